This design comes from an exercise in tuning for small area, a short achievable clock period and few clock cycles on the open sky130 flow, not from production work. RTL that was checked went through simulation tests only; none was proved equivalent to the original. Order is by start time. A run may have started before the one above it ended, and the first run may already hold edits. Some runs may be left out. An edit can pass the tests and still lose a function that they never use. No functional check of the RTL was part of runs 1 to 4, 6, 7, 9, 15 and 16. No activity file was given, so power comes from the tool's default toggle rates.

==> design/flow/design.v <==
package cpu_pkg;
endpackage
module MulPP(input logic [63:0] a, input logic [63:0] b, output logic [358:0] pp);
    wire n0 = b[0] ^ 1'b0;
    wire n1 = (b[1] & ~b[0] & ~1'b0) | (~b[1] & b[0] & 1'b0);
    wire n2 = b[1] & ~(b[0] & 1'b0);
    wire n3 = (a[0] & n0) ^ n2;
    wire n4 = ((a[1] & n0) | (a[0] & n1)) ^ n2;
    wire n5 = ((a[2] & n0) | (a[1] & n1)) ^ n2;
    wire n6 = ((a[3] & n0) | (a[2] & n1)) ^ n2;
    wire n7 = ((a[4] & n0) | (a[3] & n1)) ^ n2;
    wire n8 = ((a[5] & n0) | (a[4] & n1)) ^ n2;
    wire n9 = ((a[6] & n0) | (a[5] & n1)) ^ n2;
    wire n10 = ((a[7] & n0) | (a[6] & n1)) ^ n2;
    wire n11 = ((a[8] & n0) | (a[7] & n1)) ^ n2;
    wire n12 = ((a[9] & n0) | (a[8] & n1)) ^ n2;
    wire n13 = ((a[10] & n0) | (a[9] & n1)) ^ n2;
    wire n14 = ((a[11] & n0) | (a[10] & n1)) ^ n2;
    wire n15 = ((a[12] & n0) | (a[11] & n1)) ^ n2;
    wire n16 = ((a[13] & n0) | (a[12] & n1)) ^ n2;
    wire n17 = ((a[14] & n0) | (a[13] & n1)) ^ n2;
    wire n18 = ((a[15] & n0) | (a[14] & n1)) ^ n2;
    wire n19 = ((a[16] & n0) | (a[15] & n1)) ^ n2;
    wire n20 = ((a[17] & n0) | (a[16] & n1)) ^ n2;
    wire n21 = ((a[18] & n0) | (a[17] & n1)) ^ n2;
    wire n22 = ((a[19] & n0) | (a[18] & n1)) ^ n2;
    wire n23 = ((a[20] & n0) | (a[19] & n1)) ^ n2;
    wire n24 = ((a[21] & n0) | (a[20] & n1)) ^ n2;
    wire n25 = ((a[22] & n0) | (a[21] & n1)) ^ n2;
    wire n26 = ((a[23] & n0) | (a[22] & n1)) ^ n2;
    wire n27 = ((a[24] & n0) | (a[23] & n1)) ^ n2;
    wire n28 = ((a[25] & n0) | (a[24] & n1)) ^ n2;
    wire n29 = ((a[26] & n0) | (a[25] & n1)) ^ n2;
    wire n30 = ((a[27] & n0) | (a[26] & n1)) ^ n2;
    wire n31 = ((a[28] & n0) | (a[27] & n1)) ^ n2;
    wire n32 = ((a[29] & n0) | (a[28] & n1)) ^ n2;
    wire n33 = ((a[30] & n0) | (a[29] & n1)) ^ n2;
    wire n34 = ((a[31] & n0) | (a[30] & n1)) ^ n2;
    wire n35 = ((a[32] & n0) | (a[31] & n1)) ^ n2;
    wire n36 = ((a[33] & n0) | (a[32] & n1)) ^ n2;
    wire n37 = ((a[34] & n0) | (a[33] & n1)) ^ n2;
    wire n38 = ((a[35] & n0) | (a[34] & n1)) ^ n2;
    wire n39 = ((a[36] & n0) | (a[35] & n1)) ^ n2;
    wire n40 = ((a[37] & n0) | (a[36] & n1)) ^ n2;
    wire n41 = ((a[38] & n0) | (a[37] & n1)) ^ n2;
    wire n42 = ((a[39] & n0) | (a[38] & n1)) ^ n2;
    wire n43 = ((a[40] & n0) | (a[39] & n1)) ^ n2;
    wire n44 = ((a[41] & n0) | (a[40] & n1)) ^ n2;
    wire n45 = ((a[42] & n0) | (a[41] & n1)) ^ n2;
    wire n46 = ((a[43] & n0) | (a[42] & n1)) ^ n2;
    wire n47 = ((a[44] & n0) | (a[43] & n1)) ^ n2;
    wire n48 = ((a[45] & n0) | (a[44] & n1)) ^ n2;
    wire n49 = ((a[46] & n0) | (a[45] & n1)) ^ n2;
    wire n50 = ((a[47] & n0) | (a[46] & n1)) ^ n2;
    wire n51 = ((a[48] & n0) | (a[47] & n1)) ^ n2;
    wire n52 = ((a[49] & n0) | (a[48] & n1)) ^ n2;
    wire n53 = ((a[50] & n0) | (a[49] & n1)) ^ n2;
    wire n54 = ((a[51] & n0) | (a[50] & n1)) ^ n2;
    wire n55 = ((a[52] & n0) | (a[51] & n1)) ^ n2;
    wire n56 = ((a[53] & n0) | (a[52] & n1)) ^ n2;
    wire n57 = ((a[54] & n0) | (a[53] & n1)) ^ n2;
    wire n58 = ((a[55] & n0) | (a[54] & n1)) ^ n2;
    wire n59 = ((a[56] & n0) | (a[55] & n1)) ^ n2;
    wire n60 = ((a[57] & n0) | (a[56] & n1)) ^ n2;
    wire n61 = ((a[58] & n0) | (a[57] & n1)) ^ n2;
    wire n62 = ((a[59] & n0) | (a[58] & n1)) ^ n2;
    wire n63 = ((a[60] & n0) | (a[59] & n1)) ^ n2;
    wire n64 = ((a[61] & n0) | (a[60] & n1)) ^ n2;
    wire n65 = ((a[62] & n0) | (a[61] & n1)) ^ n2;
    wire n66 = ((a[63] & n0) | (a[62] & n1)) ^ n2;
    wire n67 = b[2] ^ b[1];
    wire n68 = (b[3] & ~b[2] & ~b[1]) | (~b[3] & b[2] & b[1]);
    wire n69 = b[3] & ~(b[2] & b[1]);
    wire n70 = (a[0] & n67) ^ n69;
    wire n71 = ((a[1] & n67) | (a[0] & n68)) ^ n69;
    wire n72 = ((a[2] & n67) | (a[1] & n68)) ^ n69;
    wire n73 = ((a[3] & n67) | (a[2] & n68)) ^ n69;
    wire n74 = ((a[4] & n67) | (a[3] & n68)) ^ n69;
    wire n75 = ((a[5] & n67) | (a[4] & n68)) ^ n69;
    wire n76 = ((a[6] & n67) | (a[5] & n68)) ^ n69;
    wire n77 = ((a[7] & n67) | (a[6] & n68)) ^ n69;
    wire n78 = ((a[8] & n67) | (a[7] & n68)) ^ n69;
    wire n79 = ((a[9] & n67) | (a[8] & n68)) ^ n69;
    wire n80 = ((a[10] & n67) | (a[9] & n68)) ^ n69;
    wire n81 = ((a[11] & n67) | (a[10] & n68)) ^ n69;
    wire n82 = ((a[12] & n67) | (a[11] & n68)) ^ n69;
    wire n83 = ((a[13] & n67) | (a[12] & n68)) ^ n69;
    wire n84 = ((a[14] & n67) | (a[13] & n68)) ^ n69;
    wire n85 = ((a[15] & n67) | (a[14] & n68)) ^ n69;
    wire n86 = ((a[16] & n67) | (a[15] & n68)) ^ n69;
    wire n87 = ((a[17] & n67) | (a[16] & n68)) ^ n69;
    wire n88 = ((a[18] & n67) | (a[17] & n68)) ^ n69;
    wire n89 = ((a[19] & n67) | (a[18] & n68)) ^ n69;
    wire n90 = ((a[20] & n67) | (a[19] & n68)) ^ n69;
    wire n91 = ((a[21] & n67) | (a[20] & n68)) ^ n69;
    wire n92 = ((a[22] & n67) | (a[21] & n68)) ^ n69;
    wire n93 = ((a[23] & n67) | (a[22] & n68)) ^ n69;
    wire n94 = ((a[24] & n67) | (a[23] & n68)) ^ n69;
    wire n95 = ((a[25] & n67) | (a[24] & n68)) ^ n69;
    wire n96 = ((a[26] & n67) | (a[25] & n68)) ^ n69;
    wire n97 = ((a[27] & n67) | (a[26] & n68)) ^ n69;
    wire n98 = ((a[28] & n67) | (a[27] & n68)) ^ n69;
    wire n99 = ((a[29] & n67) | (a[28] & n68)) ^ n69;
    wire n100 = ((a[30] & n67) | (a[29] & n68)) ^ n69;
    wire n101 = ((a[31] & n67) | (a[30] & n68)) ^ n69;
    wire n102 = ((a[32] & n67) | (a[31] & n68)) ^ n69;
    wire n103 = ((a[33] & n67) | (a[32] & n68)) ^ n69;
    wire n104 = ((a[34] & n67) | (a[33] & n68)) ^ n69;
    wire n105 = ((a[35] & n67) | (a[34] & n68)) ^ n69;
    wire n106 = ((a[36] & n67) | (a[35] & n68)) ^ n69;
    wire n107 = ((a[37] & n67) | (a[36] & n68)) ^ n69;
    wire n108 = ((a[38] & n67) | (a[37] & n68)) ^ n69;
    wire n109 = ((a[39] & n67) | (a[38] & n68)) ^ n69;
    wire n110 = ((a[40] & n67) | (a[39] & n68)) ^ n69;
    wire n111 = ((a[41] & n67) | (a[40] & n68)) ^ n69;
    wire n112 = ((a[42] & n67) | (a[41] & n68)) ^ n69;
    wire n113 = ((a[43] & n67) | (a[42] & n68)) ^ n69;
    wire n114 = ((a[44] & n67) | (a[43] & n68)) ^ n69;
    wire n115 = ((a[45] & n67) | (a[44] & n68)) ^ n69;
    wire n116 = ((a[46] & n67) | (a[45] & n68)) ^ n69;
    wire n117 = ((a[47] & n67) | (a[46] & n68)) ^ n69;
    wire n118 = ((a[48] & n67) | (a[47] & n68)) ^ n69;
    wire n119 = ((a[49] & n67) | (a[48] & n68)) ^ n69;
    wire n120 = ((a[50] & n67) | (a[49] & n68)) ^ n69;
    wire n121 = ((a[51] & n67) | (a[50] & n68)) ^ n69;
    wire n122 = ((a[52] & n67) | (a[51] & n68)) ^ n69;
    wire n123 = ((a[53] & n67) | (a[52] & n68)) ^ n69;
    wire n124 = ((a[54] & n67) | (a[53] & n68)) ^ n69;
    wire n125 = ((a[55] & n67) | (a[54] & n68)) ^ n69;
    wire n126 = ((a[56] & n67) | (a[55] & n68)) ^ n69;
    wire n127 = ((a[57] & n67) | (a[56] & n68)) ^ n69;
    wire n128 = ((a[58] & n67) | (a[57] & n68)) ^ n69;
    wire n129 = ((a[59] & n67) | (a[58] & n68)) ^ n69;
    wire n130 = ((a[60] & n67) | (a[59] & n68)) ^ n69;
    wire n131 = ((a[61] & n67) | (a[60] & n68)) ^ n69;
    wire n132 = b[4] ^ b[3];
    wire n133 = (b[5] & ~b[4] & ~b[3]) | (~b[5] & b[4] & b[3]);
    wire n134 = b[5] & ~(b[4] & b[3]);
    wire n135 = (a[0] & n132) ^ n134;
    wire n136 = ((a[1] & n132) | (a[0] & n133)) ^ n134;
    wire n137 = ((a[2] & n132) | (a[1] & n133)) ^ n134;
    wire n138 = ((a[3] & n132) | (a[2] & n133)) ^ n134;
    wire n139 = ((a[4] & n132) | (a[3] & n133)) ^ n134;
    wire n140 = ((a[5] & n132) | (a[4] & n133)) ^ n134;
    wire n141 = ((a[6] & n132) | (a[5] & n133)) ^ n134;
    wire n142 = ((a[7] & n132) | (a[6] & n133)) ^ n134;
    wire n143 = ((a[8] & n132) | (a[7] & n133)) ^ n134;
    wire n144 = ((a[9] & n132) | (a[8] & n133)) ^ n134;
    wire n145 = ((a[10] & n132) | (a[9] & n133)) ^ n134;
    wire n146 = ((a[11] & n132) | (a[10] & n133)) ^ n134;
    wire n147 = ((a[12] & n132) | (a[11] & n133)) ^ n134;
    wire n148 = ((a[13] & n132) | (a[12] & n133)) ^ n134;
    wire n149 = ((a[14] & n132) | (a[13] & n133)) ^ n134;
    wire n150 = ((a[15] & n132) | (a[14] & n133)) ^ n134;
    wire n151 = ((a[16] & n132) | (a[15] & n133)) ^ n134;
    wire n152 = ((a[17] & n132) | (a[16] & n133)) ^ n134;
    wire n153 = ((a[18] & n132) | (a[17] & n133)) ^ n134;
    wire n154 = ((a[19] & n132) | (a[18] & n133)) ^ n134;
    wire n155 = ((a[20] & n132) | (a[19] & n133)) ^ n134;
    wire n156 = ((a[21] & n132) | (a[20] & n133)) ^ n134;
    wire n157 = ((a[22] & n132) | (a[21] & n133)) ^ n134;
    wire n158 = ((a[23] & n132) | (a[22] & n133)) ^ n134;
    wire n159 = ((a[24] & n132) | (a[23] & n133)) ^ n134;
    wire n160 = ((a[25] & n132) | (a[24] & n133)) ^ n134;
    wire n161 = ((a[26] & n132) | (a[25] & n133)) ^ n134;
    wire n162 = ((a[27] & n132) | (a[26] & n133)) ^ n134;
    wire n163 = ((a[28] & n132) | (a[27] & n133)) ^ n134;
    wire n164 = ((a[29] & n132) | (a[28] & n133)) ^ n134;
    wire n165 = ((a[30] & n132) | (a[29] & n133)) ^ n134;
    wire n166 = ((a[31] & n132) | (a[30] & n133)) ^ n134;
    wire n167 = ((a[32] & n132) | (a[31] & n133)) ^ n134;
    wire n168 = ((a[33] & n132) | (a[32] & n133)) ^ n134;
    wire n169 = ((a[34] & n132) | (a[33] & n133)) ^ n134;
    wire n170 = ((a[35] & n132) | (a[34] & n133)) ^ n134;
    wire n171 = ((a[36] & n132) | (a[35] & n133)) ^ n134;
    wire n172 = ((a[37] & n132) | (a[36] & n133)) ^ n134;
    wire n173 = ((a[38] & n132) | (a[37] & n133)) ^ n134;
    wire n174 = ((a[39] & n132) | (a[38] & n133)) ^ n134;
    wire n175 = ((a[40] & n132) | (a[39] & n133)) ^ n134;
    wire n176 = ((a[41] & n132) | (a[40] & n133)) ^ n134;
    wire n177 = ((a[42] & n132) | (a[41] & n133)) ^ n134;
    wire n178 = ((a[43] & n132) | (a[42] & n133)) ^ n134;
    wire n179 = ((a[44] & n132) | (a[43] & n133)) ^ n134;
    wire n180 = ((a[45] & n132) | (a[44] & n133)) ^ n134;
    wire n181 = ((a[46] & n132) | (a[45] & n133)) ^ n134;
    wire n182 = ((a[47] & n132) | (a[46] & n133)) ^ n134;
    wire n183 = ((a[48] & n132) | (a[47] & n133)) ^ n134;
    wire n184 = ((a[49] & n132) | (a[48] & n133)) ^ n134;
    wire n185 = ((a[50] & n132) | (a[49] & n133)) ^ n134;
    wire n186 = ((a[51] & n132) | (a[50] & n133)) ^ n134;
    wire n187 = ((a[52] & n132) | (a[51] & n133)) ^ n134;
    wire n188 = ((a[53] & n132) | (a[52] & n133)) ^ n134;
    wire n189 = ((a[54] & n132) | (a[53] & n133)) ^ n134;
    wire n190 = ((a[55] & n132) | (a[54] & n133)) ^ n134;
    wire n191 = ((a[56] & n132) | (a[55] & n133)) ^ n134;
    wire n192 = ((a[57] & n132) | (a[56] & n133)) ^ n134;
    wire n193 = ((a[58] & n132) | (a[57] & n133)) ^ n134;
    wire n194 = ((a[59] & n132) | (a[58] & n133)) ^ n134;
    wire n195 = b[6] ^ b[5];
    wire n196 = (b[7] & ~b[6] & ~b[5]) | (~b[7] & b[6] & b[5]);
    wire n197 = b[7] & ~(b[6] & b[5]);
    wire n198 = (a[0] & n195) ^ n197;
    wire n199 = ((a[1] & n195) | (a[0] & n196)) ^ n197;
    wire n200 = ((a[2] & n195) | (a[1] & n196)) ^ n197;
    wire n201 = ((a[3] & n195) | (a[2] & n196)) ^ n197;
    wire n202 = ((a[4] & n195) | (a[3] & n196)) ^ n197;
    wire n203 = ((a[5] & n195) | (a[4] & n196)) ^ n197;
    wire n204 = ((a[6] & n195) | (a[5] & n196)) ^ n197;
    wire n205 = ((a[7] & n195) | (a[6] & n196)) ^ n197;
    wire n206 = ((a[8] & n195) | (a[7] & n196)) ^ n197;
    wire n207 = ((a[9] & n195) | (a[8] & n196)) ^ n197;
    wire n208 = ((a[10] & n195) | (a[9] & n196)) ^ n197;
    wire n209 = ((a[11] & n195) | (a[10] & n196)) ^ n197;
    wire n210 = ((a[12] & n195) | (a[11] & n196)) ^ n197;
    wire n211 = ((a[13] & n195) | (a[12] & n196)) ^ n197;
    wire n212 = ((a[14] & n195) | (a[13] & n196)) ^ n197;
    wire n213 = ((a[15] & n195) | (a[14] & n196)) ^ n197;
    wire n214 = ((a[16] & n195) | (a[15] & n196)) ^ n197;
    wire n215 = ((a[17] & n195) | (a[16] & n196)) ^ n197;
    wire n216 = ((a[18] & n195) | (a[17] & n196)) ^ n197;
    wire n217 = ((a[19] & n195) | (a[18] & n196)) ^ n197;
    wire n218 = ((a[20] & n195) | (a[19] & n196)) ^ n197;
    wire n219 = ((a[21] & n195) | (a[20] & n196)) ^ n197;
    wire n220 = ((a[22] & n195) | (a[21] & n196)) ^ n197;
    wire n221 = ((a[23] & n195) | (a[22] & n196)) ^ n197;
    wire n222 = ((a[24] & n195) | (a[23] & n196)) ^ n197;
    wire n223 = ((a[25] & n195) | (a[24] & n196)) ^ n197;
    wire n224 = ((a[26] & n195) | (a[25] & n196)) ^ n197;
    wire n225 = ((a[27] & n195) | (a[26] & n196)) ^ n197;
    wire n226 = ((a[28] & n195) | (a[27] & n196)) ^ n197;
    wire n227 = ((a[29] & n195) | (a[28] & n196)) ^ n197;
    wire n228 = ((a[30] & n195) | (a[29] & n196)) ^ n197;
    wire n229 = ((a[31] & n195) | (a[30] & n196)) ^ n197;
    wire n230 = ((a[32] & n195) | (a[31] & n196)) ^ n197;
    wire n231 = ((a[33] & n195) | (a[32] & n196)) ^ n197;
    wire n232 = ((a[34] & n195) | (a[33] & n196)) ^ n197;
    wire n233 = ((a[35] & n195) | (a[34] & n196)) ^ n197;
    wire n234 = ((a[36] & n195) | (a[35] & n196)) ^ n197;
    wire n235 = ((a[37] & n195) | (a[36] & n196)) ^ n197;
    wire n236 = ((a[38] & n195) | (a[37] & n196)) ^ n197;
    wire n237 = ((a[39] & n195) | (a[38] & n196)) ^ n197;
    wire n238 = ((a[40] & n195) | (a[39] & n196)) ^ n197;
    wire n239 = ((a[41] & n195) | (a[40] & n196)) ^ n197;
    wire n240 = ((a[42] & n195) | (a[41] & n196)) ^ n197;
    wire n241 = ((a[43] & n195) | (a[42] & n196)) ^ n197;
    wire n242 = ((a[44] & n195) | (a[43] & n196)) ^ n197;
    wire n243 = ((a[45] & n195) | (a[44] & n196)) ^ n197;
    wire n244 = ((a[46] & n195) | (a[45] & n196)) ^ n197;
    wire n245 = ((a[47] & n195) | (a[46] & n196)) ^ n197;
    wire n246 = ((a[48] & n195) | (a[47] & n196)) ^ n197;
    wire n247 = ((a[49] & n195) | (a[48] & n196)) ^ n197;
    wire n248 = ((a[50] & n195) | (a[49] & n196)) ^ n197;
    wire n249 = ((a[51] & n195) | (a[50] & n196)) ^ n197;
    wire n250 = ((a[52] & n195) | (a[51] & n196)) ^ n197;
    wire n251 = ((a[53] & n195) | (a[52] & n196)) ^ n197;
    wire n252 = ((a[54] & n195) | (a[53] & n196)) ^ n197;
    wire n253 = ((a[55] & n195) | (a[54] & n196)) ^ n197;
    wire n254 = ((a[56] & n195) | (a[55] & n196)) ^ n197;
    wire n255 = ((a[57] & n195) | (a[56] & n196)) ^ n197;
    wire n256 = b[8] ^ b[7];
    wire n257 = (b[9] & ~b[8] & ~b[7]) | (~b[9] & b[8] & b[7]);
    wire n258 = b[9] & ~(b[8] & b[7]);
    wire n259 = (a[0] & n256) ^ n258;
    wire n260 = ((a[1] & n256) | (a[0] & n257)) ^ n258;
    wire n261 = ((a[2] & n256) | (a[1] & n257)) ^ n258;
    wire n262 = ((a[3] & n256) | (a[2] & n257)) ^ n258;
    wire n263 = ((a[4] & n256) | (a[3] & n257)) ^ n258;
    wire n264 = ((a[5] & n256) | (a[4] & n257)) ^ n258;
    wire n265 = ((a[6] & n256) | (a[5] & n257)) ^ n258;
    wire n266 = ((a[7] & n256) | (a[6] & n257)) ^ n258;
    wire n267 = ((a[8] & n256) | (a[7] & n257)) ^ n258;
    wire n268 = ((a[9] & n256) | (a[8] & n257)) ^ n258;
    wire n269 = ((a[10] & n256) | (a[9] & n257)) ^ n258;
    wire n270 = ((a[11] & n256) | (a[10] & n257)) ^ n258;
    wire n271 = ((a[12] & n256) | (a[11] & n257)) ^ n258;
    wire n272 = ((a[13] & n256) | (a[12] & n257)) ^ n258;
    wire n273 = ((a[14] & n256) | (a[13] & n257)) ^ n258;
    wire n274 = ((a[15] & n256) | (a[14] & n257)) ^ n258;
    wire n275 = ((a[16] & n256) | (a[15] & n257)) ^ n258;
    wire n276 = ((a[17] & n256) | (a[16] & n257)) ^ n258;
    wire n277 = ((a[18] & n256) | (a[17] & n257)) ^ n258;
    wire n278 = ((a[19] & n256) | (a[18] & n257)) ^ n258;
    wire n279 = ((a[20] & n256) | (a[19] & n257)) ^ n258;
    wire n280 = ((a[21] & n256) | (a[20] & n257)) ^ n258;
    wire n281 = ((a[22] & n256) | (a[21] & n257)) ^ n258;
    wire n282 = ((a[23] & n256) | (a[22] & n257)) ^ n258;
    wire n283 = ((a[24] & n256) | (a[23] & n257)) ^ n258;
    wire n284 = ((a[25] & n256) | (a[24] & n257)) ^ n258;
    wire n285 = ((a[26] & n256) | (a[25] & n257)) ^ n258;
    wire n286 = ((a[27] & n256) | (a[26] & n257)) ^ n258;
    wire n287 = ((a[28] & n256) | (a[27] & n257)) ^ n258;
    wire n288 = ((a[29] & n256) | (a[28] & n257)) ^ n258;
    wire n289 = ((a[30] & n256) | (a[29] & n257)) ^ n258;
    wire n290 = ((a[31] & n256) | (a[30] & n257)) ^ n258;
    wire n291 = ((a[32] & n256) | (a[31] & n257)) ^ n258;
    wire n292 = ((a[33] & n256) | (a[32] & n257)) ^ n258;
    wire n293 = ((a[34] & n256) | (a[33] & n257)) ^ n258;
    wire n294 = ((a[35] & n256) | (a[34] & n257)) ^ n258;
    wire n295 = ((a[36] & n256) | (a[35] & n257)) ^ n258;
    wire n296 = ((a[37] & n256) | (a[36] & n257)) ^ n258;
    wire n297 = ((a[38] & n256) | (a[37] & n257)) ^ n258;
    wire n298 = ((a[39] & n256) | (a[38] & n257)) ^ n258;
    wire n299 = ((a[40] & n256) | (a[39] & n257)) ^ n258;
    wire n300 = ((a[41] & n256) | (a[40] & n257)) ^ n258;
    wire n301 = ((a[42] & n256) | (a[41] & n257)) ^ n258;
    wire n302 = ((a[43] & n256) | (a[42] & n257)) ^ n258;
    wire n303 = ((a[44] & n256) | (a[43] & n257)) ^ n258;
    wire n304 = ((a[45] & n256) | (a[44] & n257)) ^ n258;
    wire n305 = ((a[46] & n256) | (a[45] & n257)) ^ n258;
    wire n306 = ((a[47] & n256) | (a[46] & n257)) ^ n258;
    wire n307 = ((a[48] & n256) | (a[47] & n257)) ^ n258;
    wire n308 = ((a[49] & n256) | (a[48] & n257)) ^ n258;
    wire n309 = ((a[50] & n256) | (a[49] & n257)) ^ n258;
    wire n310 = ((a[51] & n256) | (a[50] & n257)) ^ n258;
    wire n311 = ((a[52] & n256) | (a[51] & n257)) ^ n258;
    wire n312 = ((a[53] & n256) | (a[52] & n257)) ^ n258;
    wire n313 = ((a[54] & n256) | (a[53] & n257)) ^ n258;
    wire n314 = ((a[55] & n256) | (a[54] & n257)) ^ n258;
    wire n315 = b[10] ^ b[9];
    wire n316 = (b[11] & ~b[10] & ~b[9]) | (~b[11] & b[10] & b[9]);
    wire n317 = b[11] & ~(b[10] & b[9]);
    wire n318 = (a[0] & n315) ^ n317;
    wire n319 = ((a[1] & n315) | (a[0] & n316)) ^ n317;
    wire n320 = ((a[2] & n315) | (a[1] & n316)) ^ n317;
    wire n321 = ((a[3] & n315) | (a[2] & n316)) ^ n317;
    wire n322 = ((a[4] & n315) | (a[3] & n316)) ^ n317;
    wire n323 = ((a[5] & n315) | (a[4] & n316)) ^ n317;
    wire n324 = ((a[6] & n315) | (a[5] & n316)) ^ n317;
    wire n325 = ((a[7] & n315) | (a[6] & n316)) ^ n317;
    wire n326 = ((a[8] & n315) | (a[7] & n316)) ^ n317;
    wire n327 = ((a[9] & n315) | (a[8] & n316)) ^ n317;
    wire n328 = ((a[10] & n315) | (a[9] & n316)) ^ n317;
    wire n329 = ((a[11] & n315) | (a[10] & n316)) ^ n317;
    wire n330 = ((a[12] & n315) | (a[11] & n316)) ^ n317;
    wire n331 = ((a[13] & n315) | (a[12] & n316)) ^ n317;
    wire n332 = ((a[14] & n315) | (a[13] & n316)) ^ n317;
    wire n333 = ((a[15] & n315) | (a[14] & n316)) ^ n317;
    wire n334 = ((a[16] & n315) | (a[15] & n316)) ^ n317;
    wire n335 = ((a[17] & n315) | (a[16] & n316)) ^ n317;
    wire n336 = ((a[18] & n315) | (a[17] & n316)) ^ n317;
    wire n337 = ((a[19] & n315) | (a[18] & n316)) ^ n317;
    wire n338 = ((a[20] & n315) | (a[19] & n316)) ^ n317;
    wire n339 = ((a[21] & n315) | (a[20] & n316)) ^ n317;
    wire n340 = ((a[22] & n315) | (a[21] & n316)) ^ n317;
    wire n341 = ((a[23] & n315) | (a[22] & n316)) ^ n317;
    wire n342 = ((a[24] & n315) | (a[23] & n316)) ^ n317;
    wire n343 = ((a[25] & n315) | (a[24] & n316)) ^ n317;
    wire n344 = ((a[26] & n315) | (a[25] & n316)) ^ n317;
    wire n345 = ((a[27] & n315) | (a[26] & n316)) ^ n317;
    wire n346 = ((a[28] & n315) | (a[27] & n316)) ^ n317;
    wire n347 = ((a[29] & n315) | (a[28] & n316)) ^ n317;
    wire n348 = ((a[30] & n315) | (a[29] & n316)) ^ n317;
    wire n349 = ((a[31] & n315) | (a[30] & n316)) ^ n317;
    wire n350 = ((a[32] & n315) | (a[31] & n316)) ^ n317;
    wire n351 = ((a[33] & n315) | (a[32] & n316)) ^ n317;
    wire n352 = ((a[34] & n315) | (a[33] & n316)) ^ n317;
    wire n353 = ((a[35] & n315) | (a[34] & n316)) ^ n317;
    wire n354 = ((a[36] & n315) | (a[35] & n316)) ^ n317;
    wire n355 = ((a[37] & n315) | (a[36] & n316)) ^ n317;
    wire n356 = ((a[38] & n315) | (a[37] & n316)) ^ n317;
    wire n357 = ((a[39] & n315) | (a[38] & n316)) ^ n317;
    wire n358 = ((a[40] & n315) | (a[39] & n316)) ^ n317;
    wire n359 = ((a[41] & n315) | (a[40] & n316)) ^ n317;
    wire n360 = ((a[42] & n315) | (a[41] & n316)) ^ n317;
    wire n361 = ((a[43] & n315) | (a[42] & n316)) ^ n317;
    wire n362 = ((a[44] & n315) | (a[43] & n316)) ^ n317;
    wire n363 = ((a[45] & n315) | (a[44] & n316)) ^ n317;
    wire n364 = ((a[46] & n315) | (a[45] & n316)) ^ n317;
    wire n365 = ((a[47] & n315) | (a[46] & n316)) ^ n317;
    wire n366 = ((a[48] & n315) | (a[47] & n316)) ^ n317;
    wire n367 = ((a[49] & n315) | (a[48] & n316)) ^ n317;
    wire n368 = ((a[50] & n315) | (a[49] & n316)) ^ n317;
    wire n369 = ((a[51] & n315) | (a[50] & n316)) ^ n317;
    wire n370 = ((a[52] & n315) | (a[51] & n316)) ^ n317;
    wire n371 = ((a[53] & n315) | (a[52] & n316)) ^ n317;
    wire n372 = b[12] ^ b[11];
    wire n373 = (b[13] & ~b[12] & ~b[11]) | (~b[13] & b[12] & b[11]);
    wire n374 = b[13] & ~(b[12] & b[11]);
    wire n375 = (a[0] & n372) ^ n374;
    wire n376 = ((a[1] & n372) | (a[0] & n373)) ^ n374;
    wire n377 = ((a[2] & n372) | (a[1] & n373)) ^ n374;
    wire n378 = ((a[3] & n372) | (a[2] & n373)) ^ n374;
    wire n379 = ((a[4] & n372) | (a[3] & n373)) ^ n374;
    wire n380 = ((a[5] & n372) | (a[4] & n373)) ^ n374;
    wire n381 = ((a[6] & n372) | (a[5] & n373)) ^ n374;
    wire n382 = ((a[7] & n372) | (a[6] & n373)) ^ n374;
    wire n383 = ((a[8] & n372) | (a[7] & n373)) ^ n374;
    wire n384 = ((a[9] & n372) | (a[8] & n373)) ^ n374;
    wire n385 = ((a[10] & n372) | (a[9] & n373)) ^ n374;
    wire n386 = ((a[11] & n372) | (a[10] & n373)) ^ n374;
    wire n387 = ((a[12] & n372) | (a[11] & n373)) ^ n374;
    wire n388 = ((a[13] & n372) | (a[12] & n373)) ^ n374;
    wire n389 = ((a[14] & n372) | (a[13] & n373)) ^ n374;
    wire n390 = ((a[15] & n372) | (a[14] & n373)) ^ n374;
    wire n391 = ((a[16] & n372) | (a[15] & n373)) ^ n374;
    wire n392 = ((a[17] & n372) | (a[16] & n373)) ^ n374;
    wire n393 = ((a[18] & n372) | (a[17] & n373)) ^ n374;
    wire n394 = ((a[19] & n372) | (a[18] & n373)) ^ n374;
    wire n395 = ((a[20] & n372) | (a[19] & n373)) ^ n374;
    wire n396 = ((a[21] & n372) | (a[20] & n373)) ^ n374;
    wire n397 = ((a[22] & n372) | (a[21] & n373)) ^ n374;
    wire n398 = ((a[23] & n372) | (a[22] & n373)) ^ n374;
    wire n399 = ((a[24] & n372) | (a[23] & n373)) ^ n374;
    wire n400 = ((a[25] & n372) | (a[24] & n373)) ^ n374;
    wire n401 = ((a[26] & n372) | (a[25] & n373)) ^ n374;
    wire n402 = ((a[27] & n372) | (a[26] & n373)) ^ n374;
    wire n403 = ((a[28] & n372) | (a[27] & n373)) ^ n374;
    wire n404 = ((a[29] & n372) | (a[28] & n373)) ^ n374;
    wire n405 = ((a[30] & n372) | (a[29] & n373)) ^ n374;
    wire n406 = ((a[31] & n372) | (a[30] & n373)) ^ n374;
    wire n407 = ((a[32] & n372) | (a[31] & n373)) ^ n374;
    wire n408 = ((a[33] & n372) | (a[32] & n373)) ^ n374;
    wire n409 = ((a[34] & n372) | (a[33] & n373)) ^ n374;
    wire n410 = ((a[35] & n372) | (a[34] & n373)) ^ n374;
    wire n411 = ((a[36] & n372) | (a[35] & n373)) ^ n374;
    wire n412 = ((a[37] & n372) | (a[36] & n373)) ^ n374;
    wire n413 = ((a[38] & n372) | (a[37] & n373)) ^ n374;
    wire n414 = ((a[39] & n372) | (a[38] & n373)) ^ n374;
    wire n415 = ((a[40] & n372) | (a[39] & n373)) ^ n374;
    wire n416 = ((a[41] & n372) | (a[40] & n373)) ^ n374;
    wire n417 = ((a[42] & n372) | (a[41] & n373)) ^ n374;
    wire n418 = ((a[43] & n372) | (a[42] & n373)) ^ n374;
    wire n419 = ((a[44] & n372) | (a[43] & n373)) ^ n374;
    wire n420 = ((a[45] & n372) | (a[44] & n373)) ^ n374;
    wire n421 = ((a[46] & n372) | (a[45] & n373)) ^ n374;
    wire n422 = ((a[47] & n372) | (a[46] & n373)) ^ n374;
    wire n423 = ((a[48] & n372) | (a[47] & n373)) ^ n374;
    wire n424 = ((a[49] & n372) | (a[48] & n373)) ^ n374;
    wire n425 = ((a[50] & n372) | (a[49] & n373)) ^ n374;
    wire n426 = ((a[51] & n372) | (a[50] & n373)) ^ n374;
    wire n427 = b[14] ^ b[13];
    wire n428 = (b[15] & ~b[14] & ~b[13]) | (~b[15] & b[14] & b[13]);
    wire n429 = b[15] & ~(b[14] & b[13]);
    wire n430 = (a[0] & n427) ^ n429;
    wire n431 = ((a[1] & n427) | (a[0] & n428)) ^ n429;
    wire n432 = ((a[2] & n427) | (a[1] & n428)) ^ n429;
    wire n433 = ((a[3] & n427) | (a[2] & n428)) ^ n429;
    wire n434 = ((a[4] & n427) | (a[3] & n428)) ^ n429;
    wire n435 = ((a[5] & n427) | (a[4] & n428)) ^ n429;
    wire n436 = ((a[6] & n427) | (a[5] & n428)) ^ n429;
    wire n437 = ((a[7] & n427) | (a[6] & n428)) ^ n429;
    wire n438 = ((a[8] & n427) | (a[7] & n428)) ^ n429;
    wire n439 = ((a[9] & n427) | (a[8] & n428)) ^ n429;
    wire n440 = ((a[10] & n427) | (a[9] & n428)) ^ n429;
    wire n441 = ((a[11] & n427) | (a[10] & n428)) ^ n429;
    wire n442 = ((a[12] & n427) | (a[11] & n428)) ^ n429;
    wire n443 = ((a[13] & n427) | (a[12] & n428)) ^ n429;
    wire n444 = ((a[14] & n427) | (a[13] & n428)) ^ n429;
    wire n445 = ((a[15] & n427) | (a[14] & n428)) ^ n429;
    wire n446 = ((a[16] & n427) | (a[15] & n428)) ^ n429;
    wire n447 = ((a[17] & n427) | (a[16] & n428)) ^ n429;
    wire n448 = ((a[18] & n427) | (a[17] & n428)) ^ n429;
    wire n449 = ((a[19] & n427) | (a[18] & n428)) ^ n429;
    wire n450 = ((a[20] & n427) | (a[19] & n428)) ^ n429;
    wire n451 = ((a[21] & n427) | (a[20] & n428)) ^ n429;
    wire n452 = ((a[22] & n427) | (a[21] & n428)) ^ n429;
    wire n453 = ((a[23] & n427) | (a[22] & n428)) ^ n429;
    wire n454 = ((a[24] & n427) | (a[23] & n428)) ^ n429;
    wire n455 = ((a[25] & n427) | (a[24] & n428)) ^ n429;
    wire n456 = ((a[26] & n427) | (a[25] & n428)) ^ n429;
    wire n457 = ((a[27] & n427) | (a[26] & n428)) ^ n429;
    wire n458 = ((a[28] & n427) | (a[27] & n428)) ^ n429;
    wire n459 = ((a[29] & n427) | (a[28] & n428)) ^ n429;
    wire n460 = ((a[30] & n427) | (a[29] & n428)) ^ n429;
    wire n461 = ((a[31] & n427) | (a[30] & n428)) ^ n429;
    wire n462 = ((a[32] & n427) | (a[31] & n428)) ^ n429;
    wire n463 = ((a[33] & n427) | (a[32] & n428)) ^ n429;
    wire n464 = ((a[34] & n427) | (a[33] & n428)) ^ n429;
    wire n465 = ((a[35] & n427) | (a[34] & n428)) ^ n429;
    wire n466 = ((a[36] & n427) | (a[35] & n428)) ^ n429;
    wire n467 = ((a[37] & n427) | (a[36] & n428)) ^ n429;
    wire n468 = ((a[38] & n427) | (a[37] & n428)) ^ n429;
    wire n469 = ((a[39] & n427) | (a[38] & n428)) ^ n429;
    wire n470 = ((a[40] & n427) | (a[39] & n428)) ^ n429;
    wire n471 = ((a[41] & n427) | (a[40] & n428)) ^ n429;
    wire n472 = ((a[42] & n427) | (a[41] & n428)) ^ n429;
    wire n473 = ((a[43] & n427) | (a[42] & n428)) ^ n429;
    wire n474 = ((a[44] & n427) | (a[43] & n428)) ^ n429;
    wire n475 = ((a[45] & n427) | (a[44] & n428)) ^ n429;
    wire n476 = ((a[46] & n427) | (a[45] & n428)) ^ n429;
    wire n477 = ((a[47] & n427) | (a[46] & n428)) ^ n429;
    wire n478 = ((a[48] & n427) | (a[47] & n428)) ^ n429;
    wire n479 = ((a[49] & n427) | (a[48] & n428)) ^ n429;
    wire n480 = b[16] ^ b[15];
    wire n481 = (b[17] & ~b[16] & ~b[15]) | (~b[17] & b[16] & b[15]);
    wire n482 = b[17] & ~(b[16] & b[15]);
    wire n483 = (a[0] & n480) ^ n482;
    wire n484 = ((a[1] & n480) | (a[0] & n481)) ^ n482;
    wire n485 = ((a[2] & n480) | (a[1] & n481)) ^ n482;
    wire n486 = ((a[3] & n480) | (a[2] & n481)) ^ n482;
    wire n487 = ((a[4] & n480) | (a[3] & n481)) ^ n482;
    wire n488 = ((a[5] & n480) | (a[4] & n481)) ^ n482;
    wire n489 = ((a[6] & n480) | (a[5] & n481)) ^ n482;
    wire n490 = ((a[7] & n480) | (a[6] & n481)) ^ n482;
    wire n491 = ((a[8] & n480) | (a[7] & n481)) ^ n482;
    wire n492 = ((a[9] & n480) | (a[8] & n481)) ^ n482;
    wire n493 = ((a[10] & n480) | (a[9] & n481)) ^ n482;
    wire n494 = ((a[11] & n480) | (a[10] & n481)) ^ n482;
    wire n495 = ((a[12] & n480) | (a[11] & n481)) ^ n482;
    wire n496 = ((a[13] & n480) | (a[12] & n481)) ^ n482;
    wire n497 = ((a[14] & n480) | (a[13] & n481)) ^ n482;
    wire n498 = ((a[15] & n480) | (a[14] & n481)) ^ n482;
    wire n499 = ((a[16] & n480) | (a[15] & n481)) ^ n482;
    wire n500 = ((a[17] & n480) | (a[16] & n481)) ^ n482;
    wire n501 = ((a[18] & n480) | (a[17] & n481)) ^ n482;
    wire n502 = ((a[19] & n480) | (a[18] & n481)) ^ n482;
    wire n503 = ((a[20] & n480) | (a[19] & n481)) ^ n482;
    wire n504 = ((a[21] & n480) | (a[20] & n481)) ^ n482;
    wire n505 = ((a[22] & n480) | (a[21] & n481)) ^ n482;
    wire n506 = ((a[23] & n480) | (a[22] & n481)) ^ n482;
    wire n507 = ((a[24] & n480) | (a[23] & n481)) ^ n482;
    wire n508 = ((a[25] & n480) | (a[24] & n481)) ^ n482;
    wire n509 = ((a[26] & n480) | (a[25] & n481)) ^ n482;
    wire n510 = ((a[27] & n480) | (a[26] & n481)) ^ n482;
    wire n511 = ((a[28] & n480) | (a[27] & n481)) ^ n482;
    wire n512 = ((a[29] & n480) | (a[28] & n481)) ^ n482;
    wire n513 = ((a[30] & n480) | (a[29] & n481)) ^ n482;
    wire n514 = ((a[31] & n480) | (a[30] & n481)) ^ n482;
    wire n515 = ((a[32] & n480) | (a[31] & n481)) ^ n482;
    wire n516 = ((a[33] & n480) | (a[32] & n481)) ^ n482;
    wire n517 = ((a[34] & n480) | (a[33] & n481)) ^ n482;
    wire n518 = ((a[35] & n480) | (a[34] & n481)) ^ n482;
    wire n519 = ((a[36] & n480) | (a[35] & n481)) ^ n482;
    wire n520 = ((a[37] & n480) | (a[36] & n481)) ^ n482;
    wire n521 = ((a[38] & n480) | (a[37] & n481)) ^ n482;
    wire n522 = ((a[39] & n480) | (a[38] & n481)) ^ n482;
    wire n523 = ((a[40] & n480) | (a[39] & n481)) ^ n482;
    wire n524 = ((a[41] & n480) | (a[40] & n481)) ^ n482;
    wire n525 = ((a[42] & n480) | (a[41] & n481)) ^ n482;
    wire n526 = ((a[43] & n480) | (a[42] & n481)) ^ n482;
    wire n527 = ((a[44] & n480) | (a[43] & n481)) ^ n482;
    wire n528 = ((a[45] & n480) | (a[44] & n481)) ^ n482;
    wire n529 = ((a[46] & n480) | (a[45] & n481)) ^ n482;
    wire n530 = ((a[47] & n480) | (a[46] & n481)) ^ n482;
    wire n531 = b[18] ^ b[17];
    wire n532 = (b[19] & ~b[18] & ~b[17]) | (~b[19] & b[18] & b[17]);
    wire n533 = b[19] & ~(b[18] & b[17]);
    wire n534 = (a[0] & n531) ^ n533;
    wire n535 = ((a[1] & n531) | (a[0] & n532)) ^ n533;
    wire n536 = ((a[2] & n531) | (a[1] & n532)) ^ n533;
    wire n537 = ((a[3] & n531) | (a[2] & n532)) ^ n533;
    wire n538 = ((a[4] & n531) | (a[3] & n532)) ^ n533;
    wire n539 = ((a[5] & n531) | (a[4] & n532)) ^ n533;
    wire n540 = ((a[6] & n531) | (a[5] & n532)) ^ n533;
    wire n541 = ((a[7] & n531) | (a[6] & n532)) ^ n533;
    wire n542 = ((a[8] & n531) | (a[7] & n532)) ^ n533;
    wire n543 = ((a[9] & n531) | (a[8] & n532)) ^ n533;
    wire n544 = ((a[10] & n531) | (a[9] & n532)) ^ n533;
    wire n545 = ((a[11] & n531) | (a[10] & n532)) ^ n533;
    wire n546 = ((a[12] & n531) | (a[11] & n532)) ^ n533;
    wire n547 = ((a[13] & n531) | (a[12] & n532)) ^ n533;
    wire n548 = ((a[14] & n531) | (a[13] & n532)) ^ n533;
    wire n549 = ((a[15] & n531) | (a[14] & n532)) ^ n533;
    wire n550 = ((a[16] & n531) | (a[15] & n532)) ^ n533;
    wire n551 = ((a[17] & n531) | (a[16] & n532)) ^ n533;
    wire n552 = ((a[18] & n531) | (a[17] & n532)) ^ n533;
    wire n553 = ((a[19] & n531) | (a[18] & n532)) ^ n533;
    wire n554 = ((a[20] & n531) | (a[19] & n532)) ^ n533;
    wire n555 = ((a[21] & n531) | (a[20] & n532)) ^ n533;
    wire n556 = ((a[22] & n531) | (a[21] & n532)) ^ n533;
    wire n557 = ((a[23] & n531) | (a[22] & n532)) ^ n533;
    wire n558 = ((a[24] & n531) | (a[23] & n532)) ^ n533;
    wire n559 = ((a[25] & n531) | (a[24] & n532)) ^ n533;
    wire n560 = ((a[26] & n531) | (a[25] & n532)) ^ n533;
    wire n561 = ((a[27] & n531) | (a[26] & n532)) ^ n533;
    wire n562 = ((a[28] & n531) | (a[27] & n532)) ^ n533;
    wire n563 = ((a[29] & n531) | (a[28] & n532)) ^ n533;
    wire n564 = ((a[30] & n531) | (a[29] & n532)) ^ n533;
    wire n565 = ((a[31] & n531) | (a[30] & n532)) ^ n533;
    wire n566 = ((a[32] & n531) | (a[31] & n532)) ^ n533;
    wire n567 = ((a[33] & n531) | (a[32] & n532)) ^ n533;
    wire n568 = ((a[34] & n531) | (a[33] & n532)) ^ n533;
    wire n569 = ((a[35] & n531) | (a[34] & n532)) ^ n533;
    wire n570 = ((a[36] & n531) | (a[35] & n532)) ^ n533;
    wire n571 = ((a[37] & n531) | (a[36] & n532)) ^ n533;
    wire n572 = ((a[38] & n531) | (a[37] & n532)) ^ n533;
    wire n573 = ((a[39] & n531) | (a[38] & n532)) ^ n533;
    wire n574 = ((a[40] & n531) | (a[39] & n532)) ^ n533;
    wire n575 = ((a[41] & n531) | (a[40] & n532)) ^ n533;
    wire n576 = ((a[42] & n531) | (a[41] & n532)) ^ n533;
    wire n577 = ((a[43] & n531) | (a[42] & n532)) ^ n533;
    wire n578 = ((a[44] & n531) | (a[43] & n532)) ^ n533;
    wire n579 = ((a[45] & n531) | (a[44] & n532)) ^ n533;
    wire n580 = b[20] ^ b[19];
    wire n581 = (b[21] & ~b[20] & ~b[19]) | (~b[21] & b[20] & b[19]);
    wire n582 = b[21] & ~(b[20] & b[19]);
    wire n583 = (a[0] & n580) ^ n582;
    wire n584 = ((a[1] & n580) | (a[0] & n581)) ^ n582;
    wire n585 = ((a[2] & n580) | (a[1] & n581)) ^ n582;
    wire n586 = ((a[3] & n580) | (a[2] & n581)) ^ n582;
    wire n587 = ((a[4] & n580) | (a[3] & n581)) ^ n582;
    wire n588 = ((a[5] & n580) | (a[4] & n581)) ^ n582;
    wire n589 = ((a[6] & n580) | (a[5] & n581)) ^ n582;
    wire n590 = ((a[7] & n580) | (a[6] & n581)) ^ n582;
    wire n591 = ((a[8] & n580) | (a[7] & n581)) ^ n582;
    wire n592 = ((a[9] & n580) | (a[8] & n581)) ^ n582;
    wire n593 = ((a[10] & n580) | (a[9] & n581)) ^ n582;
    wire n594 = ((a[11] & n580) | (a[10] & n581)) ^ n582;
    wire n595 = ((a[12] & n580) | (a[11] & n581)) ^ n582;
    wire n596 = ((a[13] & n580) | (a[12] & n581)) ^ n582;
    wire n597 = ((a[14] & n580) | (a[13] & n581)) ^ n582;
    wire n598 = ((a[15] & n580) | (a[14] & n581)) ^ n582;
    wire n599 = ((a[16] & n580) | (a[15] & n581)) ^ n582;
    wire n600 = ((a[17] & n580) | (a[16] & n581)) ^ n582;
    wire n601 = ((a[18] & n580) | (a[17] & n581)) ^ n582;
    wire n602 = ((a[19] & n580) | (a[18] & n581)) ^ n582;
    wire n603 = ((a[20] & n580) | (a[19] & n581)) ^ n582;
    wire n604 = ((a[21] & n580) | (a[20] & n581)) ^ n582;
    wire n605 = ((a[22] & n580) | (a[21] & n581)) ^ n582;
    wire n606 = ((a[23] & n580) | (a[22] & n581)) ^ n582;
    wire n607 = ((a[24] & n580) | (a[23] & n581)) ^ n582;
    wire n608 = ((a[25] & n580) | (a[24] & n581)) ^ n582;
    wire n609 = ((a[26] & n580) | (a[25] & n581)) ^ n582;
    wire n610 = ((a[27] & n580) | (a[26] & n581)) ^ n582;
    wire n611 = ((a[28] & n580) | (a[27] & n581)) ^ n582;
    wire n612 = ((a[29] & n580) | (a[28] & n581)) ^ n582;
    wire n613 = ((a[30] & n580) | (a[29] & n581)) ^ n582;
    wire n614 = ((a[31] & n580) | (a[30] & n581)) ^ n582;
    wire n615 = ((a[32] & n580) | (a[31] & n581)) ^ n582;
    wire n616 = ((a[33] & n580) | (a[32] & n581)) ^ n582;
    wire n617 = ((a[34] & n580) | (a[33] & n581)) ^ n582;
    wire n618 = ((a[35] & n580) | (a[34] & n581)) ^ n582;
    wire n619 = ((a[36] & n580) | (a[35] & n581)) ^ n582;
    wire n620 = ((a[37] & n580) | (a[36] & n581)) ^ n582;
    wire n621 = ((a[38] & n580) | (a[37] & n581)) ^ n582;
    wire n622 = ((a[39] & n580) | (a[38] & n581)) ^ n582;
    wire n623 = ((a[40] & n580) | (a[39] & n581)) ^ n582;
    wire n624 = ((a[41] & n580) | (a[40] & n581)) ^ n582;
    wire n625 = ((a[42] & n580) | (a[41] & n581)) ^ n582;
    wire n626 = ((a[43] & n580) | (a[42] & n581)) ^ n582;
    wire n627 = b[22] ^ b[21];
    wire n628 = (b[23] & ~b[22] & ~b[21]) | (~b[23] & b[22] & b[21]);
    wire n629 = b[23] & ~(b[22] & b[21]);
    wire n630 = (a[0] & n627) ^ n629;
    wire n631 = ((a[1] & n627) | (a[0] & n628)) ^ n629;
    wire n632 = ((a[2] & n627) | (a[1] & n628)) ^ n629;
    wire n633 = ((a[3] & n627) | (a[2] & n628)) ^ n629;
    wire n634 = ((a[4] & n627) | (a[3] & n628)) ^ n629;
    wire n635 = ((a[5] & n627) | (a[4] & n628)) ^ n629;
    wire n636 = ((a[6] & n627) | (a[5] & n628)) ^ n629;
    wire n637 = ((a[7] & n627) | (a[6] & n628)) ^ n629;
    wire n638 = ((a[8] & n627) | (a[7] & n628)) ^ n629;
    wire n639 = ((a[9] & n627) | (a[8] & n628)) ^ n629;
    wire n640 = ((a[10] & n627) | (a[9] & n628)) ^ n629;
    wire n641 = ((a[11] & n627) | (a[10] & n628)) ^ n629;
    wire n642 = ((a[12] & n627) | (a[11] & n628)) ^ n629;
    wire n643 = ((a[13] & n627) | (a[12] & n628)) ^ n629;
    wire n644 = ((a[14] & n627) | (a[13] & n628)) ^ n629;
    wire n645 = ((a[15] & n627) | (a[14] & n628)) ^ n629;
    wire n646 = ((a[16] & n627) | (a[15] & n628)) ^ n629;
    wire n647 = ((a[17] & n627) | (a[16] & n628)) ^ n629;
    wire n648 = ((a[18] & n627) | (a[17] & n628)) ^ n629;
    wire n649 = ((a[19] & n627) | (a[18] & n628)) ^ n629;
    wire n650 = ((a[20] & n627) | (a[19] & n628)) ^ n629;
    wire n651 = ((a[21] & n627) | (a[20] & n628)) ^ n629;
    wire n652 = ((a[22] & n627) | (a[21] & n628)) ^ n629;
    wire n653 = ((a[23] & n627) | (a[22] & n628)) ^ n629;
    wire n654 = ((a[24] & n627) | (a[23] & n628)) ^ n629;
    wire n655 = ((a[25] & n627) | (a[24] & n628)) ^ n629;
    wire n656 = ((a[26] & n627) | (a[25] & n628)) ^ n629;
    wire n657 = ((a[27] & n627) | (a[26] & n628)) ^ n629;
    wire n658 = ((a[28] & n627) | (a[27] & n628)) ^ n629;
    wire n659 = ((a[29] & n627) | (a[28] & n628)) ^ n629;
    wire n660 = ((a[30] & n627) | (a[29] & n628)) ^ n629;
    wire n661 = ((a[31] & n627) | (a[30] & n628)) ^ n629;
    wire n662 = ((a[32] & n627) | (a[31] & n628)) ^ n629;
    wire n663 = ((a[33] & n627) | (a[32] & n628)) ^ n629;
    wire n664 = ((a[34] & n627) | (a[33] & n628)) ^ n629;
    wire n665 = ((a[35] & n627) | (a[34] & n628)) ^ n629;
    wire n666 = ((a[36] & n627) | (a[35] & n628)) ^ n629;
    wire n667 = ((a[37] & n627) | (a[36] & n628)) ^ n629;
    wire n668 = ((a[38] & n627) | (a[37] & n628)) ^ n629;
    wire n669 = ((a[39] & n627) | (a[38] & n628)) ^ n629;
    wire n670 = ((a[40] & n627) | (a[39] & n628)) ^ n629;
    wire n671 = ((a[41] & n627) | (a[40] & n628)) ^ n629;
    wire n672 = b[24] ^ b[23];
    wire n673 = (b[25] & ~b[24] & ~b[23]) | (~b[25] & b[24] & b[23]);
    wire n674 = b[25] & ~(b[24] & b[23]);
    wire n675 = (a[0] & n672) ^ n674;
    wire n676 = ((a[1] & n672) | (a[0] & n673)) ^ n674;
    wire n677 = ((a[2] & n672) | (a[1] & n673)) ^ n674;
    wire n678 = ((a[3] & n672) | (a[2] & n673)) ^ n674;
    wire n679 = ((a[4] & n672) | (a[3] & n673)) ^ n674;
    wire n680 = ((a[5] & n672) | (a[4] & n673)) ^ n674;
    wire n681 = ((a[6] & n672) | (a[5] & n673)) ^ n674;
    wire n682 = ((a[7] & n672) | (a[6] & n673)) ^ n674;
    wire n683 = ((a[8] & n672) | (a[7] & n673)) ^ n674;
    wire n684 = ((a[9] & n672) | (a[8] & n673)) ^ n674;
    wire n685 = ((a[10] & n672) | (a[9] & n673)) ^ n674;
    wire n686 = ((a[11] & n672) | (a[10] & n673)) ^ n674;
    wire n687 = ((a[12] & n672) | (a[11] & n673)) ^ n674;
    wire n688 = ((a[13] & n672) | (a[12] & n673)) ^ n674;
    wire n689 = ((a[14] & n672) | (a[13] & n673)) ^ n674;
    wire n690 = ((a[15] & n672) | (a[14] & n673)) ^ n674;
    wire n691 = ((a[16] & n672) | (a[15] & n673)) ^ n674;
    wire n692 = ((a[17] & n672) | (a[16] & n673)) ^ n674;
    wire n693 = ((a[18] & n672) | (a[17] & n673)) ^ n674;
    wire n694 = ((a[19] & n672) | (a[18] & n673)) ^ n674;
    wire n695 = ((a[20] & n672) | (a[19] & n673)) ^ n674;
    wire n696 = ((a[21] & n672) | (a[20] & n673)) ^ n674;
    wire n697 = ((a[22] & n672) | (a[21] & n673)) ^ n674;
    wire n698 = ((a[23] & n672) | (a[22] & n673)) ^ n674;
    wire n699 = ((a[24] & n672) | (a[23] & n673)) ^ n674;
    wire n700 = ((a[25] & n672) | (a[24] & n673)) ^ n674;
    wire n701 = ((a[26] & n672) | (a[25] & n673)) ^ n674;
    wire n702 = ((a[27] & n672) | (a[26] & n673)) ^ n674;
    wire n703 = ((a[28] & n672) | (a[27] & n673)) ^ n674;
    wire n704 = ((a[29] & n672) | (a[28] & n673)) ^ n674;
    wire n705 = ((a[30] & n672) | (a[29] & n673)) ^ n674;
    wire n706 = ((a[31] & n672) | (a[30] & n673)) ^ n674;
    wire n707 = ((a[32] & n672) | (a[31] & n673)) ^ n674;
    wire n708 = ((a[33] & n672) | (a[32] & n673)) ^ n674;
    wire n709 = ((a[34] & n672) | (a[33] & n673)) ^ n674;
    wire n710 = ((a[35] & n672) | (a[34] & n673)) ^ n674;
    wire n711 = ((a[36] & n672) | (a[35] & n673)) ^ n674;
    wire n712 = ((a[37] & n672) | (a[36] & n673)) ^ n674;
    wire n713 = ((a[38] & n672) | (a[37] & n673)) ^ n674;
    wire n714 = ((a[39] & n672) | (a[38] & n673)) ^ n674;
    wire n715 = b[26] ^ b[25];
    wire n716 = (b[27] & ~b[26] & ~b[25]) | (~b[27] & b[26] & b[25]);
    wire n717 = b[27] & ~(b[26] & b[25]);
    wire n718 = (a[0] & n715) ^ n717;
    wire n719 = ((a[1] & n715) | (a[0] & n716)) ^ n717;
    wire n720 = ((a[2] & n715) | (a[1] & n716)) ^ n717;
    wire n721 = ((a[3] & n715) | (a[2] & n716)) ^ n717;
    wire n722 = ((a[4] & n715) | (a[3] & n716)) ^ n717;
    wire n723 = ((a[5] & n715) | (a[4] & n716)) ^ n717;
    wire n724 = ((a[6] & n715) | (a[5] & n716)) ^ n717;
    wire n725 = ((a[7] & n715) | (a[6] & n716)) ^ n717;
    wire n726 = ((a[8] & n715) | (a[7] & n716)) ^ n717;
    wire n727 = ((a[9] & n715) | (a[8] & n716)) ^ n717;
    wire n728 = ((a[10] & n715) | (a[9] & n716)) ^ n717;
    wire n729 = ((a[11] & n715) | (a[10] & n716)) ^ n717;
    wire n730 = ((a[12] & n715) | (a[11] & n716)) ^ n717;
    wire n731 = ((a[13] & n715) | (a[12] & n716)) ^ n717;
    wire n732 = ((a[14] & n715) | (a[13] & n716)) ^ n717;
    wire n733 = ((a[15] & n715) | (a[14] & n716)) ^ n717;
    wire n734 = ((a[16] & n715) | (a[15] & n716)) ^ n717;
    wire n735 = ((a[17] & n715) | (a[16] & n716)) ^ n717;
    wire n736 = ((a[18] & n715) | (a[17] & n716)) ^ n717;
    wire n737 = ((a[19] & n715) | (a[18] & n716)) ^ n717;
    wire n738 = ((a[20] & n715) | (a[19] & n716)) ^ n717;
    wire n739 = ((a[21] & n715) | (a[20] & n716)) ^ n717;
    wire n740 = ((a[22] & n715) | (a[21] & n716)) ^ n717;
    wire n741 = ((a[23] & n715) | (a[22] & n716)) ^ n717;
    wire n742 = ((a[24] & n715) | (a[23] & n716)) ^ n717;
    wire n743 = ((a[25] & n715) | (a[24] & n716)) ^ n717;
    wire n744 = ((a[26] & n715) | (a[25] & n716)) ^ n717;
    wire n745 = ((a[27] & n715) | (a[26] & n716)) ^ n717;
    wire n746 = ((a[28] & n715) | (a[27] & n716)) ^ n717;
    wire n747 = ((a[29] & n715) | (a[28] & n716)) ^ n717;
    wire n748 = ((a[30] & n715) | (a[29] & n716)) ^ n717;
    wire n749 = ((a[31] & n715) | (a[30] & n716)) ^ n717;
    wire n750 = ((a[32] & n715) | (a[31] & n716)) ^ n717;
    wire n751 = ((a[33] & n715) | (a[32] & n716)) ^ n717;
    wire n752 = ((a[34] & n715) | (a[33] & n716)) ^ n717;
    wire n753 = ((a[35] & n715) | (a[34] & n716)) ^ n717;
    wire n754 = ((a[36] & n715) | (a[35] & n716)) ^ n717;
    wire n755 = ((a[37] & n715) | (a[36] & n716)) ^ n717;
    wire n756 = b[28] ^ b[27];
    wire n757 = (b[29] & ~b[28] & ~b[27]) | (~b[29] & b[28] & b[27]);
    wire n758 = b[29] & ~(b[28] & b[27]);
    wire n759 = (a[0] & n756) ^ n758;
    wire n760 = ((a[1] & n756) | (a[0] & n757)) ^ n758;
    wire n761 = ((a[2] & n756) | (a[1] & n757)) ^ n758;
    wire n762 = ((a[3] & n756) | (a[2] & n757)) ^ n758;
    wire n763 = ((a[4] & n756) | (a[3] & n757)) ^ n758;
    wire n764 = ((a[5] & n756) | (a[4] & n757)) ^ n758;
    wire n765 = ((a[6] & n756) | (a[5] & n757)) ^ n758;
    wire n766 = ((a[7] & n756) | (a[6] & n757)) ^ n758;
    wire n767 = ((a[8] & n756) | (a[7] & n757)) ^ n758;
    wire n768 = ((a[9] & n756) | (a[8] & n757)) ^ n758;
    wire n769 = ((a[10] & n756) | (a[9] & n757)) ^ n758;
    wire n770 = ((a[11] & n756) | (a[10] & n757)) ^ n758;
    wire n771 = ((a[12] & n756) | (a[11] & n757)) ^ n758;
    wire n772 = ((a[13] & n756) | (a[12] & n757)) ^ n758;
    wire n773 = ((a[14] & n756) | (a[13] & n757)) ^ n758;
    wire n774 = ((a[15] & n756) | (a[14] & n757)) ^ n758;
    wire n775 = ((a[16] & n756) | (a[15] & n757)) ^ n758;
    wire n776 = ((a[17] & n756) | (a[16] & n757)) ^ n758;
    wire n777 = ((a[18] & n756) | (a[17] & n757)) ^ n758;
    wire n778 = ((a[19] & n756) | (a[18] & n757)) ^ n758;
    wire n779 = ((a[20] & n756) | (a[19] & n757)) ^ n758;
    wire n780 = ((a[21] & n756) | (a[20] & n757)) ^ n758;
    wire n781 = ((a[22] & n756) | (a[21] & n757)) ^ n758;
    wire n782 = ((a[23] & n756) | (a[22] & n757)) ^ n758;
    wire n783 = ((a[24] & n756) | (a[23] & n757)) ^ n758;
    wire n784 = ((a[25] & n756) | (a[24] & n757)) ^ n758;
    wire n785 = ((a[26] & n756) | (a[25] & n757)) ^ n758;
    wire n786 = ((a[27] & n756) | (a[26] & n757)) ^ n758;
    wire n787 = ((a[28] & n756) | (a[27] & n757)) ^ n758;
    wire n788 = ((a[29] & n756) | (a[28] & n757)) ^ n758;
    wire n789 = ((a[30] & n756) | (a[29] & n757)) ^ n758;
    wire n790 = ((a[31] & n756) | (a[30] & n757)) ^ n758;
    wire n791 = ((a[32] & n756) | (a[31] & n757)) ^ n758;
    wire n792 = ((a[33] & n756) | (a[32] & n757)) ^ n758;
    wire n793 = ((a[34] & n756) | (a[33] & n757)) ^ n758;
    wire n794 = ((a[35] & n756) | (a[34] & n757)) ^ n758;
    wire n795 = b[30] ^ b[29];
    wire n796 = (b[31] & ~b[30] & ~b[29]) | (~b[31] & b[30] & b[29]);
    wire n797 = b[31] & ~(b[30] & b[29]);
    wire n798 = (a[0] & n795) ^ n797;
    wire n799 = ((a[1] & n795) | (a[0] & n796)) ^ n797;
    wire n800 = ((a[2] & n795) | (a[1] & n796)) ^ n797;
    wire n801 = ((a[3] & n795) | (a[2] & n796)) ^ n797;
    wire n802 = ((a[4] & n795) | (a[3] & n796)) ^ n797;
    wire n803 = ((a[5] & n795) | (a[4] & n796)) ^ n797;
    wire n804 = ((a[6] & n795) | (a[5] & n796)) ^ n797;
    wire n805 = ((a[7] & n795) | (a[6] & n796)) ^ n797;
    wire n806 = ((a[8] & n795) | (a[7] & n796)) ^ n797;
    wire n807 = ((a[9] & n795) | (a[8] & n796)) ^ n797;
    wire n808 = ((a[10] & n795) | (a[9] & n796)) ^ n797;
    wire n809 = ((a[11] & n795) | (a[10] & n796)) ^ n797;
    wire n810 = ((a[12] & n795) | (a[11] & n796)) ^ n797;
    wire n811 = ((a[13] & n795) | (a[12] & n796)) ^ n797;
    wire n812 = ((a[14] & n795) | (a[13] & n796)) ^ n797;
    wire n813 = ((a[15] & n795) | (a[14] & n796)) ^ n797;
    wire n814 = ((a[16] & n795) | (a[15] & n796)) ^ n797;
    wire n815 = ((a[17] & n795) | (a[16] & n796)) ^ n797;
    wire n816 = ((a[18] & n795) | (a[17] & n796)) ^ n797;
    wire n817 = ((a[19] & n795) | (a[18] & n796)) ^ n797;
    wire n818 = ((a[20] & n795) | (a[19] & n796)) ^ n797;
    wire n819 = ((a[21] & n795) | (a[20] & n796)) ^ n797;
    wire n820 = ((a[22] & n795) | (a[21] & n796)) ^ n797;
    wire n821 = ((a[23] & n795) | (a[22] & n796)) ^ n797;
    wire n822 = ((a[24] & n795) | (a[23] & n796)) ^ n797;
    wire n823 = ((a[25] & n795) | (a[24] & n796)) ^ n797;
    wire n824 = ((a[26] & n795) | (a[25] & n796)) ^ n797;
    wire n825 = ((a[27] & n795) | (a[26] & n796)) ^ n797;
    wire n826 = ((a[28] & n795) | (a[27] & n796)) ^ n797;
    wire n827 = ((a[29] & n795) | (a[28] & n796)) ^ n797;
    wire n828 = ((a[30] & n795) | (a[29] & n796)) ^ n797;
    wire n829 = ((a[31] & n795) | (a[30] & n796)) ^ n797;
    wire n830 = ((a[32] & n795) | (a[31] & n796)) ^ n797;
    wire n831 = ((a[33] & n795) | (a[32] & n796)) ^ n797;
    wire n832 = b[32] ^ b[31];
    wire n833 = (b[33] & ~b[32] & ~b[31]) | (~b[33] & b[32] & b[31]);
    wire n834 = b[33] & ~(b[32] & b[31]);
    wire n835 = (a[0] & n832) ^ n834;
    wire n836 = ((a[1] & n832) | (a[0] & n833)) ^ n834;
    wire n837 = ((a[2] & n832) | (a[1] & n833)) ^ n834;
    wire n838 = ((a[3] & n832) | (a[2] & n833)) ^ n834;
    wire n839 = ((a[4] & n832) | (a[3] & n833)) ^ n834;
    wire n840 = ((a[5] & n832) | (a[4] & n833)) ^ n834;
    wire n841 = ((a[6] & n832) | (a[5] & n833)) ^ n834;
    wire n842 = ((a[7] & n832) | (a[6] & n833)) ^ n834;
    wire n843 = ((a[8] & n832) | (a[7] & n833)) ^ n834;
    wire n844 = ((a[9] & n832) | (a[8] & n833)) ^ n834;
    wire n845 = ((a[10] & n832) | (a[9] & n833)) ^ n834;
    wire n846 = ((a[11] & n832) | (a[10] & n833)) ^ n834;
    wire n847 = ((a[12] & n832) | (a[11] & n833)) ^ n834;
    wire n848 = ((a[13] & n832) | (a[12] & n833)) ^ n834;
    wire n849 = ((a[14] & n832) | (a[13] & n833)) ^ n834;
    wire n850 = ((a[15] & n832) | (a[14] & n833)) ^ n834;
    wire n851 = ((a[16] & n832) | (a[15] & n833)) ^ n834;
    wire n852 = ((a[17] & n832) | (a[16] & n833)) ^ n834;
    wire n853 = ((a[18] & n832) | (a[17] & n833)) ^ n834;
    wire n854 = ((a[19] & n832) | (a[18] & n833)) ^ n834;
    wire n855 = ((a[20] & n832) | (a[19] & n833)) ^ n834;
    wire n856 = ((a[21] & n832) | (a[20] & n833)) ^ n834;
    wire n857 = ((a[22] & n832) | (a[21] & n833)) ^ n834;
    wire n858 = ((a[23] & n832) | (a[22] & n833)) ^ n834;
    wire n859 = ((a[24] & n832) | (a[23] & n833)) ^ n834;
    wire n860 = ((a[25] & n832) | (a[24] & n833)) ^ n834;
    wire n861 = ((a[26] & n832) | (a[25] & n833)) ^ n834;
    wire n862 = ((a[27] & n832) | (a[26] & n833)) ^ n834;
    wire n863 = ((a[28] & n832) | (a[27] & n833)) ^ n834;
    wire n864 = ((a[29] & n832) | (a[28] & n833)) ^ n834;
    wire n865 = ((a[30] & n832) | (a[29] & n833)) ^ n834;
    wire n866 = ((a[31] & n832) | (a[30] & n833)) ^ n834;
    wire n867 = b[34] ^ b[33];
    wire n868 = (b[35] & ~b[34] & ~b[33]) | (~b[35] & b[34] & b[33]);
    wire n869 = b[35] & ~(b[34] & b[33]);
    wire n870 = (a[0] & n867) ^ n869;
    wire n871 = ((a[1] & n867) | (a[0] & n868)) ^ n869;
    wire n872 = ((a[2] & n867) | (a[1] & n868)) ^ n869;
    wire n873 = ((a[3] & n867) | (a[2] & n868)) ^ n869;
    wire n874 = ((a[4] & n867) | (a[3] & n868)) ^ n869;
    wire n875 = ((a[5] & n867) | (a[4] & n868)) ^ n869;
    wire n876 = ((a[6] & n867) | (a[5] & n868)) ^ n869;
    wire n877 = ((a[7] & n867) | (a[6] & n868)) ^ n869;
    wire n878 = ((a[8] & n867) | (a[7] & n868)) ^ n869;
    wire n879 = ((a[9] & n867) | (a[8] & n868)) ^ n869;
    wire n880 = ((a[10] & n867) | (a[9] & n868)) ^ n869;
    wire n881 = ((a[11] & n867) | (a[10] & n868)) ^ n869;
    wire n882 = ((a[12] & n867) | (a[11] & n868)) ^ n869;
    wire n883 = ((a[13] & n867) | (a[12] & n868)) ^ n869;
    wire n884 = ((a[14] & n867) | (a[13] & n868)) ^ n869;
    wire n885 = ((a[15] & n867) | (a[14] & n868)) ^ n869;
    wire n886 = ((a[16] & n867) | (a[15] & n868)) ^ n869;
    wire n887 = ((a[17] & n867) | (a[16] & n868)) ^ n869;
    wire n888 = ((a[18] & n867) | (a[17] & n868)) ^ n869;
    wire n889 = ((a[19] & n867) | (a[18] & n868)) ^ n869;
    wire n890 = ((a[20] & n867) | (a[19] & n868)) ^ n869;
    wire n891 = ((a[21] & n867) | (a[20] & n868)) ^ n869;
    wire n892 = ((a[22] & n867) | (a[21] & n868)) ^ n869;
    wire n893 = ((a[23] & n867) | (a[22] & n868)) ^ n869;
    wire n894 = ((a[24] & n867) | (a[23] & n868)) ^ n869;
    wire n895 = ((a[25] & n867) | (a[24] & n868)) ^ n869;
    wire n896 = ((a[26] & n867) | (a[25] & n868)) ^ n869;
    wire n897 = ((a[27] & n867) | (a[26] & n868)) ^ n869;
    wire n898 = ((a[28] & n867) | (a[27] & n868)) ^ n869;
    wire n899 = ((a[29] & n867) | (a[28] & n868)) ^ n869;
    wire n900 = b[36] ^ b[35];
    wire n901 = (b[37] & ~b[36] & ~b[35]) | (~b[37] & b[36] & b[35]);
    wire n902 = b[37] & ~(b[36] & b[35]);
    wire n903 = (a[0] & n900) ^ n902;
    wire n904 = ((a[1] & n900) | (a[0] & n901)) ^ n902;
    wire n905 = ((a[2] & n900) | (a[1] & n901)) ^ n902;
    wire n906 = ((a[3] & n900) | (a[2] & n901)) ^ n902;
    wire n907 = ((a[4] & n900) | (a[3] & n901)) ^ n902;
    wire n908 = ((a[5] & n900) | (a[4] & n901)) ^ n902;
    wire n909 = ((a[6] & n900) | (a[5] & n901)) ^ n902;
    wire n910 = ((a[7] & n900) | (a[6] & n901)) ^ n902;
    wire n911 = ((a[8] & n900) | (a[7] & n901)) ^ n902;
    wire n912 = ((a[9] & n900) | (a[8] & n901)) ^ n902;
    wire n913 = ((a[10] & n900) | (a[9] & n901)) ^ n902;
    wire n914 = ((a[11] & n900) | (a[10] & n901)) ^ n902;
    wire n915 = ((a[12] & n900) | (a[11] & n901)) ^ n902;
    wire n916 = ((a[13] & n900) | (a[12] & n901)) ^ n902;
    wire n917 = ((a[14] & n900) | (a[13] & n901)) ^ n902;
    wire n918 = ((a[15] & n900) | (a[14] & n901)) ^ n902;
    wire n919 = ((a[16] & n900) | (a[15] & n901)) ^ n902;
    wire n920 = ((a[17] & n900) | (a[16] & n901)) ^ n902;
    wire n921 = ((a[18] & n900) | (a[17] & n901)) ^ n902;
    wire n922 = ((a[19] & n900) | (a[18] & n901)) ^ n902;
    wire n923 = ((a[20] & n900) | (a[19] & n901)) ^ n902;
    wire n924 = ((a[21] & n900) | (a[20] & n901)) ^ n902;
    wire n925 = ((a[22] & n900) | (a[21] & n901)) ^ n902;
    wire n926 = ((a[23] & n900) | (a[22] & n901)) ^ n902;
    wire n927 = ((a[24] & n900) | (a[23] & n901)) ^ n902;
    wire n928 = ((a[25] & n900) | (a[24] & n901)) ^ n902;
    wire n929 = ((a[26] & n900) | (a[25] & n901)) ^ n902;
    wire n930 = ((a[27] & n900) | (a[26] & n901)) ^ n902;
    wire n931 = b[38] ^ b[37];
    wire n932 = (b[39] & ~b[38] & ~b[37]) | (~b[39] & b[38] & b[37]);
    wire n933 = b[39] & ~(b[38] & b[37]);
    wire n934 = (a[0] & n931) ^ n933;
    wire n935 = ((a[1] & n931) | (a[0] & n932)) ^ n933;
    wire n936 = ((a[2] & n931) | (a[1] & n932)) ^ n933;
    wire n937 = ((a[3] & n931) | (a[2] & n932)) ^ n933;
    wire n938 = ((a[4] & n931) | (a[3] & n932)) ^ n933;
    wire n939 = ((a[5] & n931) | (a[4] & n932)) ^ n933;
    wire n940 = ((a[6] & n931) | (a[5] & n932)) ^ n933;
    wire n941 = ((a[7] & n931) | (a[6] & n932)) ^ n933;
    wire n942 = ((a[8] & n931) | (a[7] & n932)) ^ n933;
    wire n943 = ((a[9] & n931) | (a[8] & n932)) ^ n933;
    wire n944 = ((a[10] & n931) | (a[9] & n932)) ^ n933;
    wire n945 = ((a[11] & n931) | (a[10] & n932)) ^ n933;
    wire n946 = ((a[12] & n931) | (a[11] & n932)) ^ n933;
    wire n947 = ((a[13] & n931) | (a[12] & n932)) ^ n933;
    wire n948 = ((a[14] & n931) | (a[13] & n932)) ^ n933;
    wire n949 = ((a[15] & n931) | (a[14] & n932)) ^ n933;
    wire n950 = ((a[16] & n931) | (a[15] & n932)) ^ n933;
    wire n951 = ((a[17] & n931) | (a[16] & n932)) ^ n933;
    wire n952 = ((a[18] & n931) | (a[17] & n932)) ^ n933;
    wire n953 = ((a[19] & n931) | (a[18] & n932)) ^ n933;
    wire n954 = ((a[20] & n931) | (a[19] & n932)) ^ n933;
    wire n955 = ((a[21] & n931) | (a[20] & n932)) ^ n933;
    wire n956 = ((a[22] & n931) | (a[21] & n932)) ^ n933;
    wire n957 = ((a[23] & n931) | (a[22] & n932)) ^ n933;
    wire n958 = ((a[24] & n931) | (a[23] & n932)) ^ n933;
    wire n959 = ((a[25] & n931) | (a[24] & n932)) ^ n933;
    wire n960 = b[40] ^ b[39];
    wire n961 = (b[41] & ~b[40] & ~b[39]) | (~b[41] & b[40] & b[39]);
    wire n962 = b[41] & ~(b[40] & b[39]);
    wire n963 = (a[0] & n960) ^ n962;
    wire n964 = ((a[1] & n960) | (a[0] & n961)) ^ n962;
    wire n965 = ((a[2] & n960) | (a[1] & n961)) ^ n962;
    wire n966 = ((a[3] & n960) | (a[2] & n961)) ^ n962;
    wire n967 = ((a[4] & n960) | (a[3] & n961)) ^ n962;
    wire n968 = ((a[5] & n960) | (a[4] & n961)) ^ n962;
    wire n969 = ((a[6] & n960) | (a[5] & n961)) ^ n962;
    wire n970 = ((a[7] & n960) | (a[6] & n961)) ^ n962;
    wire n971 = ((a[8] & n960) | (a[7] & n961)) ^ n962;
    wire n972 = ((a[9] & n960) | (a[8] & n961)) ^ n962;
    wire n973 = ((a[10] & n960) | (a[9] & n961)) ^ n962;
    wire n974 = ((a[11] & n960) | (a[10] & n961)) ^ n962;
    wire n975 = ((a[12] & n960) | (a[11] & n961)) ^ n962;
    wire n976 = ((a[13] & n960) | (a[12] & n961)) ^ n962;
    wire n977 = ((a[14] & n960) | (a[13] & n961)) ^ n962;
    wire n978 = ((a[15] & n960) | (a[14] & n961)) ^ n962;
    wire n979 = ((a[16] & n960) | (a[15] & n961)) ^ n962;
    wire n980 = ((a[17] & n960) | (a[16] & n961)) ^ n962;
    wire n981 = ((a[18] & n960) | (a[17] & n961)) ^ n962;
    wire n982 = ((a[19] & n960) | (a[18] & n961)) ^ n962;
    wire n983 = ((a[20] & n960) | (a[19] & n961)) ^ n962;
    wire n984 = ((a[21] & n960) | (a[20] & n961)) ^ n962;
    wire n985 = ((a[22] & n960) | (a[21] & n961)) ^ n962;
    wire n986 = ((a[23] & n960) | (a[22] & n961)) ^ n962;
    wire n987 = b[42] ^ b[41];
    wire n988 = (b[43] & ~b[42] & ~b[41]) | (~b[43] & b[42] & b[41]);
    wire n989 = b[43] & ~(b[42] & b[41]);
    wire n990 = (a[0] & n987) ^ n989;
    wire n991 = ((a[1] & n987) | (a[0] & n988)) ^ n989;
    wire n992 = ((a[2] & n987) | (a[1] & n988)) ^ n989;
    wire n993 = ((a[3] & n987) | (a[2] & n988)) ^ n989;
    wire n994 = ((a[4] & n987) | (a[3] & n988)) ^ n989;
    wire n995 = ((a[5] & n987) | (a[4] & n988)) ^ n989;
    wire n996 = ((a[6] & n987) | (a[5] & n988)) ^ n989;
    wire n997 = ((a[7] & n987) | (a[6] & n988)) ^ n989;
    wire n998 = ((a[8] & n987) | (a[7] & n988)) ^ n989;
    wire n999 = ((a[9] & n987) | (a[8] & n988)) ^ n989;
    wire n1000 = ((a[10] & n987) | (a[9] & n988)) ^ n989;
    wire n1001 = ((a[11] & n987) | (a[10] & n988)) ^ n989;
    wire n1002 = ((a[12] & n987) | (a[11] & n988)) ^ n989;
    wire n1003 = ((a[13] & n987) | (a[12] & n988)) ^ n989;
    wire n1004 = ((a[14] & n987) | (a[13] & n988)) ^ n989;
    wire n1005 = ((a[15] & n987) | (a[14] & n988)) ^ n989;
    wire n1006 = ((a[16] & n987) | (a[15] & n988)) ^ n989;
    wire n1007 = ((a[17] & n987) | (a[16] & n988)) ^ n989;
    wire n1008 = ((a[18] & n987) | (a[17] & n988)) ^ n989;
    wire n1009 = ((a[19] & n987) | (a[18] & n988)) ^ n989;
    wire n1010 = ((a[20] & n987) | (a[19] & n988)) ^ n989;
    wire n1011 = ((a[21] & n987) | (a[20] & n988)) ^ n989;
    wire n1012 = b[44] ^ b[43];
    wire n1013 = (b[45] & ~b[44] & ~b[43]) | (~b[45] & b[44] & b[43]);
    wire n1014 = b[45] & ~(b[44] & b[43]);
    wire n1015 = (a[0] & n1012) ^ n1014;
    wire n1016 = ((a[1] & n1012) | (a[0] & n1013)) ^ n1014;
    wire n1017 = ((a[2] & n1012) | (a[1] & n1013)) ^ n1014;
    wire n1018 = ((a[3] & n1012) | (a[2] & n1013)) ^ n1014;
    wire n1019 = ((a[4] & n1012) | (a[3] & n1013)) ^ n1014;
    wire n1020 = ((a[5] & n1012) | (a[4] & n1013)) ^ n1014;
    wire n1021 = ((a[6] & n1012) | (a[5] & n1013)) ^ n1014;
    wire n1022 = ((a[7] & n1012) | (a[6] & n1013)) ^ n1014;
    wire n1023 = ((a[8] & n1012) | (a[7] & n1013)) ^ n1014;
    wire n1024 = ((a[9] & n1012) | (a[8] & n1013)) ^ n1014;
    wire n1025 = ((a[10] & n1012) | (a[9] & n1013)) ^ n1014;
    wire n1026 = ((a[11] & n1012) | (a[10] & n1013)) ^ n1014;
    wire n1027 = ((a[12] & n1012) | (a[11] & n1013)) ^ n1014;
    wire n1028 = ((a[13] & n1012) | (a[12] & n1013)) ^ n1014;
    wire n1029 = ((a[14] & n1012) | (a[13] & n1013)) ^ n1014;
    wire n1030 = ((a[15] & n1012) | (a[14] & n1013)) ^ n1014;
    wire n1031 = ((a[16] & n1012) | (a[15] & n1013)) ^ n1014;
    wire n1032 = ((a[17] & n1012) | (a[16] & n1013)) ^ n1014;
    wire n1033 = ((a[18] & n1012) | (a[17] & n1013)) ^ n1014;
    wire n1034 = ((a[19] & n1012) | (a[18] & n1013)) ^ n1014;
    wire n1035 = b[46] ^ b[45];
    wire n1036 = (b[47] & ~b[46] & ~b[45]) | (~b[47] & b[46] & b[45]);
    wire n1037 = b[47] & ~(b[46] & b[45]);
    wire n1038 = (a[0] & n1035) ^ n1037;
    wire n1039 = ((a[1] & n1035) | (a[0] & n1036)) ^ n1037;
    wire n1040 = ((a[2] & n1035) | (a[1] & n1036)) ^ n1037;
    wire n1041 = ((a[3] & n1035) | (a[2] & n1036)) ^ n1037;
    wire n1042 = ((a[4] & n1035) | (a[3] & n1036)) ^ n1037;
    wire n1043 = ((a[5] & n1035) | (a[4] & n1036)) ^ n1037;
    wire n1044 = ((a[6] & n1035) | (a[5] & n1036)) ^ n1037;
    wire n1045 = ((a[7] & n1035) | (a[6] & n1036)) ^ n1037;
    wire n1046 = ((a[8] & n1035) | (a[7] & n1036)) ^ n1037;
    wire n1047 = ((a[9] & n1035) | (a[8] & n1036)) ^ n1037;
    wire n1048 = ((a[10] & n1035) | (a[9] & n1036)) ^ n1037;
    wire n1049 = ((a[11] & n1035) | (a[10] & n1036)) ^ n1037;
    wire n1050 = ((a[12] & n1035) | (a[11] & n1036)) ^ n1037;
    wire n1051 = ((a[13] & n1035) | (a[12] & n1036)) ^ n1037;
    wire n1052 = ((a[14] & n1035) | (a[13] & n1036)) ^ n1037;
    wire n1053 = ((a[15] & n1035) | (a[14] & n1036)) ^ n1037;
    wire n1054 = ((a[16] & n1035) | (a[15] & n1036)) ^ n1037;
    wire n1055 = ((a[17] & n1035) | (a[16] & n1036)) ^ n1037;
    wire n1056 = b[48] ^ b[47];
    wire n1057 = (b[49] & ~b[48] & ~b[47]) | (~b[49] & b[48] & b[47]);
    wire n1058 = b[49] & ~(b[48] & b[47]);
    wire n1059 = (a[0] & n1056) ^ n1058;
    wire n1060 = ((a[1] & n1056) | (a[0] & n1057)) ^ n1058;
    wire n1061 = ((a[2] & n1056) | (a[1] & n1057)) ^ n1058;
    wire n1062 = ((a[3] & n1056) | (a[2] & n1057)) ^ n1058;
    wire n1063 = ((a[4] & n1056) | (a[3] & n1057)) ^ n1058;
    wire n1064 = ((a[5] & n1056) | (a[4] & n1057)) ^ n1058;
    wire n1065 = ((a[6] & n1056) | (a[5] & n1057)) ^ n1058;
    wire n1066 = ((a[7] & n1056) | (a[6] & n1057)) ^ n1058;
    wire n1067 = ((a[8] & n1056) | (a[7] & n1057)) ^ n1058;
    wire n1068 = ((a[9] & n1056) | (a[8] & n1057)) ^ n1058;
    wire n1069 = ((a[10] & n1056) | (a[9] & n1057)) ^ n1058;
    wire n1070 = ((a[11] & n1056) | (a[10] & n1057)) ^ n1058;
    wire n1071 = ((a[12] & n1056) | (a[11] & n1057)) ^ n1058;
    wire n1072 = ((a[13] & n1056) | (a[12] & n1057)) ^ n1058;
    wire n1073 = ((a[14] & n1056) | (a[13] & n1057)) ^ n1058;
    wire n1074 = ((a[15] & n1056) | (a[14] & n1057)) ^ n1058;
    wire n1075 = b[50] ^ b[49];
    wire n1076 = (b[51] & ~b[50] & ~b[49]) | (~b[51] & b[50] & b[49]);
    wire n1077 = b[51] & ~(b[50] & b[49]);
    wire n1078 = (a[0] & n1075) ^ n1077;
    wire n1079 = ((a[1] & n1075) | (a[0] & n1076)) ^ n1077;
    wire n1080 = ((a[2] & n1075) | (a[1] & n1076)) ^ n1077;
    wire n1081 = ((a[3] & n1075) | (a[2] & n1076)) ^ n1077;
    wire n1082 = ((a[4] & n1075) | (a[3] & n1076)) ^ n1077;
    wire n1083 = ((a[5] & n1075) | (a[4] & n1076)) ^ n1077;
    wire n1084 = ((a[6] & n1075) | (a[5] & n1076)) ^ n1077;
    wire n1085 = ((a[7] & n1075) | (a[6] & n1076)) ^ n1077;
    wire n1086 = ((a[8] & n1075) | (a[7] & n1076)) ^ n1077;
    wire n1087 = ((a[9] & n1075) | (a[8] & n1076)) ^ n1077;
    wire n1088 = ((a[10] & n1075) | (a[9] & n1076)) ^ n1077;
    wire n1089 = ((a[11] & n1075) | (a[10] & n1076)) ^ n1077;
    wire n1090 = ((a[12] & n1075) | (a[11] & n1076)) ^ n1077;
    wire n1091 = ((a[13] & n1075) | (a[12] & n1076)) ^ n1077;
    wire n1092 = b[52] ^ b[51];
    wire n1093 = (b[53] & ~b[52] & ~b[51]) | (~b[53] & b[52] & b[51]);
    wire n1094 = b[53] & ~(b[52] & b[51]);
    wire n1095 = (a[0] & n1092) ^ n1094;
    wire n1096 = ((a[1] & n1092) | (a[0] & n1093)) ^ n1094;
    wire n1097 = ((a[2] & n1092) | (a[1] & n1093)) ^ n1094;
    wire n1098 = ((a[3] & n1092) | (a[2] & n1093)) ^ n1094;
    wire n1099 = ((a[4] & n1092) | (a[3] & n1093)) ^ n1094;
    wire n1100 = ((a[5] & n1092) | (a[4] & n1093)) ^ n1094;
    wire n1101 = ((a[6] & n1092) | (a[5] & n1093)) ^ n1094;
    wire n1102 = ((a[7] & n1092) | (a[6] & n1093)) ^ n1094;
    wire n1103 = ((a[8] & n1092) | (a[7] & n1093)) ^ n1094;
    wire n1104 = ((a[9] & n1092) | (a[8] & n1093)) ^ n1094;
    wire n1105 = ((a[10] & n1092) | (a[9] & n1093)) ^ n1094;
    wire n1106 = ((a[11] & n1092) | (a[10] & n1093)) ^ n1094;
    wire n1107 = b[54] ^ b[53];
    wire n1108 = (b[55] & ~b[54] & ~b[53]) | (~b[55] & b[54] & b[53]);
    wire n1109 = b[55] & ~(b[54] & b[53]);
    wire n1110 = (a[0] & n1107) ^ n1109;
    wire n1111 = ((a[1] & n1107) | (a[0] & n1108)) ^ n1109;
    wire n1112 = ((a[2] & n1107) | (a[1] & n1108)) ^ n1109;
    wire n1113 = ((a[3] & n1107) | (a[2] & n1108)) ^ n1109;
    wire n1114 = ((a[4] & n1107) | (a[3] & n1108)) ^ n1109;
    wire n1115 = ((a[5] & n1107) | (a[4] & n1108)) ^ n1109;
    wire n1116 = ((a[6] & n1107) | (a[5] & n1108)) ^ n1109;
    wire n1117 = ((a[7] & n1107) | (a[6] & n1108)) ^ n1109;
    wire n1118 = ((a[8] & n1107) | (a[7] & n1108)) ^ n1109;
    wire n1119 = ((a[9] & n1107) | (a[8] & n1108)) ^ n1109;
    wire n1120 = b[56] ^ b[55];
    wire n1121 = (b[57] & ~b[56] & ~b[55]) | (~b[57] & b[56] & b[55]);
    wire n1122 = b[57] & ~(b[56] & b[55]);
    wire n1123 = (a[0] & n1120) ^ n1122;
    wire n1124 = ((a[1] & n1120) | (a[0] & n1121)) ^ n1122;
    wire n1125 = ((a[2] & n1120) | (a[1] & n1121)) ^ n1122;
    wire n1126 = ((a[3] & n1120) | (a[2] & n1121)) ^ n1122;
    wire n1127 = ((a[4] & n1120) | (a[3] & n1121)) ^ n1122;
    wire n1128 = ((a[5] & n1120) | (a[4] & n1121)) ^ n1122;
    wire n1129 = ((a[6] & n1120) | (a[5] & n1121)) ^ n1122;
    wire n1130 = ((a[7] & n1120) | (a[6] & n1121)) ^ n1122;
    wire n1131 = b[58] ^ b[57];
    wire n1132 = (b[59] & ~b[58] & ~b[57]) | (~b[59] & b[58] & b[57]);
    wire n1133 = b[59] & ~(b[58] & b[57]);
    wire n1134 = (a[0] & n1131) ^ n1133;
    wire n1135 = ((a[1] & n1131) | (a[0] & n1132)) ^ n1133;
    wire n1136 = ((a[2] & n1131) | (a[1] & n1132)) ^ n1133;
    wire n1137 = ((a[3] & n1131) | (a[2] & n1132)) ^ n1133;
    wire n1138 = ((a[4] & n1131) | (a[3] & n1132)) ^ n1133;
    wire n1139 = ((a[5] & n1131) | (a[4] & n1132)) ^ n1133;
    wire n1140 = b[60] ^ b[59];
    wire n1141 = (b[61] & ~b[60] & ~b[59]) | (~b[61] & b[60] & b[59]);
    wire n1142 = b[61] & ~(b[60] & b[59]);
    wire n1143 = (a[0] & n1140) ^ n1142;
    wire n1144 = ((a[1] & n1140) | (a[0] & n1141)) ^ n1142;
    wire n1145 = ((a[2] & n1140) | (a[1] & n1141)) ^ n1142;
    wire n1146 = ((a[3] & n1140) | (a[2] & n1141)) ^ n1142;
    wire n1147 = b[62] ^ b[61];
    wire n1148 = (b[63] & ~b[62] & ~b[61]) | (~b[63] & b[62] & b[61]);
    wire n1149 = b[63] & ~(b[62] & b[61]);
    wire n1150 = (a[0] & n1147) ^ n1149;
    wire n1151 = ((a[1] & n1147) | (a[0] & n1148)) ^ n1149;
    wire n1152 = n57 ^ n122;
    wire n1153 = n57 & n122;
    wire n1154 = n58 ^ n123;
    wire n1155 = n58 & n123;
    wire n1156 = n59 ^ n124 ^ n187;
    wire n1157 = (n59 & n124) | (n59 & n187) | (n124 & n187);
    wire n1158 = n248 ^ n307;
    wire n1159 = n248 & n307;
    wire n1160 = n60 ^ n125 ^ n188;
    wire n1161 = (n60 & n125) | (n60 & n188) | (n125 & n188);
    wire n1162 = n249 ^ n308;
    wire n1163 = n249 & n308;
    wire n1164 = n61 ^ n126 ^ n189;
    wire n1165 = (n61 & n126) | (n61 & n189) | (n126 & n189);
    wire n1166 = n250 ^ n309 ^ n366;
    wire n1167 = (n250 & n309) | (n250 & n366) | (n309 & n366);
    wire n1168 = n421 ^ n474;
    wire n1169 = n421 & n474;
    wire n1170 = n62 ^ n127 ^ n190;
    wire n1171 = (n62 & n127) | (n62 & n190) | (n127 & n190);
    wire n1172 = n251 ^ n310 ^ n367;
    wire n1173 = (n251 & n310) | (n251 & n367) | (n310 & n367);
    wire n1174 = n422 ^ n475;
    wire n1175 = n422 & n475;
    wire n1176 = n63 ^ n128 ^ n191;
    wire n1177 = (n63 & n128) | (n63 & n191) | (n128 & n191);
    wire n1178 = n252 ^ n311 ^ n368;
    wire n1179 = (n252 & n311) | (n252 & n368) | (n311 & n368);
    wire n1180 = n423 ^ n476 ^ n527;
    wire n1181 = (n423 & n476) | (n423 & n527) | (n476 & n527);
    wire n1182 = n576 ^ n623;
    wire n1183 = n576 & n623;
    wire n1184 = n64 ^ n129 ^ n192;
    wire n1185 = (n64 & n129) | (n64 & n192) | (n129 & n192);
    wire n1186 = n253 ^ n312 ^ n369;
    wire n1187 = (n253 & n312) | (n253 & n369) | (n312 & n369);
    wire n1188 = n424 ^ n477 ^ n528;
    wire n1189 = (n424 & n477) | (n424 & n528) | (n477 & n528);
    wire n1190 = n577 ^ n624;
    wire n1191 = n577 & n624;
    wire n1192 = n65 ^ n130 ^ n193;
    wire n1193 = (n65 & n130) | (n65 & n193) | (n130 & n193);
    wire n1194 = n254 ^ n313 ^ n370;
    wire n1195 = (n254 & n313) | (n254 & n370) | (n313 & n370);
    wire n1196 = n425 ^ n478 ^ n529;
    wire n1197 = (n425 & n478) | (n425 & n529) | (n478 & n529);
    wire n1198 = n578 ^ n625 ^ n670;
    wire n1199 = (n578 & n625) | (n578 & n670) | (n625 & n670);
    wire n1200 = n713 ^ n754;
    wire n1201 = n713 & n754;
    wire n1202 = n66 ^ n131 ^ n194;
    wire n1203 = (n66 & n131) | (n66 & n194) | (n131 & n194);
    wire n1204 = n255 ^ n314 ^ n371;
    wire n1205 = (n255 & n314) | (n255 & n371) | (n314 & n371);
    wire n1206 = n426 ^ n479 ^ n530;
    wire n1207 = (n426 & n479) | (n426 & n530) | (n479 & n530);
    wire n1208 = n579 ^ n626 ^ n671;
    wire n1209 = (n579 & n626) | (n579 & n671) | (n626 & n671);
    wire n1210 = n714 ^ n755;
    wire n1211 = n714 & n755;
    wire n1212 = n39 ^ n104;
    wire n1213 = n39 & n104;
    wire n1214 = n40 ^ n105;
    wire n1215 = n40 & n105;
    wire n1216 = n41 ^ n106 ^ n169;
    wire n1217 = (n41 & n106) | (n41 & n169) | (n106 & n169);
    wire n1218 = n230 ^ n289;
    wire n1219 = n230 & n289;
    wire n1220 = n42 ^ n107 ^ n170;
    wire n1221 = (n42 & n107) | (n42 & n170) | (n107 & n170);
    wire n1222 = n231 ^ n290;
    wire n1223 = n231 & n290;
    wire n1224 = n43 ^ n108 ^ n171;
    wire n1225 = (n43 & n108) | (n43 & n171) | (n108 & n171);
    wire n1226 = n232 ^ n291 ^ n348;
    wire n1227 = (n232 & n291) | (n232 & n348) | (n291 & n348);
    wire n1228 = n403 ^ n456;
    wire n1229 = n403 & n456;
    wire n1230 = n44 ^ n109 ^ n172;
    wire n1231 = (n44 & n109) | (n44 & n172) | (n109 & n172);
    wire n1232 = n233 ^ n292 ^ n349;
    wire n1233 = (n233 & n292) | (n233 & n349) | (n292 & n349);
    wire n1234 = n404 ^ n457;
    wire n1235 = n404 & n457;
    wire n1236 = n45 ^ n110 ^ n173;
    wire n1237 = (n45 & n110) | (n45 & n173) | (n110 & n173);
    wire n1238 = n234 ^ n293 ^ n350;
    wire n1239 = (n234 & n293) | (n234 & n350) | (n293 & n350);
    wire n1240 = n405 ^ n458 ^ n509;
    wire n1241 = (n405 & n458) | (n405 & n509) | (n458 & n509);
    wire n1242 = n558 ^ n605;
    wire n1243 = n558 & n605;
    wire n1244 = n46 ^ n111 ^ n174;
    wire n1245 = (n46 & n111) | (n46 & n174) | (n111 & n174);
    wire n1246 = n235 ^ n294 ^ n351;
    wire n1247 = (n235 & n294) | (n235 & n351) | (n294 & n351);
    wire n1248 = n406 ^ n459 ^ n510;
    wire n1249 = (n406 & n459) | (n406 & n510) | (n459 & n510);
    wire n1250 = n559 ^ n606;
    wire n1251 = n559 & n606;
    wire n1252 = n47 ^ n112 ^ n175;
    wire n1253 = (n47 & n112) | (n47 & n175) | (n112 & n175);
    wire n1254 = n236 ^ n295 ^ n352;
    wire n1255 = (n236 & n295) | (n236 & n352) | (n295 & n352);
    wire n1256 = n407 ^ n460 ^ n511;
    wire n1257 = (n407 & n460) | (n407 & n511) | (n460 & n511);
    wire n1258 = n560 ^ n607 ^ n652;
    wire n1259 = (n560 & n607) | (n560 & n652) | (n607 & n652);
    wire n1260 = n695 ^ n736;
    wire n1261 = n695 & n736;
    wire n1262 = n48 ^ n113 ^ n176;
    wire n1263 = (n48 & n113) | (n48 & n176) | (n113 & n176);
    wire n1264 = n237 ^ n296 ^ n353;
    wire n1265 = (n237 & n296) | (n237 & n353) | (n296 & n353);
    wire n1266 = n408 ^ n461 ^ n512;
    wire n1267 = (n408 & n461) | (n408 & n512) | (n461 & n512);
    wire n1268 = n561 ^ n608 ^ n653;
    wire n1269 = (n561 & n608) | (n561 & n653) | (n608 & n653);
    wire n1270 = n696 ^ n737;
    wire n1271 = n696 & n737;
    wire n1272 = n49 ^ n114 ^ n177;
    wire n1273 = (n49 & n114) | (n49 & n177) | (n114 & n177);
    wire n1274 = n238 ^ n297 ^ n354;
    wire n1275 = (n238 & n297) | (n238 & n354) | (n297 & n354);
    wire n1276 = n409 ^ n462 ^ n513;
    wire n1277 = (n409 & n462) | (n409 & n513) | (n462 & n513);
    wire n1278 = n562 ^ n609 ^ n654;
    wire n1279 = (n562 & n609) | (n562 & n654) | (n609 & n654);
    wire n1280 = n697 ^ n738 ^ n777;
    wire n1281 = (n697 & n738) | (n697 & n777) | (n738 & n777);
    wire n1282 = n814 ^ n849;
    wire n1283 = n814 & n849;
    wire n1284 = n50 ^ n115 ^ n178;
    wire n1285 = (n50 & n115) | (n50 & n178) | (n115 & n178);
    wire n1286 = n239 ^ n298 ^ n355;
    wire n1287 = (n239 & n298) | (n239 & n355) | (n298 & n355);
    wire n1288 = n410 ^ n463 ^ n514;
    wire n1289 = (n410 & n463) | (n410 & n514) | (n463 & n514);
    wire n1290 = n563 ^ n610 ^ n655;
    wire n1291 = (n563 & n610) | (n563 & n655) | (n610 & n655);
    wire n1292 = n698 ^ n739 ^ n778;
    wire n1293 = (n698 & n739) | (n698 & n778) | (n739 & n778);
    wire n1294 = n815 ^ n850;
    wire n1295 = n815 & n850;
    wire n1296 = n51 ^ n116 ^ n179;
    wire n1297 = (n51 & n116) | (n51 & n179) | (n116 & n179);
    wire n1298 = n240 ^ n299 ^ n356;
    wire n1299 = (n240 & n299) | (n240 & n356) | (n299 & n356);
    wire n1300 = n411 ^ n464 ^ n515;
    wire n1301 = (n411 & n464) | (n411 & n515) | (n464 & n515);
    wire n1302 = n564 ^ n611 ^ n656;
    wire n1303 = (n564 & n611) | (n564 & n656) | (n611 & n656);
    wire n1304 = n699 ^ n740 ^ n779;
    wire n1305 = (n699 & n740) | (n699 & n779) | (n740 & n779);
    wire n1306 = n816 ^ n851 ^ n884;
    wire n1307 = (n816 & n851) | (n816 & n884) | (n851 & n884);
    wire n1308 = n915 ^ n944;
    wire n1309 = n915 & n944;
    wire n1310 = n52 ^ n117 ^ n180;
    wire n1311 = (n52 & n117) | (n52 & n180) | (n117 & n180);
    wire n1312 = n241 ^ n300 ^ n357;
    wire n1313 = (n241 & n300) | (n241 & n357) | (n300 & n357);
    wire n1314 = n412 ^ n465 ^ n516;
    wire n1315 = (n412 & n465) | (n412 & n516) | (n465 & n516);
    wire n1316 = n565 ^ n612 ^ n657;
    wire n1317 = (n565 & n612) | (n565 & n657) | (n612 & n657);
    wire n1318 = n700 ^ n741 ^ n780;
    wire n1319 = (n700 & n741) | (n700 & n780) | (n741 & n780);
    wire n1320 = n817 ^ n852 ^ n885;
    wire n1321 = (n817 & n852) | (n817 & n885) | (n852 & n885);
    wire n1322 = n916 ^ n945;
    wire n1323 = n916 & n945;
    wire n1324 = n53 ^ n118 ^ n181;
    wire n1325 = (n53 & n118) | (n53 & n181) | (n118 & n181);
    wire n1326 = n242 ^ n301 ^ n358;
    wire n1327 = (n242 & n301) | (n242 & n358) | (n301 & n358);
    wire n1328 = n413 ^ n466 ^ n517;
    wire n1329 = (n413 & n466) | (n413 & n517) | (n466 & n517);
    wire n1330 = n566 ^ n613 ^ n658;
    wire n1331 = (n566 & n613) | (n566 & n658) | (n613 & n658);
    wire n1332 = n701 ^ n742 ^ n781;
    wire n1333 = (n701 & n742) | (n701 & n781) | (n742 & n781);
    wire n1334 = n818 ^ n853 ^ n886;
    wire n1335 = (n818 & n853) | (n818 & n886) | (n853 & n886);
    wire n1336 = n917 ^ n946 ^ n973;
    wire n1337 = (n917 & n946) | (n917 & n973) | (n946 & n973);
    wire n1338 = n998 ^ n1021;
    wire n1339 = n998 & n1021;
    wire n1340 = n54 ^ n119 ^ n182;
    wire n1341 = (n54 & n119) | (n54 & n182) | (n119 & n182);
    wire n1342 = n243 ^ n302 ^ n359;
    wire n1343 = (n243 & n302) | (n243 & n359) | (n302 & n359);
    wire n1344 = n414 ^ n467 ^ n518;
    wire n1345 = (n414 & n467) | (n414 & n518) | (n467 & n518);
    wire n1346 = n567 ^ n614 ^ n659;
    wire n1347 = (n567 & n614) | (n567 & n659) | (n614 & n659);
    wire n1348 = n702 ^ n743 ^ n782;
    wire n1349 = (n702 & n743) | (n702 & n782) | (n743 & n782);
    wire n1350 = n819 ^ n854 ^ n887;
    wire n1351 = (n819 & n854) | (n819 & n887) | (n854 & n887);
    wire n1352 = n918 ^ n947 ^ n974;
    wire n1353 = (n918 & n947) | (n918 & n974) | (n947 & n974);
    wire n1354 = n999 ^ n1022;
    wire n1355 = n999 & n1022;
    wire n1356 = n55 ^ n120 ^ n183;
    wire n1357 = (n55 & n120) | (n55 & n183) | (n120 & n183);
    wire n1358 = n244 ^ n303 ^ n360;
    wire n1359 = (n244 & n303) | (n244 & n360) | (n303 & n360);
    wire n1360 = n415 ^ n468 ^ n519;
    wire n1361 = (n415 & n468) | (n415 & n519) | (n468 & n519);
    wire n1362 = n568 ^ n615 ^ n660;
    wire n1363 = (n568 & n615) | (n568 & n660) | (n615 & n660);
    wire n1364 = n703 ^ n744 ^ n783;
    wire n1365 = (n703 & n744) | (n703 & n783) | (n744 & n783);
    wire n1366 = n820 ^ n855 ^ n888;
    wire n1367 = (n820 & n855) | (n820 & n888) | (n855 & n888);
    wire n1368 = n919 ^ n948 ^ n975;
    wire n1369 = (n919 & n948) | (n919 & n975) | (n948 & n975);
    wire n1370 = n1000 ^ n1023 ^ n1044;
    wire n1371 = (n1000 & n1023) | (n1000 & n1044) | (n1023 & n1044);
    wire n1372 = n1063 ^ n1080;
    wire n1373 = n1063 & n1080;
    wire n1374 = n56 ^ n121 ^ n184;
    wire n1375 = (n56 & n121) | (n56 & n184) | (n121 & n184);
    wire n1376 = n245 ^ n304 ^ n361;
    wire n1377 = (n245 & n304) | (n245 & n361) | (n304 & n361);
    wire n1378 = n416 ^ n469 ^ n520;
    wire n1379 = (n416 & n469) | (n416 & n520) | (n469 & n520);
    wire n1380 = n569 ^ n616 ^ n661;
    wire n1381 = (n569 & n616) | (n569 & n661) | (n616 & n661);
    wire n1382 = n704 ^ n745 ^ n784;
    wire n1383 = (n704 & n745) | (n704 & n784) | (n745 & n784);
    wire n1384 = n821 ^ n856 ^ n889;
    wire n1385 = (n821 & n856) | (n821 & n889) | (n856 & n889);
    wire n1386 = n920 ^ n949 ^ n976;
    wire n1387 = (n920 & n949) | (n920 & n976) | (n949 & n976);
    wire n1388 = n1001 ^ n1024 ^ n1045;
    wire n1389 = (n1001 & n1024) | (n1001 & n1045) | (n1024 & n1045);
    wire n1390 = n1064 ^ n1081;
    wire n1391 = n1064 & n1081;
    wire n1392 = n1152 ^ n185 ^ n246;
    wire n1393 = (n1152 & n185) | (n1152 & n246) | (n185 & n246);
    wire n1394 = n305 ^ n362 ^ n417;
    wire n1395 = (n305 & n362) | (n305 & n417) | (n362 & n417);
    wire n1396 = n470 ^ n521 ^ n570;
    wire n1397 = (n470 & n521) | (n470 & n570) | (n521 & n570);
    wire n1398 = n617 ^ n662 ^ n705;
    wire n1399 = (n617 & n662) | (n617 & n705) | (n662 & n705);
    wire n1400 = n746 ^ n785 ^ n822;
    wire n1401 = (n746 & n785) | (n746 & n822) | (n785 & n822);
    wire n1402 = n857 ^ n890 ^ n921;
    wire n1403 = (n857 & n890) | (n857 & n921) | (n890 & n921);
    wire n1404 = n950 ^ n977 ^ n1002;
    wire n1405 = (n950 & n977) | (n950 & n1002) | (n977 & n1002);
    wire n1406 = n1025 ^ n1046 ^ n1065;
    wire n1407 = (n1025 & n1046) | (n1025 & n1065) | (n1046 & n1065);
    wire n1408 = n1082 ^ n1097 ^ n1110;
    wire n1409 = (n1082 & n1097) | (n1082 & n1110) | (n1097 & n1110);
    wire n1410 = n1153 ^ n1154 ^ n186;
    wire n1411 = (n1153 & n1154) | (n1153 & n186) | (n1154 & n186);
    wire n1412 = n247 ^ n306 ^ n363;
    wire n1413 = (n247 & n306) | (n247 & n363) | (n306 & n363);
    wire n1414 = n418 ^ n471 ^ n522;
    wire n1415 = (n418 & n471) | (n418 & n522) | (n471 & n522);
    wire n1416 = n571 ^ n618 ^ n663;
    wire n1417 = (n571 & n618) | (n571 & n663) | (n618 & n663);
    wire n1418 = n706 ^ n747 ^ n786;
    wire n1419 = (n706 & n747) | (n706 & n786) | (n747 & n786);
    wire n1420 = n823 ^ n858 ^ n891;
    wire n1421 = (n823 & n858) | (n823 & n891) | (n858 & n891);
    wire n1422 = n922 ^ n951 ^ n978;
    wire n1423 = (n922 & n951) | (n922 & n978) | (n951 & n978);
    wire n1424 = n1003 ^ n1026 ^ n1047;
    wire n1425 = (n1003 & n1026) | (n1003 & n1047) | (n1026 & n1047);
    wire n1426 = n1066 ^ n1083 ^ n1098;
    wire n1427 = (n1066 & n1083) | (n1066 & n1098) | (n1083 & n1098);
    wire n1428 = n1155 ^ n1156 ^ n1158;
    wire n1429 = (n1155 & n1156) | (n1155 & n1158) | (n1156 & n1158);
    wire n1430 = n364 ^ n419 ^ n472;
    wire n1431 = (n364 & n419) | (n364 & n472) | (n419 & n472);
    wire n1432 = n523 ^ n572 ^ n619;
    wire n1433 = (n523 & n572) | (n523 & n619) | (n572 & n619);
    wire n1434 = n664 ^ n707 ^ n748;
    wire n1435 = (n664 & n707) | (n664 & n748) | (n707 & n748);
    wire n1436 = n787 ^ n824 ^ n859;
    wire n1437 = (n787 & n824) | (n787 & n859) | (n824 & n859);
    wire n1438 = n892 ^ n923 ^ n952;
    wire n1439 = (n892 & n923) | (n892 & n952) | (n923 & n952);
    wire n1440 = n979 ^ n1004 ^ n1027;
    wire n1441 = (n979 & n1004) | (n979 & n1027) | (n1004 & n1027);
    wire n1442 = n1048 ^ n1067 ^ n1084;
    wire n1443 = (n1048 & n1067) | (n1048 & n1084) | (n1067 & n1084);
    wire n1444 = n1099 ^ n1112 ^ n1123;
    wire n1445 = (n1099 & n1112) | (n1099 & n1123) | (n1112 & n1123);
    wire n1446 = n1157 ^ n1159 ^ n1160;
    wire n1447 = (n1157 & n1159) | (n1157 & n1160) | (n1159 & n1160);
    wire n1448 = n1162 ^ n365 ^ n420;
    wire n1449 = (n1162 & n365) | (n1162 & n420) | (n365 & n420);
    wire n1450 = n473 ^ n524 ^ n573;
    wire n1451 = (n473 & n524) | (n473 & n573) | (n524 & n573);
    wire n1452 = n620 ^ n665 ^ n708;
    wire n1453 = (n620 & n665) | (n620 & n708) | (n665 & n708);
    wire n1454 = n749 ^ n788 ^ n825;
    wire n1455 = (n749 & n788) | (n749 & n825) | (n788 & n825);
    wire n1456 = n860 ^ n893 ^ n924;
    wire n1457 = (n860 & n893) | (n860 & n924) | (n893 & n924);
    wire n1458 = n953 ^ n980 ^ n1005;
    wire n1459 = (n953 & n980) | (n953 & n1005) | (n980 & n1005);
    wire n1460 = n1028 ^ n1049 ^ n1068;
    wire n1461 = (n1028 & n1049) | (n1028 & n1068) | (n1049 & n1068);
    wire n1462 = n1085 ^ n1100 ^ n1113;
    wire n1463 = (n1085 & n1100) | (n1085 & n1113) | (n1100 & n1113);
    wire n1464 = n1161 ^ n1163 ^ n1164;
    wire n1465 = (n1161 & n1163) | (n1161 & n1164) | (n1163 & n1164);
    wire n1466 = n1166 ^ n1168 ^ n525;
    wire n1467 = (n1166 & n1168) | (n1166 & n525) | (n1168 & n525);
    wire n1468 = n574 ^ n621 ^ n666;
    wire n1469 = (n574 & n621) | (n574 & n666) | (n621 & n666);
    wire n1470 = n709 ^ n750 ^ n789;
    wire n1471 = (n709 & n750) | (n709 & n789) | (n750 & n789);
    wire n1472 = n826 ^ n861 ^ n894;
    wire n1473 = (n826 & n861) | (n826 & n894) | (n861 & n894);
    wire n1474 = n925 ^ n954 ^ n981;
    wire n1475 = (n925 & n954) | (n925 & n981) | (n954 & n981);
    wire n1476 = n1006 ^ n1029 ^ n1050;
    wire n1477 = (n1006 & n1029) | (n1006 & n1050) | (n1029 & n1050);
    wire n1478 = n1069 ^ n1086 ^ n1101;
    wire n1479 = (n1069 & n1086) | (n1069 & n1101) | (n1086 & n1101);
    wire n1480 = n1114 ^ n1125 ^ n1134;
    wire n1481 = (n1114 & n1125) | (n1114 & n1134) | (n1125 & n1134);
    wire n1482 = n1165 ^ n1167 ^ n1169;
    wire n1483 = (n1165 & n1167) | (n1165 & n1169) | (n1167 & n1169);
    wire n1484 = n1170 ^ n1172 ^ n1174;
    wire n1485 = (n1170 & n1172) | (n1170 & n1174) | (n1172 & n1174);
    wire n1486 = n526 ^ n575 ^ n622;
    wire n1487 = (n526 & n575) | (n526 & n622) | (n575 & n622);
    wire n1488 = n667 ^ n710 ^ n751;
    wire n1489 = (n667 & n710) | (n667 & n751) | (n710 & n751);
    wire n1490 = n790 ^ n827 ^ n862;
    wire n1491 = (n790 & n827) | (n790 & n862) | (n827 & n862);
    wire n1492 = n895 ^ n926 ^ n955;
    wire n1493 = (n895 & n926) | (n895 & n955) | (n926 & n955);
    wire n1494 = n982 ^ n1007 ^ n1030;
    wire n1495 = (n982 & n1007) | (n982 & n1030) | (n1007 & n1030);
    wire n1496 = n1051 ^ n1070 ^ n1087;
    wire n1497 = (n1051 & n1070) | (n1051 & n1087) | (n1070 & n1087);
    wire n1498 = n1102 ^ n1115 ^ n1126;
    wire n1499 = (n1102 & n1115) | (n1102 & n1126) | (n1115 & n1126);
    wire n1500 = n1171 ^ n1173 ^ n1175;
    wire n1501 = (n1171 & n1173) | (n1171 & n1175) | (n1173 & n1175);
    wire n1502 = n1176 ^ n1178 ^ n1180;
    wire n1503 = (n1176 & n1178) | (n1176 & n1180) | (n1178 & n1180);
    wire n1504 = n1182 ^ n668 ^ n711;
    wire n1505 = (n1182 & n668) | (n1182 & n711) | (n668 & n711);
    wire n1506 = n752 ^ n791 ^ n828;
    wire n1507 = (n752 & n791) | (n752 & n828) | (n791 & n828);
    wire n1508 = n863 ^ n896 ^ n927;
    wire n1509 = (n863 & n896) | (n863 & n927) | (n896 & n927);
    wire n1510 = n956 ^ n983 ^ n1008;
    wire n1511 = (n956 & n983) | (n956 & n1008) | (n983 & n1008);
    wire n1512 = n1031 ^ n1052 ^ n1071;
    wire n1513 = (n1031 & n1052) | (n1031 & n1071) | (n1052 & n1071);
    wire n1514 = n1088 ^ n1103 ^ n1116;
    wire n1515 = (n1088 & n1103) | (n1088 & n1116) | (n1103 & n1116);
    wire n1516 = n1127 ^ n1136 ^ n1143;
    wire n1517 = (n1127 & n1136) | (n1127 & n1143) | (n1136 & n1143);
    wire n1518 = n1177 ^ n1179 ^ n1181;
    wire n1519 = (n1177 & n1179) | (n1177 & n1181) | (n1179 & n1181);
    wire n1520 = n1183 ^ n1184 ^ n1186;
    wire n1521 = (n1183 & n1184) | (n1183 & n1186) | (n1184 & n1186);
    wire n1522 = n1188 ^ n1190 ^ n669;
    wire n1523 = (n1188 & n1190) | (n1188 & n669) | (n1190 & n669);
    wire n1524 = n712 ^ n753 ^ n792;
    wire n1525 = (n712 & n753) | (n712 & n792) | (n753 & n792);
    wire n1526 = n829 ^ n864 ^ n897;
    wire n1527 = (n829 & n864) | (n829 & n897) | (n864 & n897);
    wire n1528 = n928 ^ n957 ^ n984;
    wire n1529 = (n928 & n957) | (n928 & n984) | (n957 & n984);
    wire n1530 = n1009 ^ n1032 ^ n1053;
    wire n1531 = (n1009 & n1032) | (n1009 & n1053) | (n1032 & n1053);
    wire n1532 = n1072 ^ n1089 ^ n1104;
    wire n1533 = (n1072 & n1089) | (n1072 & n1104) | (n1089 & n1104);
    wire n1534 = n1117 ^ n1128 ^ n1137;
    wire n1535 = (n1117 & n1128) | (n1117 & n1137) | (n1128 & n1137);
    wire n1536 = n1185 ^ n1187 ^ n1189;
    wire n1537 = (n1185 & n1187) | (n1185 & n1189) | (n1187 & n1189);
    wire n1538 = n1191 ^ n1192 ^ n1194;
    wire n1539 = (n1191 & n1192) | (n1191 & n1194) | (n1192 & n1194);
    wire n1540 = n1196 ^ n1198 ^ n1200;
    wire n1541 = (n1196 & n1198) | (n1196 & n1200) | (n1198 & n1200);
    wire n1542 = n793 ^ n830 ^ n865;
    wire n1543 = (n793 & n830) | (n793 & n865) | (n830 & n865);
    wire n1544 = n898 ^ n929 ^ n958;
    wire n1545 = (n898 & n929) | (n898 & n958) | (n929 & n958);
    wire n1546 = n985 ^ n1010 ^ n1033;
    wire n1547 = (n985 & n1010) | (n985 & n1033) | (n1010 & n1033);
    wire n1548 = n1054 ^ n1073 ^ n1090;
    wire n1549 = (n1054 & n1073) | (n1054 & n1090) | (n1073 & n1090);
    wire n1550 = n1105 ^ n1118 ^ n1129;
    wire n1551 = (n1105 & n1118) | (n1105 & n1129) | (n1118 & n1129);
    wire n1552 = n1138 ^ n1145 ^ n1150;
    wire n1553 = (n1138 & n1145) | (n1138 & n1150) | (n1145 & n1150);
    wire n1554 = n1193 ^ n1195 ^ n1197;
    wire n1555 = (n1193 & n1195) | (n1193 & n1197) | (n1195 & n1197);
    wire n1556 = n1199 ^ n1201 ^ n1202;
    wire n1557 = (n1199 & n1201) | (n1199 & n1202) | (n1201 & n1202);
    wire n1558 = n1204 ^ n1206 ^ n1208;
    wire n1559 = (n1204 & n1206) | (n1204 & n1208) | (n1206 & n1208);
    wire n1560 = n1210 ^ n794 ^ n831;
    wire n1561 = (n1210 & n794) | (n1210 & n831) | (n794 & n831);
    wire n1562 = n866 ^ n899 ^ n930;
    wire n1563 = (n866 & n899) | (n866 & n930) | (n899 & n930);
    wire n1564 = n959 ^ n986 ^ n1011;
    wire n1565 = (n959 & n986) | (n959 & n1011) | (n986 & n1011);
    wire n1566 = n1034 ^ n1055 ^ n1074;
    wire n1567 = (n1034 & n1055) | (n1034 & n1074) | (n1055 & n1074);
    wire n1568 = n1091 ^ n1106 ^ n1119;
    wire n1569 = (n1091 & n1106) | (n1091 & n1119) | (n1106 & n1119);
    wire n1570 = n1130 ^ n1139 ^ n1146;
    wire n1571 = (n1130 & n1139) | (n1130 & n1146) | (n1139 & n1146);
    wire n1572 = n27 ^ n92;
    wire n1573 = n27 & n92;
    wire n1574 = n28 ^ n93;
    wire n1575 = n28 & n93;
    wire n1576 = n29 ^ n94 ^ n157;
    wire n1577 = (n29 & n94) | (n29 & n157) | (n94 & n157);
    wire n1578 = n218 ^ n277;
    wire n1579 = n218 & n277;
    wire n1580 = n30 ^ n95 ^ n158;
    wire n1581 = (n30 & n95) | (n30 & n158) | (n95 & n158);
    wire n1582 = n219 ^ n278;
    wire n1583 = n219 & n278;
    wire n1584 = n31 ^ n96 ^ n159;
    wire n1585 = (n31 & n96) | (n31 & n159) | (n96 & n159);
    wire n1586 = n220 ^ n279 ^ n336;
    wire n1587 = (n220 & n279) | (n220 & n336) | (n279 & n336);
    wire n1588 = n391 ^ n444;
    wire n1589 = n391 & n444;
    wire n1590 = n32 ^ n97 ^ n160;
    wire n1591 = (n32 & n97) | (n32 & n160) | (n97 & n160);
    wire n1592 = n221 ^ n280 ^ n337;
    wire n1593 = (n221 & n280) | (n221 & n337) | (n280 & n337);
    wire n1594 = n392 ^ n445;
    wire n1595 = n392 & n445;
    wire n1596 = n33 ^ n98 ^ n161;
    wire n1597 = (n33 & n98) | (n33 & n161) | (n98 & n161);
    wire n1598 = n222 ^ n281 ^ n338;
    wire n1599 = (n222 & n281) | (n222 & n338) | (n281 & n338);
    wire n1600 = n393 ^ n446 ^ n497;
    wire n1601 = (n393 & n446) | (n393 & n497) | (n446 & n497);
    wire n1602 = n546 ^ n593;
    wire n1603 = n546 & n593;
    wire n1604 = n34 ^ n99 ^ n162;
    wire n1605 = (n34 & n99) | (n34 & n162) | (n99 & n162);
    wire n1606 = n223 ^ n282 ^ n339;
    wire n1607 = (n223 & n282) | (n223 & n339) | (n282 & n339);
    wire n1608 = n394 ^ n447 ^ n498;
    wire n1609 = (n394 & n447) | (n394 & n498) | (n447 & n498);
    wire n1610 = n547 ^ n594;
    wire n1611 = n547 & n594;
    wire n1612 = n35 ^ n100 ^ n163;
    wire n1613 = (n35 & n100) | (n35 & n163) | (n100 & n163);
    wire n1614 = n224 ^ n283 ^ n340;
    wire n1615 = (n224 & n283) | (n224 & n340) | (n283 & n340);
    wire n1616 = n395 ^ n448 ^ n499;
    wire n1617 = (n395 & n448) | (n395 & n499) | (n448 & n499);
    wire n1618 = n548 ^ n595 ^ n640;
    wire n1619 = (n548 & n595) | (n548 & n640) | (n595 & n640);
    wire n1620 = n683 ^ n724;
    wire n1621 = n683 & n724;
    wire n1622 = n36 ^ n101 ^ n164;
    wire n1623 = (n36 & n101) | (n36 & n164) | (n101 & n164);
    wire n1624 = n225 ^ n284 ^ n341;
    wire n1625 = (n225 & n284) | (n225 & n341) | (n284 & n341);
    wire n1626 = n396 ^ n449 ^ n500;
    wire n1627 = (n396 & n449) | (n396 & n500) | (n449 & n500);
    wire n1628 = n549 ^ n596 ^ n641;
    wire n1629 = (n549 & n596) | (n549 & n641) | (n596 & n641);
    wire n1630 = n684 ^ n725;
    wire n1631 = n684 & n725;
    wire n1632 = n37 ^ n102 ^ n165;
    wire n1633 = (n37 & n102) | (n37 & n165) | (n102 & n165);
    wire n1634 = n226 ^ n285 ^ n342;
    wire n1635 = (n226 & n285) | (n226 & n342) | (n285 & n342);
    wire n1636 = n397 ^ n450 ^ n501;
    wire n1637 = (n397 & n450) | (n397 & n501) | (n450 & n501);
    wire n1638 = n550 ^ n597 ^ n642;
    wire n1639 = (n550 & n597) | (n550 & n642) | (n597 & n642);
    wire n1640 = n685 ^ n726 ^ n765;
    wire n1641 = (n685 & n726) | (n685 & n765) | (n726 & n765);
    wire n1642 = n802 ^ n837;
    wire n1643 = n802 & n837;
    wire n1644 = n38 ^ n103 ^ n166;
    wire n1645 = (n38 & n103) | (n38 & n166) | (n103 & n166);
    wire n1646 = n227 ^ n286 ^ n343;
    wire n1647 = (n227 & n286) | (n227 & n343) | (n286 & n343);
    wire n1648 = n398 ^ n451 ^ n502;
    wire n1649 = (n398 & n451) | (n398 & n502) | (n451 & n502);
    wire n1650 = n551 ^ n598 ^ n643;
    wire n1651 = (n551 & n598) | (n551 & n643) | (n598 & n643);
    wire n1652 = n686 ^ n727 ^ n766;
    wire n1653 = (n686 & n727) | (n686 & n766) | (n727 & n766);
    wire n1654 = n803 ^ n838;
    wire n1655 = n803 & n838;
    wire n1656 = n1212 ^ n167 ^ n228;
    wire n1657 = (n1212 & n167) | (n1212 & n228) | (n167 & n228);
    wire n1658 = n287 ^ n344 ^ n399;
    wire n1659 = (n287 & n344) | (n287 & n399) | (n344 & n399);
    wire n1660 = n452 ^ n503 ^ n552;
    wire n1661 = (n452 & n503) | (n452 & n552) | (n503 & n552);
    wire n1662 = n599 ^ n644 ^ n687;
    wire n1663 = (n599 & n644) | (n599 & n687) | (n644 & n687);
    wire n1664 = n728 ^ n767 ^ n804;
    wire n1665 = (n728 & n767) | (n728 & n804) | (n767 & n804);
    wire n1666 = n839 ^ n872 ^ n903;
    wire n1667 = (n839 & n872) | (n839 & n903) | (n872 & n903);
    wire n1668 = n1213 ^ n1214 ^ n168;
    wire n1669 = (n1213 & n1214) | (n1213 & n168) | (n1214 & n168);
    wire n1670 = n229 ^ n288 ^ n345;
    wire n1671 = (n229 & n288) | (n229 & n345) | (n288 & n345);
    wire n1672 = n400 ^ n453 ^ n504;
    wire n1673 = (n400 & n453) | (n400 & n504) | (n453 & n504);
    wire n1674 = n553 ^ n600 ^ n645;
    wire n1675 = (n553 & n600) | (n553 & n645) | (n600 & n645);
    wire n1676 = n688 ^ n729 ^ n768;
    wire n1677 = (n688 & n729) | (n688 & n768) | (n729 & n768);
    wire n1678 = n805 ^ n840 ^ n873;
    wire n1679 = (n805 & n840) | (n805 & n873) | (n840 & n873);
    wire n1680 = n1215 ^ n1216 ^ n1218;
    wire n1681 = (n1215 & n1216) | (n1215 & n1218) | (n1216 & n1218);
    wire n1682 = n346 ^ n401 ^ n454;
    wire n1683 = (n346 & n401) | (n346 & n454) | (n401 & n454);
    wire n1684 = n505 ^ n554 ^ n601;
    wire n1685 = (n505 & n554) | (n505 & n601) | (n554 & n601);
    wire n1686 = n646 ^ n689 ^ n730;
    wire n1687 = (n646 & n689) | (n646 & n730) | (n689 & n730);
    wire n1688 = n769 ^ n806 ^ n841;
    wire n1689 = (n769 & n806) | (n769 & n841) | (n806 & n841);
    wire n1690 = n874 ^ n905 ^ n934;
    wire n1691 = (n874 & n905) | (n874 & n934) | (n905 & n934);
    wire n1692 = n1217 ^ n1219 ^ n1220;
    wire n1693 = (n1217 & n1219) | (n1217 & n1220) | (n1219 & n1220);
    wire n1694 = n1222 ^ n347 ^ n402;
    wire n1695 = (n1222 & n347) | (n1222 & n402) | (n347 & n402);
    wire n1696 = n455 ^ n506 ^ n555;
    wire n1697 = (n455 & n506) | (n455 & n555) | (n506 & n555);
    wire n1698 = n602 ^ n647 ^ n690;
    wire n1699 = (n602 & n647) | (n602 & n690) | (n647 & n690);
    wire n1700 = n731 ^ n770 ^ n807;
    wire n1701 = (n731 & n770) | (n731 & n807) | (n770 & n807);
    wire n1702 = n842 ^ n875 ^ n906;
    wire n1703 = (n842 & n875) | (n842 & n906) | (n875 & n906);
    wire n1704 = n1221 ^ n1223 ^ n1224;
    wire n1705 = (n1221 & n1223) | (n1221 & n1224) | (n1223 & n1224);
    wire n1706 = n1226 ^ n1228 ^ n507;
    wire n1707 = (n1226 & n1228) | (n1226 & n507) | (n1228 & n507);
    wire n1708 = n556 ^ n603 ^ n648;
    wire n1709 = (n556 & n603) | (n556 & n648) | (n603 & n648);
    wire n1710 = n691 ^ n732 ^ n771;
    wire n1711 = (n691 & n732) | (n691 & n771) | (n732 & n771);
    wire n1712 = n808 ^ n843 ^ n876;
    wire n1713 = (n808 & n843) | (n808 & n876) | (n843 & n876);
    wire n1714 = n907 ^ n936 ^ n963;
    wire n1715 = (n907 & n936) | (n907 & n963) | (n936 & n963);
    wire n1716 = n1225 ^ n1227 ^ n1229;
    wire n1717 = (n1225 & n1227) | (n1225 & n1229) | (n1227 & n1229);
    wire n1718 = n1230 ^ n1232 ^ n1234;
    wire n1719 = (n1230 & n1232) | (n1230 & n1234) | (n1232 & n1234);
    wire n1720 = n508 ^ n557 ^ n604;
    wire n1721 = (n508 & n557) | (n508 & n604) | (n557 & n604);
    wire n1722 = n649 ^ n692 ^ n733;
    wire n1723 = (n649 & n692) | (n649 & n733) | (n692 & n733);
    wire n1724 = n772 ^ n809 ^ n844;
    wire n1725 = (n772 & n809) | (n772 & n844) | (n809 & n844);
    wire n1726 = n877 ^ n908 ^ n937;
    wire n1727 = (n877 & n908) | (n877 & n937) | (n908 & n937);
    wire n1728 = n1231 ^ n1233 ^ n1235;
    wire n1729 = (n1231 & n1233) | (n1231 & n1235) | (n1233 & n1235);
    wire n1730 = n1236 ^ n1238 ^ n1240;
    wire n1731 = (n1236 & n1238) | (n1236 & n1240) | (n1238 & n1240);
    wire n1732 = n1242 ^ n650 ^ n693;
    wire n1733 = (n1242 & n650) | (n1242 & n693) | (n650 & n693);
    wire n1734 = n734 ^ n773 ^ n810;
    wire n1735 = (n734 & n773) | (n734 & n810) | (n773 & n810);
    wire n1736 = n845 ^ n878 ^ n909;
    wire n1737 = (n845 & n878) | (n845 & n909) | (n878 & n909);
    wire n1738 = n938 ^ n965 ^ n990;
    wire n1739 = (n938 & n965) | (n938 & n990) | (n965 & n990);
    wire n1740 = n1237 ^ n1239 ^ n1241;
    wire n1741 = (n1237 & n1239) | (n1237 & n1241) | (n1239 & n1241);
    wire n1742 = n1243 ^ n1244 ^ n1246;
    wire n1743 = (n1243 & n1244) | (n1243 & n1246) | (n1244 & n1246);
    wire n1744 = n1248 ^ n1250 ^ n651;
    wire n1745 = (n1248 & n1250) | (n1248 & n651) | (n1250 & n651);
    wire n1746 = n694 ^ n735 ^ n774;
    wire n1747 = (n694 & n735) | (n694 & n774) | (n735 & n774);
    wire n1748 = n811 ^ n846 ^ n879;
    wire n1749 = (n811 & n846) | (n811 & n879) | (n846 & n879);
    wire n1750 = n910 ^ n939 ^ n966;
    wire n1751 = (n910 & n939) | (n910 & n966) | (n939 & n966);
    wire n1752 = n1245 ^ n1247 ^ n1249;
    wire n1753 = (n1245 & n1247) | (n1245 & n1249) | (n1247 & n1249);
    wire n1754 = n1251 ^ n1252 ^ n1254;
    wire n1755 = (n1251 & n1252) | (n1251 & n1254) | (n1252 & n1254);
    wire n1756 = n1256 ^ n1258 ^ n1260;
    wire n1757 = (n1256 & n1258) | (n1256 & n1260) | (n1258 & n1260);
    wire n1758 = n775 ^ n812 ^ n847;
    wire n1759 = (n775 & n812) | (n775 & n847) | (n812 & n847);
    wire n1760 = n880 ^ n911 ^ n940;
    wire n1761 = (n880 & n911) | (n880 & n940) | (n911 & n940);
    wire n1762 = n967 ^ n992 ^ n1015;
    wire n1763 = (n967 & n992) | (n967 & n1015) | (n992 & n1015);
    wire n1764 = n1253 ^ n1255 ^ n1257;
    wire n1765 = (n1253 & n1255) | (n1253 & n1257) | (n1255 & n1257);
    wire n1766 = n1259 ^ n1261 ^ n1262;
    wire n1767 = (n1259 & n1261) | (n1259 & n1262) | (n1261 & n1262);
    wire n1768 = n1264 ^ n1266 ^ n1268;
    wire n1769 = (n1264 & n1266) | (n1264 & n1268) | (n1266 & n1268);
    wire n1770 = n1270 ^ n776 ^ n813;
    wire n1771 = (n1270 & n776) | (n1270 & n813) | (n776 & n813);
    wire n1772 = n848 ^ n881 ^ n912;
    wire n1773 = (n848 & n881) | (n848 & n912) | (n881 & n912);
    wire n1774 = n941 ^ n968 ^ n993;
    wire n1775 = (n941 & n968) | (n941 & n993) | (n968 & n993);
    wire n1776 = n1263 ^ n1265 ^ n1267;
    wire n1777 = (n1263 & n1265) | (n1263 & n1267) | (n1265 & n1267);
    wire n1778 = n1269 ^ n1271 ^ n1272;
    wire n1779 = (n1269 & n1271) | (n1269 & n1272) | (n1271 & n1272);
    wire n1780 = n1274 ^ n1276 ^ n1278;
    wire n1781 = (n1274 & n1276) | (n1274 & n1278) | (n1276 & n1278);
    wire n1782 = n1280 ^ n1282 ^ n882;
    wire n1783 = (n1280 & n1282) | (n1280 & n882) | (n1282 & n882);
    wire n1784 = n913 ^ n942 ^ n969;
    wire n1785 = (n913 & n942) | (n913 & n969) | (n942 & n969);
    wire n1786 = n994 ^ n1017 ^ n1038;
    wire n1787 = (n994 & n1017) | (n994 & n1038) | (n1017 & n1038);
    wire n1788 = n1273 ^ n1275 ^ n1277;
    wire n1789 = (n1273 & n1275) | (n1273 & n1277) | (n1275 & n1277);
    wire n1790 = n1279 ^ n1281 ^ n1283;
    wire n1791 = (n1279 & n1281) | (n1279 & n1283) | (n1281 & n1283);
    wire n1792 = n1284 ^ n1286 ^ n1288;
    wire n1793 = (n1284 & n1286) | (n1284 & n1288) | (n1286 & n1288);
    wire n1794 = n1290 ^ n1292 ^ n1294;
    wire n1795 = (n1290 & n1292) | (n1290 & n1294) | (n1292 & n1294);
    wire n1796 = n883 ^ n914 ^ n943;
    wire n1797 = (n883 & n914) | (n883 & n943) | (n914 & n943);
    wire n1798 = n970 ^ n995 ^ n1018;
    wire n1799 = (n970 & n995) | (n970 & n1018) | (n995 & n1018);
    wire n1800 = n1285 ^ n1287 ^ n1289;
    wire n1801 = (n1285 & n1287) | (n1285 & n1289) | (n1287 & n1289);
    wire n1802 = n1291 ^ n1293 ^ n1295;
    wire n1803 = (n1291 & n1293) | (n1291 & n1295) | (n1293 & n1295);
    wire n1804 = n1296 ^ n1298 ^ n1300;
    wire n1805 = (n1296 & n1298) | (n1296 & n1300) | (n1298 & n1300);
    wire n1806 = n1302 ^ n1304 ^ n1306;
    wire n1807 = (n1302 & n1304) | (n1302 & n1306) | (n1304 & n1306);
    wire n1808 = n1308 ^ n971 ^ n996;
    wire n1809 = (n1308 & n971) | (n1308 & n996) | (n971 & n996);
    wire n1810 = n1019 ^ n1040 ^ n1059;
    wire n1811 = (n1019 & n1040) | (n1019 & n1059) | (n1040 & n1059);
    wire n1812 = n1297 ^ n1299 ^ n1301;
    wire n1813 = (n1297 & n1299) | (n1297 & n1301) | (n1299 & n1301);
    wire n1814 = n1303 ^ n1305 ^ n1307;
    wire n1815 = (n1303 & n1305) | (n1303 & n1307) | (n1305 & n1307);
    wire n1816 = n1309 ^ n1310 ^ n1312;
    wire n1817 = (n1309 & n1310) | (n1309 & n1312) | (n1310 & n1312);
    wire n1818 = n1314 ^ n1316 ^ n1318;
    wire n1819 = (n1314 & n1316) | (n1314 & n1318) | (n1316 & n1318);
    wire n1820 = n1320 ^ n1322 ^ n972;
    wire n1821 = (n1320 & n1322) | (n1320 & n972) | (n1322 & n972);
    wire n1822 = n997 ^ n1020 ^ n1041;
    wire n1823 = (n997 & n1020) | (n997 & n1041) | (n1020 & n1041);
    wire n1824 = n1311 ^ n1313 ^ n1315;
    wire n1825 = (n1311 & n1313) | (n1311 & n1315) | (n1313 & n1315);
    wire n1826 = n1317 ^ n1319 ^ n1321;
    wire n1827 = (n1317 & n1319) | (n1317 & n1321) | (n1319 & n1321);
    wire n1828 = n1323 ^ n1324 ^ n1326;
    wire n1829 = (n1323 & n1324) | (n1323 & n1326) | (n1324 & n1326);
    wire n1830 = n1328 ^ n1330 ^ n1332;
    wire n1831 = (n1328 & n1330) | (n1328 & n1332) | (n1330 & n1332);
    wire n1832 = n1334 ^ n1336 ^ n1338;
    wire n1833 = (n1334 & n1336) | (n1334 & n1338) | (n1336 & n1338);
    wire n1834 = n1042 ^ n1061 ^ n1078;
    wire n1835 = (n1042 & n1061) | (n1042 & n1078) | (n1061 & n1078);
    wire n1836 = n1325 ^ n1327 ^ n1329;
    wire n1837 = (n1325 & n1327) | (n1325 & n1329) | (n1327 & n1329);
    wire n1838 = n1331 ^ n1333 ^ n1335;
    wire n1839 = (n1331 & n1333) | (n1331 & n1335) | (n1333 & n1335);
    wire n1840 = n1337 ^ n1339 ^ n1340;
    wire n1841 = (n1337 & n1339) | (n1337 & n1340) | (n1339 & n1340);
    wire n1842 = n1342 ^ n1344 ^ n1346;
    wire n1843 = (n1342 & n1344) | (n1342 & n1346) | (n1344 & n1346);
    wire n1844 = n1348 ^ n1350 ^ n1352;
    wire n1845 = (n1348 & n1350) | (n1348 & n1352) | (n1350 & n1352);
    wire n1846 = n1354 ^ n1043 ^ n1062;
    wire n1847 = (n1354 & n1043) | (n1354 & n1062) | (n1043 & n1062);
    wire n1848 = n1341 ^ n1343 ^ n1345;
    wire n1849 = (n1341 & n1343) | (n1341 & n1345) | (n1343 & n1345);
    wire n1850 = n1347 ^ n1349 ^ n1351;
    wire n1851 = (n1347 & n1349) | (n1347 & n1351) | (n1349 & n1351);
    wire n1852 = n1353 ^ n1355 ^ n1356;
    wire n1853 = (n1353 & n1355) | (n1353 & n1356) | (n1355 & n1356);
    wire n1854 = n1358 ^ n1360 ^ n1362;
    wire n1855 = (n1358 & n1360) | (n1358 & n1362) | (n1360 & n1362);
    wire n1856 = n1364 ^ n1366 ^ n1368;
    wire n1857 = (n1364 & n1366) | (n1364 & n1368) | (n1366 & n1368);
    wire n1858 = n1370 ^ n1372 ^ n1095;
    wire n1859 = (n1370 & n1372) | (n1370 & n1095) | (n1372 & n1095);
    wire n1860 = n1357 ^ n1359 ^ n1361;
    wire n1861 = (n1357 & n1359) | (n1357 & n1361) | (n1359 & n1361);
    wire n1862 = n1363 ^ n1365 ^ n1367;
    wire n1863 = (n1363 & n1365) | (n1363 & n1367) | (n1365 & n1367);
    wire n1864 = n1369 ^ n1371 ^ n1373;
    wire n1865 = (n1369 & n1371) | (n1369 & n1373) | (n1371 & n1373);
    wire n1866 = n1374 ^ n1376 ^ n1378;
    wire n1867 = (n1374 & n1376) | (n1374 & n1378) | (n1376 & n1378);
    wire n1868 = n1380 ^ n1382 ^ n1384;
    wire n1869 = (n1380 & n1382) | (n1380 & n1384) | (n1382 & n1384);
    wire n1870 = n1386 ^ n1388 ^ n1390;
    wire n1871 = (n1386 & n1388) | (n1386 & n1390) | (n1388 & n1390);
    wire n1872 = n1375 ^ n1377 ^ n1379;
    wire n1873 = (n1375 & n1377) | (n1375 & n1379) | (n1377 & n1379);
    wire n1874 = n1381 ^ n1383 ^ n1385;
    wire n1875 = (n1381 & n1383) | (n1381 & n1385) | (n1383 & n1385);
    wire n1876 = n1387 ^ n1389 ^ n1391;
    wire n1877 = (n1387 & n1389) | (n1387 & n1391) | (n1389 & n1391);
    wire n1878 = n1392 ^ n1394 ^ n1396;
    wire n1879 = (n1392 & n1394) | (n1392 & n1396) | (n1394 & n1396);
    wire n1880 = n1398 ^ n1400 ^ n1402;
    wire n1881 = (n1398 & n1400) | (n1398 & n1402) | (n1400 & n1402);
    wire n1882 = n1404 ^ n1406 ^ n1408;
    wire n1883 = (n1404 & n1406) | (n1404 & n1408) | (n1406 & n1408);
    wire n1884 = n1393 ^ n1395 ^ n1397;
    wire n1885 = (n1393 & n1395) | (n1393 & n1397) | (n1395 & n1397);
    wire n1886 = n1399 ^ n1401 ^ n1403;
    wire n1887 = (n1399 & n1401) | (n1399 & n1403) | (n1401 & n1403);
    wire n1888 = n1405 ^ n1407 ^ n1409;
    wire n1889 = (n1405 & n1407) | (n1405 & n1409) | (n1407 & n1409);
    wire n1890 = n1410 ^ n1412 ^ n1414;
    wire n1891 = (n1410 & n1412) | (n1410 & n1414) | (n1412 & n1414);
    wire n1892 = n1416 ^ n1418 ^ n1420;
    wire n1893 = (n1416 & n1418) | (n1416 & n1420) | (n1418 & n1420);
    wire n1894 = n1422 ^ n1424 ^ n1426;
    wire n1895 = (n1422 & n1424) | (n1422 & n1426) | (n1424 & n1426);
    wire n1896 = n1411 ^ n1413 ^ n1415;
    wire n1897 = (n1411 & n1413) | (n1411 & n1415) | (n1413 & n1415);
    wire n1898 = n1417 ^ n1419 ^ n1421;
    wire n1899 = (n1417 & n1419) | (n1417 & n1421) | (n1419 & n1421);
    wire n1900 = n1423 ^ n1425 ^ n1427;
    wire n1901 = (n1423 & n1425) | (n1423 & n1427) | (n1425 & n1427);
    wire n1902 = n1428 ^ n1430 ^ n1432;
    wire n1903 = (n1428 & n1430) | (n1428 & n1432) | (n1430 & n1432);
    wire n1904 = n1434 ^ n1436 ^ n1438;
    wire n1905 = (n1434 & n1436) | (n1434 & n1438) | (n1436 & n1438);
    wire n1906 = n1440 ^ n1442 ^ n1444;
    wire n1907 = (n1440 & n1442) | (n1440 & n1444) | (n1442 & n1444);
    wire n1908 = n1429 ^ n1431 ^ n1433;
    wire n1909 = (n1429 & n1431) | (n1429 & n1433) | (n1431 & n1433);
    wire n1910 = n1435 ^ n1437 ^ n1439;
    wire n1911 = (n1435 & n1437) | (n1435 & n1439) | (n1437 & n1439);
    wire n1912 = n1441 ^ n1443 ^ n1445;
    wire n1913 = (n1441 & n1443) | (n1441 & n1445) | (n1443 & n1445);
    wire n1914 = n1446 ^ n1448 ^ n1450;
    wire n1915 = (n1446 & n1448) | (n1446 & n1450) | (n1448 & n1450);
    wire n1916 = n1452 ^ n1454 ^ n1456;
    wire n1917 = (n1452 & n1454) | (n1452 & n1456) | (n1454 & n1456);
    wire n1918 = n1458 ^ n1460 ^ n1462;
    wire n1919 = (n1458 & n1460) | (n1458 & n1462) | (n1460 & n1462);
    wire n1920 = n1447 ^ n1449 ^ n1451;
    wire n1921 = (n1447 & n1449) | (n1447 & n1451) | (n1449 & n1451);
    wire n1922 = n1453 ^ n1455 ^ n1457;
    wire n1923 = (n1453 & n1455) | (n1453 & n1457) | (n1455 & n1457);
    wire n1924 = n1459 ^ n1461 ^ n1463;
    wire n1925 = (n1459 & n1461) | (n1459 & n1463) | (n1461 & n1463);
    wire n1926 = n1464 ^ n1466 ^ n1468;
    wire n1927 = (n1464 & n1466) | (n1464 & n1468) | (n1466 & n1468);
    wire n1928 = n1470 ^ n1472 ^ n1474;
    wire n1929 = (n1470 & n1472) | (n1470 & n1474) | (n1472 & n1474);
    wire n1930 = n1476 ^ n1478 ^ n1480;
    wire n1931 = (n1476 & n1478) | (n1476 & n1480) | (n1478 & n1480);
    wire n1932 = n1465 ^ n1467 ^ n1469;
    wire n1933 = (n1465 & n1467) | (n1465 & n1469) | (n1467 & n1469);
    wire n1934 = n1471 ^ n1473 ^ n1475;
    wire n1935 = (n1471 & n1473) | (n1471 & n1475) | (n1473 & n1475);
    wire n1936 = n1477 ^ n1479 ^ n1481;
    wire n1937 = (n1477 & n1479) | (n1477 & n1481) | (n1479 & n1481);
    wire n1938 = n1482 ^ n1484 ^ n1486;
    wire n1939 = (n1482 & n1484) | (n1482 & n1486) | (n1484 & n1486);
    wire n1940 = n1488 ^ n1490 ^ n1492;
    wire n1941 = (n1488 & n1490) | (n1488 & n1492) | (n1490 & n1492);
    wire n1942 = n1494 ^ n1496 ^ n1498;
    wire n1943 = (n1494 & n1496) | (n1494 & n1498) | (n1496 & n1498);
    wire n1944 = n1483 ^ n1485 ^ n1487;
    wire n1945 = (n1483 & n1485) | (n1483 & n1487) | (n1485 & n1487);
    wire n1946 = n1489 ^ n1491 ^ n1493;
    wire n1947 = (n1489 & n1491) | (n1489 & n1493) | (n1491 & n1493);
    wire n1948 = n1495 ^ n1497 ^ n1499;
    wire n1949 = (n1495 & n1497) | (n1495 & n1499) | (n1497 & n1499);
    wire n1950 = n1500 ^ n1502 ^ n1504;
    wire n1951 = (n1500 & n1502) | (n1500 & n1504) | (n1502 & n1504);
    wire n1952 = n1506 ^ n1508 ^ n1510;
    wire n1953 = (n1506 & n1508) | (n1506 & n1510) | (n1508 & n1510);
    wire n1954 = n1512 ^ n1514 ^ n1516;
    wire n1955 = (n1512 & n1514) | (n1512 & n1516) | (n1514 & n1516);
    wire n1956 = n1501 ^ n1503 ^ n1505;
    wire n1957 = (n1501 & n1503) | (n1501 & n1505) | (n1503 & n1505);
    wire n1958 = n1507 ^ n1509 ^ n1511;
    wire n1959 = (n1507 & n1509) | (n1507 & n1511) | (n1509 & n1511);
    wire n1960 = n1513 ^ n1515 ^ n1517;
    wire n1961 = (n1513 & n1515) | (n1513 & n1517) | (n1515 & n1517);
    wire n1962 = n1518 ^ n1520 ^ n1522;
    wire n1963 = (n1518 & n1520) | (n1518 & n1522) | (n1520 & n1522);
    wire n1964 = n1524 ^ n1526 ^ n1528;
    wire n1965 = (n1524 & n1526) | (n1524 & n1528) | (n1526 & n1528);
    wire n1966 = n1530 ^ n1532 ^ n1534;
    wire n1967 = (n1530 & n1532) | (n1530 & n1534) | (n1532 & n1534);
    wire n1968 = n1519 ^ n1521 ^ n1523;
    wire n1969 = (n1519 & n1521) | (n1519 & n1523) | (n1521 & n1523);
    wire n1970 = n1525 ^ n1527 ^ n1529;
    wire n1971 = (n1525 & n1527) | (n1525 & n1529) | (n1527 & n1529);
    wire n1972 = n1531 ^ n1533 ^ n1535;
    wire n1973 = (n1531 & n1533) | (n1531 & n1535) | (n1533 & n1535);
    wire n1974 = n1536 ^ n1538 ^ n1540;
    wire n1975 = (n1536 & n1538) | (n1536 & n1540) | (n1538 & n1540);
    wire n1976 = n1542 ^ n1544 ^ n1546;
    wire n1977 = (n1542 & n1544) | (n1542 & n1546) | (n1544 & n1546);
    wire n1978 = n1548 ^ n1550 ^ n1552;
    wire n1979 = (n1548 & n1550) | (n1548 & n1552) | (n1550 & n1552);
    wire n1980 = n1537 ^ n1539 ^ n1541;
    wire n1981 = (n1537 & n1539) | (n1537 & n1541) | (n1539 & n1541);
    wire n1982 = n1543 ^ n1545 ^ n1547;
    wire n1983 = (n1543 & n1545) | (n1543 & n1547) | (n1545 & n1547);
    wire n1984 = n1549 ^ n1551 ^ n1553;
    wire n1985 = (n1549 & n1551) | (n1549 & n1553) | (n1551 & n1553);
    wire n1986 = n1554 ^ n1556 ^ n1558;
    wire n1987 = (n1554 & n1556) | (n1554 & n1558) | (n1556 & n1558);
    wire n1988 = n1560 ^ n1562 ^ n1564;
    wire n1989 = (n1560 & n1562) | (n1560 & n1564) | (n1562 & n1564);
    wire n1990 = n1566 ^ n1568 ^ n1570;
    wire n1991 = (n1566 & n1568) | (n1566 & n1570) | (n1568 & n1570);
    wire n1992 = n19 ^ n84;
    wire n1993 = n19 & n84;
    wire n1994 = n20 ^ n85;
    wire n1995 = n20 & n85;
    wire n1996 = n21 ^ n86 ^ n149;
    wire n1997 = (n21 & n86) | (n21 & n149) | (n86 & n149);
    wire n1998 = n210 ^ n269;
    wire n1999 = n210 & n269;
    wire n2000 = n22 ^ n87 ^ n150;
    wire n2001 = (n22 & n87) | (n22 & n150) | (n87 & n150);
    wire n2002 = n211 ^ n270;
    wire n2003 = n211 & n270;
    wire n2004 = n23 ^ n88 ^ n151;
    wire n2005 = (n23 & n88) | (n23 & n151) | (n88 & n151);
    wire n2006 = n212 ^ n271 ^ n328;
    wire n2007 = (n212 & n271) | (n212 & n328) | (n271 & n328);
    wire n2008 = n383 ^ n436;
    wire n2009 = n383 & n436;
    wire n2010 = n24 ^ n89 ^ n152;
    wire n2011 = (n24 & n89) | (n24 & n152) | (n89 & n152);
    wire n2012 = n213 ^ n272 ^ n329;
    wire n2013 = (n213 & n272) | (n213 & n329) | (n272 & n329);
    wire n2014 = n384 ^ n437;
    wire n2015 = n384 & n437;
    wire n2016 = n25 ^ n90 ^ n153;
    wire n2017 = (n25 & n90) | (n25 & n153) | (n90 & n153);
    wire n2018 = n214 ^ n273 ^ n330;
    wire n2019 = (n214 & n273) | (n214 & n330) | (n273 & n330);
    wire n2020 = n385 ^ n438 ^ n489;
    wire n2021 = (n385 & n438) | (n385 & n489) | (n438 & n489);
    wire n2022 = n538 ^ n585;
    wire n2023 = n538 & n585;
    wire n2024 = n26 ^ n91 ^ n154;
    wire n2025 = (n26 & n91) | (n26 & n154) | (n91 & n154);
    wire n2026 = n215 ^ n274 ^ n331;
    wire n2027 = (n215 & n274) | (n215 & n331) | (n274 & n331);
    wire n2028 = n386 ^ n439 ^ n490;
    wire n2029 = (n386 & n439) | (n386 & n490) | (n439 & n490);
    wire n2030 = n539 ^ n586;
    wire n2031 = n539 & n586;
    wire n2032 = n1572 ^ n155 ^ n216;
    wire n2033 = (n1572 & n155) | (n1572 & n216) | (n155 & n216);
    wire n2034 = n275 ^ n332 ^ n387;
    wire n2035 = (n275 & n332) | (n275 & n387) | (n332 & n387);
    wire n2036 = n440 ^ n491 ^ n540;
    wire n2037 = (n440 & n491) | (n440 & n540) | (n491 & n540);
    wire n2038 = n587 ^ n632 ^ n675;
    wire n2039 = (n587 & n632) | (n587 & n675) | (n632 & n675);
    wire n2040 = n1573 ^ n1574 ^ n156;
    wire n2041 = (n1573 & n1574) | (n1573 & n156) | (n1574 & n156);
    wire n2042 = n217 ^ n276 ^ n333;
    wire n2043 = (n217 & n276) | (n217 & n333) | (n276 & n333);
    wire n2044 = n388 ^ n441 ^ n492;
    wire n2045 = (n388 & n441) | (n388 & n492) | (n441 & n492);
    wire n2046 = n541 ^ n588 ^ n633;
    wire n2047 = (n541 & n588) | (n541 & n633) | (n588 & n633);
    wire n2048 = n1575 ^ n1576 ^ n1578;
    wire n2049 = (n1575 & n1576) | (n1575 & n1578) | (n1576 & n1578);
    wire n2050 = n334 ^ n389 ^ n442;
    wire n2051 = (n334 & n389) | (n334 & n442) | (n389 & n442);
    wire n2052 = n493 ^ n542 ^ n589;
    wire n2053 = (n493 & n542) | (n493 & n589) | (n542 & n589);
    wire n2054 = n634 ^ n677 ^ n718;
    wire n2055 = (n634 & n677) | (n634 & n718) | (n677 & n718);
    wire n2056 = n1577 ^ n1579 ^ n1580;
    wire n2057 = (n1577 & n1579) | (n1577 & n1580) | (n1579 & n1580);
    wire n2058 = n1582 ^ n335 ^ n390;
    wire n2059 = (n1582 & n335) | (n1582 & n390) | (n335 & n390);
    wire n2060 = n443 ^ n494 ^ n543;
    wire n2061 = (n443 & n494) | (n443 & n543) | (n494 & n543);
    wire n2062 = n590 ^ n635 ^ n678;
    wire n2063 = (n590 & n635) | (n590 & n678) | (n635 & n678);
    wire n2064 = n1581 ^ n1583 ^ n1584;
    wire n2065 = (n1581 & n1583) | (n1581 & n1584) | (n1583 & n1584);
    wire n2066 = n1586 ^ n1588 ^ n495;
    wire n2067 = (n1586 & n1588) | (n1586 & n495) | (n1588 & n495);
    wire n2068 = n544 ^ n591 ^ n636;
    wire n2069 = (n544 & n591) | (n544 & n636) | (n591 & n636);
    wire n2070 = n679 ^ n720 ^ n759;
    wire n2071 = (n679 & n720) | (n679 & n759) | (n720 & n759);
    wire n2072 = n1585 ^ n1587 ^ n1589;
    wire n2073 = (n1585 & n1587) | (n1585 & n1589) | (n1587 & n1589);
    wire n2074 = n1590 ^ n1592 ^ n1594;
    wire n2075 = (n1590 & n1592) | (n1590 & n1594) | (n1592 & n1594);
    wire n2076 = n496 ^ n545 ^ n592;
    wire n2077 = (n496 & n545) | (n496 & n592) | (n545 & n592);
    wire n2078 = n637 ^ n680 ^ n721;
    wire n2079 = (n637 & n680) | (n637 & n721) | (n680 & n721);
    wire n2080 = n1591 ^ n1593 ^ n1595;
    wire n2081 = (n1591 & n1593) | (n1591 & n1595) | (n1593 & n1595);
    wire n2082 = n1596 ^ n1598 ^ n1600;
    wire n2083 = (n1596 & n1598) | (n1596 & n1600) | (n1598 & n1600);
    wire n2084 = n1602 ^ n638 ^ n681;
    wire n2085 = (n1602 & n638) | (n1602 & n681) | (n638 & n681);
    wire n2086 = n722 ^ n761 ^ n798;
    wire n2087 = (n722 & n761) | (n722 & n798) | (n761 & n798);
    wire n2088 = n1597 ^ n1599 ^ n1601;
    wire n2089 = (n1597 & n1599) | (n1597 & n1601) | (n1599 & n1601);
    wire n2090 = n1603 ^ n1604 ^ n1606;
    wire n2091 = (n1603 & n1604) | (n1603 & n1606) | (n1604 & n1606);
    wire n2092 = n1608 ^ n1610 ^ n639;
    wire n2093 = (n1608 & n1610) | (n1608 & n639) | (n1610 & n639);
    wire n2094 = n682 ^ n723 ^ n762;
    wire n2095 = (n682 & n723) | (n682 & n762) | (n723 & n762);
    wire n2096 = n1605 ^ n1607 ^ n1609;
    wire n2097 = (n1605 & n1607) | (n1605 & n1609) | (n1607 & n1609);
    wire n2098 = n1611 ^ n1612 ^ n1614;
    wire n2099 = (n1611 & n1612) | (n1611 & n1614) | (n1612 & n1614);
    wire n2100 = n1616 ^ n1618 ^ n1620;
    wire n2101 = (n1616 & n1618) | (n1616 & n1620) | (n1618 & n1620);
    wire n2102 = n763 ^ n800 ^ n835;
    wire n2103 = (n763 & n800) | (n763 & n835) | (n800 & n835);
    wire n2104 = n1613 ^ n1615 ^ n1617;
    wire n2105 = (n1613 & n1615) | (n1613 & n1617) | (n1615 & n1617);
    wire n2106 = n1619 ^ n1621 ^ n1622;
    wire n2107 = (n1619 & n1621) | (n1619 & n1622) | (n1621 & n1622);
    wire n2108 = n1624 ^ n1626 ^ n1628;
    wire n2109 = (n1624 & n1626) | (n1624 & n1628) | (n1626 & n1628);
    wire n2110 = n1630 ^ n764 ^ n801;
    wire n2111 = (n1630 & n764) | (n1630 & n801) | (n764 & n801);
    wire n2112 = n1623 ^ n1625 ^ n1627;
    wire n2113 = (n1623 & n1625) | (n1623 & n1627) | (n1625 & n1627);
    wire n2114 = n1629 ^ n1631 ^ n1632;
    wire n2115 = (n1629 & n1631) | (n1629 & n1632) | (n1631 & n1632);
    wire n2116 = n1634 ^ n1636 ^ n1638;
    wire n2117 = (n1634 & n1636) | (n1634 & n1638) | (n1636 & n1638);
    wire n2118 = n1640 ^ n1642 ^ n870;
    wire n2119 = (n1640 & n1642) | (n1640 & n870) | (n1642 & n870);
    wire n2120 = n1633 ^ n1635 ^ n1637;
    wire n2121 = (n1633 & n1635) | (n1633 & n1637) | (n1635 & n1637);
    wire n2122 = n1639 ^ n1641 ^ n1643;
    wire n2123 = (n1639 & n1641) | (n1639 & n1643) | (n1641 & n1643);
    wire n2124 = n1644 ^ n1646 ^ n1648;
    wire n2125 = (n1644 & n1646) | (n1644 & n1648) | (n1646 & n1648);
    wire n2126 = n1650 ^ n1652 ^ n1654;
    wire n2127 = (n1650 & n1652) | (n1650 & n1654) | (n1652 & n1654);
    wire n2128 = n1645 ^ n1647 ^ n1649;
    wire n2129 = (n1645 & n1647) | (n1645 & n1649) | (n1647 & n1649);
    wire n2130 = n1651 ^ n1653 ^ n1655;
    wire n2131 = (n1651 & n1653) | (n1651 & n1655) | (n1653 & n1655);
    wire n2132 = n1656 ^ n1658 ^ n1660;
    wire n2133 = (n1656 & n1658) | (n1656 & n1660) | (n1658 & n1660);
    wire n2134 = n1662 ^ n1664 ^ n1666;
    wire n2135 = (n1662 & n1664) | (n1662 & n1666) | (n1664 & n1666);
    wire n2136 = n1657 ^ n1659 ^ n1661;
    wire n2137 = (n1657 & n1659) | (n1657 & n1661) | (n1659 & n1661);
    wire n2138 = n1663 ^ n1665 ^ n1667;
    wire n2139 = (n1663 & n1665) | (n1663 & n1667) | (n1665 & n1667);
    wire n2140 = n1668 ^ n1670 ^ n1672;
    wire n2141 = (n1668 & n1670) | (n1668 & n1672) | (n1670 & n1672);
    wire n2142 = n1674 ^ n1676 ^ n1678;
    wire n2143 = (n1674 & n1676) | (n1674 & n1678) | (n1676 & n1678);
    wire n2144 = n1669 ^ n1671 ^ n1673;
    wire n2145 = (n1669 & n1671) | (n1669 & n1673) | (n1671 & n1673);
    wire n2146 = n1675 ^ n1677 ^ n1679;
    wire n2147 = (n1675 & n1677) | (n1675 & n1679) | (n1677 & n1679);
    wire n2148 = n1680 ^ n1682 ^ n1684;
    wire n2149 = (n1680 & n1682) | (n1680 & n1684) | (n1682 & n1684);
    wire n2150 = n1686 ^ n1688 ^ n1690;
    wire n2151 = (n1686 & n1688) | (n1686 & n1690) | (n1688 & n1690);
    wire n2152 = n1681 ^ n1683 ^ n1685;
    wire n2153 = (n1681 & n1683) | (n1681 & n1685) | (n1683 & n1685);
    wire n2154 = n1687 ^ n1689 ^ n1691;
    wire n2155 = (n1687 & n1689) | (n1687 & n1691) | (n1689 & n1691);
    wire n2156 = n1692 ^ n1694 ^ n1696;
    wire n2157 = (n1692 & n1694) | (n1692 & n1696) | (n1694 & n1696);
    wire n2158 = n1698 ^ n1700 ^ n1702;
    wire n2159 = (n1698 & n1700) | (n1698 & n1702) | (n1700 & n1702);
    wire n2160 = n1693 ^ n1695 ^ n1697;
    wire n2161 = (n1693 & n1695) | (n1693 & n1697) | (n1695 & n1697);
    wire n2162 = n1699 ^ n1701 ^ n1703;
    wire n2163 = (n1699 & n1701) | (n1699 & n1703) | (n1701 & n1703);
    wire n2164 = n1704 ^ n1706 ^ n1708;
    wire n2165 = (n1704 & n1706) | (n1704 & n1708) | (n1706 & n1708);
    wire n2166 = n1710 ^ n1712 ^ n1714;
    wire n2167 = (n1710 & n1712) | (n1710 & n1714) | (n1712 & n1714);
    wire n2168 = n1705 ^ n1707 ^ n1709;
    wire n2169 = (n1705 & n1707) | (n1705 & n1709) | (n1707 & n1709);
    wire n2170 = n1711 ^ n1713 ^ n1715;
    wire n2171 = (n1711 & n1713) | (n1711 & n1715) | (n1713 & n1715);
    wire n2172 = n1716 ^ n1718 ^ n1720;
    wire n2173 = (n1716 & n1718) | (n1716 & n1720) | (n1718 & n1720);
    wire n2174 = n1722 ^ n1724 ^ n1726;
    wire n2175 = (n1722 & n1724) | (n1722 & n1726) | (n1724 & n1726);
    wire n2176 = n1717 ^ n1719 ^ n1721;
    wire n2177 = (n1717 & n1719) | (n1717 & n1721) | (n1719 & n1721);
    wire n2178 = n1723 ^ n1725 ^ n1727;
    wire n2179 = (n1723 & n1725) | (n1723 & n1727) | (n1725 & n1727);
    wire n2180 = n1728 ^ n1730 ^ n1732;
    wire n2181 = (n1728 & n1730) | (n1728 & n1732) | (n1730 & n1732);
    wire n2182 = n1734 ^ n1736 ^ n1738;
    wire n2183 = (n1734 & n1736) | (n1734 & n1738) | (n1736 & n1738);
    wire n2184 = n1729 ^ n1731 ^ n1733;
    wire n2185 = (n1729 & n1731) | (n1729 & n1733) | (n1731 & n1733);
    wire n2186 = n1735 ^ n1737 ^ n1739;
    wire n2187 = (n1735 & n1737) | (n1735 & n1739) | (n1737 & n1739);
    wire n2188 = n1740 ^ n1742 ^ n1744;
    wire n2189 = (n1740 & n1742) | (n1740 & n1744) | (n1742 & n1744);
    wire n2190 = n1746 ^ n1748 ^ n1750;
    wire n2191 = (n1746 & n1748) | (n1746 & n1750) | (n1748 & n1750);
    wire n2192 = n1741 ^ n1743 ^ n1745;
    wire n2193 = (n1741 & n1743) | (n1741 & n1745) | (n1743 & n1745);
    wire n2194 = n1747 ^ n1749 ^ n1751;
    wire n2195 = (n1747 & n1749) | (n1747 & n1751) | (n1749 & n1751);
    wire n2196 = n1752 ^ n1754 ^ n1756;
    wire n2197 = (n1752 & n1754) | (n1752 & n1756) | (n1754 & n1756);
    wire n2198 = n1758 ^ n1760 ^ n1762;
    wire n2199 = (n1758 & n1760) | (n1758 & n1762) | (n1760 & n1762);
    wire n2200 = n1753 ^ n1755 ^ n1757;
    wire n2201 = (n1753 & n1755) | (n1753 & n1757) | (n1755 & n1757);
    wire n2202 = n1759 ^ n1761 ^ n1763;
    wire n2203 = (n1759 & n1761) | (n1759 & n1763) | (n1761 & n1763);
    wire n2204 = n1764 ^ n1766 ^ n1768;
    wire n2205 = (n1764 & n1766) | (n1764 & n1768) | (n1766 & n1768);
    wire n2206 = n1770 ^ n1772 ^ n1774;
    wire n2207 = (n1770 & n1772) | (n1770 & n1774) | (n1772 & n1774);
    wire n2208 = n1765 ^ n1767 ^ n1769;
    wire n2209 = (n1765 & n1767) | (n1765 & n1769) | (n1767 & n1769);
    wire n2210 = n1771 ^ n1773 ^ n1775;
    wire n2211 = (n1771 & n1773) | (n1771 & n1775) | (n1773 & n1775);
    wire n2212 = n1776 ^ n1778 ^ n1780;
    wire n2213 = (n1776 & n1778) | (n1776 & n1780) | (n1778 & n1780);
    wire n2214 = n1782 ^ n1784 ^ n1786;
    wire n2215 = (n1782 & n1784) | (n1782 & n1786) | (n1784 & n1786);
    wire n2216 = n1777 ^ n1779 ^ n1781;
    wire n2217 = (n1777 & n1779) | (n1777 & n1781) | (n1779 & n1781);
    wire n2218 = n1783 ^ n1785 ^ n1787;
    wire n2219 = (n1783 & n1785) | (n1783 & n1787) | (n1785 & n1787);
    wire n2220 = n1788 ^ n1790 ^ n1792;
    wire n2221 = (n1788 & n1790) | (n1788 & n1792) | (n1790 & n1792);
    wire n2222 = n1794 ^ n1796 ^ n1798;
    wire n2223 = (n1794 & n1796) | (n1794 & n1798) | (n1796 & n1798);
    wire n2224 = n1789 ^ n1791 ^ n1793;
    wire n2225 = (n1789 & n1791) | (n1789 & n1793) | (n1791 & n1793);
    wire n2226 = n1795 ^ n1797 ^ n1799;
    wire n2227 = (n1795 & n1797) | (n1795 & n1799) | (n1797 & n1799);
    wire n2228 = n1800 ^ n1802 ^ n1804;
    wire n2229 = (n1800 & n1802) | (n1800 & n1804) | (n1802 & n1804);
    wire n2230 = n1806 ^ n1808 ^ n1810;
    wire n2231 = (n1806 & n1808) | (n1806 & n1810) | (n1808 & n1810);
    wire n2232 = n1801 ^ n1803 ^ n1805;
    wire n2233 = (n1801 & n1803) | (n1801 & n1805) | (n1803 & n1805);
    wire n2234 = n1807 ^ n1809 ^ n1811;
    wire n2235 = (n1807 & n1809) | (n1807 & n1811) | (n1809 & n1811);
    wire n2236 = n1812 ^ n1814 ^ n1816;
    wire n2237 = (n1812 & n1814) | (n1812 & n1816) | (n1814 & n1816);
    wire n2238 = n1818 ^ n1820 ^ n1822;
    wire n2239 = (n1818 & n1820) | (n1818 & n1822) | (n1820 & n1822);
    wire n2240 = n1813 ^ n1815 ^ n1817;
    wire n2241 = (n1813 & n1815) | (n1813 & n1817) | (n1815 & n1817);
    wire n2242 = n1819 ^ n1821 ^ n1823;
    wire n2243 = (n1819 & n1821) | (n1819 & n1823) | (n1821 & n1823);
    wire n2244 = n1824 ^ n1826 ^ n1828;
    wire n2245 = (n1824 & n1826) | (n1824 & n1828) | (n1826 & n1828);
    wire n2246 = n1830 ^ n1832 ^ n1834;
    wire n2247 = (n1830 & n1832) | (n1830 & n1834) | (n1832 & n1834);
    wire n2248 = n1825 ^ n1827 ^ n1829;
    wire n2249 = (n1825 & n1827) | (n1825 & n1829) | (n1827 & n1829);
    wire n2250 = n1831 ^ n1833 ^ n1835;
    wire n2251 = (n1831 & n1833) | (n1831 & n1835) | (n1833 & n1835);
    wire n2252 = n1836 ^ n1838 ^ n1840;
    wire n2253 = (n1836 & n1838) | (n1836 & n1840) | (n1838 & n1840);
    wire n2254 = n1842 ^ n1844 ^ n1846;
    wire n2255 = (n1842 & n1844) | (n1842 & n1846) | (n1844 & n1846);
    wire n2256 = n1837 ^ n1839 ^ n1841;
    wire n2257 = (n1837 & n1839) | (n1837 & n1841) | (n1839 & n1841);
    wire n2258 = n1843 ^ n1845 ^ n1847;
    wire n2259 = (n1843 & n1845) | (n1843 & n1847) | (n1845 & n1847);
    wire n2260 = n1848 ^ n1850 ^ n1852;
    wire n2261 = (n1848 & n1850) | (n1848 & n1852) | (n1850 & n1852);
    wire n2262 = n1854 ^ n1856 ^ n1858;
    wire n2263 = (n1854 & n1856) | (n1854 & n1858) | (n1856 & n1858);
    wire n2264 = n1849 ^ n1851 ^ n1853;
    wire n2265 = (n1849 & n1851) | (n1849 & n1853) | (n1851 & n1853);
    wire n2266 = n1855 ^ n1857 ^ n1859;
    wire n2267 = (n1855 & n1857) | (n1855 & n1859) | (n1857 & n1859);
    wire n2268 = n1860 ^ n1862 ^ n1864;
    wire n2269 = (n1860 & n1862) | (n1860 & n1864) | (n1862 & n1864);
    wire n2270 = n1866 ^ n1868 ^ n1870;
    wire n2271 = (n1866 & n1868) | (n1866 & n1870) | (n1868 & n1870);
    wire n2272 = n1861 ^ n1863 ^ n1865;
    wire n2273 = (n1861 & n1863) | (n1861 & n1865) | (n1863 & n1865);
    wire n2274 = n1867 ^ n1869 ^ n1871;
    wire n2275 = (n1867 & n1869) | (n1867 & n1871) | (n1869 & n1871);
    wire n2276 = n1872 ^ n1874 ^ n1876;
    wire n2277 = (n1872 & n1874) | (n1872 & n1876) | (n1874 & n1876);
    wire n2278 = n1878 ^ n1880 ^ n1882;
    wire n2279 = (n1878 & n1880) | (n1878 & n1882) | (n1880 & n1882);
    wire n2280 = n1873 ^ n1875 ^ n1877;
    wire n2281 = (n1873 & n1875) | (n1873 & n1877) | (n1875 & n1877);
    wire n2282 = n1879 ^ n1881 ^ n1883;
    wire n2283 = (n1879 & n1881) | (n1879 & n1883) | (n1881 & n1883);
    wire n2284 = n1884 ^ n1886 ^ n1888;
    wire n2285 = (n1884 & n1886) | (n1884 & n1888) | (n1886 & n1888);
    wire n2286 = n1890 ^ n1892 ^ n1894;
    wire n2287 = (n1890 & n1892) | (n1890 & n1894) | (n1892 & n1894);
    wire n2288 = n1885 ^ n1887 ^ n1889;
    wire n2289 = (n1885 & n1887) | (n1885 & n1889) | (n1887 & n1889);
    wire n2290 = n1891 ^ n1893 ^ n1895;
    wire n2291 = (n1891 & n1893) | (n1891 & n1895) | (n1893 & n1895);
    wire n2292 = n1896 ^ n1898 ^ n1900;
    wire n2293 = (n1896 & n1898) | (n1896 & n1900) | (n1898 & n1900);
    wire n2294 = n1902 ^ n1904 ^ n1906;
    wire n2295 = (n1902 & n1904) | (n1902 & n1906) | (n1904 & n1906);
    wire n2296 = n1897 ^ n1899 ^ n1901;
    wire n2297 = (n1897 & n1899) | (n1897 & n1901) | (n1899 & n1901);
    wire n2298 = n1903 ^ n1905 ^ n1907;
    wire n2299 = (n1903 & n1905) | (n1903 & n1907) | (n1905 & n1907);
    wire n2300 = n1908 ^ n1910 ^ n1912;
    wire n2301 = (n1908 & n1910) | (n1908 & n1912) | (n1910 & n1912);
    wire n2302 = n1914 ^ n1916 ^ n1918;
    wire n2303 = (n1914 & n1916) | (n1914 & n1918) | (n1916 & n1918);
    wire n2304 = n1909 ^ n1911 ^ n1913;
    wire n2305 = (n1909 & n1911) | (n1909 & n1913) | (n1911 & n1913);
    wire n2306 = n1915 ^ n1917 ^ n1919;
    wire n2307 = (n1915 & n1917) | (n1915 & n1919) | (n1917 & n1919);
    wire n2308 = n1920 ^ n1922 ^ n1924;
    wire n2309 = (n1920 & n1922) | (n1920 & n1924) | (n1922 & n1924);
    wire n2310 = n1926 ^ n1928 ^ n1930;
    wire n2311 = (n1926 & n1928) | (n1926 & n1930) | (n1928 & n1930);
    wire n2312 = n1921 ^ n1923 ^ n1925;
    wire n2313 = (n1921 & n1923) | (n1921 & n1925) | (n1923 & n1925);
    wire n2314 = n1927 ^ n1929 ^ n1931;
    wire n2315 = (n1927 & n1929) | (n1927 & n1931) | (n1929 & n1931);
    wire n2316 = n1932 ^ n1934 ^ n1936;
    wire n2317 = (n1932 & n1934) | (n1932 & n1936) | (n1934 & n1936);
    wire n2318 = n1938 ^ n1940 ^ n1942;
    wire n2319 = (n1938 & n1940) | (n1938 & n1942) | (n1940 & n1942);
    wire n2320 = n1933 ^ n1935 ^ n1937;
    wire n2321 = (n1933 & n1935) | (n1933 & n1937) | (n1935 & n1937);
    wire n2322 = n1939 ^ n1941 ^ n1943;
    wire n2323 = (n1939 & n1941) | (n1939 & n1943) | (n1941 & n1943);
    wire n2324 = n1944 ^ n1946 ^ n1948;
    wire n2325 = (n1944 & n1946) | (n1944 & n1948) | (n1946 & n1948);
    wire n2326 = n1950 ^ n1952 ^ n1954;
    wire n2327 = (n1950 & n1952) | (n1950 & n1954) | (n1952 & n1954);
    wire n2328 = n1945 ^ n1947 ^ n1949;
    wire n2329 = (n1945 & n1947) | (n1945 & n1949) | (n1947 & n1949);
    wire n2330 = n1951 ^ n1953 ^ n1955;
    wire n2331 = (n1951 & n1953) | (n1951 & n1955) | (n1953 & n1955);
    wire n2332 = n1956 ^ n1958 ^ n1960;
    wire n2333 = (n1956 & n1958) | (n1956 & n1960) | (n1958 & n1960);
    wire n2334 = n1962 ^ n1964 ^ n1966;
    wire n2335 = (n1962 & n1964) | (n1962 & n1966) | (n1964 & n1966);
    wire n2336 = n1957 ^ n1959 ^ n1961;
    wire n2337 = (n1957 & n1959) | (n1957 & n1961) | (n1959 & n1961);
    wire n2338 = n1963 ^ n1965 ^ n1967;
    wire n2339 = (n1963 & n1965) | (n1963 & n1967) | (n1965 & n1967);
    wire n2340 = n1968 ^ n1970 ^ n1972;
    wire n2341 = (n1968 & n1970) | (n1968 & n1972) | (n1970 & n1972);
    wire n2342 = n1974 ^ n1976 ^ n1978;
    wire n2343 = (n1974 & n1976) | (n1974 & n1978) | (n1976 & n1978);
    wire n2344 = n1969 ^ n1971 ^ n1973;
    wire n2345 = (n1969 & n1971) | (n1969 & n1973) | (n1971 & n1973);
    wire n2346 = n1975 ^ n1977 ^ n1979;
    wire n2347 = (n1975 & n1977) | (n1975 & n1979) | (n1977 & n1979);
    wire n2348 = n1980 ^ n1982 ^ n1984;
    wire n2349 = (n1980 & n1982) | (n1980 & n1984) | (n1982 & n1984);
    wire n2350 = n1986 ^ n1988 ^ n1990;
    wire n2351 = (n1986 & n1988) | (n1986 & n1990) | (n1988 & n1990);
    wire n2352 = n13 ^ n78;
    wire n2353 = n13 & n78;
    wire n2354 = n14 ^ n79;
    wire n2355 = n14 & n79;
    wire n2356 = n15 ^ n80 ^ n143;
    wire n2357 = (n15 & n80) | (n15 & n143) | (n80 & n143);
    wire n2358 = n204 ^ n263;
    wire n2359 = n204 & n263;
    wire n2360 = n16 ^ n81 ^ n144;
    wire n2361 = (n16 & n81) | (n16 & n144) | (n81 & n144);
    wire n2362 = n205 ^ n264;
    wire n2363 = n205 & n264;
    wire n2364 = n17 ^ n82 ^ n145;
    wire n2365 = (n17 & n82) | (n17 & n145) | (n82 & n145);
    wire n2366 = n206 ^ n265 ^ n322;
    wire n2367 = (n206 & n265) | (n206 & n322) | (n265 & n322);
    wire n2368 = n377 ^ n430;
    wire n2369 = n377 & n430;
    wire n2370 = n18 ^ n83 ^ n146;
    wire n2371 = (n18 & n83) | (n18 & n146) | (n83 & n146);
    wire n2372 = n207 ^ n266 ^ n323;
    wire n2373 = (n207 & n266) | (n207 & n323) | (n266 & n323);
    wire n2374 = n378 ^ n431;
    wire n2375 = n378 & n431;
    wire n2376 = n1992 ^ n147 ^ n208;
    wire n2377 = (n1992 & n147) | (n1992 & n208) | (n147 & n208);
    wire n2378 = n267 ^ n324 ^ n379;
    wire n2379 = (n267 & n324) | (n267 & n379) | (n324 & n379);
    wire n2380 = n432 ^ n483 ^ n482;
    wire n2381 = (n432 & n483) | (n432 & n482) | (n483 & n482);
    wire n2382 = n1993 ^ n1994 ^ n148;
    wire n2383 = (n1993 & n1994) | (n1993 & n148) | (n1994 & n148);
    wire n2384 = n209 ^ n268 ^ n325;
    wire n2385 = (n209 & n268) | (n209 & n325) | (n268 & n325);
    wire n2386 = n380 ^ n433 ^ n484;
    wire n2387 = (n380 & n433) | (n380 & n484) | (n433 & n484);
    wire n2388 = n1995 ^ n1996 ^ n1998;
    wire n2389 = (n1995 & n1996) | (n1995 & n1998) | (n1996 & n1998);
    wire n2390 = n326 ^ n381 ^ n434;
    wire n2391 = (n326 & n381) | (n326 & n434) | (n381 & n434);
    wire n2392 = n485 ^ n534 ^ n533;
    wire n2393 = (n485 & n534) | (n485 & n533) | (n534 & n533);
    wire n2394 = n1997 ^ n1999 ^ n2000;
    wire n2395 = (n1997 & n1999) | (n1997 & n2000) | (n1999 & n2000);
    wire n2396 = n2002 ^ n327 ^ n382;
    wire n2397 = (n2002 & n327) | (n2002 & n382) | (n327 & n382);
    wire n2398 = n435 ^ n486 ^ n535;
    wire n2399 = (n435 & n486) | (n435 & n535) | (n486 & n535);
    wire n2400 = n2001 ^ n2003 ^ n2004;
    wire n2401 = (n2001 & n2003) | (n2001 & n2004) | (n2003 & n2004);
    wire n2402 = n2006 ^ n2008 ^ n487;
    wire n2403 = (n2006 & n2008) | (n2006 & n487) | (n2008 & n487);
    wire n2404 = n536 ^ n583 ^ n582;
    wire n2405 = (n536 & n583) | (n536 & n582) | (n583 & n582);
    wire n2406 = n2005 ^ n2007 ^ n2009;
    wire n2407 = (n2005 & n2007) | (n2005 & n2009) | (n2007 & n2009);
    wire n2408 = n2010 ^ n2012 ^ n2014;
    wire n2409 = (n2010 & n2012) | (n2010 & n2014) | (n2012 & n2014);
    wire n2410 = n488 ^ n537 ^ n584;
    wire n2411 = (n488 & n537) | (n488 & n584) | (n537 & n584);
    wire n2412 = n2011 ^ n2013 ^ n2015;
    wire n2413 = (n2011 & n2013) | (n2011 & n2015) | (n2013 & n2015);
    wire n2414 = n2016 ^ n2018 ^ n2020;
    wire n2415 = (n2016 & n2018) | (n2016 & n2020) | (n2018 & n2020);
    wire n2416 = n2022 ^ n630 ^ n629;
    wire n2417 = (n2022 & n630) | (n2022 & n629) | (n630 & n629);
    wire n2418 = n2017 ^ n2019 ^ n2021;
    wire n2419 = (n2017 & n2019) | (n2017 & n2021) | (n2019 & n2021);
    wire n2420 = n2023 ^ n2024 ^ n2026;
    wire n2421 = (n2023 & n2024) | (n2023 & n2026) | (n2024 & n2026);
    wire n2422 = n2028 ^ n2030 ^ n631;
    wire n2423 = (n2028 & n2030) | (n2028 & n631) | (n2030 & n631);
    wire n2424 = n2025 ^ n2027 ^ n2029;
    wire n2425 = (n2025 & n2027) | (n2025 & n2029) | (n2027 & n2029);
    wire n2426 = n2031 ^ n2032 ^ n2034;
    wire n2427 = (n2031 & n2032) | (n2031 & n2034) | (n2032 & n2034);
    wire n2428 = n2036 ^ n2038 ^ n674;
    wire n2429 = (n2036 & n2038) | (n2036 & n674) | (n2038 & n674);
    wire n2430 = n2033 ^ n2035 ^ n2037;
    wire n2431 = (n2033 & n2035) | (n2033 & n2037) | (n2035 & n2037);
    wire n2432 = n2039 ^ n2040 ^ n2042;
    wire n2433 = (n2039 & n2040) | (n2039 & n2042) | (n2040 & n2042);
    wire n2434 = n2044 ^ n2046 ^ n676;
    wire n2435 = (n2044 & n2046) | (n2044 & n676) | (n2046 & n676);
    wire n2436 = n2041 ^ n2043 ^ n2045;
    wire n2437 = (n2041 & n2043) | (n2041 & n2045) | (n2043 & n2045);
    wire n2438 = n2047 ^ n2048 ^ n2050;
    wire n2439 = (n2047 & n2048) | (n2047 & n2050) | (n2048 & n2050);
    wire n2440 = n2052 ^ n2054 ^ n717;
    wire n2441 = (n2052 & n2054) | (n2052 & n717) | (n2054 & n717);
    wire n2442 = n2049 ^ n2051 ^ n2053;
    wire n2443 = (n2049 & n2051) | (n2049 & n2053) | (n2051 & n2053);
    wire n2444 = n2055 ^ n2056 ^ n2058;
    wire n2445 = (n2055 & n2056) | (n2055 & n2058) | (n2056 & n2058);
    wire n2446 = n2060 ^ n2062 ^ n719;
    wire n2447 = (n2060 & n2062) | (n2060 & n719) | (n2062 & n719);
    wire n2448 = n2057 ^ n2059 ^ n2061;
    wire n2449 = (n2057 & n2059) | (n2057 & n2061) | (n2059 & n2061);
    wire n2450 = n2063 ^ n2064 ^ n2066;
    wire n2451 = (n2063 & n2064) | (n2063 & n2066) | (n2064 & n2066);
    wire n2452 = n2068 ^ n2070 ^ n758;
    wire n2453 = (n2068 & n2070) | (n2068 & n758) | (n2070 & n758);
    wire n2454 = n2065 ^ n2067 ^ n2069;
    wire n2455 = (n2065 & n2067) | (n2065 & n2069) | (n2067 & n2069);
    wire n2456 = n2071 ^ n2072 ^ n2074;
    wire n2457 = (n2071 & n2072) | (n2071 & n2074) | (n2072 & n2074);
    wire n2458 = n2076 ^ n2078 ^ n760;
    wire n2459 = (n2076 & n2078) | (n2076 & n760) | (n2078 & n760);
    wire n2460 = n2073 ^ n2075 ^ n2077;
    wire n2461 = (n2073 & n2075) | (n2073 & n2077) | (n2075 & n2077);
    wire n2462 = n2079 ^ n2080 ^ n2082;
    wire n2463 = (n2079 & n2080) | (n2079 & n2082) | (n2080 & n2082);
    wire n2464 = n2084 ^ n2086 ^ n797;
    wire n2465 = (n2084 & n2086) | (n2084 & n797) | (n2086 & n797);
    wire n2466 = n2081 ^ n2083 ^ n2085;
    wire n2467 = (n2081 & n2083) | (n2081 & n2085) | (n2083 & n2085);
    wire n2468 = n2087 ^ n2088 ^ n2090;
    wire n2469 = (n2087 & n2088) | (n2087 & n2090) | (n2088 & n2090);
    wire n2470 = n2092 ^ n2094 ^ n799;
    wire n2471 = (n2092 & n2094) | (n2092 & n799) | (n2094 & n799);
    wire n2472 = n2089 ^ n2091 ^ n2093;
    wire n2473 = (n2089 & n2091) | (n2089 & n2093) | (n2091 & n2093);
    wire n2474 = n2095 ^ n2096 ^ n2098;
    wire n2475 = (n2095 & n2096) | (n2095 & n2098) | (n2096 & n2098);
    wire n2476 = n2100 ^ n2102 ^ n834;
    wire n2477 = (n2100 & n2102) | (n2100 & n834) | (n2102 & n834);
    wire n2478 = n2097 ^ n2099 ^ n2101;
    wire n2479 = (n2097 & n2099) | (n2097 & n2101) | (n2099 & n2101);
    wire n2480 = n2103 ^ n2104 ^ n2106;
    wire n2481 = (n2103 & n2104) | (n2103 & n2106) | (n2104 & n2106);
    wire n2482 = n2108 ^ n2110 ^ n836;
    wire n2483 = (n2108 & n2110) | (n2108 & n836) | (n2110 & n836);
    wire n2484 = n2105 ^ n2107 ^ n2109;
    wire n2485 = (n2105 & n2107) | (n2105 & n2109) | (n2107 & n2109);
    wire n2486 = n2111 ^ n2112 ^ n2114;
    wire n2487 = (n2111 & n2112) | (n2111 & n2114) | (n2112 & n2114);
    wire n2488 = n2116 ^ n2118 ^ n869;
    wire n2489 = (n2116 & n2118) | (n2116 & n869) | (n2118 & n869);
    wire n2490 = n2113 ^ n2115 ^ n2117;
    wire n2491 = (n2113 & n2115) | (n2113 & n2117) | (n2115 & n2117);
    wire n2492 = n2119 ^ n2120 ^ n2122;
    wire n2493 = (n2119 & n2120) | (n2119 & n2122) | (n2120 & n2122);
    wire n2494 = n2124 ^ n2126 ^ n871;
    wire n2495 = (n2124 & n2126) | (n2124 & n871) | (n2126 & n871);
    wire n2496 = n2121 ^ n2123 ^ n2125;
    wire n2497 = (n2121 & n2123) | (n2121 & n2125) | (n2123 & n2125);
    wire n2498 = n2127 ^ n2128 ^ n2130;
    wire n2499 = (n2127 & n2128) | (n2127 & n2130) | (n2128 & n2130);
    wire n2500 = n2132 ^ n2134 ^ n902;
    wire n2501 = (n2132 & n2134) | (n2132 & n902) | (n2134 & n902);
    wire n2502 = n2129 ^ n2131 ^ n2133;
    wire n2503 = (n2129 & n2131) | (n2129 & n2133) | (n2131 & n2133);
    wire n2504 = n2135 ^ n2136 ^ n2138;
    wire n2505 = (n2135 & n2136) | (n2135 & n2138) | (n2136 & n2138);
    wire n2506 = n2140 ^ n2142 ^ n904;
    wire n2507 = (n2140 & n2142) | (n2140 & n904) | (n2142 & n904);
    wire n2508 = n2137 ^ n2139 ^ n2141;
    wire n2509 = (n2137 & n2139) | (n2137 & n2141) | (n2139 & n2141);
    wire n2510 = n2143 ^ n2144 ^ n2146;
    wire n2511 = (n2143 & n2144) | (n2143 & n2146) | (n2144 & n2146);
    wire n2512 = n2148 ^ n2150 ^ n933;
    wire n2513 = (n2148 & n2150) | (n2148 & n933) | (n2150 & n933);
    wire n2514 = n2145 ^ n2147 ^ n2149;
    wire n2515 = (n2145 & n2147) | (n2145 & n2149) | (n2147 & n2149);
    wire n2516 = n2151 ^ n2152 ^ n2154;
    wire n2517 = (n2151 & n2152) | (n2151 & n2154) | (n2152 & n2154);
    wire n2518 = n2156 ^ n2158 ^ n935;
    wire n2519 = (n2156 & n2158) | (n2156 & n935) | (n2158 & n935);
    wire n2520 = n2153 ^ n2155 ^ n2157;
    wire n2521 = (n2153 & n2155) | (n2153 & n2157) | (n2155 & n2157);
    wire n2522 = n2159 ^ n2160 ^ n2162;
    wire n2523 = (n2159 & n2160) | (n2159 & n2162) | (n2160 & n2162);
    wire n2524 = n2164 ^ n2166 ^ n962;
    wire n2525 = (n2164 & n2166) | (n2164 & n962) | (n2166 & n962);
    wire n2526 = n2161 ^ n2163 ^ n2165;
    wire n2527 = (n2161 & n2163) | (n2161 & n2165) | (n2163 & n2165);
    wire n2528 = n2167 ^ n2168 ^ n2170;
    wire n2529 = (n2167 & n2168) | (n2167 & n2170) | (n2168 & n2170);
    wire n2530 = n2172 ^ n2174 ^ n964;
    wire n2531 = (n2172 & n2174) | (n2172 & n964) | (n2174 & n964);
    wire n2532 = n2169 ^ n2171 ^ n2173;
    wire n2533 = (n2169 & n2171) | (n2169 & n2173) | (n2171 & n2173);
    wire n2534 = n2175 ^ n2176 ^ n2178;
    wire n2535 = (n2175 & n2176) | (n2175 & n2178) | (n2176 & n2178);
    wire n2536 = n2180 ^ n2182 ^ n989;
    wire n2537 = (n2180 & n2182) | (n2180 & n989) | (n2182 & n989);
    wire n2538 = n2177 ^ n2179 ^ n2181;
    wire n2539 = (n2177 & n2179) | (n2177 & n2181) | (n2179 & n2181);
    wire n2540 = n2183 ^ n2184 ^ n2186;
    wire n2541 = (n2183 & n2184) | (n2183 & n2186) | (n2184 & n2186);
    wire n2542 = n2188 ^ n2190 ^ n991;
    wire n2543 = (n2188 & n2190) | (n2188 & n991) | (n2190 & n991);
    wire n2544 = n2185 ^ n2187 ^ n2189;
    wire n2545 = (n2185 & n2187) | (n2185 & n2189) | (n2187 & n2189);
    wire n2546 = n2191 ^ n2192 ^ n2194;
    wire n2547 = (n2191 & n2192) | (n2191 & n2194) | (n2192 & n2194);
    wire n2548 = n2196 ^ n2198 ^ n1014;
    wire n2549 = (n2196 & n2198) | (n2196 & n1014) | (n2198 & n1014);
    wire n2550 = n2193 ^ n2195 ^ n2197;
    wire n2551 = (n2193 & n2195) | (n2193 & n2197) | (n2195 & n2197);
    wire n2552 = n2199 ^ n2200 ^ n2202;
    wire n2553 = (n2199 & n2200) | (n2199 & n2202) | (n2200 & n2202);
    wire n2554 = n2204 ^ n2206 ^ n1016;
    wire n2555 = (n2204 & n2206) | (n2204 & n1016) | (n2206 & n1016);
    wire n2556 = n2201 ^ n2203 ^ n2205;
    wire n2557 = (n2201 & n2203) | (n2201 & n2205) | (n2203 & n2205);
    wire n2558 = n2207 ^ n2208 ^ n2210;
    wire n2559 = (n2207 & n2208) | (n2207 & n2210) | (n2208 & n2210);
    wire n2560 = n2212 ^ n2214 ^ n1037;
    wire n2561 = (n2212 & n2214) | (n2212 & n1037) | (n2214 & n1037);
    wire n2562 = n2209 ^ n2211 ^ n2213;
    wire n2563 = (n2209 & n2211) | (n2209 & n2213) | (n2211 & n2213);
    wire n2564 = n2215 ^ n2216 ^ n2218;
    wire n2565 = (n2215 & n2216) | (n2215 & n2218) | (n2216 & n2218);
    wire n2566 = n2220 ^ n2222 ^ n1039;
    wire n2567 = (n2220 & n2222) | (n2220 & n1039) | (n2222 & n1039);
    wire n2568 = n2217 ^ n2219 ^ n2221;
    wire n2569 = (n2217 & n2219) | (n2217 & n2221) | (n2219 & n2221);
    wire n2570 = n2223 ^ n2224 ^ n2226;
    wire n2571 = (n2223 & n2224) | (n2223 & n2226) | (n2224 & n2226);
    wire n2572 = n2228 ^ n2230 ^ n1058;
    wire n2573 = (n2228 & n2230) | (n2228 & n1058) | (n2230 & n1058);
    wire n2574 = n2225 ^ n2227 ^ n2229;
    wire n2575 = (n2225 & n2227) | (n2225 & n2229) | (n2227 & n2229);
    wire n2576 = n2231 ^ n2232 ^ n2234;
    wire n2577 = (n2231 & n2232) | (n2231 & n2234) | (n2232 & n2234);
    wire n2578 = n2236 ^ n2238 ^ n1060;
    wire n2579 = (n2236 & n2238) | (n2236 & n1060) | (n2238 & n1060);
    wire n2580 = n2233 ^ n2235 ^ n2237;
    wire n2581 = (n2233 & n2235) | (n2233 & n2237) | (n2235 & n2237);
    wire n2582 = n2239 ^ n2240 ^ n2242;
    wire n2583 = (n2239 & n2240) | (n2239 & n2242) | (n2240 & n2242);
    wire n2584 = n2244 ^ n2246 ^ n1077;
    wire n2585 = (n2244 & n2246) | (n2244 & n1077) | (n2246 & n1077);
    wire n2586 = n2241 ^ n2243 ^ n2245;
    wire n2587 = (n2241 & n2243) | (n2241 & n2245) | (n2243 & n2245);
    wire n2588 = n2247 ^ n2248 ^ n2250;
    wire n2589 = (n2247 & n2248) | (n2247 & n2250) | (n2248 & n2250);
    wire n2590 = n2252 ^ n2254 ^ n1079;
    wire n2591 = (n2252 & n2254) | (n2252 & n1079) | (n2254 & n1079);
    wire n2592 = n2249 ^ n2251 ^ n2253;
    wire n2593 = (n2249 & n2251) | (n2249 & n2253) | (n2251 & n2253);
    wire n2594 = n2255 ^ n2256 ^ n2258;
    wire n2595 = (n2255 & n2256) | (n2255 & n2258) | (n2256 & n2258);
    wire n2596 = n2260 ^ n2262 ^ n1094;
    wire n2597 = (n2260 & n2262) | (n2260 & n1094) | (n2262 & n1094);
    wire n2598 = n2257 ^ n2259 ^ n2261;
    wire n2599 = (n2257 & n2259) | (n2257 & n2261) | (n2259 & n2261);
    wire n2600 = n2263 ^ n2264 ^ n2266;
    wire n2601 = (n2263 & n2264) | (n2263 & n2266) | (n2264 & n2266);
    wire n2602 = n2268 ^ n2270 ^ n1096;
    wire n2603 = (n2268 & n2270) | (n2268 & n1096) | (n2270 & n1096);
    wire n2604 = n2265 ^ n2267 ^ n2269;
    wire n2605 = (n2265 & n2267) | (n2265 & n2269) | (n2267 & n2269);
    wire n2606 = n2271 ^ n2272 ^ n2274;
    wire n2607 = (n2271 & n2272) | (n2271 & n2274) | (n2272 & n2274);
    wire n2608 = n2276 ^ n2278 ^ n1109;
    wire n2609 = (n2276 & n2278) | (n2276 & n1109) | (n2278 & n1109);
    wire n2610 = n2273 ^ n2275 ^ n2277;
    wire n2611 = (n2273 & n2275) | (n2273 & n2277) | (n2275 & n2277);
    wire n2612 = n2279 ^ n2280 ^ n2282;
    wire n2613 = (n2279 & n2280) | (n2279 & n2282) | (n2280 & n2282);
    wire n2614 = n2284 ^ n2286 ^ n1111;
    wire n2615 = (n2284 & n2286) | (n2284 & n1111) | (n2286 & n1111);
    wire n2616 = n2281 ^ n2283 ^ n2285;
    wire n2617 = (n2281 & n2283) | (n2281 & n2285) | (n2283 & n2285);
    wire n2618 = n2287 ^ n2288 ^ n2290;
    wire n2619 = (n2287 & n2288) | (n2287 & n2290) | (n2288 & n2290);
    wire n2620 = n2292 ^ n2294 ^ n1122;
    wire n2621 = (n2292 & n2294) | (n2292 & n1122) | (n2294 & n1122);
    wire n2622 = n2289 ^ n2291 ^ n2293;
    wire n2623 = (n2289 & n2291) | (n2289 & n2293) | (n2291 & n2293);
    wire n2624 = n2295 ^ n2296 ^ n2298;
    wire n2625 = (n2295 & n2296) | (n2295 & n2298) | (n2296 & n2298);
    wire n2626 = n2300 ^ n2302 ^ n1124;
    wire n2627 = (n2300 & n2302) | (n2300 & n1124) | (n2302 & n1124);
    wire n2628 = n2297 ^ n2299 ^ n2301;
    wire n2629 = (n2297 & n2299) | (n2297 & n2301) | (n2299 & n2301);
    wire n2630 = n2303 ^ n2304 ^ n2306;
    wire n2631 = (n2303 & n2304) | (n2303 & n2306) | (n2304 & n2306);
    wire n2632 = n2308 ^ n2310 ^ n1133;
    wire n2633 = (n2308 & n2310) | (n2308 & n1133) | (n2310 & n1133);
    wire n2634 = n2305 ^ n2307 ^ n2309;
    wire n2635 = (n2305 & n2307) | (n2305 & n2309) | (n2307 & n2309);
    wire n2636 = n2311 ^ n2312 ^ n2314;
    wire n2637 = (n2311 & n2312) | (n2311 & n2314) | (n2312 & n2314);
    wire n2638 = n2316 ^ n2318 ^ n1135;
    wire n2639 = (n2316 & n2318) | (n2316 & n1135) | (n2318 & n1135);
    wire n2640 = n2313 ^ n2315 ^ n2317;
    wire n2641 = (n2313 & n2315) | (n2313 & n2317) | (n2315 & n2317);
    wire n2642 = n2319 ^ n2320 ^ n2322;
    wire n2643 = (n2319 & n2320) | (n2319 & n2322) | (n2320 & n2322);
    wire n2644 = n2324 ^ n2326 ^ n1142;
    wire n2645 = (n2324 & n2326) | (n2324 & n1142) | (n2326 & n1142);
    wire n2646 = n2321 ^ n2323 ^ n2325;
    wire n2647 = (n2321 & n2323) | (n2321 & n2325) | (n2323 & n2325);
    wire n2648 = n2327 ^ n2328 ^ n2330;
    wire n2649 = (n2327 & n2328) | (n2327 & n2330) | (n2328 & n2330);
    wire n2650 = n2332 ^ n2334 ^ n1144;
    wire n2651 = (n2332 & n2334) | (n2332 & n1144) | (n2334 & n1144);
    wire n2652 = n2329 ^ n2331 ^ n2333;
    wire n2653 = (n2329 & n2331) | (n2329 & n2333) | (n2331 & n2333);
    wire n2654 = n2335 ^ n2336 ^ n2338;
    wire n2655 = (n2335 & n2336) | (n2335 & n2338) | (n2336 & n2338);
    wire n2656 = n2340 ^ n2342 ^ n1149;
    wire n2657 = (n2340 & n2342) | (n2340 & n1149) | (n2342 & n1149);
    wire n2658 = n2337 ^ n2339 ^ n2341;
    wire n2659 = (n2337 & n2339) | (n2337 & n2341) | (n2339 & n2341);
    wire n2660 = n2343 ^ n2344 ^ n2346;
    wire n2661 = (n2343 & n2344) | (n2343 & n2346) | (n2344 & n2346);
    wire n2662 = n2348 ^ n2350 ^ n1151;
    wire n2663 = (n2348 & n2350) | (n2348 & n1151) | (n2350 & n1151);
    assign pp[0] = n3;
    assign pp[1] = n2;
    assign pp[2] = n4;
    assign pp[3] = n5;
    assign pp[4] = n70;
    assign pp[5] = n69;
    assign pp[6] = n6;
    assign pp[7] = n71;
    assign pp[8] = n7;
    assign pp[9] = n72;
    assign pp[10] = n135;
    assign pp[11] = n134;
    assign pp[12] = n8;
    assign pp[13] = n73;
    assign pp[14] = n136;
    assign pp[15] = n9;
    assign pp[16] = n74;
    assign pp[17] = n137;
    assign pp[18] = n198;
    assign pp[19] = n197;
    assign pp[20] = n10;
    assign pp[21] = n75;
    assign pp[22] = n138;
    assign pp[23] = n199;
    assign pp[24] = n11;
    assign pp[25] = n76;
    assign pp[26] = n139;
    assign pp[27] = n200;
    assign pp[28] = n259;
    assign pp[29] = n258;
    assign pp[30] = n12;
    assign pp[31] = n77;
    assign pp[32] = n140;
    assign pp[33] = n201;
    assign pp[34] = n260;
    assign pp[35] = n2352;
    assign pp[36] = n141;
    assign pp[37] = n202;
    assign pp[38] = n261;
    assign pp[39] = n318;
    assign pp[40] = n317;
    assign pp[41] = n2353;
    assign pp[42] = n2354;
    assign pp[43] = n142;
    assign pp[44] = n203;
    assign pp[45] = n262;
    assign pp[46] = n319;
    assign pp[47] = n2355;
    assign pp[48] = n2356;
    assign pp[49] = n2358;
    assign pp[50] = n320;
    assign pp[51] = n375;
    assign pp[52] = n374;
    assign pp[53] = n2357;
    assign pp[54] = n2359;
    assign pp[55] = n2360;
    assign pp[56] = n2362;
    assign pp[57] = n321;
    assign pp[58] = n376;
    assign pp[59] = n2361;
    assign pp[60] = n2363;
    assign pp[61] = n2364;
    assign pp[62] = n2366;
    assign pp[63] = n2368;
    assign pp[64] = n429;
    assign pp[65] = n2365;
    assign pp[66] = n2367;
    assign pp[67] = n2369;
    assign pp[68] = n2370;
    assign pp[69] = n2372;
    assign pp[70] = n2374;
    assign pp[71] = n2371;
    assign pp[72] = n2373;
    assign pp[73] = n2375;
    assign pp[74] = n2376;
    assign pp[75] = n2378;
    assign pp[76] = n2380;
    assign pp[77] = n2377;
    assign pp[78] = n2379;
    assign pp[79] = n2381;
    assign pp[80] = n2382;
    assign pp[81] = n2384;
    assign pp[82] = n2386;
    assign pp[83] = n2383;
    assign pp[84] = n2385;
    assign pp[85] = n2387;
    assign pp[86] = n2388;
    assign pp[87] = n2390;
    assign pp[88] = n2392;
    assign pp[89] = n2389;
    assign pp[90] = n2391;
    assign pp[91] = n2393;
    assign pp[92] = n2394;
    assign pp[93] = n2396;
    assign pp[94] = n2398;
    assign pp[95] = n2395;
    assign pp[96] = n2397;
    assign pp[97] = n2399;
    assign pp[98] = n2400;
    assign pp[99] = n2402;
    assign pp[100] = n2404;
    assign pp[101] = n2401;
    assign pp[102] = n2403;
    assign pp[103] = n2405;
    assign pp[104] = n2406;
    assign pp[105] = n2408;
    assign pp[106] = n2410;
    assign pp[107] = n2407;
    assign pp[108] = n2409;
    assign pp[109] = n2411;
    assign pp[110] = n2412;
    assign pp[111] = n2414;
    assign pp[112] = n2416;
    assign pp[113] = n2413;
    assign pp[114] = n2415;
    assign pp[115] = n2417;
    assign pp[116] = n2418;
    assign pp[117] = n2420;
    assign pp[118] = n2422;
    assign pp[119] = n2419;
    assign pp[120] = n2421;
    assign pp[121] = n2423;
    assign pp[122] = n2424;
    assign pp[123] = n2426;
    assign pp[124] = n2428;
    assign pp[125] = n2425;
    assign pp[126] = n2427;
    assign pp[127] = n2429;
    assign pp[128] = n2430;
    assign pp[129] = n2432;
    assign pp[130] = n2434;
    assign pp[131] = n2431;
    assign pp[132] = n2433;
    assign pp[133] = n2435;
    assign pp[134] = n2436;
    assign pp[135] = n2438;
    assign pp[136] = n2440;
    assign pp[137] = n2437;
    assign pp[138] = n2439;
    assign pp[139] = n2441;
    assign pp[140] = n2442;
    assign pp[141] = n2444;
    assign pp[142] = n2446;
    assign pp[143] = n2443;
    assign pp[144] = n2445;
    assign pp[145] = n2447;
    assign pp[146] = n2448;
    assign pp[147] = n2450;
    assign pp[148] = n2452;
    assign pp[149] = n2449;
    assign pp[150] = n2451;
    assign pp[151] = n2453;
    assign pp[152] = n2454;
    assign pp[153] = n2456;
    assign pp[154] = n2458;
    assign pp[155] = n2455;
    assign pp[156] = n2457;
    assign pp[157] = n2459;
    assign pp[158] = n2460;
    assign pp[159] = n2462;
    assign pp[160] = n2464;
    assign pp[161] = n2461;
    assign pp[162] = n2463;
    assign pp[163] = n2465;
    assign pp[164] = n2466;
    assign pp[165] = n2468;
    assign pp[166] = n2470;
    assign pp[167] = n2467;
    assign pp[168] = n2469;
    assign pp[169] = n2471;
    assign pp[170] = n2472;
    assign pp[171] = n2474;
    assign pp[172] = n2476;
    assign pp[173] = n2473;
    assign pp[174] = n2475;
    assign pp[175] = n2477;
    assign pp[176] = n2478;
    assign pp[177] = n2480;
    assign pp[178] = n2482;
    assign pp[179] = n2479;
    assign pp[180] = n2481;
    assign pp[181] = n2483;
    assign pp[182] = n2484;
    assign pp[183] = n2486;
    assign pp[184] = n2488;
    assign pp[185] = n2485;
    assign pp[186] = n2487;
    assign pp[187] = n2489;
    assign pp[188] = n2490;
    assign pp[189] = n2492;
    assign pp[190] = n2494;
    assign pp[191] = n2491;
    assign pp[192] = n2493;
    assign pp[193] = n2495;
    assign pp[194] = n2496;
    assign pp[195] = n2498;
    assign pp[196] = n2500;
    assign pp[197] = n2497;
    assign pp[198] = n2499;
    assign pp[199] = n2501;
    assign pp[200] = n2502;
    assign pp[201] = n2504;
    assign pp[202] = n2506;
    assign pp[203] = n2503;
    assign pp[204] = n2505;
    assign pp[205] = n2507;
    assign pp[206] = n2508;
    assign pp[207] = n2510;
    assign pp[208] = n2512;
    assign pp[209] = n2509;
    assign pp[210] = n2511;
    assign pp[211] = n2513;
    assign pp[212] = n2514;
    assign pp[213] = n2516;
    assign pp[214] = n2518;
    assign pp[215] = n2515;
    assign pp[216] = n2517;
    assign pp[217] = n2519;
    assign pp[218] = n2520;
    assign pp[219] = n2522;
    assign pp[220] = n2524;
    assign pp[221] = n2521;
    assign pp[222] = n2523;
    assign pp[223] = n2525;
    assign pp[224] = n2526;
    assign pp[225] = n2528;
    assign pp[226] = n2530;
    assign pp[227] = n2527;
    assign pp[228] = n2529;
    assign pp[229] = n2531;
    assign pp[230] = n2532;
    assign pp[231] = n2534;
    assign pp[232] = n2536;
    assign pp[233] = n2533;
    assign pp[234] = n2535;
    assign pp[235] = n2537;
    assign pp[236] = n2538;
    assign pp[237] = n2540;
    assign pp[238] = n2542;
    assign pp[239] = n2539;
    assign pp[240] = n2541;
    assign pp[241] = n2543;
    assign pp[242] = n2544;
    assign pp[243] = n2546;
    assign pp[244] = n2548;
    assign pp[245] = n2545;
    assign pp[246] = n2547;
    assign pp[247] = n2549;
    assign pp[248] = n2550;
    assign pp[249] = n2552;
    assign pp[250] = n2554;
    assign pp[251] = n2551;
    assign pp[252] = n2553;
    assign pp[253] = n2555;
    assign pp[254] = n2556;
    assign pp[255] = n2558;
    assign pp[256] = n2560;
    assign pp[257] = n2557;
    assign pp[258] = n2559;
    assign pp[259] = n2561;
    assign pp[260] = n2562;
    assign pp[261] = n2564;
    assign pp[262] = n2566;
    assign pp[263] = n2563;
    assign pp[264] = n2565;
    assign pp[265] = n2567;
    assign pp[266] = n2568;
    assign pp[267] = n2570;
    assign pp[268] = n2572;
    assign pp[269] = n2569;
    assign pp[270] = n2571;
    assign pp[271] = n2573;
    assign pp[272] = n2574;
    assign pp[273] = n2576;
    assign pp[274] = n2578;
    assign pp[275] = n2575;
    assign pp[276] = n2577;
    assign pp[277] = n2579;
    assign pp[278] = n2580;
    assign pp[279] = n2582;
    assign pp[280] = n2584;
    assign pp[281] = n2581;
    assign pp[282] = n2583;
    assign pp[283] = n2585;
    assign pp[284] = n2586;
    assign pp[285] = n2588;
    assign pp[286] = n2590;
    assign pp[287] = n2587;
    assign pp[288] = n2589;
    assign pp[289] = n2591;
    assign pp[290] = n2592;
    assign pp[291] = n2594;
    assign pp[292] = n2596;
    assign pp[293] = n2593;
    assign pp[294] = n2595;
    assign pp[295] = n2597;
    assign pp[296] = n2598;
    assign pp[297] = n2600;
    assign pp[298] = n2602;
    assign pp[299] = n2599;
    assign pp[300] = n2601;
    assign pp[301] = n2603;
    assign pp[302] = n2604;
    assign pp[303] = n2606;
    assign pp[304] = n2608;
    assign pp[305] = n2605;
    assign pp[306] = n2607;
    assign pp[307] = n2609;
    assign pp[308] = n2610;
    assign pp[309] = n2612;
    assign pp[310] = n2614;
    assign pp[311] = n2611;
    assign pp[312] = n2613;
    assign pp[313] = n2615;
    assign pp[314] = n2616;
    assign pp[315] = n2618;
    assign pp[316] = n2620;
    assign pp[317] = n2617;
    assign pp[318] = n2619;
    assign pp[319] = n2621;
    assign pp[320] = n2622;
    assign pp[321] = n2624;
    assign pp[322] = n2626;
    assign pp[323] = n2623;
    assign pp[324] = n2625;
    assign pp[325] = n2627;
    assign pp[326] = n2628;
    assign pp[327] = n2630;
    assign pp[328] = n2632;
    assign pp[329] = n2629;
    assign pp[330] = n2631;
    assign pp[331] = n2633;
    assign pp[332] = n2634;
    assign pp[333] = n2636;
    assign pp[334] = n2638;
    assign pp[335] = n2635;
    assign pp[336] = n2637;
    assign pp[337] = n2639;
    assign pp[338] = n2640;
    assign pp[339] = n2642;
    assign pp[340] = n2644;
    assign pp[341] = n2641;
    assign pp[342] = n2643;
    assign pp[343] = n2645;
    assign pp[344] = n2646;
    assign pp[345] = n2648;
    assign pp[346] = n2650;
    assign pp[347] = n2647;
    assign pp[348] = n2649;
    assign pp[349] = n2651;
    assign pp[350] = n2652;
    assign pp[351] = n2654;
    assign pp[352] = n2656;
    assign pp[353] = n2653;
    assign pp[354] = n2655;
    assign pp[355] = n2657;
    assign pp[356] = n2658;
    assign pp[357] = n2660;
    assign pp[358] = n2662;
endmodule
module MulFin(input logic [358:0] pp, output logic [63:0] p);
    wire m0 = pp[15] ^ pp[16];
    wire m1 = pp[15] & pp[16];
    wire m2 = pp[20] ^ pp[21];
    wire m3 = pp[20] & pp[21];
    wire m4 = pp[24] ^ pp[25] ^ pp[26];
    wire m5 = (pp[24] & pp[25]) | (pp[24] & pp[26]) | (pp[25] & pp[26]);
    wire m6 = pp[27] ^ pp[28];
    wire m7 = pp[27] & pp[28];
    wire m8 = pp[30] ^ pp[31] ^ pp[32];
    wire m9 = (pp[30] & pp[31]) | (pp[30] & pp[32]) | (pp[31] & pp[32]);
    wire m10 = pp[33] ^ pp[34];
    wire m11 = pp[33] & pp[34];
    wire m12 = pp[35] ^ pp[36] ^ pp[37];
    wire m13 = (pp[35] & pp[36]) | (pp[35] & pp[37]) | (pp[36] & pp[37]);
    wire m14 = pp[38] ^ pp[39] ^ pp[40];
    wire m15 = (pp[38] & pp[39]) | (pp[38] & pp[40]) | (pp[39] & pp[40]);
    wire m16 = pp[41] ^ pp[42] ^ pp[43];
    wire m17 = (pp[41] & pp[42]) | (pp[41] & pp[43]) | (pp[42] & pp[43]);
    wire m18 = pp[44] ^ pp[45] ^ pp[46];
    wire m19 = (pp[44] & pp[45]) | (pp[44] & pp[46]) | (pp[45] & pp[46]);
    wire m20 = pp[47] ^ pp[48] ^ pp[49];
    wire m21 = (pp[47] & pp[48]) | (pp[47] & pp[49]) | (pp[48] & pp[49]);
    wire m22 = pp[50] ^ pp[51] ^ pp[52];
    wire m23 = (pp[50] & pp[51]) | (pp[50] & pp[52]) | (pp[51] & pp[52]);
    wire m24 = pp[53] ^ pp[54] ^ pp[55];
    wire m25 = (pp[53] & pp[54]) | (pp[53] & pp[55]) | (pp[54] & pp[55]);
    wire m26 = pp[56] ^ pp[57] ^ pp[58];
    wire m27 = (pp[56] & pp[57]) | (pp[56] & pp[58]) | (pp[57] & pp[58]);
    wire m28 = pp[59] ^ pp[60] ^ pp[61];
    wire m29 = (pp[59] & pp[60]) | (pp[59] & pp[61]) | (pp[60] & pp[61]);
    wire m30 = pp[62] ^ pp[63] ^ pp[64];
    wire m31 = (pp[62] & pp[63]) | (pp[62] & pp[64]) | (pp[63] & pp[64]);
    wire m32 = pp[65] ^ pp[66] ^ pp[67];
    wire m33 = (pp[65] & pp[66]) | (pp[65] & pp[67]) | (pp[66] & pp[67]);
    wire m34 = pp[68] ^ pp[69] ^ pp[70];
    wire m35 = (pp[68] & pp[69]) | (pp[68] & pp[70]) | (pp[69] & pp[70]);
    wire m36 = pp[71] ^ pp[72] ^ pp[73];
    wire m37 = (pp[71] & pp[72]) | (pp[71] & pp[73]) | (pp[72] & pp[73]);
    wire m38 = pp[74] ^ pp[75] ^ pp[76];
    wire m39 = (pp[74] & pp[75]) | (pp[74] & pp[76]) | (pp[75] & pp[76]);
    wire m40 = pp[77] ^ pp[78] ^ pp[79];
    wire m41 = (pp[77] & pp[78]) | (pp[77] & pp[79]) | (pp[78] & pp[79]);
    wire m42 = pp[80] ^ pp[81] ^ pp[82];
    wire m43 = (pp[80] & pp[81]) | (pp[80] & pp[82]) | (pp[81] & pp[82]);
    wire m44 = pp[83] ^ pp[84] ^ pp[85];
    wire m45 = (pp[83] & pp[84]) | (pp[83] & pp[85]) | (pp[84] & pp[85]);
    wire m46 = pp[86] ^ pp[87] ^ pp[88];
    wire m47 = (pp[86] & pp[87]) | (pp[86] & pp[88]) | (pp[87] & pp[88]);
    wire m48 = pp[89] ^ pp[90] ^ pp[91];
    wire m49 = (pp[89] & pp[90]) | (pp[89] & pp[91]) | (pp[90] & pp[91]);
    wire m50 = pp[92] ^ pp[93] ^ pp[94];
    wire m51 = (pp[92] & pp[93]) | (pp[92] & pp[94]) | (pp[93] & pp[94]);
    wire m52 = pp[95] ^ pp[96] ^ pp[97];
    wire m53 = (pp[95] & pp[96]) | (pp[95] & pp[97]) | (pp[96] & pp[97]);
    wire m54 = pp[98] ^ pp[99] ^ pp[100];
    wire m55 = (pp[98] & pp[99]) | (pp[98] & pp[100]) | (pp[99] & pp[100]);
    wire m56 = pp[101] ^ pp[102] ^ pp[103];
    wire m57 = (pp[101] & pp[102]) | (pp[101] & pp[103]) | (pp[102] & pp[103]);
    wire m58 = pp[104] ^ pp[105] ^ pp[106];
    wire m59 = (pp[104] & pp[105]) | (pp[104] & pp[106]) | (pp[105] & pp[106]);
    wire m60 = pp[107] ^ pp[108] ^ pp[109];
    wire m61 = (pp[107] & pp[108]) | (pp[107] & pp[109]) | (pp[108] & pp[109]);
    wire m62 = pp[110] ^ pp[111] ^ pp[112];
    wire m63 = (pp[110] & pp[111]) | (pp[110] & pp[112]) | (pp[111] & pp[112]);
    wire m64 = pp[113] ^ pp[114] ^ pp[115];
    wire m65 = (pp[113] & pp[114]) | (pp[113] & pp[115]) | (pp[114] & pp[115]);
    wire m66 = pp[116] ^ pp[117] ^ pp[118];
    wire m67 = (pp[116] & pp[117]) | (pp[116] & pp[118]) | (pp[117] & pp[118]);
    wire m68 = pp[119] ^ pp[120] ^ pp[121];
    wire m69 = (pp[119] & pp[120]) | (pp[119] & pp[121]) | (pp[120] & pp[121]);
    wire m70 = pp[122] ^ pp[123] ^ pp[124];
    wire m71 = (pp[122] & pp[123]) | (pp[122] & pp[124]) | (pp[123] & pp[124]);
    wire m72 = pp[125] ^ pp[126] ^ pp[127];
    wire m73 = (pp[125] & pp[126]) | (pp[125] & pp[127]) | (pp[126] & pp[127]);
    wire m74 = pp[128] ^ pp[129] ^ pp[130];
    wire m75 = (pp[128] & pp[129]) | (pp[128] & pp[130]) | (pp[129] & pp[130]);
    wire m76 = pp[131] ^ pp[132] ^ pp[133];
    wire m77 = (pp[131] & pp[132]) | (pp[131] & pp[133]) | (pp[132] & pp[133]);
    wire m78 = pp[134] ^ pp[135] ^ pp[136];
    wire m79 = (pp[134] & pp[135]) | (pp[134] & pp[136]) | (pp[135] & pp[136]);
    wire m80 = pp[137] ^ pp[138] ^ pp[139];
    wire m81 = (pp[137] & pp[138]) | (pp[137] & pp[139]) | (pp[138] & pp[139]);
    wire m82 = pp[140] ^ pp[141] ^ pp[142];
    wire m83 = (pp[140] & pp[141]) | (pp[140] & pp[142]) | (pp[141] & pp[142]);
    wire m84 = pp[143] ^ pp[144] ^ pp[145];
    wire m85 = (pp[143] & pp[144]) | (pp[143] & pp[145]) | (pp[144] & pp[145]);
    wire m86 = pp[146] ^ pp[147] ^ pp[148];
    wire m87 = (pp[146] & pp[147]) | (pp[146] & pp[148]) | (pp[147] & pp[148]);
    wire m88 = pp[149] ^ pp[150] ^ pp[151];
    wire m89 = (pp[149] & pp[150]) | (pp[149] & pp[151]) | (pp[150] & pp[151]);
    wire m90 = pp[152] ^ pp[153] ^ pp[154];
    wire m91 = (pp[152] & pp[153]) | (pp[152] & pp[154]) | (pp[153] & pp[154]);
    wire m92 = pp[155] ^ pp[156] ^ pp[157];
    wire m93 = (pp[155] & pp[156]) | (pp[155] & pp[157]) | (pp[156] & pp[157]);
    wire m94 = pp[158] ^ pp[159] ^ pp[160];
    wire m95 = (pp[158] & pp[159]) | (pp[158] & pp[160]) | (pp[159] & pp[160]);
    wire m96 = pp[161] ^ pp[162] ^ pp[163];
    wire m97 = (pp[161] & pp[162]) | (pp[161] & pp[163]) | (pp[162] & pp[163]);
    wire m98 = pp[164] ^ pp[165] ^ pp[166];
    wire m99 = (pp[164] & pp[165]) | (pp[164] & pp[166]) | (pp[165] & pp[166]);
    wire m100 = pp[167] ^ pp[168] ^ pp[169];
    wire m101 = (pp[167] & pp[168]) | (pp[167] & pp[169]) | (pp[168] & pp[169]);
    wire m102 = pp[170] ^ pp[171] ^ pp[172];
    wire m103 = (pp[170] & pp[171]) | (pp[170] & pp[172]) | (pp[171] & pp[172]);
    wire m104 = pp[173] ^ pp[174] ^ pp[175];
    wire m105 = (pp[173] & pp[174]) | (pp[173] & pp[175]) | (pp[174] & pp[175]);
    wire m106 = pp[176] ^ pp[177] ^ pp[178];
    wire m107 = (pp[176] & pp[177]) | (pp[176] & pp[178]) | (pp[177] & pp[178]);
    wire m108 = pp[179] ^ pp[180] ^ pp[181];
    wire m109 = (pp[179] & pp[180]) | (pp[179] & pp[181]) | (pp[180] & pp[181]);
    wire m110 = pp[182] ^ pp[183] ^ pp[184];
    wire m111 = (pp[182] & pp[183]) | (pp[182] & pp[184]) | (pp[183] & pp[184]);
    wire m112 = pp[185] ^ pp[186] ^ pp[187];
    wire m113 = (pp[185] & pp[186]) | (pp[185] & pp[187]) | (pp[186] & pp[187]);
    wire m114 = pp[188] ^ pp[189] ^ pp[190];
    wire m115 = (pp[188] & pp[189]) | (pp[188] & pp[190]) | (pp[189] & pp[190]);
    wire m116 = pp[191] ^ pp[192] ^ pp[193];
    wire m117 = (pp[191] & pp[192]) | (pp[191] & pp[193]) | (pp[192] & pp[193]);
    wire m118 = pp[194] ^ pp[195] ^ pp[196];
    wire m119 = (pp[194] & pp[195]) | (pp[194] & pp[196]) | (pp[195] & pp[196]);
    wire m120 = pp[197] ^ pp[198] ^ pp[199];
    wire m121 = (pp[197] & pp[198]) | (pp[197] & pp[199]) | (pp[198] & pp[199]);
    wire m122 = pp[200] ^ pp[201] ^ pp[202];
    wire m123 = (pp[200] & pp[201]) | (pp[200] & pp[202]) | (pp[201] & pp[202]);
    wire m124 = pp[203] ^ pp[204] ^ pp[205];
    wire m125 = (pp[203] & pp[204]) | (pp[203] & pp[205]) | (pp[204] & pp[205]);
    wire m126 = pp[206] ^ pp[207] ^ pp[208];
    wire m127 = (pp[206] & pp[207]) | (pp[206] & pp[208]) | (pp[207] & pp[208]);
    wire m128 = pp[209] ^ pp[210] ^ pp[211];
    wire m129 = (pp[209] & pp[210]) | (pp[209] & pp[211]) | (pp[210] & pp[211]);
    wire m130 = pp[212] ^ pp[213] ^ pp[214];
    wire m131 = (pp[212] & pp[213]) | (pp[212] & pp[214]) | (pp[213] & pp[214]);
    wire m132 = pp[215] ^ pp[216] ^ pp[217];
    wire m133 = (pp[215] & pp[216]) | (pp[215] & pp[217]) | (pp[216] & pp[217]);
    wire m134 = pp[218] ^ pp[219] ^ pp[220];
    wire m135 = (pp[218] & pp[219]) | (pp[218] & pp[220]) | (pp[219] & pp[220]);
    wire m136 = pp[221] ^ pp[222] ^ pp[223];
    wire m137 = (pp[221] & pp[222]) | (pp[221] & pp[223]) | (pp[222] & pp[223]);
    wire m138 = pp[224] ^ pp[225] ^ pp[226];
    wire m139 = (pp[224] & pp[225]) | (pp[224] & pp[226]) | (pp[225] & pp[226]);
    wire m140 = pp[227] ^ pp[228] ^ pp[229];
    wire m141 = (pp[227] & pp[228]) | (pp[227] & pp[229]) | (pp[228] & pp[229]);
    wire m142 = pp[230] ^ pp[231] ^ pp[232];
    wire m143 = (pp[230] & pp[231]) | (pp[230] & pp[232]) | (pp[231] & pp[232]);
    wire m144 = pp[233] ^ pp[234] ^ pp[235];
    wire m145 = (pp[233] & pp[234]) | (pp[233] & pp[235]) | (pp[234] & pp[235]);
    wire m146 = pp[236] ^ pp[237] ^ pp[238];
    wire m147 = (pp[236] & pp[237]) | (pp[236] & pp[238]) | (pp[237] & pp[238]);
    wire m148 = pp[239] ^ pp[240] ^ pp[241];
    wire m149 = (pp[239] & pp[240]) | (pp[239] & pp[241]) | (pp[240] & pp[241]);
    wire m150 = pp[242] ^ pp[243] ^ pp[244];
    wire m151 = (pp[242] & pp[243]) | (pp[242] & pp[244]) | (pp[243] & pp[244]);
    wire m152 = pp[245] ^ pp[246] ^ pp[247];
    wire m153 = (pp[245] & pp[246]) | (pp[245] & pp[247]) | (pp[246] & pp[247]);
    wire m154 = pp[248] ^ pp[249] ^ pp[250];
    wire m155 = (pp[248] & pp[249]) | (pp[248] & pp[250]) | (pp[249] & pp[250]);
    wire m156 = pp[251] ^ pp[252] ^ pp[253];
    wire m157 = (pp[251] & pp[252]) | (pp[251] & pp[253]) | (pp[252] & pp[253]);
    wire m158 = pp[254] ^ pp[255] ^ pp[256];
    wire m159 = (pp[254] & pp[255]) | (pp[254] & pp[256]) | (pp[255] & pp[256]);
    wire m160 = pp[257] ^ pp[258] ^ pp[259];
    wire m161 = (pp[257] & pp[258]) | (pp[257] & pp[259]) | (pp[258] & pp[259]);
    wire m162 = pp[260] ^ pp[261] ^ pp[262];
    wire m163 = (pp[260] & pp[261]) | (pp[260] & pp[262]) | (pp[261] & pp[262]);
    wire m164 = pp[263] ^ pp[264] ^ pp[265];
    wire m165 = (pp[263] & pp[264]) | (pp[263] & pp[265]) | (pp[264] & pp[265]);
    wire m166 = pp[266] ^ pp[267] ^ pp[268];
    wire m167 = (pp[266] & pp[267]) | (pp[266] & pp[268]) | (pp[267] & pp[268]);
    wire m168 = pp[269] ^ pp[270] ^ pp[271];
    wire m169 = (pp[269] & pp[270]) | (pp[269] & pp[271]) | (pp[270] & pp[271]);
    wire m170 = pp[272] ^ pp[273] ^ pp[274];
    wire m171 = (pp[272] & pp[273]) | (pp[272] & pp[274]) | (pp[273] & pp[274]);
    wire m172 = pp[275] ^ pp[276] ^ pp[277];
    wire m173 = (pp[275] & pp[276]) | (pp[275] & pp[277]) | (pp[276] & pp[277]);
    wire m174 = pp[278] ^ pp[279] ^ pp[280];
    wire m175 = (pp[278] & pp[279]) | (pp[278] & pp[280]) | (pp[279] & pp[280]);
    wire m176 = pp[281] ^ pp[282] ^ pp[283];
    wire m177 = (pp[281] & pp[282]) | (pp[281] & pp[283]) | (pp[282] & pp[283]);
    wire m178 = pp[284] ^ pp[285] ^ pp[286];
    wire m179 = (pp[284] & pp[285]) | (pp[284] & pp[286]) | (pp[285] & pp[286]);
    wire m180 = pp[287] ^ pp[288] ^ pp[289];
    wire m181 = (pp[287] & pp[288]) | (pp[287] & pp[289]) | (pp[288] & pp[289]);
    wire m182 = pp[290] ^ pp[291] ^ pp[292];
    wire m183 = (pp[290] & pp[291]) | (pp[290] & pp[292]) | (pp[291] & pp[292]);
    wire m184 = pp[293] ^ pp[294] ^ pp[295];
    wire m185 = (pp[293] & pp[294]) | (pp[293] & pp[295]) | (pp[294] & pp[295]);
    wire m186 = pp[296] ^ pp[297] ^ pp[298];
    wire m187 = (pp[296] & pp[297]) | (pp[296] & pp[298]) | (pp[297] & pp[298]);
    wire m188 = pp[299] ^ pp[300] ^ pp[301];
    wire m189 = (pp[299] & pp[300]) | (pp[299] & pp[301]) | (pp[300] & pp[301]);
    wire m190 = pp[302] ^ pp[303] ^ pp[304];
    wire m191 = (pp[302] & pp[303]) | (pp[302] & pp[304]) | (pp[303] & pp[304]);
    wire m192 = pp[305] ^ pp[306] ^ pp[307];
    wire m193 = (pp[305] & pp[306]) | (pp[305] & pp[307]) | (pp[306] & pp[307]);
    wire m194 = pp[308] ^ pp[309] ^ pp[310];
    wire m195 = (pp[308] & pp[309]) | (pp[308] & pp[310]) | (pp[309] & pp[310]);
    wire m196 = pp[311] ^ pp[312] ^ pp[313];
    wire m197 = (pp[311] & pp[312]) | (pp[311] & pp[313]) | (pp[312] & pp[313]);
    wire m198 = pp[314] ^ pp[315] ^ pp[316];
    wire m199 = (pp[314] & pp[315]) | (pp[314] & pp[316]) | (pp[315] & pp[316]);
    wire m200 = pp[317] ^ pp[318] ^ pp[319];
    wire m201 = (pp[317] & pp[318]) | (pp[317] & pp[319]) | (pp[318] & pp[319]);
    wire m202 = pp[320] ^ pp[321] ^ pp[322];
    wire m203 = (pp[320] & pp[321]) | (pp[320] & pp[322]) | (pp[321] & pp[322]);
    wire m204 = pp[323] ^ pp[324] ^ pp[325];
    wire m205 = (pp[323] & pp[324]) | (pp[323] & pp[325]) | (pp[324] & pp[325]);
    wire m206 = pp[326] ^ pp[327] ^ pp[328];
    wire m207 = (pp[326] & pp[327]) | (pp[326] & pp[328]) | (pp[327] & pp[328]);
    wire m208 = pp[329] ^ pp[330] ^ pp[331];
    wire m209 = (pp[329] & pp[330]) | (pp[329] & pp[331]) | (pp[330] & pp[331]);
    wire m210 = pp[332] ^ pp[333] ^ pp[334];
    wire m211 = (pp[332] & pp[333]) | (pp[332] & pp[334]) | (pp[333] & pp[334]);
    wire m212 = pp[335] ^ pp[336] ^ pp[337];
    wire m213 = (pp[335] & pp[336]) | (pp[335] & pp[337]) | (pp[336] & pp[337]);
    wire m214 = pp[338] ^ pp[339] ^ pp[340];
    wire m215 = (pp[338] & pp[339]) | (pp[338] & pp[340]) | (pp[339] & pp[340]);
    wire m216 = pp[341] ^ pp[342] ^ pp[343];
    wire m217 = (pp[341] & pp[342]) | (pp[341] & pp[343]) | (pp[342] & pp[343]);
    wire m218 = pp[344] ^ pp[345] ^ pp[346];
    wire m219 = (pp[344] & pp[345]) | (pp[344] & pp[346]) | (pp[345] & pp[346]);
    wire m220 = pp[347] ^ pp[348] ^ pp[349];
    wire m221 = (pp[347] & pp[348]) | (pp[347] & pp[349]) | (pp[348] & pp[349]);
    wire m222 = pp[350] ^ pp[351] ^ pp[352];
    wire m223 = (pp[350] & pp[351]) | (pp[350] & pp[352]) | (pp[351] & pp[352]);
    wire m224 = pp[353] ^ pp[354] ^ pp[355];
    wire m225 = (pp[353] & pp[354]) | (pp[353] & pp[355]) | (pp[354] & pp[355]);
    wire m226 = pp[356] ^ pp[357] ^ pp[358];
    wire m227 = (pp[356] & pp[357]) | (pp[356] & pp[358]) | (pp[357] & pp[358]);
    wire m228 = pp[8] ^ pp[9];
    wire m229 = pp[8] & pp[9];
    wire m230 = pp[12] ^ pp[13];
    wire m231 = pp[12] & pp[13];
    wire m232 = m0 ^ pp[17] ^ pp[18];
    wire m233 = (m0 & pp[17]) | (m0 & pp[18]) | (pp[17] & pp[18]);
    wire m234 = m1 ^ m2 ^ pp[22];
    wire m235 = (m1 & m2) | (m1 & pp[22]) | (m2 & pp[22]);
    wire m236 = m3 ^ m4 ^ m6;
    wire m237 = (m3 & m4) | (m3 & m6) | (m4 & m6);
    wire m238 = m5 ^ m7 ^ m8;
    wire m239 = (m5 & m7) | (m5 & m8) | (m7 & m8);
    wire m240 = m9 ^ m11 ^ m12;
    wire m241 = (m9 & m11) | (m9 & m12) | (m11 & m12);
    wire m242 = m13 ^ m15 ^ m16;
    wire m243 = (m13 & m15) | (m13 & m16) | (m15 & m16);
    wire m244 = m17 ^ m19 ^ m20;
    wire m245 = (m17 & m19) | (m17 & m20) | (m19 & m20);
    wire m246 = m21 ^ m23 ^ m24;
    wire m247 = (m21 & m23) | (m21 & m24) | (m23 & m24);
    wire m248 = m25 ^ m27 ^ m28;
    wire m249 = (m25 & m27) | (m25 & m28) | (m27 & m28);
    wire m250 = m29 ^ m31 ^ m32;
    wire m251 = (m29 & m31) | (m29 & m32) | (m31 & m32);
    wire m252 = m33 ^ m35 ^ m36;
    wire m253 = (m33 & m35) | (m33 & m36) | (m35 & m36);
    wire m254 = m37 ^ m39 ^ m40;
    wire m255 = (m37 & m39) | (m37 & m40) | (m39 & m40);
    wire m256 = m41 ^ m43 ^ m44;
    wire m257 = (m41 & m43) | (m41 & m44) | (m43 & m44);
    wire m258 = m45 ^ m47 ^ m48;
    wire m259 = (m45 & m47) | (m45 & m48) | (m47 & m48);
    wire m260 = m49 ^ m51 ^ m52;
    wire m261 = (m49 & m51) | (m49 & m52) | (m51 & m52);
    wire m262 = m53 ^ m55 ^ m56;
    wire m263 = (m53 & m55) | (m53 & m56) | (m55 & m56);
    wire m264 = m57 ^ m59 ^ m60;
    wire m265 = (m57 & m59) | (m57 & m60) | (m59 & m60);
    wire m266 = m61 ^ m63 ^ m64;
    wire m267 = (m61 & m63) | (m61 & m64) | (m63 & m64);
    wire m268 = m65 ^ m67 ^ m68;
    wire m269 = (m65 & m67) | (m65 & m68) | (m67 & m68);
    wire m270 = m69 ^ m71 ^ m72;
    wire m271 = (m69 & m71) | (m69 & m72) | (m71 & m72);
    wire m272 = m73 ^ m75 ^ m76;
    wire m273 = (m73 & m75) | (m73 & m76) | (m75 & m76);
    wire m274 = m77 ^ m79 ^ m80;
    wire m275 = (m77 & m79) | (m77 & m80) | (m79 & m80);
    wire m276 = m81 ^ m83 ^ m84;
    wire m277 = (m81 & m83) | (m81 & m84) | (m83 & m84);
    wire m278 = m85 ^ m87 ^ m88;
    wire m279 = (m85 & m87) | (m85 & m88) | (m87 & m88);
    wire m280 = m89 ^ m91 ^ m92;
    wire m281 = (m89 & m91) | (m89 & m92) | (m91 & m92);
    wire m282 = m93 ^ m95 ^ m96;
    wire m283 = (m93 & m95) | (m93 & m96) | (m95 & m96);
    wire m284 = m97 ^ m99 ^ m100;
    wire m285 = (m97 & m99) | (m97 & m100) | (m99 & m100);
    wire m286 = m101 ^ m103 ^ m104;
    wire m287 = (m101 & m103) | (m101 & m104) | (m103 & m104);
    wire m288 = m105 ^ m107 ^ m108;
    wire m289 = (m105 & m107) | (m105 & m108) | (m107 & m108);
    wire m290 = m109 ^ m111 ^ m112;
    wire m291 = (m109 & m111) | (m109 & m112) | (m111 & m112);
    wire m292 = m113 ^ m115 ^ m116;
    wire m293 = (m113 & m115) | (m113 & m116) | (m115 & m116);
    wire m294 = m117 ^ m119 ^ m120;
    wire m295 = (m117 & m119) | (m117 & m120) | (m119 & m120);
    wire m296 = m121 ^ m123 ^ m124;
    wire m297 = (m121 & m123) | (m121 & m124) | (m123 & m124);
    wire m298 = m125 ^ m127 ^ m128;
    wire m299 = (m125 & m127) | (m125 & m128) | (m127 & m128);
    wire m300 = m129 ^ m131 ^ m132;
    wire m301 = (m129 & m131) | (m129 & m132) | (m131 & m132);
    wire m302 = m133 ^ m135 ^ m136;
    wire m303 = (m133 & m135) | (m133 & m136) | (m135 & m136);
    wire m304 = m137 ^ m139 ^ m140;
    wire m305 = (m137 & m139) | (m137 & m140) | (m139 & m140);
    wire m306 = m141 ^ m143 ^ m144;
    wire m307 = (m141 & m143) | (m141 & m144) | (m143 & m144);
    wire m308 = m145 ^ m147 ^ m148;
    wire m309 = (m145 & m147) | (m145 & m148) | (m147 & m148);
    wire m310 = m149 ^ m151 ^ m152;
    wire m311 = (m149 & m151) | (m149 & m152) | (m151 & m152);
    wire m312 = m153 ^ m155 ^ m156;
    wire m313 = (m153 & m155) | (m153 & m156) | (m155 & m156);
    wire m314 = m157 ^ m159 ^ m160;
    wire m315 = (m157 & m159) | (m157 & m160) | (m159 & m160);
    wire m316 = m161 ^ m163 ^ m164;
    wire m317 = (m161 & m163) | (m161 & m164) | (m163 & m164);
    wire m318 = m165 ^ m167 ^ m168;
    wire m319 = (m165 & m167) | (m165 & m168) | (m167 & m168);
    wire m320 = m169 ^ m171 ^ m172;
    wire m321 = (m169 & m171) | (m169 & m172) | (m171 & m172);
    wire m322 = m173 ^ m175 ^ m176;
    wire m323 = (m173 & m175) | (m173 & m176) | (m175 & m176);
    wire m324 = m177 ^ m179 ^ m180;
    wire m325 = (m177 & m179) | (m177 & m180) | (m179 & m180);
    wire m326 = m181 ^ m183 ^ m184;
    wire m327 = (m181 & m183) | (m181 & m184) | (m183 & m184);
    wire m328 = m185 ^ m187 ^ m188;
    wire m329 = (m185 & m187) | (m185 & m188) | (m187 & m188);
    wire m330 = m189 ^ m191 ^ m192;
    wire m331 = (m189 & m191) | (m189 & m192) | (m191 & m192);
    wire m332 = m193 ^ m195 ^ m196;
    wire m333 = (m193 & m195) | (m193 & m196) | (m195 & m196);
    wire m334 = m197 ^ m199 ^ m200;
    wire m335 = (m197 & m199) | (m197 & m200) | (m199 & m200);
    wire m336 = m201 ^ m203 ^ m204;
    wire m337 = (m201 & m203) | (m201 & m204) | (m203 & m204);
    wire m338 = m205 ^ m207 ^ m208;
    wire m339 = (m205 & m207) | (m205 & m208) | (m207 & m208);
    wire m340 = m209 ^ m211 ^ m212;
    wire m341 = (m209 & m211) | (m209 & m212) | (m211 & m212);
    wire m342 = m213 ^ m215 ^ m216;
    wire m343 = (m213 & m215) | (m213 & m216) | (m215 & m216);
    wire m344 = m217 ^ m219 ^ m220;
    wire m345 = (m217 & m219) | (m217 & m220) | (m219 & m220);
    wire m346 = m221 ^ m223 ^ m224;
    wire m347 = (m221 & m223) | (m221 & m224) | (m223 & m224);
    wire m348 = pp[3] ^ pp[4];
    wire m349 = pp[3] & pp[4];
    wire m350 = pp[6] ^ pp[7];
    wire m351 = pp[6] & pp[7];
    wire m352 = m228 ^ pp[10] ^ pp[11];
    wire m353 = (m228 & pp[10]) | (m228 & pp[11]) | (pp[10] & pp[11]);
    wire m354 = m229 ^ m230 ^ pp[14];
    wire m355 = (m229 & m230) | (m229 & pp[14]) | (m230 & pp[14]);
    wire m356 = m231 ^ m232 ^ pp[19];
    wire m357 = (m231 & m232) | (m231 & pp[19]) | (m232 & pp[19]);
    wire m358 = m233 ^ m234 ^ pp[23];
    wire m359 = (m233 & m234) | (m233 & pp[23]) | (m234 & pp[23]);
    wire m360 = m235 ^ m236 ^ pp[29];
    wire m361 = (m235 & m236) | (m235 & pp[29]) | (m236 & pp[29]);
    wire m362 = m237 ^ m238 ^ m10;
    wire m363 = (m237 & m238) | (m237 & m10) | (m238 & m10);
    wire m364 = m239 ^ m240 ^ m14;
    wire m365 = (m239 & m240) | (m239 & m14) | (m240 & m14);
    wire m366 = m241 ^ m242 ^ m18;
    wire m367 = (m241 & m242) | (m241 & m18) | (m242 & m18);
    wire m368 = m243 ^ m244 ^ m22;
    wire m369 = (m243 & m244) | (m243 & m22) | (m244 & m22);
    wire m370 = m245 ^ m246 ^ m26;
    wire m371 = (m245 & m246) | (m245 & m26) | (m246 & m26);
    wire m372 = m247 ^ m248 ^ m30;
    wire m373 = (m247 & m248) | (m247 & m30) | (m248 & m30);
    wire m374 = m249 ^ m250 ^ m34;
    wire m375 = (m249 & m250) | (m249 & m34) | (m250 & m34);
    wire m376 = m251 ^ m252 ^ m38;
    wire m377 = (m251 & m252) | (m251 & m38) | (m252 & m38);
    wire m378 = m253 ^ m254 ^ m42;
    wire m379 = (m253 & m254) | (m253 & m42) | (m254 & m42);
    wire m380 = m255 ^ m256 ^ m46;
    wire m381 = (m255 & m256) | (m255 & m46) | (m256 & m46);
    wire m382 = m257 ^ m258 ^ m50;
    wire m383 = (m257 & m258) | (m257 & m50) | (m258 & m50);
    wire m384 = m259 ^ m260 ^ m54;
    wire m385 = (m259 & m260) | (m259 & m54) | (m260 & m54);
    wire m386 = m261 ^ m262 ^ m58;
    wire m387 = (m261 & m262) | (m261 & m58) | (m262 & m58);
    wire m388 = m263 ^ m264 ^ m62;
    wire m389 = (m263 & m264) | (m263 & m62) | (m264 & m62);
    wire m390 = m265 ^ m266 ^ m66;
    wire m391 = (m265 & m266) | (m265 & m66) | (m266 & m66);
    wire m392 = m267 ^ m268 ^ m70;
    wire m393 = (m267 & m268) | (m267 & m70) | (m268 & m70);
    wire m394 = m269 ^ m270 ^ m74;
    wire m395 = (m269 & m270) | (m269 & m74) | (m270 & m74);
    wire m396 = m271 ^ m272 ^ m78;
    wire m397 = (m271 & m272) | (m271 & m78) | (m272 & m78);
    wire m398 = m273 ^ m274 ^ m82;
    wire m399 = (m273 & m274) | (m273 & m82) | (m274 & m82);
    wire m400 = m275 ^ m276 ^ m86;
    wire m401 = (m275 & m276) | (m275 & m86) | (m276 & m86);
    wire m402 = m277 ^ m278 ^ m90;
    wire m403 = (m277 & m278) | (m277 & m90) | (m278 & m90);
    wire m404 = m279 ^ m280 ^ m94;
    wire m405 = (m279 & m280) | (m279 & m94) | (m280 & m94);
    wire m406 = m281 ^ m282 ^ m98;
    wire m407 = (m281 & m282) | (m281 & m98) | (m282 & m98);
    wire m408 = m283 ^ m284 ^ m102;
    wire m409 = (m283 & m284) | (m283 & m102) | (m284 & m102);
    wire m410 = m285 ^ m286 ^ m106;
    wire m411 = (m285 & m286) | (m285 & m106) | (m286 & m106);
    wire m412 = m287 ^ m288 ^ m110;
    wire m413 = (m287 & m288) | (m287 & m110) | (m288 & m110);
    wire m414 = m289 ^ m290 ^ m114;
    wire m415 = (m289 & m290) | (m289 & m114) | (m290 & m114);
    wire m416 = m291 ^ m292 ^ m118;
    wire m417 = (m291 & m292) | (m291 & m118) | (m292 & m118);
    wire m418 = m293 ^ m294 ^ m122;
    wire m419 = (m293 & m294) | (m293 & m122) | (m294 & m122);
    wire m420 = m295 ^ m296 ^ m126;
    wire m421 = (m295 & m296) | (m295 & m126) | (m296 & m126);
    wire m422 = m297 ^ m298 ^ m130;
    wire m423 = (m297 & m298) | (m297 & m130) | (m298 & m130);
    wire m424 = m299 ^ m300 ^ m134;
    wire m425 = (m299 & m300) | (m299 & m134) | (m300 & m134);
    wire m426 = m301 ^ m302 ^ m138;
    wire m427 = (m301 & m302) | (m301 & m138) | (m302 & m138);
    wire m428 = m303 ^ m304 ^ m142;
    wire m429 = (m303 & m304) | (m303 & m142) | (m304 & m142);
    wire m430 = m305 ^ m306 ^ m146;
    wire m431 = (m305 & m306) | (m305 & m146) | (m306 & m146);
    wire m432 = m307 ^ m308 ^ m150;
    wire m433 = (m307 & m308) | (m307 & m150) | (m308 & m150);
    wire m434 = m309 ^ m310 ^ m154;
    wire m435 = (m309 & m310) | (m309 & m154) | (m310 & m154);
    wire m436 = m311 ^ m312 ^ m158;
    wire m437 = (m311 & m312) | (m311 & m158) | (m312 & m158);
    wire m438 = m313 ^ m314 ^ m162;
    wire m439 = (m313 & m314) | (m313 & m162) | (m314 & m162);
    wire m440 = m315 ^ m316 ^ m166;
    wire m441 = (m315 & m316) | (m315 & m166) | (m316 & m166);
    wire m442 = m317 ^ m318 ^ m170;
    wire m443 = (m317 & m318) | (m317 & m170) | (m318 & m170);
    wire m444 = m319 ^ m320 ^ m174;
    wire m445 = (m319 & m320) | (m319 & m174) | (m320 & m174);
    wire m446 = m321 ^ m322 ^ m178;
    wire m447 = (m321 & m322) | (m321 & m178) | (m322 & m178);
    wire m448 = m323 ^ m324 ^ m182;
    wire m449 = (m323 & m324) | (m323 & m182) | (m324 & m182);
    wire m450 = m325 ^ m326 ^ m186;
    wire m451 = (m325 & m326) | (m325 & m186) | (m326 & m186);
    wire m452 = m327 ^ m328 ^ m190;
    wire m453 = (m327 & m328) | (m327 & m190) | (m328 & m190);
    wire m454 = m329 ^ m330 ^ m194;
    wire m455 = (m329 & m330) | (m329 & m194) | (m330 & m194);
    wire m456 = m331 ^ m332 ^ m198;
    wire m457 = (m331 & m332) | (m331 & m198) | (m332 & m198);
    wire m458 = m333 ^ m334 ^ m202;
    wire m459 = (m333 & m334) | (m333 & m202) | (m334 & m202);
    wire m460 = m335 ^ m336 ^ m206;
    wire m461 = (m335 & m336) | (m335 & m206) | (m336 & m206);
    wire m462 = m337 ^ m338 ^ m210;
    wire m463 = (m337 & m338) | (m337 & m210) | (m338 & m210);
    wire m464 = m339 ^ m340 ^ m214;
    wire m465 = (m339 & m340) | (m339 & m214) | (m340 & m214);
    wire m466 = m341 ^ m342 ^ m218;
    wire m467 = (m341 & m342) | (m341 & m218) | (m342 & m218);
    wire m468 = m343 ^ m344 ^ m222;
    wire m469 = (m343 & m344) | (m343 & m222) | (m344 & m222);
    wire m470 = m345 ^ m346 ^ m226;
    wire m471 = (m345 & m346) | (m345 & m226) | (m346 & m226);
    wire [63:0] ra = {m469, m467, m465, m463, m461, m459, m457, m455, m453, m451, m449, m447, m445, m443, m441, m439, m437, m435, m433, m431, m429, m427, m425, m423, m421, m419, m417, m415, m413, m411, m409, m407, m405, m403, m401, m399, m397, m395, m393, m391, m389, m387, m385, m383, m381, m379, m377, m375, m373, m371, m369, m367, m365, m363, m361, m359, m357, m355, m353, m351, m349, m348, pp[2], pp[0]};
    wire [63:0] rb = {m470, m468, m466, m464, m462, m460, m458, m456, m454, m452, m450, m448, m446, m444, m442, m440, m438, m436, m434, m432, m430, m428, m426, m424, m422, m420, m418, m416, m414, m412, m410, m408, m406, m404, m402, m400, m398, m396, m394, m392, m390, m388, m386, m384, m382, m380, m378, m376, m374, m372, m370, m368, m366, m364, m362, m360, m358, m356, m354, m352, m350, pp[5], 1'b0, pp[1]};
    assign p = ra + rb;
endmodule
module RegisterFile(input  logic        clk_i, we_i,
                    input  logic [4:0]  wa_i, ra1_i, ra2_i,
                    input  logic [63:0] wd_i,
                    output logic [63:0] rd1_o, rd2_o);
    logic [63:0] regs [1:31];
    always_ff @(posedge clk_i) begin
        if (we_i && wa_i != 5'd0)
            regs[wa_i] <= wd_i;
    end
    assign rd1_o = (ra1_i == 5'd0) ? 64'd0 : regs[ra1_i];
    assign rd2_o = (ra2_i == 5'd0) ? 64'd0 : regs[ra2_i];
endmodule
module CPU(input  logic        clk_i, rst_i,
           output logic [63:0] imem_addr_o,
           input  logic [31:0] imem_data_i,
           output logic        dmem_we_o, dmem_re_o,
           output logic [2:0]  dmem_funct3_o,
           output logic [63:0] dmem_addr_o, dmem_wdata_o,
           input  logic [63:0] dmem_rdata_i,
           output logic        wb_we_o,
           output logic [4:0]  wb_rd_o,
           output logic [63:0] wb_data_o);
    logic [63:2] pc_q;
    logic        d_v;
    logic [31:0] d_ins;
    logic        d_pred;
    logic [63:2] d_alt;
    logic        e_v;
    logic [63:0] e_a, e_b, e_sd;
    logic        e_fa_m, e_fa_w, e_fb_m, e_fb_w, e_fs_m, e_fs_w;
    logic        e_add, e_sub, e_and, e_or, e_mul;
    logic        e_ld, e_st, e_br, e_wr;
    logic [4:0]  e_rd;
    logic [2:0]  e_f3;
    logic        e_beq, e_bne, e_blt, e_bge;
    logic        e_pred;
    logic [63:2] e_alt;
    logic        m_wr, m_ld, m_mul, m_we, m_re;
    logic [4:0]  m_rd;
    logic [2:0]  m_f3;
    logic [63:0] m_res, m_sd;
    logic        w_wr;
    logic [4:0]  w_rd;
    logic [63:0] w_data;
    logic [31:0] ins;
    assign ins = imem_data_i;
    assign imem_addr_o = {pc_q, 2'b00};
    logic        f_immok, f_isbr, f_same, f_pred;
    logic [13:2] f_off;           
    logic [63:2] f_seq, f_tgt;
    logic [14:2] f_lo;
    logic [63:14] f_hi, f_hi_p1, f_hi_m1;
    assign f_immok = ins[1:0] == 2'b11;
    assign f_isbr  = ins[6:2] == 5'b11000;
    assign f_off   = f_immok ? {ins[31], ins[7], ins[30:25], ins[11:8]} : 12'b0;
    assign f_same  = ins[19:15] == ins[24:20];
    always_comb begin
        if (f_same)
            f_pred = (ins[14:12] == 3'b000) || (ins[14:12] == 3'b101) || (ins[14:12] == 3'b111);
        else
            f_pred = (f_off[13] || ins[14:12] == 3'b001 || ins[14:12] == 3'b101 || ins[14:12] == 3'b111)
                     && ins[14:13] != 2'b01;
        f_pred = f_pred && f_isbr && !(f_off == 12'd1);
    end
    assign f_seq   = pc_q + 62'd1;
    assign f_hi    = pc_q[63:14];
    assign f_hi_p1 = pc_q[63:14] + 50'd1;
    assign f_hi_m1 = pc_q[63:14] - 50'd1;
    assign f_lo    = {1'b0, pc_q[13:2]} + {1'b0, f_off};
    assign f_tgt[13:2]  = f_lo[13:2];
    assign f_tgt[63:14] = f_off[13] ? (f_lo[14] ? f_hi : f_hi_m1) : (f_lo[14] ? f_hi_p1 : f_hi);
    logic [4:0]  d_op, d_rs1, d_rs2, d_rd;
    logic [2:0]  d_f3;
    logic [6:0]  d_f7;
    logic        d_immok, d_r, d_i, d_ld, d_st, d_br, d_alu, d_wr, d_use1, d_use2;
    logic [11:0] d_imm;
    logic [63:0] d_rf1, d_rf2, d_v1, d_v2;
    logic        stall;
    assign d_op    = d_ins[6:2];
    assign d_rs1   = d_ins[19:15];
    assign d_rs2   = d_ins[24:20];
    assign d_rd    = d_ins[11:7];
    assign d_f3    = d_ins[14:12];
    assign d_f7    = d_ins[31:25];
    assign d_immok = d_ins[1:0] == 2'b11;
    assign d_r     = d_op == 5'b01100;
    assign d_i     = d_op == 5'b00100;
    assign d_ld    = d_op == 5'b00000;
    assign d_st    = d_op == 5'b01000;
    assign d_br    = d_op == 5'b11000 && !(d_immok && {d_ins[31], d_ins[7], d_ins[30:25], d_ins[11:8]} == 12'd1);
    assign d_alu   = d_r | d_i;
    assign d_wr    = (d_alu | d_ld) && d_rd != 5'd0;
    assign d_use1  = d_alu | d_ld | d_st | d_br;
    assign d_use2  = d_r | d_st | d_br;
    assign d_imm   = !d_immok ? 12'd0 : d_st ? {d_ins[31:25], d_ins[11:7]} : d_ins[31:20];
    RegisterFile rf(.clk_i, .we_i(w_wr), .wa_i(w_rd), .wd_i(w_data),
                    .ra1_i(d_rs1), .ra2_i(d_rs2), .rd1_o(d_rf1), .rd2_o(d_rf2));
    assign d_v1 = (w_wr && w_rd == d_rs1) ? w_data : d_rf1;
    assign d_v2 = (w_wr && w_rd == d_rs2) ? w_data : d_rf2;
    assign stall = d_v && e_v && e_wr && (e_ld || e_mul) &&
                   ((d_use1 && d_rs1 == e_rd) || (d_use2 && d_rs2 == e_rd));
    logic [63:0] x_a, x_b, x_s, x_sum, x_res;
    logic        x_eq, x_ltu, x_taken, x_redir;
    logic [63:0] x_op2;
    assign x_a = e_fa_m ? m_res : e_fa_w ? w_data : e_a;
    assign x_b = e_fb_m ? m_res : e_fb_w ? w_data : e_b;
    assign x_s = e_fs_m ? m_res : e_fs_w ? w_data : e_sd;
    assign x_op2 = e_sub ? ~x_b : x_b;
    assign x_sum = x_a + x_op2 + {63'd0, e_sub};
    always_comb begin
        x_res = x_sum;
        if (e_and) x_res = x_a & x_b;
        if (e_or)  x_res = x_a | x_b;
    end
    assign x_eq  = x_a == x_s;
    assign x_ltu = x_a < x_s;
    assign x_taken = (e_beq & x_eq) | (e_bne & ~x_eq) | (e_blt & x_ltu) | (e_bge & ~x_ltu);
    assign x_redir = e_v && e_br && (x_taken != e_pred);
    logic [358:0] x_pp, m_pp;
    MulPP mul_pp(.a(x_a), .b(x_b), .pp(x_pp));
    logic [63:0] m_prod;
    MulFin mul_fin(.pp(m_pp), .p(m_prod));
    assign dmem_we_o     = m_we;
    assign dmem_re_o     = m_re;
    assign dmem_funct3_o = m_f3;
    assign dmem_addr_o   = m_res;
    assign dmem_wdata_o  = m_sd;
    assign wb_we_o   = w_wr;
    assign wb_rd_o   = w_rd;
    assign wb_data_o = w_data;
    always_ff @(posedge clk_i) begin
        if (rst_i)
            pc_q <= 62'd0;
        else if (x_redir)
            pc_q <= e_alt;
        else if (!stall)
            pc_q <= f_pred ? f_tgt : f_seq;
        if (rst_i || x_redir)
            d_v <= 1'b0;
        else if (!stall)
            d_v <= 1'b1;
        if (!stall) begin
            d_ins  <= ins;
            d_pred <= f_pred;
            d_alt  <= f_pred ? f_seq : f_tgt;
        end
        e_v   <= !rst_i && !x_redir && d_v && !stall;
        e_a   <= d_v1;
        e_b   <= (d_i | d_ld | d_st) ? {{52{d_imm[11]}}, d_imm} : d_v2;
        e_sd  <= d_v2;
        e_fa_m <= e_v && e_wr && e_rd == d_rs1;
        e_fa_w <= m_wr && m_rd == d_rs1;
        e_fb_m <= !(d_i | d_ld | d_st) && e_v && e_wr && e_rd == d_rs2;
        e_fb_w <= !(d_i | d_ld | d_st) && m_wr && m_rd == d_rs2;
        e_fs_m <= e_v && e_wr && e_rd == d_rs2;
        e_fs_w <= m_wr && m_rd == d_rs2;
        e_sub <= d_alu && d_f7 == 7'b0100000 && d_f3 == 3'b000;
        e_and <= d_alu && d_f7 == 7'b0000000 && d_f3 == 3'b111;
        e_or  <= d_alu && d_f7 == 7'b0000000 && d_f3 == 3'b110;
        e_mul <= d_alu && d_f7 == 7'b0000001 && d_f3 == 3'b000;
        e_ld  <= d_ld;
        e_st  <= d_st;
        e_br  <= d_br;
        e_wr  <= d_wr;
        e_rd  <= d_rd;
        e_f3  <= d_f3;
        e_beq <= d_f3 == 3'b000;
        e_bne <= d_f3 == 3'b001;
        e_blt <= d_f3 == 3'b100 || d_f3 == 3'b110;
        e_bge <= d_f3 == 3'b101 || d_f3 == 3'b111;
        e_pred <= d_pred;
        e_alt  <= d_alt;
        m_wr  <= e_v && e_wr;
        m_we  <= e_v && e_st;
        m_re  <= e_v && e_ld;
        m_ld  <= e_ld;
        m_mul <= e_mul;
        m_rd  <= e_rd;
        m_f3  <= e_f3;
        m_res <= x_res;
        m_sd  <= x_s;
        m_pp  <= x_pp;
        w_wr   <= !rst_i && m_wr;
        w_rd   <= m_rd;
        w_data <= m_ld ? dmem_rdata_i : m_mul ? m_prod : m_res;
    end
endmodule
==> design/flow/run.sh <==
#!/bin/bash
# synth_recipe.tcl (not shown) runs the flow's synth.tcl, then flattens the netlist and writes it again
# the make line also repeats each setting of config.mk as NAME=value (left out here)
make -C /OpenROAD-flow-scripts/flow DESIGN_CONFIG=/design/flow/config.mk WORK_HOME=/design/flow/orfs CLKGATE_MAP_FILE= SYNTH_SCRIPT=/design/flow/synth_recipe.tcl finish
==> design/flow/config.mk <==
export PLATFORM = sky130hd
export DESIGN_NAME = CPU
export DESIGN_NICKNAME = CPU
export VERILOG_FILES = /design/flow/design.v
export SDC_FILE = /design/flow/constraint.sdc
export NUM_CORES = 8
export LEC_CHECK = 0
export CAP_MARGIN = 20
export CORE_MARGIN = 2
export CORE_UTILIZATION = 40
export SLEW_MARGIN = 20
==> design/flow/constraint.sdc <==
create_clock -name core_clock -period 16.0 [get_ports {clk_i}]
set_input_delay 3.2000 -clock core_clock [delete_from_list [all_inputs] [get_ports {clk_i}]]
set_output_delay 3.2000 -clock core_clock [all_outputs]
set_load 0.01 [all_outputs]
==> results of run 1 <==
sequential cells by signal, indices dropped and copies added (netlist names), 3 cells and up, named ones only:
signal   cells
e_f3         3
w_rd         5
d_alt       62
rf.regs   1984
m_pp       359
m_res       64
e_alt       62
e_b         64
m_f3         3
e_sd        64
m_rd         5
pc_q        62
m_sd        64
e_a         64
w_data      64
d_ins       32
e_rd         5
cells in the final DEF (no fill, tap or decap), types with 49 or more instances in the layout:
| cell | synthesis | final |
|---|---|---|
| edfxtp_1 | 2079 | 2079 |
| mux4_2 | 1152 | 1152 |
| inv_1 | 1094 | 1087 |
| xnor2_1 | 959 | 958 |
| nand2_1 | 915 | 911 |
| a22oi_1 | 908 | 908 |
| dfxtp_1 | 925 | 899 |
| fa_1 | 898 | 898 |
| mux2i_1 | 505 | 503 |
| o21ai_0 | 523 | 502 |
| xor2_1 | 435 | 435 |
| buf_4 | 9 | 424 |
| nor2_1 | 452 | 416 |
| a21oi_1 | 395 | 395 |
| clkdlybuf4s50_1 | 0 | 361 |
| clkbuf_16 | 0 | 344 |
| ha_1 | 296 | 283 |
| nand3_1 | 198 | 198 |
| a21o_1 | 118 | 118 |
| o21a_1 | 117 | 116 |
| diode_2 | 0 | 85 |
| nor3_1 | 95 | 85 |
| o211ai_1 | 84 | 84 |
| clkbuf_1 | 833 | 74 |
| a211oi_1 | 67 | 66 |
| clkinv_2 | 0 | 63 |
| nand4_1 | 62 | 62 |
| clkinv_1 | 4 | 49 |
worst paths after layout:
| path | start | endpoint | depth (start not counted) |
|---|---|---|---|
| max reg2reg | w_data[1] | m_pp[358] | 23 |
| min reg2reg | d_alt[45] | e_alt[45] | 0 |
| max | w_data[1] | m_pp[358] | 23 |
| min | d_alt[45] | e_alt[45] | 0 |
through the flow:
| stage | hold slack [ns] | area [sq um] | setup WS (ns) | utilization (%) | instances |
|---|---|---|---|---|---|
| after floorplan | 0.3096 | 179900 | 9.206 | - | 14020 |
| after global placement | 0.3122 | 191200 | 7.294 | 42.63 | 19640 |
| after detailed placement | 0.3121 | 191200 | 7.383 | 42.63 | 19640 |
| after CTS | 0.2957 | 202500 | 8.402 | 45.15 | 20270 |
| after global routing | 0.3066 | 202700 | 7.846 | 45.20 | 20340 |
| final | 0.2991 | 202800 | 8.202 | 45.21 | 20360 |
layer usage:
metal / vias up / GRT usage [%] / share of wire (%)
met5: - / 0.3295 / 0.045
met4: 22 / 21.85 / 8.4
met3: 2520 / 9.376 / 12
met2: 9447 / 47.06 / 44
met1: 65780 / 39.66 / 36
li1: 51400 / - / -
worst max-delay path, delay by kind of cell (launching register included):
kind	cells	cell delay (ns)
compound gates	2	1.06
xor+xnor	12	2.09
fa+ha+maj	2	0.96
buf+inv	4	1.68
flops	1	0.29
mux	1	0.30
simple gates	2	1.22
cells by family (layout without fill, tap and decap cells):
logic type / Yosys count / in the layout / synth area share [%]
and+or+nand+nor: 1994 / 1994 / 4.889
DFF: 3004 / 3004 / 45.01
xor gates and xnor gates: 1394 / 1394 / 6.789
other: 1 / 87 / 0.002085
muxes: 1660 / 1660 / 17.26
buffers and inverters: 2250 / 2546 / 4.739
AOI/OAI and AO/OA: 2524 / 2524 / 9.262
adders and majority gates: 1194 / 1194 / 12.06
layout make-up:
cell class,count,area share [%]
flip-flops and latches,3004,39.97
well taps,5952,3.673
multi-input cells,8768,45.08
repair buffers,805,3.530
clock buffers,433,4.485
inverters,1112,2.062
diodes,85,0.1049
clock inverters,196,1.097
==> flow_summary_export.csv, run 1 <==
group,metric,value,unit
run_status,status,"complete, no violations",
setup_path,required,16.89,ns
yosys,syn_area,179800,sq um
detailed_routing,ant_nets,0,
sta,rsz0062_at_grt,"false",
sta,setup_violations,0,
global_routing,grt_usage,31.63,%
cts,h-tree-depth,5,
setup_path,path_max_fanout,37,
cts,cts-root-buf,"clkbuf_16",
yosys,ys_seq_area_share,45.01,%
global_routing,grt_overflow_total,0,
cells_and_area,multi_input_area,91410,sq um
sta,slew_viol_final,0,
yosys,synth.area.top_cells,"edfxtp_1 (35%), mux4_2 (14%), dfxtp_1 (10%)",
run,drv_cap,0,
setup_path,crit_arrival,8.69,ns
placed_design,io_buffers,362,
floorplan,coreArea,448500,sq um
sta,finClkSkew,0.1172,ns
cts,clk_latency,1.03,ns
yosys,async_flop_share,0,%
sta,tightest_slew,1.361,ns
cts,cts_sinks,3004,
setup_path,critPathKind,"flop to flop",
placed_design,dp_hpwl,463200,microns
yosys,synth-edff-count,2079,
floorplan,die_y,674.5,microns
cts,cts.clk_slew.worst_paths,0.07,ns
sta,timing.final.crit_share,48.74,%
cts,cts_tree,"done",
sta,fmax,128.2,MHz
floorplan,dieArea,455000,sq um
placed_design,place.gp.congestion,1.009,
yosys,ys_warn_count,2,
floorplan,start_util,40.10,%
setup_path,slowest_delay,0.87,ns
setup_path,critPathCaptureType,"flop",
setup_path,rrSetupSlack,8.20,ns
cells_and_area,nets,15330,
yosys,avgSynthCellArea,12.83,sq um
sta,slew_headroom,8.288,%
yosys,ys_top_cells_by_count,"edfxtp_1 (2,079), mux4_2 (1,152), inv_1 (1,094)",
detailed_routing,wirelength,732700,microns
yosys,ys_ff_latch,3004,
cells_and_area,regArea,81030,sq um
sta,final-hold-violation-count,0,
cells_and_area,area_growth,12.73,%
detailed_routing,num_vias,129200,
cts,cts_resized,0,
yosys,yosys.cell_count.top_type,"edfxtp_1",
yosys,synth_top_area_share,34.71,%
detailed_routing,first_iter_violations,19330,
setup_path,crit_top_cell,"xnor2_1",
yosys,synth_flop_cell,"edfxtp_1",
yosys,synthDistinctLibCells,93,
floorplan,io_pins,365,
yosys,syn_inst,14020,
global_routing,grt_first_pass_wirelength,1010000,microns
sta,finalSetupTns,0,ns
yosys,synth_largest_area_cell,"edfxtp_1",
detailed_routing,post_drt_wl_per_cell,36.00,microns
global_routing,antenna_found_initial,77,
cells_and_area,n_fill_cell,40100,
cts,postCtsSetupBuffers,0,
cts,ctsHoldBuffers,0,
detailed_routing,drtPass1Iterations,10,
detailed_routing,drc,0,
cts,numCtsBuffers,343,
floorplan,core.rowCount,246,
detailed_routing,viasPerCell,6.346,
sta,fin_crit,7.798,ns
global_routing,grt_max_degree,142,
setup_path,slowest_stage,"o21a_1",
floorplan,fp.dieW,674.5,microns
worst_hold_path,hold_class,"flop to flop",
cells_and_area,drive_gt1_share,16.38,%
cts,cts_buffer_depth,4,
global_routing,grt_pass1_vias,126800,
setup_path,crit_chain,"buf_4 -> mux2i_1 -> o21a_1 -> clkinv_2 -> or3_1 -> nand2_2 -> buf_4 -> a22oi_1 -> xor2_1 -> fa_1 -> inv_1 -> fa_1 -> xnor2_1 -> xnor2_1 -> xnor2_1 -> xnor2_1 -> xnor2_1 -> xnor2_1 -> xnor2_1 -> xnor2_1 -> xnor2_1 -> xnor2_1 -> xnor2_1",
setup_path,critPathLaunchType,"flop",
Power of run 1 is not shown: default switching activity piles up to over one toggle a cycle in this logic, so the estimate is an artifact.
==> inputs of run 2 (changes only) <==
--- a/design/flow/config.mk
+++ b/design/flow/config.mk
@@ -7,5 +7,5 @@
 export LEC_CHECK = 0
-export CAP_MARGIN = 20
+export CAP_MARGIN = 60
 export CORE_MARGIN = 2
 export CORE_UTILIZATION = 40
-export SLEW_MARGIN = 20
+export SLEW_MARGIN = 60
==> flow_summary_export.csv, run 2 <==
group,metric,value,unit
cells_and_area,layout_commonest_cell,"edfxtp_1",
worst_hold_path,holdPathStages,0,
sta,final-hold-violation-count,0,
cts,h-tree-depth,5,
cells_and_area,layout_common_cells,"edfxtp_1 (2,079), mux4_2 (1,152), inv_1 (1,086), xnor2_1 (926), nand2_1 (911)",
sta,timing.final.crit_share,47.63,%
yosys,avgSynthCellArea,12.83,sq um
sta,slew_headroom,53.45,%
cells_and_area,post-route-util,46.24,%
yosys,synth-compound-area-share,9.262,%
sta,setup_violations,0,
sta,tightest_slew,0.6847,ns
setup_path,rrSetupSlack,8.85,ns
placed_design,place.gp.congestion,1.009,
yosys,syn_inst,14020,
setup_path,crit_top_cell,"o21ai_0",
yosys,synth.area.top_cells,"edfxtp_1 (35%), mux4_2 (14%), dfxtp_1 (10%)",
detailed_routing,wirelength,733700,microns
cts,cts_tree,"done",
setup_path,critPathKind,"input port to flop",
yosys,ys_top_cells_by_count,"edfxtp_1 (2,079), mux4_2 (1,152), inv_1 (1,094)",
yosys,synth_xor_area_share,6.789,%
cells_and_area,largest_reg_flops,1984,
detailed_routing,viasPerCell,6.344,
run_status,status,"complete, no violations",
global_routing,antenna_found_initial,76,
worst_hold_path,worstHoldStart,"d_alt[45]",
sta,finClkSkew,0.09241,ns
cts,clk_latency,1.02,ns
floorplan,core.rowCount,246,
setup_path,r2r_end,"m_pp[358]",
cts,cts.clk_slew.worst_paths,0.06,ns
yosys,synthDistinctLibCells,93,
cts,cts-root-buf,"clkbuf_16",
sta,rsz0062_at_grt,"false",
cts,numCtsBuffers,343,
detailed_routing,drc,0,
yosys,synth_largest_area_cell,"edfxtp_1",
detailed_routing,num_vias,129900,
setup_path,path_max_fanout,13,
setup_path,slowest_delay,0.79,ns
setup_path,required,16.93,ns
sta,finalSetupTns,0,ns
yosys,ys_warn_count,2,
cells_and_area,reg.largest.list,"rf.regs (1984), m_pp (359)",
floorplan,coreArea,448500,sq um
floorplan,io_pins,365,
floorplan,dieArea,455000,sq um
cells_and_area,n_fill_cell,39560,
setup_path,slowest_stage,"clkdlybuf4s50_1",
worst_hold_path,min_to,"e_alt[45]",
global_routing,grt_overflow_total,0,
sta,timing.final.ws_setup,8.380,ns
yosys,yosys.cell_count.top_type,"edfxtp_1",
yosys,ys_seq_area_share,45.01,%
sta,fmax,131.2,MHz
placed_design,io_buffers,362,
global_routing,grt_usage,31.65,%
yosys,synth.area.mux_share,17.26,%
placed_design,dp.cells,19730,
yosys,synth_top_area_share,34.71,%
yosys,synth-edff-count,2079,
cells_and_area,area_growth,15.31,%
floorplan,fp.dieW,674.5,microns
setup_path,crit_arrival,8.55,ns
detailed_routing,drtPass1Iterations,9,
cts,cts_resized,0,
detailed_routing,first_iter_violations,19480,
yosys,async_flop_share,0,%
setup_path,r2r-start,"e_fb_w",
sta,fin_crit,7.620,ns
global_routing,grt_first_pass_wirelength,1011000,microns
cts,postCtsSetupBuffers,0,
global_routing,grt_max_degree,86,
cts,ctsHoldBuffers,0,
placed_design,pre_cts_ws,7.608,ns
setup_path,critPathLaunchType,"input port",
cts,cts_buffer_depth,4,
setup_path,rr_worst_depth,24,
yosys,synth_flop_cell,"edfxtp_1",
sta,slew_viol_final,0,
yosys,synth_top_family_by_area,"multiplexers",
setup_path,crit_chain,"clkdlybuf4s50_1 -> nand3_1 -> inv_1 -> ha_1 -> inv_1 -> fa_1 -> nor2b_1 -> o21ai_0 -> a21oi_1 -> o21ai_0 -> a21oi_1 -> o21ai_0 -> o211ai_1 -> buf_2 -> buf_2 -> clkdlybuf4s15_2 -> buf_1 -> nand4_1 -> o21ai_0 -> a31oi_1 -> nor2_1 -> xnor2_1 -> a211oi_1",
yosys,synthSimpleGateAreaFrac,4.889,%
floorplan,die_y,674.5,microns
cells_and_area,nets,15430,
detailed_routing,post_drt_wl_per_cell,35.85,microns
run,drv_cap,0,
yosys,synth_fa_ha_area_share,12.06,%
worst_hold_path,hold_class,"flop to flop",
placed_design,dp_hpwl,476000,microns
cells_and_area,largest-register,"rf.regs",
floorplan,start_util,40.10,%
cts,cts_sinks,3004,
cells_and_area,drive_gt1_share,18.38,%
cells_and_area,instances_no_fill,20470,
yosys,ys_ff_latch,3004,
yosys,syn_area,179800,sq um
detailed_routing,ant_nets,0,
global_routing,grt_pass1_vias,127700,
setup_path,critPathCaptureType,"flop",
run 2: per-stage QoR:
| stage | hold slack (ns) | instance area, sq um |
|---|---|---|
| finish | 0.3128 | 207400 |
| global route | 0.3201 | 207300 |
| CTS | 0.3120 | 206600 |
| detailed placement | 0.3121 | 194900 |
| global placement | 0.3122 | 191200 |
| floorplan | 0.3096 | 179900 |
run 2: worst max path at each step:
stage                   start        to  cells after the start
2_1_floorplan  imem_data_i[0]  pc_q[40]                     20
3_3_place_gp   imem_data_i[0]  pc_q[40]                     19
3_5_place_dp   imem_data_i[1]  pc_q[59]                     23
4_1_cts        imem_data_i[1]  pc_q[58]                     23
5_1_grt        imem_data_i[1]  pc_q[59]                     23
6_report       imem_data_i[0]  pc_q[59]                     23
run 2: cells by family (layout without fill, tap and decap cells):
family | Yosys count | count (layout)
mux | 1660 | 1660
fa+ha+maj | 1194 | 1194
xor+xnor | 1394 | 1394
buf+inv | 2250 | 2646
flops | 3004 | 3004
other cells | 1 | 100
compound gates | 2524 | 2524
simple gates | 1994 | 1994
run 2: final cells by class:
type                    instances  area (sq um)  area share (%)
multi-input cells            8768         92590           44.65
diodes                         98         245.2          0.1183
repair buffers                908         10170           4.906
flip-flops and latches       3004         81050           39.09
inverters                    1112          4213           2.031
clock inverters               189          2479           1.195
well taps                    5952          7447           3.591
clock buffers                 437          9169           4.421
run 2: worst max-delay path, delay by kind of cell:
| family | cells | cell delay, ns |
|---|---|---|
| AOI/OAI and AO/OA | 9 | 2.03 |
| adders and majority gates | 2 | 0.58 |
| buffers and inverters | 7 | 1.79 |
| and+or+nand+nor | 4 | 0.86 |
| xor gates and xnor gates | 1 | 0.08 |
run 2: layer usage:
metal | global-route usage, % | wire length [microns]
met3 | 9.761 | 89140
met1 | 39.50 | 262200
met5 | 0.4145 | 455
met4 | 21.92 | 62370
met2 | 46.98 | 319600
Power of run 2 is left out for the same reason.
==> inputs of run 3 (changes only) <==
==> design/flow/flow/run.sh (new file) <==
#!/bin/bash
# Standard synthesis and layout (standard.sh), with one change: the delay cells
# (clkdlybuf4s*, dlygate*, dlymetal*) are kept out of the layout steps, so the port
# buffers and the resizer's buffers are plain buffers.
set -euo pipefail
PLATFORM_DONT_USE="sky130_fd_sc_hd__probe_p_8 sky130_fd_sc_hd__probec_p_8 sky130_fd_sc_hd__lpflow_bleeder_1 sky130_fd_sc_hd__lpflow_clkbufkapwr_1 sky130_fd_sc_hd__lpflow_clkbufkapwr_16 sky130_fd_sc_hd__lpflow_clkbufkapwr_2 sky130_fd_sc_hd__lpflow_clkbufkapwr_4 sky130_fd_sc_hd__lpflow_clkbufkapwr_8 sky130_fd_sc_hd__lpflow_clkinvkapwr_1 sky130_fd_sc_hd__lpflow_clkinvkapwr_16 sky130_fd_sc_hd__lpflow_clkinvkapwr_2 sky130_fd_sc_hd__lpflow_clkinvkapwr_4 sky130_fd_sc_hd__lpflow_clkinvkapwr_8 sky130_fd_sc_hd__lpflow_decapkapwr_12 sky130_fd_sc_hd__lpflow_decapkapwr_3 sky130_fd_sc_hd__lpflow_decapkapwr_4 sky130_fd_sc_hd__lpflow_decapkapwr_6 sky130_fd_sc_hd__lpflow_decapkapwr_8 sky130_fd_sc_hd__lpflow_inputiso0n_1 sky130_fd_sc_hd__lpflow_inputiso0p_1 sky130_fd_sc_hd__lpflow_inputiso1n_1 sky130_fd_sc_hd__lpflow_inputiso1p_1 sky130_fd_sc_hd__lpflow_inputisolatch_1 sky130_fd_sc_hd__lpflow_isobufsrc_1 sky130_fd_sc_hd__lpflow_isobufsrc_16 sky130_fd_sc_hd__lpflow_isobufsrc_2 sky130_fd_sc_hd__lpflow_isobufsrc_4 sky130_fd_sc_hd__lpflow_isobufsrc_8 sky130_fd_sc_hd__lpflow_isobufsrckapwr_16 sky130_fd_sc_hd__lpflow_lsbuf_lh_hl_isowell_tap_1 sky130_fd_sc_hd__lpflow_lsbuf_lh_hl_isowell_tap_2 sky130_fd_sc_hd__lpflow_lsbuf_lh_hl_isowell_tap_4 sky130_fd_sc_hd__lpflow_lsbuf_lh_isowell_4 sky130_fd_sc_hd__lpflow_lsbuf_lh_isowell_tap_1 sky130_fd_sc_hd__lpflow_lsbuf_lh_isowell_tap_2 sky130_fd_sc_hd__lpflow_lsbuf_lh_isowell_tap_4"
EXTRA_DONT_USE="sky130_fd_sc_hd__clkdlybuf4s* sky130_fd_sc_hd__dlygate* sky130_fd_sc_hd__dlymetal*"
bash standard.sh synth > synth.log 2>&1
bash standard.sh "DONT_USE_CELLS=$PLATFORM_DONT_USE $EXTRA_DONT_USE" finish > layout.log 2>&1
==> design/flow/standard.sh (new file) <==
#!/bin/bash
# synth_recipe.tcl (not shown) runs the flow's synth.tcl, then flattens the netlist and writes it again
# the make line also repeats each setting of config.mk as NAME=value (left out here)
make -C /OpenROAD-flow-scripts/flow DESIGN_CONFIG=/design/flow/config.mk WORK_HOME=/design/flow/orfs CLKGATE_MAP_FILE= SYNTH_SCRIPT=/design/flow/synth_recipe.tcl "${@:-finish}"
--- a/design/flow/config.mk
+++ b/design/flow/config.mk
@@ -7,5 +7,5 @@
 export LEC_CHECK = 0
-export CAP_MARGIN = 60
+export CAP_MARGIN = 20
 export CORE_MARGIN = 2
 export CORE_UTILIZATION = 40
-export SLEW_MARGIN = 60
+export SLEW_MARGIN = 20
removed: design/flow/run.sh
==> flow_summary_export.csv, run 3 <==
group,metric,value,unit
detailed_routing,drtPass1Iterations,6,
sta,setup_violations,0,
yosys,synthDistinctLibCells,93,
cells_and_area,n_fill_cell,40400,
sta,finalSetupTns,0,ns
yosys,ys_top_cells_by_count,"edfxtp_1 (2,079), mux4_2 (1,152), inv_1 (1,094)",
cts,cts_resized,0,
yosys,synth_top_area_share,34.71,%
detailed_routing,viasPerCell,6.247,
yosys,ys_warn_count,2,
cells_and_area,layout_common_cells,"edfxtp_1 (2,079), mux4_2 (1,152), inv_1 (1,088), xnor2_1 (948), nand2_1 (911)",
global_routing,grt_overflow_total,0,
run,drv_cap,0,
placed_design,dp_hpwl,485900,microns
cts,cts.clk_slew.worst_paths,0.06,ns
worst_hold_path,hold_class,"flop to flop",
sta,slew_headroom,9.716,%
yosys,ys_ff_latch,3004,
run_status,status,"complete, no violations",
cells_and_area,largest_reg_flops,1984,
global_routing,grt_pass1_vias,123900,
cells_and_area,nets,15320,
setup_path,critPathCaptureType,"flop",
placed_design,io_buffers,362,
yosys,synth_flop_cell,"edfxtp_1",
cells_and_area,reg.largest.list,"rf.regs (1984), m_pp (359)",
detailed_routing,post_drt_wl_per_cell,35.03,microns
yosys,synth-edff-count,2079,
cts,cts-root-buf,"clkbuf_16",
yosys,synth.area.top_cells,"edfxtp_1 (35%), mux4_2 (14%), dfxtp_1 (10%)",
yosys,yosys.cell_count.top_type,"edfxtp_1",
sta,final-hold-violation-count,0,
floorplan,coreArea,448500,sq um
cells_and_area,drive_gt1_share,15.77,%
floorplan,io_pins,365,
yosys,synth_largest_area_cell,"edfxtp_1",
setup_path,crit_arrival,9.07,ns
placed_design,place.gp.congestion,1.047,
detailed_routing,drc,0,
cts,cts_sinks,3004,
placed_design,place_area,187900,sq um
setup_path,required,16.77,ns
cells_and_area,area_growth,10.83,%
detailed_routing,num_vias,127200,
cells_and_area,layout_commonest_cell,"edfxtp_1",
sta,tightest_slew,1.345,ns
sta,finClkSkew,0.09640,ns
setup_path,critPathKind,"flop to flop",
cts,ctsHoldBuffers,0,
floorplan,core.rowCount,246,
detailed_routing,ant_nets,0,
cts,cts_buffer_depth,4,
setup_path,critPathLaunchType,"flop",
global_routing,grt_usage,30.74,%
detailed_routing,first_iter_violations,18120,
sta,slew_viol_final,0,
floorplan,fp.dieW,674.5,microns
setup_path,path_max_fanout,46,
sta,fin_crit,8.295,ns
yosys,ys_seq_area_share,45.01,%
cts,numCtsBuffers,328,
cts,h-tree-depth,5,
yosys,syn_area,179800,sq um
yosys,syn_inst,14020,
cts,postCtsSetupBuffers,0,
yosys,avgSynthCellArea,12.83,sq um
cts,clk_latency,0.99,ns
global_routing,antenna_found_initial,88,
cells_and_area,largest-register,"rf.regs",
floorplan,dieArea,455000,sq um
yosys,async_flop_share,0,%
sta,rsz0062_at_grt,"false",
floorplan,start_util,40.10,%
cells_and_area,design_area,199300,sq um
global_routing,grt_max_degree,117,
floorplan,die_y,674.5,microns
global_routing,grt_first_pass_wirelength,985000,microns
cts,cts_tree,"done",
sta,fmax,120.5,MHz
detailed_routing,wirelength,713300,microns
sta,timing.final.crit_share,51.85,%
## run 3: critical path, cell delays in order, from the launching register on
cell      delay, ns
dfxtp_4        0.71
buf_2          0.62
buf_2          0.77
mux2i_1        0.27
o21ai_4        0.56
ha_1           0.36
a21oi_1        0.16
nor2b_1        0.06
o21ai_0        0.15
nand2b_1       0.08
a21oi_1        0.17
o21ai_0        0.32
o21bai_1       0.25
nor4b_2        0.83
mux2i_1        0.34
nand2_1        0.16
mux2_2         0.94
buf_2          0.91
mux2i_1        0.27
nor2_1         0.05
## run 3: cell type report
class	instances	area (sq um)	share of cell area, %
multi-input combinational	8768	91420	45.86
sequential	3004	81030	40.65
clock buffer	434	9179	4.605
tap	5952	7447	3.736
inverter	1112	4179	2.097
timing repair buffer	809	3970	1.992
clock inverter	164	1812	0.9089
antenna	117	292.8	0.1469
## run 3: metal layers
layer | track usage [%] | vias to the layer above | part of all wire (%)
met5 | 0 | - | 0.017
met3 | 8.729 | 1754 | 12
met4 | 19.98 | 18 | 7.8
met2 | 46.26 | 8462 | 44
li1 | - | 51420 | -
met1 | 38.88 | 65530 | 36
## run 3: per-stage QoR
| step | utilization (%) | setup WS (ns) | instances | hold WS [ns] |
|---|---|---|---|---|
| 6_report | 44.45 | 7.705 | 20360 | 0.2610 |
| 4_1_cts | 44.36 | 8.038 | 20240 | 0.2817 |
| 3_5_place_dp | 41.91 | 7.758 | 19650 | 0.3182 |
| 5_1_grt | 44.44 | 7.434 | 20340 | 0.2985 |
| 2_1_floorplan | - | 9.206 | 14020 | 0.3096 |
| 3_3_place_gp | 41.89 | 7.688 | 19640 | 0.3136 |
## run 3: logic make-up (layout without fill, tap and decap cells)
group / count (synthesis) / count (layout) / synth area share (%)
adder cells (fa/ha/maj): 1194 / 1194 / 12.06
XOR/XNOR: 1394 / 1394 / 6.789
flip-flops: 3004 / 3004 / 45.01
other: 1 / 119 / 0.002085
AND/OR/NAND/NOR: 1994 / 1994 / 4.889
buffers and inverters: 2250 / 2519 / 4.739
multiplexers: 1660 / 1660 / 17.26
AO/OA/AOI/OAI: 2524 / 2524 / 9.262
## run 3: final timing paths
path / from / to / slack [ns] / cells past startpoint
worst max-delay path: e_fa_w / pc_q[15] / 7.70 / 19
worst max register to register: e_fa_w / pc_q[15] / 7.70 / 19
worst min register to register: d_alt[24] / e_alt[24] / 0.26 / 0
worst min-delay path: d_alt[24] / e_alt[24] / 0.26 / 0
Power of run 3 is left out for the same reason.
## Run 4: large edit since run 3, in outline
design/flow/design.v: 3691 -> 3543 lines; modules unchanged: 0
  MulPP: edited, 3025 -> 3045 lines, shown in part
  MulFin: edited, 477 -> 249 lines, not shown
  RegisterFile: edited, 12 -> 20 lines
  CPU: edited, 175 -> 227 lines
==> module MulPP as of run 4, first 28 of 3045 lines <==
module MulPP(input logic [63:0] a, input logic [31:0] one, two, neg, output logic [246:0] pp);
    wire n0 = (a[0] & one[0]) ^ neg[0];
    wire n1 = ((a[1] & one[0]) | (a[0] & two[0])) ^ neg[0];
    wire n2 = ((a[2] & one[0]) | (a[1] & two[0])) ^ neg[0];
    wire n3 = ((a[3] & one[0]) | (a[2] & two[0])) ^ neg[0];
    wire n4 = ((a[4] & one[0]) | (a[3] & two[0])) ^ neg[0];
    wire n5 = ((a[5] & one[0]) | (a[4] & two[0])) ^ neg[0];
    wire n6 = ((a[6] & one[0]) | (a[5] & two[0])) ^ neg[0];
    wire n7 = ((a[7] & one[0]) | (a[6] & two[0])) ^ neg[0];
    wire n8 = ((a[8] & one[0]) | (a[7] & two[0])) ^ neg[0];
    wire n9 = ((a[9] & one[0]) | (a[8] & two[0])) ^ neg[0];
    wire n10 = ((a[10] & one[0]) | (a[9] & two[0])) ^ neg[0];
    wire n11 = ((a[11] & one[0]) | (a[10] & two[0])) ^ neg[0];
    wire n12 = ((a[12] & one[0]) | (a[11] & two[0])) ^ neg[0];
    wire n13 = ((a[13] & one[0]) | (a[12] & two[0])) ^ neg[0];
    wire n14 = ((a[14] & one[0]) | (a[13] & two[0])) ^ neg[0];
    wire n15 = ((a[15] & one[0]) | (a[14] & two[0])) ^ neg[0];
    wire n16 = ((a[16] & one[0]) | (a[15] & two[0])) ^ neg[0];
    wire n17 = ((a[17] & one[0]) | (a[16] & two[0])) ^ neg[0];
    wire n18 = ((a[18] & one[0]) | (a[17] & two[0])) ^ neg[0];
    wire n19 = ((a[19] & one[0]) | (a[18] & two[0])) ^ neg[0];
    wire n20 = ((a[20] & one[0]) | (a[19] & two[0])) ^ neg[0];
    wire n21 = ((a[21] & one[0]) | (a[20] & two[0])) ^ neg[0];
    wire n22 = ((a[22] & one[0]) | (a[21] & two[0])) ^ neg[0];
    wire n23 = ((a[23] & one[0]) | (a[22] & two[0])) ^ neg[0];
    wire n24 = ((a[24] & one[0]) | (a[23] & two[0])) ^ neg[0];
    wire n25 = ((a[25] & one[0]) | (a[24] & two[0])) ^ neg[0];
    wire n26 = ((a[26] & one[0]) | (a[25] & two[0])) ^ neg[0];
==> module RegisterFile as of run 4 <==
module RegisterFile(input  logic        clk_i,
                    input  logic [31:1] we_i,
                    input  logic [63:0] wd_i,
                    input  logic [31:1] rs1_i, rs2_i,
                    output logic [63:0] rd1_o, rd2_o);
    logic [63:0] regs [1:31];
    always_ff @(posedge clk_i) begin
        for (int i = 1; i < 32; i++)
            if (we_i[i])
                regs[i] <= wd_i;
    end
    always_comb begin
        rd1_o = 64'd0;
        rd2_o = 64'd0;
        for (int i = 1; i < 32; i++) begin
            rd1_o = rd1_o | (regs[i] & {64{rs1_i[i]}});
            rd2_o = rd2_o | (regs[i] & {64{rs2_i[i]}});
        end
    end
endmodule
==> module CPU as of run 4 <==
module CPU(input  logic        clk_i, rst_i,
           output logic [63:0] imem_addr_o,
           input  logic [31:0] imem_data_i,
           output logic        dmem_we_o, dmem_re_o,
           output logic [2:0]  dmem_funct3_o,
           output logic [63:0] dmem_addr_o, dmem_wdata_o,
           input  logic [63:0] dmem_rdata_i,
           output logic        wb_we_o,
           output logic [4:0]  wb_rd_o,
           output logic [63:0] wb_data_o);
    logic [13:2]  pc_lo;
    logic [63:14] pc_hi;
    logic [1:0]   pc_adj;         
    logic         d_v;
    logic [31:0]  d_ins;
    logic [31:1]  d_rs1oh, d_rs2oh;
    logic         d_pred;
    logic [13:2]  d_alt_lo;
    logic [1:0]   d_alt_adj;
    logic [63:14] d_pchi;
    logic         e_v;
    logic [63:0]  e_a, e_b, e_sd;
    logic         e_fa_m, e_fa_w, e_fb_m, e_fb_w, e_fs_m, e_fs_w;
    logic         e_sub, e_and, e_or, e_mul;
    logic         e_ld, e_st, e_br, e_wr;
    logic [4:0]   e_rd;
    logic [2:0]   e_f3;
    logic         e_beq, e_bne, e_blt, e_bge;
    logic         e_pred;
    logic [63:2]  e_alt;
    logic [63:0]  e_ma;
    logic [31:0]  e_one, e_two, e_neg;
    logic         m_wr, m_ld, m_mul, m_we, m_re;
    logic [4:0]   m_rd;
    logic [2:0]   m_f3;
    logic [63:0]  m_res, m_sd;
    logic         w_wr;
    logic [4:0]   w_rd;
    logic [31:1]  w_oh;
    logic [63:0]  w_data;
    logic [31:0] ins;
    assign ins = imem_data_i;
    assign imem_addr_o = {pc_hi, pc_lo, 2'b00};
    logic        f_immok, f_isbr, f_same, f_pred, f_busy;
    logic [13:2] f_off;           
    logic [14:2] f_seq, f_tgt;    
    logic [1:0]  f_seq_adj, f_tgt_adj;
    logic [31:1] f_rs1oh, f_rs2oh;
    assign f_busy  = pc_adj != 2'b00;
    assign f_immok = ins[1:0] == 2'b11;
    assign f_isbr  = ins[6:2] == 5'b11000;
    assign f_off   = f_immok ? {ins[31], ins[7], ins[30:25], ins[11:8]} : 12'b0;
    assign f_same  = ins[19:15] == ins[24:20];
    always_comb begin
        if (f_same)
            f_pred = (ins[14:12] == 3'b000) || (ins[14:12] == 3'b101) || (ins[14:12] == 3'b111);
        else
            f_pred = (f_off[13] || ins[14:12] == 3'b001 || ins[14:12] == 3'b101 || ins[14:12] == 3'b111)
                     && ins[14:13] != 2'b01;
        f_pred = f_pred && f_isbr && !(f_off == 12'd1);
    end
    assign f_seq     = {1'b0, pc_lo} + 13'd1;
    assign f_seq_adj = {1'b0, f_seq[14]};
    assign f_tgt     = {1'b0, pc_lo} + {1'b0, f_off};
    assign f_tgt_adj = f_off[13] ? {~f_tgt[14], 1'b0} : {1'b0, f_tgt[14]};
    always_comb begin
        for (int i = 1; i < 32; i++) begin
            f_rs1oh[i] = ins[19:15] == i[4:0];
            f_rs2oh[i] = ins[24:20] == i[4:0];
        end
    end
    logic [4:0]  d_op, d_rs1, d_rs2, d_rd;
    logic [2:0]  d_f3;
    logic [6:0]  d_f7;
    logic        d_immok, d_r, d_i, d_ld, d_st, d_br, d_alu, d_mul, d_wr, d_use1, d_use2, d_useimm;
    logic [11:0] d_imm;
    logic [63:0] d_rf1, d_rf2, d_v1, d_v2, d_op2;
    logic [31:0] d_one, d_two, d_neg;
    logic        d_byp1, d_byp2;
    logic        stall;
    assign d_op    = d_ins[6:2];
    assign d_rs1   = d_ins[19:15];
    assign d_rs2   = d_ins[24:20];
    assign d_rd    = d_ins[11:7];
    assign d_f3    = d_ins[14:12];
    assign d_f7    = d_ins[31:25];
    assign d_immok = d_ins[1:0] == 2'b11;
    assign d_r     = d_op == 5'b01100;
    assign d_i     = d_op == 5'b00100;
    assign d_ld    = d_op == 5'b00000;
    assign d_st    = d_op == 5'b01000;
    assign d_br    = d_op == 5'b11000 && !(d_immok && {d_ins[31], d_ins[7], d_ins[30:25], d_ins[11:8]} == 12'd1);
    assign d_alu   = d_r | d_i;
    assign d_mul   = d_alu && d_f7 == 7'b0000001 && d_f3 == 3'b000;
    assign d_wr    = (d_alu | d_ld) && d_rd != 5'd0;
    assign d_use1  = d_alu | d_ld | d_st | d_br;
    assign d_use2  = d_r | d_st | d_br;
    assign d_useimm = d_i | d_ld | d_st;
    assign d_imm   = !d_immok ? 12'd0 : d_st ? {d_ins[31:25], d_ins[11:7]} : d_ins[31:20];
    RegisterFile rf(.clk_i, .we_i(w_oh), .wd_i(w_data),
                    .rs1_i(d_rs1oh), .rs2_i(d_rs2oh), .rd1_o(d_rf1), .rd2_o(d_rf2));
    assign d_byp1 = |(w_oh & d_rs1oh);
    assign d_byp2 = |(w_oh & d_rs2oh);
    assign d_v1 = d_byp1 ? w_data : d_rf1;
    assign d_v2 = d_byp2 ? w_data : d_rf2;
    assign d_op2 = d_useimm ? {{52{d_imm[11]}}, d_imm} : d_v2;
    always_comb begin
        for (int k = 0; k < 32; k++) begin
            logic b2, b1, b0;
            b2 = d_op2[2*k+1];
            b1 = d_op2[2*k];
            b0 = (k == 0) ? 1'b0 : d_op2[2*k-1];
            d_one[k] = b1 ^ b0;
            d_two[k] = (b2 & ~b1 & ~b0) | (~b2 & b1 & b0);
            d_neg[k] = b2 & ~(b1 & b0);
        end
    end
    assign stall = d_v && (
                   (e_v && e_wr && (e_ld || e_mul) &&
                    ((d_use1 && d_rs1 == e_rd) || (d_use2 && d_rs2 == e_rd))) ||
                   (d_mul && e_v && e_wr &&
                    ((d_use1 && d_rs1 == e_rd) || (d_use2 && d_rs2 == e_rd))) ||
                   (d_mul && m_wr &&
                    ((d_use1 && d_rs1 == m_rd) || (d_use2 && d_rs2 == m_rd))));
    logic [63:0] x_a, x_b, x_s, x_sum, x_res, x_op2;
    logic        x_eq, x_ltu, x_taken, x_redir;
    assign x_a = e_fa_m ? m_res : e_fa_w ? w_data : e_a;
    assign x_b = e_fb_m ? m_res : e_fb_w ? w_data : e_b;
    assign x_s = e_fs_m ? m_res : e_fs_w ? w_data : e_sd;
    assign x_op2 = e_sub ? ~x_b : x_b;
    assign x_sum = x_a + x_op2 + {63'd0, e_sub};
    always_comb begin
        x_res = x_sum;
        if (e_and) x_res = x_a & x_b;
        if (e_or)  x_res = x_a | x_b;
    end
    assign x_eq  = x_a == x_s;
    assign x_ltu = x_a < x_s;
    assign x_taken = (e_beq & x_eq) | (e_bne & ~x_eq) | (e_blt & x_ltu) | (e_bge & ~x_ltu);
    assign x_redir = e_v && e_br && (x_taken != e_pred);
    logic [246:0] x_pp, m_pp;
    MulPP mul_pp(.a(e_ma), .one(e_one), .two(e_two), .neg(e_neg), .pp(x_pp));
    logic [63:0] m_prod;
    MulFin mul_fin(.pp(m_pp), .p(m_prod));
    assign dmem_we_o     = m_we;
    assign dmem_re_o     = m_re;
    assign dmem_funct3_o = m_f3;
    assign dmem_addr_o   = m_res;
    assign dmem_wdata_o  = m_sd;
    assign wb_we_o   = w_wr;
    assign wb_rd_o   = w_rd;
    assign wb_data_o = w_data;
    always_ff @(posedge clk_i) begin
        if (rst_i) begin
            pc_lo  <= 12'd0;
            pc_hi  <= 50'd0;
            pc_adj <= 2'b00;
        end else if (x_redir) begin
            {pc_hi, pc_lo} <= e_alt;
            pc_adj <= 2'b00;
        end else if (f_busy) begin
            pc_hi  <= pc_adj[0] ? pc_hi + 50'd1 : pc_hi - 50'd1;
            pc_adj <= 2'b00;
        end else if (!stall) begin
            pc_lo  <= f_pred ? f_tgt[13:2] : f_seq[13:2];
            pc_adj <= f_pred ? f_tgt_adj : f_seq_adj;
        end
        if (rst_i || x_redir)
            d_v <= 1'b0;
        else if (!stall)
            d_v <= !f_busy;
        if (!stall) begin
            d_ins     <= ins;
            d_rs1oh   <= f_rs1oh;
            d_rs2oh   <= f_rs2oh;
            d_pred    <= f_pred;
            d_alt_lo  <= f_pred ? f_seq[13:2] : f_tgt[13:2];
            d_alt_adj <= f_pred ? f_seq_adj : f_tgt_adj;
            d_pchi    <= pc_hi;
        end
        e_v    <= !rst_i && !x_redir && d_v && !stall;
        e_a    <= d_v1;
        e_b    <= d_op2;
        e_sd   <= d_v2;
        e_fa_m <= e_v && e_wr && e_rd == d_rs1;
        e_fa_w <= m_wr && m_rd == d_rs1;
        e_fb_m <= !d_useimm && e_v && e_wr && e_rd == d_rs2;
        e_fb_w <= !d_useimm && m_wr && m_rd == d_rs2;
        e_fs_m <= e_v && e_wr && e_rd == d_rs2;
        e_fs_w <= m_wr && m_rd == d_rs2;
        e_sub  <= d_alu && d_f7 == 7'b0100000 && d_f3 == 3'b000;
        e_and  <= d_alu && d_f7 == 7'b0000000 && d_f3 == 3'b111;
        e_or   <= d_alu && d_f7 == 7'b0000000 && d_f3 == 3'b110;
        e_mul  <= d_mul;
        e_ma   <= d_mul ? d_v1  : 64'd0;
        e_one  <= d_mul ? d_one : 32'd0;
        e_two  <= d_mul ? d_two : 32'd0;
        e_neg  <= d_mul ? d_neg : 32'd0;
        e_ld   <= d_ld;
        e_st   <= d_st;
        e_br   <= d_br;
        e_wr   <= d_wr;
        e_rd   <= d_rd;
        e_f3   <= d_f3;
        e_beq  <= d_f3 == 3'b000;
        e_bne  <= d_f3 == 3'b001;
        e_blt  <= d_f3 == 3'b100 || d_f3 == 3'b110;
        e_bge  <= d_f3 == 3'b101 || d_f3 == 3'b111;
        e_pred <= d_pred;
        e_alt  <= {d_alt_adj[0] ? d_pchi + 50'd1 : d_alt_adj[1] ? d_pchi - 50'd1 : d_pchi, d_alt_lo};
        m_wr  <= e_v && e_wr;
        m_we  <= e_v && e_st;
        m_re  <= e_v && e_ld;
        m_ld  <= e_ld;
        m_mul <= e_mul;
        m_rd  <= e_rd;
        m_f3  <= e_f3;
        m_res <= x_res;
        m_sd  <= x_s;
        m_pp  <= x_pp;
        w_wr   <= !rst_i && m_wr;
        w_rd   <= m_rd;
        for (int i = 1; i < 32; i++)
            w_oh[i] <= !rst_i && m_wr && m_rd == i[4:0];
        w_data <= m_ld ? dmem_rdata_i : m_mul ? m_prod : m_res;
    end
endmodule
--- a/design/flow/flow/run.sh
+++ b/design/flow/flow/run.sh
@@ -1,5 +1,7 @@
 #!/bin/bash
-# Standard synthesis and layout (standard.sh), with one change: the delay cells
-# (clkdlybuf4s*, dlygate*, dlymetal*) are kept out of the layout steps, so the port
-# buffers and the resizer's buffers are plain buffers.
+# The standard synthesis, then the standard layout (standard.sh) with these changes:
+#  - the delay cells (clkdlybuf4s*, dlygate*, dlymetal*) are kept out of the layout steps,
+#    so the port buffers and the resizer's buffers are plain buffers;
+#  - the resizer's timing repair (after CTS and after global routing) works to a setup
+#    margin, so that paths end well inside the clock period (the SDC is the standard flow's, unchanged).
 set -euo pipefail
@@ -7,3 +9,4 @@
 EXTRA_DONT_USE="sky130_fd_sc_hd__clkdlybuf4s* sky130_fd_sc_hd__dlygate* sky130_fd_sc_hd__dlymetal*"
+MARGIN=$(cat flow/margin.txt)
 bash standard.sh synth > synth.log 2>&1
-bash standard.sh "DONT_USE_CELLS=$PLATFORM_DONT_USE $EXTRA_DONT_USE" finish > layout.log 2>&1
+bash standard.sh "DONT_USE_CELLS=$PLATFORM_DONT_USE $EXTRA_DONT_USE" "SETUP_SLACK_MARGIN=$MARGIN" finish > layout.log 2>&1
==> design/flow/flow/margin.txt (new file) <==
11
==> flow_summary_export.csv, run 4 <==
group,metric,value,unit
run_status,status,"complete, no violations",
cts,cts-root-buf,"clkbuf_16",
floorplan,fp.dieW,662.6,microns
cells_and_area,nets,16510,
yosys,syn_area,173500,sq um
sta,slew_headroom,7.095,%
cts,h-tree-depth,5,
yosys,ys_top_cells_by_count,"edfxtp_1 (2,143), a22oi_1 (1,873), dfxtp_1 (996)",
setup_path,critPathLaunchType,"flop",
sta,fmax,179.4,MHz
sta,final-hold-violation-count,0,
cells_and_area,post-route-util,45.93,%
cells_and_area,drive_gt1_share,12.12,%
yosys,synth-edff-count,2143,
placed_design,place_area,181200,sq um
placed_design,pre_cts_ws,8.284,ns
setup_path,required,16.95,ns
yosys,synth_flop_cell,"edfxtp_1",
cells_and_area,layout_commonest_cell,"edfxtp_1",
cts,cts_buffer_depth,4,
power,power.leakage,71.06,nW
power,ir_worst_vdd,0.1137,mV
cts,ctsHoldBuffers,0,
detailed_routing,drtPass1Iterations,13,
detailed_routing,viasPerCell,7.093,
placed_design,dp_hpwl,574100,microns
cells_and_area,largest_reg_flops,1984,
floorplan,coreArea,431500,sq um
yosys,synth.area.top_cells,"edfxtp_1 (37%), dfxtp_1 (11%), fa_1 (10%)",
sta,finClkSkew,0.1193,ns
yosys,ys_ff_latch,3139,
cells_and_area,instances_no_fill,21360,
setup_path,critPathKind,"flop to flop",
yosys,syn_inst,14900,
detailed_routing,ant_nets,0,
setup_path,path_max_fanout,24,
global_routing,grt_max_degree,83,
yosys,synth_top_area_share,37.09,%
yosys,synthDistinctLibCells,87,
floorplan,io_pins,365,
cells_and_area,area_growth,14.24,%
sta,whs,0.3007,ns
sta,fin_crit,5.575,ns
global_routing,antenna_found_initial,150,
setup_path,slowest_stage,"edfxtp_1",
floorplan,core.rowCount,241,
worst_hold_path,hold_class,"flop to flop",
yosys,synth_largest_area_cell,"edfxtp_1",
global_routing,grt_usage,40.30,%
floorplan,start_util,40.21,%
cts,cts.clk_slew.worst_paths,0.07,ns
cells_and_area,n_fill_cell,39460,
power,p_per_area,116.8,nW/um^2
cts,cts_sinks,3139,
power,power,23.16,mW
sta,finalSetupTns,0,ns
cts,clk_latency,1.09,ns
detailed_routing,drc,0,
cells_and_area,regArea,84900,sq um
sta,setup_violations,0,
yosys,avgSynthCellArea,11.64,sq um
yosys,yosys.cell_count.top_type,"edfxtp_1",
setup_path,crit_top_cell,"buf_2",
cells_and_area,layout_common_cells,"edfxtp_1 (2,143), a22oi_1 (1,873), fa_1 (895), inv_1 (864), xor2_1 (791)",
detailed_routing,wirelength,919900,microns
setup_path,critPathCaptureType,"flop",
cts,cts_tree,"done",
placed_design,place.gp.congestion,1.018,
sta,timing.final.crit_share,34.85,%
setup_path,slowest_delay,0.89,ns
detailed_routing,first_iter_violations,32340,
setup_path,crit_chain,"buf_4 -> buf_2 -> buf_2 -> a22oi_1 -> nand4_1 -> nor3_1 -> o21ai_1 -> buf_1 -> and2_1",
yosys,async_flop_share,0,%
cells_and_area,design_area,198200,sq um
sta,timing.final.ws_setup,10.42,ns
cells_and_area,reg.largest.list,"rf.regs (1984), m_pp (247)",
sta,slew_viol_final,0,
run,drv_cap,0,
yosys,ys_seq_area_share,48.59,%
global_routing,grt_overflow_total,0,
sta,rsz0062_at_grt,"true",
global_routing,grt_pass1_vias,141600,
floorplan,die_y,662.6,microns
cells_and_area,largest-register,"rf.regs",
setup_path,crit_arrival,6.53,ns
yosys,ys_warn_count,3,
placed_design,io_buffers,362,
placed_design,dp.cells,20260,
detailed_routing,post_drt_wl_per_cell,43.07,microns
global_routing,grt_first_pass_wirelength,1226000,microns
detailed_routing,num_vias,151500,
cts,numCtsBuffers,348,
sta,tightest_slew,1.383,ns
floorplan,dieArea,439000,sq um
cells_and_area,multi_input_area,82910,sq um
==> run 4: final timing paths <==
kind	start	to	slack, ns	cells past startpoint
hold reg to reg	d_alt_lo[4]	e_alt[4]	0.30	0
hold / removal	d_alt_lo[4]	e_alt[4]	0.30	0
setup / recovery	d_rs1oh[5]	e_ma[32]	10.42	9
setup reg to reg	d_rs1oh[5]	e_ma[32]	10.42	9
==> run 4: timing repair <==
| action | CTS | global route |
|---|---|---|
| endpoints found under the setup margin | 505 | 185 |
| resized for setup | 611 | 237 |
| buffers inserted | 161 | 80 |
| hold endpoints to repair | 0 | 0 |
| pin swaps | 40 | 76 |
| gates cloned | 16 | 6 |
==> run 4: per-layer routing <==
layer  vias up  GRT usage [%]  share of wire [%]
li1      56550              -                  -
met1     74480          49.64                 34
met2     16000          53.97                 39
met3      4371          18.59                 17
met4        96          31.58                 10
met5         -         0.6186               0.11
==> run 4: cell type report <==
class                   count  area share (%)
diodes                    188          0.2374
clock buffers             455           4.841
clock inverters           189           1.060
inverters                 879           1.672
multi-input cells        9620           41.83
flip-flops and latches   3139           42.83
well taps                5710           3.605
repair buffers           1177           3.915
repair inverters            1        0.003788
==> run 4: kinds of logic after synthesis <==
family,after synthesis,synth area share (%)
AO/OA/AOI/OAI,4411,18.86
XOR/XNOR,1430,7.219
adder cells (fa/ha/maj),1241,12.83
buffers and inverters,2151,4.664
flip-flops,3139,48.59
multiplexers,270,1.565
other,1,0.002162
AND/OR/NAND/NOR,2260,6.275
==> run 4: worst max-delay path: cells and delay by family (launching register included) <==
family / cells / cell delay [ns]
simple gates: 3 / 0.46
buf+inv: 4 / 3.21
compound gates: 2 / 0.76
flops: 1 / 0.89
==> run 4: report_power, final <==
part / switching, mW / leakage (nW) / total, mW / internal, mW
Sequential: 0.782 / 28.0 / 10.5 / 9.76
Combinational: 3.13 / 37.3 / 4.18 / 1.05
Clock: 3.66 / 5.73 / 8.44 / 4.78
Total: 7.57 / 71.1 / 23.2 / 15.6
==> run 5: too many edits to list; what changed since run 4 <==
design/flow/design.v: 3543 -> 3728 lines; modules unchanged: 1
  MulPP: edited, 3045 -> 3025 lines, shown in part
  MulFin: edited, 249 -> 477 lines, not shown
  CPU: edited, 227 -> 204 lines
==> module MulPP as of run 5, first 36 of 3025 lines <==
module MulPP(input logic [63:0] a, input logic [63:0] b, output logic [358:0] pp);
    wire n0 = b[0] ^ 1'b0;
    wire n1 = (b[1] & ~b[0] & ~1'b0) | (~b[1] & b[0] & 1'b0);
    wire n2 = b[1] & ~(b[0] & 1'b0);
    wire n3 = (a[0] & n0) ^ n2;
    wire n4 = ((a[1] & n0) | (a[0] & n1)) ^ n2;
    wire n5 = ((a[2] & n0) | (a[1] & n1)) ^ n2;
    wire n6 = ((a[3] & n0) | (a[2] & n1)) ^ n2;
    wire n7 = ((a[4] & n0) | (a[3] & n1)) ^ n2;
    wire n8 = ((a[5] & n0) | (a[4] & n1)) ^ n2;
    wire n9 = ((a[6] & n0) | (a[5] & n1)) ^ n2;
    wire n10 = ((a[7] & n0) | (a[6] & n1)) ^ n2;
    wire n11 = ((a[8] & n0) | (a[7] & n1)) ^ n2;
    wire n12 = ((a[9] & n0) | (a[8] & n1)) ^ n2;
    wire n13 = ((a[10] & n0) | (a[9] & n1)) ^ n2;
    wire n14 = ((a[11] & n0) | (a[10] & n1)) ^ n2;
    wire n15 = ((a[12] & n0) | (a[11] & n1)) ^ n2;
    wire n16 = ((a[13] & n0) | (a[12] & n1)) ^ n2;
    wire n17 = ((a[14] & n0) | (a[13] & n1)) ^ n2;
    wire n18 = ((a[15] & n0) | (a[14] & n1)) ^ n2;
    wire n19 = ((a[16] & n0) | (a[15] & n1)) ^ n2;
    wire n20 = ((a[17] & n0) | (a[16] & n1)) ^ n2;
    wire n21 = ((a[18] & n0) | (a[17] & n1)) ^ n2;
    wire n22 = ((a[19] & n0) | (a[18] & n1)) ^ n2;
    wire n23 = ((a[20] & n0) | (a[19] & n1)) ^ n2;
    wire n24 = ((a[21] & n0) | (a[20] & n1)) ^ n2;
    wire n25 = ((a[22] & n0) | (a[21] & n1)) ^ n2;
    wire n26 = ((a[23] & n0) | (a[22] & n1)) ^ n2;
    wire n27 = ((a[24] & n0) | (a[23] & n1)) ^ n2;
    wire n28 = ((a[25] & n0) | (a[24] & n1)) ^ n2;
    wire n29 = ((a[26] & n0) | (a[25] & n1)) ^ n2;
    wire n30 = ((a[27] & n0) | (a[26] & n1)) ^ n2;
    wire n31 = ((a[28] & n0) | (a[27] & n1)) ^ n2;
    wire n32 = ((a[29] & n0) | (a[28] & n1)) ^ n2;
    wire n33 = ((a[30] & n0) | (a[29] & n1)) ^ n2;
    wire n34 = ((a[31] & n0) | (a[30] & n1)) ^ n2;
==> module CPU, changes in run 5 <==
@@ -30,4 +30,2 @@
     logic [63:2]  e_alt;
-    logic [63:0]  e_ma;
-    logic [31:0]  e_one, e_two, e_neg;
     logic         m_wr, m_ld, m_mul, m_we, m_re;
@@ -74,6 +72,5 @@
     logic [6:0]  d_f7;
-    logic        d_immok, d_r, d_i, d_ld, d_st, d_br, d_alu, d_mul, d_wr, d_use1, d_use2, d_useimm;
+    logic        d_immok, d_r, d_i, d_ld, d_st, d_br, d_alu, d_wr, d_use1, d_use2, d_useimm;
     logic [11:0] d_imm;
-    logic [63:0] d_rf1, d_rf2, d_v1, d_v2, d_op2;
-    logic [31:0] d_one, d_two, d_neg;
+    logic [63:0] d_rf1, d_rf2, d_v1, d_v2;
     logic        d_byp1, d_byp2;
@@ -93,3 +90,2 @@
     assign d_alu   = d_r | d_i;
-    assign d_mul   = d_alu && d_f7 == 7'b0000001 && d_f3 == 3'b000;
     assign d_wr    = (d_alu | d_ld) && d_rd != 5'd0;
@@ -105,22 +101,5 @@
     assign d_v2 = d_byp2 ? w_data : d_rf2;
-    assign d_op2 = d_useimm ? {{52{d_imm[11]}}, d_imm} : d_v2;
-    always_comb begin
-        for (int k = 0; k < 32; k++) begin
-            logic b2, b1, b0;
-            b2 = d_op2[2*k+1];
-            b1 = d_op2[2*k];
-            b0 = (k == 0) ? 1'b0 : d_op2[2*k-1];
-            d_one[k] = b1 ^ b0;
-            d_two[k] = (b2 & ~b1 & ~b0) | (~b2 & b1 & b0);
-            d_neg[k] = b2 & ~(b1 & b0);
-        end
-    end
-    assign stall = d_v && (
-                   (e_v && e_wr && (e_ld || e_mul) &&
-                    ((d_use1 && d_rs1 == e_rd) || (d_use2 && d_rs2 == e_rd))) ||
-                   (d_mul && e_v && e_wr &&
-                    ((d_use1 && d_rs1 == e_rd) || (d_use2 && d_rs2 == e_rd))) ||
-                   (d_mul && m_wr &&
-                    ((d_use1 && d_rs1 == m_rd) || (d_use2 && d_rs2 == m_rd))));
-    logic [63:0] x_a, x_b, x_s, x_sum, x_res, x_op2;
+    assign stall = d_v && e_v && e_wr && (e_ld || e_mul) &&
+                   ((d_use1 && d_rs1 == e_rd) || (d_use2 && d_rs2 == e_rd));
+    logic [63:0] x_a, x_b, x_s, x_sum, x_res, x_op2, x_ma, x_mb;
     logic        x_eq, x_ltu, x_taken, x_redir;
@@ -140,4 +119,6 @@
     assign x_redir = e_v && e_br && (x_taken != e_pred);
-    logic [246:0] x_pp, m_pp;
-    MulPP mul_pp(.a(e_ma), .one(e_one), .two(e_two), .neg(e_neg), .pp(x_pp));
+    assign x_ma = x_a & {64{e_mul}};
+    assign x_mb = x_b & {64{e_mul}};
+    logic [358:0] x_pp, m_pp;
+    MulPP mul_pp(.a(x_ma), .b(x_mb), .pp(x_pp));
     logic [63:0] m_prod;
@@ -182,3 +163,3 @@
         e_a    <= d_v1;
-        e_b    <= d_op2;
+        e_b    <= d_useimm ? {{52{d_imm[11]}}, d_imm} : d_v2;
         e_sd   <= d_v2;
@@ -193,7 +174,3 @@
         e_or   <= d_alu && d_f7 == 7'b0000000 && d_f3 == 3'b110;
-        e_mul  <= d_mul;
-        e_ma   <= d_mul ? d_v1  : 64'd0;
-        e_one  <= d_mul ? d_one : 32'd0;
-        e_two  <= d_mul ? d_two : 32'd0;
-        e_neg  <= d_mul ? d_neg : 32'd0;
+        e_mul  <= d_alu && d_f7 == 7'b0000001 && d_f3 == 3'b000;
         e_ld   <= d_ld;
==> design/flow/flow/margin.txt (replaced) <==
10.5
==> flow_summary_export.csv, run 5 <==
group,metric,value,unit
yosys,ys_top_cells_by_count,"edfxtp_1 (2,143), a22oi_1 (1,872), inv_1 (1,151)",
setup_path,rrSetupSlack,10.44,ns
cts,cts.clk_slew.worst_paths,0.06,ns
global_routing,grt_overflow_total,0,
cells_and_area,reg.largest.list,"rf.regs (1984), m_pp (359)",
setup_path,rr_worst_depth,16,
global_routing,grt_max_degree,123,
setup_path,critPathLaunchType,"flop",
setup_path,critical-path-top-delay-family,"adder cells",
yosys,synth_largest_area_cell,"edfxtp_1",
cts,clk_latency,1.01,ns
cts,cts_sinks,3091,
setup_path,crit_top_cell,"fa_1",
setup_path,slowest_delay,0.56,ns
placed_design,dp_hpwl,533200,microns
power,switchingPower,6.922,mW
floorplan,die_y,665.6,microns
yosys,synth.area.top_cells,"edfxtp_1 (37%), dfxtp_1 (11%), fa_1 (10%)",
power,p_per_area,111.4,nW/um^2
power,swShare,31.41,%
setup_path,path_max_fanout,21,
placed_design,place_area,182200,sq um
cts,h-tree-depth,5,
detailed_routing,drc,0,
cells_and_area,design_area,197700,sq um
setup_path,cp_num_buf_inv,4,
power,power.clock.fraction,37.3,%
cts,numCtsBuffers,334,
worst_hold_path,holdPathStages,0,
power,ir_worst_vdd,0.1053,mV
cells_and_area,largest-register,"rf.regs",
floorplan,core.rowCount,242,
cts,cts_tree,"done",
detailed_routing,post_drt_wl_per_cell,39.34,microns
yosys,ys_ff_latch,3091,
sta,whs,0.3317,ns
cells_and_area,n_fill_cell,40030,
global_routing,met1_usage,46.80,%
cts,cts-root-buf,"clkbuf_16",
global_routing,grt_first_pass_wirelength,1151000,microns
global_routing,grt_pass1_vias,141900,
detailed_routing,num_vias,149300,
setup_path,crit_arrival,6.45,ns
cells_and_area,area_growth,12.93,%
yosys,avgSynthCellArea,11.35,sq um
cells_and_area,largest_reg_flops,1984,
detailed_routing,viasPerCell,6.886,
setup_path,crit_chain,"buf_4 -> clkbuf_16 -> mux2i_1 -> nor2_1 -> a21oi_4 -> nand3_1 -> o31ai_1 -> buf_1 -> nand2_4 -> o21ai_0 -> xor2_1 -> fa_1 -> fa_1 -> inv_1 -> fa_1 -> fa_1",
floorplan,io_pins,365,
yosys,synth-edff-count,2143,
cells_and_area,nets,16900,
cells_and_area,drive_gt1_share,9.771,%
sta,finClkSkew,0.07961,ns
sta,fin_crit,5.558,ns
global_routing,grt_usage,36.95,%
sta,rsz0062_at_grt,"true",
detailed_routing,wirelength,853200,microns
sta,timing.final.crit_share,34.74,%
worst_hold_path,worstHoldStart,"e_f3[2]",
setup_path,critPathCaptureType,"flop",
yosys,syn_inst,15430,
setup_path,critPathKind,"flop to flop",
setup_path,worstSetupStartpoint,"e_fb_w",
sta,slew_headroom,6.026,%
yosys,synth_top_area_share,36.75,%
sta,fmax,179.9,MHz
floorplan,fp.dieW,665.6,microns
global_routing,antenna_found_initial,86,
run_status,status,"complete, no violations",
yosys,yosys.cell_count.top_type,"edfxtp_1",
yosys,syn_area,175100,sq um
power,comb_power_share,15.4,%
cells_and_area,layout_common_cells,"edfxtp_1 (2,143), a22oi_1 (1,872), inv_1 (1,145), xnor2_1 (939), fa_1 (890)",
detailed_routing,drtPass1Iterations,16,
floorplan,dieArea,443000,sq um
yosys,ys_warn_count,3,
sta,slew_viol_final,0,
sta,setup_violations,0,
sta,finalSetupTns,0,ns
worst_hold_path,min_to,"m_f3[2]",
placed_design,place.gp.congestion,0.9914,
setup_path,r2r-start,"e_fb_w",
floorplan,coreArea,435100,sq um
global_routing,grtUsageMet2,50.50,%
cts,cts_buffer_depth,4,
setup_path,required,16.89,ns
cells_and_area,layout_commonest_cell,"edfxtp_1",
placed_design,io_buffers,362,
yosys,ys_seq_area_share,47.59,%
cells_and_area,post-route-util,45.44,%
yosys,synth_flop_cell,"edfxtp_1",
detailed_routing,ant_nets,0,
setup_path,slowest_stage,"fa_1",
power,power.leakage,70.04,nW
sta,final-hold-violation-count,0,
global_routing,top_usage_layer,"met2",
floorplan,start_util,40.24,%
power,seqPwrFrac,47.3,%
setup_path,r2r_end,"m_pp[346]",
global_routing,use_met3,14.98,%
sta,tightest_slew,1.410,ns
worst_hold_path,hold_class,"flop to flop",
yosys,async_flop_share,0,%
power,internal-power,15.11,mW
detailed_routing,first_iter_violations,30950,
yosys,synthDistinctLibCells,97,
run,drv_cap,0,
[run 5: layer usage]
metal | vias to the layer above | share of wire, % | wire [microns]
met5 | - | 0.075 | 636
met4 | 44 | 9.4 | 80570
met3 | 3516 | 17 | 142500
met2 | 14610 | 39 | 333700
met1 | 73690 | 35 | 295700
li1 | 57470 | - | -
[run 5: cell families (layout without fill, tap and decap cells)]
family / count (synthesis) / in the layout / synth area share [%]
buffers and inverters: 2435 / 2829 / 5.330
other: 1 / 122 / 0.002142
xor gates and xnor gates: 1364 / 1364 / 6.827
muxes: 327 / 328 / 1.886
adders and majority gates: 1243 / 1243 / 12.74
and+or+nand+nor: 2583 / 2587 / 7.167
DFF: 3091 / 3091 / 47.59
AOI/OAI and AO/OA: 4386 / 4388 / 18.46
[run 5: stage by stage]
step	setup WS, ns	cells	power (mW)
6_report	10.44	21690	22.04
3_5_place_dp	7.414	20740	13.64
4_1_cts	10.45	21440	21.77
2_1_floorplan	10.37	15430	11.56
5_1_grt	10.38	21650	22.40
3_3_place_gp	7.338	20740	13.62
[run 5: cell type report]
class,count,area [sq um],share of cell area (%)
inverters,1156,4375,2.213
flip-flops and latches,3091,83560,42.26
repair buffers,1059,6485,3.280
multi-input cells,9912,84420,42.70
well taps,5734,7174,3.629
repair inverters,1,5.005,0.002531
clock buffers,420,9086,4.595
diodes,120,300.3,0.1519
clock inverters,193,2312,1.169
[run 5: how the worst max path moves through the flow]
stage	to	slack, ns	cells past startpoint
after floorplan	pc_lo[12]	10.37	18
after global placement	pc_hi[51]	7.34	19
after detailed placement	pc_hi[51]	7.41	19
after CTS	w_data[48]	10.45	19
after global routing	w_data[58]	10.38	20
final	m_pp[346]	10.44	16
[run 5: power groups by stage]
stage          clock network, mW  registers (mW)  logic (mW)
2_1_floorplan                  0            10.4        1.12
3_3_place_gp                   0            10.5        3.07
3_5_place_dp                   0            10.5        3.09
4_1_cts                     8.20            10.4        3.21
5_1_grt                     8.51            10.4        3.51
6_report                    8.22            10.4        3.40
[run 5: what timing repair did]
| action | in CTS | in global routing |
|---|---|---|
| pin swaps | 38 | 70 |
| cloned | 5 | 11 |
| hold buffers | 0 | 0 |
| endpoints found under the setup margin | 415 | 228 |
| gates resized for setup | 399 | 207 |
| buffers inserted | 77 | 113 |
| hold endpoints to repair | 0 | 0 |
Testbench counts for the RTL of run 5, summed over its fixed seeds: cycles 45,035.
## Run 6: large edit since run 5, in outline
design/flow/design.v: 3728 -> 3557 lines; modules unchanged: 1
  MulPP: edited, 3025 -> 3045 lines, shown in part
  MulFin: edited, 477 -> 249 lines, not shown
  CPU: edited, 204 -> 241 lines
==> module MulPP as of run 6, first 28 of 3045 lines <==
module MulPP(input logic [63:0] a, input logic [31:0] one, two, neg, output logic [246:0] pp);
    wire n0 = (a[0] & one[0]) ^ neg[0];
    wire n1 = ((a[1] & one[0]) | (a[0] & two[0])) ^ neg[0];
    wire n2 = ((a[2] & one[0]) | (a[1] & two[0])) ^ neg[0];
    wire n3 = ((a[3] & one[0]) | (a[2] & two[0])) ^ neg[0];
    wire n4 = ((a[4] & one[0]) | (a[3] & two[0])) ^ neg[0];
    wire n5 = ((a[5] & one[0]) | (a[4] & two[0])) ^ neg[0];
    wire n6 = ((a[6] & one[0]) | (a[5] & two[0])) ^ neg[0];
    wire n7 = ((a[7] & one[0]) | (a[6] & two[0])) ^ neg[0];
    wire n8 = ((a[8] & one[0]) | (a[7] & two[0])) ^ neg[0];
    wire n9 = ((a[9] & one[0]) | (a[8] & two[0])) ^ neg[0];
    wire n10 = ((a[10] & one[0]) | (a[9] & two[0])) ^ neg[0];
    wire n11 = ((a[11] & one[0]) | (a[10] & two[0])) ^ neg[0];
    wire n12 = ((a[12] & one[0]) | (a[11] & two[0])) ^ neg[0];
    wire n13 = ((a[13] & one[0]) | (a[12] & two[0])) ^ neg[0];
    wire n14 = ((a[14] & one[0]) | (a[13] & two[0])) ^ neg[0];
    wire n15 = ((a[15] & one[0]) | (a[14] & two[0])) ^ neg[0];
    wire n16 = ((a[16] & one[0]) | (a[15] & two[0])) ^ neg[0];
    wire n17 = ((a[17] & one[0]) | (a[16] & two[0])) ^ neg[0];
    wire n18 = ((a[18] & one[0]) | (a[17] & two[0])) ^ neg[0];
    wire n19 = ((a[19] & one[0]) | (a[18] & two[0])) ^ neg[0];
    wire n20 = ((a[20] & one[0]) | (a[19] & two[0])) ^ neg[0];
    wire n21 = ((a[21] & one[0]) | (a[20] & two[0])) ^ neg[0];
    wire n22 = ((a[22] & one[0]) | (a[21] & two[0])) ^ neg[0];
    wire n23 = ((a[23] & one[0]) | (a[22] & two[0])) ^ neg[0];
    wire n24 = ((a[24] & one[0]) | (a[23] & two[0])) ^ neg[0];
    wire n25 = ((a[25] & one[0]) | (a[24] & two[0])) ^ neg[0];
    wire n26 = ((a[26] & one[0]) | (a[25] & two[0])) ^ neg[0];
==> module CPU, changes in run 6 <==
@@ -19,6 +19,6 @@
     logic [1:0]   d_alt_adj;
-    logic [63:14] d_pchi;
     logic         e_v;
-    logic [63:0]  e_a, e_b, e_sd;
-    logic         e_fa_m, e_fa_w, e_fb_m, e_fb_w, e_fs_m, e_fs_w;
+    logic [63:0]  e_a, e_sd;
+    logic [11:0]  e_imm;
+    logic         e_fa_m, e_fa_w, e_fa_r, e_fs_m, e_fs_w, e_fs_r, e_fb_m, e_fb_w, e_fb_r, e_fb_i;
     logic         e_sub, e_and, e_or, e_mul;
@@ -29,3 +29,5 @@
     logic         e_pred;
-    logic [63:2]  e_alt;
+    logic [13:2]  e_alt_lo;
+    logic [1:0]   e_alt_adj;
+    logic [31:0]  e_one, e_two, e_neg;
     logic         m_wr, m_ld, m_mul, m_we, m_re;
@@ -38,2 +40,3 @@
     logic [63:0]  w_data;
+    logic [63:0]  w_out;          
     logic [31:0] ins;
@@ -41,3 +44,3 @@
     assign imem_addr_o = {pc_hi, pc_lo, 2'b00};
-    logic        f_immok, f_isbr, f_same, f_pred, f_busy;
+    logic        f_immok, f_isbr, f_same, f_pred, f_busy, f_hold;
     logic [13:2] f_off;           
@@ -47,2 +50,3 @@
     assign f_busy  = pc_adj != 2'b00;
+    assign f_hold  = (d_v && d_ins[6:2] == 5'b11000) || (e_v && e_br);
     assign f_immok = ins[1:0] == 2'b11;
@@ -72,5 +76,6 @@
     logic [6:0]  d_f7;
-    logic        d_immok, d_r, d_i, d_ld, d_st, d_br, d_alu, d_wr, d_use1, d_use2, d_useimm;
+    logic        d_immok, d_r, d_i, d_ld, d_st, d_br, d_alu, d_mul, d_wr, d_use1, d_use2, d_useimm;
     logic [11:0] d_imm;
-    logic [63:0] d_rf1, d_rf2, d_v1, d_v2;
+    logic [63:0] d_rf1, d_rf2, d_v1, d_v2, d_op2;
+    logic [31:0] d_one, d_two, d_neg;
     logic        d_byp1, d_byp2;
@@ -90,2 +95,3 @@
     assign d_alu   = d_r | d_i;
+    assign d_mul   = d_alu && d_f7 == 7'b0000001 && d_f3 == 3'b000;
     assign d_wr    = (d_alu | d_ld) && d_rd != 5'd0;
@@ -101,9 +107,32 @@
     assign d_v2 = d_byp2 ? w_data : d_rf2;
-    assign stall = d_v && e_v && e_wr && (e_ld || e_mul) &&
-                   ((d_use1 && d_rs1 == e_rd) || (d_use2 && d_rs2 == e_rd));
-    logic [63:0] x_a, x_b, x_s, x_sum, x_res, x_op2, x_ma, x_mb;
+    assign d_op2 = d_useimm ? {{52{d_imm[11]}}, d_imm} : d_v2;
+    always_comb begin
+        for (int k = 0; k < 32; k++) begin
+            logic b2, b1, b0;
+            b2 = d_op2[2*k+1];
+            b1 = d_op2[2*k];
+            b0 = (k == 0) ? 1'b0 : d_op2[2*k-1];
+            d_one[k] = b1 ^ b0;
+            d_two[k] = (b2 & ~b1 & ~b0) | (~b2 & b1 & b0);
+            d_neg[k] = b2 & ~(b1 & b0);
+        end
+    end
+    assign stall = d_v && (
+                   (e_v && e_wr && (e_ld || e_mul) &&
+                    ((d_use1 && d_rs1 == e_rd) || (d_use2 && d_rs2 == e_rd))) ||
+                   (d_mul && e_v && e_wr &&
+                    ((d_use1 && d_rs1 == e_rd) || (d_use2 && d_rs2 == e_rd))) ||
+                   (d_mul && m_wr &&
+                    ((d_use1 && d_rs1 == m_rd) || (d_use2 && d_rs2 == m_rd))));
+    logic d_fa_m, d_fa_w, d_fs_m, d_fs_w;
+    assign d_fa_m = e_v && e_wr && e_rd == d_rs1;
+    assign d_fa_w = !d_fa_m && m_wr && m_rd == d_rs1;
+    assign d_fs_m = e_v && e_wr && e_rd == d_rs2;
+    assign d_fs_w = !d_fs_m && m_wr && m_rd == d_rs2;
+    logic [63:0] x_a, x_b, x_s, x_sum, x_res, x_op2;
     logic        x_eq, x_ltu, x_taken, x_redir;
-    assign x_a = e_fa_m ? m_res : e_fa_w ? w_data : e_a;
-    assign x_b = e_fb_m ? m_res : e_fb_w ? w_data : e_b;
-    assign x_s = e_fs_m ? m_res : e_fs_w ? w_data : e_sd;
+    assign x_a = ({64{e_fa_m}} & m_res) | ({64{e_fa_w}} & w_data) | ({64{e_fa_r}} & e_a);
+    assign x_s = ({64{e_fs_m}} & m_res) | ({64{e_fs_w}} & w_data) | ({64{e_fs_r}} & e_sd);
+    assign x_b = ({64{e_fb_m}} & m_res) | ({64{e_fb_w}} & w_data) | ({64{e_fb_r}} & e_sd) |
+                 ({64{e_fb_i}} & {{52{e_imm[11]}}, e_imm});
     assign x_op2 = e_sub ? ~x_b : x_b;
@@ -119,6 +148,4 @@
     assign x_redir = e_v && e_br && (x_taken != e_pred);
-    assign x_ma = x_a & {64{e_mul}};
-    assign x_mb = x_b & {64{e_mul}};
-    logic [358:0] x_pp, m_pp;
-    MulPP mul_pp(.a(x_ma), .b(x_mb), .pp(x_pp));
+    logic [246:0] x_pp, m_pp;
+    MulPP mul_pp(.a(e_a & {64{e_mul}}), .one(e_one), .two(e_two), .neg(e_neg), .pp(x_pp));
     logic [63:0] m_prod;
@@ -132,3 +159,3 @@
     assign wb_rd_o   = w_rd;
-    assign wb_data_o = w_data;
+    assign wb_data_o = w_out;
     always_ff @(posedge clk_i) begin
@@ -139,7 +166,9 @@
         end else if (x_redir) begin
-            {pc_hi, pc_lo} <= e_alt;
-            pc_adj <= 2'b00;
+            pc_lo  <= e_alt_lo;
+            pc_adj <= e_alt_adj;
         end else if (f_busy) begin
-            pc_hi  <= pc_adj[0] ? pc_hi + 50'd1 : pc_hi - 50'd1;
-            pc_adj <= 2'b00;
+            if (!f_hold) begin
+                pc_hi  <= pc_adj[0] ? pc_hi + 50'd1 : pc_hi - 50'd1;
+                pc_adj <= 2'b00;
+            end
         end else if (!stall) begin
@@ -159,3 +188,2 @@
             d_alt_adj <= f_pred ? f_seq_adj : f_tgt_adj;
-            d_pchi    <= pc_hi;
         end
@@ -163,10 +191,14 @@
         e_a    <= d_v1;
-        e_b    <= d_useimm ? {{52{d_imm[11]}}, d_imm} : d_v2;
         e_sd   <= d_v2;
-        e_fa_m <= e_v && e_wr && e_rd == d_rs1;
-        e_fa_w <= m_wr && m_rd == d_rs1;
-        e_fb_m <= !d_useimm && e_v && e_wr && e_rd == d_rs2;
-        e_fb_w <= !d_useimm && m_wr && m_rd == d_rs2;
-        e_fs_m <= e_v && e_wr && e_rd == d_rs2;
-        e_fs_w <= m_wr && m_rd == d_rs2;
+        e_imm  <= d_imm;
+        e_fa_m <= d_fa_m;
+        e_fa_w <= d_fa_w;
+        e_fa_r <= !d_fa_m && !d_fa_w;
+        e_fs_m <= d_fs_m;
+        e_fs_w <= d_fs_w;
+        e_fs_r <= !d_fs_m && !d_fs_w;
+        e_fb_m <= !d_useimm && d_fs_m;
+        e_fb_w <= !d_useimm && d_fs_w;
+        e_fb_r <= !d_useimm && !d_fs_m && !d_fs_w;
+        e_fb_i <= d_useimm;
         e_sub  <= d_alu && d_f7 == 7'b0100000 && d_f3 == 3'b000;
@@ -174,3 +206,6 @@
         e_or   <= d_alu && d_f7 == 7'b0000000 && d_f3 == 3'b110;
-        e_mul  <= d_alu && d_f7 == 7'b0000001 && d_f3 == 3'b000;
+        e_mul  <= d_mul;
+        e_one  <= d_mul ? d_one : 32'd0;
+        e_two  <= d_mul ? d_two : 32'd0;
+        e_neg  <= d_mul ? d_neg : 32'd0;
         e_ld   <= d_ld;
@@ -186,3 +221,4 @@
         e_pred <= d_pred;
-        e_alt  <= {d_alt_adj[0] ? d_pchi + 50'd1 : d_alt_adj[1] ? d_pchi - 50'd1 : d_pchi, d_alt_lo};
+        e_alt_lo  <= d_alt_lo;
+        e_alt_adj <= d_alt_adj;
         m_wr  <= e_v && e_wr;
@@ -202,2 +238,3 @@
         w_data <= m_ld ? dmem_rdata_i : m_mul ? m_prod : m_res;
+        w_out  <= (m_ld ? dmem_rdata_i : m_mul ? m_prod : m_res) & {64{m_wr}};
     end
==> design/flow/flow/margin.txt (replaced) <==
11
--- a/design/flow/config.mk
+++ b/design/flow/config.mk
@@ -7,5 +7,5 @@
 export LEC_CHECK = 0
-export CAP_MARGIN = 20
+export CAP_MARGIN = 40
 export CORE_MARGIN = 2
 export CORE_UTILIZATION = 40
-export SLEW_MARGIN = 20
+export SLEW_MARGIN = 60
==> flow_summary_export.csv, run 6 <==
group,metric,value,unit
sta,rsz0062_at_grt,"true",
cts,cts_sinks,2993,
detailed_routing,drc,0,
setup_path,critical-path-top-delay-family,"flip-flops",
setup_path,cp_num_buf_inv,1,
setup_path,required,12.80,ns
power,p_per_area,110.0,nW/um^2
cts,h-tree-depth,5,
cts,cts_tree,"done",
power,power.clock.fraction,37.2,%
setup_path,slowest_delay,0.53,ns
placed_design,place_area,179900,sq um
power,power.leakage,68.70,nW
sta,slew_viol_final,0,
sta,timing.final.crit_share,31.16,%
floorplan,io_pins,365,
global_routing,antenna_found_initial,63,
yosys,synth.area.top_cells,"edfxtp_1 (37%), dfxtp_1 (11%), fa_1 (11%)",
floorplan,dieArea,424800,sq um
cts,numCtsBuffers,328,
placed_design,place.gp.congestion,0.9973,
cts,ctsHoldBuffers,0,
worst_hold_path,holdPathStages,0,
setup_path,path_max_fanout,6,
cells_and_area,reg.largest.list,"rf.regs (1984), m_pp (247)",
detailed_routing,post_drt_wl_per_cell,40.42,microns
power,ir_worst_vdd,0.1126,mV
floorplan,fp.dieW,651.7,microns
detailed_routing,first_iter_violations,32220,
detailed_routing,drtPass1Iterations,16,
sta,final-hold-violation-count,0,
yosys,async_flop_share,0,%
placed_design,dp.cells,19640,
cells_and_area,largest-register,"rf.regs",
worst_hold_path,hold_class,"flop to flop",
global_routing,grt_max_degree,75,
setup_path,critPathLaunchType,"flop",
detailed_routing,viasPerCell,7.090,
cts,clk_latency,1.01,ns
cts,cts_buffer_depth,4,
setup_path,cp.depth,1,
setup_path,critPathCaptureType,"output port",
cells_and_area,nets,15900,
global_routing,grt_overflow_total,0,
setup_path,crit_arrival,1.79,ns
yosys,synth_flop_cell,"edfxtp_1",
yosys,ys_warn_count,3,
floorplan,core.rowCount,237,
cells_and_area,n_fill_cell,37470,
floorplan,coreArea,417200,sq um
floorplan,die_y,651.7,microns
sta,finClkSkew,0.1086,ns
yosys,synth_largest_area_cell,"edfxtp_1",
sta,setup_violations,0,
power,comb_power_share,14.1,%
power,switchingPower,6.604,mW
global_routing,grt_usage,37.48,%
placed_design,dp_hpwl,538200,microns
cells_and_area,layout_common_cells,"edfxtp_1 (2,093), a22oi_1 (1,839), fa_1 (896), inv_1 (810), xor2_1 (742)",
yosys,synthDistinctLibCells,101,
yosys,ys_seq_area_share,48.19,%
setup_path,slowest_stage,"dfxtp_4",
sta,fin_crit,4.986,ns
sta,fmax,200.6,MHz
cts,cts.clk_slew.worst_paths,0.06,ns
power,seqPwrFrac,48.7,%
cells_and_area,design_area,192800,sq um
run_status,status,"complete, no violations",
cells_and_area,area_growth,14.90,%
floorplan,start_util,40.22,%
sta,whs,0.3272,ns
yosys,avgSynthCellArea,11.69,sq um
sta,slew_headroom,25.51,%
placed_design,io_buffers,362,
detailed_routing,wirelength,825500,microns
global_routing,grt_pass1_vias,137500,
detailed_routing,ant_nets,0,
power,swShare,31.13,%
setup_path,critPathKind,"flop to output port",
yosys,yosys.cell_count.top_type,"edfxtp_1",
sta,tightest_slew,1.117,ns
yosys,ys_top_cells_by_count,"edfxtp_1 (2,093), a22oi_1 (1,840), clkbuf_1 (962)",
yosys,synth-edff-count,2093,
sta,finalSetupTns,0,ns
detailed_routing,num_vias,144800,
run,drv_cap,0,
global_routing,grt_first_pass_wirelength,1121000,microns
yosys,synth_top_area_share,37.45,%
power,internal-power,14.61,mW
cells_and_area,drive_gt1_share,12.05,%
setup_path,crit_chain,"buf_1",
yosys,syn_area,167800,sq um
cells_and_area,instances_no_fill,20420,
yosys,syn_inst,14360,
cells_and_area,layout_commonest_cell,"edfxtp_1",
cells_and_area,largest_reg_flops,1984,
yosys,ys_ff_latch,2993,
cts,cts-root-buf,"clkbuf_16",
setup_path,rr_worst_depth,13,
run 6: cell count changes after synthesis, moves of 61 or more:
cell / before / now
o21a_1: 117 / 20
or4_1: 71 / 10
nand3_1: 423 / 324
xnor2_1: 948 / 627
a22o_1: 413 / 622
inv_1: 1151 / 813
nand2_1: 897 / 740
a21oi_1: 254 / 342
o21ai_0: 536 / 314
mux2i_1: 319 / 65
xor2_1: 415 / 748
a222oi_1: 130 / 195
a221oi_1: 395 / 529
run 6: path summary, 6_finish.rpt:
path         startpoint         endpoint  slack (ns)
min reg2reg     e_f3[2]          m_f3[2]        0.33
min             e_f3[2]          m_f3[2]        0.33
max           m_res[11]  dmem_addr_o[11]       11.01
max reg2reg       e_mul        m_pp[242]       11.02
run 6: cells by family (layout without fill, tap and decap cells):
group                      count (synthesis)  count (layout)  share of synthesized area [%]
buffers and inverters                   2108            2571                          4.729
xor gates and xnor gates                1375            1375                          7.176
adders and majority gates               1239            1239                          13.25
other                                      1             100                       0.002234
and+or+nand+nor                         2217            2219                          6.459
AOI/OAI and AO/OA                       4351            4351                          19.74
DFF                                     2993            2993                          48.19
muxes                                     76              76                         0.4615
run 6: repair_timing:
item | 4_1_cts | 5_1_grt
hold endpoints to repair | 0 | 0
buffers inserted | 29 | 32
cloned | 1 | 3
setup endpoints to repair | 205 | 110
resized for setup | 121 | 113
pin swaps | 13 | 47
run 6: layout make-up:
| type | instances | area [sq um] | share of cell area (%) |
|---|---|---|---|
| Antenna cell | 98 | 245.2 | 0.1272 |
| Inverter | 818 | 3092 | 1.603 |
| Multi-Input combinational cell | 9262 | 80600 | 41.80 |
| Clock inverter | 157 | 1737 | 0.9006 |
| Timing Repair Buffer | 1157 | 9737 | 5.049 |
| Tap cell | 5497 | 6878 | 3.567 |
| Sequential cell | 2993 | 81420 | 42.22 |
| Clock buffer | 439 | 9126 | 4.733 |
run 6: power by group through the flow:
stage | Combinational (mW) | Clock, mW | Sequential (mW)
6_report | 2.98 | 7.89 | 10.3
5_1_grt | 3.09 | 8.15 | 10.3
4_1_cts | 2.80 | 7.86 | 10.2
3_5_place_dp | 2.78 | 0 | 10.4
3_3_place_gp | 2.68 | 0 | 10.4
2_1_floorplan | 1.07 | 0 | 10.1
run 6: per-layer routing:
| layer | track usage [%] | wire [microns] | share of wire [%] |
|---|---|---|---|
| met1 | 47.97 | 283900 | 34 |
| met2 | 50.17 | 316900 | 38 |
| met3 | 16.04 | 146500 | 18 |
| met4 | 26.86 | 77420 | 9.4 |
| met5 | 0.4980 | 771 | 0.093 |
run 6: per-stage QoR:
step                setup slack (ns)  utilization [%]  power, mW
floorplan                      10.29                -      11.16
global placement               8.601            41.79      13.05
detailed placement             9.651            43.12      13.13
CTS                            10.88            45.84      20.87
global route                   10.92            46.20      21.51
finish                         11.01            46.22      21.21
==> inputs of run 7 (changes only) <==
--- a/design/flow/config.mk
+++ b/design/flow/config.mk
@@ -10,2 +10,4 @@
 export CORE_UTILIZATION = 40
+export CTS_CLUSTER_DIAMETER = 100
+export CTS_CLUSTER_SIZE = 30
 export SLEW_MARGIN = 60
==> flow_summary_export.csv, run 7 <==
group,metric,value,unit
run_status,status,"complete, no violations",
sta,finClkSkew,0.1362,ns
sta,rsz0062_at_grt,"true",
cells_and_area,nets,15710,
yosys,synth-edff-count,2093,
cts,cts-root-buf,"clkbuf_16",
cts,ctsHoldBuffers,0,
yosys,async_flop_share,0,%
cts,cts_sinks,2993,
yosys,ys_ff_latch,2993,
yosys,ys_seq_area_share,48.19,%
setup_path,cp_num_buf_inv,1,
global_routing,grt_first_pass_wirelength,1111000,microns
power,power,18.00,mW
global_routing,grt_overflow_total,0,
global_routing,grt_max_degree,75,
global_routing,grt_pass1_vias,135200,
placed_design,place.gp.congestion,0.9973,
detailed_routing,ant_nets,0,
yosys,syn_area,167800,sq um
setup_path,path_max_fanout,5,
global_routing,antenna_found_initial,60,
yosys,synthDistinctLibCells,101,
power,p_per_area,96.44,nW/um^2
floorplan,die_y,651.7,microns
detailed_routing,drc,0,
sta,slew_viol_final,0,
detailed_routing,wirelength,821300,microns
sta,setup_violations,0,
detailed_routing,post_drt_wl_per_cell,40.92,microns
yosys,synth_top_area_share,37.45,%
setup_path,critPathCaptureType,"output port",
yosys,synth.area.top_cells,"edfxtp_1 (37%), dfxtp_1 (11%), fa_1 (11%)",
cells_and_area,area_growth,11.20,%
yosys,synth_largest_area_cell,"edfxtp_1",
cts,cts_buffer_depth,4,
cts,clk_latency,1.02,ns
sta,finalSetupTns,0,ns
cells_and_area,largest-register,"rf.regs",
setup_path,critical-path-top-delay-family,"flip-flops",
floorplan,io_pins,365,
yosys,yosys.cell_count.top_type,"edfxtp_1",
worst_hold_path,hold_class,"flop to flop",
cells_and_area,largest_reg_flops,1984,
setup_path,crit_arrival,1.84,ns
cts,numCtsBuffers,139,
cells_and_area,drive_gt1_share,10.32,%
cells_and_area,layout_common_cells,"edfxtp_1 (2,093), a22oi_1 (1,839), fa_1 (896), inv_1 (810), xor2_1 (741)",
floorplan,fp.dieW,651.7,microns
detailed_routing,viasPerCell,7.150,
detailed_routing,num_vias,143500,
floorplan,core.rowCount,237,
detailed_routing,first_iter_violations,32210,
floorplan,start_util,40.22,%
sta,fmax,198.6,MHz
setup_path,critPathKind,"flop to output port",
setup_path,critPathLaunchType,"flop",
floorplan,coreArea,417200,sq um
setup_path,required,12.80,ns
cts,h-tree-depth,4,
placed_design,dp_hpwl,538200,microns
setup_path,slowest_stage,"dfxtp_1",
cts,cts_tree,"done",
cells_and_area,reg.largest.list,"rf.regs (1984), m_pp (247)",
cts,cts.clk_slew.worst_paths,0.12,ns
sta,tightest_slew,0.9441,ns
setup_path,slowest_delay,0.51,ns
yosys,avgSynthCellArea,11.69,sq um
yosys,synth_flop_cell,"edfxtp_1",
setup_path,crit_chain,"buf_2",
sta,slew_headroom,37.06,%
yosys,syn_inst,14360,
run,drv_cap,0,
sta,final-hold-violation-count,0,
floorplan,dieArea,424800,sq um
yosys,ys_top_cells_by_count,"edfxtp_1 (2,093), a22oi_1 (1,840), clkbuf_1 (962)",
sta,timing.final.crit_share,31.47,%
power,ir_worst_vdd,0.09673,mV
sta,fin_crit,5.035,ns
power,power.leakage,65.68,nW
placed_design,io_buffers,362,
yosys,ys_warn_count,3,
global_routing,grt_usage,37.20,%
cells_and_area,layout_commonest_cell,"edfxtp_1",
detailed_routing,drtPass1Iterations,17,
-- run 7: cell counts after synthesis --
Identical to the previous run, type by type.
-- run 7: kinds of logic (layout without fill, tap and decap cells) --
logic type | after synthesis | count (layout) | share of synthesized area (%)
AOI/OAI and AO/OA | 4351 | 4351 | 19.74
xor gates and xnor gates | 1375 | 1375 | 7.176
adders and majority gates | 1239 | 1239 | 13.25
buffers and inverters | 2108 | 2224 | 4.729
DFF | 2993 | 2993 | 48.19
muxes | 76 | 76 | 0.4615
other | 1 | 95 | 0.002234
and+or+nand+nor | 2217 | 2222 | 6.459
-- run 7: area by class of cell --
class | count | area (sq um)
clock buffers | 201 | 3869
inverters | 818 | 3092
multi-input cells | 9265 | 80610
flip-flops and latches | 2993 | 81410
fillers | 38020 | 230600
diodes | 93 | 232.7
clock inverters | 45 | 767.0
repair buffers | 1160 | 9767
well taps | 5497 | 6878
-- run 7: power breakdown --
part           internal (mW)  total [mW]  switching, mW
registers               9.31        10.3           1.02
clock network           1.87        4.69           2.82
logic                  0.780        2.98           2.20
total                   12.0        18.0           6.04
-- run 7: timing repair --
action / 4_1_cts / 5_1_grt
endpoints found under the setup margin: 200 / 111
cloned: 1 / 6
gates resized for setup: 122 / 111
buffers inserted: 30 / 34
pin swaps: 16 / 46
-- run 7: layer usage --
metal	vias up	track usage, %	part of all wire, %
met2	15140	49.98	38
met1	70820	47.90	35
met3	3421	15.69	18
met4	43	26.05	9.2
li1	54090	-	-
met5	-	0	0.047
-- run 7: worst register-to-register path, cell delays in order (launching register included) --
cell	delay, ns
dfxtp_2	0.68
and2_4	0.47
buf_2	0.51
a22oi_1	0.20
xor2_1	0.23
fa_1	0.47
fa_1	0.67
inv_1	0.11
fa_1	0.43
fa_1	0.58
fa_1	0.47
-- run 7: worst paths after layout --
check | start | end | slack [ns] | cells past startpoint
worst max-delay path | m_res[12] | dmem_addr_o[12] | 10.97 | 1
worst min-delay path | d_alt_lo[12] | e_alt_lo[12] | 0.35 | 0
worst max register to register | e_a[18] | m_pp[238] | 11.02 | 10
worst min register to register | d_alt_lo[12] | e_alt_lo[12] | 0.35 | 0
-- run 7: through the flow --
step	instances	instance area, sq um	setup slack, ns	utilization (%)	hold WS [ns]
3_5_place_dp	19640	179900	9.651	43.12	0.3135
3_3_place_gp	19410	174400	8.601	41.79	0.3126
5_1_grt	20040	186600	10.83	44.71	0.3436
6_report	20070	186600	10.97	44.73	0.3458
4_1_cts	19910	185100	10.89	44.36	0.3303
2_1_floorplan	14360	168000	10.29	-	0.3096
==> inputs of run 8 (changes only) <==
--- a/design/flow/design.v
+++ b/design/flow/design.v
@@ -3352,2 +3352,3 @@
     logic [63:0]  m_res, m_sd;
+    logic [63:0]  m_addr;         
     logic         w_wr;
@@ -3421,4 +3422,7 @@
     assign d_byp2 = |(w_oh & d_rs2oh);
-    assign d_v1 = d_byp1 ? w_data : d_rf1;
-    assign d_v2 = d_byp2 ? w_data : d_rf2;
+    logic d_mbyp1, d_mbyp2;
+    assign d_mbyp1 = m_wr && !m_ld && !m_mul && m_rd == d_rs1;
+    assign d_mbyp2 = m_wr && !m_ld && !m_mul && m_rd == d_rs2;
+    assign d_v1 = d_mbyp1 ? m_res : d_byp1 ? w_data : d_rf1;
+    assign d_v2 = d_mbyp2 ? m_res : d_byp2 ? w_data : d_rf2;
     assign d_op2 = d_useimm ? {{52{d_imm[11]}}, d_imm} : d_v2;
@@ -3440,3 +3444,3 @@
                     ((d_use1 && d_rs1 == e_rd) || (d_use2 && d_rs2 == e_rd))) ||
-                   (d_mul && m_wr &&
+                   (d_mul && m_wr && (m_ld || m_mul) &&
                     ((d_use1 && d_rs1 == m_rd) || (d_use2 && d_rs2 == m_rd))));
@@ -3471,3 +3475,3 @@
     assign dmem_funct3_o = m_f3;
-    assign dmem_addr_o   = m_res;
+    assign dmem_addr_o   = m_addr;
     assign dmem_wdata_o  = m_sd;
@@ -3547,2 +3551,4 @@
         m_res <= x_res;
+        if (e_ld || e_st)
+            m_addr <= x_sum;
         m_sd  <= x_s;
--- a/design/flow/config.mk
+++ b/design/flow/config.mk
@@ -11,3 +11,3 @@
 export CTS_CLUSTER_DIAMETER = 100
-export CTS_CLUSTER_SIZE = 30
+export CTS_CLUSTER_SIZE = 28
 export SLEW_MARGIN = 60
==> flow_summary_export.csv, run 8 <==
group,metric,value,unit
cts,h-tree-depth,4,
cells_and_area,layout_common_cells,"edfxtp_1 (2,157), a22oi_1 (1,828), nand2_1 (943), fa_1 (896), inv_1 (790)",
placed_design,place_area,184000,sq um
detailed_routing,ant_nets,0,
run,drv_cap,0,
global_routing,grt_pass1_vias,140800,
yosys,synthDistinctLibCells,92,
yosys,ys_warn_count,3,
detailed_routing,viasPerCell,7.118,
run_status,status,"complete, no violations",
yosys,synth.area.top_cells,"edfxtp_1 (38%), dfxtp_1 (11%), fa_1 (10%)",
setup_path,r2r-start,"e_mul",
cts,cts-root-buf,"clkbuf_16",
sta,setup_violations,0,
setup_path,rrSetupSlack,11.01,ns
cells_and_area,nets,16240,
detailed_routing,num_vias,147800,
worst_hold_path,hold_class,"flop to flop",
cts,cts_tree,"done",
cts,cts_buffer_depth,4,
setup_path,rr_worst_depth,17,
sta,final-hold-violation-count,0,
yosys,async_flop_share,0,%
sta,tightest_slew,0.7246,ns
sta,fmax,198.2,MHz
global_routing,grt_max_degree,90,
power,p_per_area,98.06,nW/um^2
cts,cts_sinks,3057,
power,power.leakage,68.17,nW
cells_and_area,drive_gt1_share,10.73,%
worst_hold_path,worstHoldStart,"e_f3[0]",
floorplan,io_pins,365,
detailed_routing,drc,0,
global_routing,grt_overflow_total,0,
detailed_routing,wirelength,858800,microns
cells_and_area,largest_reg_flops,1984,
floorplan,start_util,40.17,%
yosys,avgSynthCellArea,11.54,sq um
global_routing,antenna_found_initial,69,
worst_hold_path,min_to,"m_f3[0]",
sta,timing.final.crit_share,31.53,%
setup_path,critPathCaptureType,"flop",
power,ir_worst_vdd,0.1180,mV
floorplan,die_y,658.8,microns
yosys,yosys.cell_count.top_type,"edfxtp_1",
floorplan,core.rowCount,240,
yosys,synth_flop_cell,"edfxtp_1",
setup_path,path_max_fanout,5,
sta,finalSetupTns,0,ns
cts,clk_latency,1.01,ns
cts,cts.clk_slew.worst_paths,0.11,ns
sta,whs,0.3384,ns
setup_path,critPathLaunchType,"input port",
setup_path,required,16.82,ns
placed_design,io_buffers,362,
sta,rsz0062_at_grt,"true",
cells_and_area,area_growth,11.55,%
yosys,syn_inst,14860,
floorplan,fp.dieW,658.8,microns
worst_hold_path,holdPathStages,0,
yosys,syn_area,171500,sq um
yosys,synth_top_area_share,37.76,%
global_routing,grt_first_pass_wirelength,1161000,microns
sta,fin_crit,5.044,ns
yosys,synth-edff-count,2157,
sta,slew_viol_final,0,
sta,slew_headroom,51.69,%
setup_path,r2r_end,"m_pp[246]",
setup_path,crit_arrival,5.87,ns
detailed_routing,post_drt_wl_per_cell,41.37,microns
cells_and_area,layout_commonest_cell,"edfxtp_1",
cts,ctsHoldBuffers,0,
yosys,ys_ff_latch,3057,
yosys,ys_seq_area_share,48.27,%
setup_path,critPathKind,"input port to flop",
detailed_routing,first_iter_violations,30760,
sta,finClkSkew,0.09103,ns
floorplan,coreArea,427000,sq um
cells_and_area,design_area,191300,sq um
detailed_routing,drtPass1Iterations,14,
cells_and_area,reg.largest.list,"rf.regs (1984), m_pp (247)",
cells_and_area,largest-register,"rf.regs",
floorplan,dieArea,434100,sq um
placed_design,dp_hpwl,578700,microns
yosys,synth_largest_area_cell,"edfxtp_1",
cts,numCtsBuffers,151,
placed_design,place.gp.congestion,1.022,
yosys,ys_top_cells_by_count,"edfxtp_1 (2,157), a22oi_1 (1,830), clkbuf_1 (991)",
global_routing,grt_usage,38.22,%
## run 8: worst max path at each step
stage	slack (ns)	to	startpoint
final	10.96	pc_adj[0]	imem_data_i[1]
after global routing	10.79	pc_adj[1]	imem_data_i[0]
after CTS	10.92	pc_adj[1]	imem_data_i[1]
after detailed placement	9.46	pc_lo[13]	imem_data_i[0]
after global placement	9.25	pc_lo[13]	imem_data_i[0]
after floorplan	10.21	pc_lo[12]	imem_data_i[1]
## run 8: logic make-up after synthesis
group / count (synthesis) / synth area share, %
AOI/OAI and AO/OA: 4435 / 19.57
DFF: 3057 / 48.27
and+or+nand+nor: 2545 / 7.076
buffers and inverters: 2139 / 4.696
xor gates and xnor gates: 1372 / 7.006
adders and majority gates: 1239 / 12.96
muxes: 70 / 0.4143
other: 1 / 0.002186
## run 8: per-layer routing
metal  GRT usage (%)  up-vias  part of all wire (%)
met5          0.9641        -                 0.097
met4           28.99       56                   9.6
met3           15.05     3700                    16
met2           52.41    14920                    39
met1           48.08    73140                    35
li1                -    55960                     -
## run 8: per-stage QoR
stage | util, % | power [mW] | instances | setup WS (ns)
detailed placement | 43.10 | 13.71 | 20310 | 9.460
global route | 44.77 | 18.94 | 20700 | 10.79
global placement | 41.80 | 13.57 | 20090 | 9.249
floorplan | - | 11.48 | 14860 | 10.21
finish | 44.81 | 18.76 | 20760 | 10.96
CTS | 44.36 | 18.36 | 20600 | 10.92
## run 8: timing repair
action,CTS,global route
hold endpoints to repair,0,0
endpoints found under the setup margin,165,133
resized for setup,96,135
cloned,0,5
pin swaps,24,30
setup buffers,38,47
## run 8: final cells by class
class / instances / area [sq um]
clock inverters: 48 / 765.7
inverters: 800 / 3027
clock buffers: 202 / 4096
well taps: 5687 / 7116
repair buffers: 1225 / 9902
multi-input cells: 9667 / 82970
fillers: 39420 / 235700
flip-flops and latches: 3057 / 83260
diodes: 74 / 185.2
## run 8: power by group
part	internal, mW	switching, mW	leakage (nW)
combinational	0.826	2.45	38.7
sequential	9.53	1.11	27.2
clock	1.94	2.91	2.33
## run 8: critical path, cell delays in order
cell and delay (ns):
buf_12 0.10, buf_6 0.11, buf_1 0.12, and3_1 0.20
ha_1 0.31, inv_1 0.12, a21oi_2 0.06, o21ai_2 0.14
buf_2 0.15, a21oi_2 0.07, o21ai_2 0.15, a21oi_2 0.08
o21a_2 0.23, o41ai_4 0.28, buf_6 0.16, nor3_4 0.04
a2111oi_4 0.28, nor3_1 0.08
Testbench counts for the RTL of run 8, summed over its fixed seeds: cycles 45,344.
==> inputs of run 9 (changes only) <==
--- a/design/flow/design.v
+++ b/design/flow/design.v
@@ -3331,3 +3331,2 @@
     logic [31:0]  d_ins;
-    logic [31:1]  d_rs1oh, d_rs2oh;
     logic         d_pred;
@@ -3365,3 +3364,3 @@
     logic [1:0]  f_seq_adj, f_tgt_adj;
-    logic [31:1] f_rs1oh, f_rs2oh;
+    logic [31:1] d_rs1oh, d_rs2oh;
     assign f_busy  = pc_adj != 2'b00;
@@ -3386,4 +3385,4 @@
         for (int i = 1; i < 32; i++) begin
-            f_rs1oh[i] = ins[19:15] == i[4:0];
-            f_rs2oh[i] = ins[24:20] == i[4:0];
+            d_rs1oh[i] = d_ins[19:15] == i[4:0];
+            d_rs2oh[i] = d_ins[24:20] == i[4:0];
         end
@@ -3503,4 +3502,2 @@
             d_ins     <= ins;
-            d_rs1oh   <= f_rs1oh;
-            d_rs2oh   <= f_rs2oh;
             d_pred    <= f_pred;
==> flow_summary_export.csv, run 9 <==
group,metric,value,unit
run_status,status,"complete, no violations",
detailed_routing,wirelength,847800,microns
sta,fmax,195.9,MHz
global_routing,grt_pass1_vias,138300,
cells_and_area,area_growth,12.09,%
cells_and_area,layout_common_cells,"a22oi_1 (2,379), edfxtp_1 (2,095), nand2_1 (922), fa_1 (893), inv_1 (817)",
detailed_routing,ant_nets,0,
sta,final-hold-violation-count,0,
cells_and_area,regArea,81450,sq um
setup_path,slowest_stage,"edfxtp_1",
run,drv_cap,0,
yosys,async_flop_share,0,%
yosys,synthDistinctLibCells,90,
global_routing,grt_first_pass_wirelength,1145000,microns
power,seqPwrFrac,56.4,%
detailed_routing,viasPerCell,7.046,
yosys,syn_inst,14910,
global_routing,grt_overflow_total,0,
yosys,synth_flop_cell,"edfxtp_1",
cells_and_area,reg.largest.list,"rf.regs (1984), m_pp (247)",
setup_path,cp_num_buf_inv,1,
cts,cts-root-buf,"clkbuf_16",
placed_design,place.gp.congestion,1.056,
power,comb_power_share,17.7,%
placed_design,dp_hpwl,568500,microns
setup_path,critPathKind,"flop to output port",
cts,cts_buffer_depth,4,
sta,setup_violations,0,
setup_path,crit_arrival,1.90,ns
global_routing,grt_max_degree,75,
setup_path,slowest_delay,0.72,ns
floorplan,io_pins,365,
detailed_routing,drc,0,
sta,finClkSkew,0.1145,ns
floorplan,core.rowCount,239,
cells_and_area,largest-register,"rf.regs",
yosys,synth-edff-count,2095,
cts,clk_latency,1.05,ns
power,power.clock.fraction,25.9,%
setup_path,critical-path-top-delay-family,"flip-flops",
detailed_routing,num_vias,147000,
sta,tightest_slew,1.038,ns
global_routing,grt_usage,38.27,%
yosys,ys_ff_latch,2995,
power,switchingPower,6.309,mW
setup_path,critPathCaptureType,"output port",
cts,ctsHoldBuffers,0,
cts,numCtsBuffers,147,
power,p_per_area,97.15,nW/um^2
yosys,synth_top_area_share,37.12,%
yosys,yosys.cell_count.top_type,"a22oi_1",
worst_hold_path,hold_class,"flop to flop",
placed_design,io_buffers,362,
setup_path,critPathLaunchType,"flop",
cts,h-tree-depth,4,
sta,fin_crit,5.104,ns
yosys,avgSynthCellArea,11.37,sq um
cts,cts_sinks,2995,
sta,slew_headroom,30.80,%
floorplan,coreArea,422800,sq um
sta,slew_viol_final,0,
detailed_routing,post_drt_wl_per_cell,40.63,microns
floorplan,dieArea,428900,sq um
power,swShare,34.18,%
yosys,ys_seq_area_share,47.75,%
yosys,ys_warn_count,3,
cts,cts_tree,"done",
cts,cts.clk_slew.worst_paths,0.11,ns
detailed_routing,drtPass1Iterations,13,
power,ir_worst_vdd,0.08487,mV
power,internal-power,12.15,mW
setup_path,required,12.80,ns
detailed_routing,first_iter_violations,33680,
setup_path,path_max_fanout,2,
cells_and_area,nets,16330,
power,power.leakage,67.89,nW
sta,timing.final.crit_share,31.90,%
cells_and_area,layout_commonest_cell,"a22oi_1",
yosys,ys_top_cells_by_count,"a22oi_1 (2,383), edfxtp_1 (2,095), clkbuf_1 (1,013)",
floorplan,die_y,654.9,microns
yosys,synth.area.top_cells,"edfxtp_1 (37%), dfxtp_1 (11%), fa_1 (11%)",
floorplan,fp.dieW,654.9,microns
sta,finalSetupTns,0,ns
yosys,syn_area,169500,sq um
cells_and_area,n_fill_cell,39190,
global_routing,antenna_found_initial,76,
power,power,18.46,mW
cells_and_area,drive_gt1_share,10.72,%
yosys,synth_largest_area_cell,"edfxtp_1",
sta,rsz0062_at_grt,"true",
floorplan,start_util,40.08,%
cells_and_area,largest_reg_flops,1984,
setup_path,crit_chain,"buf_6",
cells_and_area,multi_input_area,82760,sq um
[run 9: cell types whose count changed after synthesis, sizes merged, moves of 62 or more]
cell    delta
nor3      -69
xor2      +67
a22oi    +553
nor2      +74
edfxtp    -62
a22o     -285
a221oi   -275
[run 9: power by group through the flow]
stage	clock network, mW	logic (mW)	registers, mW
after detailed placement	0	3.02	10.5
after CTS	4.75	3.04	10.3
after global placement	0	2.84	10.5
after global routing	4.99	3.37	10.3
final	4.78	3.26	10.4
after floorplan	0	1.19	10.1
[run 9: through the flow]
step / utilization [%] / worst slack [ns] / hold WS [ns] / instances / instance area, sq um
2_1_floorplan: - / 10.31 / 0.3096 / 14910 / 169600
3_3_place_gp: 41.81 / 9.457 / 0.3178 / 20120 / 176800
3_5_place_dp: 43.29 / 9.678 / 0.3144 / 20410 / 183000
4_1_cts: 44.54 / 10.92 / 0.3398 / 20680 / 188300
5_1_grt: 44.91 / 10.90 / 0.3522 / 20820 / 189900
6_report: 44.93 / 10.90 / 0.3380 / 20870 / 190000
[run 9: what timing repair did]
item | CTS | global route
gates resized for setup | 91 | 106
setup endpoints to repair | 227 | 155
gates cloned | 2 | 5
hold endpoints to repair | 0 | 0
setup buffers | 20 | 38
pin swaps | 16 | 33
[run 9: metal layers]
layer	share of wire (%)	GRT usage (%)
met5	0.067	0.3622
met4	9.6	28.25
met3	18	16.39
met2	38	49.92
met1	35	49.76
[run 9: logic make-up after synthesis]
| family | after synthesis | share of synthesized area [%] |
|---|---|---|
| other | 1 | 0.002213 |
| flip-flops | 2995 | 47.75 |
| AND/OR/NAND/NOR | 2621 | 7.429 |
| multiplexers | 64 | 0.3831 |
| buffers and inverters | 2144 | 4.785 |
| AO/OA/AOI/OAI | 4452 | 19.35 |
| adder cells (fa/ha/maj) | 1239 | 13.12 |
| XOR/XNOR | 1390 | 7.183 |
[run 9: path summary, 6_finish.rpt]
path | start | endpoint | slack [ns] | cells after the start
worst max-delay path | m_addr[36] | dmem_addr_o[36] | 10.90 | 1
worst min-delay path | e_f3[1] | m_f3[1] | 0.34 | 0
worst max register to register | d_ins[21] | e_one[6] | 10.90 | 16
worst min register to register | e_f3[1] | m_f3[1] | 0.34 | 0
[run 9: final cells by class]
class	count	share of cell area (%)
multi-input cells	9771	43.56
well taps	5663	3.730
clock inverters	54	0.4103
repair buffers	1252	5.534
flip-flops and latches	2995	42.87
inverters	821	1.627
diodes	120	0.1581
clock buffers	189	2.107
==> inputs of run 10 (changes only) <==
--- a/design/flow/design.v
+++ b/design/flow/design.v
@@ -3331,2 +3331,3 @@
     logic [31:0]  d_ins;
+    logic [31:1]  d_rs1oh, d_rs2oh;
     logic         d_pred;
@@ -3364,3 +3365,3 @@
     logic [1:0]  f_seq_adj, f_tgt_adj;
-    logic [31:1] d_rs1oh, d_rs2oh;
+    logic [31:1] f_rs1oh, f_rs2oh;
     assign f_busy  = pc_adj != 2'b00;
@@ -3385,4 +3386,4 @@
         for (int i = 1; i < 32; i++) begin
-            d_rs1oh[i] = d_ins[19:15] == i[4:0];
-            d_rs2oh[i] = d_ins[24:20] == i[4:0];
+            f_rs1oh[i] = ins[19:15] == i[4:0];
+            f_rs2oh[i] = ins[24:20] == i[4:0];
         end
@@ -3502,2 +3503,4 @@
             d_ins     <= ins;
+            d_rs1oh   <= f_rs1oh;
+            d_rs2oh   <= f_rs2oh;
             d_pred    <= f_pred;
--- a/design/flow/config.mk
+++ b/design/flow/config.mk
@@ -10,4 +10,4 @@
 export CORE_UTILIZATION = 40
-export CTS_CLUSTER_DIAMETER = 100
-export CTS_CLUSTER_SIZE = 28
+export CTS_CLUSTER_DIAMETER = 80
+export CTS_CLUSTER_SIZE = 20
 export SLEW_MARGIN = 60
==> flow_summary_export.csv, run 10 <==
group,metric,value,unit
floorplan,die_y,658.8,microns
sta,fmax,192.7,MHz
global_routing,grt_max_degree,90,
placed_design,io_buffers,362,
floorplan,coreArea,427000,sq um
setup_path,critPathLaunchType,"input port",
cts,cts.clk_slew.worst_paths,0.08,ns
global_routing,grt_overflow_total,0,
cells_and_area,reg.largest.list,"rf.regs (1984), m_pp (247)",
sta,fin_crit,5.190,ns
detailed_routing,wirelength,860900,microns
yosys,synth_largest_area_cell,"edfxtp_1",
floorplan,core.rowCount,240,
placed_design,place_area,184000,sq um
power,p_per_area,100.5,nW/um^2
cells_and_area,drive_gt1_share,10.93,%
detailed_routing,num_vias,148100,
power,ir_worst_vdd,0.1264,mV
floorplan,dieArea,434100,sq um
cells_and_area,area_growth,12.17,%
cts,cts_sinks,3057,
global_routing,antenna_found_initial,71,
power,power,19.33,mW
global_routing,grtUsageMet2,52.51,%
run_status,status,"complete, no violations",
setup_path,required,16.91,ns
sta,setup_violations,0,
cts,cts-root-buf,"clkbuf_16",
yosys,avgSynthCellArea,11.54,sq um
placed_design,dp_hpwl,578700,microns
placed_design,pre_cts_ws,9.460,ns
global_routing,grt_usage,38.31,%
cts,ctsHoldBuffers,0,
cells_and_area,layout_common_cells,"edfxtp_1 (2,157), a22oi_1 (1,827), nand2_1 (943), fa_1 (896), inv_1 (791)",
setup_path,critPathKind,"input port to flop",
cts,numCtsBuffers,196,
sta,tightest_slew,1.040,ns
global_routing,grt_first_pass_wirelength,1164000,microns
setup_path,slowest_stage,"or3_4",
setup_path,critPathCaptureType,"flop",
worst_hold_path,holdPathStages,0,
sta,slew_viol_final,0,
cells_and_area,instances_no_fill,20810,
cts,cts_tree,"done",
yosys,synth_top_area_share,37.76,%
sta,whs,0.3245,ns
global_routing,grt_pass1_vias,141300,
yosys,synthDistinctLibCells,92,
yosys,synth.area.top_cells,"edfxtp_1 (38%), dfxtp_1 (11%), fa_1 (10%)",
sta,timing.final.crit_share,32.44,%
power,power.leakage,68.70,nW
detailed_routing,drc,0,
yosys,ys_ff_latch,3057,
sta,timing.final.ws_setup,10.81,ns
setup_path,slowest_delay,0.35,ns
floorplan,fp.dieW,658.8,microns
floorplan,io_pins,365,
cells_and_area,layout_commonest_cell,"edfxtp_1",
yosys,ys_top_cells_by_count,"edfxtp_1 (2,157), a22oi_1 (1,830), clkbuf_1 (991)",
placed_design,dp.cells,20310,
setup_path,crit_arrival,6.10,ns
sta,final-hold-violation-count,0,
setup_path,path_max_fanout,5,
setup_path,rr_worst_depth,15,
yosys,synth_flop_cell,"edfxtp_1",
sta,finClkSkew,0.1118,ns
floorplan,start_util,40.17,%
sta,rsz0062_at_grt,"true",
cts,cts_buffer_depth,4,
yosys,synth-edff-count,2157,
cells_and_area,largest-register,"rf.regs",
detailed_routing,drtPass1Iterations,17,
global_routing,met1_usage,47.73,%
yosys,syn_area,171500,sq um
detailed_routing,post_drt_wl_per_cell,41.37,microns
cts,clk_latency,1.06,ns
sta,finalSetupTns,0,ns
detailed_routing,viasPerCell,7.115,
cts,h-tree-depth,4,
sta,slew_headroom,30.68,%
yosys,yosys.cell_count.top_type,"edfxtp_1",
cells_and_area,post-route-util,45.05,%
global_routing,use_met3,15.80,%
cells_and_area,largest_reg_flops,1984,
setup_path,crit_chain,"buf_12 -> and3_4 -> ha_4 -> inv_2 -> fa_2 -> nor2b_2 -> o21ai_2 -> a21oi_2 -> o21ai_2 -> a21oi_2 -> o21ai_1 -> a21oi_1 -> o21a_2 -> buf_1 -> buf_6 -> or3_4 -> a31oi_4 -> a2111oi_4 -> a31o_1",
yosys,syn_inst,14860,
global_routing,top_usage_layer,"met2",
cells_and_area,design_area,192400,sq um
yosys,ys_seq_area_share,48.27,%
yosys,async_flop_share,0,%
cells_and_area,nets,16280,
yosys,ys_warn_count,3,
detailed_routing,ant_nets,0,
placed_design,place.gp.congestion,1.022,
worst_hold_path,hold_class,"flop to flop",
detailed_routing,first_iter_violations,31000,
run,drv_cap,0,
==> run 10: cell count changes after synthesis, moves of 35 or more <==
cell and delta:
a22o_1 +285, a221oi_1 +277, buf_1 +63, nand3_1 -35, a22oi_1 -553, nor3_1 +69, xnor2_1 +49, xor2_1 -67
a21oi_1 -57, edfxtp_1 +62, nor2_1 -74
==> run 10: kinds of logic (layout without fill, tap and decap cells) <==
| kind of cell | after synthesis | count (layout) | share of synthesized area, % |
|---|---|---|---|
| AO/OA/AOI/OAI | 4435 | 4435 | 19.57 |
| flip-flops | 3057 | 3057 | 48.27 |
| AND/OR/NAND/NOR | 2545 | 2549 | 7.076 |
| buffers and inverters | 2139 | 2334 | 4.696 |
| XOR/XNOR | 1372 | 1372 | 7.006 |
| adder cells (fa/ha/maj) | 1239 | 1239 | 12.96 |
| multiplexers | 70 | 70 | 0.4143 |
| other | 1 | 68 | 0.002186 |
==> run 10: critical path: cells and delay by family <==
kind	cells	cell delay, ns
AO/OA/AOI/OAI	10	1.59
AND/OR/NAND/NOR	3	0.58
buffers and inverters	4	0.37
adder cells (fa/ha/maj)	2	0.36
==> run 10: worst paths after layout <==
kind | from | to | slack [ns]
setup / recovery | imem_data_i[1] | pc_lo[12] | 10.81
hold / removal | e_f3[0] | m_f3[0] | 0.32
setup reg to reg | e_mul | m_pp[194] | 11.02
hold reg to reg | e_f3[0] | m_f3[0] | 0.32
==> run 10: layout make-up <==
cell class	instances	area (sq um)
clock buffers	261	5223
inverters	800	3027
fillers	39330	234600
well taps	5687	7116
repair buffers	1219	9871
clock inverters	54	724.4
flip-flops and latches	3057	83270
diodes	66	165.2
multi-input cells	9667	82990
==> run 10: power by group <==
group          switching (mW)  internal, mW  leakage, nW
clock network            3.01          2.40         2.87
logic                    2.45         0.822         38.6
registers                1.12          9.53         27.2
total                    6.58          12.8         68.7
==> run 10: repair_timing <==
action,in CTS,in global routing
endpoints found under the setup margin,183,114
resized for setup,96,127
gates cloned,0,6
pin swaps,19,35
buffers inserted,29,52
==> run 10: layer usage <==
metal  vias up  wire, microns
li1      56080              -
met1     73210         294000
met2     14880         338900
met3      3840         144100
met4        54          83080
met5         -            846
Testbench counts for the RTL of run 10, summed over its fixed seeds: cycles 45,344.
## Run 11: large edit since run 10, in outline
design/flow/design.v: 3563 -> 2166 lines; modules unchanged: 1
  MulStep: new, 1891 lines, shown in part
  CPU: edited, 247 -> 253 lines
  removed: MulPP, MulFin
==> module MulStep as of run 11, first 29 of 1891 lines <==
module MulStep(input logic [63:0] a, input logic [15:0] one, two, neg,
               input logic [63:0] acc0, acc1, output logic [63:0] s, c);
    wire n0 = (a[0] & one[0]) ^ neg[0];
    wire n1 = ((a[1] & one[0]) | (a[0] & two[0])) ^ neg[0];
    wire n2 = ((a[2] & one[0]) | (a[1] & two[0])) ^ neg[0];
    wire n3 = ((a[3] & one[0]) | (a[2] & two[0])) ^ neg[0];
    wire n4 = ((a[4] & one[0]) | (a[3] & two[0])) ^ neg[0];
    wire n5 = ((a[5] & one[0]) | (a[4] & two[0])) ^ neg[0];
    wire n6 = ((a[6] & one[0]) | (a[5] & two[0])) ^ neg[0];
    wire n7 = ((a[7] & one[0]) | (a[6] & two[0])) ^ neg[0];
    wire n8 = ((a[8] & one[0]) | (a[7] & two[0])) ^ neg[0];
    wire n9 = ((a[9] & one[0]) | (a[8] & two[0])) ^ neg[0];
    wire n10 = ((a[10] & one[0]) | (a[9] & two[0])) ^ neg[0];
    wire n11 = ((a[11] & one[0]) | (a[10] & two[0])) ^ neg[0];
    wire n12 = ((a[12] & one[0]) | (a[11] & two[0])) ^ neg[0];
    wire n13 = ((a[13] & one[0]) | (a[12] & two[0])) ^ neg[0];
    wire n14 = ((a[14] & one[0]) | (a[13] & two[0])) ^ neg[0];
    wire n15 = ((a[15] & one[0]) | (a[14] & two[0])) ^ neg[0];
    wire n16 = ((a[16] & one[0]) | (a[15] & two[0])) ^ neg[0];
    wire n17 = ((a[17] & one[0]) | (a[16] & two[0])) ^ neg[0];
    wire n18 = ((a[18] & one[0]) | (a[17] & two[0])) ^ neg[0];
    wire n19 = ((a[19] & one[0]) | (a[18] & two[0])) ^ neg[0];
    wire n20 = ((a[20] & one[0]) | (a[19] & two[0])) ^ neg[0];
    wire n21 = ((a[21] & one[0]) | (a[20] & two[0])) ^ neg[0];
    wire n22 = ((a[22] & one[0]) | (a[21] & two[0])) ^ neg[0];
    wire n23 = ((a[23] & one[0]) | (a[22] & two[0])) ^ neg[0];
    wire n24 = ((a[24] & one[0]) | (a[23] & two[0])) ^ neg[0];
    wire n25 = ((a[25] & one[0]) | (a[24] & two[0])) ^ neg[0];
    wire n26 = ((a[26] & one[0]) | (a[25] & two[0])) ^ neg[0];
==> module CPU, changes in run 11 <==
@@ -31,3 +31,4 @@
     logic [1:0]   e_alt_adj;
-    logic [31:0]  e_one, e_two, e_neg;
+    logic [31:0]  e_one, e_two, e_neg;   
+    logic         e_p2;                  
     logic         m_wr, m_ld, m_mul, m_we, m_re;
@@ -82,3 +83,3 @@
     logic        d_byp1, d_byp2;
-    logic        stall;
+    logic        stall, hold, stall_f;
     assign d_op    = d_ins[6:2];
@@ -118,5 +119,5 @@
             b0 = (k == 0) ? 1'b0 : d_op2[2*k-1];
-            d_one[k] = b1 ^ b0;
-            d_two[k] = (b2 & ~b1 & ~b0) | (~b2 & b1 & b0);
-            d_neg[k] = b2 & ~(b1 & b0);
+            d_one[(k % 2) * 16 + k / 2] = b1 ^ b0;
+            d_two[(k % 2) * 16 + k / 2] = (b2 & ~b1 & ~b0) | (~b2 & b1 & b0);
+            d_neg[(k % 2) * 16 + k / 2] = b2 & ~(b1 & b0);
         end
@@ -135,2 +136,4 @@
     assign d_fs_w = !d_fs_m && m_wr && m_rd == d_rs2;
+    assign hold    = e_v && e_mul && !e_p2;
+    assign stall_f = stall || hold;
     logic [63:0] x_a, x_b, x_s, x_sum, x_res, x_op2;
@@ -152,6 +155,7 @@
     assign x_redir = e_v && e_br && (x_taken != e_pred);
-    logic [246:0] x_pp, m_pp;
-    MulPP mul_pp(.a(e_a & {64{e_mul}}), .one(e_one), .two(e_two), .neg(e_neg), .pp(x_pp));
+    logic [63:0] x_ms, x_mc, m_ms, m_mc;
+    MulStep mul_step(.a(e_a & {64{e_mul}}), .one(e_one[15:0]), .two(e_two[15:0]), .neg(e_neg[15:0]),
+                     .acc0(m_ms & {64{e_p2}}), .acc1(m_mc & {64{e_p2}}), .s(x_ms), .c(x_mc));
     logic [63:0] m_prod;
-    MulFin mul_fin(.pp(m_pp), .p(m_prod));
+    assign m_prod = m_ms + m_mc;
     assign dmem_we_o     = m_we;
@@ -177,3 +181,3 @@
             end
-        end else if (!stall) begin
+        end else if (!stall_f) begin
             pc_lo  <= f_pred ? f_tgt[13:2] : f_seq[13:2];
@@ -183,5 +187,5 @@
             d_v <= 1'b0;
-        else if (!stall)
+        else if (!stall_f)
             d_v <= !f_busy;
-        if (!stall) begin
+        if (!stall_f) begin
             d_ins     <= ins;
@@ -193,4 +197,5 @@
         end
-        e_v    <= !rst_i && !x_redir && d_v && !stall;
-        e_a    <= d_v1;
+        e_v    <= !rst_i && (hold || (!x_redir && d_v && !stall));
+        e_p2   <= hold;
+        e_a    <= hold ? {e_a[61:0], 2'b00} : d_v1;
         e_sd   <= d_v2;
@@ -210,11 +215,11 @@
         e_or   <= d_alu && d_f7 == 7'b0000000 && d_f3 == 3'b110;
-        e_mul  <= d_mul;
-        e_one  <= d_mul ? d_one : 32'd0;
-        e_two  <= d_mul ? d_two : 32'd0;
-        e_neg  <= d_mul ? d_neg : 32'd0;
-        e_ld   <= d_ld;
-        e_st   <= d_st;
-        e_br   <= d_br;
-        e_wr   <= d_wr;
-        e_rd   <= d_rd;
+        e_mul  <= hold || d_mul;
+        e_one  <= hold ? {16'd0, e_one[31:16]} : d_mul ? d_one : 32'd0;
+        e_two  <= hold ? {16'd0, e_two[31:16]} : d_mul ? d_two : 32'd0;
+        e_neg  <= hold ? {16'd0, e_neg[31:16]} : d_mul ? d_neg : 32'd0;
+        e_ld   <= !hold && d_ld;
+        e_st   <= !hold && d_st;
+        e_br   <= !hold && d_br;
+        e_wr   <= hold ? e_wr : d_wr;
+        e_rd   <= hold ? e_rd : d_rd;
         e_f3   <= d_f3;
@@ -227,3 +232,3 @@
         e_alt_adj <= d_alt_adj;
-        m_wr  <= e_v && e_wr;
+        m_wr  <= e_v && e_wr && !hold;
         m_we  <= e_v && e_st;
@@ -238,3 +243,4 @@
         m_sd  <= x_s;
-        m_pp  <= x_pp;
+        m_ms  <= x_ms;
+        m_mc  <= x_mc;
         w_wr   <= !rst_i && m_wr;
==> flow_summary_export.csv, run 11 <==
group,metric,value,unit
sta,finClkSkew,0.1274,ns
setup_path,required,16.84,ns
yosys,async_flop_share,0,%
cells_and_area,nets,14620,
run,drv_cap,0,
cts,cts_tree,"done",
setup_path,critPathCaptureType,"flop",
cells_and_area,regArea,80960,sq um
cells_and_area,largest_reg_flops,1984,
sta,rsz0062_at_grt,"true",
floorplan,die_y,625.1,microns
detailed_routing,viasPerCell,7.159,
detailed_routing,num_vias,134900,
worst_hold_path,hold_class,"flop to flop",
floorplan,coreArea,384800,sq um
cts,cts.clk_slew.worst_paths,0.08,ns
sta,fmax,196.3,MHz
cts,cts_sinks,2939,
sta,fin_crit,5.095,ns
floorplan,io_pins,365,
setup_path,path_max_fanout,6,
global_routing,grt_overflow_total,0,
yosys,ys_ff_latch,2939,
yosys,yosys.cell_count.top_type,"edfxtp_1",
sta,slew_headroom,48.85,%
power,power.leakage,62.67,nW
detailed_routing,drc,0,
run_status,status,"complete, no violations",
floorplan,fp.dieW,625.1,microns
detailed_routing,drtPass1Iterations,14,
cts,cts_buffer_depth,4,
cells_and_area,design_area,173500,sq um
detailed_routing,ant_nets,0,
yosys,synth-edff-count,2163,
yosys,ys_seq_area_share,52.16,%
placed_design,io_buffers,362,
cts,numCtsBuffers,188,
floorplan,start_util,40.10,%
power,p_per_area,107.5,nW/um^2
cts,ctsHoldBuffers,0,
cells_and_area,multi_input_area,68140,sq um
sta,setup_violations,0,
global_routing,grt_first_pass_wirelength,1038000,microns
cts,clk_latency,1.01,ns
cells_and_area,largest-register,"rf.regs",
yosys,ys_warn_count,3,
global_routing,antenna_found_initial,64,
setup_path,critPathKind,"flop to flop",
cts,cts-root-buf,"clkbuf_16",
global_routing,grt_max_degree,79,
sta,timing.final.crit_share,31.85,%
power,ir_worst_vdd,0.1170,mV
yosys,synth.area.top_cells,"edfxtp_1 (42%), dfxtp_1 (10%), fa_1 (6.8%)",
yosys,synth_flop_cell,"edfxtp_1",
detailed_routing,post_drt_wl_per_cell,41.20,microns
cells_and_area,drive_gt1_share,10.38,%
placed_design,place_area,165600,sq um
sta,finalSetupTns,0,ns
setup_path,rrSetupSlack,10.90,ns
global_routing,grt_usage,38.02,%
yosys,synthDistinctLibCells,93,
yosys,synth_top_area_share,42.09,%
sta,slew_viol_final,0,
yosys,ys_top_cells_by_count,"edfxtp_1 (2,163), a22oi_1 (1,255), nand2_1 (1,066)",
yosys,avgSynthCellArea,11.49,sq um
detailed_routing,first_iter_violations,28860,
sta,final-hold-violation-count,0,
yosys,syn_area,154300,sq um
floorplan,core.rowCount,228,
yosys,synth_largest_area_cell,"edfxtp_1",
cells_and_area,n_fill_cell,35290,
yosys,syn_inst,13430,
setup_path,critPathLaunchType,"flop",
sta,tightest_slew,0.7673,ns
placed_design,dp_hpwl,510900,microns
placed_design,place.gp.congestion,1.034,
cells_and_area,layout_common_cells,"edfxtp_1 (2,163), a22oi_1 (1,232), nand2_1 (1,055), inv_1 (798), a22o_1 (710)",
cells_and_area,area_growth,12.41,%
setup_path,crit_arrival,5.93,ns
cells_and_area,layout_commonest_cell,"edfxtp_1",
cts,h-tree-depth,4,
global_routing,grt_pass1_vias,126400,
detailed_routing,wirelength,776100,microns
floorplan,dieArea,390800,sq um
==> run 11: cells by family after synthesis <==
group                    Yosys count  synth area share [%]
AO/OA/AOI/OAI                   4101                 20.09
flip-flops                      2939                 52.16
AND/OR/NAND/NOR                 2675                 8.132
buffers and inverters           1918                 4.677
adder cells (fa/ha/maj)          871                 9.622
XOR/XNOR                         835                 4.739
multiplexers                      89                0.5798
other                              1              0.002430
==> run 11: cell type report <==
type	instances	share of cell area (%)
Antenna cell	40	0.05771
Clock buffer	239	2.907
Clock inverter	42	0.2878
Inverter	819	1.775
Multi-Input combinational cell	8575	39.28
Sequential cell	2939	46.67
Tap cell	5060	3.650
Timing Repair Buffer	1125	5.370
==> run 11: per-stage QoR <==
stage               hold WS, ns  power [mW]  cells  util, %  setup slack (ns)
detailed placement       0.3121       13.36  18400    43.04             9.905
floorplan                0.3096       11.22  13430        -             10.61
CTS                      0.3390       18.27  18710    44.60             10.73
finish                   0.3418       18.65  18840    45.07             10.90
global placement         0.3186       13.26  18210    41.84             9.262
global route             0.3500       18.84  18800    45.05             10.79
==> run 11: power breakdown <==
| group | internal (mW) | switching, mW | leakage (nW) | total [mW] |
|---|---|---|---|---|
| sequential | 9.25 | 1.25 | 26.2 | 10.5 |
| clock | 2.29 | 2.83 | 2.70 | 5.12 |
| combinational | 0.802 | 2.23 | 33.7 | 3.03 |
| total | 12.3 | 6.31 | 62.7 | 18.6 |
==> run 11: worst paths after layout <==
| check | end | start | cells past startpoint |
|---|---|---|---|
| min | m_f3[1] | e_f3[1] | 0 |
| max | m_mc[58] | e_mul | 19 |
| min reg2reg | m_f3[1] | e_f3[1] | 0 |
| max reg2reg | m_mc[58] | e_mul | 19 |
==> run 11: repair_timing <==
| action | in CTS | in global routing |
|---|---|---|
| endpoints found under the setup margin | 93 | 85 |
| gates cloned | 2 | 13 |
| pin swaps | 6 | 57 |
| gates resized for setup | 78 | 172 |
| setup buffers | 25 | 53 |
==> run 11: worst max-delay path: stages, from the launching register on <==
cell and delay [ns]:
dfxtp_4 0.37, buf_12 0.15, buf_12 0.15, buf_16 0.13, and2_4 0.17, buf_1 0.10, buf_6 0.14, buf_6 0.11
buf_6 0.11, a22oi_2 0.18, xor2_1 0.22, fa_2 0.48, fa_1 0.57, inv_2 0.04, fa_2 0.35, fa_1 0.51
inv_2 0.05, fa_1 0.53, inv_1 0.05, fa_2 0.51
==> run 11: layer usage <==
metal	share of wire (%)	wire [microns]	vias to the layer above	track usage, %
li1	-	-	51470	-
met1	34	266200	66120	47.72
met2	40	312100	13650	53.55
met3	17	128200	3582	14.89
met4	8.8	68670	56	26.01
met5	0.12	961	-	0.8890
Testbench counts for the RTL of run 11, summed over its fixed seeds: cycles 47,033.
==> inputs of run 12 (changes only) <==
--- a/design/flow/config.mk
+++ b/design/flow/config.mk
@@ -11,3 +11,3 @@
 export CTS_CLUSTER_DIAMETER = 80
-export CTS_CLUSTER_SIZE = 20
+export CTS_CLUSTER_SIZE = 24
 export SLEW_MARGIN = 60
==> flow_summary_export.csv, run 12 <==
group,metric,value,unit
setup_path,slowest_stage,"dfxtp_4",
yosys,synth_largest_area_cell,"edfxtp_1",
sta,tightest_slew,0.8018,ns
setup_path,r2r_end,"m_mc[47]",
setup_path,crit_arrival,5.80,ns
worst_hold_path,hold_class,"flop to flop",
power,power.leakage,62.48,nW
floorplan,start_util,40.10,%
yosys,yosys.cell_count.top_type,"edfxtp_1",
placed_design,dp_hpwl,510900,microns
yosys,synthDistinctLibCells,93,
setup_path,critPathKind,"flop to flop",
setup_path,crit_top_cell,"fa_1",
cts,ctsHoldBuffers,0,
global_routing,grt_usage,38.02,%
sta,slew_headroom,46.55,%
global_routing,antenna_found_initial,68,
setup_path,path_max_fanout,45,
setup_path,rr_worst_depth,12,
setup_path,critical-path-top-delay-family,"adder cells",
cells_and_area,post-route-util,44.98,%
yosys,syn_inst,13430,
setup_path,slowest_delay,0.58,ns
floorplan,die_y,625.1,microns
floorplan,coreArea,384800,sq um
yosys,synth-edff-count,2163,
setup_path,rrSetupSlack,10.97,ns
worst_hold_path,min_to,"m_f3[1]",
yosys,ys_warn_count,3,
setup_path,critPathLaunchType,"flop",
setup_path,r2r-start,"e_one[0]",
sta,finalSetupTns,0,ns
cells_and_area,regArea,80960,sq um
detailed_routing,post_drt_wl_per_cell,41.17,microns
worst_hold_path,worstHoldStart,"e_f3[1]",
yosys,synth_top_area_share,42.09,%
sta,fmax,198.7,MHz
power,comb_power_share,16.4,%
setup_path,crit_chain,"buf_6 -> a22o_1 -> nand2_1 -> xnor2_1 -> fa_1 -> fa_1 -> fa_1 -> fa_1 -> inv_1 -> fa_1 -> inv_1 -> fa_1",
detailed_routing,drc,0,
yosys,avgSynthCellArea,11.49,sq um
floorplan,dieArea,390800,sq um
power,power,18.46,mW
yosys,ys_top_cells_by_count,"edfxtp_1 (2,163), a22oi_1 (1,255), nand2_1 (1,066)",
run_status,status,"complete, no violations",
detailed_routing,ant_nets,0,
setup_path,cp_num_buf_inv,3,
cells_and_area,area_growth,12.18,%
floorplan,core.rowCount,228,
yosys,ys_ff_latch,2939,
detailed_routing,num_vias,134900,
global_routing,grt_overflow_total,0,
cells_and_area,layout_common_cells,"edfxtp_1 (2,163), a22oi_1 (1,232), nand2_1 (1,055), inv_1 (799), a22o_1 (710)",
cts,h-tree-depth,4,
power,p_per_area,106.7,nW/um^2
yosys,syn_area,154300,sq um
cells_and_area,largest_reg_flops,1984,
sta,slew_viol_final,0,
global_routing,grt_max_degree,79,
cts,cts_sinks,2939,
yosys,synth_flop_cell,"edfxtp_1",
power,internal-power,12.15,mW
detailed_routing,viasPerCell,7.172,
yosys,synth.area.top_cells,"edfxtp_1 (42%), dfxtp_1 (10%), fa_1 (6.8%)",
power,ir_worst_vdd,0.1107,mV
setup_path,required,16.76,ns
floorplan,io_pins,365,
floorplan,fp.dieW,625.1,microns
sta,fin_crit,5.033,ns
power,switchingPower,6.309,mW
cells_and_area,multi_input_area,68070,sq um
cts,cts_tree,"done",
sta,finClkSkew,0.1106,ns
cts,numCtsBuffers,170,
run,drv_cap,0,
worst_hold_path,holdPathStages,0,
sta,final-hold-violation-count,0,
cts,cts.clk_slew.worst_paths,0.10,ns
yosys,ys_seq_area_share,52.16,%
sta,rsz0062_at_grt,"true",
global_routing,grt_pass1_vias,126000,
placed_design,io_buffers,362,
detailed_routing,wirelength,774600,microns
sta,timing.final.crit_share,31.46,%
sta,setup_violations,0,
power,swShare,34.17,%
cells_and_area,nets,14600,
placed_design,place.gp.congestion,1.034,
cells_and_area,layout_commonest_cell,"edfxtp_1",
yosys,async_flop_share,0,%
cts,cts_buffer_depth,4,
power,power.clock.fraction,26.8,%
global_routing,grt_first_pass_wirelength,1037000,microns
setup_path,critPathCaptureType,"flop",
detailed_routing,drtPass1Iterations,13,
cts,clk_latency,1.01,ns
cells_and_area,n_fill_cell,35290,
cells_and_area,largest-register,"rf.regs",
power,seqPwrFrac,56.8,%
detailed_routing,first_iter_violations,29990,
cells_and_area,drive_gt1_share,10.30,%
cts,cts-root-buf,"clkbuf_16",
run 12: logic make-up (layout without fill, tap and decap cells):
logic type      Yosys count  in the layout  synth area share (%)
fa+ha+maj               871            871                 9.622
compound gates         4101           4102                 20.09
xor+xnor                835            835                 4.739
buf+inv                1918           2210                 4.677
mux                      89             89                0.5798
simple gates           2675           2676                 8.132
other cells               1             33              0.002430
flops                  2939           2939                 52.16
run 12: what timing repair did:
item / CTS / global route
gates cloned: 3 / 9
endpoints found under the setup margin: 93 / 88
gates resized for setup: 80 / 168
buffers inserted: 33 / 43
pin swaps: 7 / 52
run 12: power groups by stage:
stage	registers, mW	clock network [mW]	logic, mW
finish	10.5	4.95	3.03
global placement	10.5	0	2.71
CTS	10.4	4.91	2.83
global route	10.4	5.15	3.13
detailed placement	10.5	0	2.82
floorplan	10.0	0	1.22
run 12: worst max path at each step:
stage,from,endpoint,slack [ns],depth (start not counted)
2_1_floorplan,imem_data_i[0],pc_adj[1],10.61,16
3_3_place_gp,imem_data_i[24],pc_lo[9],9.26,12
3_5_place_dp,imem_data_i[0],pc_adj[1],9.90,16
4_1_cts,e_one[1],m_mc[63],10.73,18
5_1_grt,e_mul,m_mc[63],10.83,21
6_report,e_one[0],m_mc[47],10.97,12
run 12: layer usage:
metal / routed length (microns) / up-vias / global-route usage, %
met2: 311300 / 13770 / 53.46
met5: 364 / - / 0.8149
li1: - / 51390 / -
met1: 266900 / 66310 / 48.23
met4: 67310 / 36 / 25.62
met3: 128800 / 3432 / 14.51
run 12: final cells by class:
type / instances / share of cell area, %
multi-input cells: 8575 / 39.32
well taps: 5060 / 3.658
diodes: 31 / 0.04482
flip-flops and latches: 2939 / 46.77
clock inverters: 61 / 0.4380
clock buffers: 205 / 2.588
repair buffers: 1125 / 5.398
inverters: 819 / 1.779
run 12: per-stage QoR:
stage	worst slack, ns	instances	cell area, sq um	hold slack [ns]
after global routing	10.83	18790	173000	0.3424
after global placement	9.262	18210	161000	0.3186
after detailed placement	9.905	18400	165600	0.3121
final	10.97	18820	173100	0.3449
after CTS	10.73	18710	171400	0.3419
after floorplan	10.61	13430	154600	0.3096
==> run 13: too many edits to list; what changed since run 12 <==
design/flow/design.v: 2166 -> 2232 lines; modules unchanged: 1
  MulStep: edited, 1891 -> 1955 lines, shown in part
  CPU: edited, 253 -> 255 lines
==> module MulStep as of run 13, first 28 of 1955 lines <==
module MulStep(input logic [63:0] a, input logic [15:0] one, two, neg,
               input logic [63:0] acc0, acc1, acc2, output logic [63:0] r0, r1, r2);
    wire n0 = (a[0] & one[0]) ^ neg[0];
    wire n1 = ((a[1] & one[0]) | (a[0] & two[0])) ^ neg[0];
    wire n2 = ((a[2] & one[0]) | (a[1] & two[0])) ^ neg[0];
    wire n3 = ((a[3] & one[0]) | (a[2] & two[0])) ^ neg[0];
    wire n4 = ((a[4] & one[0]) | (a[3] & two[0])) ^ neg[0];
    wire n5 = ((a[5] & one[0]) | (a[4] & two[0])) ^ neg[0];
    wire n6 = ((a[6] & one[0]) | (a[5] & two[0])) ^ neg[0];
    wire n7 = ((a[7] & one[0]) | (a[6] & two[0])) ^ neg[0];
    wire n8 = ((a[8] & one[0]) | (a[7] & two[0])) ^ neg[0];
    wire n9 = ((a[9] & one[0]) | (a[8] & two[0])) ^ neg[0];
    wire n10 = ((a[10] & one[0]) | (a[9] & two[0])) ^ neg[0];
    wire n11 = ((a[11] & one[0]) | (a[10] & two[0])) ^ neg[0];
    wire n12 = ((a[12] & one[0]) | (a[11] & two[0])) ^ neg[0];
    wire n13 = ((a[13] & one[0]) | (a[12] & two[0])) ^ neg[0];
    wire n14 = ((a[14] & one[0]) | (a[13] & two[0])) ^ neg[0];
    wire n15 = ((a[15] & one[0]) | (a[14] & two[0])) ^ neg[0];
    wire n16 = ((a[16] & one[0]) | (a[15] & two[0])) ^ neg[0];
    wire n17 = ((a[17] & one[0]) | (a[16] & two[0])) ^ neg[0];
    wire n18 = ((a[18] & one[0]) | (a[17] & two[0])) ^ neg[0];
    wire n19 = ((a[19] & one[0]) | (a[18] & two[0])) ^ neg[0];
    wire n20 = ((a[20] & one[0]) | (a[19] & two[0])) ^ neg[0];
    wire n21 = ((a[21] & one[0]) | (a[20] & two[0])) ^ neg[0];
    wire n22 = ((a[22] & one[0]) | (a[21] & two[0])) ^ neg[0];
    wire n23 = ((a[23] & one[0]) | (a[22] & two[0])) ^ neg[0];
    wire n24 = ((a[24] & one[0]) | (a[23] & two[0])) ^ neg[0];
    wire n25 = ((a[25] & one[0]) | (a[24] & two[0])) ^ neg[0];
==> module CPU, changes in run 13 <==
@@ -155,7 +155,8 @@
     assign x_redir = e_v && e_br && (x_taken != e_pred);
-    logic [63:0] x_ms, x_mc, m_ms, m_mc;
+    logic [63:0] x_m0, x_m1, x_m2, m_m0, m_m1, m_m2;
     MulStep mul_step(.a(e_a & {64{e_mul}}), .one(e_one[15:0]), .two(e_two[15:0]), .neg(e_neg[15:0]),
-                     .acc0(m_ms & {64{e_p2}}), .acc1(m_mc & {64{e_p2}}), .s(x_ms), .c(x_mc));
+                     .acc0(m_m0 & {64{e_p2}}), .acc1(m_m1 & {64{e_p2}}), .acc2(m_m2 & {64{e_p2}}),
+                     .r0(x_m0), .r1(x_m1), .r2(x_m2));
     logic [63:0] m_prod;
-    assign m_prod = m_ms + m_mc;
+    assign m_prod = m_m0 + m_m1 + m_m2;
     assign dmem_we_o     = m_we;
@@ -243,4 +244,5 @@
         m_sd  <= x_s;
-        m_ms  <= x_ms;
-        m_mc  <= x_mc;
+        m_m0  <= x_m0;
+        m_m1  <= x_m1;
+        m_m2  <= x_m2;
         w_wr   <= !rst_i && m_wr;
--- a/design/flow/config.mk
+++ b/design/flow/config.mk
@@ -11,3 +11,3 @@
 export CTS_CLUSTER_DIAMETER = 80
-export CTS_CLUSTER_SIZE = 24
+export CTS_CLUSTER_SIZE = 20
 export SLEW_MARGIN = 60
==> flow_summary_export.csv, run 13 <==
group,metric,value,unit
global_routing,grt_first_pass_wirelength,1053000,microns
detailed_routing,post_drt_wl_per_cell,41.26,microns
power,seqPwrFrac,55.9,%
global_routing,grt_overflow_total,0,
yosys,synthDistinctLibCells,99,
detailed_routing,drtPass1Iterations,14,
placed_design,pre_cts_ws,9.588,ns
cells_and_area,area_growth,11.94,%
worst_hold_path,hold_class,"flop to flop",
cts,clk_latency,1.02,ns
sta,slew_viol_final,0,
detailed_routing,first_iter_violations,29140,
sta,rsz0062_at_grt,"true",
yosys,ys_top_cells_by_count,"edfxtp_1 (2,163), a22oi_1 (1,239), nand2_1 (1,177)",
sta,finalSetupTns,0,ns
yosys,synth-edff-count,2163,
cells_and_area,largest_reg_flops,1984,
cells_and_area,layout_common_cells,"edfxtp_1 (2,163), a22oi_1 (1,239), nand2_1 (1,173), a22o_1 (730), dfxtp_1 (658)",
floorplan,io_pins,365,
setup_path,crit_chain,"fa_1 -> ha_1 -> and3_1 -> nand3_1 -> buf_2 -> o31ai_4 -> buf_6 -> a21oi_1 -> o21bai_1 -> a21oi_1 -> o21bai_1 -> a21oi_1 -> xnor2_1 -> mux2i_2 -> o21ai_1",
cts,h-tree-depth,4,
floorplan,core.rowCount,229,
detailed_routing,wirelength,780400,microns
sta,whs,0.3431,ns
sta,final-hold-violation-count,0,
cells_and_area,layout_commonest_cell,"edfxtp_1",
power,ir_worst_vdd,0.09103,mV
sta,tightest_slew,0.7218,ns
power,switchingPower,6.376,mW
sta,finClkSkew,0.1215,ns
setup_path,slowest_stage,"fa_1",
floorplan,fp.dieW,629.4,microns
yosys,async_flop_share,0,%
power,power.leakage,62.28,nW
power,p_per_area,107.8,nW/um^2
setup_path,cp_num_buf_inv,2,
yosys,synth.area.top_cells,"edfxtp_1 (42%), dfxtp_1 (11%), fa_1 (7.5%)",
placed_design,place.gp.congestion,1.067,
global_routing,grt_pass1_vias,128000,
global_routing,grt_usage,38.05,%
cts,cts_buffer_depth,4,
cells_and_area,n_fill_cell,36170,
floorplan,die_y,629.4,microns
cts,cts-root-buf,"clkbuf_16",
cells_and_area,post-route-util,45.00,%
sta,fin_crit,5.159,ns
cells_and_area,drive_gt1_share,10.15,%
sta,timing.final.ws_setup,10.84,ns
cts,numCtsBuffers,188,
yosys,synth_flop_cell,"edfxtp_1",
floorplan,start_util,40.20,%
yosys,avgSynthCellArea,11.66,sq um
power,comb_power_share,16.7,%
cts,cts_tree,"done",
yosys,ys_warn_count,3,
setup_path,critPathLaunchType,"flop",
detailed_routing,ant_nets,0,
placed_design,dp_hpwl,516400,microns
yosys,syn_inst,13420,
setup_path,path_max_fanout,4,
run,drv_cap,0,
sta,fmax,193.8,MHz
setup_path,crit_top_cell,"a21oi_1",
cells_and_area,nets,14610,
detailed_routing,num_vias,135400,
power,power.clock.fraction,27.4,%
yosys,synth_top_area_share,41.52,%
global_routing,grt_max_degree,91,
run_status,status,"complete, no violations",
setup_path,critPathCaptureType,"flop",
floorplan,dieArea,396100,sq um
setup_path,critical-path-top-delay-family,"compound AO/OA/AOI/OAI gates",
setup_path,critPathKind,"flop to flop",
cts,cts.clk_slew.worst_paths,0.10,ns
yosys,syn_area,156400,sq um
cts,cts_sinks,3003,
yosys,ys_ff_latch,3003,
floorplan,coreArea,389100,sq um
sta,slew_headroom,51.88,%
yosys,yosys.cell_count.top_type,"edfxtp_1",
power,swShare,33.77,%
global_routing,antenna_found_initial,51,
sta,timing.final.crit_share,32.24,%
placed_design,io_buffers,362,
detailed_routing,drc,0,
sta,setup_violations,0,
yosys,ys_seq_area_share,52.27,%
power,internal-power,12.50,mW
setup_path,crit_arrival,5.94,ns
detailed_routing,viasPerCell,7.161,
setup_path,required,16.78,ns
yosys,synth_largest_area_cell,"edfxtp_1",
setup_path,slowest_delay,0.72,ns
cells_and_area,largest-register,"rf.regs",
[run 13: cells by family (layout without fill, tap and decap cells)]
kind of cell	Yosys count	count (layout)	synth area share, %
compound gates	4079	4079	19.72
flops	3003	3003	52.27
simple gates	2776	2776	8.361
buf+inv	1708	1967	4.120
fa+ha+maj	932	932	10.28
xor+xnor	842	842	4.723
mux	80	80	0.5231
other cells	1	39	0.002397
[run 13: worst reg2reg max path, stage by stage, from the launching register on]
cell and delay, ns:
dfxtp_1 0.34, fa_1 0.72, ha_1 0.59, and3_1 0.30
nand3_1 0.14, buf_2 0.30, o31ai_4 0.35, buf_6 0.21
a21oi_1 0.15, o21bai_1 0.17, a21oi_1 0.14, o21bai_1 0.16
a21oi_1 0.10, xnor2_1 0.51, mux2i_2 0.28, o21ai_1 0.56
[run 13: worst paths after layout]
kind / slack (ns) / from / depth (start not counted) / endpoint
worst min register to register: 0.34 / e_f3[1] / 0 / m_f3[1]
worst min-delay path: 0.34 / e_f3[1] / 0 / m_f3[1]
worst max-delay path: 10.84 / m_m0[11] / 15 / w_data[17]
worst max register to register: 10.84 / m_m0[11] / 15 / w_data[17]
[run 13: area by class of cell]
| type | count | area, sq um | share of cell area [%] |
|---|---|---|---|
| flip-flops and latches | 3003 | 82170 | 46.93 |
| multi-input cells | 8711 | 69770 | 39.85 |
| repair buffers | 1071 | 8656 | 4.943 |
| well taps | 5197 | 6502 | 3.713 |
| clock buffers | 253 | 5127 | 2.928 |
| inverters | 605 | 2291 | 1.308 |
| clock inverters | 38 | 496.7 | 0.2837 |
| diodes | 37 | 92.59 | 0.05288 |
[run 13: power by group through the flow]
stage / clock [mW] / sequential [mW] / combinational, mW
after floorplan: 0 / 10.2 / 1.18
after global placement: 0 / 10.6 / 2.83
after detailed placement: 0 / 10.6 / 2.95
after CTS: 5.14 / 10.4 / 2.96
after global routing: 5.39 / 10.5 / 3.26
final: 5.18 / 10.5 / 3.15
[run 13: what timing repair did]
action                                  CTS  global route
setup buffers                             4            20
gates resized for setup                  30            44
cloned                                    0             1
hold buffers                              0             0
pin swaps                                 3            13
endpoints found under the setup margin   69            73
[run 13: stage by stage]
stage	instance area (sq um)	cells	total power [mW]
2_1_floorplan	156600	13420	11.35
3_3_place_gp	163400	18350	13.45
3_5_place_dp	168100	18530	13.57
4_1_cts	173900	18830	18.54
5_1_grt	175000	18880	19.10
6_report	175100	18920	18.88
[run 13: layer usage]
layer	wire length (microns)	global-route usage [%]	share of wire [%]	up-vias
li1	-	-	-	51480
met5	731	0.4348	0.094	-
met1	268200	47.68	34	66890
met4	74900	28.35	9.6	40
met2	308900	52.45	40	13550
met3	127700	15.26	16	3487
Testbench counts for the RTL of run 13, summed over its fixed seeds: cycles 47,033.
==> inputs of run 14 (changes only) <==
--- a/design/flow/config.mk
+++ b/design/flow/config.mk
@@ -11,3 +11,3 @@
 export CTS_CLUSTER_DIAMETER = 80
-export CTS_CLUSTER_SIZE = 20
-export SLEW_MARGIN = 60
+export CTS_CLUSTER_SIZE = 24
+export SLEW_MARGIN = 50
==> flow_summary_export.csv, run 14 <==
group,metric,value,unit
floorplan,io_pins,365,
cells_and_area,area_growth,10.07,%
floorplan,fp.dieW,629.4,microns
yosys,synth_largest_area_cell,"edfxtp_1",
run,drv_cap,0,
floorplan,die_y,629.4,microns
cells_and_area,layout_commonest_cell,"edfxtp_1",
detailed_routing,first_iter_violations,29350,
placed_design,io_buffers,362,
global_routing,grt_pass1_vias,126800,
sta,rsz0062_at_grt,"true",
detailed_routing,drtPass1Iterations,13,
setup_path,critPathCaptureType,"flop",
placed_design,dp_hpwl,502400,microns
global_routing,grtUsageMet2,52.07,%
yosys,syn_area,156400,sq um
yosys,synth-compound-area-share,19.72,%
cts,cts.clk_slew.worst_paths,0.10,ns
yosys,async_flop_share,0,%
cells_and_area,largest-register,"rf.regs",
yosys,synth-edff-count,2163,
cts,cts-root-buf,"clkbuf_16",
detailed_routing,ant_nets,0,
setup_path,path_max_fanout,31,
placed_design,place.gp.congestion,1.067,
yosys,synth_xor_area_share,4.723,%
floorplan,start_util,40.20,%
yosys,synth.area.mux_share,0.5231,%
run_status,status,"complete, no violations",
power,ir_worst_vdd,0.09269,mV
floorplan,dieArea,396100,sq um
sta,fin_crit,5.157,ns
cts,clk_latency,1.03,ns
floorplan,coreArea,389100,sq um
worst_hold_path,hold_class,"flop to flop",
sta,slew_viol_final,0,
cells_and_area,layout_common_cells,"edfxtp_1 (2,163), a22oi_1 (1,237), nand2_1 (1,173), a22o_1 (730), dfxtp_1 (700)",
yosys,synth_top_family_by_area,"compound AO/OA/AOI/OAI gates",
yosys,synthDistinctLibCells,99,
detailed_routing,num_vias,134600,
yosys,synth_fa_ha_area_share,10.28,%
global_routing,grt_first_pass_wirelength,1047000,microns
setup_path,required,16.76,ns
global_routing,grt_usage,37.85,%
sta,finalSetupTns,0,ns
sta,whs,0.3452,ns
cts,h-tree-depth,4,
yosys,ys_warn_count,3,
setup_path,critPathKind,"flop to flop",
sta,timing.final.crit_share,32.23,%
sta,final-hold-violation-count,0,
yosys,synth_flop_cell,"edfxtp_1",
cts,cts_tree,"done",
sta,tightest_slew,0.9061,ns
global_routing,met1_usage,47.84,%
global_routing,grt_max_degree,124,
yosys,synth.area.top_cells,"edfxtp_1 (42%), dfxtp_1 (11%), fa_1 (7.5%)",
yosys,ys_ff_latch,3003,
power,p_per_area,108.7,nW/um^2
global_routing,use_met3,14.67,%
sta,finClkSkew,0.1129,ns
sta,setup_violations,0,
cells_and_area,largest_reg_flops,1984,
cts,cts_sinks,3003,
sta,fmax,193.9,MHz
floorplan,core.rowCount,229,
global_routing,antenna_found_initial,58,
cells_and_area,drive_gt1_share,8.524,%
yosys,avgSynthCellArea,11.66,sq um
detailed_routing,post_drt_wl_per_cell,41.47,microns
detailed_routing,viasPerCell,7.169,
yosys,syn_inst,13420,
cells_and_area,nets,14470,
cts,numCtsBuffers,169,
yosys,synth_top_area_share,41.52,%
global_routing,top_usage_layer,"met2",
yosys,ys_top_cells_by_count,"edfxtp_1 (2,163), a22oi_1 (1,239), nand2_1 (1,177)",
yosys,synthSimpleGateAreaFrac,8.361,%
cts,cts_buffer_depth,4,
power,power.leakage,61.09,nW
global_routing,grt_overflow_total,0,
yosys,yosys.cell_count.top_type,"edfxtp_1",
yosys,ys_seq_area_share,52.27,%
setup_path,critPathLaunchType,"flop",
detailed_routing,drc,0,
setup_path,crit_arrival,5.92,ns
detailed_routing,wirelength,778300,microns
sta,slew_headroom,39.59,%
run 14: logic make-up after synthesis:
group,count (synthesis)
AO/OA/AOI/OAI,4079
flip-flops,3003
AND/OR/NAND/NOR,2776
buffers and inverters,1708
adder cells (fa/ha/maj),932
XOR/XNOR,842
multiplexers,80
other,1
run 14: final timing paths:
| check | slack [ns] | start | end | cells past startpoint |
|---|---|---|---|---|
| setup / recovery | 10.84 | d_rs2oh[24] | e_one[7] | 15 |
| hold / removal | 0.35 | e_f3[0] | m_f3[0] | 0 |
| hold reg to reg | 0.35 | e_f3[0] | m_f3[0] | 0 |
| setup reg to reg | 10.84 | d_rs2oh[24] | e_one[7] | 15 |
run 14: per-stage QoR:
stage | setup WS, ns | cells | power, mW | utilization [%] | instance area, sq um
finish | 10.84 | 18770 | 18.71 | 44.25 | 172200
global route | 10.89 | 18740 | 18.92 | 44.23 | 172100
CTS | 10.87 | 18700 | 18.38 | 44.00 | 171200
detailed placement | 9.026 | 18430 | 13.49 | 42.55 | 165600
global placement | 8.923 | 18350 | 13.45 | 41.98 | 163400
floorplan | 10.39 | 13420 | 11.35 | - | 156600
run 14: worst max-delay path: stages (launching register included):
cell	delay, ns
edfxtp_1	0.37
buf_4	0.58
buf_6	0.69
buf_2	0.69
a22oi_1	0.20
nand3_1	0.13
nor3_1	0.06
buf_1	0.36
nand2_1	0.17
o21ai_0	0.10
o21ai_1	0.42
nand2_1	0.15
nand2_1	0.12
ha_1	0.14
nand2_1	0.04
o21ai_0	0.61
run 14: routing by layer:
| metal | part of all wire, % | routed length, microns |
|---|---|---|
| met1 | 35 | 269200 |
| met2 | 40 | 308000 |
| met3 | 16 | 126400 |
| met4 | 9.6 | 74410 |
| met5 | 0.044 | 339 |
run 14: power breakdown:
| part | internal (mW) | switching (mW) |
|---|---|---|
| clock | 2.19 | 2.91 |
| sequential | 9.39 | 1.15 |
| combinational | 0.744 | 2.33 |
| total | 12.3 | 6.39 |
run 14: cell type report:
type,instances,area [sq um]
Multi-Input combinational cell,8711,69380
Timing Repair Buffer,947,6419
Tap cell,5197,6502
Fill cell,36450,216900
Clock inverter,61,910.9
Inverter,605,2283
Antenna cell,33,82.58
Sequential cell,3003,82080
Clock buffer,212,4516
run 14: timing repair:
| item | CTS | global route |
|---|---|---|
| pin swaps | 2 | 10 |
| resized for setup | 57 | 50 |
| hold buffers | 0 | 0 |
| endpoints found under the setup margin | 159 | 104 |
| setup buffers | 3 | 10 |
| gates cloned | 0 | 1 |
==> inputs of run 15 (changes only) <==
--- a/design/flow/design.v
+++ b/design/flow/design.v
@@ -2137,3 +2137,6 @@
     logic [63:0] m_prod;
-    assign m_prod = m_m0 + m_m1 + m_m2;
+    logic [63:0] m_cs_s, m_cs_c;
+    assign m_cs_s = m_m0 ^ m_m1 ^ m_m2;
+    assign m_cs_c = {(m_m0[62:0] & m_m1[62:0]) | (m_m0[62:0] & m_m2[62:0]) | (m_m1[62:0] & m_m2[62:0]), 1'b0};
+    assign m_prod = m_cs_s + m_cs_c;
     assign dmem_we_o     = m_we;
--- a/design/flow/config.mk
+++ b/design/flow/config.mk
@@ -9,5 +9,5 @@
 export CORE_MARGIN = 2
-export CORE_UTILIZATION = 40
+export CORE_UTILIZATION = 55
 export CTS_CLUSTER_DIAMETER = 80
 export CTS_CLUSTER_SIZE = 24
-export SLEW_MARGIN = 50
+export SLEW_MARGIN = 60
==> flow_summary_export.csv, run 15 <==
group,metric,value,unit
power,seqPwrFrac,55.9,%
cells_and_area,layout_common_cells,"edfxtp_1 (2,163), a22oi_1 (1,247), nand2_1 (1,136), a22o_1 (716), dfxtp_1 (683)",
power,p_per_area,108.4,nW/um^2
cts,cts_sinks,3003,
power,power.leakage,63.15,nW
cells_and_area,largest_reg_flops,1984,
cts,numCtsBuffers,171,
sta,whs,0.3417,ns
cts,cts_buffer_depth,4,
floorplan,io_pins,365,
yosys,synthSimpleGateAreaFrac,8.118,%
detailed_routing,post_drt_wl_per_cell,44.53,microns
sta,fin_crit,5.046,ns
global_routing,antenna_found_initial,73,
yosys,synth_largest_area_cell,"edfxtp_1",
run,drv_cap,0,
cells_and_area,instances_no_fill,17500,
global_routing,grt_max_degree,105,
sta,fmax,198.2,MHz
cells_and_area,nets,14620,
setup_path,required,16.83,ns
sta,tightest_slew,0.7724,ns
global_routing,grt_usage,52.50,%
cells_and_area,drive_gt1_share,10.62,%
yosys,synthDistinctLibCells,84,
power,swShare,34.00,%
yosys,synth_flop_cell,"edfxtp_1",
detailed_routing,wirelength,779100,microns
yosys,synth_top_area_share,41.53,%
floorplan,coreArea,282500,sq um
run_status,status,"complete, no violations",
setup_path,critPathKind,"flop to flop",
cells_and_area,post-route-util,61.48,%
yosys,avgSynthCellArea,11.66,sq um
power,comb_power_share,17.2,%
floorplan,fp.dieW,537.2,microns
floorplan,start_util,55.35,%
yosys,synth.area.top_cells,"edfxtp_1 (42%), dfxtp_1 (11%), fa_1 (7.5%)",
yosys,synth_fa_ha_area_share,10.28,%
sta,setup_violations,0,
power,ir_worst_vdd,0.1261,mV
cells_and_area,layout_commonest_cell,"edfxtp_1",
placed_design,io_buffers,362,
power,power,18.83,mW
cts,cts-root-buf,"clkbuf_16",
detailed_routing,drc,0,
setup_path,critPathLaunchType,"flop",
worst_hold_path,hold_class,"flop to flop",
global_routing,grt_first_pass_wirelength,1049000,microns
setup_path,crit_chain,"buf_4 -> buf_4 -> buf_4 -> buf_4 -> a22o_1 -> a221oi_1 -> nand4_1 -> nor3_2 -> nand2_1 -> o211ai_1 -> nand2_1 -> a21oi_1 -> inv_1 -> ha_1 -> and3_1",
detailed_routing,ant_nets,0,
detailed_routing,first_iter_violations,32660,
global_routing,grt_overflow_total,0,
placed_design,place.gp.congestion,1.092,
cells_and_area,n_fill_cell,22470,
detailed_routing,viasPerCell,7.968,
placed_design,dp_hpwl,515600,microns
cells_and_area,largest-register,"rf.regs",
yosys,ys_seq_area_share,52.29,%
yosys,syn_area,156400,sq um
yosys,synth.area.mux_share,0.5336,%
setup_path,critPathCaptureType,"flop",
setup_path,slowest_delay,0.60,ns
yosys,synth_xor_area_share,4.671,%
cts,cts_tree,"done",
cts,cts.clk_slew.worst_paths,0.09,ns
setup_path,crit_arrival,5.88,ns
global_routing,grt_pass1_vias,129700,
cts,clk_latency,0.99,ns
detailed_routing,num_vias,139400,
yosys,ys_warn_count,3,
floorplan,die_y,537.2,microns
placed_design,dp.cells,17110,
cts,h-tree-depth,4,
yosys,syn_inst,13410,
sta,timing.final.crit_share,31.54,%
sta,slew_headroom,48.51,%
yosys,synth-edff-count,2163,
yosys,ys_ff_latch,3003,
sta,final-hold-violation-count,0,
setup_path,crit_top_cell,"buf_4",
sta,rsz0062_at_grt,"false",
yosys,async_flop_share,0,%
yosys,yosys.cell_count.top_type,"edfxtp_1",
floorplan,dieArea,288600,sq um
sta,slew_viol_final,0,
setup_path,path_max_fanout,14,
yosys,synth_top_family_by_area,"compound AO/OA/AOI/OAI gates",
yosys,ys_top_cells_by_count,"edfxtp_1 (2,163), a22oi_1 (1,249), nand2_1 (1,142)",
sta,finalSetupTns,0,ns
power,power.clock.fraction,26.8,%
detailed_routing,drtPass1Iterations,17,
floorplan,core.rowCount,195,
power,internal-power,12.43,mW
cells_and_area,area_growth,11.07,%
sta,finClkSkew,0.09604,ns
setup_path,slowest_stage,"nor3_2",
power,switchingPower,6.400,mW
yosys,synth-compound-area-share,20.00,%
==> run 15: cell count changes after synthesis, moves of 15 or more <==
cell	before	now
nand2_1	1177	1142
o21ai_0	338	395
a21o_1	128	195
clkbuf_1	790	860
nor2_1	350	335
xnor2_1	461	443
o21ai_1	38	4
buf_1	300	249
==> run 15: power by group through the flow <==
stage               Sequential (mW)  Combinational (mW)  Clock (mW)
floorplan                      10.2                1.21           0
global placement               10.5                2.78           0
detailed placement             10.5                2.96           0
CTS                            10.4                2.97        5.00
global route                   10.4                3.31        5.26
finish                         10.5                3.25        5.05
==> run 15: layout make-up <==
cell class	count	area (sq um)	area share, %
timing repair buffer	1122	8786	5.058
sequential	3003	82150	47.30
tap	3743	4683	2.696
inverter	592	2257	1.300
clock buffer	201	4516	2.600
clock inverter	71	909.6	0.5237
antenna	64	160.2	0.09221
multi-input combinational	8702	70220	40.43
timing repair inverter	1	8.758	0.005042
==> run 15: path summary, 6_finish.rpt <==
kind	from	to	slack, ns	cells after the start
hold / removal	d_alt_adj[0]	e_alt_adj[0]	0.34	0
hold reg to reg	d_alt_adj[0]	e_alt_adj[0]	0.34	0
setup reg to reg	d_rs2oh[21]	e_one[24]	10.95	15
setup / recovery	d_rs2oh[21]	e_one[24]	10.95	15
==> run 15: per-layer routing <==
metal	global-route usage (%)	wire length, microns
met4	35.78	71740
met1	67.88	261600
met5	0.8553	848
met2	67.95	293100
met3	26.35	151900
==> run 15: kinds of logic after synthesis <==
| kind of cell | after synthesis |
|---|---|
| XOR/XNOR | 834 |
| AND/OR/NAND/NOR | 2704 |
| other | 1 |
| flip-flops | 3003 |
| adder cells (fa/ha/maj) | 932 |
| multiplexers | 82 |
| buffers and inverters | 1707 |
| AO/OA/AOI/OAI | 4148 |
==> run 15: per-stage QoR <==
stage	area [sq um]	worst slack, ns
CTS	172100	10.95
global placement	161600	8.709
global route	173500	10.97
detailed placement	166600	9.128
floorplan	156500	10.40
finish	173700	10.95
==> run 15: what timing repair did <==
| item | 4_1_cts | 5_1_grt |
|---|---|---|
| resized for setup | 26 | 59 |
| endpoints found under the setup margin | 54 | 65 |
| gates cloned | 0 | 1 |
| hold buffers | 0 | 0 |
| pin swaps | 3 | 20 |
| endpoints found under the hold margin | 0 | 0 |
| buffers inserted | 2 | 15 |
==> run 15: worst max-delay path, delay by kind of cell (launching register included) <==
family	cells	cell delay (ns)
AOI/OAI and AO/OA	4	1.20
adders and majority gates	1	0.27
buffers and inverters	5	1.39
DFF	1	0.56
and+or+nand+nor	5	1.38
==> inputs of run 16 (changes only) <==
==> design/flow/flow/margin.txt (replaced) <==
11.3
--- a/design/flow/config.mk
+++ b/design/flow/config.mk
@@ -9,3 +9,3 @@
 export CORE_MARGIN = 2
-export CORE_UTILIZATION = 55
+export CORE_UTILIZATION = 40
 export CTS_CLUSTER_DIAMETER = 80
==> flow_summary_export.csv, run 16 <==
group,metric,value,unit
sta,slew_viol_final,0,
worst_hold_path,hold_class,"flop to flop",
sta,slew_headroom,52.48,%
yosys,synth_xor_area_share,4.671,%
setup_path,critPathKind,"flop to output port",
setup_path,critical-path-top-delay-family,"flip-flops",
yosys,async_flop_share,0,%
cells_and_area,drive_gt1_share,12.64,%
yosys,avgSynthCellArea,11.66,sq um
yosys,synth.area.mux_share,0.5336,%
yosys,synthSimpleGateAreaFrac,8.118,%
detailed_routing,viasPerCell,7.209,
setup_path,required,12.80,ns
global_routing,grt_first_pass_wirelength,1062000,microns
cells_and_area,post-route-util,45.54,%
detailed_routing,first_iter_violations,29830,
sta,finalSetupTns,0,ns
cells_and_area,layout_common_cells,"edfxtp_1 (2,163), a22oi_1 (1,245), nand2_1 (1,134), a22o_1 (716), fa_1 (587)",
floorplan,fp.dieW,629.3,microns
yosys,synth_largest_area_cell,"edfxtp_1",
cts,cts-root-buf,"clkbuf_16",
yosys,ys_seq_area_share,52.29,%
sta,final-hold-violation-count,0,
cts,cts_buffer_depth,4,
detailed_routing,num_vias,137100,
sta,fin_crit,4.860,ns
placed_design,place_area,168200,sq um
global_routing,antenna_found_initial,52,
global_routing,grt_usage,38.32,%
cts,cts.clk_slew.worst_paths,0.10,ns
floorplan,die_y,629.3,microns
global_routing,grt_pass1_vias,128700,
placed_design,pre_cts_ws,9.550,ns
yosys,synth.area.top_cells,"edfxtp_1 (42%), dfxtp_1 (11%), fa_1 (7.5%)",
floorplan,coreArea,389100,sq um
power,ir_worst_vdd,0.1078,mV
setup_path,critPathCaptureType,"output port",
setup_path,path_max_fanout,1,
yosys,synth_top_family_by_area,"compound AO/OA/AOI/OAI gates",
cts,cts_sinks,3003,
run,drv_cap,0,
detailed_routing,drc,0,
yosys,ys_ff_latch,3003,
placed_design,dp_hpwl,513600,microns
floorplan,dieArea,396000,sq um
floorplan,core.rowCount,229,
detailed_routing,wirelength,789900,microns
placed_design,place.gp.congestion,1.043,
power,p_per_area,106.4,nW/um^2
run_status,status,"complete, no violations",
yosys,syn_area,156400,sq um
detailed_routing,post_drt_wl_per_cell,41.54,microns
cells_and_area,area_growth,13.30,%
yosys,synth_fa_ha_area_share,10.28,%
cts,clk_latency,1.02,ns
setup_path,crit_arrival,1.66,ns
yosys,syn_inst,13410,
cells_and_area,layout_commonest_cell,"edfxtp_1",
yosys,ys_warn_count,3,
global_routing,grt_overflow_total,0,
global_routing,grtUsageMet2,52.68,%
cells_and_area,largest_reg_flops,1984,
setup_path,slowest_delay,0.50,ns
sta,fmax,205.8,MHz
detailed_routing,drtPass1Iterations,12,
cts,h-tree-depth,4,
yosys,yosys.cell_count.top_type,"edfxtp_1",
sta,setup_violations,0,
yosys,synthDistinctLibCells,84,
cts,cts_tree,"done",
setup_path,critPathLaunchType,"flop",
cells_and_area,design_area,177200,sq um
yosys,synth_top_area_share,41.53,%
setup_path,slowest_stage,"edfxtp_1",
sta,timing.final.crit_share,30.37,%
global_routing,top_usage_layer,"met2",
sta,rsz0062_at_grt,"true",
placed_design,io_buffers,362,
cells_and_area,nets,14710,
setup_path,crit_chain,"clkbuf_2",
power,power.leakage,64.06,nW
global_routing,use_met3,16.47,%
setup_path,cp_num_buf_inv,1,
sta,timing.final.ws_setup,11.14,ns
floorplan,start_util,40.19,%
yosys,synth-edff-count,2163,
floorplan,io_pins,365,
cts,numCtsBuffers,172,
global_routing,grt_max_degree,103,
yosys,synth-compound-area-share,20.00,%
global_routing,met1_usage,47.74,%
sta,finClkSkew,0.1177,ns
yosys,synth_flop_cell,"edfxtp_1",
cells_and_area,largest-register,"rf.regs",
detailed_routing,ant_nets,0,
sta,tightest_slew,0.7128,ns
yosys,ys_top_cells_by_count,"edfxtp_1 (2,163), a22oi_1 (1,249), nand2_1 (1,142)",
run 16: cell count changes in the layout (fill, tap and decap cells not counted), sizes merged:
cell and change:
clkinv -8, clkbuf +56, diode -13, and2 +4
bufinv -5, buf +23, bufbuf +7, clkinvlp -1
run 16: cells by family after synthesis:
group	count (synthesis)
AO/OA/AOI/OAI	4148
buffers and inverters	1707
AND/OR/NAND/NOR	2704
multiplexers	82
flip-flops	3003
XOR/XNOR	834
other	1
adder cells (fa/ha/maj)	932
run 16: metrics by stage:
step / power (mW) / instances / hold WS, ns
2_1_floorplan: 11.37 / 13410 / 0.3096
4_1_cts: 18.43 / 18890 / 0.3396
3_5_place_dp: 13.54 / 18530 / 0.3135
3_3_place_gp: 13.40 / 18320 / 0.3153
6_report: 18.85 / 19020 / 0.3346
5_1_grt: 19.05 / 18970 / 0.3393
run 16: area by class of cell:
class                      count  area [sq um]
inverter                     592          2267
tap                         5197          6502
timing repair buffer        1198         10510
multi-input combinational   8706         70090
timing repair inverter         2         17.52
antenna                       51         127.6
fill                       35960        211900
sequential                  3003         82350
clock buffer                 211          4598
clock inverter                56         725.7
run 16: path summary, 6_finish.rpt:
| check | endpoint | startpoint | depth (start not counted) | slack, ns |
|---|---|---|---|---|
| setup reg to reg | w_out[51] | m_m2[10] | 13 | 11.16 |
| hold reg to reg | e_alt_lo[9] | d_alt_lo[9] | 0 | 0.33 |
| hold / removal | e_alt_lo[9] | d_alt_lo[9] | 0 | 0.33 |
| setup / recovery | dmem_addr_o[2] | m_addr[2] | 1 | 11.14 |
run 16: power breakdown:
part | switching, mW | internal (mW)
logic | 2.36 | 0.855
clock network | 2.94 | 2.13
registers | 1.16 | 9.40
run 16: what timing repair did:
item                                    4_1_cts  5_1_grt
buffers inserted                             85       43
hold buffers                                  0        0
cloned                                       11        4
pin swaps                                    15       45
resized for setup                           540      177
endpoints found under the setup margin      413      229
run 16: layer usage:
layer  wire length (microns)  part of all wire, %
met1                  268000                   34
met5                     363                0.046
met2                  310500                   39
met4                   74020                  9.4
met3                  137000                   17
==> inputs of run 17 (changes only) <==
--- a/design/flow/design.v
+++ b/design/flow/design.v
@@ -2137,6 +2137,3 @@
     logic [63:0] m_prod;
-    logic [63:0] m_cs_s, m_cs_c;
-    assign m_cs_s = m_m0 ^ m_m1 ^ m_m2;
-    assign m_cs_c = {(m_m0[62:0] & m_m1[62:0]) | (m_m0[62:0] & m_m2[62:0]) | (m_m1[62:0] & m_m2[62:0]), 1'b0};
-    assign m_prod = m_cs_s + m_cs_c;
+    assign m_prod = m_m0 + m_m1 + m_m2;
     assign dmem_we_o     = m_we;
==> design/flow/flow/margin.txt (replaced) <==
11.2
==> flow_summary_export.csv, run 17 <==
group,metric,value,unit
cts,ctsHoldBuffers,0,
yosys,yosys.cell_count.top_type,"edfxtp_1",
power,power,18.81,mW
yosys,ys_warn_count,3,
setup_path,slowest_stage,"fa_2",
cells_and_area,area_growth,12.50,%
detailed_routing,first_iter_violations,29000,
yosys,avgSynthCellArea,11.66,sq um
yosys,syn_inst,13420,
run,drv_cap,0,
detailed_routing,wl_met2,310600,microns
sta,rsz0062_at_grt,"true",
cells_and_area,layout_commonest_cell,"edfxtp_1",
global_routing,grt_max_degree,99,
floorplan,fp.dieW,629.4,microns
setup_path,rr_worst_depth,16,
floorplan,coreArea,389100,sq um
floorplan,start_util,40.20,%
yosys,synth-edff-count,2163,
setup_path,crit_path_end,"d_alt_lo[12]",
cells_and_area,largest-register,"rf.regs",
sta,setup_violations,0,
placed_design,io_buffers,362,
setup_path,rrSetupSlack,11.12,ns
yosys,synth.area.top_cells,"edfxtp_1 (42%), dfxtp_1 (11%), fa_1 (7.5%)",
detailed_routing,drc,0,
setup_path,required,16.83,ns
cells_and_area,layout_common_cells,"edfxtp_1 (2,163), a22oi_1 (1,239), nand2_1 (1,169), a22o_1 (730), dfxtp_1 (632)",
placed_design,place_area,168600,sq um
global_routing,grt_first_pass_wirelength,1054000,microns
global_routing,grt_pass1_vias,128000,
setup_path,crit_chain,"buf_12 -> and3_4 -> ha_4 -> inv_2 -> fa_2 -> nor2b_4 -> o21ai_2 -> a21oi_2 -> o21ai_2 -> a21oi_2 -> a311oi_2 -> xnor2_1 -> buf_1 -> buf_1 -> buf_1 -> buf_1 -> buf_1 -> nor2_1 -> a21oi_1",
global_routing,antenna_found_initial,63,
cts,clk_latency,1.03,ns
setup_path,r2r-start,"d_rs2oh[31]",
sta,slew_headroom,51.01,%
run_status,status,"complete, no violations",
cells_and_area,nets,14680,
detailed_routing,highest_layer,"met5",
sta,timing.final.ws_setup,11.12,ns
sta,slew_viol_final,0,
cts,cts.clk_slew.worst_paths,0.09,ns
setup_path,crit_top_cell,"buf_1",
setup_path,cp.depth,19,
cells_and_area,multi_input_area,69870,sq um
cts,cts-root-buf,"clkbuf_16",
setup_path,worstSetupStartpoint,"imem_data_i[1]",
yosys,ys_seq_area_share,52.27,%
cts,cts_buffer_depth,4,
cells_and_area,drive_gt1_share,11.32,%
sta,finClkSkew,0.1142,ns
yosys,ys_ff_latch,3003,
cts,numCtsBuffers,171,
detailed_routing,num_vias,135600,
sta,final-hold-violation-count,0,
sta,fin_crit,4.880,ns
placed_design,dp_hpwl,521200,microns
cells_and_area,largest_reg_flops,1984,
floorplan,core.rowCount,229,
setup_path,crit_arrival,5.71,ns
global_routing,grt_overflow_total,0,
detailed_routing,wirelength,783800,microns
setup_path,slowest_delay,0.36,ns
yosys,ys_top_cells_by_count,"edfxtp_1 (2,163), a22oi_1 (1,239), nand2_1 (1,177)",
detailed_routing,ant_nets,0,
floorplan,die_y,629.4,microns
cts,cts_tree,"done",
setup_path,critPathLaunchType,"input port",
yosys,synthDistinctLibCells,99,
power,p_per_area,106.9,nW/um^2
global_routing,grt_usage,38.06,%
cells_and_area,design_area,176000,sq um
sta,fmax,204.9,MHz
detailed_routing,post_drt_wl_per_cell,41.29,microns
cells_and_area,instances_no_fill,18980,
worst_hold_path,hold_class,"flop to flop",
setup_path,critPathCaptureType,"flop",
floorplan,io_pins,365,
yosys,async_flop_share,0,%
sta,finalSetupTns,0,ns
setup_path,r2r_end,"e_one[7]",
yosys,synth_top_area_share,41.52,%
yosys,synth_largest_area_cell,"edfxtp_1",
cells_and_area,n_fill_cell,36010,
yosys,synth_flop_cell,"edfxtp_1",
setup_path,cp_num_buf_inv,7,
sta,tightest_slew,0.7348,ns
setup_path,path_max_fanout,3,
detailed_routing,drtPass1Iterations,11,
cts,h-tree-depth,4,
placed_design,dp.cells,18580,
detailed_routing,met1Wirelength,270200,microns
floorplan,dieArea,396100,sq um
sta,timing.final.crit_share,30.50,%
cts,cts_sinks,3003,
setup_path,critPathKind,"input port to flop",
cells_and_area,regArea,82240,sq um
setup_path,critical-path-top-delay-family,"compound AO/OA/AOI/OAI gates",
placed_design,pre_cts_ws,9.560,ns
yosys,syn_area,156400,sq um
power,ir_worst_vdd,0.09387,mV
detailed_routing,route.met3.wl,128100,microns
power,power.leakage,62.97,nW
detailed_routing,viasPerCell,7.143,
placed_design,place.gp.congestion,1.048,
==> run 17: worst min path at each step <==
stage / start / end / slack [ns] / depth (start not counted)
floorplan: e_f3[0] / m_f3[0] / 0.31 / 0
CTS: e_f3[0] / m_f3[0] / 0.34 / 0
global route: e_f3[0] / m_f3[0] / 0.34 / 0
detailed placement: e_f3[2] / m_f3[2] / 0.32 / 0
global placement: e_f3[2] / m_f3[2] / 0.32 / 0
finish: e_f3[0] / m_f3[0] / 0.33 / 0
==> run 17: area by class of cell <==
class / instances / area share [%]
repair buffers: 1154 / 5.418
flip-flops and latches: 3003 / 46.73
clock inverters: 60 / 0.5247
diodes: 43 / 0.06114
well taps: 5197 / 3.695
clock buffers: 208 / 2.558
inverters: 605 / 1.305
multi-input cells: 8712 / 39.70
==> run 17: repair_timing <==
item                       in CTS  in global routing
resized for setup             172                 98
setup endpoints to repair     197                110
setup buffers                  28                 33
cloned                          0                  2
pin swaps                      15                 33
==> run 17: logic make-up (layout without fill, tap and decap cells) <==
kind of cell	Yosys count	after routing	synth area share, %
xor gates and xnor gates	842	842	4.723
muxes	80	80	0.5231
AOI/OAI and AO/OA	4079	4079	19.72
DFF	3003	3003	52.27
other	1	45	0.002397
adders and majority gates	932	932	10.28
buffers and inverters	1708	2027	4.120
and+or+nand+nor	2776	2777	8.361
==> run 17: metrics by stage <==
| step | hold WS, ns | util, % |
|---|---|---|
| 2_1_floorplan | 0.3096 | - |
| 3_3_place_gp | 0.3192 | 41.99 |
| 4_1_cts | 0.3354 | 44.87 |
| 6_report | 0.3342 | 45.23 |
| 5_1_grt | 0.3403 | 45.20 |
| 3_5_place_dp | 0.3150 | 43.33 |
==> run 17: per-layer routing <==
layer	track usage, %	vias to the layer above
met4	28.01	30
met1	47.99	66890
met5	0.3019	-
met3	14.54	3530
li1	-	51600
met2	52.86	13540
==> run 17: report_power, final <==
part           switching (mW)  internal [mW]  total (mW)
sequential               1.12           9.40        10.5
clock                    2.91           2.20        5.11
combinational            2.36          0.810        3.17
total                    6.40           12.4        18.8
Testbench counts for the RTL of run 17, summed over its fixed seeds: cycles 47,033.
==> inputs of run 18 (changes only) <==
--- a/design/flow/config.mk
+++ b/design/flow/config.mk
@@ -7,3 +7,3 @@
 export LEC_CHECK = 0
-export CAP_MARGIN = 40
+export CAP_MARGIN = 20
 export CORE_MARGIN = 2
==> flow_summary_export.csv, run 18 <==
group,metric,value,unit
run_status,status,"complete, no violations",
placed_design,place.gp.congestion,1.048,
setup_path,path_max_fanout,4,
cells_and_area,layout_commonest_cell,"edfxtp_1",
placed_design,io_buffers,362,
yosys,synth_top_area_share,41.52,%
sta,fin_crit,4.915,ns
power,power.clock.fraction,26.6,%
setup_path,crit_chain,"buf_12 -> buf_6 -> and3_1 -> ha_1 -> or2_2 -> a21oi_1 -> a21oi_2 -> a311oi_2 -> xnor2_1 -> mux2_4 -> o22ai_2 -> nor2_1 -> mux2_4",
cells_and_area,largest_reg_flops,1984,
yosys,avgSynthCellArea,11.66,sq um
yosys,ys_ff_latch,3003,
setup_path,critPathCaptureType,"flop",
yosys,yosys.cell_count.top_type,"edfxtp_1",
setup_path,critPathLaunchType,"input port",
floorplan,io_pins,365,
sta,slew_headroom,51.24,%
power,swShare,34.07,%
cts,cts_buffer_depth,4,
yosys,async_flop_share,0,%
cells_and_area,area_growth,12.38,%
floorplan,dieArea,396100,sq um
cts,cts_sinks,3003,
yosys,synth_xor_area_share,4.723,%
power,seqPwrFrac,56.5,%
detailed_routing,viasPerCell,7.181,
floorplan,start_util,40.20,%
detailed_routing,drc,0,
sta,slew_viol_final,0,
yosys,syn_inst,13420,
sta,setup_violations,0,
yosys,synth_top_family_by_area,"compound AO/OA/AOI/OAI gates",
global_routing,grt_usage,37.99,%
global_routing,grt_pass1_vias,127100,
floorplan,fp.dieW,629.4,microns
yosys,synth_flop_cell,"edfxtp_1",
yosys,synth_fa_ha_area_share,10.28,%
power,switchingPower,6.355,mW
sta,rsz0062_at_grt,"true",
setup_path,r2r-start,"m_m2[11]",
yosys,ys_seq_area_share,52.27,%
cts,cts_tree,"done",
yosys,synth.area.top_cells,"edfxtp_1 (42%), dfxtp_1 (11%), fa_1 (7.5%)",
setup_path,rrSetupSlack,11.14,ns
setup_path,slowest_delay,0.36,ns
global_routing,grt_overflow_total,0,
setup_path,rr_worst_depth,15,
detailed_routing,post_drt_wl_per_cell,41.30,microns
worst_hold_path,holdPathStages,0,
cells_and_area,drive_gt1_share,11.21,%
sta,tightest_slew,0.7237,ns
global_routing,grt_max_degree,99,
detailed_routing,ant_nets,0,
detailed_routing,wirelength,784400,microns
setup_path,crit_top_cell,"mux2_4",
cells_and_area,layout_common_cells,"edfxtp_1 (2,163), a22oi_1 (1,238), nand2_1 (1,170), a22o_1 (730), dfxtp_1 (636)",
placed_design,place_area,168600,sq um
cts,ctsHoldBuffers,0,
setup_path,slowest_stage,"ha_1",
cts,h-tree-depth,4,
power,comb_power_share,16.9,%
cts,cts.clk_slew.worst_paths,0.10,ns
cts,numCtsBuffers,168,
yosys,synth_largest_area_cell,"edfxtp_1",
global_routing,antenna_found_initial,63,
yosys,synth-compound-area-share,19.72,%
yosys,synthSimpleGateAreaFrac,8.361,%
detailed_routing,num_vias,136400,
sta,finClkSkew,0.1179,ns
setup_path,crit_arrival,5.76,ns
power,internal-power,12.30,mW
yosys,syn_area,156400,sq um
setup_path,cp_num_buf_inv,2,
worst_hold_path,min_to,"m_f3[0]",
setup_path,required,16.85,ns
sta,timing.final.crit_share,30.72,%
sta,final-hold-violation-count,0,
cells_and_area,largest-register,"rf.regs",
floorplan,core.rowCount,229,
worst_hold_path,worstHoldStart,"e_f3[0]",
detailed_routing,drtPass1Iterations,14,
yosys,synthDistinctLibCells,99,
setup_path,critPathKind,"input port to flop",
sta,fmax,203.5,MHz
yosys,ys_top_cells_by_count,"edfxtp_1 (2,163), a22oi_1 (1,239), nand2_1 (1,177)",
global_routing,grt_first_pass_wirelength,1052000,microns
cts,cts-root-buf,"clkbuf_16",
sta,finalSetupTns,0,ns
cells_and_area,design_area,175800,sq um
setup_path,critical-path-top-delay-family,"compound AO/OA/AOI/OAI gates",
yosys,synth.area.mux_share,0.5231,%
power,ir_worst_vdd,0.08015,mV
detailed_routing,first_iter_violations,30020,
floorplan,die_y,629.4,microns
placed_design,dp_hpwl,521100,microns
setup_path,r2r_end,"w_data[63]",
yosys,synth-edff-count,2163,
power,power.leakage,62.84,nW
floorplan,coreArea,389100,sq um
cts,clk_latency,1.03,ns
yosys,ys_warn_count,3,
worst_hold_path,hold_class,"flop to flop",
cells_and_area,nets,14680,
run,drv_cap,0,
power,p_per_area,106.1,nW/um^2
-- run 18: cell counts after synthesis --
Identical to the previous run, type by type.
-- run 18: how the worst max path moves through the flow --
stage | cells past startpoint | end | from
floorplan | 15 | pc_lo[12] | imem_data_i[1]
global placement | 12 | pc_lo[12] | imem_data_i[19]
detailed placement | 13 | pc_lo[12] | imem_data_i[0]
CTS | 1 | dmem_addr_o[3] | m_addr[3]
global route | 19 | d_alt_lo[12] | imem_data_i[0]
finish | 13 | pc_lo[12] | imem_data_i[0]
-- run 18: power by group through the flow --
stage	Combinational (mW)	Sequential (mW)	Clock [mW]
5_1_grt	3.24	10.4	5.18
6_report	3.16	10.5	4.96
3_3_place_gp	2.81	10.6	0
3_5_place_dp	2.94	10.6	0
4_1_cts	2.96	10.4	4.93
2_1_floorplan	1.18	10.2	0
-- run 18: metrics by stage --
stage                     util [%]  power (mW)  worst slack, ns  hold slack (ns)  std cells
final                        45.18       18.65            11.09           0.3454      18990
after global routing         45.14       18.84            10.95           0.3504      18940
after detailed placement     43.33       13.53            9.540           0.3150      18580
after global placement       41.99       13.41            8.524           0.3192      18350
after CTS                    44.82       18.29            11.09           0.3444      18870
after floorplan                  -       11.35            10.39           0.3096      13420
-- run 18: logic make-up after synthesis --
| group | after synthesis |
|---|---|
| compound gates | 4079 |
| xor+xnor | 842 |
| simple gates | 2776 |
| other cells | 1 |
| fa+ha+maj | 932 |
| flops | 3003 |
| mux | 80 |
| buf+inv | 1708 |
-- run 18: final cells by class --
type	instances	area (sq um)
sequential	3003	82240
antenna	61	152.6
tap	5197	6502
clock buffer	205	4428
clock inverter	56	767.0
inverter	605	2297
timing repair buffer	1155	9492
fill	35930	213300
multi-input combinational	8712	69920
-- run 18: worst register-to-register path, stage by stage, from the launching register on --
cell,delay (ns)
dfxtp_1,0.34
fa_2,0.79
ha_1,0.38
and3_1,0.26
a221oi_4,0.34
buf_6,0.23
o21a_1,0.27
o21ai_0,0.18
o211ai_1,0.32
buf_2,0.28
a211oi_4,0.11
o21ai_0,0.29
nand2_2,0.21
nand3_1,0.18
mux2i_1,0.29
nand2_2,0.23
-- run 18: repair_timing --
| action | CTS | global route |
|---|---|---|
| pin swaps | 16 | 37 |
| gates resized for setup | 177 | 91 |
| gates cloned | 0 | 5 |
| buffers inserted | 26 | 41 |
| setup endpoints to repair | 197 | 109 |
-- run 18: metal layers --
| layer | vias to the layer above | wire, microns | global-route usage [%] | share of wire, % |
|---|---|---|---|---|
| li1 | 51640 | - | - | - |
| met1 | 66970 | 269600 | 48.05 | 34 |
| met2 | 14190 | 310400 | 52.88 | 40 |
| met3 | 3551 | 130300 | 14.69 | 17 |
| met4 | 40 | 73540 | 27.06 | 9.4 |
| met5 | - | 489 | 0.2174 | 0.062 |
==> inputs of run 19 (changes only) <==
==> design/flow/design.v: back to that of run 11 <==
--- a/design/flow/config.mk
+++ b/design/flow/config.mk
@@ -7,3 +7,3 @@
 export LEC_CHECK = 0
-export CAP_MARGIN = 20
+export CAP_MARGIN = 40
 export CORE_MARGIN = 2
==> flow_summary_export.csv, run 19 <==
group,metric,value,unit
placed_design,dp.cells,18410,
yosys,synth_top_area_share,42.09,%
cells_and_area,area_growth,12.80,%
yosys,yosys.cell_count.top_type,"edfxtp_1",
cts,cts_sinks,2939,
detailed_routing,drc,0,
floorplan,die_y,625.1,microns
yosys,synth.area.mux_share,0.5798,%
setup_path,critical-path-top-delay-family,"adder cells",
floorplan,fp.dieW,625.1,microns
global_routing,grt_usage,38.38,%
setup_path,crit_top_cell,"xnor2_1",
yosys,syn_inst,13430,
yosys,ys_warn_count,3,
detailed_routing,viasPerCell,7.205,
yosys,synth_largest_area_cell,"edfxtp_1",
cts,cts_tree,"done",
cts,cts_buffer_depth,4,
sta,rsz0062_at_grt,"true",
placed_design,place.gp.congestion,1.044,
sta,fmax,201.7,MHz
cells_and_area,largest_reg_flops,1984,
power,ir_worst_vdd,0.08581,mV
setup_path,critPathCaptureType,"flop",
power,power,18.39,mW
setup_path,path_max_fanout,6,
yosys,synth_top_family_by_area,"compound AO/OA/AOI/OAI gates",
global_routing,grt_pass1_vias,127600,
setup_path,critPathKind,"flop to flop",
sta,setup_violations,0,
placed_design,dp_hpwl,509000,microns
run,drv_cap,0,
cells_and_area,instances_no_fill,18900,
detailed_routing,post_drt_wl_per_cell,41.41,microns
yosys,synth.area.top_cells,"edfxtp_1 (42%), dfxtp_1 (10%), fa_1 (6.8%)",
detailed_routing,num_vias,136100,
yosys,synth-compound-area-share,20.09,%
setup_path,crit_chain,"buf_12 -> and2_4 -> buf_6 -> a22oi_1 -> xor2_1 -> fa_1 -> fa_1 -> inv_1 -> fa_1 -> inv_1 -> fa_1 -> xnor2_2 -> xnor2_1 -> xnor2_1 -> xnor2_1 -> xnor2_1 -> xnor2_1 -> xnor2_1",
placed_design,io_buffers,362,
cts,cts-root-buf,"clkbuf_16",
detailed_routing,drtPass1Iterations,15,
setup_path,slowest_stage,"fa_1",
yosys,ys_seq_area_share,52.16,%
floorplan,coreArea,384800,sq um
power,p_per_area,105.7,nW/um^2
cells_and_area,n_fill_cell,35290,
yosys,synth_fa_ha_area_share,9.622,%
global_routing,grt_first_pass_wirelength,1046000,microns
cts,clk_latency,0.99,ns
cts,numCtsBuffers,165,
cts,ctsHoldBuffers,0,
sta,timing.final.crit_share,30.99,%
worst_hold_path,hold_class,"flop to flop",
global_routing,antenna_found_initial,73,
sta,slew_viol_final,0,
yosys,synthSimpleGateAreaFrac,8.132,%
floorplan,io_pins,365,
placed_design,place_area,165700,sq um
sta,final-hold-violation-count,0,
yosys,synth_flop_cell,"edfxtp_1",
sta,fin_crit,4.958,ns
run_status,status,"complete, no violations",
power,power.leakage,63.22,nW
setup_path,critPathLaunchType,"flop",
yosys,synth-edff-count,2163,
cells_and_area,nets,14640,
floorplan,dieArea,390800,sq um
cells_and_area,largest-register,"rf.regs",
sta,slew_headroom,43.93,%
cells_and_area,multi_input_area,68230,sq um
setup_path,cp_num_buf_inv,4,
yosys,ys_ff_latch,2939,
cts,h-tree-depth,4,
cells_and_area,design_area,174100,sq um
cells_and_area,drive_gt1_share,11.25,%
yosys,synth_xor_area_share,4.739,%
yosys,syn_area,154300,sq um
floorplan,start_util,40.10,%
yosys,avgSynthCellArea,11.49,sq um
setup_path,crit_arrival,5.79,ns
sta,finClkSkew,0.1144,ns
yosys,ys_top_cells_by_count,"edfxtp_1 (2,163), a22oi_1 (1,255), nand2_1 (1,066)",
sta,whs,0.3354,ns
detailed_routing,first_iter_violations,30260,
cells_and_area,layout_commonest_cell,"edfxtp_1",
floorplan,core.rowCount,228,
setup_path,slowest_delay,0.54,ns
yosys,synthDistinctLibCells,93,
detailed_routing,ant_nets,0,
detailed_routing,wirelength,782500,microns
sta,tightest_slew,0.8410,ns
global_routing,grt_overflow_total,0,
sta,finalSetupTns,0,ns
yosys,async_flop_share,0,%
cts,cts.clk_slew.worst_paths,0.10,ns
global_routing,grt_max_degree,79,
cells_and_area,regArea,81000,sq um
setup_path,required,16.83,ns
cells_and_area,layout_common_cells,"edfxtp_1 (2,163), a22oi_1 (1,236), nand2_1 (1,054), inv_1 (806), a22o_1 (710)",
==> run 19: changes by cell type after synthesis, moves of 18 or more <==
cell / before / now
a22o_1: 730 / 710
dfxtp_1: 840 / 776
fa_1: 588 / 526
inv_1: 602 / 814
mux2i_1: 66 / 86
nand2_1: 1177 / 1066
nand3_1: 281 / 302
nor2_1: 350 / 380
o211ai_1: 50 / 32
xnor2_1: 461 / 396
xor2_1: 380 / 439
==> run 19: final timing paths <==
path	from	to	slack, ns	cells after the start
max	e_mul	m_mc[63]	11.04	18
min	e_f3[2]	m_f3[2]	0.34	0
max reg2reg	e_mul	m_mc[63]	11.04	18
min reg2reg	e_f3[2]	m_f3[2]	0.34	0
==> run 19: per-stage QoR <==
step	worst slack, ns	util (%)
after floorplan	10.60	-
final	11.04	45.23
after global routing	10.91	45.19
after global placement	9.199	41.89
after detailed placement	9.823	43.05
after CTS	11.06	44.75
==> run 19: area by class of cell <==
type | instances | share of cell area [%]
tap | 5060 | 3.637
timing repair buffer | 1174 | 5.801
multi-input combinational | 8575 | 39.20
clock buffer | 207 | 2.548
sequential | 2939 | 46.54
antenna | 66 | 0.09489
clock inverter | 56 | 0.4047
inverter | 819 | 1.773
==> run 19: power by group <==
group / internal (mW) / total, mW / switching (mW)
Sequential: 9.24 / 10.4 / 1.20
Combinational: 0.816 / 3.05 / 2.23
Clock: 2.11 / 4.90 / 2.79
==> run 19: repair_timing <==
action                                  4_1_cts  5_1_grt
cloned                                       13       10
endpoints found under the setup margin      184       96
setup buffers                                52       65
pin swaps                                    24       62
resized for setup                           264      161
==> run 19: kinds of logic after synthesis <==
family,count (synthesis)
AOI/OAI and AO/OA,4101
xor gates and xnor gates,835
adders and majority gates,871
buffers and inverters,1918
DFF,2939
muxes,89
other,1
and+or+nand+nor,2675
==> run 19: metal layers <==
metal	wire length (microns)	global-route usage (%)
met5	845	0.4445
met4	66690	25.48
met3	134000	15.77
met2	312600	53.55
met1	268400	48.47
Testbench counts for the RTL of run 19, summed over its fixed seeds: cycles 47,033.
==> inputs of run 20 (changes only) <==
==> design/flow/design.v: back to that of run 13 <==
==> design/flow/flow/margin.txt (replaced) <==
11.25
--- a/design/flow/config.mk
+++ b/design/flow/config.mk
@@ -12,2 +12,2 @@
 export CTS_CLUSTER_SIZE = 24
-export SLEW_MARGIN = 60
+export SLEW_MARGIN = 55
==> flow_summary_export.csv, run 20 <==
group,metric,value,unit
run_status,status,"complete, no violations",
sta,timing.final.crit_share,30.92,%
detailed_routing,drtPass1Iterations,14,
cts,cts.clk_slew.worst_paths,0.10,ns
setup_path,crit_arrival,5.86,ns
cts,cts-root-buf,"clkbuf_16",
floorplan,start_util,40.20,%
sta,final-hold-violation-count,0,
sta,slew_viol_final,0,
run,drv_cap,0,
detailed_routing,wirelength,785400,microns
power,internal-power,12.28,mW
detailed_routing,ant_nets,0,
cts,cts_buffer_depth,4,
placed_design,place.gp.congestion,1.048,
yosys,syn_area,156400,sq um
floorplan,fp.dieW,629.4,microns
yosys,synth_flop_cell,"edfxtp_1",
setup_path,critPathLaunchType,"flop",
cells_and_area,largest-register,"rf.regs",
yosys,synth_largest_area_cell,"edfxtp_1",
sta,rsz0062_at_grt,"true",
worst_hold_path,hold_class,"flop to flop",
power,swShare,33.98,%
global_routing,grt_usage,38.03,%
placed_design,dp.cells,18520,
yosys,avgSynthCellArea,11.66,sq um
detailed_routing,viasPerCell,7.179,
power,comb_power_share,16.9,%
cells_and_area,instances_no_fill,18910,
power,power.clock.fraction,26.6,%
cts,h-tree-depth,4,
cts,ctsHoldBuffers,0,
sta,finalSetupTns,0,ns
global_routing,grt_first_pass_wirelength,1052000,microns
global_routing,antenna_found_initial,57,
power,switchingPower,6.318,mW
placed_design,io_buffers,362,
setup_path,slowest_delay,0.65,ns
cts,clk_latency,1.01,ns
floorplan,core.rowCount,229,
setup_path,required,16.92,ns
setup_path,rrSetupSlack,11.05,ns
detailed_routing,num_vias,135700,
yosys,syn_inst,13420,
cells_and_area,drive_gt1_share,10.79,%
sta,whs,0.3403,ns
floorplan,io_pins,365,
cells_and_area,nets,14620,
floorplan,die_y,629.4,microns
power,ir_worst_vdd,0.09323,mV
setup_path,critPathKind,"flop to flop",
cts,numCtsBuffers,167,
yosys,ys_top_cells_by_count,"edfxtp_1 (2,163), a22oi_1 (1,239), nand2_1 (1,177)",
yosys,ys_warn_count,3,
cts,cts_sinks,3003,
sta,finClkSkew,0.1048,ns
yosys,synth.area.top_cells,"edfxtp_1 (42%), dfxtp_1 (11%), fa_1 (7.5%)",
cts,cts_tree,"done",
yosys,ys_ff_latch,3003,
power,power.leakage,62.39,nW
yosys,synth-edff-count,2163,
power,p_per_area,106.5,nW/um^2
setup_path,path_max_fanout,4,
yosys,synthDistinctLibCells,99,
cells_and_area,largest_reg_flops,1984,
cells_and_area,layout_common_cells,"edfxtp_1 (2,163), a22oi_1 (1,237), nand2_1 (1,171), a22o_1 (730), dfxtp_1 (639)",
sta,timing.final.ws_setup,11.05,ns
placed_design,dp_hpwl,513800,microns
global_routing,grt_overflow_total,0,
sta,fin_crit,4.947,ns
setup_path,crit_top_cell,"a21oi_1",
power,seqPwrFrac,56.5,%
yosys,async_flop_share,0,%
yosys,synth_top_area_share,41.52,%
floorplan,dieArea,396100,sq um
cells_and_area,area_growth,11.61,%
sta,setup_violations,0,
setup_path,critPathCaptureType,"flop",
floorplan,coreArea,389100,sq um
power,power,18.60,mW
yosys,yosys.cell_count.top_type,"edfxtp_1",
detailed_routing,first_iter_violations,29300,
sta,fmax,202.1,MHz
global_routing,grt_max_degree,99,
detailed_routing,post_drt_wl_per_cell,41.54,microns
yosys,ys_seq_area_share,52.27,%
global_routing,grt_pass1_vias,127200,
sta,tightest_slew,0.8580,ns
sta,slew_headroom,42.80,%
setup_path,slowest_stage,"fa_2",
placed_design,pre_cts_ws,9.371,ns
setup_path,crit_chain,"fa_2 -> ha_1 -> and3_1 -> nand3_1 -> buf_2 -> o31ai_4 -> a21oi_1 -> o21bai_1 -> a21oi_1 -> xnor2_2 -> mux2i_1 -> o21ai_2 -> and2_1",
detailed_routing,drc,0,
cells_and_area,layout_commonest_cell,"edfxtp_1",
==> run 20: cell types whose count changed after synthesis, sizes merged, moves of 30 or more <==
cell	before	now
xnor2	396	461
fa	526	588
nand2	1066	1178
nor2	380	350
xor2	439	380
inv	816	603
dfxtp	776	840
==> run 20: cell type report <==
| type | instances | area [sq um] |
|---|---|---|
| Fill cell | 36210 | 214500 |
| Sequential cell | 3003 | 82220 |
| Multi-Input combinational cell | 8711 | 69750 |
| Timing Repair Buffer | 1099 | 8558 |
| Tap cell | 5197 | 6502 |
| Clock buffer | 201 | 4423 |
| Inverter | 605 | 2295 |
| Clock inverter | 53 | 742.0 |
| Antenna cell | 40 | 100.1 |
==> run 20: final timing paths <==
kind,from,to,cells after the start
worst min register to register,e_f3[2],m_f3[2],0
worst max-delay path,m_m2[11],w_out[15],13
worst max register to register,m_m2[11],w_out[15],13
worst min-delay path,e_f3[2],m_f3[2],0
==> run 20: timing repair <==
action                                  CTS  global route
gates resized for setup                 279           133
setup buffers                            40            42
pin swaps                                19            45
endpoints found under the setup margin  303           141
gates cloned                              1             3
==> run 20: kinds of logic after synthesis <==
logic type / count (synthesis) / share of synthesized area, %
AOI/OAI and AO/OA: 4079 / 19.72
xor gates and xnor gates: 842 / 4.723
and+or+nand+nor: 2776 / 8.361
other: 1 / 0.002397
DFF: 3003 / 52.27
muxes: 80 / 0.5231
adders and majority gates: 932 / 10.28
buffers and inverters: 1708 / 4.120
==> run 20: metal layers <==
layer,track usage (%),wire length [microns],vias up
met5,0.3261,533,-
met4,26.81,73380,56
met3,15.33,131100,3573
met2,52.85,310500,13680
met1,47.84,269900,66960
li1,-,-,51470
==> run 20: power groups by stage <==
| stage | registers (mW) | clock network (mW) | logic [mW] |
|---|---|---|---|
| 2_1_floorplan | 10.2 | 0 | 1.18 |
| 3_3_place_gp | 10.6 | 0 | 2.81 |
| 3_5_place_dp | 10.6 | 0 | 2.92 |
| 4_1_cts | 10.4 | 4.91 | 2.94 |
| 5_1_grt | 10.4 | 5.16 | 3.22 |
| 6_report | 10.5 | 4.95 | 3.14 |
==> run 20: worst max-delay path, delay by kind of cell (launching register included) <==
kind                     cells  cell delay (ns)
AO/OA/AOI/OAI                5             1.60
adder cells (fa/ha/maj)      2             1.12
AND/OR/NAND/NOR              3             0.60
XOR/XNOR                     1             0.51
multiplexers                 1             0.44
flip-flops                   1             0.35
buffers and inverters        1             0.30
==> run 20: stage by stage <==
stage	util [%]	area (sq um)
2_1_floorplan	-	156600
3_3_place_gp	41.99	163400
3_5_place_dp	42.96	167200
4_1_cts	44.52	173200
5_1_grt	44.85	174500
6_report	44.87	174600
Testbench counts for the RTL of run 20, summed over its fixed seeds: cycles 47,033.

[what the ideal ports hide]
In the flow no input, the clock included, has a driving cell. The finished layouts below were timed again as built, in two steps.
Step 1, drivers: a clkbuf_16 drives clk_i and a buf_2 each remaining input, both assumed.
Step 2 also shifts input and output timing later by t, the mid clock arrival at the registers, as if the neighbouring blocks saw the same clock.
Three values: ideal ports, drivers, drivers and shift; two values: the first two.
run	shift t [ns]	setup slack, ns	hold WS [ns]	cell pins on the clock port's net
run 1	1.089	8.202 / 8.202 / 7.206	0.299 / 0.299 / 0.299	1
run 2	1.102	8.380 / 8.482 / 7.380	0.313 / 0.313 / 0.313	1
run 3	1.067	7.705 / 7.705 / 7.583	0.261 / 0.261 / 0.261	1
run 4	1.133	10.425 / 10.425 / 9.898	0.301 / 0.301 / 0.301	1
run 5	1.096	10.442 / 10.389 / 9.689	0.332 / 0.332 / 0.332	1
run 6	1.088	11.014 / 10.881 / 10.089	0.327 / 0.327 / 0.327	1
run 7	1.075	10.965 / 10.836 / 10.017	0.346 / 0.346 / 0.346	1
run 8	1.092	10.956 / 10.896 / 9.951	0.338 / 0.338 / 0.338	1
run 9	1.127	10.896 / 10.766 / 10.141	0.338 / 0.338 / 0.338	1
run 10	1.123	10.810 / 10.850 / 9.727	0.324 / 0.324 / 0.324	1
run 11	1.079	10.905 / 10.905 / 10.206	0.342 / 0.342 / 0.342	1
run 12	1.074	10.967 / 10.923 / 10.224	0.345 / 0.345 / 0.345	1
run 13	1.083	10.841 / 10.841 / 10.113	0.343 / 0.343 / 0.343	1
run 14	1.089	10.843 / 10.843 / 10.012	0.345 / 0.345 / 0.345	1
run 15	1.051	10.954 / 10.926 / 10.094	0.342 / 0.342 / 0.342	1
run 16	1.091	11.140 / 11.015 / 10.217	0.335 / 0.335 / 0.335	1
run 17	1.091	11.120 / 10.998 / 10.093	0.334 / 0.334 / 0.334	1
run 18	1.094	11.085 / 11.019 / 10.067	0.345 / 0.345 / 0.345	1
run 19	1.065	11.042 / 11.042 / 10.285	0.335 / 0.335 / 0.335	1
run 20	1.075	11.053 / 11.009 / 10.081	0.340 / 0.340 / 0.340	1
After both steps every run listed still meets setup and hold. The setup slack of run 10, which loses most, moves by +0.040 ns with the drivers and by -1.083 ns with both steps.
